Context: an optimization exercise on an open-source flow, tuned for small area, a short achievable clock period and few clock cycles per item. The choices shown serve that exercise and are no tape-out recipe.
At most, simulation tests tie the RTL to the original design; equivalence was not proved.
The runs stand in the order in which they began. Some may have run side by side, so a run need not build on the results above it, and the first need not be the original design.
The series may have gaps, and a smaller design here may also do less where the tests do not look.
Only the layout flow was run in runs 3 to 6, 14, 16, 17 and 36; the RTL was not checked for function there.
Power and IR drop assume default switching activity.

$ cat flow/run.sh
#!/bin/bash
# synth_recipe.tcl (not shown) runs the flow's synth.tcl, then flattens the netlist and writes it again
# the make line also repeats each setting of config.mk as NAME=value (left out here)
make -C /OpenROAD-flow-scripts/flow DESIGN_CONFIG=/design/flow/config.mk WORK_HOME=/design/flow/orfs CLKGATE_MAP_FILE= SYNTH_SCRIPT=/design/flow/synth_recipe.tcl finish
$ cat flow/config.mk
export PLATFORM = sky130hd
export DESIGN_NAME = MyDesign
export DESIGN_NICKNAME = MyDesign
export VERILOG_FILES = /design/flow/design.v
export SDC_FILE = /design/flow/constraint.sdc
export NUM_CORES = 4
export LEC_CHECK = 0
export CAP_MARGIN = 20
export CORE_MARGIN = 2
export CORE_UTILIZATION = 40
export SLEW_MARGIN = 20
$ cat flow/constraint.sdc
create_clock -name core_clock -period 6.5 [get_ports {clk}]
set_input_delay 1.3000 -clock core_clock [delete_from_list [all_inputs] [get_ports {clk}]]
set_output_delay 1.3000 -clock core_clock [all_outputs]
set_load 0.01 [all_outputs]
$ cat flow/design.v
module MyDesign
(
	input wire			go,		 
	output reg			busy,	 
	input wire 			reset,		 
	input wire			clk,		 
	output reg signed [15:0]	write_data,
	output reg [11:0]	write_address,
	output reg 			write_enable,
	output reg [11:0]	read_input_address,	 
	input wire [15:0]	read_input_data,	 
	output reg [11:0]	read_weight_address,	 
	input wire [15:0]	read_weight_data	 
);
	reg [7:0]			size_count;				 
	reg signed [15:0]	current_data;			 
	reg signed [15:0]	current_weight;			 
    reg [15:0]       	mult_counter_up;		 
	reg [7:0]       	convolution_counter_up;	 
	reg signed [15:0]	accumulator;		 
	reg [3:0]		current_state;				 
	reg [3:0]		next_state;					 
	reg [1:0]    	data_input_enable;			 
	reg [1:0]		weight_input_enable;		 
    reg [1:0]       finish_sum_mult_sel;         
    reg [1:0]		counter_mux_sel;			 
	reg [1:0]		counter_convolution_sel;	 
	reg [1:0]		address_input_mux_sel;		 
	reg [1:0]		address_weight_mux_sel;		 
	reg [1:0]		size_count_mux_sel;			 
	reg [1:0]       ref_mux_sel;                 
	reg [1:0]		accum_n_enable;				 
	reg [9:0]		reference_address;			 
   	wire signed [7:0] 	input_n0 , input_n1; 	 
   	wire signed [1:0]	weight_n0, weight_n1;	 
	wire signed [10:0]	input_mul_weight;		 
	wire [7:0]      	weight_selector;         
	assign input_n1 = current_data[15:8];
	assign input_n0 = current_data[7:0];
	assign weight_selector = {{mult_counter_up[15:2] & 14'b0} , mult_counter_up[1:0]};
	assign {weight_n1,weight_n0} = current_weight >> 4*weight_selector; 
	assign input_mul_weight = input_n1 *weight_n1 + input_n0*weight_n0;
	localparam s0  = 3'b000;
	localparam s1  = 3'b001;
	localparam s2  = 3'b010;
	localparam s3  = 3'b011;
	localparam s4  = 3'b100;
	localparam s5  = 3'b101;
	localparam s6  = 3'b110;
	localparam s7  = 3'b111;
	localparam s8  = 4'b1000;
	always @(posedge clk or negedge reset) begin
		if (!reset)
			current_state <= 4'b0;
		else
			current_state <= next_state;
	end
	always @(*) begin
		casex (current_state)
			s0 : begin								 
                data_input_enable = 2'b0;            
                weight_input_enable = 2'b0;          
                accum_n_enable  = 2'b0;              
                counter_mux_sel = 2'b0;              
				counter_convolution_sel = 2'b0;		 
                address_input_mux_sel = 2'b0;        
                address_weight_mux_sel = 2'b0;       
                size_count_mux_sel = 2'b0;           
                ref_mux_sel  = 2'b0;                 
                finish_sum_mult_sel = 2'b00;         
				busy = 1'b0;
				if (go == 1'b1)
					next_state = s1;
				else
					next_state = s0;
			end
			s1 : begin								 
                data_input_enable = 2'b01;           
                weight_input_enable = 2'b01;         
                accum_n_enable  = 2'b00;              
                counter_mux_sel = 2'b10;             
				counter_convolution_sel = 2'b10;	 
                address_input_mux_sel = 2'b00;       
                address_weight_mux_sel = 2'b00;      
                size_count_mux_sel = 2'b01;          
                ref_mux_sel  = 2'b01;                
                finish_sum_mult_sel = 2'b00;          
				busy = 1'b1;
				next_state 	= s2;
			end
			s2 : begin                               
                data_input_enable = 2'b10;           
                weight_input_enable = 2'b10;         
                accum_n_enable  = 2'b10;             
                counter_mux_sel = 2'b10;             
				counter_convolution_sel = 2'b10;	 
                address_input_mux_sel = 2'b01;        
                address_weight_mux_sel = 2'b01;       
                size_count_mux_sel = 2'b10;          
                ref_mux_sel  = 2'b11;                
                finish_sum_mult_sel = 2'b00;          
				busy = 1'b1;
				next_state 	= s3;
			end
			s3 : begin
                data_input_enable = 2'b01;           
                weight_input_enable = 2'b01;         
				accum_n_enable  = 2'b10;             
				counter_mux_sel = 2'b10;             
				counter_convolution_sel = 2'b10;	 
                address_input_mux_sel = 2'b11;        
                address_weight_mux_sel = 2'b11;       
				size_count_mux_sel = 2'b10;          
				ref_mux_sel  = 2'b11;                
				finish_sum_mult_sel = 2'b10;          
				busy = 1'b1;
				next_state 	= s4;
			end
			s4 : begin								 
                data_input_enable = 2'b01;           
                weight_input_enable = 2'b01;         
				accum_n_enable  = 2'b10;             
				counter_mux_sel = 2'b10;             
				counter_convolution_sel = 2'b10;	 
                address_input_mux_sel = 2'b11;        
                address_weight_mux_sel = 2'b11;       
				size_count_mux_sel = 2'b10;          
				ref_mux_sel  = 2'b11;                
				finish_sum_mult_sel = 2'b10;          
				busy = 1'b1;
				next_state 	= s5;
			end
			s5 : begin
				data_input_enable = 2'b10;           
                weight_input_enable = 2'b10;         
				accum_n_enable  = 2'b01;             
				counter_mux_sel = 2'b01;             
				counter_convolution_sel = 2'b01;	 
				size_count_mux_sel = 2'b10;          
				ref_mux_sel  = 2'b11;                
				finish_sum_mult_sel = 2'b10;          
				busy = 1'b1;
				if (weight_selector == 8'b00000011) 		 
				    address_weight_mux_sel = 2'b10;      	 
				else
					address_weight_mux_sel = 2'b11;      	 
				if (2*(convolution_counter_up) < size_count-2)		 
					begin	
				    	address_input_mux_sel = 2'b10;       
						next_state = s3;
					end
				else
					begin
						if ( (2*mult_counter_up)+2 == (size_count*size_count) )	 
								address_input_mux_sel = 2'b10;       
						else	
								address_input_mux_sel = 2'b01;        
						begin		
							next_state = s6;					
						end
					end
			end
			s6 : begin			 
				accum_n_enable  = 2'b00;             
				counter_mux_sel = 2'b10;             
				counter_convolution_sel = 2'b00;	 
                address_input_mux_sel = 2'b11;        
                address_weight_mux_sel = 2'b11;       
				size_count_mux_sel = 2'b10;          
				ref_mux_sel  = 2'b11;                
				finish_sum_mult_sel = 2'b01;          
				busy = 1'b1;
			if ( (2*mult_counter_up) == (size_count*size_count) )	 
				begin
					data_input_enable = 2'b00;           
                	weight_input_enable = 2'b00;         
					next_state = s7;					 
				end
			else
				begin
					data_input_enable = 2'b10;           
                	weight_input_enable = 2'b10;         
					next_state = s4;					 
				end
			end
			s7 : begin  
				data_input_enable = 2'b10;           
                weight_input_enable = 2'b10;         
			    accum_n_enable  = 2'b00;             
				counter_mux_sel = 2'b00;             
				counter_convolution_sel = 2'b00;	 
                address_input_mux_sel = 2'b10;       
                address_weight_mux_sel = 2'b10;      
                size_count_mux_sel = 2'b01;          
                ref_mux_sel  = 2'b10;                
				finish_sum_mult_sel = 2'b10;         
				busy = 1'b1;
				if(read_input_data[7:0]== 8'b11111111)	 
					next_state 	= s8;
				else
					begin
						next_state = s3;
					end
			end
			s8 : begin  
				data_input_enable = 2'b10;           
                weight_input_enable = 2'b10;         
			    accum_n_enable  = 2'b10;             
				counter_mux_sel = 2'b10;             
				counter_convolution_sel = 2'b10;	 
				address_input_mux_sel = 2'b11;       
                address_weight_mux_sel = 2'b11;      
				size_count_mux_sel = 2'b10;          
                ref_mux_sel  = 2'b11;                
				finish_sum_mult_sel = 2'b10;         
				busy = 1'b0;
				next_state 	= s0;
			end
			default : begin
                data_input_enable = 2'b0;            
                weight_input_enable = 2'b0;          
                accum_n_enable  = 2'b0;              
                counter_mux_sel = 2'b0;              
				counter_convolution_sel = 2'b00;	 
                address_input_mux_sel = 2'b0;        
                address_weight_mux_sel = 2'b0;       
                size_count_mux_sel = 2'b0;           
                ref_mux_sel  = 2'b0;                 
                finish_sum_mult_sel = 2'b00;          
                busy = 1'b1;
				next_state 	= s0;
			end
		endcase 
	end
	always @(posedge clk) 
    begin
			if (data_input_enable == 2'b0) 
				current_data <= 16'b0;               
			else if (data_input_enable == 2'b01)
				current_data <= read_input_data;     
			else if (data_input_enable == 2'b10)
				current_data <= current_data;        
	end
    always @(posedge clk) 
    begin
			if (weight_input_enable == 2'b0) 
				current_weight <= 16'b0;             
			else if (weight_input_enable == 2'b01)
				current_weight <= read_weight_data;  
    		else if (weight_input_enable == 2'b10)
				current_weight <= current_weight;    
	end
	always @(posedge clk) 
	begin
			if (accum_n_enable == 2'b0)
				accumulator <= 16'b0;							 
			else if (accum_n_enable == 2'b01)
				accumulator <= accumulator + input_mul_weight;	 
			else if(accum_n_enable == 2'b10)
				accumulator <= accumulator;						 
	end
	always @(posedge clk) 
	begin
			if (counter_mux_sel == 2'b0)
				mult_counter_up <= 16'b0;					 
			else if (counter_mux_sel == 2'b01)
				mult_counter_up <= mult_counter_up + 8'b01;	 
			else if (counter_mux_sel == 2'b10)
				mult_counter_up <= mult_counter_up;			 
    end	
	always @(posedge clk) 
	begin
			if (counter_convolution_sel == 2'b0)
				convolution_counter_up <= 8'b0;								 
			else if (counter_convolution_sel == 2'b01)
				convolution_counter_up <= convolution_counter_up + 8'b01;	 
			else if (counter_convolution_sel == 2'b10)
				convolution_counter_up <= convolution_counter_up;			 
    end	
	always @(posedge clk) 
	begin
			if (size_count_mux_sel == 2'b0)			 
				size_count <= 8'b0;
			else if (size_count_mux_sel == 2'b01)	 
				size_count <= read_input_data[7:0];
			else if (size_count_mux_sel == 2'b10)	 
				size_count <= size_count;
	end
	always @(posedge clk) 
	begin
			if (ref_mux_sel == 2'b00)	        		 
				reference_address <= 10'b0;
			else if (ref_mux_sel == 2'b01)	             
				reference_address <= reference_address + 1'b1;
			else if (ref_mux_sel == 2'b10)	             
				reference_address <= reference_address + (size_count>>1) + 1'b1;
			else if (ref_mux_sel == 2'b11)	             
				reference_address <= reference_address;
	end
	always @(posedge clk) 
	begin
			if (address_input_mux_sel == 2'b00)
                read_input_address <= 11'b0;                           
            else if (address_input_mux_sel == 2'b01)
				read_input_address <= reference_address;               
			else if (address_input_mux_sel == 2'b10)
				read_input_address <= read_input_address + 1'b1;     
			else if (address_input_mux_sel == 2'b11)
				read_input_address <= read_input_address;            
	end
	always @(posedge clk) 
	begin
			if (address_weight_mux_sel == 2'b00)
				read_weight_address <= 11'b0;                         
			else if (address_weight_mux_sel == 2'b01)
				read_weight_address <= reference_address;             
            else if (address_weight_mux_sel == 2'b10)
				read_weight_address <= read_weight_address + 1'b1;  
			else if (address_weight_mux_sel == 2'b11)
				read_weight_address <= read_weight_address;          
	end
    always@(posedge clk)
    begin
        if (finish_sum_mult_sel == 2'b0 )begin			 
            write_enable = 1'b0;
            write_address = 12'b111111111111;   
            write_data = 16'b0;
		end
        else if (finish_sum_mult_sel == 2'b01 )begin	 
            	write_enable = 1'b1;
            	write_address = write_address + 1'b1;
           		write_data = accumulator;
		end
		else if(finish_sum_mult_sel == 2'b10 )			 
		begin
			write_enable = 1'b0;
			write_address = write_address;
			write_data = write_data; 
		end
    end
endmodule	 
==> results of run 1 <==
[metrics by stage]
step           hold slack (ps)  area (um^2)
6_report                   471        12600
5_1_grt                    492        12600
4_1_cts                    474        12600
3_5_place_dp               455        12000
3_3_place_gp               454        12000
2_1_floorplan              437        10800
[final cells by class]
type | count | share of cell area (%)
timing repair buffer | 111 | 8.42
sequential | 147 | 23.5
multi-input combinational | 954 | 57.8
tap | 341 | 3.37
inverter | 77 | 2.29
clock inverter | 15 | 1.28
clock buffer | 17 | 3.37
[state kept, by name, indices dropped and copies added, names as in the netlist]
name,flops
current_data,16
read_input_address,12
write_data,16
mult_counter_up,16
reference_address,10
read_weight_address,12
write_enable,1
size_count,8
convolution_counter_up,8
current_weight,16
accumulator,16
current_state,4
write_address,12
[cell families after synthesis]
logic type,Yosys count
simple gates,399
compound gates,296
flops,147
buf+inv,137
fa+ha+maj,132
xor+xnor,88
mux,39
[critical path: stages, from the launching register on]
cell and delay, ps:
dfxtp_1 460, nand2_1 120, fa_1 540, fa_1 520
fa_1 550, inv_1 50, fa_1 410, ha_1 350
a21o_1 230, a2111oi_0 460, a311oi_1 130, and2_1 230
a22o_1 210, mux2i_1 270, o41ai_4 160, a211oi_2 340
ha_1 220, buf_6 210, nor2_1 60, a22o_1 190
a22oi_1 180, nor2_1 60
[cell usage in the layout, fill, tap and decap left out, drive strengths merged, types with 21 or more instances in the layout]
master	n
a22o	38
fa	55
and2	26
a21oi	64
o21ai	48
dfxtp	143
and3	21
nand2b	25
buf	23
nand2	104
clkdlybuf4s50	88
a21o	21
mux2i	32
nor3	31
nand3	26
inv	85
nor2	106
xor2	43
xnor2	44
ha	77
[per-layer routing]
layer  vias up  wire length (um)  track usage [%]
li1       4527                 -                -
met1      4383             12600             26.4
met2       165             13200             33.3
met3        34              1080             3.41
met4         2               412             5.88
met5         -                11                0
[repair_timing]
action                                  CTS  global route
endpoints found under the setup margin    0            10
gates resized for setup                   0            10
buffers inserted                          0             2
[Yosys cell counts (all sizes together) (11+ instances only)]
| master | n | area, um^2 |
|---|---|---|
| clkbuf | 48 | 181 |
| a21oi | 64 | 324 |
| a22oi | 18 | 135 |
| a211oi | 17 | 133 |
| xnor2 | 44 | 385 |
| a21o | 21 | 158 |
| fa | 55 | 1100 |
| o22ai | 11 | 68.8 |
| ha | 77 | 963 |
| mux2i | 32 | 320 |
| nor3 | 31 | 155 |
| inv | 77 | 289 |
| nor2 | 106 | 398 |
| xor2 | 43 | 377 |
| nand2b | 25 | 156 |
| nand2 | 104 | 390 |
| a22o | 38 | 333 |
| nand4 | 20 | 125 |
| dfxtp | 143 | 2860 |
| and3 | 21 | 131 |
| and2 | 26 | 163 |
| o21ai | 48 | 240 |
| buf | 12 | 71.3 |
| nand3 | 26 | 130 |
[final timing paths]
check                                               startpoint                                  to  slack (ps)  cells after the start
worst min-delay path            current_weight[9]$_SDFFE_PN0N_      current_weight[9]$_SDFFE_PN0N_         470                      1
max in group asynchronous                                reset          current_state[0]$_DFF_PN0_        5270                      1
min in group asynchronous                                reset          current_state[3]$_DFF_PN0_        1060                      1
worst min register to register  current_weight[9]$_SDFFE_PN0N_      current_weight[9]$_SDFFE_PN0N_         470                      1
worst max-delay path                size_count[7]$_SDFFE_PN0N_  read_input_address[9]$_SDFFE_PN0P_         420                     21
worst max register to register      size_count[7]$_SDFFE_PN0N_  read_input_address[9]$_SDFFE_PN0P_         420                     21
==> implementation parameters, run 1 <==
Parameter                              Value

Clock tree
  Clock tree from TritonCTS    done
  CTS clock-pin slew for the worst setup and hold paths    70 ps
  Buffers from clock root to sink, at most    2
  Master cell of the clock root buffer    clkbuf_16
  Clock sinks    147
  Post-CTS Hold Fix Bufs    0
  Clock latency of the later-clocked register in the worst-skew pair    440 ps
  Number of buffers created by CTS    17
  CTS HTree Levels    4

STA
  Setup Viol. Count Final    0
  Clock skew after layout    16.1 ps
  Fmax    165 MHz
  Min Tclk post-route    6080 ps
  Final Worst Setup Slack    424 ps
  Final-report max-slew violation count    0
  Share of the clock period used by the worst path after layout    93.5%
  Hold Fails Final Rpt    0
  Transition at the pin with the smallest max-transition slack    894 ps
  Setup repair after global routing missed its margin    false
  Final TNS setup    0 ps
  Max transition margin    40.4%

GRT
  Pin count of the biggest net entering global routing    33
  First-pass GRT wire length    45700 um
  All-layer global routing usage    19.9%
  Number of global-route vias before repair    9070
  Overflow after GRT    0
  Number of antenna violations at the first check in global routing    2

Cells and area
  Area taken by flip-flops and latches    2970 um^2
  Final cell count without fillers    1662
  Net count, final    1475
  Fraction of final layout cells with drive strength greater than 1    6.28%
  Antenna diode count    0
  Multi-input combinational cell area    7310 um^2
  Fill cell instance count of the final layout    2588
  Post-layout util    47.3%
  Synthesis-to-layout area growth    17.4%

Setup path
  Nature of the critical path startpoint    flop
  Critical path capture point type    flop
  Critical Path AT    6400 ps
  WP data required    6820 ps
  Critical Setup Path Class    flop to flop
  Largest driver fanout on the critical path    27

Min path
  Worst min path class    flop to flop

Route
  Number of DRC markers in iteration 0    585
  Average wire length per cell after detail routing    16.4 um
  Avg Vias per Cell    5.48
  Drt total wl    27200 um
  Antenna Nets Post-Route    0
  Routed vias    9111
  Total iterations of the first detailed-routing run    5
  Residual DRC    0

Yosys
  Number of unique standard cell types used by synthesis    76
  Synth warnings    1
  Simple-gate share of the synthesized area    18.1%
  Number of enable-type register cells in the synthesized netlist    0
  Fraction of synthesized area in multiplexers    3.91%
  Leading register cell type out of synthesis    dfxtp_1
  Netlist area before placement    10800 um^2
  Area share of fa/ha/maj cells after synthesis    19.2%
  Compound-Gate Fraction of Synth Area    19.0%
  Post-synthesis async set-or-reset flop share    2.72%
  Dominant combinational cell family by area after synthesis    adder cells
  FF+latch count, synth    147
  Post-synthesis sequential area ratio    27.5%
  XOR/XNOR Fraction of Synth Area    7.28%
  Post-Syn Instances    1238
  Mean Syn Cell Area    8.70 um^2

Floorplanning
  DIE WIDTH    168 um
  Core area    26700 um^2
  Vertical extent of the die    168 um
  Number of rows in the core area    60
  Full die area    28300 um^2
  Top-level I/O count    89
  Initial Utilization    40.3%

Placed design
  Post-Place Worst Slack    36.2 ps
  HPWL after detailed placement    20300 um
  # placed instances    1627
  GPL Wtd Cong    0.896
  Buffers added on ports    88

Run
  MaxCap Viol Count    0

Run status
  Status  no timing/DRC/antenna violations
Testbench counts, summed over its fixed seeds: cycles 128,942, macs 85,808.
Power of run 1 is not shown: the default activity estimate is doubtful for this run.
==> inputs of run 2 (changes only) <==
==> flow/design.v (replaced) <==
module MyDesign
(
	input  wire        go,
	output reg         busy,
	input  wire        reset,
	input  wire        clk,
	output wire [15:0] write_data,
	output wire [11:0] write_address,
	output wire        write_enable,
	output wire [11:0] read_input_address,
	input  wire [15:0] read_input_data,
	output wire [11:0] read_weight_address,
	input  wire [15:0] read_weight_data
);
	localparam S_IDLE = 2'd0, S_RUN = 2'd1, S_FLUSH = 2'd2, S_TAIL = 2'd3;
	reg [1:0]  st;
	reg        bub;         
	reg [4:0]  p;           
	reg [3:0]  g;           
	reg [4:0]  K;           
	reg [4:0]  Kn;          
	reg        endn;        
	reg        l1;          
	reg [9:0]  XB;          
	reg [9:0]  IA;
	reg [11:0] B;           
	reg [11:0] WA;
	reg [11:0] OC;
	assign read_input_address  = {2'b00, IA};
	assign read_weight_address = WA;
	assign write_address       = OC;
	wire       sg   = K[0];                   
	wire [4:0] off1 = {1'b0, K[4:1]};         
	wire [4:0] off2 = K;                      
	wire [5:0] off3 = K + K[4:1];             
	wire [4:0] KP   = K + {4'b0, sg};         
	wire [4:0] Pm1  = {KP[3:0] - 4'd1, 1'b1};  
	wire       lastp = (p == Pm1);
	wire       lastg = (g == K[3:0] - 4'd1);
	wire       adv   = sg ? (p[1:0] == 2'd2) : (p[1:0] == 2'd3);
	wire       blkl  = sg ? (p[4:1] == {KP[3:0] - 4'd1}) : lastp;
	wire       dummy = (p[4:1] >= K);
	reg  t_f, t_w, t_z, t_cap;
	always @(*) begin
		t_f = 1'b0; t_w = 1'b0; t_z = 1'b1; t_cap = 1'b0;
		case (st)
			S_RUN: begin
				if (bub) t_cap = 1'b1;
				else begin
					t_f = (p == 5'd0);
					t_w = ~(l1 & (g == 4'd0));
					t_z = dummy;
				end
			end
			S_FLUSH: begin t_f = 1'b1; t_w = 1'b1; end
			default: ;
		endcase
	end
	reg  [5:0]  incB;
	reg  [11:0] Bn;
	reg  [4:0]  pn;
	reg  [5:0]  offn;
	always @(*) begin
		if (adv) incB = blkl ? (lastg ? off3 + 6'd2 : off3 + 6'd1) : 6'd1;
		else     incB = 6'd0;
		Bn = B + {6'b0, incB};
		pn = lastp ? 5'd0 : p + 5'd1;
		case (sg ? (2'd0 - pn[1:0]) : pn[1:0])
			2'd0: offn = 6'd0;
			2'd1: offn = {1'b0, off1};
			2'd2: offn = {1'b0, off2};
			default: offn = off3;
		endcase
	end
	wire [9:0] XBn = XB + {4'b0, K, 1'b1};    
	always @(posedge clk or negedge reset) begin
		if (!reset) begin
			st <= S_IDLE; busy <= 1'b0; bub <= 1'b0; IA <= 10'd0;
		end else begin
			case (st)
				S_IDLE: begin
					IA <= 10'd0;
					if (go) begin
						busy <= 1'b1;
						st   <= S_RUN;
						bub  <= 1'b1;
						IA   <= {4'b0, read_input_data[6:2], 1'b1};
					end
				end
				S_RUN: begin
					if (bub) begin
						bub <= 1'b0;
						IA  <= XB;
					end else if (!lastp) begin
						IA <= IA + 10'd1;
					end else if (!lastg) begin
						IA <= XB;
					end else if (endn) begin
						st <= S_FLUSH;
					end else begin
						bub <= 1'b1;
						IA  <= XBn + {4'b0, Kn, 1'b0};
					end
				end
				S_FLUSH: st <= S_TAIL;
				default: begin
					if (p == 5'd4) begin
						st   <= S_IDLE;
						busy <= 1'b0;
						IA   <= 10'd0;
					end
				end
			endcase
		end
	end
	always @(posedge clk) begin
		case (st)
			S_IDLE: begin
				K  <= read_input_data[6:2];
				l1 <= 1'b1;
				XB <= 10'd1;
				B  <= 12'd1;
				WA <= 12'd1 + {8'b0, read_input_data[6:3]};
				OC <= 12'd0;
			end
			S_RUN: begin
				if (bub) begin
					p  <= 5'd0;
					g  <= 4'd0;
					WA <= B;
				end else begin
					B <= Bn;
					p <= pn;
					if (lastp) g <= g + 4'd1;
					if (lastp && lastg) begin
						K  <= Kn;
						XB <= XBn;
						l1 <= 1'b0;
						WA <= Bn + {8'b0, Kn[4:1]};
					end else
						WA <= Bn + {6'b0, offn};
				end
			end
			S_FLUSH: p <= 5'd0;
			default: p <= p + 5'd1;
		endcase
		if (write_enable) OC <= OC + 12'd1;
	end
	reg        fA, wA, zA, capA, mA;
	reg [1:0]  pA;
	always @(posedge clk or negedge reset) begin
		if (!reset) fA <= 1'b0;
		else        fA <= t_f;
	end
	always @(posedge clk) begin
		wA <= t_w; zA <= t_z; capA <= t_cap; mA <= sg; pA <= p[1:0];
		if (capA) begin
			Kn   <= read_input_data[6:2];
			endn <= &read_input_data[7:0];
		end
	end
	reg [15:0] X0, X1, X2, X3;
	reg [3:0]  xf;
	reg [3:0]  xw, xm;
	reg [1:0]  xp0, xp1, xp2, xp3;
	always @(posedge clk or negedge reset) begin
		if (!reset) xf <= 4'b0;
		else        xf <= {xf[2:0], fA};
	end
	always @(posedge clk) begin
		X0 <= zA ? 16'd0 : read_input_data;
		X1 <= X0; X2 <= X1; X3 <= X2;
		xw <= {xw[2:0], wA};
		xm <= {xm[2:0], mA};
		xp0 <= pA; xp1 <= xp0; xp2 <= xp1; xp3 <= xp2;
	end
	reg [15:0] S1;
	reg [15:4] S2;
	reg [15:8] S3;
	reg [15:12] S4;
	always @(posedge clk) begin
		S1 <= read_weight_data;
		S2 <= S1[15:4];
		S3 <= S2[15:8];
		S4 <= S3[15:12];
	end
	wire [15:0] acc0, acc1, acc2, acc3;
	wire [3:0]  we = xf & xw;
	nn_row #(.ODD(0)) r0 (.clk(clk), .x(X0), .f(xf[0]), .m(xm[0]), .pi(xp0),
		.n0(S1[3:0]), .n1(S2[7:4]), .n2(S3[11:8]), .n3(S4[15:12]), .acc(acc0));
	nn_row #(.ODD(1)) r1 (.clk(clk), .x(X1), .f(xf[1]), .m(xm[1]), .pi(xp1),
		.n0(S1[3:0]), .n1(S2[7:4]), .n2(S3[11:8]), .n3(S4[15:12]), .acc(acc1));
	nn_row #(.ODD(0)) r2 (.clk(clk), .x(X2), .f(xf[2]), .m(xm[2]), .pi(xp2),
		.n0(S1[3:0]), .n1(S2[7:4]), .n2(S3[11:8]), .n3(S4[15:12]), .acc(acc2));
	nn_row #(.ODD(1)) r3 (.clk(clk), .x(X3), .f(xf[3]), .m(xm[3]), .pi(xp3),
		.n0(S1[3:0]), .n1(S2[7:4]), .n2(S3[11:8]), .n3(S4[15:12]), .acc(acc3));
	assign write_enable = |we;
	assign write_data = ({16{we[0]}} & acc0) | ({16{we[1]}} & acc1)
	                  | ({16{we[2]}} & acc2) | ({16{we[3]}} & acc3);
endmodule
module nn_row #(parameter ODD = 0)
(
	input  wire        clk,
	input  wire [15:0] x,
	input  wire        f,
	input  wire        m,
	input  wire [1:0]  pi,
	input  wire [3:0]  n0, n1, n2, n3,
	output reg  [15:0] acc
);
	wire [1:0] j = {pi[1] ^ (m & (ODD != 0)), pi[0]};
	reg  [3:0] wn;
	always @(*) begin
		case (j)
			2'd0: wn = n0;
			2'd1: wn = n1;
			2'd2: wn = n2;
			default: wn = n3;
		endcase
	end
	wire signed [7:0]  xl = x[7:0];
	wire signed [7:0]  xh = x[15:8];
	wire signed [1:0]  wl = wn[1:0];
	wire signed [1:0]  wh = wn[3:2];
	wire signed [10:0] s  = xl * wl + xh * wh;
	always @(posedge clk)
		acc <= (f ? 16'd0 : acc) + {{5{s[10]}}, s};
endmodule
==> run 2 against run 1 <==
  * Still clean on timing, DRC and antenna
  * Synthesized cell count is 66% higher
  * Non-clock buffer count is 2 lower
  * Global-route usage is 0.90 points lower
  * Routed wire length is 74% higher
  * Utilization is 1.1 points lower
  * Flip-flop and latch count is 129 higher
==> implementation parameters, run 2 <==
Parameter                              Value

Yosys
  Post-synthesis sequential area ratio    32.6%
  Mean Syn Cell Area    9.36 um^2
  Most frequent cells after synthesis    ha_1, dfxtp_1, nor2_1
  Synth warnings    3
  Dominant cell by count in the synthesized netlist    ha_1
  Number of unique standard cell types used by synthesis    88
  Leading register cell type out of synthesis    dfxtp_1
  Post-synthesis async set-or-reset flop share    6.88%
  Area leader, netlist    dfxtp_1
  Top cells by area, synth    dfxtp_1, ha_1, edfxtp_1, xnor2_1, a21oi_1
  FF+latch count, synth    276
  Post-Syn Instances    2060
  Number of enable-type register cells in the synthesized netlist    67
  Netlist area before placement    19300 um^2
  Top-area cell type share of the netlist area    19.7%

Min path
  Worst Hold Launch    S2[11]$_DFF_P_
  Number of cells on the worst hold path    0
  WHS Endpoint    S3[11]$_DFF_P_
  Worst min path class    flop to flop

Run status
  Status  no timing/DRC/antenna violations

Clock tree
  Clock latency of the later-clocked register in the worst-skew pair    540 ps
  Post CTS Setup Buffer Count    0
  CTS HTree Levels    2
  Clock tree from TritonCTS    done
  Clock sinks    276
  Number of buffers created by CTS    35
  CTS clock-pin slew for the worst setup and hold paths    60 ps
  Buffers from clock root to sink, at most    3
  Master cell of the clock root buffer    clkbuf_16

STA
  Share of the clock period used by the worst path after layout    93.1%
  Setup Viol. Count Final    0
  Transition at the pin with the smallest max-transition slack    913 ps
  Final Worst Setup Slack    450 ps
  Final-report max-slew violation count    0
  Final TNS setup    0 ps
  Clock skew after layout    22.1 ps
  Max transition margin    38.7%
  Min Tclk post-route    6050 ps
  Fmax    165 MHz
  Hold Fails Final Rpt    0

Route
  Average wire length per cell after detail routing    16.9 um
  Total iterations of the first detailed-routing run    5
  Avg Vias per Cell    5.36
  Antenna Nets Post-Route    0
  Number of DRC markers in iteration 0    939
  Drt total wl    47300 um
  Residual DRC    0
  Routed vias    15.0k

Placed design
  Post-Place Worst Slack    219 ps
  # placed instances    2735
  HPWL after detailed placement    36500 um
  GPL Wtd Cong    0.883
  Buffers added on ports    86

GRT
  Pin count of the biggest net entering global routing    42
  Number of global-route vias before repair    14.9k
  Number of antenna violations at the first check in global routing    0
  Overflow after GRT    0
  First-pass GRT wire length    76500 um
  All-layer global routing usage    19.0%

Setup path
  Crit path max-delay family    compound AO/OA/AOI/OAI gates
  Nature of the critical path startpoint    flop
  Launch instance of the worst register-to-register path    xm[1]$_DFF_P_
  Critical path capture point type    flop
  Register-to-Register Setup Slack    450 ps
  Worst path bufs/invs    2
  Cell repeated most along the worst path    a21oi_1
  Crit-path max cell delay    680 ps
  Critical Path AT    6440 ps
  Cell with the biggest individual delay on the critical path    or4b_2
  End of the worst register-to-register path    r1.acc[13]$_DFF_P_
  Cell depth of the worst flop-to-flop path    25
  Largest driver fanout on the critical path    8
  WP data required    6890 ps
  Critical Setup Path Class    flop to flop

Floorplanning
  DIE WIDTH    224 um
  Top-level I/O count    89
  Core area    47600 um^2
  Initial Utilization    40.5%
  Number of rows in the core area    80
  Full die area    50000 um^2
  Vertical extent of the die    224 um

Cells and area
  Net count, final    2474
  Antenna diode count    0
  Most frequent cells in the layout    ha_1, nor2_1, dfxtp_1, a21oi_1, xnor2_1
  Fraction of final layout cells with drive strength greater than 1    6.32%
  Fill cell instance count of the final layout    4524
  Leading cell type in the layout, fill and taps excluded    ha_1
  Final cell count without fillers    2799
  Synthesis-to-layout area growth    14.2%

Run
  MaxCap Viol Count    0
[run 2: changes by cell type in the layout (fill, tap and decap cells not counted), moves of 34 or more]
cell      previous run  this run
and2_1              26        85
o21bai_1             8        51
edfxtp_1             0        67
ha_1                75       251
nor2b_1              9        86
xnor2_1             44       144
a21oi_1             63       145
nor2_1             105       190
dfxtp_1            141       189
a22o_1              38         4
[run 2: what timing repair did]
item | 4_1_cts | 5_1_grt
resized for setup | 0 | 8
hold buffers | 0 | 0
setup endpoints to repair | 0 | 6
[run 2: layout make-up]
type	count	area (um^2)	share of cell area [%]
Clock buffer	48	995	4.51
Clock inverter	16	133	0.602
Inverter	102	383	1.74
Multi-Input combinational cell	1633	12400	56.4
Sequential cell	276	6290	28.6
Tap cell	615	769	3.49
Timing Repair Buffer	109	1030	4.69
[run 2: metrics by stage]
step | instance area [um^2] | util, % | hold slack (ps)
3_3_place_gp | 20900 | 43.8 | 314
4_1_cts | 22000 | 46.2 | 326
2_1_floorplan | 19300 | - | 310
6_report | 22000 | 46.2 | 323
5_1_grt | 22000 | 46.2 | 332
3_5_place_dp | 20900 | 43.8 | 312
[run 2: cell families (layout without fill, tap and decap cells)]
group,after synthesis,after routing,synth area share (%)
AND/OR/NAND/NOR,641,641,16.7
AO/OA/AOI/OAI,468,468,16.2
adder cells (fa/ha/maj),282,282,19.4
flip-flops,276,276,32.6
XOR/XNOR,199,199,9.11
buffers and inverters,152,275,3.15
multiplexers,41,41,2.73
other,1,2,0.0194
[run 2: worst max path at each step]
| stage | cells past startpoint | endpoint | startpoint |
|---|---|---|---|
| CTS | 26 | r1.acc[13]$_DFF_P_ | xm[1]$_DFF_P_ |
| global route | 25 | r1.acc[13]$_DFF_P_ | xm[1]$_DFF_P_ |
| detailed placement | 26 | r1.acc[13]$_DFF_P_ | xm[1]$_DFF_P_ |
| finish | 25 | r1.acc[13]$_DFF_P_ | xm[1]$_DFF_P_ |
| global placement | 26 | r1.acc[13]$_DFF_P_ | xm[1]$_DFF_P_ |
| floorplan | 27 | r1.acc[13]$_DFF_P_ | xm[1]$_DFF_P_ |
[run 2: layer usage]
metal / track usage [%] / wire length (um)
met5: 0 / 0
met4: 6.84 / 1390
met3: 2.19 / 1930
met2: 32.8 / 22800
met1: 24.5 / 21100
Testbench counts for the RTL of run 2, summed over its fixed seeds: cycles 11,403, macs 85,808.
Power of run 2 is left out: the tool's default activity adds up to more than one toggle a clock period on the data nets, which glitch-free logic cannot reach.
==> inputs of run 3 (changes only) <==
--- a/flow/design.v
+++ b/flow/design.v
@@ -174,26 +174,28 @@
 		xm <= {xm[2:0], mA};
 		xp0 <= pA; xp1 <= xp0; xp2 <= xp1; xp3 <= xp2;
 	end
-	reg [15:0] S1;
-	reg [15:4] S2;
-	reg [15:8] S3;
-	reg [15:12] S4;
+	reg [15:0]  S1;
+	reg [15:4]  S2;
+	reg [15:8]  S3;
 	always @(posedge clk) begin
 		S1 <= read_weight_data;
 		S2 <= S1[15:4];
 		S3 <= S2[15:8];
-		S4 <= S3[15:12];
-	end
+	end
+	wire [3:0] c0 = read_weight_data[3:0];
+	wire [3:0] c1 = S1[7:4];
+	wire [3:0] c2 = S2[11:8];
+	wire [3:0] c3 = S3[15:12];
 	wire [15:0] acc0, acc1, acc2, acc3;
 	wire [3:0]  we = xf & xw;
-	nn_row #(.ODD(0)) r0 (.clk(clk), .x(X0), .f(xf[0]), .m(xm[0]), .pi(xp0),
-		.n0(S1[3:0]), .n1(S2[7:4]), .n2(S3[11:8]), .n3(S4[15:12]), .acc(acc0));
-	nn_row #(.ODD(1)) r1 (.clk(clk), .x(X1), .f(xf[1]), .m(xm[1]), .pi(xp1),
-		.n0(S1[3:0]), .n1(S2[7:4]), .n2(S3[11:8]), .n3(S4[15:12]), .acc(acc1));
-	nn_row #(.ODD(0)) r2 (.clk(clk), .x(X2), .f(xf[2]), .m(xm[2]), .pi(xp2),
-		.n0(S1[3:0]), .n1(S2[7:4]), .n2(S3[11:8]), .n3(S4[15:12]), .acc(acc2));
-	nn_row #(.ODD(1)) r3 (.clk(clk), .x(X3), .f(xf[3]), .m(xm[3]), .pi(xp3),
-		.n0(S1[3:0]), .n1(S2[7:4]), .n2(S3[11:8]), .n3(S4[15:12]), .acc(acc3));
+	nn_row #(.ODD(0)) r0 (.clk(clk), .x(X0), .f(xf[0]), .m(mA), .pi(pA),
+		.c0(c0), .c1(c1), .c2(c2), .c3(c3), .acc(acc0));
+	nn_row #(.ODD(1)) r1 (.clk(clk), .x(X1), .f(xf[1]), .m(xm[0]), .pi(xp0),
+		.c0(c0), .c1(c1), .c2(c2), .c3(c3), .acc(acc1));
+	nn_row #(.ODD(0)) r2 (.clk(clk), .x(X2), .f(xf[2]), .m(xm[1]), .pi(xp1),
+		.c0(c0), .c1(c1), .c2(c2), .c3(c3), .acc(acc2));
+	nn_row #(.ODD(1)) r3 (.clk(clk), .x(X3), .f(xf[3]), .m(xm[2]), .pi(xp2),
+		.c0(c0), .c1(c1), .c2(c2), .c3(c3), .acc(acc3));
 	assign write_enable = |we;
 	assign write_data = ({16{we[0]}} & acc0) | ({16{we[1]}} & acc1)
 	                  | ({16{we[2]}} & acc2) | ({16{we[3]}} & acc3);
@@ -205,24 +207,26 @@
 	input  wire        f,
 	input  wire        m,
 	input  wire [1:0]  pi,
-	input  wire [3:0]  n0, n1, n2, n3,
+	input  wire [3:0]  c0, c1, c2, c3,
 	output reg  [15:0] acc
 );
 	wire [1:0] j = {pi[1] ^ (m & (ODD != 0)), pi[0]};
 	reg  [3:0] wn;
-	always @(*) begin
+	always @(posedge clk) begin
 		case (j)
-			2'd0: wn = n0;
-			2'd1: wn = n1;
-			2'd2: wn = n2;
-			default: wn = n3;
-		endcase
-	end
-	wire signed [7:0]  xl = x[7:0];
-	wire signed [7:0]  xh = x[15:8];
-	wire signed [1:0]  wl = wn[1:0];
-	wire signed [1:0]  wh = wn[3:2];
-	wire signed [10:0] s  = xl * wl + xh * wh;
+			2'd0: wn <= c0;
+			2'd1: wn <= c1;
+			2'd2: wn <= c2;
+			default: wn <= c3;
+		endcase
+	end
+	wire [15:0] xl = {{8{x[7]}}, x[7:0]};
+	wire [15:0] xh = {{8{x[15]}}, x[15:8]};
+	wire [15:0] tl = wn[0] ? xl : (wn[1] ? {xl[14:0], 1'b0} : 16'd0);
+	wire [15:0] th = wn[2] ? xh : (wn[3] ? {xh[14:0], 1'b0} : 16'd0);
+	wire [15:0] pl = tl ^ {16{wn[1]}};
+	wire [15:0] ph = th ^ {16{wn[3]}};
+	wire [15:0] a  = f ? 16'd0 : acc;
 	always @(posedge clk)
-		acc <= (f ? 16'd0 : acc) + {{5{s[10]}}, s};
+		acc <= a + pl + ph + {14'd0, wn[3] & wn[1], wn[3] ^ wn[1]};
 endmodule
--- a/flow/config.mk
+++ b/flow/config.mk
@@ -5,7 +5,9 @@
 export SDC_FILE = /design/flow/constraint.sdc
 export NUM_CORES = 4
 export LEC_CHECK = 0
+export ABC_CLOCK_PERIOD_IN_PS = 3000
 export CAP_MARGIN = 20
 export CORE_MARGIN = 2
 export CORE_UTILIZATION = 40
+export SETUP_SLACK_MARGIN = 3.5
 export SLEW_MARGIN = 20
==> run 3 against run 2 <==
  * First-iteration DRC count shrank 6.7%
  * Sequential share of layout area down 3.1 points
  * Hold slack improved by 1.2 ps
  * Worst setup slack improved by 1300 ps
  * Highest routed layer unchanged
==> implementation parameters, run 3 <==
Parameter                              Value

Floorplanning
  Initial Utilization    40.6%
  Number of rows in the core area    77
  DIE WIDTH    216 um
  Top-level I/O count    89
  Vertical extent of the die    216 um
  Core area    44400 um^2
  Full die area    46800 um^2

Route
  Total iterations of the first detailed-routing run    8
  Average wire length per cell after detail routing    18.5 um
  Avg Vias per Cell    5.39
  Antenna Nets Post-Route    0
  Residual DRC    0
  Drt total wl    51400 um
  Number of DRC markers in iteration 0    876
  Routed vias    15.0k

Yosys
  Post-synthesis async set-or-reset flop share    6.96%
  Dominant cell by count in the synthesized netlist    dfxtp_1
  Number of enable-type register cells in the synthesized netlist    67
  Synth warnings    3
  Post-synthesis sequential area ratio    34.5%
  Netlist area before placement    18000 um^2
  Number of unique standard cell types used by synthesis    75
  Post-Syn Instances    1897
  Top-area cell type share of the netlist area    20.7%
  Mean Syn Cell Area    9.51 um^2
  Area leader, netlist    dfxtp_1
  Top cells by area, synth    dfxtp_1, ha_1, edfxtp_1, fa_1, xnor2_1
  Leading register cell type out of synthesis    dfxtp_1
  Most frequent cells after synthesis    dfxtp_1, ha_1, inv_1
  FF+latch count, synth    273

GRT
  Number of antenna violations at the first check in global routing    3
  Number of global-route vias before repair    15.6k
  Overflow after GRT    0
  All-layer global routing usage    21.8%
  Pin count of the biggest net entering global routing    37
  First-pass GRT wire length    81400 um

Run
  MaxCap Viol Count    0

Clock tree
  Master cell of the clock root buffer    clkbuf_16
  Number of buffers created by CTS    35
  CTS HTree Levels    2
  Clock latency of the later-clocked register in the worst-skew pair    540 ps
  Post-CTS Hold Fix Bufs    0
  CTS clock-pin slew for the worst setup and hold paths    60 ps
  Clock tree from TritonCTS    done
  Clock sinks    273
  Buffers from clock root to sink, at most    3

Cells and area
  Fill cell instance count of the final layout    3707
  Post-layout util    55.7%
  Leading cell type in the layout, fill and taps excluded    dfxtp_1
  Net count, final    2439
  Synthesis-to-layout area growth    37.0%
  Most frequent cells in the layout    dfxtp_1, buf_4, nand2_1, inv_1, nor2_1
  Fraction of final layout cells with drive strength greater than 1    30.4%
  Final standard cell area without fillers    24700 um^2

Placed design
  GPL Wtd Cong    0.887
  Buffers added on ports    86
  Cell area after placement    19800 um^2
  HPWL after detailed placement    33800 um

STA
  Max transition margin    54.8%
  Min Tclk post-route    4750 ps
  Final-report max-slew violation count    0
  Transition at the pin with the smallest max-transition slack    674 ps
  Final TNS setup    0 ps
  Hold Fails Final Rpt    0
  Fmax    210 MHz
  Share of the clock period used by the worst path after layout    73.1%
  Clock skew after layout    33.2 ps
  Setup Viol. Count Final    0
  Setup repair after global routing missed its margin    true

Setup path
  Critical Setup Path Class    flop to flop
  Nature of the critical path startpoint    flop
  Critical path capture point type    flop
  WP data required    6840 ps
  Critical Path AT    5090 ps
  Largest driver fanout on the critical path    5

Min path
  Worst min path class    flop to flop

Run status
  Status  no timing/DRC/antenna violations
-- run 3: cell count changes in the layout (fill, tap and decap cells not counted), sizes merged, moves of 30 or more --
cell    previous run  this run
buf               23       236
ha               253       163
xnor2            144        77
and2              85        25
nor2             191       134
nand2b            24        70
o21bai            52         7
fa                29        73
inv              109       151
nand2            105       146
a21oi            151       114
nor2b             86        56
-- run 3: kinds of logic (layout without fill, tap and decap cells) --
family | count (synthesis) | after routing | synth area share [%]
mux | 66 | 66 | 4.81
flops | 273 | 273 | 34.5
xor+xnor | 133 | 133 | 6.54
simple gates | 567 | 569 | 15.6
buf+inv | 227 | 519 | 4.85
compound gates | 394 | 395 | 14.2
other cells | 1 | 4 | 0.0208
fa+ha+maj | 236 | 236 | 19.4
-- run 3: layout make-up --
cell class | instances | area [um^2] | area share, %
sequential | 273 | 6290 | 25.5
clock buffer | 50 | 1000 | 4.06
tap | 592 | 741 | 3.00
inverter | 152 | 589 | 2.38
antenna | 2 | 5.00 | 0.0202
multi-input combinational | 1401 | 13100 | 52.9
clock inverter | 12 | 166 | 0.673
timing repair buffer | 305 | 2850 | 11.5
-- run 3: worst max-delay path: stages (launching register included) --
cell      delay (ps)
edfxtp_1         440
buf_4            170
buf_6            130
ha_4             160
inv_1             60
fa_2             470
inv_2            110
ha_2             190
a21oi_1           80
nor3b_1          270
xnor2_1          170
nor2_1            80
ha_1             350
o21a_1           130
o31a_1           130
buf_6            130
or4b_4           550
nand2b_4         170
buf_4            140
a211oi_2         210
and3b_1          210
o32ai_2          200
-- run 3: what timing repair did --
action,4_1_cts,5_1_grt
resized for setup,393,104
endpoints found under the setup margin,122,110
pin swaps,174,114
setup buffers,157,53
gates cloned,4,0
-- run 3: final timing paths --
check	slack (ps)	start	to	cells past startpoint
worst max-delay path	1750	K[1]$_DFFE_PP_	WA[8]$_SDFFCE_PN0P_	21
worst min-delay path	320	S2[15]$_DFF_P_	S3[15]$_DFF_P_	0
worst max register to register	1750	K[1]$_DFFE_PP_	WA[8]$_SDFFCE_PN0P_	21
worst min register to register	320	S2[15]$_DFF_P_	S3[15]$_DFF_P_	0
max in group asynchronous	5110	reset	xf[0]$_DFF_PN0_	2
min in group asynchronous	1120	reset	IA[9]$_DFFE_PN0P_	2
-- run 3: per-stage QoR --
| stage | cells | hold slack, ps | setup WS (ps) |
|---|---|---|---|
| 2_1_floorplan | 1898 | 310 | 1760 |
| 3_3_place_gp | 2509 | 311 | 1320 |
| 3_5_place_dp | 2509 | 312 | 1160 |
| 4_1_cts | 2732 | 326 | 1900 |
| 5_1_grt | 2785 | 332 | 1610 |
| 6_report | 2787 | 324 | 1750 |
-- run 3: per-layer routing --
layer  up-vias  wire (um)  GRT usage (%)  share of wire, %
li1       7170          -              -                 -
met1      7332      21900           27.3                43
met2       413      25400           38.1                49
met3       116       2560           3.56               5.0
met4         0       1590           7.28               3.1
met5         -          0              0                 0
Power of run 3 is left out for the same reason.
==> inputs of run 4 (changes only) <==
==> flow/design.v (replaced) <==
module MyDesign
(
	input  wire        go,
	output reg         busy,
	input  wire        reset,
	input  wire        clk,
	output reg  [15:0] write_data,
	output wire [11:0] write_address,
	output reg         write_enable,
	output wire [11:0] read_input_address,
	input  wire [15:0] read_input_data,
	output wire [11:0] read_weight_address,
	input  wire [15:0] read_weight_data
);
	localparam S_IDLE = 2'd0, S_RUN = 2'd1, S_FLUSH = 2'd2, S_TAIL = 2'd3;
	reg [1:0]  st;
	reg        bub;         
	reg [4:0]  pd;          
	reg [3:0]  gd;          
	reg        f0;          
	reg        wfl;         
	reg [4:0]  K;           
	reg [4:0]  Kn;          
	reg        endn;        
	reg [9:0]  XB;          
	reg [9:0]  IA;
	reg [11:0] WA;
	reg [11:0] OC;
	assign read_input_address  = {2'b00, IA};
	assign read_weight_address = WA;
	assign write_address       = OC;
	wire       sg    = K[0];                  
	wire [3:0] h     = K[4:1];                
	wire [3:0] hn    = Kn[4:1];
	wire [4:0] KP    = K + {4'd0, sg};        
	wire [4:0] Pm1   = {KP[3:0] - 4'd1, 1'b1};
	wire       lastp = (pd == 5'd0);
	wire       lastg = (gd == 4'd0);
	wire [1:0] pq    = 2'd0 - pd[1:0];        
	wire       dummy = sg & (pd[4:1] == 4'd0);
	reg  [6:0] dlt;
	always @(*) begin
		if (bub)
			dlt = -{3'd0, h};
		else if (lastp & lastg)
			dlt = sg ? {3'd0, hn} - {3'd0, h} + 7'd1 : {3'd0, hn} + 7'd2;
		else if (sg) begin
			case (pq)
				2'd1:    dlt = {2'd0, K} + {3'd0, h};
				2'd3:    dlt = (pd == 5'd1) ? {2'd0, K} : -{3'd0, h};
				default: dlt = -{3'd0, h};
			endcase
		end else begin
			if (pq != 2'd0)  dlt = {3'd0, h};
			else if (lastp)  dlt = 7'd1;
			else             dlt = 7'd1 - {2'd0, K} - {3'd0, h};
		end
	end
	reg  t_f, t_z;
	always @(*) begin
		t_f = 1'b0; t_z = 1'b1;
		if (st == S_RUN && !bub) begin
			t_f = f0;
			t_z = dummy;
		end else if (st == S_FLUSH)
			t_f = 1'b1;
	end
	wire [9:0] XBn = XB + {4'b0, K, 1'b1};    
	always @(posedge clk or negedge reset) begin
		if (!reset) begin
			st <= S_IDLE; busy <= 1'b0; bub <= 1'b0;
		end else begin
			case (st)
				S_IDLE: if (go) begin
					busy <= 1'b1;
					st   <= S_RUN;
					bub  <= 1'b1;
				end
				S_RUN: begin
					if (bub)
						bub <= 1'b0;
					else if (lastp & lastg) begin
						if (endn) st <= S_FLUSH;
						else      bub <= 1'b1;
					end
				end
				S_FLUSH: st <= S_TAIL;
				default: if (pd == 5'd5) begin
					st   <= S_IDLE;
					busy <= 1'b0;
				end
			endcase
		end
	end
	always @(posedge clk) begin
		case (st)
			S_IDLE: begin
				K   <= read_input_data[6:2];
				XB  <= 10'd1;
				IA  <= go ? {4'b0, read_input_data[6:2], 1'b1} : 10'd0;
				WA  <= 12'd1 + {8'b0, read_input_data[6:3]};
				wfl <= 1'b0;
			end
			S_RUN: begin
				WA <= WA + {{5{dlt[6]}}, dlt};
				if (bub) begin
					pd <= Pm1;
					gd <= K[3:0] - 4'd1;
					f0 <= 1'b1;
					IA <= XB;
				end else if (!lastp) begin
					pd <= pd - 5'd1;
					f0 <= 1'b0;
					IA <= IA + 10'd1;
				end else begin
					pd  <= Pm1;
					gd  <= gd - 4'd1;
					f0  <= 1'b1;
					wfl <= 1'b1;
					IA  <= XB;
					if (lastg) begin
						K  <= Kn;
						XB <= XBn;
						IA <= XBn + {4'b0, Kn, 1'b0};
					end
				end
			end
			S_FLUSH: pd <= 5'd0;
			default: begin
				pd <= pd + 5'd1;
				IA <= 10'd0;
			end
		endcase
	end
	reg        fA, wA, zA, capA, mA;
	reg [1:0]  pA;
	always @(posedge clk or negedge reset) begin
		if (!reset) fA <= 1'b0;
		else        fA <= t_f;
	end
	always @(posedge clk) begin
		wA <= wfl | (st == S_FLUSH); zA <= t_z; capA <= bub; mA <= sg; pA <= ~pd[1:0];
		if (capA) begin
			Kn   <= read_input_data[6:2];
			endn <= &read_input_data[7:0];
		end
	end
	reg [15:0] X0, X1, X2, X3;
	reg [3:0]  xf, xw;
	reg [2:0]  xm;
	reg [1:0]  xp0, xp1, xp2;
	always @(posedge clk or negedge reset) begin
		if (!reset) xf <= 4'b0;
		else        xf <= {xf[2:0], fA};
	end
	always @(posedge clk) begin
		X0 <= zA ? 16'd0 : read_input_data;
		X1 <= X0; X2 <= X1; X3 <= X2;
		xw <= {xw[2:0], wA};
		xm <= {xm[1:0], mA};
		xp0 <= pA; xp1 <= xp0; xp2 <= xp1;
	end
	reg [15:0]  S1;
	reg [15:4]  S2;
	reg [15:8]  S3;
	always @(posedge clk) begin
		S1 <= read_weight_data;
		S2 <= S1[15:4];
		S3 <= S2[15:8];
	end
	wire [3:0] c0 = read_weight_data[3:0];
	wire [3:0] c1 = S1[7:4];
	wire [3:0] c2 = S2[11:8];
	wire [3:0] c3 = S3[15:12];
	wire [15:0] acc0, acc1, acc2, acc3;
	wire [15:0] cy0, cy1, cy2, cy3;
	nn_row #(.ODD(0)) r0 (.clk(clk), .x(X0), .f(xf[0]), .m(mA), .pi(pA),
		.c0(c0), .c1(c1), .c2(c2), .c3(c3), .acc(acc0), .cy(cy0));
	nn_row #(.ODD(1)) r1 (.clk(clk), .x(X1), .f(xf[1]), .m(xm[0]), .pi(xp0),
		.c0(c0), .c1(c1), .c2(c2), .c3(c3), .acc(acc1), .cy(cy1));
	nn_row #(.ODD(0)) r2 (.clk(clk), .x(X2), .f(xf[2]), .m(xm[1]), .pi(xp1),
		.c0(c0), .c1(c1), .c2(c2), .c3(c3), .acc(acc2), .cy(cy2));
	nn_row #(.ODD(1)) r3 (.clk(clk), .x(X3), .f(xf[3]), .m(xm[2]), .pi(xp2),
		.c0(c0), .c1(c1), .c2(c2), .c3(c3), .acc(acc3), .cy(cy3));
	wire [3:0]  we = xf & xw;
	wire [15:0] wacc = ({16{we[0]}} & acc0) | ({16{we[1]}} & acc1)
	                 | ({16{we[2]}} & acc2) | ({16{we[3]}} & acc3);
	wire [15:0] wcy  = ({16{we[0]}} & cy0) | ({16{we[1]}} & cy1)
	                 | ({16{we[2]}} & cy2) | ({16{we[3]}} & cy3);
	always @(posedge clk or negedge reset) begin
		if (!reset) write_enable <= 1'b0;
		else        write_enable <= |we;
	end
	always @(posedge clk) begin
		write_data <= wacc + wcy;
		if (st == S_IDLE) OC <= 12'd0;
		else if (write_enable) OC <= OC + 12'd1;
	end
endmodule
module nn_row #(parameter ODD = 0)
(
	input  wire        clk,
	input  wire [15:0] x,
	input  wire        f,
	input  wire        m,
	input  wire [1:0]  pi,
	input  wire [3:0]  c0, c1, c2, c3,
	output reg  [15:0] acc,
	output wire [15:0] cy
);
	wire [1:0] j = {pi[1] ^ (m & (ODD != 0)), pi[0]};
	reg  [3:0] wn;
	always @(posedge clk) begin
		case (j)
			2'd0: wn <= c0;
			2'd1: wn <= c1;
			2'd2: wn <= c2;
			default: wn <= c3;
		endcase
	end
	reg [7:1] k;                
	assign cy = {1'b0, k[7], 1'b0, k[6], 1'b0, k[5], 1'b0, k[4],
	             1'b0, k[3], 1'b0, k[2], 1'b0, k[1], 2'b00};
	wire [9:0] xl = {{2{x[7]}}, x[7:0]};
	wire [9:0] xh = {{2{x[15]}}, x[15:8]};
	wire [9:0] tl = wn[0] ? xl : (wn[1] ? {xl[8:0], 1'b0} : 10'd0);
	wire [9:0] th = wn[2] ? xh : (wn[3] ? {xh[8:0], 1'b0} : 10'd0);
	wire [9:0] vl = tl ^ {10{wn[1]}};
	wire [9:0] vh = th ^ {10{wn[3]}};
	wire [9:0] ul = {~vl[9], vl[8:0]};
	wire [9:0] uh = {~vh[9], vh[8:0]};
	wire [15:0] a  = f ? 16'd0 : acc;
	wire [7:1]  kk = f ? 7'd0 : k;
	wire [15:0] s, cc;
	assign s[9:0]  = a[9:0] ^ ul ^ uh;
	assign cc[0]   = wn[1];
	assign cc[10:1] = (a[9:0] & ul) | (a[9:0] & uh) | (ul & uh);
	assign s[10]   = ~(a[10] ^ cc[10]);
	assign s[15:11] = ~a[15:11];
	wire   cc11    = a[10] | cc[10];
	wire [15:0] cc2 = {a[14:11], cc11, 1'b0, cc[9:0]};
	wire [8:0]  ci = {1'b0, kk, wn[3]};
	wire [15:0] sum;
	wire [7:0]  co;
	genvar i;
	generate for (i = 0; i < 8; i = i + 1) begin : seg
		wire [2:0] t = {1'b0, s[2*i+1:2*i]} + {1'b0, cc2[2*i+1:2*i]} + {2'b0, ci[i]};
		assign sum[2*i+1:2*i] = t[1:0];
		assign co[i] = t[2];
	end endgenerate
	always @(posedge clk) begin
		acc <= sum;
		k   <= co[6:0];
	end
endmodule
==> flow/config.mk (replaced) <==
export PLATFORM = sky130hd
export DESIGN_NAME = MyDesign
export DESIGN_NICKNAME = MyDesign
export VERILOG_FILES = /design/flow/design.v
export SDC_FILE = /design/flow/constraint.sdc
export NUM_CORES = 4
export LEC_CHECK = 0
export CAP_MARGIN = 20
export CORE_MARGIN = 2
export CORE_UTILIZATION = 40
export SETUP_SLACK_MARGIN = 3.0
export SLEW_MARGIN = 20
==> run 4 against run 3 <==
  * Worst setup slack better by 1000 ps
  * Highest routed layer unchanged
  * Clock skew decreased by 13 ps
  * Die area is 8.7% lower
  * Maximum frequency increased by 28%
  * Still clean on timing, DRC and antenna
  * Utilization fell by 6.8 points
  * Via count decreased by 22%
==> implementation parameters, run 4 <==
Parameter                              Value

Run status
  Status  no timing/DRC/antenna violations

Cells and area
  Post-layout util    48.8%
  Fraction of final layout cells with drive strength greater than 1    13.9%
  Synthesis-to-layout area growth    21.0%
  Net count, final    1952
  Most frequent cells in the layout    dfxtp_1, inv_1, nand2_1, fa_1, clkdlybuf4s50_1
  Antenna diode count    0
  Fill cell instance count of the final layout    3776
  Leading cell type in the layout, fill and taps excluded    dfxtp_1

Clock tree
  Buffers from clock root to sink, at most    3
  Master cell of the clock root buffer    clkbuf_16
  Clock tree from TritonCTS    done
  Number of buffers created by CTS    36
  CTS clock-pin slew for the worst setup and hold paths    60 ps
  Post-CTS Hold Fix Bufs    0
  Clock sinks    307
  CTS HTree Levels    2
  Clock latency of the later-clocked register in the worst-skew pair    550 ps

Placed design
  GPL Wtd Cong    0.832
  Post-Place Worst Slack    2130 ps
  HPWL after detailed placement    27900 um
  Buffers added on ports    86

Route
  Total iterations of the first detailed-routing run    5
  Drt total wl    38600 um
  Top Layer Used    met4
  Detailed route wirelength on metal2    19400 um
  Residual DRC    0
  Avg Vias per Cell    5.08
  Antenna Nets Post-Route    0
  Routed vias    11.7k
  Number of DRC markers in iteration 0    517
  Met1 wire length    16900 um
  Average wire length per cell after detail routing    16.7 um
  Met3 wire len    1280 um

STA
  Hold Fails Final Rpt    0
  Share of the clock period used by the worst path after layout    57.2%
  Max transition margin    48.8%
  Min Tclk post-route    3720 ps
  Setup repair after global routing missed its margin    true
  Setup Viol. Count Final    0
  Final-report max-slew violation count    0
  Final Worst Setup Slack    2780 ps
  Clock skew after layout    20.0 ps
  Transition at the pin with the smallest max-transition slack    767 ps
  Fmax    269 MHz
  Final TNS setup    0 ps

Yosys
  FF+latch count, synth    307
  Synth warnings    3
  Area leader, netlist    dfxtp_1
  Most frequent cells after synthesis    dfxtp_1, inv_1, nand2_1
  Top-area cell type share of the netlist area    29.6%
  Dominant cell by count in the synthesized netlist    dfxtp_1
  Mean Syn Cell Area    10.2 um^2
  Leading register cell type out of synthesis    dfxtp_1
  Top cells by area, synth    dfxtp_1, fa_1, edfxtp_1, ha_1, xnor2_1
  Post-synthesis sequential area ratio    41.0%
  Netlist area before placement    16400 um^2
  Number of unique standard cell types used by synthesis    68
  Post-Syn Instances    1619
  Post-synthesis async set-or-reset flop share    3.26%
  Number of enable-type register cells in the synthesized netlist    54

GRT
  Number of antenna violations at the first check in global routing    0
  First-pass GRT wire length    63500 um
  Pin count of the biggest net entering global routing    53
  Overflow after GRT    0
  All-layer global routing usage    18.9%
  Number of global-route vias before repair    12.2k

Floorplanning
  Vertical extent of the die    207 um
  Top-level I/O count    89
  Full die area    42700 um^2
  Initial Utilization    40.4%
  Core area    40700 um^2
  DIE WIDTH    207 um
  Number of rows in the core area    74

Setup path
  Critical Path AT    4020 ps
  Crit-path max cell delay    520 ps
  Critical path cell sequence    inv_2 > ha_4 > or4b_4 > or2_4 > o311ai_1 > o21ai_2 > nor2_1 > a21oi_2 > ha_2 > buf_4 > a211oi_4 > o21ai_2 > a31oi_4 > o31ai_4 > xnor2_2 > xnor2_1 > and2_1
  Largest driver fanout on the critical path    7
  Cell with the biggest individual delay on the critical path    or4b_4
  Register-to-Register Setup Slack    2780 ps
  Critical Setup Path Class    flop to flop
  Worst path bufs/invs    2
  Crit path max-delay family    simple AND/OR/NAND/NOR gates
  Critical path capture point type    flop
  Nature of the critical path startpoint    flop
  WP data required    6800 ps
  Cell repeated most along the worst path    o21ai_2

Run
  MaxCap Viol Count    0

Min path
  Worst min path class    flop to flop
[run 4: cell count changes after synthesis, moves of 13 or more]
cell and change:
a21o_1 -17, o21a_1 -18, a211oi_1 -15, mux2i_1 -19, edfxtp_1 -13, nand3_1 +23
ha_1 -93, nand2_1 -28, nor2_1 -68, dfxtp_1 +56, nand2b_1 +13, fa_1 +29
xor2_1 -17, a21oi_1 -35
[run 4: worst register-to-register path: stages (launching register included)]
cell,delay (ps)
edfxtp_1,410
inv_2,140
ha_4,140
or4b_4,520
or2_4,330
o311ai_1,120
o21ai_2,90
nor2_1,120
a21oi_2,60
ha_2,210
buf_4,150
a211oi_4,280
o21ai_2,110
a31oi_4,240
o31ai_4,110
xnor2_2,150
xnor2_1,130
and2_1,160
[run 4: logic make-up (layout without fill, tap and decap cells)]
| family | after synthesis | count (layout) | synth area share [%] |
|---|---|---|---|
| adders and majority gates | 172 | 172 | 17.7 |
| muxes | 53 | 53 | 4.54 |
| and+or+nand+nor | 482 | 482 | 15.2 |
| other | 1 | 2 | 0.0228 |
| buffers and inverters | 223 | 375 | 5.29 |
| AOI/OAI and AO/OA | 276 | 276 | 10.6 |
| xor gates and xnor gates | 105 | 105 | 5.59 |
| DFF | 307 | 307 | 41.0 |
[run 4: worst paths after layout]
check | start | end | depth (start not counted)
max in group asynchronous | reset | xf[3]$_DFF_PN0_ | 1
setup / recovery | pd[1]$_DFFE_PN_ | WA[11]$_SDFFCE_PN0P_ | 17
hold reg to reg | S2[12]$_DFF_P_ | S3[12]$_DFF_P_ | 0
hold / removal | S2[12]$_DFF_P_ | S3[12]$_DFF_P_ | 0
min in group asynchronous | reset | xf[1]$_DFF_PN0_ | 1
setup reg to reg | pd[1]$_DFFE_PN_ | WA[11]$_SDFFCE_PN0P_ | 17
[run 4: layout make-up]
cell class,instances,area (um^2),share of cell area [%]
Clock buffer,52,1030,5.19
Clock inverter,13,108,0.541
Inverter,150,566,2.84
Multi-Input combinational cell,1090,9310,46.8
Sequential cell,307,6740,33.9
Tap cell,532,666,3.35
Timing Repair Buffer,160,1480,7.41
[run 4: routing by layer]
metal,global-route usage (%),up-vias
li1,-,5699
met1,23.6,5759
met2,33.4,176
met3,2.90,59
met4,6.21,0
met5,0,-
[run 4: per-stage QoR]
step	cell area, um^2	hold WS, ps	cells
after floorplan	16500	310	1620
after global placement	17700	311	2167
after detailed placement	17700	312	2167
after CTS	19500	326	2293
after global routing	19900	331	2304
final	19900	325	2304
[run 4: what timing repair did]
item,4_1_cts,5_1_grt
pin swaps,59,49
buffers inserted,61,11
setup endpoints to repair,19,17
resized for setup,49,51
cloned,0,0
Power of run 4 is not shown: the default activity estimate is doubtful for this run.
==> inputs of run 5 (changes only) <==
--- a/flow/design.v
+++ b/flow/design.v
@@ -23,8 +23,10 @@
 	reg [4:0]  Kn;          
 	reg        endn;        
 	reg [9:0]  XB;          
+	reg [9:0]  XBN;         
 	reg [9:0]  IA;
 	reg [11:0] WA;
+	reg [6:0]  dW;          
 	reg [11:0] OC;
 	assign read_input_address  = {2'b00, IA};
 	assign read_weight_address = WA;
@@ -34,38 +36,45 @@
 	wire [3:0] hn    = Kn[4:1];
 	wire [4:0] KP    = K + {4'd0, sg};        
 	wire [4:0] Pm1   = {KP[3:0] - 4'd1, 1'b1};
-	wire       lastp = (pd == 5'd0);
-	wire       lastg = (gd == 4'd0);
-	wire [1:0] pq    = 2'd0 - pd[1:0];        
+	reg        lastp;       
+	reg        lastg;       
+	wire       lastl = lastp & lastg;
 	wire       dummy = sg & (pd[4:1] == 4'd0);
-	reg  [6:0] dlt;
+	wire       run   = (st == S_RUN);
+	wire       bub_n = run & ~bub & lastl & ~endn;
+	wire       rel   = bub | lastp;           
+	wire [4:0] pd_n  = rel ? Pm1 : pd - 5'd1;
+	wire       l0_n  = ~rel & (pd == 5'd1);   
+	wire       l1_n  = ~rel & (pd == 5'd2);
+	wire       lg_n  = bub ? (K == 5'd1) : (lastp ? (gd == 4'd1) : lastg);
+	wire [1:0] pq_n  = 2'd0 - pd_n[1:0];         
+	reg [6:0] dW_n;
 	always @(*) begin
-		if (bub)
-			dlt = -{3'd0, h};
-		else if (lastp & lastg)
-			dlt = sg ? {3'd0, hn} - {3'd0, h} + 7'd1 : {3'd0, hn} + 7'd2;
+		if (bub_n)
+			dW_n = -{3'd0, hn};
+		else if (l0_n & lg_n)
+			dW_n = sg ? {3'd0, hn} - {3'd0, h} + 7'd1 : {3'd0, hn} + 7'd2;
 		else if (sg) begin
-			case (pq)
-				2'd1:    dlt = {2'd0, K} + {3'd0, h};
-				2'd3:    dlt = (pd == 5'd1) ? {2'd0, K} : -{3'd0, h};
-				default: dlt = -{3'd0, h};
+			case (pq_n)
+				2'd1:    dW_n = {2'd0, K} + {3'd0, h};
+				2'd3:    dW_n = l1_n ? {2'd0, K} : -{3'd0, h};
+				default: dW_n = -{3'd0, h};
 			endcase
 		end else begin
-			if (pq != 2'd0)  dlt = {3'd0, h};
-			else if (lastp)  dlt = 7'd1;
-			else             dlt = 7'd1 - {2'd0, K} - {3'd0, h};
+			if (pq_n != 2'd0) dW_n = {3'd0, h};
+			else if (l0_n)    dW_n = 7'd1;
+			else              dW_n = 7'd1 - {2'd0, K} - {3'd0, h};
 		end
 	end
 	reg  t_f, t_z;
 	always @(*) begin
 		t_f = 1'b0; t_z = 1'b1;
-		if (st == S_RUN && !bub) begin
+		if (run && !bub) begin
 			t_f = f0;
 			t_z = dummy;
 		end else if (st == S_FLUSH)
 			t_f = 1'b1;
 	end
-	wire [9:0] XBn = XB + {4'b0, K, 1'b1};    
 	always @(posedge clk or negedge reset) begin
 		if (!reset) begin
 			st <= S_IDLE; busy <= 1'b0; bub <= 1'b0;
@@ -77,12 +86,8 @@
 					bub  <= 1'b1;
 				end
 				S_RUN: begin
-					if (bub)
-						bub <= 1'b0;
-					else if (lastp & lastg) begin
-						if (endn) st <= S_FLUSH;
-						else      bub <= 1'b1;
-					end
+					bub <= bub_n;
+					if (~bub & lastl & endn) st <= S_FLUSH;
 				end
 				S_FLUSH: st <= S_TAIL;
 				default: if (pd == 5'd5) begin
@@ -92,38 +97,37 @@
 			endcase
 		end
 	end
+	wire [3:0] hp = read_input_data[6:3];
 	always @(posedge clk) begin
 		case (st)
 			S_IDLE: begin
 				K   <= read_input_data[6:2];
 				XB  <= 10'd1;
+				XBN <= {4'b0, read_input_data[6:2] + 5'd1, 1'b0};
 				IA  <= go ? {4'b0, read_input_data[6:2], 1'b1} : 10'd0;
-				WA  <= 12'd1 + {8'b0, read_input_data[6:3]};
+				WA  <= 12'd1 + {8'b0, hp};
+				dW  <= -{3'd0, hp};
 				wfl <= 1'b0;
+				lastp <= 1'b0;
 			end
 			S_RUN: begin
-				WA <= WA + {{5{dlt[6]}}, dlt};
-				if (bub) begin
-					pd <= Pm1;
-					gd <= K[3:0] - 4'd1;
-					f0 <= 1'b1;
+				WA <= WA + {{5{dW[6]}}, dW};
+				dW <= dW_n;
+				pd <= pd_n;
+				lastp <= l0_n;
+				lastg <= lg_n;
+				f0 <= rel;
+				if (bub)        gd <= K[3:0] - 4'd1;
+				else if (lastp) gd <= gd - 4'd1;
+				if (lastp) wfl <= 1'b1;
+				if (~rel)       IA <= IA + 10'd1;
+				else if (~bub & lastl) begin
+					K   <= Kn;
+					XB  <= XBN;
+					XBN <= XBN + {4'b0, Kn, 1'b1};
+					IA  <= XBN + {4'b0, Kn, 1'b0};
+				end else
 					IA <= XB;
-				end else if (!lastp) begin
-					pd <= pd - 5'd1;
-					f0 <= 1'b0;
-					IA <= IA + 10'd1;
-				end else begin
-					pd  <= Pm1;
-					gd  <= gd - 4'd1;
-					f0  <= 1'b1;
-					wfl <= 1'b1;
-					IA  <= XB;
-					if (lastg) begin
-						K  <= Kn;
-						XB <= XBn;
-						IA <= XBn + {4'b0, Kn, 1'b0};
-					end
-				end
 			end
 			S_FLUSH: pd <= 5'd0;
 			default: begin
--- a/flow/config.mk
+++ b/flow/config.mk
@@ -8,5 +8,5 @@
 export CAP_MARGIN = 20
 export CORE_MARGIN = 2
 export CORE_UTILIZATION = 40
-export SETUP_SLACK_MARGIN = 3.0
+export SETUP_SLACK_MARGIN = 4.0
 export SLEW_MARGIN = 20
==> run 5 against run 4 <==
  * Area after synthesis rose by 5.3%
  * Critical path depth fell by 7
  * Non-clock buffer count rose by 6
  * Utilization fell by 0.24 points
  * Cell count rose by 5.2%
  * Via count rose by 4.2%
  * Worst setup slack improved by 1200 ps
  * Register-to-register slack improved by 1200 ps
  * Die area rose by 5.2%
  * Highest routed layer unchanged
==> implementation parameters, run 5 <==
Parameter                              Value

STA
  Share of the clock period used by the worst path after layout    39.1%
  Hold Fails Final Rpt    0
  Setup Viol. Count Final    0
  Final TNS setup    0 ps
  Max transition margin    51.3%
  Setup repair after global routing missed its margin    true
  Fmax    393 MHz
  Clock skew after layout    28.1 ps
  Final-report max-slew violation count    0
  Final Worst Setup Slack    3960 ps
  Min Tclk post-route    2540 ps
  Transition at the pin with the smallest max-transition slack    728 ps

Floorplanning
  Full die area    45000 um^2
  Vertical extent of the die    212 um
  Number of rows in the core area    76
  DIE WIDTH    212 um
  Initial Utilization    40.4%
  Core area    42900 um^2
  Top-level I/O count    89

Setup path
  Crit-path max cell delay    560 ps
  Critical Path AT    2840 ps
  Critical path cell sequence    inv_2 > ha_4 > inv_2 > fa_2 > ha_4 > nand3b_1 > nor4bb_2 > a21oi_2 > a41oi_2 > o31ai_1
  Critical path capture point type    flop
  Critical Setup Path Class    flop to flop
  Worst path bufs/invs    2
  WP data required    6800 ps
  Nature of the critical path startpoint    flop
  Cell with the biggest individual delay on the critical path    fa_2
  Largest driver fanout on the critical path    4
  Crit path max-delay family    adder cells

Clock tree
  Clock sinks    326
  CTS clock-pin slew for the worst setup and hold paths    60 ps
  CTS HTree Levels    2
  Clock tree from TritonCTS    done
  Master cell of the clock root buffer    clkbuf_16
  Number of buffers created by CTS    38
  Buffers from clock root to sink, at most    3
  Clock latency of the later-clocked register in the worst-skew pair    550 ps
  Post-CTS Hold Fix Bufs    0

Yosys
  Post-synthesis sequential area ratio    42.2%
  Top cells by area, synth    dfxtp_1, edfxtp_1, fa_1, ha_1, inv_1
  Area leader, netlist    dfxtp_1
  Post-Syn Instances    1678
  Dominant cell by count in the synthesized netlist    dfxtp_1
  Leading register cell type out of synthesis    dfxtp_1
  Number of unique standard cell types used by synthesis    82
  Mean Syn Cell Area    10.3 um^2
  Top-area cell type share of the netlist area    28.1%
  Netlist area before placement    17300 um^2
  Synth warnings    3
  FF+latch count, synth    326
  Most frequent cells after synthesis    dfxtp_1, inv_1, nand2_1
  Number of enable-type register cells in the synthesized netlist    73
  Post-synthesis async set-or-reset flop share    3.07%

Route
  Number of DRC markers in iteration 0    777
  Residual DRC    0
  Average wire length per cell after detail routing    17.3 um
  Total iterations of the first detailed-routing run    5
  Antenna Nets Post-Route    0
  Routed vias    12.2k
  Avg Vias per Cell    5.03
  Drt total wl    41800 um

GRT
  Number of global-route vias before repair    12.5k
  All-layer global routing usage    19.1%
  First-pass GRT wire length    67200 um
  Overflow after GRT    0
  Pin count of the biggest net entering global routing    50
  Number of antenna violations at the first check in global routing    0

Cells and area
  Fraction of final layout cells with drive strength greater than 1    18.3%
  Antenna diode count    0
  Most frequent cells in the layout    dfxtp_1, inv_1, nand2_1, fa_1, nand2b_1
  Fill cell instance count of the final layout    3961
  Leading cell type in the layout, fill and taps excluded    dfxtp_1
  Synthesis-to-layout area growth    20.4%
  Net count, final    2017

Run status
  Status  no timing/DRC/antenna violations

Placed design
  GPL Wtd Cong    0.861
  HPWL after detailed placement    30000 um
  Post-Place Worst Slack    3040 ps
  Buffers added on ports    86

Run
  MaxCap Viol Count    0

Min path
  Worst min path class    flop to flop
==> run 5: final cells by class <==
| class | instances | area, um^2 | share of cell area [%] |
|---|---|---|---|
| clock buffer | 51 | 1090 | 5.25 |
| timing repair buffer | 166 | 1380 | 6.63 |
| multi-input combinational | 1116 | 9450 | 45.3 |
| sequential | 326 | 7390 | 35.5 |
| inverter | 163 | 614 | 2.95 |
| tap | 585 | 732 | 3.51 |
| clock inverter | 17 | 184 | 0.882 |
==> run 5: kinds of logic after synthesis <==
family	share of synthesized area, %
AOI/OAI and AO/OA	10.6
xor gates and xnor gates	4.80
adders and majority gates	16.8
buffers and inverters	5.59
DFF	42.2
muxes	4.85
other	0.0217
and+or+nand+nor	15.1
==> run 5: worst paths after layout <==
path / from / to / slack (ps) / cells past startpoint
min in group asynchronous: reset / bub$_DFFE_PN0P_ / 1170 / 1
max: Kn[1]$_DFFE_PP_ / dW[4]$_DFFE_PP_ / 3960 / 10
max reg2reg: Kn[1]$_DFFE_PP_ / dW[4]$_DFFE_PP_ / 3960 / 10
min: S1[15]$_DFF_P_ / S2[15]$_DFF_P_ / 320 / 0
min reg2reg: S1[15]$_DFF_P_ / S2[15]$_DFF_P_ / 320 / 0
max in group asynchronous: reset / xf[2]$_DFF_PN0_ / 4760 / 1
==> run 5: routing by layer <==
| layer | track usage [%] | vias up | routed length, um |
|---|---|---|---|
| met5 | 0 | - | 0 |
| met4 | 5.32 | 0 | 945 |
| met3 | 3.59 | 63 | 1830 |
| li1 | - | 5950 | - |
| met2 | 32.7 | 250 | 20400 |
| met1 | 24.7 | 5926 | 18600 |
==> run 5: repair_timing <==
action | in CTS | in global routing
pin swaps | 20 | 34
resized for setup | 213 | 87
endpoints found under the setup margin | 122 | 47
gates cloned | 1 | 4
buffers inserted | 53 | 21
==> run 5: metrics by stage <==
step / instance area, um^2 / hold WS [ps] / util, % / instances
6_report: 20800 / 320 / 48.6 / 2424
3_5_place_dp: 18600 / 312 / 43.3 / 2277
2_1_floorplan: 17300 / 310 / - / 1679
3_3_place_gp: 18600 / 314 / 43.3 / 2277
4_1_cts: 20400 / 323 / 47.5 / 2399
5_1_grt: 20800 / 328 / 48.6 / 2424
Power of run 5 is not shown: the default activity estimate is doubtful for this run.
==> inputs of run 6 (changes only) <==
--- a/flow/config.mk
+++ b/flow/config.mk
@@ -8,5 +8,5 @@
 export CAP_MARGIN = 20
 export CORE_MARGIN = 2
 export CORE_UTILIZATION = 40
-export SETUP_SLACK_MARGIN = 4.0
+export SETUP_SLACK_MARGIN = 3.6
 export SLEW_MARGIN = 20
==> run 6 against run 5 <==
  * Hold slack got worse by 0.51 ps
  * Critical path depth is 9 lower
  * Cell count is 2.6% lower
  * Sequential share of layout area rose by 0.85 points
  * Highest routed layer unchanged
==> implementation parameters, run 6 <==
Parameter                              Value

STA
  Clock skew after layout    9.98 ps
  Transition at the pin with the smallest max-transition slack    933 ps
  Final-report max-slew violation count    0
  Setup Viol. Count Final    0
  Max transition margin    37.6%
  Final TNS setup    0 ps
  Setup repair after global routing missed its margin    true
  Fmax    351 MHz
  Min Tclk post-route    2850 ps
  Hold Fails Final Rpt    0
  Share of the clock period used by the worst path after layout    43.9%

Placed design
  GPL Wtd Cong    0.880
  Buffers added on ports    86
  # placed instances    2277
  HPWL after detailed placement    30400 um

GRT
  All-layer global routing usage    18.5%
  Pin count of the biggest net entering global routing    49
  Number of antenna violations at the first check in global routing    0
  First-pass GRT wire length    65000 um
  Number of global-route vias before repair    12.0k
  Overflow after GRT    0

Yosys
  Dominant cell by count in the synthesized netlist    dfxtp_1
  Number of enable-type register cells in the synthesized netlist    73
  Leading register cell type out of synthesis    dfxtp_1
  Area leader, netlist    dfxtp_1
  Number of unique standard cell types used by synthesis    82
  Dominant combinational cell family by area after synthesis    adder cells
  Compound-Gate Fraction of Synth Area    10.6%
  XOR/XNOR Fraction of Synth Area    4.80%
  Top cells by area, synth    dfxtp_1, edfxtp_1, fa_1, ha_1, inv_1
  Post-synthesis async set-or-reset flop share    3.07%
  Netlist area before placement    17300 um^2
  Mean Syn Cell Area    10.3 um^2
  Top-area cell type share of the netlist area    28.1%
  Most frequent cells after synthesis    dfxtp_1, inv_1, nand2_1
  Simple-gate share of the synthesized area    15.1%
  Synth warnings    3
  Post-Syn Instances    1678
  FF+latch count, synth    326
  Fraction of synthesized area in multiplexers    4.85%
  Post-synthesis sequential area ratio    42.2%
  Area share of fa/ha/maj cells after synthesis    16.8%

Setup path
  Worst path bufs/invs    1
  Nature of the critical path startpoint    flop
  Largest driver fanout on the critical path    3
  Critical path capture point type    output pin
  WP data required    5200 ps
  Critical Setup Path Class    flop to output pin
  Critical Path AT    1550 ps
  Critical path cell sequence    clkdlybuf4s50_1
  Crit-path max cell delay    570 ps
  Crit path max-delay family    buffers and inverters
  Cell with the biggest individual delay on the critical path    clkdlybuf4s50_1

Route
  Residual DRC    0
  Routed vias    11.9k
  Antenna Nets Post-Route    0
  Avg Vias per Cell    5.06
  Total iterations of the first detailed-routing run    5
  Average wire length per cell after detail routing    17.3 um
  Number of DRC markers in iteration 0    769
  Drt total wl    40800 um

Cells and area
  Net count, final    1954
  Synthesis-to-layout area growth    16.5%
  Fill cell instance count of the final layout    3966
  Multi-input combinational cell area    9100 um^2
  Antenna diode count    0
  Leading cell type in the layout, fill and taps excluded    dfxtp_1
  Fraction of final layout cells with drive strength greater than 1    9.35%
  Area taken by flip-flops and latches    7320 um^2
  Most frequent cells in the layout    dfxtp_1, inv_1, nand2_1, fa_1, nand2b_1
  Final cell count without fillers    2361

Clock tree
  CTS HTree Levels    2
  Clock sinks    326
  Master cell of the clock root buffer    clkbuf_16
  Post-CTS Hold Fix Bufs    0
  Buffers from clock root to sink, at most    3
  Clock tree from TritonCTS    done
  CTS clock-pin slew for the worst setup and hold paths    60 ps
  Clock latency of the later-clocked register in the worst-skew pair    560 ps
  Number of buffers created by CTS    39

Floorplanning
  Core area    42900 um^2
  Number of rows in the core area    76
  DIE WIDTH    212 um
  Full die area    45000 um^2
  Initial Utilization    40.4%
  Vertical extent of the die    212 um
  Top-level I/O count    89

Min path
  Worst min path class    flop to flop

Run status
  Status  no timing/DRC/antenna violations

Run
  MaxCap Viol Count    0
[run 6: final timing paths]
| kind | from | slack [ps] | depth (start not counted) | end |
|---|---|---|---|---|
| setup reg to reg | xf[2]$_DFF_PN0_ | 3680 | 11 | write_data[14]$_DFF_P_ |
| min in group asynchronous | reset | 1180 | 1 | st[0]$_DFFE_PN0P_ |
| hold / removal | xm[1]$_DFF_P_ | 320 | 0 | xm[2]$_DFF_P_ |
| setup / recovery | IA[0]$_DFFE_PN_ | 3650 | 1 | read_input_address[0] |
| max in group asynchronous | reset | 4760 | 1 | xf[3]$_DFF_PN0_ |
| hold reg to reg | xm[1]$_DFF_P_ | 320 | 0 | xm[2]$_DFF_P_ |
[run 6: area by class of cell]
cell class	instances	share of cell area (%)
well taps	585	3.63
repair buffers	105	5.04
multi-input cells	1113	45.1
clock buffers	52	5.79
flip-flops and latches	326	36.3
inverters	163	3.03
clock inverters	17	1.12
[run 6: metrics by stage]
step / worst slack, ps / hold WS, ps / util (%) / area [um^2]
global route: 3550 / 328 / 47.0 / 20200
detailed placement: 3010 / 312 / 43.3 / 18600
global placement: 3180 / 312 / 43.3 / 18600
floorplan: 3880 / 310 / - / 17300
finish: 3650 / 320 / 47.0 / 20200
CTS: 3600 / 323 / 46.7 / 20000
[run 6: cell families after synthesis]
kind of cell	Yosys count
simple gates	510
compound gates	274
other cells	1
mux	62
flops	326
fa+ha+maj	171
buf+inv	240
xor+xnor	94
[run 6: what timing repair did]
item / CTS / global route
endpoints found under the hold margin: 0 / 0
setup endpoints to repair: 19 / 12
setup buffers: 6 / 9
gates resized for setup: 17 / 13
pin swaps: 0 / 3
cloned: 0 / 0
[run 6: per-layer routing]
layer,routed length (um),part of all wire (%),GRT usage [%],up-vias
met5,0,0,0,-
met4,961,2.4,5.93,0
met3,1700,4.2,2.79,65
met2,19900,49,31.5,258
met1,18300,45,24.3,5798
li1,-,-,-,5816
Power of run 6 is not shown: the default activity estimate is doubtful for this run.
==> inputs of run 7 (changes only) <==
--- a/flow/design.v
+++ b/flow/design.v
@@ -27,6 +27,8 @@
 	reg [9:0]  IA;
 	reg [11:0] WA;
 	reg [6:0]  dW;          
+	reg [5:0]  ckh;         
+	reg [6:0]  cL;          
 	reg [11:0] OC;
 	assign read_input_address  = {2'b00, IA};
 	assign read_weight_address = WA;
@@ -53,17 +55,17 @@
 		if (bub_n)
 			dW_n = -{3'd0, hn};
 		else if (l0_n & lg_n)
-			dW_n = sg ? {3'd0, hn} - {3'd0, h} + 7'd1 : {3'd0, hn} + 7'd2;
+			dW_n = cL;
 		else if (sg) begin
 			case (pq_n)
-				2'd1:    dW_n = {2'd0, K} + {3'd0, h};
+				2'd1:    dW_n = bub ? {2'd0, K} + {3'd0, h} : {1'b0, ckh};
 				2'd3:    dW_n = l1_n ? {2'd0, K} : -{3'd0, h};
 				default: dW_n = -{3'd0, h};
 			endcase
 		end else begin
 			if (pq_n != 2'd0) dW_n = {3'd0, h};
 			else if (l0_n)    dW_n = 7'd1;
-			else              dW_n = 7'd1 - {2'd0, K} - {3'd0, h};
+			else              dW_n = 7'd1 - {1'b0, ckh};
 		end
 	end
 	reg  t_f, t_z;
@@ -99,6 +101,17 @@
 	end
 	wire [3:0] hp = read_input_data[6:3];
 	always @(posedge clk) begin
+		ckh <= K + {1'b0, h};
+		cL  <= sg ? {3'd0, hn} - {3'd0, h} + 7'd1 : {3'd0, hn} + 7'd2;
+	end
+	always @(posedge clk) begin
+		WA    <= WA + {{5{dW[6]}}, dW};
+		dW    <= dW_n;
+		pd    <= pd_n;
+		lastp <= l0_n;
+		lastg <= lg_n;
+		f0    <= rel;
+		IA    <= 10'd0;
 		case (st)
 			S_IDLE: begin
 				K   <= read_input_data[6:2];
@@ -111,12 +124,6 @@
 				lastp <= 1'b0;
 			end
 			S_RUN: begin
-				WA <= WA + {{5{dW[6]}}, dW};
-				dW <= dW_n;
-				pd <= pd_n;
-				lastp <= l0_n;
-				lastg <= lg_n;
-				f0 <= rel;
 				if (bub)        gd <= K[3:0] - 4'd1;
 				else if (lastp) gd <= gd - 4'd1;
 				if (lastp) wfl <= 1'b1;
@@ -130,20 +137,21 @@
 					IA <= XB;
 			end
 			S_FLUSH: pd <= 5'd0;
-			default: begin
-				pd <= pd + 5'd1;
-				IA <= 10'd0;
-			end
+			default: pd <= pd + 5'd1;
 		endcase
 	end
 	reg        fA, wA, zA, capA, mA;
 	reg [1:0]  pA;
 	always @(posedge clk or negedge reset) begin
-		if (!reset) fA <= 1'b0;
-		else        fA <= t_f;
-	end
-	always @(posedge clk) begin
-		wA <= wfl | (st == S_FLUSH); zA <= t_z; capA <= bub; mA <= sg; pA <= ~pd[1:0];
+		if (!reset) begin
+			fA <= 1'b0; wA <= 1'b0;
+		end else begin
+			fA <= t_f;
+			wA <= t_f & (wfl | (st == S_FLUSH));    
+		end
+	end
+	always @(posedge clk) begin
+		zA <= t_z; capA <= bub; mA <= sg; pA <= ~pd[1:0];
 		if (capA) begin
 			Kn   <= read_input_data[6:2];
 			endn <= &read_input_data[7:0];
@@ -154,13 +162,16 @@
 	reg [2:0]  xm;
 	reg [1:0]  xp0, xp1, xp2;
 	always @(posedge clk or negedge reset) begin
-		if (!reset) xf <= 4'b0;
-		else        xf <= {xf[2:0], fA};
+		if (!reset) begin
+			xf <= 4'b0; xw <= 4'b0;
+		end else begin
+			xf <= {xf[2:0], fA};
+			xw <= {xw[2:0], wA};
+		end
 	end
 	always @(posedge clk) begin
 		X0 <= zA ? 16'd0 : read_input_data;
 		X1 <= X0; X2 <= X1; X3 <= X2;
-		xw <= {xw[2:0], wA};
 		xm <= {xm[1:0], mA};
 		xp0 <= pA; xp1 <= xp0; xp2 <= xp1;
 	end
@@ -186,7 +197,7 @@
 		.c0(c0), .c1(c1), .c2(c2), .c3(c3), .acc(acc2), .cy(cy2));
 	nn_row #(.ODD(1)) r3 (.clk(clk), .x(X3), .f(xf[3]), .m(xm[2]), .pi(xp2),
 		.c0(c0), .c1(c1), .c2(c2), .c3(c3), .acc(acc3), .cy(cy3));
-	wire [3:0]  we = xf & xw;
+	wire [3:0]  we = xw;
 	wire [15:0] wacc = ({16{we[0]}} & acc0) | ({16{we[1]}} & acc1)
 	                 | ({16{we[2]}} & acc2) | ({16{we[3]}} & acc3);
 	wire [15:0] wcy  = ({16{we[0]}} & cy0) | ({16{we[1]}} & cy1)
@@ -197,8 +208,7 @@
 	end
 	always @(posedge clk) begin
 		write_data <= wacc + wcy;
-		if (st == S_IDLE) OC <= 12'd0;
-		else if (write_enable) OC <= OC + 12'd1;
+		OC <= (st == S_IDLE) ? 12'd0 : OC + {11'd0, write_enable};
 	end
 endmodule
 module nn_row #(parameter ODD = 0)
@@ -213,37 +223,42 @@
 	output wire [15:0] cy
 );
 	wire [1:0] j = {pi[1] ^ (m & (ODD != 0)), pi[0]};
-	reg  [3:0] wn;
-	always @(posedge clk) begin
+	reg  [3:0] wsel;
+	always @(*) begin
 		case (j)
-			2'd0: wn <= c0;
-			2'd1: wn <= c1;
-			2'd2: wn <= c2;
-			default: wn <= c3;
+			2'd0: wsel = c0;
+			2'd1: wsel = c1;
+			2'd2: wsel = c2;
+			default: wsel = c3;
 		endcase
+	end
+	reg  [2:0] dl, dh;
+	always @(posedge clk) begin
+		dl <= {wsel[1], wsel[1] & ~wsel[0], wsel[0]};
+		dh <= {wsel[3], wsel[3] & ~wsel[2], wsel[2]};
 	end
 	reg [7:1] k;                
 	assign cy = {1'b0, k[7], 1'b0, k[6], 1'b0, k[5], 1'b0, k[4],
 	             1'b0, k[3], 1'b0, k[2], 1'b0, k[1], 2'b00};
 	wire [9:0] xl = {{2{x[7]}}, x[7:0]};
 	wire [9:0] xh = {{2{x[15]}}, x[15:8]};
-	wire [9:0] tl = wn[0] ? xl : (wn[1] ? {xl[8:0], 1'b0} : 10'd0);
-	wire [9:0] th = wn[2] ? xh : (wn[3] ? {xh[8:0], 1'b0} : 10'd0);
-	wire [9:0] vl = tl ^ {10{wn[1]}};
-	wire [9:0] vh = th ^ {10{wn[3]}};
+	wire [9:0] tl = ({10{dl[0]}} & xl) | ({10{dl[1]}} & {xl[8:0], 1'b0});
+	wire [9:0] th = ({10{dh[0]}} & xh) | ({10{dh[1]}} & {xh[8:0], 1'b0});
+	wire [9:0] vl = tl ^ {10{dl[2]}};
+	wire [9:0] vh = th ^ {10{dh[2]}};
 	wire [9:0] ul = {~vl[9], vl[8:0]};
 	wire [9:0] uh = {~vh[9], vh[8:0]};
 	wire [15:0] a  = f ? 16'd0 : acc;
 	wire [7:1]  kk = f ? 7'd0 : k;
 	wire [15:0] s, cc;
 	assign s[9:0]  = a[9:0] ^ ul ^ uh;
-	assign cc[0]   = wn[1];
+	assign cc[0]   = dl[2];
 	assign cc[10:1] = (a[9:0] & ul) | (a[9:0] & uh) | (ul & uh);
 	assign s[10]   = ~(a[10] ^ cc[10]);
 	assign s[15:11] = ~a[15:11];
 	wire   cc11    = a[10] | cc[10];
 	wire [15:0] cc2 = {a[14:11], cc11, 1'b0, cc[9:0]};
-	wire [8:0]  ci = {1'b0, kk, wn[3]};
+	wire [8:0]  ci = {1'b0, kk, dh[2]};
 	wire [15:0] sum;
 	wire [7:0]  co;
 	genvar i;
--- a/flow/config.mk
+++ b/flow/config.mk
@@ -8,5 +8,5 @@
 export CAP_MARGIN = 20
 export CORE_MARGIN = 2
 export CORE_UTILIZATION = 40
-export SETUP_SLACK_MARGIN = 3.6
+export SETUP_SLACK_MARGIN = 4.3
 export SLEW_MARGIN = 20
==> run 7 against run 6 <==
  * Register-to-register slack improved by 450 ps
  * Design area is 8.1% higher
  * Worst setup slack better by 450 ps
  * Die area decreased by 1.4%
  * Non-clock buffer count is 94 higher
  * Maximum frequency rose by 19%
  * Routed wire length increased by 3.7%
  * Flip-flop and latch count grew 20
  * Cell count is 1.3% lower
  * Clock-buffer cell count up 9
==> implementation parameters, run 7 <==
Parameter                              Value

Yosys
  Number of enable-type register cells in the synthesized netlist    36
  Synth warnings    3
  Top-area cell type share of the netlist area    34.6%
  Area share of fa/ha/maj cells after synthesis    17.0%
  Compound-Gate Fraction of Synth Area    11.3%
  Mean Syn Cell Area    10.7 um^2
  Most frequent cells after synthesis    dfxtp_1, inv_1, a22oi_1
  Area leader, netlist    dfxtp_1
  Netlist area before placement    17100 um^2
  Top cells by area, synth    dfxtp_1, fa_1, edfxtp_1, ha_1, a22oi_1
  XOR/XNOR Fraction of Synth Area    8.06%
  Dominant cell by count in the synthesized netlist    dfxtp_1
  Leading register cell type out of synthesis    dfxtp_1
  FF+latch count, synth    346
  Dominant combinational cell family by area after synthesis    adder cells
  Post-Syn Instances    1597
  Fraction of synthesized area in multiplexers    3.68%
  Post-synthesis async set-or-reset flop share    4.34%
  Simple-gate share of the synthesized area    11.6%
  Number of unique standard cell types used by synthesis    73
  Post-synthesis sequential area ratio    43.2%

Setup path
  Crit path max-delay family    flip-flops
  Critical Path AT    1100 ps
  Cell with the biggest individual delay on the critical path    dfrtp_1
  Nature of the critical path startpoint    flop
  WP data required    5200 ps
  Largest driver fanout on the critical path    2
  Critical Setup Path Class    flop to output pin
  Worst path bufs/invs    1
  Critical path capture point type    output pin
  Critical path cell sequence    buf_2
  Crit-path max cell delay    400 ps
  CP startpoint    write_enable$_DFF_PN0_
  Launch instance of the worst register-to-register path    xw[0]$_DFF_PN0_

Cells and area
  Most frequent cells in the layout    dfxtp_1, inv_1, buf_4, xor2_1, nand2_1
  Net count, final    1966
  Synthesis-to-layout area growth    27.9%
  Fraction of final layout cells with drive strength greater than 1    30.9%
  Leading cell type in the layout, fill and taps excluded    dfxtp_1
  Antenna diode count    0

Clock tree
  Number of buffers created by CTS    40
  Clock latency of the later-clocked register in the worst-skew pair    550 ps
  Clock tree from TritonCTS    done
  Buffers from clock root to sink, at most    3
  Master cell of the clock root buffer    clkbuf_16
  CTS clock-pin slew for the worst setup and hold paths    60 ps
  Clock sinks    346
  CTS HTree Levels    2

Run
  MaxCap Viol Count    0

STA
  Share of the clock period used by the worst path after layout    36.9%
  Transition at the pin with the smallest max-transition slack    747 ps
  Final TNS setup    0 ps
  Fmax    417 MHz
  Hold Fails Final Rpt    0
  Clock skew after layout    15.2 ps
  Max transition margin    50.1%
  Min Tclk post-route    2400 ps
  Setup Viol. Count Final    0
  Final-report max-slew violation count    0
  Setup repair after global routing missed its margin    true

GRT
  Pin count of the biggest net entering global routing    52
  Overflow after GRT    0
  All-layer global routing usage    19.6%
  First-pass GRT wire length    67800 um
  Number of antenna violations at the first check in global routing    0
  Number of global-route vias before repair    12.6k

Placed design
  HPWL after detailed placement    29000 um
  GPL Wtd Cong    0.841
  Buffers added on ports    86

Floorplanning
  Number of rows in the core area    75
  Core area    42000 um^2
  Vertical extent of the die    210 um
  Top-level I/O count    89
  DIE WIDTH    210 um
  Initial Utilization    40.6%
  Full die area    44300 um^2

Route
  Average wire length per cell after detail routing    18.2 um
  Total iterations of the first detailed-routing run    4
  Residual DRC    0
  Drt total wl    42300 um
  Avg Vias per Cell    5.08
  Number of DRC markers in iteration 0    600
  Antenna Nets Post-Route    0
  Routed vias    11.8k

Min path
  Worst Hold Launch    S2[14]$_DFF_P_
  Worst min path class    flop to flop

Run status
  Status  no timing/DRC/antenna violations
## run 7: repair_timing
action                                 CTS  global route
setup endpoints to repair              159           132
endpoints found under the hold margin    0             0
buffers inserted                        80            26
pin swaps                               71            63
gates cloned                             1             0
gates resized for setup                511            75
hold buffers                             0             0
## run 7: stage by stage
step	hold WS, ps	instances	util (%)	area [um^2]	setup WS [ps]
finish	321	2330	51.9	21800	4100
global route	332	2330	51.9	21800	4050
CTS	324	2304	50.8	21400	4050
detailed placement	313	2150	44.5	18700	3510
global placement	312	2150	44.5	18700	3530
floorplan	310	1598	-	17700	4250
## run 7: routing by layer
layer	vias to the layer above	GRT usage, %	wire length, um
li1	5701	-	-
met4	0	7.12	1210
met5	-	0	0
met2	206	34.7	21300
met3	81	2.79	1390
met1	5858	24.4	18400
## run 7: worst paths after layout
kind	cells after the start	slack, ps	endpoint
worst min register to register	0	320	S3[14]$_DFF_P_
worst min-delay path	0	320	S3[14]$_DFF_P_
worst max register to register	9	4130	write_data[14]$_DFF_P_
worst max-delay path	1	4100	write_enable
min in group asynchronous	1	740	xw[0]$_DFF_PN0_
max in group asynchronous	1	5330	xf[0]$_DFF_PN0_
## run 7: area by class of cell
cell class / count / area (um^2)
clock inverter: 12 / 97.6
multi-input combinational: 1024 / 9920
tap: 539 / 674
inverter: 149 / 573
timing repair buffer: 199 / 1840
sequential: 346 / 7560
clock buffer: 61 / 1160
fill: 3743 / 20200
## run 7: cell families (layout without fill, tap and decap cells)
| kind of cell | count (synthesis) | count (layout) |
|---|---|---|
| AO/OA/AOI/OAI | 282 | 282 |
| XOR/XNOR | 157 | 157 |
| adder cells (fa/ha/maj) | 171 | 171 |
| buffers and inverters | 228 | 421 |
| flip-flops | 346 | 346 |
| multiplexers | 41 | 41 |
| other | 1 | 2 |
| AND/OR/NAND/NOR | 371 | 371 |
Testbench counts for the RTL of run 7, summed over its fixed seeds: cycles 11,427, macs 85,808.
Power of run 7 is not shown: the default activity estimate is doubtful for this run.
==> inputs of run 8 (changes only) <==
--- a/flow/config.mk
+++ b/flow/config.mk
@@ -8,5 +8,5 @@
 export CAP_MARGIN = 20
 export CORE_MARGIN = 2
 export CORE_UTILIZATION = 40
-export SETUP_SLACK_MARGIN = 4.3
+export SETUP_SLACK_MARGIN = 4.0
 export SLEW_MARGIN = 20
==> run 8 against run 7 <==
  * Clock skew rose by 8.0 ps
  * Worst setup slack got worse by 69 ps
  * Global-route usage fell by 1.4 points
  * Maximum frequency fell by 2.8%
  * Hold slack improved by 3.2 ps
  * Die area did not move
  * Highest routed layer unchanged
==> implementation parameters, run 8 <==
Parameter                              Value

Run status
  Status  no timing/DRC/antenna violations

Placed design
  GPL Wtd Cong    0.938
  Buffers added on ports    86
  Cell area after placement    18300 um^2
  HPWL after detailed placement    29100 um

Route
  Routed vias    11.4k
  Antenna Nets Post-Route    0
  Avg Vias per Cell    5.11
  Drt total wl    39400 um
  Number of DRC markers in iteration 0    755
  Total iterations of the first detailed-routing run    6
  Average wire length per cell after detail routing    17.7 um
  Residual DRC    0

GRT
  Number of antenna violations at the first check in global routing    0
  Number of global-route vias before repair    11.6k
  Pin count of the biggest net entering global routing    52
  All-layer global routing usage    18.3%
  First-pass GRT wire length    63600 um
  Overflow after GRT    0

Clock tree
  Buffers from clock root to sink, at most    3
  Master cell of the clock root buffer    clkbuf_16
  Number of buffers created by CTS    40
  Post-CTS Hold Fix Bufs    0
  Clock sinks    346
  CTS HTree Levels    2
  CTS clock-pin slew for the worst setup and hold paths    60 ps
  Clock tree from TritonCTS    done
  Clock latency of the later-clocked register in the worst-skew pair    550 ps

STA
  Setup repair after global routing missed its margin    true
  Hold Fails Final Rpt    0
  Tightest hold margin    324 ps
  Final-report max-slew violation count    0
  Max transition margin    32.1%
  Transition at the pin with the smallest max-transition slack    1010 ps
  Final TNS setup    0 ps
  Share of the clock period used by the worst path after layout    38.0%
  Min Tclk post-route    2470 ps
  Fmax    405 MHz
  Setup Viol. Count Final    0
  Clock skew after layout    23.1 ps

Floorplanning
  Number of rows in the core area    75
  Full die area    44300 um^2
  Core area    42000 um^2
  Initial Utilization    40.6%
  Top-level I/O count    89
  DIE WIDTH    210 um
  Vertical extent of the die    210 um

Yosys
  Most frequent cells after synthesis    dfxtp_1, inv_1, a22oi_1
  Synth warnings    3
  Leading register cell type out of synthesis    dfxtp_1
  Netlist area before placement    17100 um^2
  Mean Syn Cell Area    10.7 um^2
  Number of enable-type register cells in the synthesized netlist    36
  Post-Syn Instances    1597
  Post-synthesis async set-or-reset flop share    4.34%
  Top-area cell type share of the netlist area    34.6%
  Number of unique standard cell types used by synthesis    73
  Post-synthesis sequential area ratio    43.2%
  Dominant cell by count in the synthesized netlist    dfxtp_1
  Area leader, netlist    dfxtp_1
  Top cells by area, synth    dfxtp_1, fa_1, edfxtp_1, ha_1, a22oi_1
  FF+latch count, synth    346

Setup path
  WP data required    6930 ps
  Nature of the critical path startpoint    flop
  Critical Path AT    2900 ps
  Largest driver fanout on the critical path    14
  Critical path capture point type    flop
  Critical Setup Path Class    flop to flop

Cells and area
  Antenna diode count    0
  Most frequent cells in the layout    dfxtp_1, inv_1, a22oi_1, fa_1
  Fill cell instance count of the final layout    3905
  Post-layout util    47.4%
  Net count, final    1865
  Synthesis-to-layout area growth    16.8%
  Leading cell type in the layout, fill and taps excluded    dfxtp_1
  Area taken by flip-flops and latches    7460 um^2
  Final standard cell area without fillers    19900 um^2
  Fraction of final layout cells with drive strength greater than 1    12.8%
  Multi-input combinational cell area    8900 um^2

Run
  MaxCap Viol Count    0

Min path
  Worst min path class    flop to flop
run 8: worst max-delay path, stage by stage, from the launching register on:
cell       delay [ps]
dfrtp_4           570
a22oi_1           220
nand2_1            80
ha_1              350
a21oi_2            90
a211oi_2          240
or3_1             170
o2111ai_1         170
o31a_1            350
xnor2_1           120
run 8: cell families after synthesis:
logic type	share of synthesized area [%]
buffers and inverters	5.14
multiplexers	3.68
adder cells (fa/ha/maj)	17.0
other	0.0220
flip-flops	43.2
AO/OA/AOI/OAI	11.3
AND/OR/NAND/NOR	11.6
XOR/XNOR	8.06
run 8: final cells by class:
type | count | area share, %
multi-input combinational | 1024 | 44.7
sequential | 346 | 37.4
clock buffer | 56 | 6.22
timing repair buffer | 98 | 4.74
tap | 539 | 3.39
inverter | 149 | 2.81
clock inverter | 16 | 0.703
run 8: layer usage:
layer / wire length [um] / GRT usage, % / up-vias
met5: 0 / 0 / -
met4: 1090 / 6.53 / 0
met3: 1820 / 2.59 / 69
met2: 18600 / 29.9 / 285
met1: 17900 / 24.8 / 5555
li1: - / - / 5484
run 8: what timing repair did:
item | CTS | global route
endpoints found under the setup margin | 72 | 42
endpoints found under the hold margin | 0 | 0
pin swaps | 0 | 0
gates resized for setup | 149 | 52
setup buffers | 2 | 5
run 8: path summary, 6_finish.rpt:
kind                       depth (start not counted)                endpoint       startpoint  slack [ps]
max in group asynchronous                          1         xw[0]$_DFF_PN0_            reset        4460
setup reg to reg                                   9  write_data[14]$_DFF_P_  xw[0]$_DFF_PN0_        4030
hold / removal                                     0          S3[15]$_DFF_P_   S2[15]$_DFF_P_         320
min in group asynchronous                          1         xf[3]$_DFF_PN0_            reset        1310
setup / recovery                                   9  write_data[14]$_DFF_P_  xw[0]$_DFF_PN0_        4030
hold reg to reg                                    0          S3[15]$_DFF_P_   S2[15]$_DFF_P_         320
run 8: stage by stage:
step | cells | worst slack, ps
finish | 2228 | 4030
global route | 2228 | 3870
CTS | 2223 | 3830
detailed placement | 2149 | 3470
global placement | 2149 | 3500
floorplan | 1598 | 3990
Power of run 8 is not shown: the default activity estimate is doubtful for this run.
==> inputs of run 9 (changes only) <==
--- a/flow/config.mk
+++ b/flow/config.mk
@@ -7,6 +7,7 @@
 export LEC_CHECK = 0
 export CAP_MARGIN = 20
 export CORE_MARGIN = 2
-export CORE_UTILIZATION = 40
+export CORE_UTILIZATION = 65
+export CTS_BUF_LIST = sky130_fd_sc_hd__clkbuf_8
 export SETUP_SLACK_MARGIN = 4.0
 export SLEW_MARGIN = 20
==> run 9 against run 8 <==
  * Still clean
  * Hold slack is essentially flat
  * Clock skew is 6.5 ps lower
  * Area after synthesis stayed put
  * Global-route usage is 9.3 points higher
==> implementation parameters, run 9 <==
Parameter                              Value

Route
  Avg Vias per Cell    5.52
  Average wire length per cell after detail routing    17.9 um
  Antenna Nets Post-Route    0
  Drt total wl    37000 um
  Total iterations of the first detailed-routing run    6
  Routed vias    11.4k
  Number of DRC markers in iteration 0    788
  Residual DRC    0

Clock tree
  Master cell of the clock root buffer    clkbuf_8
  Post-CTS Hold Fix Bufs    0
  Clock tree from TritonCTS    done
  Clock sinks    346
  Number of buffers created by CTS    55
  Buffers from clock root to sink, at most    3
  Clock latency of the later-clocked register in the worst-skew pair    600 ps
  CTS clock-pin slew for the worst setup and hold paths    60 ps
  CTS HTree Levels    2

STA
  Max transition margin    33.3%
  Transition at the pin with the smallest max-transition slack    998 ps
  Setup repair after global routing missed its margin    true
  Final-report max-slew violation count    0
  Tightest hold margin    324 ps
  Hold Fails Final Rpt    0
  Fmax    401 MHz
  Clock skew after layout    16.6 ps
  Share of the clock period used by the worst path after layout    38.4%
  Min Tclk post-route    2490 ps
  Setup Viol. Count Final    0
  Final TNS setup    0 ps

Floorplanning
  DIE WIDTH    166 um
  Top-level I/O count    89
  Number of rows in the core area    59
  Full die area    27600 um^2
  Vertical extent of the die    166 um
  Core area    25900 um^2
  Initial Utilization    65.8%

GRT
  Number of antenna violations at the first check in global routing    0
  Pin count of the biggest net entering global routing    52
  First-pass GRT wire length    61300 um
  All-layer global routing usage    27.6%
  Number of global-route vias before repair    11.9k
  Overflow after GRT    0

Yosys
  Most frequent cells after synthesis    dfxtp_1, inv_1, a22oi_1
  Post-synthesis sequential area ratio    43.2%
  Top-area cell type share of the netlist area    34.6%
  Leading register cell type out of synthesis    dfxtp_1
  Post-synthesis async set-or-reset flop share    4.34%
  Netlist area before placement    17100 um^2
  FF+latch count, synth    346
  Mean Syn Cell Area    10.7 um^2
  Post-Syn Instances    1597
  Synth warnings    3
  Dominant cell by count in the synthesized netlist    dfxtp_1
  Area leader, netlist    dfxtp_1
  Top cells by area, synth    dfxtp_1, fa_1, edfxtp_1, ha_1, a22oi_1
  Number of unique standard cell types used by synthesis    73
  Number of enable-type register cells in the synthesized netlist    36

Setup path
  Worst path bufs/invs    1
  Critical path capture point type    output pin
  Critical Path AT    1190 ps
  Critical Setup Path Class    flop to output pin
  Largest driver fanout on the critical path    2
  Critical path cell sequence    buf_2
  Nature of the critical path startpoint    flop
  WP data required    5200 ps
  Crit path max-delay family    flip-flops
  Crit-path max cell delay    430 ps
  Cell with the biggest individual delay on the critical path    dfrtp_1

Cells and area
  Fraction of final layout cells with drive strength greater than 1    15.9%
  Fill cell instance count of the final layout    1825
  Area taken by flip-flops and latches    7460 um^2
  Antenna diode count    0
  Multi-input combinational cell area    8920 um^2
  Net count, final    1899
  Synthesis-to-layout area growth    14.5%
  Leading cell type in the layout, fill and taps excluded    dfxtp_1
  Most frequent cells in the layout    dfxtp_1, inv_1, a22oi_1, fa_1, nand2_1
  Final standard cell area without fillers    19500 um^2

Run status
  Status  no timing/DRC/antenna violations

Placed design
  GPL Wtd Cong    0.887
  Cell area after placement    18100 um^2
  Buffers added on ports    86
  HPWL after detailed placement    27100 um

Min path
  Worst min path class    flop to flop

Run
  MaxCap Viol Count    0
-- run 9: final timing paths --
check	depth (start not counted)	to	from	slack [ps]
setup / recovery	1	write_enable	write_enable$_DFF_PN0_	4010
hold / removal	0	S2[8]$_DFF_P_	S1[8]$_DFF_P_	320
setup reg to reg	6	r2.acc[7]$_DFF_P_	r2.dh[0]$_DFF_P_	4050
hold reg to reg	0	S2[8]$_DFF_P_	S1[8]$_DFF_P_	320
max in group asynchronous	1	xw[0]$_DFF_PN0_	reset	4520
min in group asynchronous	1	xf[3]$_DFF_PN0_	reset	1250
-- run 9: final cells by class --
cell class,count,share of cell area [%]
Multi-Input combinational cell,1024,45.7
Clock inverter,35,1.11
Tap cell,335,2.15
Clock buffer,67,4.72
Sequential cell,346,38.2
Inverter,149,2.86
Timing Repair Buffer,117,5.27
-- run 9: kinds of logic (layout without fill, tap and decap cells) --
logic type                 after synthesis  count (layout)  share of synthesized area [%]
AOI/OAI and AO/OA                      282             282                           11.3
xor gates and xnor gates               157             157                           8.06
other                                    1               2                         0.0220
muxes                                   41              41                           3.68
buffers and inverters                  228             368                           5.14
adders and majority gates              171             171                           17.0
and+or+nand+nor                        371             371                           11.6
DFF                                    346             346                           43.2
-- run 9: per-stage QoR --
stage	setup WS, ps	cells	util [%]
after detailed placement	3420	1946	69.7
after global routing	3930	2073	75.4
after CTS	3890	2062	74.8
final	4010	2073	75.4
after global placement	3440	1946	69.7
after floorplan	3990	1598	-
-- run 9: timing repair --
item	4_1_cts	5_1_grt
buffers inserted	14	11
setup endpoints to repair	74	48
endpoints found under the hold margin	0	0
pin swaps	0	4
cloned	0	0
gates resized for setup	194	50
-- run 9: metal layers --
metal,wire length (um),up-vias,GRT usage (%)
li1,-,5576,-
met1,15900,5460,36.2
met2,18200,304,47.3
met3,1650,94,3.67
met4,1250,0,9.72
met5,0,-,0
-- run 9: worst register-to-register path: cells and delay by family, from the launching register on --
kind | cells | cell delay (ps)
adder cells (fa/ha/maj) | 3 | 1290
flip-flops | 1 | 370
XOR/XNOR | 1 | 340
AO/OA/AOI/OAI | 1 | 240
buffers and inverters | 1 | 80
Power of run 9 is not shown: the default activity estimate is doubtful for this run.
==> inputs of run 10 (changes only) <==
--- a/flow/config.mk
+++ b/flow/config.mk
@@ -8,6 +8,7 @@
 export CAP_MARGIN = 20
 export CORE_MARGIN = 2
 export CORE_UTILIZATION = 65
-export CTS_BUF_LIST = sky130_fd_sc_hd__clkbuf_8
+export CTS_BUF_LIST = sky130_fd_sc_hd__clkbuf_4 sky130_fd_sc_hd__clkbuf_8
+export CTS_CLUSTER_SIZE = 40
 export SETUP_SLACK_MARGIN = 4.0
 export SLEW_MARGIN = 20
==> run 10 against run 9 <==
  * Maximum frequency barely moved
  * First-iteration DRC count down 4.6%
  * Design area up 0.53%
  * Critical path type unchanged
  * Sequential share of layout area is 0.20 points lower
  * Area after synthesis stayed put
  * Cell count rose by 0.14%
  * Critical path depth is the same
  * Highest routed layer unchanged
==> implementation parameters, run 10 <==
Parameter                              Value

STA
  Share of the clock period used by the worst path after layout    38.3%
  Setup repair after global routing missed its margin    true
  Final-report max-slew violation count    0
  Clock skew after layout    11.9 ps
  Max transition margin    34.3%
  Min Tclk post-route    2490 ps
  Setup Viol. Count Final    0
  Fmax    401 MHz
  Final TNS setup    0 ps
  Transition at the pin with the smallest max-transition slack    983 ps
  Final Worst Setup Slack    4010 ps
  Hold Fails Final Rpt    0

Placed design
  Cell area after placement    18100 um^2
  Post-Place Worst Slack    3420 ps
  Buffers added on ports    86
  GPL Wtd Cong    0.887
  HPWL after detailed placement    27100 um

Cells and area
  Most frequent cells in the layout    dfxtp_1, inv_1, a22oi_1, fa_1, nand2_1
  Final standard cell area without fillers    19600 um^2
  Antenna diode count    0
  Synthesis-to-layout area growth    15.1%
  Fraction of final layout cells with drive strength greater than 1    16.9%
  Leading cell type in the layout, fill and taps excluded    dfxtp_1
  Net count, final    1902

Floorplanning
  Number of rows in the core area    59
  Vertical extent of the die    166 um
  Initial Utilization    65.8%
  Full die area    27600 um^2
  DIE WIDTH    166 um
  Top-level I/O count    89
  Core area    25900 um^2

Yosys
  Post-Syn Instances    1597
  Netlist area before placement    17100 um^2
  FF+latch count, synth    346
  Area share of fa/ha/maj cells after synthesis    17.0%
  Number of unique standard cell types used by synthesis    73
  Top cells by area, synth    dfxtp_1, fa_1, edfxtp_1, ha_1, a22oi_1
  Area leader, netlist    dfxtp_1
  Most frequent cells after synthesis    dfxtp_1, inv_1, a22oi_1
  Simple-gate share of the synthesized area    11.6%
  Synth warnings    3
  Dominant cell by count in the synthesized netlist    dfxtp_1
  Leading register cell type out of synthesis    dfxtp_1
  Post-synthesis sequential area ratio    43.2%
  Fraction of synthesized area in multiplexers    3.68%
  Mean Syn Cell Area    10.7 um^2
  Compound-Gate Fraction of Synth Area    11.3%
  Top-area cell type share of the netlist area    34.6%
  Dominant combinational cell family by area after synthesis    adder cells
  Number of enable-type register cells in the synthesized netlist    36
  Post-synthesis async set-or-reset flop share    4.34%
  XOR/XNOR Fraction of Synth Area    8.06%

Min path
  Worst min path class    flop to flop
  Worst Hold Launch    S1[8]$_DFF_P_

Setup path
  Critical Setup Path Class    flop to output pin
  Largest driver fanout on the critical path    2
  Cell with the biggest individual delay on the critical path    dfrtp_1
  Critical path capture point type    output pin
  Crit-path max cell delay    430 ps
  Launch instance of the worst register-to-register path    xw[3]$_DFF_PN0_
  Nature of the critical path startpoint    flop
  WP data required    5200 ps
  Worst path bufs/invs    1
  CP startpoint    write_enable$_DFF_PN0_
  Critical Path AT    1190 ps
  Critical path cell sequence    buf_2
  Crit path max-delay family    flip-flops

Clock tree
  Number of buffers created by CTS    55
  Buffers from clock root to sink, at most    3
  Clock sinks    346
  CTS HTree Levels    2
  Clock tree from TritonCTS    done
  Clock latency of the later-clocked register in the worst-skew pair    600 ps
  Master cell of the clock root buffer    clkbuf_8
  CTS clock-pin slew for the worst setup and hold paths    60 ps

Route
  Total iterations of the first detailed-routing run    5
  Number of DRC markers in iteration 0    752
  Average wire length per cell after detail routing    17.9 um
  Residual DRC    0
  Avg Vias per Cell    5.52
  Drt total wl    37100 um
  Antenna Nets Post-Route    0
  Routed vias    11.5k

GRT
  First-pass GRT wire length    61300 um
  Number of antenna violations at the first check in global routing    0
  All-layer global routing usage    27.6%
  Overflow after GRT    0
  Pin count of the biggest net entering global routing    52
  Number of global-route vias before repair    11.9k

Run status
  Status  no timing/DRC/antenna violations

Run
  MaxCap Viol Count    0
-- run 10: cell counts after synthesis --
Identical to the previous run, type by type.
-- run 10: cell type report --
cell class	instances	area, um^2
Clock buffer	80	1020
Clock inverter	22	169
Fill cell	1803	6280
Inverter	149	559
Multi-Input combinational cell	1024	8930
Sequential cell	346	7460
Tap cell	335	419
Timing Repair Buffer	120	1080
-- run 10: repair_timing --
| action | in CTS | in global routing |
|---|---|---|
| hold buffers | 0 | 0 |
| pin swaps | 0 | 3 |
| gates resized for setup | 189 | 55 |
| setup buffers | 16 | 12 |
| endpoints found under the setup margin | 75 | 56 |
-- run 10: path summary, 6_finish.rpt --
kind	to	slack, ps	cells past startpoint
worst max-delay path	write_enable	4010	1
worst min-delay path	S2[8]$_DFF_P_	330	0
worst max register to register	write_data[14]$_DFF_P_	4020	10
worst min register to register	S2[8]$_DFF_P_	330	0
max in group asynchronous	xw[0]$_DFF_PN0_	4530	1
min in group asynchronous	xf[3]$_DFF_PN0_	1250	1
-- run 10: through the flow --
stage	utilization, %	cells	hold slack [ps]
after floorplan	-	1598	310
after global placement	69.7	1946	310
after detailed placement	69.7	1946	312
after CTS	75.1	2064	324
after global routing	75.8	2076	333
final	75.8	2076	326
-- run 10: layer usage --
layer  part of all wire (%)  vias up  track usage (%)  wire length (um)
met1                     43     5486             36.2             15800
met5                      0        -                0                 0
li1                       -     5578                -                 -
met4                    3.4        0             9.68              1270
met3                    4.5       93             3.67              1680
met2                     49      298             47.4             18300
-- run 10: kinds of logic (layout without fill, tap and decap cells) --
kind of cell,after synthesis,in the layout
AOI/OAI and AO/OA,282,282
xor gates and xnor gates,157,157
adders and majority gates,171,171
buffers and inverters,228,371
DFF,346,346
muxes,41,41
other,1,2
and+or+nand+nor,371,371
Power of run 10 is not shown: the default activity estimate is doubtful for this run.
==> inputs of run 11 (changes only) <==
==> flow/config.mk (replaced) <==
export PLATFORM = sky130hd
export DESIGN_NAME = MyDesign
export DESIGN_NICKNAME = MyDesign
export VERILOG_FILES = /design/flow/design.v
export SDC_FILE = /design/flow/constraint.sdc
export NUM_CORES = 4
export LEC_CHECK = 0
export CAP_MARGIN = 5
export CORE_MARGIN = 2
export CORE_UTILIZATION = 65
export CTS_BUF_LIST = sky130_fd_sc_hd__clkbuf_8
export SETUP_SLACK_MARGIN = 4.0
export SLEW_MARGIN = 5
==> run 11 against run 10 <==
  * Highest routed layer unchanged
  * Die area unchanged
  * Cell count fell by 0.14%
  * Worst setup slack worse by 1.6 ps
  * Utilization fell by 0.40 points
  * Largest cell class unchanged
  * Register-to-register slack better by 30 ps
  * First-iteration DRC count is 4.8% higher
  * Clock skew is 4.6 ps higher
  * Critical endpoint unchanged
  * Via count decreased by 0.18%
==> implementation parameters, run 11 <==
Parameter                              Value

Yosys
  Dominant cell by count in the synthesized netlist    dfxtp_1
  Dominant combinational cell family by area after synthesis    adder cells
  Number of enable-type register cells in the synthesized netlist    36
  Most frequent cells after synthesis    dfxtp_1, inv_1, a22oi_1
  Netlist area before placement    17100 um^2
  Post-Syn Instances    1597
  Fraction of synthesized area in multiplexers    3.68%
  Area share of fa/ha/maj cells after synthesis    17.0%
  Area leader, netlist    dfxtp_1
  XOR/XNOR Fraction of Synth Area    8.06%
  Simple-gate share of the synthesized area    11.6%
  FF+latch count, synth    346
  Top-area cell type share of the netlist area    34.6%
  Number of unique standard cell types used by synthesis    73
  Compound-Gate Fraction of Synth Area    11.3%
  Mean Syn Cell Area    10.7 um^2
  Top cells by area, synth    dfxtp_1, fa_1, edfxtp_1, ha_1, a22oi_1
  Post-synthesis async set-or-reset flop share    4.34%
  Post-synthesis sequential area ratio    43.2%
  Leading register cell type out of synthesis    dfxtp_1
  Synth warnings    3

Min path
  Worst min path class    flop to flop

Clock tree
  Clock tree from TritonCTS    done
  CTS HTree Levels    2
  Buffers from clock root to sink, at most    3
  Clock latency of the later-clocked register in the worst-skew pair    600 ps
  Number of buffers created by CTS    55
  CTS clock-pin slew for the worst setup and hold paths    60 ps
  Clock sinks    346
  Master cell of the clock root buffer    clkbuf_8

STA
  Hold Fails Final Rpt    0
  Setup repair after global routing missed its margin    true
  Final-report max-slew violation count    0
  Final TNS setup    0 ps
  Min Tclk post-route    2490 ps
  Setup Viol. Count Final    0
  Clock skew after layout    16.6 ps
  Fmax    401 MHz
  Transition at the pin with the smallest max-transition slack    998 ps
  Max transition margin    33.3%
  Share of the clock period used by the worst path after layout    38.4%

GRT
  All-layer global routing usage    27.6%
  Pin count of the biggest net entering global routing    52
  Number of antenna violations at the first check in global routing    0
  Overflow after GRT    0
  First-pass GRT wire length    61300 um
  Number of global-route vias before repair    11.9k

Setup path
  Worst path bufs/invs    1
  Register-to-Register Setup Slack    4050 ps
  Largest driver fanout on the critical path    2
  Crit-path max cell delay    430 ps
  Critical path cell sequence    buf_2
  WP data required    5200 ps
  Nature of the critical path startpoint    flop
  Crit path max-delay family    flip-flops
  Critical Path AT    1190 ps
  Critical path capture point type    output pin
  Cell with the biggest individual delay on the critical path    dfrtp_1
  Critical Setup Path Class    flop to output pin

Floorplanning
  Top-level I/O count    89
  DIE WIDTH    166 um
  Full die area    27600 um^2
  Number of rows in the core area    59
  Core area    25900 um^2
  Initial Utilization    65.8%
  Vertical extent of the die    166 um

Cells and area
  Synthesis-to-layout area growth    14.5%
  Leading cell type in the layout, fill and taps excluded    dfxtp_1
  Net count, final    1899
  Fraction of final layout cells with drive strength greater than 1    15.9%
  Most frequent cells in the layout    dfxtp_1, inv_1, a22oi_1, fa_1, nand2_1
  Antenna diode count    0

Route
  Number of DRC markers in iteration 0    788
  Drt total wl    37000 um
  Antenna Nets Post-Route    0
  Average wire length per cell after detail routing    17.9 um
  Avg Vias per Cell    5.52
  Residual DRC    0
  Total iterations of the first detailed-routing run    6
  Routed vias    11.4k

Placed design
  Buffers added on ports    86
  GPL Wtd Cong    0.887
  HPWL after detailed placement    27100 um

Run status
  Status  no timing/DRC/antenna violations

Run
  MaxCap Viol Count    0
## run 11: changes by cell type in the layout (fill, tap and decap cells not counted), sizes merged
cell,change
clkbuf,-13
buf,-1
inv,+13
clkdlybuf4s15,-2
## run 11: area by class of cell
type / instances / area (um^2)
sequential: 346 / 7460
clock inverter: 35 / 218
fill: 1825 / 6380
tap: 335 / 419
inverter: 149 / 559
clock buffer: 67 / 922
multi-input combinational: 1024 / 8920
timing repair buffer: 117 / 1030
## run 11: layer usage
layer	track usage, %	wire length [um]	vias to the layer above
li1	-	-	5576
met1	36.2	15900	5460
met2	47.3	18200	304
met3	3.67	1650	94
met4	9.72	1250	0
met5	0	0	-
## run 11: repair_timing
item / CTS / global route
gates resized for setup: 194 / 50
pin swaps: 0 / 4
setup buffers: 14 / 11
setup endpoints to repair: 74 / 48
hold buffers: 0 / 0
## run 11: worst paths after layout
check                                            start           endpoint  cells after the start
worst min register to register           S1[8]$_DFF_P_      S2[8]$_DFF_P_                      0
worst max-delay path            write_enable$_DFF_PN0_       write_enable                      1
max in group asynchronous                        reset    xw[0]$_DFF_PN0_                      1
worst min-delay path                     S1[8]$_DFF_P_      S2[8]$_DFF_P_                      0
min in group asynchronous                        reset    xf[3]$_DFF_PN0_                      1
worst max register to register        r2.dh[0]$_DFF_P_  r2.acc[7]$_DFF_P_                      6
## run 11: through the flow
step	util (%)	hold slack, ps	worst slack, ps	area (um^2)	cells
after floorplan	-	310	3990	17100	1598
after global placement	69.7	310	3440	18100	1946
after detailed placement	69.7	312	3420	18100	1946
after CTS	74.8	324	3890	19400	2062
after global routing	75.4	333	3930	19500	2073
final	75.4	324	4010	19500	2073
## run 11: cell families (layout without fill, tap and decap cells)
kind of cell,count (synthesis),count (layout)
simple gates,371,371
mux,41,41
buf+inv,228,368
xor+xnor,157,157
compound gates,282,282
fa+ha+maj,171,171
other cells,1,2
flops,346,346
Power of run 11 is not shown: the default activity estimate is doubtful for this run.
==> inputs of run 12 (changes only) <==
==> flow/config.mk (replaced) <==
export PLATFORM = sky130hd
export DESIGN_NAME = MyDesign
export DESIGN_NICKNAME = MyDesign
export VERILOG_FILES = /design/flow/design.v
export SDC_FILE = /design/flow/constraint.sdc
export NUM_CORES = 4
export LEC_CHECK = 0
export CAP_MARGIN = 20
export CORE_MARGIN = 2
export CORE_UTILIZATION = 65
export CTS_BUF_LIST = sky130_fd_sc_hd__clkbuf_8
export PLACE_DENSITY = 0.75
export SETUP_SLACK_MARGIN = 4.1
export SLEW_MARGIN = 20
==> run 12 against run 11 <==
  * Non-clock buffer count up 34
  * Clock-buffer cell count up 7
  * Global-route usage up 0.16 points
  * Flip-flop and latch count unchanged
  * Cell count up 1.6%
  * Utilization up 1.5 points
  * First-iteration DRC count up 15%
  * Still clean
  * Critical path type unchanged
  * Critical endpoint unchanged
  * Design area up 2.1%
==> implementation parameters, run 12 <==
Parameter                              Value

Setup path
  Largest driver fanout on the critical path    2
  Worst path depth    1
  Crit path max-delay family    flip-flops
  Launch instance of the worst register-to-register path    xw[2]$_DFF_PN0_
  CP startpoint    write_enable$_DFF_PN0_
  Nature of the critical path startpoint    flop
  Critical Path AT    1170 ps
  Register-to-Register Setup Slack    4100 ps
  Critical Setup Path Class    flop to output pin
  End of the worst register-to-register path    write_data[14]$_DFF_P_
  Critical path cell sequence    buf_2
  WP data required    5200 ps
  Cell depth of the worst flop-to-flop path    10
  Crit-path max cell delay    410 ps
  Cell with the biggest individual delay on the critical path    dfrtp_1
  Timing endpoint of the critical path    write_enable
  Critical path capture point type    output pin
  Worst path bufs/invs    1

Floorplanning
  Core area    25900 um^2
  Full die area    27600 um^2
  Number of rows in the core area    59
  Top-level I/O count    89
  DIE WIDTH    166 um
  Vertical extent of the die    166 um
  Initial Utilization    65.8%

STA
  Setup Viol. Count Final    0
  Setup repair after global routing missed its margin    true
  Max transition margin    32.6%
  Min Tclk post-route    2470 ps
  Final TNS setup    0 ps
  Final-report max-slew violation count    0
  Transition at the pin with the smallest max-transition slack    1010 ps
  Hold Fails Final Rpt    0
  Fmax    405 MHz
  Clock skew after layout    23.6 ps
  Share of the clock period used by the worst path after layout    38.0%

Yosys
  Netlist area before placement    17100 um^2
  Number of unique standard cell types used by synthesis    73
  Top cells by area, synth    dfxtp_1, fa_1, edfxtp_1, ha_1, a22oi_1
  Post-synthesis async set-or-reset flop share    4.34%
  FF+latch count, synth    346
  Top-area cell type share of the netlist area    34.6%
  Number of enable-type register cells in the synthesized netlist    36
  Mean Syn Cell Area    10.7 um^2
  Area leader, netlist    dfxtp_1
  Dominant cell by count in the synthesized netlist    dfxtp_1
  Most frequent cells after synthesis    dfxtp_1, inv_1, a22oi_1
  Leading register cell type out of synthesis    dfxtp_1
  Synth warnings    3
  Post-Syn Instances    1597
  Post-synthesis sequential area ratio    43.2%

Cells and area
  Most frequent cells in the layout    dfxtp_1, inv_1, fa_1, a22oi_1, xor2_1
  Synthesis-to-layout area growth    16.9%
  Antenna diode count    0
  Net count, final    1934
  Area taken by flip-flops and latches    7520 um^2
  Leading cell type in the layout, fill and taps excluded    dfxtp_1
  Fraction of final layout cells with drive strength greater than 1    20.4%
  Fill cell instance count of the final layout    1757
  Multi-input combinational cell area    9130 um^2

Clock tree
  Clock latency of the later-clocked register in the worst-skew pair    600 ps
  CTS HTree Levels    2
  Buffers from clock root to sink, at most    3
  Number of buffers created by CTS    56
  Post-CTS Hold Fix Bufs    0
  CTS clock-pin slew for the worst setup and hold paths    70 ps
  Clock tree from TritonCTS    done
  Clock sinks    346
  Master cell of the clock root buffer    clkbuf_8

Route
  Avg Vias per Cell    5.70
  Routed vias    12.0k
  Drt total wl    39100 um
  Total iterations of the first detailed-routing run    5
  Residual DRC    0
  Antenna Nets Post-Route    0
  Number of DRC markers in iteration 0    906
  Average wire length per cell after detail routing    18.6 um

GRT
  First-pass GRT wire length    61900 um
  Number of antenna violations at the first check in global routing    0
  All-layer global routing usage    27.7%
  Overflow after GRT    0
  Pin count of the biggest net entering global routing    52
  Number of global-route vias before repair    12.4k

Min path
  Worst min path class    flop to flop

Run
  MaxCap Viol Count    0

Placed design
  HPWL after detailed placement    27000 um
  GPL Wtd Cong    0.907
  Buffers added on ports    86

Run status
  Status  no timing/DRC/antenna violations
==> run 12: cell counts after synthesis <==
Identical to the previous run, type by type.
==> run 12: cell type report <==
| class | count | share of cell area, % |
|---|---|---|
| Clock buffer | 74 | 5.11 |
| Clock inverter | 28 | 0.665 |
| Inverter | 149 | 2.81 |
| Multi-Input combinational cell | 1024 | 45.8 |
| Sequential cell | 346 | 37.7 |
| Tap cell | 335 | 2.10 |
| Timing Repair Buffer | 151 | 5.74 |
==> run 12: logic make-up (layout without fill, tap and decap cells) <==
logic type	Yosys count	count (layout)	share of synthesized area, %
and+or+nand+nor	371	371	11.6
AOI/OAI and AO/OA	282	282	11.3
other	1	2	0.0220
muxes	41	41	3.68
adders and majority gates	171	171	17.0
buffers and inverters	228	402	5.14
xor gates and xnor gates	157	157	8.06
DFF	346	346	43.2
==> run 12: worst min path at each step <==
stage                         startpoint  slack, ps  depth (start not counted)             end
after global routing          mA$_DFF_P_        330                          0   xm[0]$_DFF_P_
final                     S1[11]$_DFF_P_        320                          0  S2[11]$_DFF_P_
after CTS                  xm[1]$_DFF_P_        330                          0   xm[2]$_DFF_P_
after detailed placement   xm[1]$_DFF_P_        310                          0   xm[2]$_DFF_P_
after floorplan           S1[10]$_DFF_P_        310                          0  S2[10]$_DFF_P_
after global placement    S1[11]$_DFF_P_        310                          0  S2[11]$_DFF_P_
==> run 12: what timing repair did <==
action / 4_1_cts / 5_1_grt
pin swaps: 0 / 20
endpoints found under the setup margin: 126 / 69
setup buffers: 29 / 32
gates resized for setup: 303 / 89
==> run 12: metal layers <==
metal / global-route usage (%) / vias up / routed length (um)
met5: 0 / - / 0
met2: 48.5 / 417 / 19700
met3: 4.31 / 101 / 2280
met4: 9.15 / 0 / 1120
li1: - / 5642 / -
met1: 35.5 / 5843 / 16000
==> run 12: stage by stage <==
step / area, um^2 / utilization, % / cells / hold WS, ps / worst slack [ps]
after detailed placement: 18100 / 69.7 / 1944 / 312 / 3450
final: 19900 / 76.9 / 2107 / 323 / 4030
after global placement: 18100 / 69.7 / 1944 / 310 / 3500
after floorplan: 17100 / - / 1598 / 310 / 4030
after global routing: 19900 / 76.9 / 2107 / 329 / 4000
after CTS: 19300 / 74.6 / 2075 / 326 / 4000
Power of run 12 is not shown: the default activity estimate is doubtful for this run.
==> inputs of run 13 (changes only) <==
--- a/flow/config.mk
+++ b/flow/config.mk
@@ -7,8 +7,7 @@
 export LEC_CHECK = 0
 export CAP_MARGIN = 20
 export CORE_MARGIN = 2
-export CORE_UTILIZATION = 65
+export CORE_UTILIZATION = 80
 export CTS_BUF_LIST = sky130_fd_sc_hd__clkbuf_8
-export PLACE_DENSITY = 0.75
-export SETUP_SLACK_MARGIN = 4.1
+export SETUP_SLACK_MARGIN = 4.0
 export SLEW_MARGIN = 20
==> run 13 against run 12 <==
  * The flow now stops in global routing
  * Synthesized cell count did not move
  * Area after synthesis stayed put
==> implementation parameters, run 13 <==
Parameter                              Value

Run status
  Status    aborted with a tool error
  Stopping stage    global routing
  First error in the log    [ERROR GRT-0232] Routing congestion too high. Check the congestion heatmap in the GUI.

Yosys
  Most frequent cells after synthesis    dfxtp_1, inv_1, a22oi_1
  Leading register cell type out of synthesis    dfxtp_1
  Number of enable-type register cells in the synthesized netlist    36
  Area leader, netlist    dfxtp_1
  Dominant cell by count in the synthesized netlist    dfxtp_1
  Top-area cell type share of the netlist area    34.6%
  Number of unique standard cell types used by synthesis    73
  Post-synthesis sequential area ratio    43.2%
  Netlist area before placement    17100 um^2
  Post-Syn Instances    1597
  FF+latch count, synth    346
  Mean Syn Cell Area    10.7 um^2
  Synth warnings    3
  Post-synthesis async set-or-reset flop share    4.34%
  Top cells by area, synth    dfxtp_1, fa_1, edfxtp_1, ha_1, a22oi_1

GRT
  Number of antenna violations at the first check in global routing    9
  Overflow after GRT    12
  Pin count of the biggest net entering global routing    45
  All-layer global routing usage    76.0%

STA
  Grt repair worst endpoint    write_data[14]$_DFF_P_/D
  Type of pin the worst path ends at    register data pin

Placed design
  HPWL after detailed placement    28600 um
  Buffers added on ports    86
  Post-Place Worst Slack    3460 ps
  GPL Wtd Cong    0.904

Floorplanning
  DIE WIDTH    150 um
  Vertical extent of the die    150 um
  Number of rows in the core area    53
  Initial Utilization    81.4%
  Top-level I/O count    89

Clock tree
  CTS HTree Levels    2
  Buffers from clock root to sink, at most    3
  Number of buffers created by CTS    53
  Master cell of the clock root buffer    clkbuf_8
  Clock sinks    346
[run 13: how the worst max path moves through the flow]
stage,startpoint,end,cells past startpoint
after floorplan,xw[0]$_DFF_PN0_,write_data[14]$_DFF_P_,11
after global placement,read_input_data[3],dW[4]$_DFF_P_,6
after detailed placement,xw[0]$_DFF_PN0_,write_data[14]$_DFF_P_,10
after CTS,xw[2]$_DFF_PN0_,write_data[14]$_DFF_P_,10
[run 13: stage by stage]
stage	instance area (um^2)	instances	hold slack, ps	util (%)
floorplan	17100	1598	310	-
global placement	18000	1884	311	85.8
detailed placement	18000	1884	313	85.8
CTS	19400	1996	320	92.4
[run 13: cells by family after synthesis]
logic type,synth area share [%]
AOI/OAI and AO/OA,11.3
xor gates and xnor gates,8.06
adders and majority gates,17.0
buffers and inverters,5.14
DFF,43.2
muxes,3.68
other,0.0220
and+or+nand+nor,11.6
[run 13: what timing repair did]
action	4_1_cts
gates cloned	0
buffers inserted	15
pin swaps	1
resized for setup	208
setup endpoints to repair	113
hold buffers	0
[run 13: metal layers]
metal	overflow	track usage, %
met1	0	73.9
met2	6	91.5
met3	0	67.3
met4	6	69.4
met5	0	42.0
==> inputs of run 14 (changes only) <==
--- a/flow/design.v
+++ b/flow/design.v
@@ -15,10 +15,14 @@
 	localparam S_IDLE = 2'd0, S_RUN = 2'd1, S_FLUSH = 2'd2, S_TAIL = 2'd3;
 	reg [1:0]  st;
 	reg        bub;         
+	reg        ln;          
+	reg        hh;          
+	reg        ldn;         
 	reg [4:0]  pd;          
 	reg [3:0]  gd;          
 	reg        f0;          
 	reg        wfl;         
+	reg        lnl, hl;     
 	reg [4:0]  K;           
 	reg [4:0]  Kn;          
 	reg        endn;        
@@ -28,42 +32,61 @@
 	reg [11:0] WA;
 	reg [6:0]  dW;          
 	reg [5:0]  ckh;         
+	reg [5:0]  c3k;         
 	reg [6:0]  cL;          
-	reg [11:0] OC;
 	assign read_input_address  = {2'b00, IA};
 	assign read_weight_address = WA;
-	assign write_address       = OC;
 	wire       sg    = K[0];                  
 	wire [3:0] h     = K[4:1];                
 	wire [3:0] hn    = Kn[4:1];
-	wire [4:0] KP    = K + {4'd0, sg};        
-	wire [4:0] Pm1   = {KP[3:0] - 4'd1, 1'b1};
+	wire       LT    = K[0] & (K[4:1] != 4'd0);     
+	wire       LTn   = Kn[0] & (Kn[4:1] != 4'd0);
 	reg        lastp;       
 	reg        lastg;       
-	wire       lastl = lastp & lastg;
-	wire       dummy = sg & (pd[4:1] == 4'd0);
-	wire       run   = (st == S_RUN);
-	wire       bub_n = run & ~bub & lastl & ~endn;
-	wire       rel   = bub | lastp;           
-	wire [4:0] pd_n  = rel ? Pm1 : pd - 5'd1;
-	wire       l0_n  = ~rel & (pd == 5'd1);   
+	wire       dummy = sg & ~ln & (pd[4:1] == 4'd0);
+	wire [1:0] q     = {~pd[1] ^ (ln & ~hh), ~pd[0]};    
+	wire       run     = (st == S_RUN);
+	wire       lay_end = run & ~bub & ~ln & lastp & lastg;
+	wire       lan_end = run & ~bub & ln & lastp & hh & lastg;
+	wire       to_lane = lay_end & ~endn & LTn;
+	wire       bub_n   = (lay_end & ~endn & ~LTn) | lan_end;
+	wire       ln_n    = bub ? (LT & ~ldn) : (to_lane | (ln & ~lan_end));
+	wire       hh_n    = ~bub & ~to_lane & ln & (hh ^ lastp);
+	wire       rel     = bub | lastp;
+	wire [4:0] Ke      = lay_end ? Kn : K;
+	wire [4:0] KP      = Ke + {4'd0, Ke[0] & ~ln_n};
+	wire [4:0] Pm1     = {KP[3:0] - 4'd1, 1'b1};
+	wire [4:0] pd_n    = rel ? Pm1 : pd - 5'd1;
+	reg  [3:0] gd_n;
+	always @(*) begin
+		if (bub)                     gd_n = (LT & ~ldn) ? K[4:1] - 4'd1 : (LT ? 4'd0 : K[3:0] - 4'd1);
+		else if (to_lane)            gd_n = Kn[4:1] - 4'd1;
+		else if (lastp & (~ln | hh)) gd_n = gd - 4'd1;
+		else                         gd_n = gd;
+	end
+	wire       l0_n  = ~rel & (pd == 5'd1);
 	wire       l1_n  = ~rel & (pd == 5'd2);
-	wire       lg_n  = bub ? (K == 5'd1) : (lastp ? (gd == 4'd1) : lastg);
-	wire [1:0] pq_n  = 2'd0 - pd_n[1:0];         
+	wire       lg_n  = (gd_n == 4'd0);
+	wire [1:0] qq_n  = {~pd_n[1] ^ (ln_n & ~hh_n), ~pd_n[0]} + 2'd1;
 	reg [6:0] dW_n;
 	always @(*) begin
 		if (bub_n)
-			dW_n = -{3'd0, hn};
-		else if (l0_n & lg_n)
+			dW_n = lan_end ? -{3'd0, h} : -{3'd0, hn};
+		else if (~ln_n & l0_n & lg_n)
 			dW_n = cL;
-		else if (sg) begin
-			case (pq_n)
+		else if (ln_n) begin
+			if (l0_n & hh_n & lg_n) dW_n = {3'd0, h} + 7'd1;
+			else if (qq_n != 2'd0)  dW_n = {2'd0, Ke};
+			else if (l0_n & hh_n)   dW_n = 7'd1;
+			else                    dW_n = 7'd1 - {1'b0, c3k};
+		end else if (sg) begin
+			case (qq_n)
 				2'd1:    dW_n = bub ? {2'd0, K} + {3'd0, h} : {1'b0, ckh};
 				2'd3:    dW_n = l1_n ? {2'd0, K} : -{3'd0, h};
 				default: dW_n = -{3'd0, h};
 			endcase
 		end else begin
-			if (pq_n != 2'd0) dW_n = {3'd0, h};
+			if (qq_n != 2'd0) dW_n = {3'd0, h};
 			else if (l0_n)    dW_n = 7'd1;
 			else              dW_n = 7'd1 - {1'b0, ckh};
 		end
@@ -89,7 +112,7 @@
 				end
 				S_RUN: begin
 					bub <= bub_n;
-					if (~bub & lastl & endn) st <= S_FLUSH;
+					if (lay_end & endn) st <= S_FLUSH;
 				end
 				S_FLUSH: st <= S_TAIL;
 				default: if (pd == 5'd5) begin
@@ -102,15 +125,19 @@
 	wire [3:0] hp = read_input_data[6:3];
 	always @(posedge clk) begin
 		ckh <= K + {1'b0, h};
-		cL  <= sg ? {3'd0, hn} - {3'd0, h} + 7'd1 : {3'd0, hn} + 7'd2;
+		c3k <= K + {K, 1'b0};
+		cL  <= (sg ? 7'd1 - {3'd0, h} : 7'd2) + (LTn ? 7'd0 : {3'd0, hn});
 	end
 	always @(posedge clk) begin
 		WA    <= WA + {{5{dW[6]}}, dW};
 		dW    <= dW_n;
 		pd    <= pd_n;
+		gd    <= gd_n;
 		lastp <= l0_n;
 		lastg <= lg_n;
 		f0    <= rel;
+		ln    <= ln_n;
+		hh    <= hh_n;
 		IA    <= 10'd0;
 		case (st)
 			S_IDLE: begin
@@ -121,26 +148,37 @@
 				WA  <= 12'd1 + {8'b0, hp};
 				dW  <= -{3'd0, hp};
 				wfl <= 1'b0;
+				ldn <= 1'b0;
 				lastp <= 1'b0;
+				ln  <= 1'b0;
 			end
 			S_RUN: begin
-				if (bub)        gd <= K[3:0] - 4'd1;
-				else if (lastp) gd <= gd - 4'd1;
 				if (lastp) wfl <= 1'b1;
-				if (~rel)       IA <= IA + 10'd1;
-				else if (~bub & lastl) begin
+				if (~bub) begin
+					lnl <= ln;
+					hl  <= hh;
+				end
+				if (bub)
+					IA <= XB;
+				else if (lay_end) begin
 					K   <= Kn;
 					XB  <= XBN;
 					XBN <= XBN + {4'b0, Kn, 1'b1};
-					IA  <= XBN + {4'b0, Kn, 1'b0};
-				end else
+					IA  <= LTn ? XBN : XBN + {4'b0, Kn, 1'b0};
+					ldn <= 1'b0;
+				end else if (lan_end) begin
+					IA  <= IA + 10'd1;
+					ldn <= 1'b1;
+				end else if (lastp)
 					IA <= XB;
+				else
+					IA <= IA + 10'd1;
 			end
 			S_FLUSH: pd <= 5'd0;
 			default: pd <= pd + 5'd1;
 		endcase
 	end
-	reg        fA, wA, zA, capA, mA;
+	reg        fA, wA, zA, capA, mA, LA, HA;
 	reg [1:0]  pA;
 	always @(posedge clk or negedge reset) begin
 		if (!reset) begin
@@ -151,7 +189,8 @@
 		end
 	end
 	always @(posedge clk) begin
-		zA <= t_z; capA <= bub; mA <= sg; pA <= ~pd[1:0];
+		zA <= t_z; capA <= bub; mA <= sg & ~ln; pA <= q;
+		LA <= lnl; HA <= hl;                      
 		if (capA) begin
 			Kn   <= read_input_data[6:2];
 			endn <= &read_input_data[7:0];
@@ -160,6 +199,8 @@
 	reg [15:0] X0, X1, X2, X3;
 	reg [3:0]  xf, xw;
 	reg [2:0]  xm;
+	reg [3:0]  xL;
+	reg        xH;
 	reg [1:0]  xp0, xp1, xp2;
 	always @(posedge clk or negedge reset) begin
 		if (!reset) begin
@@ -173,6 +214,8 @@
 		X0 <= zA ? 16'd0 : read_input_data;
 		X1 <= X0; X2 <= X1; X3 <= X2;
 		xm <= {xm[1:0], mA};
+		xL <= {xL[2:0], LA};
+		xH <= HA;
 		xp0 <= pA; xp1 <= xp0; xp2 <= xp1;
 	end
 	reg [15:0]  S1;
@@ -197,6 +240,8 @@
 		.c0(c0), .c1(c1), .c2(c2), .c3(c3), .acc(acc2), .cy(cy2));
 	nn_row #(.ODD(1)) r3 (.clk(clk), .x(X3), .f(xf[3]), .m(xm[2]), .pi(xp2),
 		.c0(c0), .c1(c1), .c2(c2), .c3(c3), .acc(acc3), .cy(cy3));
+	reg [11:0] OC;
+	assign write_address = OC;
 	wire [3:0]  we = xw;
 	wire [15:0] wacc = ({16{we[0]}} & acc0) | ({16{we[1]}} & acc1)
 	                 | ({16{we[2]}} & acc2) | ({16{we[3]}} & acc3);
@@ -208,7 +253,9 @@
 	end
 	always @(posedge clk) begin
 		write_data <= wacc + wcy;
-		OC <= (st == S_IDLE) ? 12'd0 : OC + {11'd0, write_enable};
+		if (st == S_IDLE)  OC <= 12'hfff;
+		else if (|we)      OC <= OC + ((we[0] & xL[0] & xH) ? 12'hffb :
+		                               (|(we[3:1] & xL[3:1])) ? 12'd2 : 12'd1);
 	end
 endmodule
 module nn_row #(parameter ODD = 0)
--- a/flow/config.mk
+++ b/flow/config.mk
@@ -7,7 +7,7 @@
 export LEC_CHECK = 0
 export CAP_MARGIN = 20
 export CORE_MARGIN = 2
-export CORE_UTILIZATION = 80
+export CORE_UTILIZATION = 65
 export CTS_BUF_LIST = sky130_fd_sc_hd__clkbuf_8
 export SETUP_SLACK_MARGIN = 4.0
 export SLEW_MARGIN = 20
==> run 14 against run 13 <==
  * The run now finishes clean
  * Synthesized cell count grew 12%
  * Area after synthesis grew 7.3%
==> implementation parameters, run 14 <==
Parameter                              Value

Run status
  Status  no timing/DRC/antenna violations

Clock tree
  Number of buffers created by CTS    60
  Master cell of the clock root buffer    clkbuf_8
  CTS HTree Levels    2
  CTS clock-pin slew for the worst setup and hold paths    60 ps
  Clock tree from TritonCTS    done
  Post-CTS Hold Fix Bufs    0
  Clock sinks    360
  Buffers from clock root to sink, at most    3
  Clock latency of the later-clocked register in the worst-skew pair    610 ps

STA
  Clock skew after layout    31.0 ps
  Setup Viol. Count Final    0
  Final Worst Setup Slack    3360 ps
  Transition at the pin with the smallest max-transition slack    1050 ps
  Final-report max-slew violation count    0
  Min Tclk post-route    3140 ps
  Setup repair after global routing missed its margin    true
  Max transition margin    29.8%
  Share of the clock period used by the worst path after layout    48.3%
  Final TNS setup    0 ps
  Hold Fails Final Rpt    0
  Fmax    318 MHz

GRT
  Number of global-route vias before repair    14.4k
  First-pass GRT wire length    74600 um
  Pin count of the biggest net entering global routing    40
  All-layer global routing usage    32.3%
  Overflow after GRT    0
  Number of antenna violations at the first check in global routing    0

Floorplanning
  Core area    27800 um^2
  Number of rows in the core area    61
  Top-level I/O count    89
  DIE WIDTH    172 um
  Vertical extent of the die    172 um
  Initial Utilization    65.9%
  Full die area    29500 um^2

Placed design
  GPL Wtd Cong    0.907
  HPWL after detailed placement    32300 um
  Buffers added on ports    86
  Post-Place Worst Slack    2740 ps
  # placed instances    2167

Yosys
  XOR/XNOR Fraction of Synth Area    7.95%
  Fraction of synthesized area in multiplexers    3.36%
  FF+latch count, synth    360
  Area leader, netlist    dfxtp_1
  Netlist area before placement    18300 um^2
  Dominant cell by count in the synthesized netlist    dfxtp_1
  Leading register cell type out of synthesis    dfxtp_1
  Post-Syn Instances    1785
  Post-synthesis sequential area ratio    41.7%
  Dominant combinational cell family by area after synthesis    adder cells
  Post-synthesis async set-or-reset flop share    4.17%
  Number of unique standard cell types used by synthesis    79
  Area share of fa/ha/maj cells after synthesis    16.2%
  Synth warnings    3
  Compound-Gate Fraction of Synth Area    13.2%
  Most frequent cells after synthesis    dfxtp_1, inv_1, nor2_1
  Top-area cell type share of the netlist area    33.9%
  Simple-gate share of the synthesized area    12.3%
  Number of enable-type register cells in the synthesized netlist    35
  Top cells by area, synth    dfxtp_1, fa_1, edfxtp_1, ha_1, xnor2_1
  Mean Syn Cell Area    10.3 um^2

Power and ir drop
  Power share of the sequential group    31.5%
  Sw frac    41.0%
  Cell leakage power    0.00947 uW
  P_int    7470 uW
  Net load switching power    5190 uW
  Power density over cell area    565 nW/um^2
  Logic gate share of total power    52.1%
  Peak ir drop on the vdd network    0.356 mV
  Clock group share of total power    16.4%

Cells and area
  Antenna diode count    0
  Post-layout util    80.6%
  Leading cell type in the layout, fill and taps excluded    dfxtp_1
  Net count, final    2168
  Synthesis-to-layout area growth    22.4%
  Final cell count without fillers    2381
  Most frequent cells in the layout    dfxtp_1, inv_1, nor2_1, fa_1, a22oi_1
  Fraction of final layout cells with drive strength greater than 1    22.0%

Setup path
  Critical path cell sequence    clkbuf_8 > and4b_2 > and4_4 > or3b_1 > a22o_1 > nor4_4 > buf_6 > nand2_8 > mux2_4 > a2111oi_4 > o31ai_1
  Cell with the biggest individual delay on the critical path    or3b_1
  Largest driver fanout on the critical path    39
  Launch instance of the worst register-to-register path    bub$_DFFE_PN0P_
  Crit-path max cell delay    370 ps
  WP data required    6990 ps
  Cell depth of the worst flop-to-flop path    11
  Critical path capture point type    flop
  Critical Path AT    3630 ps
  Critical Setup Path Class    flop to flop
  CP startpoint    bub$_DFFE_PN0P_
  Nature of the critical path startpoint    flop

Route
  Antenna Nets Post-Route    0
  Routed vias    14.3k
  Residual DRC    0
  Total iterations of the first detailed-routing run    6
  Avg Vias per Cell    6.00
  Number of DRC markers in iteration 0    1521
  Average wire length per cell after detail routing    20.9 um
  Drt total wl    49700 um

Run
  MaxCap Viol Count    0

Min path
  Worst min path class    flop to flop
  Number of cells on the worst hold path    0
  Worst Hold Launch    xm[1]$_DFF_P_
==> run 14: logic make-up after synthesis <==
kind of cell	count (synthesis)
flip-flops	360
buffers and inverters	248
AND/OR/NAND/NOR	442
AO/OA/AOI/OAI	352
other	1
multiplexers	40
XOR/XNOR	166
adder cells (fa/ha/maj)	176
==> run 14: worst max-delay path, delay by kind of cell, from the launching register on <==
family          cells  cell delay (ps)
buf+inv             2              510
simple gates        5             1170
compound gates      3              660
flops               1              340
mux                 1              320
==> run 14: metrics by stage <==
stage / cell area, um^2 / total power, uW / hold slack, ps
final: 22400 / 12700 / 321
after global routing: 22400 / 13600 / 335
after CTS: 21700 / 12000 / 325
after detailed placement: 19500 / 9540 / 312
after global placement: 19500 / 9210 / 311
after floorplan: 18500 / 7990 / 310
==> run 14: power by group through the flow <==
stage	combinational, uW	sequential, uW	clock, uW
2_1_floorplan	4470	3520	0
3_3_place_gp	5290	3920	0
3_5_place_dp	5600	3940	0
4_1_cts	5980	3920	2080
5_1_grt	7380	4070	2190
6_report	6600	3990	2070
==> run 14: repair_timing <==
item,CTS,global route
cloned,5,1
gates resized for setup,267,111
pin swaps,32,42
buffers inserted,62,38
setup endpoints to repair,136,98
==> run 14: final timing paths <==
| kind | to | slack [ps] |
|---|---|---|
| min reg2reg | xm[2]$_DFF_P_ | 320 |
| min in group asynchronous | st[1]$_DFFE_PN0P_ | 1270 |
| min | xm[2]$_DFF_P_ | 320 |
| max in group asynchronous | xw[0]$_DFF_PN0_ | 4460 |
| max | dW[1]$_DFF_P_ | 3360 |
| max reg2reg | dW[1]$_DFF_P_ | 3360 |
==> run 14: layout make-up <==
class                   instances  area [um^2]
clock buffers                  82         1130
clock inverters                26          143
fillers                      1734         5390
inverters                     155          589
multi-input cells            1180        10400
flip-flops and latches        360         7730
well taps                     378          473
repair buffers                200         1890
==> run 14: metal layers <==
metal / share of wire (%) / up-vias / global-route usage, % / wire (um)
met5: 0 / - / 0 / 0
met1: 38 / 6994 / 38.3 / 18700
met3: 6.9 / 225 / 5.61 / 3420
met4: 4.7 / 0 / 14.1 / 2340
met2: 51 / 652 / 57.6 / 25300
li1: - / 6413 / - / -
==> inputs of run 15 (changes only) <==
==> flow/design.v: back to that of run 7 <==
--- a/flow/config.mk
+++ b/flow/config.mk
@@ -9,5 +9,6 @@
 export CORE_MARGIN = 2
 export CORE_UTILIZATION = 65
 export CTS_BUF_LIST = sky130_fd_sc_hd__clkbuf_8
+export CTS_CLUSTER_SIZE = 30
 export SETUP_SLACK_MARGIN = 4.0
 export SLEW_MARGIN = 20
==> run 15 against run 14 <==
  * Die area shrank 6.6%
  * Cell count shrank 13%
  * Critical path type is now flop to output pin
  * Critical path depth shrank 10
==> implementation parameters, run 15 <==
Parameter                              Value

Run status
  Status  no timing/DRC/antenna violations

Setup path
  Critical Setup Path Class    flop to output pin
  Critical Path AT    1190 ps
  Critical path cell sequence    buf_2
  Largest driver fanout on the critical path    2
  Crit path max-delay family    flip-flops
  Nature of the critical path startpoint    flop
  Worst path bufs/invs    1
  WP data required    5200 ps
  Critical path capture point type    output pin
  Crit-path max cell delay    430 ps
  Cell with the biggest individual delay on the critical path    dfrtp_1

Yosys
  FF+latch count, synth    346
  Number of unique standard cell types used by synthesis    73
  Dominant cell by count in the synthesized netlist    dfxtp_1
  Most frequent cells after synthesis    dfxtp_1, inv_1, a22oi_1
  Mean Syn Cell Area    10.7 um^2
  Top-area cell type share of the netlist area    34.6%
  Post-Syn Instances    1597
  Netlist area before placement    17100 um^2
  Post-synthesis sequential area ratio    43.2%
  Leading register cell type out of synthesis    dfxtp_1
  Synth warnings    3
  Area leader, netlist    dfxtp_1
  Top cells by area, synth    dfxtp_1, fa_1, edfxtp_1, ha_1, a22oi_1
  Number of enable-type register cells in the synthesized netlist    36
  Post-synthesis async set-or-reset flop share    4.34%

STA
  Fmax    401 MHz
  Clock skew after layout    16.6 ps
  Setup Viol. Count Final    0
  Setup repair after global routing missed its margin    true
  Share of the clock period used by the worst path after layout    38.4%
  Transition at the pin with the smallest max-transition slack    998 ps
  Final TNS setup    0 ps
  Min Tclk post-route    2490 ps
  Hold Fails Final Rpt    0
  Final-report max-slew violation count    0
  Max transition margin    33.3%

GRT
  Number of global-route vias before repair    11.9k
  First-pass GRT wire length    61300 um
  Number of antenna violations at the first check in global routing    0
  All-layer global routing usage    27.6%
  Pin count of the biggest net entering global routing    52
  Overflow after GRT    0

Cells and area
  Multi-input combinational cell area    8920 um^2
  Fraction of final layout cells with drive strength greater than 1    15.9%
  Antenna diode count    0
  Final cell count without fillers    2073
  Area taken by flip-flops and latches    7460 um^2
  Net count, final    1899
  Synthesis-to-layout area growth    14.5%
  Most frequent cells in the layout    dfxtp_1, inv_1, a22oi_1, fa_1, nand2_1
  Leading cell type in the layout, fill and taps excluded    dfxtp_1
  Fill cell instance count of the final layout    1825

Clock tree
  Clock tree from TritonCTS    done
  Clock sinks    346
  Clock latency of the later-clocked register in the worst-skew pair    600 ps
  CTS clock-pin slew for the worst setup and hold paths    60 ps
  Buffers from clock root to sink, at most    3
  Master cell of the clock root buffer    clkbuf_8
  CTS HTree Levels    2
  Number of buffers created by CTS    55

Floorplanning
  DIE WIDTH    166 um
  Core area    25900 um^2
  Top-level I/O count    89
  Vertical extent of the die    166 um
  Initial Utilization    65.8%
  Number of rows in the core area    59
  Full die area    27600 um^2

Route
  Number of DRC markers in iteration 0    788
  Average wire length per cell after detail routing    17.9 um
  Residual DRC    0
  Routed vias    11.4k
  Avg Vias per Cell    5.52
  Antenna Nets Post-Route    0
  Drt total wl    37000 um
  Total iterations of the first detailed-routing run    6

Run
  MaxCap Viol Count    0

Placed design
  Buffers added on ports    86
  HPWL after detailed placement    27100 um
  GPL Wtd Cong    0.887
  # placed instances    1946

Min path
  Worst min path class    flop to flop
-- run 15: cell types whose count changed after synthesis, moves of 12 or more --
cell      previous run  this run
a21oi_1             69        38
clkbuf_1            82        62
dfxtp_1            310       295
nand2_1             97        85
nor2_1             104        57
nor2b_1             75        63
xnor2_1             95        72
xor2_1              71        85
-- run 15: final timing paths --
check	to	slack (ps)	cells after the start	startpoint
min	S2[8]$_DFF_P_	320	0	S1[8]$_DFF_P_
max	write_enable	4010	1	write_enable$_DFF_PN0_
min reg2reg	S2[8]$_DFF_P_	320	0	S1[8]$_DFF_P_
max reg2reg	r2.acc[7]$_DFF_P_	4050	6	r2.dh[0]$_DFF_P_
min in group asynchronous	xf[3]$_DFF_PN0_	1250	1	reset
max in group asynchronous	xw[0]$_DFF_PN0_	4520	1	reset
-- run 15: per-stage QoR --
stage	utilization (%)	instance area (um^2)	hold WS [ps]	setup slack, ps
CTS	74.8	19400	324	3890
detailed placement	69.7	18100	312	3420
floorplan	-	17100	310	3990
global route	75.4	19500	333	3930
global placement	69.7	18100	310	3440
finish	75.4	19500	324	4010
-- run 15: metal layers --
metal	vias up	routed length [um]	track usage (%)	share of wire, %
li1	5576	-	-	-
met1	5460	15900	36.2	43
met2	304	18200	47.3	49
met3	94	1650	3.67	4.5
met4	0	1250	9.72	3.4
met5	-	0	0	0
-- run 15: area by class of cell --
cell class              instances  share of cell area [%]
multi-input cells            1024                    45.7
flip-flops and latches        346                    38.2
repair buffers                117                    5.27
clock buffers                  67                    4.72
inverters                     149                    2.86
well taps                     335                    2.15
clock inverters                35                    1.11
-- run 15: repair_timing --
item                                    in CTS  in global routing
buffers inserted                            14                 11
gates cloned                                 0                  0
pin swaps                                    0                  4
resized for setup                          194                 50
hold buffers                                 0                  0
endpoints found under the setup margin      74                 48
-- run 15: kinds of logic after synthesis --
kind of cell | synth area share, %
AO/OA/AOI/OAI | 11.3
XOR/XNOR | 8.06
adder cells (fa/ha/maj) | 17.0
buffers and inverters | 5.14
flip-flops | 43.2
multiplexers | 3.68
other | 0.0220
AND/OR/NAND/NOR | 11.6
Testbench counts for the RTL of run 15, summed over its fixed seeds: cycles 11,427, macs 85,808.
Power of run 15 is not shown: the default activity estimate is doubtful for this run.
==> inputs of run 16 (changes only) <==
--- a/flow/design.v
+++ b/flow/design.v
@@ -23,7 +23,6 @@
 	reg [4:0]  Kn;          
 	reg        endn;        
 	reg [9:0]  XB;          
-	reg [9:0]  XBN;         
 	reg [9:0]  IA;
 	reg [11:0] WA;
 	reg [6:0]  dW;          
@@ -116,7 +115,6 @@
 			S_IDLE: begin
 				K   <= read_input_data[6:2];
 				XB  <= 10'd1;
-				XBN <= {4'b0, read_input_data[6:2] + 5'd1, 1'b0};
 				IA  <= go ? {4'b0, read_input_data[6:2], 1'b1} : 10'd0;
 				WA  <= 12'd1 + {8'b0, hp};
 				dW  <= -{3'd0, hp};
@@ -130,9 +128,8 @@
 				if (~rel)       IA <= IA + 10'd1;
 				else if (~bub & lastl) begin
 					K   <= Kn;
-					XB  <= XBN;
-					XBN <= XBN + {4'b0, Kn, 1'b1};
-					IA  <= XBN + {4'b0, Kn, 1'b0};
+					XB  <= XB + {4'b0, K, 1'b1};
+					IA  <= XB + {3'b0, {1'b0, K} + {1'b0, Kn}, 1'b1};
 				end else
 					IA <= XB;
 			end
--- a/flow/config.mk
+++ b/flow/config.mk
@@ -8,7 +8,8 @@
 export CAP_MARGIN = 20
 export CORE_MARGIN = 2
 export CORE_UTILIZATION = 65
-export CTS_BUF_LIST = sky130_fd_sc_hd__clkbuf_8
-export CTS_CLUSTER_SIZE = 30
+export CTS_BUF_LIST = sky130_fd_sc_hd__clkbuf_16
+export CTS_CLUSTER_DIAMETER = 80
+export CTS_CLUSTER_SIZE = 32
 export SETUP_SLACK_MARGIN = 4.0
 export SLEW_MARGIN = 20
==> run 16 against run 15 <==
  * Still clean on timing, DRC and antenna
  * Global-route usage increased by 0.41 points
  * Via count increased by 1.3%
  * Clock-buffer cell count decreased by 50
  * Routed wire length increased by 1.8%
  * Die area decreased by 1.1%
  * Non-clock buffer count increased by 26
  * Synthesized cell count decreased by 0.25%
  * First-iteration DRC count increased by 30%
  * Largest cell class unchanged
==> implementation parameters, run 16 <==
Parameter                              Value

Run status
  Status  no timing/DRC/antenna violations

Floorplanning
  Vertical extent of the die    165 um
  Number of rows in the core area    58
  Initial Utilization    66.6%
  Full die area    27300 um^2
  Core area    25300 um^2
  Top-level I/O count    89
  DIE WIDTH    165 um

STA
  Share of the clock period used by the worst path after layout    43.7%
  Min Tclk post-route    2840 ps
  Final TNS setup    0 ps
  Hold Fails Final Rpt    0
  Max transition margin    33.1%
  Clock skew after layout    14.9 ps
  Tightest hold margin    333 ps
  Final Worst Setup Slack    3660 ps
  Final-report max-slew violation count    0
  Fmax    352 MHz
  Setup repair after global routing missed its margin    true
  Setup Viol. Count Final    0
  Transition at the pin with the smallest max-transition slack    999 ps

Yosys
  Top-area cell type share of the netlist area    35.0%
  Post-synthesis async set-or-reset flop share    4.46%
  Area share of fa/ha/maj cells after synthesis    18.0%
  XOR/XNOR Fraction of Synth Area    8.46%
  Compound-Gate Fraction of Synth Area    11.6%
  FF+latch count, synth    336
  Simple-gate share of the synthesized area    12.0%
  Post-Syn Instances    1593
  Dominant combinational cell family by area after synthesis    adder cells
  Most frequent cells after synthesis    dfxtp_1, inv_1, a22oi_1, fa_1, nand2_1
  Synth warnings    3
  Number of unique standard cell types used by synthesis    77
  Post-synthesis sequential area ratio    41.9%
  Area leader, netlist    dfxtp_1
  Mean Syn Cell Area    10.6 um^2
  Leading register cell type out of synthesis    dfxtp_1
  Dominant cell by count in the synthesized netlist    dfxtp_1
  Fraction of synthesized area in multiplexers    2.89%
  Top cells by area, synth    dfxtp_1, fa_1, ha_1, edfxtp_1, xnor2_1
  Netlist area before placement    16900 um^2
  Number of enable-type register cells in the synthesized netlist    26

Cells and area
  Post-layout util    75.4%
  Antenna diode count    0
  Most frequent cells in the layout    dfxtp_1, inv_1, fa_1, a22oi_1, nand2_1
  Net count, final    1904
  Synthesis-to-layout area growth    13.2%
  Fraction of final layout cells with drive strength greater than 1    13.3%
  Leading cell type in the layout, fill and taps excluded    dfxtp_1

Min path
  Worst min path class    flop to flop

Route
  Routed vias    11.6k
  Antenna Nets Post-Route    0
  Avg Vias per Cell    5.72
  Total iterations of the first detailed-routing run    7
  Residual DRC    0
  Drt total wl    37700 um
  Number of DRC markers in iteration 0    1025
  Average wire length per cell after detail routing    18.6 um

Clock tree
  Clock tree from TritonCTS    done
  CTS clock-pin slew for the worst setup and hold paths    110 ps
  Master cell of the clock root buffer    clkbuf_16
  CTS HTree Levels    1
  Clock sinks    336
  Buffers from clock root to sink, at most    3
  Clock latency of the later-clocked register in the worst-skew pair    520 ps
  Number of buffers created by CTS    16

GRT
  All-layer global routing usage    28.0%
  Overflow after GRT    0
  Number of global-route vias before repair    11.4k
  Pin count of the biggest net entering global routing    40
  First-pass GRT wire length    59600 um
  Number of antenna violations at the first check in global routing    0

Setup path
  Crit-path max cell delay    450 ps
  Largest driver fanout on the critical path    5
  WP data required    6920 ps
  Critical path cell sequence    buf_4 > fa_2 > a21oi_2 > nor2_1 > nor2_1 > xor2_1 > ha_2 > o21a_1 > a211oi_2 > nor3_1 > xor2_1 > o211a_1
  Critical Path AT    3260 ps
  Critical Setup Path Class    flop to flop
  Cell with the biggest individual delay on the critical path    edfxtp_1
  Critical path capture point type    flop
  Nature of the critical path startpoint    flop

Placed design
  Post-Place Worst Slack    3190 ps
  HPWL after detailed placement    27400 um
  Buffers added on ports    86
  GPL Wtd Cong    0.938

Run
  MaxCap Viol Count    0
[run 16: final timing paths]
| check | cells past startpoint | slack, ps | from | to |
|---|---|---|---|---|
| worst min-delay path | 0 | 330 | S2[13]$_DFF_P_ | S3[13]$_DFF_P_ |
| max in group asynchronous | 1 | 4630 | reset | xw[0]$_DFF_PN0_ |
| min in group asynchronous | 1 | 1260 | reset | write_enable$_DFF_PN0_ |
| worst min register to register | 0 | 330 | S2[13]$_DFF_P_ | S3[13]$_DFF_P_ |
| worst max register to register | 12 | 3660 | Kn[1]$_DFFE_PP_ | IA[9]$_DFF_P_ |
| worst max-delay path | 12 | 3660 | Kn[1]$_DFFE_PP_ | IA[9]$_DFF_P_ |
[run 16: layer usage]
metal,vias up,wire length [um],GRT usage [%]
li1,5530,-,-
met1,5606,16700,39.3
met2,378,17700,45.7
met3,64,2220,3.40
met4,0,1050,8.46
met5,-,0,0
[run 16: what timing repair did]
| item | 4_1_cts | 5_1_grt |
|---|---|---|
| hold buffers | 0 | 0 |
| setup endpoints to repair | 90 | 56 |
| setup buffers | 33 | 20 |
| cloned | 0 | 1 |
| resized for setup | 125 | 70 |
| pin swaps | 14 | 15 |
[run 16: through the flow]
stage	cell area (um^2)	cells
2_1_floorplan	16900	1594
3_3_place_gp	17900	1945
3_5_place_dp	17900	1945
4_1_cts	18800	2004
5_1_grt	19100	2025
6_report	19100	2025
[run 16: layout make-up]
class	instances	area, um^2
clock inverter	9	93.8
tap	330	413
inverter	151	571
timing repair buffer	143	1260
sequential	336	7170
multi-input combinational	1039	9170
clock buffer	17	425
fill	1805	6230
[run 16: cells by family after synthesis]
family / count (synthesis)
compound gates: 279
xor+xnor: 163
fa+ha+maj: 182
buf+inv: 220
flops: 336
mux: 28
other cells: 1
simple gates: 384
[run 16: critical path, delay by kind of cell (launching register included)]
| family | cells | cell delay (ps) |
|---|---|---|
| XOR/XNOR | 2 | 360 |
| buffers and inverters | 1 | 200 |
| AO/OA/AOI/OAI | 4 | 760 |
| adder cells (fa/ha/maj) | 2 | 700 |
| AND/OR/NAND/NOR | 3 | 280 |
| flip-flops | 1 | 450 |
Power of run 16 is not shown: the default activity estimate is doubtful for this run.
==> inputs of run 17 (changes only) <==
--- a/flow/config.mk
+++ b/flow/config.mk
@@ -9,7 +9,7 @@
 export CORE_MARGIN = 2
 export CORE_UTILIZATION = 65
 export CTS_BUF_LIST = sky130_fd_sc_hd__clkbuf_16
-export CTS_CLUSTER_DIAMETER = 80
-export CTS_CLUSTER_SIZE = 32
+export CTS_CLUSTER_DIAMETER = 60
+export CTS_CLUSTER_SIZE = 25
 export SETUP_SLACK_MARGIN = 4.0
 export SLEW_MARGIN = 20
==> run 17 against run 16 <==
  * Routed wire length grew 2.1%
  * Global-route usage grew 0.50 points
  * Die area is the same
  * Cell count grew 1.6%
  * Sequential share of layout area shrank 1.1 points
  * Critical endpoint unchanged
  * Hold slack lost 4.9 ps
  * Clock-buffer cell count grew 11
  * Synthesized cell count is the same
==> implementation parameters, run 17 <==
Parameter                              Value

Run status
  Status  no timing/DRC/antenna violations

Yosys
  Number of unique standard cell types used by synthesis    77
  Dominant cell by count in the synthesized netlist    dfxtp_1
  Top cells by area, synth    dfxtp_1, fa_1, ha_1, edfxtp_1, xnor2_1
  Mean Syn Cell Area    10.6 um^2
  Synth warnings    3
  Number of enable-type register cells in the synthesized netlist    26
  Post-Syn Instances    1593
  Leading register cell type out of synthesis    dfxtp_1
  Area leader, netlist    dfxtp_1
  Top-area cell type share of the netlist area    35.0%
  Post-synthesis async set-or-reset flop share    4.46%
  Netlist area before placement    16900 um^2
  Post-synthesis sequential area ratio    41.9%
  Most frequent cells after synthesis    dfxtp_1, inv_1, a22oi_1, fa_1, nand2_1
  FF+latch count, synth    336

Route
  Average wire length per cell after detail routing    18.7 um
  Avg Vias per Cell    5.72
  Number of DRC markers in iteration 0    812
  Total iterations of the first detailed-routing run    5
  Drt total wl    38500 um
  Residual DRC    0
  Antenna Nets Post-Route    0
  Routed vias    11.8k

Setup path
  Cell with the biggest individual delay on the critical path    edfxtp_1
  Critical path cell sequence    ha_2 > fa_2 > a21oi_2 > nor2_1 > nor2_1 > xor2_1 > ha_2 > o21a_1 > a211oi_2 > nor3_1 > xor2_1 > o211a_1
  Critical Path AT    3250 ps
  Critical path capture point type    flop
  Register-to-Register Setup Slack    3700 ps
  Largest driver fanout on the critical path    2
  Crit-path max cell delay    430 ps
  Nature of the critical path startpoint    flop
  Critical Setup Path Class    flop to flop
  WP data required    6950 ps

Cells and area
  Leading cell type in the layout, fill and taps excluded    dfxtp_1
  Area taken by flip-flops and latches    7160 um^2
  Fill cell instance count of the final layout    1724
  Antenna diode count    0
  Fraction of final layout cells with drive strength greater than 1    16.0%
  Multi-input combinational cell area    9170 um^2
  Most frequent cells in the layout    dfxtp_1, inv_1, fa_1, nand2_1, a22oi_1
  Synthesis-to-layout area growth    16.5%
  Net count, final    1924

Floorplanning
  Number of rows in the core area    58
  Initial Utilization    66.6%
  Top-level I/O count    89
  Full die area    27300 um^2
  Core area    25300 um^2
  DIE WIDTH    165 um
  Vertical extent of the die    165 um

GRT
  Overflow after GRT    0
  All-layer global routing usage    28.5%
  Number of antenna violations at the first check in global routing    0
  Pin count of the biggest net entering global routing    40
  First-pass GRT wire length    60600 um
  Number of global-route vias before repair    11.6k

Placed design
  GPL Wtd Cong    0.938
  Buffers added on ports    86
  HPWL after detailed placement    27400 um

Clock tree
  Buffers from clock root to sink, at most    3
  Clock latency of the later-clocked register in the worst-skew pair    570 ps
  CTS clock-pin slew for the worst setup and hold paths    80 ps
  Number of buffers created by CTS    27
  CTS HTree Levels    1
  Clock tree from TritonCTS    done
  Master cell of the clock root buffer    clkbuf_16
  Clock sinks    336

STA
  Fmax    357 MHz
  Final-report max-slew violation count    0
  Hold Fails Final Rpt    0
  Transition at the pin with the smallest max-transition slack    869 ps
  Min Tclk post-route    2800 ps
  Setup repair after global routing missed its margin    true
  Max transition margin    41.9%
  Setup Viol. Count Final    0
  Clock skew after layout    20.8 ps
  Share of the clock period used by the worst path after layout    43.1%
  Final TNS setup    0 ps

Min path
  Worst min path class    flop to flop

Run
  MaxCap Viol Count    0
[run 17: routing by layer]
| layer | up-vias | global-route usage [%] | share of wire [%] |
|---|---|---|---|
| met3 | 85 | 4.20 | 5.6 |
| met1 | 5757 | 39.1 | 44 |
| met4 | 0 | 9.09 | 3.1 |
| met5 | - | 0 | 0 |
| met2 | 348 | 46.8 | 47 |
| li1 | 5588 | - | - |
[run 17: final timing paths]
kind | end | startpoint | cells past startpoint
max | IA[9]$_DFF_P_ | K[0]$_DFFE_PP_ | 12
min | S3[13]$_DFF_P_ | S2[13]$_DFF_P_ | 0
max reg2reg | IA[9]$_DFF_P_ | K[0]$_DFFE_PP_ | 12
min reg2reg | S3[13]$_DFF_P_ | S2[13]$_DFF_P_ | 0
max in group asynchronous | xw[3]$_DFF_PN0_ | reset | 1
min in group asynchronous | busy$_DFFE_PN0P_ | reset | 1
[run 17: logic make-up after synthesis]
group                    Yosys count  share of synthesized area, %
AND/OR/NAND/NOR                  384                          12.0
flip-flops                       336                          41.9
AO/OA/AOI/OAI                    279                          11.6
buffers and inverters            220                          5.13
adder cells (fa/ha/maj)          182                          18.0
XOR/XNOR                         163                          8.46
multiplexers                      28                          2.89
other                              1                        0.0222
[run 17: layout make-up]
type / instances / area share, %
Inverter: 151 / 2.92
Multi-Input combinational cell: 1039 / 46.6
Sequential cell: 336 / 36.4
Tap cell: 330 / 2.10
Timing Repair Buffer: 152 / 6.86
Clock inverter: 22 / 1.51
Clock buffer: 28 / 3.56
[run 17: repair_timing]
item | in CTS | in global routing
hold buffers | 0 | 0
setup endpoints to repair | 85 | 69
cloned | 0 | 1
pin swaps | 15 | 16
resized for setup | 160 | 80
buffers inserted | 38 | 24
[run 17: critical path: cells and delay by family (launching register included)]
family | cells | cell delay, ps
flip-flops | 1 | 430
AO/OA/AOI/OAI | 4 | 750
XOR/XNOR | 2 | 360
AND/OR/NAND/NOR | 3 | 260
adder cells (fa/ha/maj) | 3 | 900
[run 17: per-stage QoR]
stage	std cells	hold slack (ps)	area [um^2]	worst slack [ps]	utilization [%]
6_report	2058	328	19700	3700	77.6
2_1_floorplan	1594	310	16900	3880	-
3_5_place_dp	1945	312	17900	3190	70.6
5_1_grt	2058	335	19700	3550	77.6
3_3_place_gp	1945	310	17900	3210	70.6
4_1_cts	2033	328	19300	3770	76.3
Power of run 17 is not shown: the default activity estimate is doubtful for this run.
==> inputs of run 18 (changes only) <==
--- a/flow/design.v
+++ b/flow/design.v
@@ -28,6 +28,7 @@
 	reg [6:0]  dW;          
 	reg [5:0]  ckh;         
 	reg [6:0]  cL;          
+	reg [6:0]  cS;          
 	reg [11:0] OC;
 	assign read_input_address  = {2'b00, IA};
 	assign read_weight_address = WA;
@@ -101,6 +102,7 @@
 	wire [3:0] hp = read_input_data[6:3];
 	always @(posedge clk) begin
 		ckh <= K + {1'b0, h};
+		cS  <= {{1'b0, K} + {1'b0, Kn}, 1'b1};
 		cL  <= sg ? {3'd0, hn} - {3'd0, h} + 7'd1 : {3'd0, hn} + 7'd2;
 	end
 	always @(posedge clk) begin
@@ -129,7 +131,7 @@
 				else if (~bub & lastl) begin
 					K   <= Kn;
 					XB  <= XB + {4'b0, K, 1'b1};
-					IA  <= XB + {3'b0, {1'b0, K} + {1'b0, Kn}, 1'b1};
+					IA  <= XB + {3'b0, cS};
 				end else
 					IA <= XB;
 			end
--- a/flow/config.mk
+++ b/flow/config.mk
@@ -8,8 +8,6 @@
 export CAP_MARGIN = 20
 export CORE_MARGIN = 2
 export CORE_UTILIZATION = 65
-export CTS_BUF_LIST = sky130_fd_sc_hd__clkbuf_16
-export CTS_CLUSTER_DIAMETER = 60
-export CTS_CLUSTER_SIZE = 25
+export CTS_BUF_LIST = sky130_fd_sc_hd__clkbuf_8
 export SETUP_SLACK_MARGIN = 4.0
 export SLEW_MARGIN = 20
==> run 18 against run 17 <==
  * Still clean
  * Area after synthesis rose by 0.78%
  * Clock skew grew 25 ps
  * Die area is 0.76% higher
  * Utilization is 1.5 points lower
  * Via count barely moved
  * Routed wire length is 0.78% higher
  * First-iteration DRC count increased by 0.49%
  * Design area about the same
  * Cell count up 1.9%
  * Register-to-register slack improved by 340 ps
  * Critical endpoint is now read_weight_address[1]
  * Largest cell class unchanged
  * Highest routed layer unchanged
==> implementation parameters, run 18 <==
Parameter                              Value

Floorplanning
  Number of rows in the core area    59
  Full die area    27500 um^2
  DIE WIDTH    166 um
  Core area    25800 um^2
  Top-level I/O count    89
  Initial Utilization    65.8%
  Vertical extent of the die    166 um

STA
  Max transition margin    46.7%
  Final TNS setup    0 ps
  Setup Viol. Count Final    0
  Final-report max-slew violation count    0
  Clock skew after layout    45.9 ps
  Tightest hold margin    326 ps
  Transition at the pin with the smallest max-transition slack    797 ps
  Setup repair after global routing missed its margin    true
  Hold Fails Final Rpt    0
  Share of the clock period used by the worst path after layout    38.1%
  Min Tclk post-route    2480 ps
  Fmax    403 MHz

Clock tree
  Clock tree from TritonCTS    done
  Master cell of the clock root buffer    clkbuf_8
  Number of buffers created by CTS    55
  Clock latency of the later-clocked register in the worst-skew pair    610 ps
  Buffers from clock root to sink, at most    3
  CTS clock-pin slew for the worst setup and hold paths    60 ps
  Clock sinks    342
  CTS HTree Levels    2

Yosys
  Post-synthesis sequential area ratio    42.2%
  Number of enable-type register cells in the synthesized netlist    26
  Dominant cell by count in the synthesized netlist    dfxtp_1
  FF+latch count, synth    342
  Post-Syn Instances    1599
  Netlist area before placement    17000 um^2
  Top-area cell type share of the netlist area    35.4%
  Most frequent cells after synthesis    dfxtp_1, inv_1, a22oi_1
  Top cells by area, synth    dfxtp_1, fa_1, ha_1, a22oi_1, edfxtp_1
  Number of unique standard cell types used by synthesis    77
  Post-synthesis async set-or-reset flop share    4.39%
  Synth warnings    3
  Area leader, netlist    dfxtp_1
  Leading register cell type out of synthesis    dfxtp_1
  Mean Syn Cell Area    10.6 um^2

Setup path
  End of the worst register-to-register path    write_data[14]$_DFF_P_
  Crit path max-delay family    flip-flops
  Largest driver fanout on the critical path    3
  Critical Setup Path Class    flop to output pin
  Critical path cell sequence    clkdlybuf4s15_2
  Crit-path max cell delay    350 ps
  Launch instance of the worst register-to-register path    xw[2]$_DFF_PN0_
  Worst path bufs/invs    1
  WP data required    5200 ps
  Critical Path AT    1180 ps
  Worst path depth    1
  Critical path capture point type    output pin
  Cell with the biggest individual delay on the critical path    dfxtp_2
  Register-to-Register Setup Slack    4040 ps
  Cell depth of the worst flop-to-flop path    11
  Nature of the critical path startpoint    flop

Cells and area
  Antenna diode count    0
  Post-layout util    76.2%
  Leading cell type in the layout, fill and taps excluded    dfxtp_1
  Fraction of final layout cells with drive strength greater than 1    16.8%
  Final standard cell area without fillers    19700 um^2
  Fill cell instance count of the final layout    1775
  Most frequent cells in the layout    dfxtp_1, inv_1, fa_1, a22oi_1, nand2_1
  Net count, final    1934
  Synthesis-to-layout area growth    15.7%

Route
  Drt total wl    38800 um
  Residual DRC    0
  Number of DRC markers in iteration 0    816
  Antenna Nets Post-Route    0
  Average wire length per cell after detail routing    18.5 um
  Avg Vias per Cell    5.62
  Total iterations of the first detailed-routing run    5
  Routed vias    11.8k

GRT
  Overflow after GRT    0
  Pin count of the biggest net entering global routing    52
  All-layer global routing usage    28.0%
  Number of antenna violations at the first check in global routing    0
  First-pass GRT wire length    62200 um
  Number of global-route vias before repair    11.8k

Run
  MaxCap Viol Count    0

Placed design
  GPL Wtd Cong    0.916
  Buffers added on ports    86
  HPWL after detailed placement    27800 um
  Cell area after placement    18000 um^2

Run status
  Status  no timing/DRC/antenna violations

Min path
  Worst Hold Launch    S1[8]$_DFF_P_
  WHS Endpoint    S2[8]$_DFF_P_
  Worst min path class    flop to flop
  Number of cells on the worst hold path    0
[run 18: cells by family (layout without fill, tap and decap cells)]
| kind of cell | Yosys count | after routing | share of synthesized area, % |
|---|---|---|---|
| other cells | 1 | 2 | 0.0221 |
| xor+xnor | 153 | 153 | 7.88 |
| compound gates | 289 | 289 | 11.8 |
| mux | 32 | 32 | 3.12 |
| buf+inv | 217 | 380 | 5.19 |
| flops | 342 | 342 | 42.2 |
| simple gates | 384 | 384 | 11.9 |
| fa+ha+maj | 181 | 181 | 17.8 |
[run 18: worst max-delay path by stage]
stage | start | endpoint | slack [ps]
CTS | OC[2]$_SDFF_PP0_ | write_address[2] | 3890
floorplan | xw[0]$_DFF_PN0_ | write_data[14]$_DFF_P_ | 4000
detailed placement | read_input_data[3] | dW[2]$_DFF_P_ | 3640
finish | WA[1]$_DFF_P_ | read_weight_address[1] | 4020
global placement | read_input_data[3] | dW[2]$_DFF_P_ | 3680
global route | xw[2]$_DFF_PN0_ | write_data[14]$_DFF_P_ | 3940
[run 18: through the flow]
stage               cells  worst slack, ps
finish               2098             4020
global route         2098             3940
CTS                  2082             3890
detailed placement   1958             3640
global placement     1958             3680
floorplan            1600             4000
[run 18: cell type report]
class / count / area, um^2 / area share (%)
Clock inverter: 39 / 234 / 1.19
Sequential cell: 342 / 7280 / 37.0
Tap cell: 335 / 419 / 2.13
Clock buffer: 63 / 867 / 4.41
Multi-Input combinational cell: 1041 / 9140 / 46.5
Inverter: 150 / 567 / 2.88
Timing Repair Buffer: 128 / 1160 / 5.91
[run 18: repair_timing]
action,in CTS,in global routing
setup endpoints to repair,94,62
setup buffers,20,16
gates cloned,2,0
gates resized for setup,204,61
pin swaps,13,8
hold buffers,0,0
[run 18: per-layer routing]
layer / vias to the layer above / track usage (%) / share of wire [%]
met5: - / 0 / 0
met4: 0 / 9.94 / 2.7
met3: 78 / 3.44 / 4.1
met2: 306 / 48.5 / 51
met1: 5753 / 36.4 / 42
li1: 5651 / - / -
Testbench counts for the RTL of run 18, summed over its fixed seeds: cycles 11,427, macs 85,808.
Power of run 18 is not shown: the default activity estimate is doubtful for this run.
==> inputs of run 19 (changes only) <==
--- a/flow/config.mk
+++ b/flow/config.mk
@@ -8,6 +8,8 @@
 export CAP_MARGIN = 20
 export CORE_MARGIN = 2
 export CORE_UTILIZATION = 65
-export CTS_BUF_LIST = sky130_fd_sc_hd__clkbuf_8
+export CTS_BUF_LIST = sky130_fd_sc_hd__clkbuf_16
+export CTS_CLUSTER_DIAMETER = 80
+export CTS_CLUSTER_SIZE = 32
 export SETUP_SLACK_MARGIN = 4.0
 export SLEW_MARGIN = 20
==> run 19 against run 18 <==
  * Largest cell class unchanged
  * Routed wire length shrank 3.3%
  * Register-to-register slack gained 30 ps
  * Still clean
  * Cell count shrank 3.7%
==> implementation parameters, run 19 <==
Parameter                              Value

Route
  Drt total wl    37500 um
  Average wire length per cell after detail routing    18.6 um
  Residual DRC    0
  Routed vias    11.5k
  Antenna Nets Post-Route    0
  Total iterations of the first detailed-routing run    5
  Number of DRC markers in iteration 0    813
  Avg Vias per Cell    5.70

Setup path
  Worst path bufs/invs    1
  Cell depth of the worst flop-to-flop path    11
  Critical Setup Path Class    flop to output pin
  Nature of the critical path startpoint    flop
  End of the worst register-to-register path    write_data[14]$_DFF_P_
  Crit path max-delay family    flip-flops
  Critical path capture point type    output pin
  Critical Path AT    1160 ps
  Launch instance of the worst register-to-register path    xw[2]$_DFF_PN0_
  WP data required    5200 ps
  Largest driver fanout on the critical path    2
  Critical path cell sequence    clkdlybuf4s15_2
  Cell with the biggest individual delay on the critical path    dfxtp_1
  Crit-path max cell delay    400 ps
  Register-to-Register Setup Slack    4070 ps

Clock tree
  CTS HTree Levels    1
  Clock latency of the later-clocked register in the worst-skew pair    520 ps
  CTS clock-pin slew for the worst setup and hold paths    110 ps
  Number of buffers created by CTS    16
  Clock tree from TritonCTS    done
  Buffers from clock root to sink, at most    3
  Master cell of the clock root buffer    clkbuf_16
  Clock sinks    342
  Post-CTS Hold Fix Bufs    0

Min path
  WHS Endpoint    S2[13]$_DFF_P_
  Worst min path class    flop to flop
  Worst Hold Launch    S1[13]$_DFF_P_
  Number of cells on the worst hold path    0

Yosys
  Top cells by area, synth    dfxtp_1, fa_1, ha_1, a22oi_1, edfxtp_1
  Area leader, netlist    dfxtp_1
  Dominant cell by count in the synthesized netlist    dfxtp_1
  Post-Syn Instances    1599
  Most frequent cells after synthesis    dfxtp_1, inv_1, a22oi_1
  Top-area cell type share of the netlist area    35.4%
  Number of unique standard cell types used by synthesis    77
  Synth warnings    3
  Mean Syn Cell Area    10.6 um^2
  Netlist area before placement    17000 um^2
  Leading register cell type out of synthesis    dfxtp_1
  Number of enable-type register cells in the synthesized netlist    26
  FF+latch count, synth    342
  Post-synthesis sequential area ratio    42.2%
  Post-synthesis async set-or-reset flop share    4.39%

STA
  Setup repair after global routing missed its margin    true
  Clock skew after layout    21.7 ps
  Share of the clock period used by the worst path after layout    37.8%
  Min Tclk post-route    2460 ps
  Final Worst Setup Slack    4040 ps
  Hold Fails Final Rpt    0
  Final TNS setup    0 ps
  Fmax    407 MHz
  Setup Viol. Count Final    0
  Max transition margin    48.9%
  Final-report max-slew violation count    0
  Transition at the pin with the smallest max-transition slack    765 ps

GRT
  First-pass GRT wire length    60600 um
  Pin count of the biggest net entering global routing    52
  All-layer global routing usage    27.2%
  Number of global-route vias before repair    11.4k
  Number of antenna violations at the first check in global routing    0
  Overflow after GRT    0

Floorplanning
  DIE WIDTH    166 um
  Top-level I/O count    89
  Number of rows in the core area    59
  Core area    25800 um^2
  Vertical extent of the die    166 um
  Full die area    27500 um^2
  Initial Utilization    65.8%

Placed design
  GPL Wtd Cong    0.916
  HPWL after detailed placement    27800 um
  Buffers added on ports    86
  Post-Place Worst Slack    3640 ps

Cells and area
  Fill cell instance count of the final layout    1838
  Synthesis-to-layout area growth    12.6%
  Fraction of final layout cells with drive strength greater than 1    12.2%
  Net count, final    1893
  Post-layout util    74.1%
  Most frequent cells in the layout    dfxtp_1, inv_1, fa_1, a22oi_1, nand2_1
  Antenna diode count    0
  Leading cell type in the layout, fill and taps excluded    dfxtp_1

Run status
  Status  no timing/DRC/antenna violations

Run
  MaxCap Viol Count    0
[run 19: changes by cell type in the layout (fill, tap and decap cells not counted), sizes merged]
cell / change
dlygate4sd2: +29
buf: -11
clkinv: -12
clkdlybuf4s15: -11
inv: -16
bufinv: -2
clkbuf: -54
bufbuf: -1
[run 19: layout make-up]
type	count	area, um^2	share of cell area (%)
Tap cell	335	419	2.19
Timing Repair Buffer	126	1180	6.16
Clock buffer	17	425	2.22
Clock inverter	9	93.8	0.490
Multi-Input combinational cell	1041	9190	48.0
Sequential cell	342	7270	38.0
Inverter	150	567	2.96
[run 19: worst max-delay path by stage]
stage / start / to / slack [ps] / depth (start not counted)
6_report: WA[3]$_DFF_P_ / read_weight_address[3] / 4040 / 1
5_1_grt: K[0]$_DFFE_PP_ / XB[6]$_SDFFCE_PN0P_ / 3920 / 9
4_1_cts: OC[2]$_SDFF_PP0_ / write_address[2] / 3990 / 1
3_5_place_dp: read_input_data[3] / dW[2]$_DFF_P_ / 3640 / 6
3_3_place_gp: read_input_data[3] / dW[2]$_DFF_P_ / 3680 / 6
2_1_floorplan: xw[0]$_DFF_PN0_ / write_data[14]$_DFF_P_ / 4000 / 12
[run 19: per-stage QoR]
stage | hold WS [ps] | cell area [um^2] | instances
2_1_floorplan | 310 | 17000 | 1600
3_3_place_gp | 312 | 18000 | 1958
3_5_place_dp | 312 | 18000 | 1958
4_1_cts | 340 | 18900 | 2005
5_1_grt | 345 | 19100 | 2020
6_report | 338 | 19100 | 2020
[run 19: logic make-up (layout without fill, tap and decap cells)]
| logic type | count (synthesis) | in the layout | share of synthesized area (%) |
|---|---|---|---|
| AOI/OAI and AO/OA | 289 | 289 | 11.8 |
| xor gates and xnor gates | 153 | 153 | 7.88 |
| adders and majority gates | 181 | 181 | 17.8 |
| buffers and inverters | 217 | 302 | 5.19 |
| DFF | 342 | 342 | 42.2 |
| muxes | 32 | 32 | 3.12 |
| other | 1 | 2 | 0.0221 |
| and+or+nand+nor | 384 | 384 | 11.9 |
[run 19: what timing repair did]
action	4_1_cts	5_1_grt
cloned	2	0
setup buffers	19	15
resized for setup	130	62
setup endpoints to repair	98	50
pin swaps	13	11
[run 19: per-layer routing]
layer	part of all wire [%]	wire, um	vias up	global-route usage, %
met2	51	19100	272	47.8
met3	3.1	1170	61	2.34
li1	-	-	5528	-
met4	2.8	1040	0	7.52
met5	0	0	-	0
met1	43	16200	5650	36.4
Power of run 19 is not shown: the default activity estimate is doubtful for this run.
==> inputs of run 20 (changes only) <==
--- a/flow/config.mk
+++ b/flow/config.mk
@@ -9,7 +9,7 @@
 export CORE_MARGIN = 2
 export CORE_UTILIZATION = 65
 export CTS_BUF_LIST = sky130_fd_sc_hd__clkbuf_16
-export CTS_CLUSTER_DIAMETER = 80
-export CTS_CLUSTER_SIZE = 32
+export CTS_CLUSTER_DIAMETER = 70
+export CTS_CLUSTER_SIZE = 28
 export SETUP_SLACK_MARGIN = 4.0
 export SLEW_MARGIN = 20
==> run 20 against run 19 <==
  * Flip-flop and latch count is the same
  * Clock-buffer cell count grew 4
  * Cell count grew 0.30%
  * Global-route usage grew 0.29 points
  * Routed wire length grew 0.94%
  * Non-clock buffer count shrank 4
  * Utilization grew 0.50 points
  * Critical path depth is the same
  * Design area grew 0.67%
  * Register-to-register slack is essentially flat
  * Clock skew shrank 4.7 ps
  * Highest routed layer unchanged
==> implementation parameters, run 20 <==
Parameter                              Value

Setup path
  Crit-path max cell delay    390 ps
  Critical path cell sequence    clkdlybuf4s15_2
  Critical Setup Path Class    flop to output pin
  Nature of the critical path startpoint    flop
  Critical path capture point type    output pin
  Crit path max-delay family    flip-flops
  WP data required    5200 ps
  Largest driver fanout on the critical path    4
  Critical Path AT    1170 ps
  Worst path bufs/invs    1
  Cell with the biggest individual delay on the critical path    dfxtp_2

Cells and area
  Fill cell instance count of the final layout    1819
  Multi-input combinational cell area    9170 um^2
  Synthesis-to-layout area growth    13.4%
  Leading cell type in the layout, fill and taps excluded    dfxtp_1
  Area taken by flip-flops and latches    7270 um^2
  Fraction of final layout cells with drive strength greater than 1    12.7%
  Net count, final    1893
  Antenna diode count    0
  Most frequent cells in the layout    dfxtp_1, inv_1, fa_1, a22oi_1, nand2_1

Route
  Number of DRC markers in iteration 0    741
  Routed vias    11.5k
  Drt total wl    37900 um
  Avg Vias per Cell    5.69
  Average wire length per cell after detail routing    18.7 um
  Residual DRC    0
  Antenna Nets Post-Route    0
  Total iterations of the first detailed-routing run    5

Floorplanning
  Top-level I/O count    89
  Number of rows in the core area    59
  Vertical extent of the die    166 um
  DIE WIDTH    166 um
  Initial Utilization    65.8%
  Full die area    27500 um^2
  Core area    25800 um^2

Clock tree
  Clock latency of the later-clocked register in the worst-skew pair    530 ps
  CTS HTree Levels    1
  Clock sinks    342
  CTS clock-pin slew for the worst setup and hold paths    100 ps
  Clock tree from TritonCTS    done
  Number of buffers created by CTS    20
  Buffers from clock root to sink, at most    3
  Master cell of the clock root buffer    clkbuf_16
  Post-CTS Hold Fix Bufs    0

STA
  Share of the clock period used by the worst path after layout    37.9%
  Final-report max-slew violation count    0
  Max transition margin    47.0%
  Setup Viol. Count Final    0
  Min Tclk post-route    2470 ps
  Transition at the pin with the smallest max-transition slack    793 ps
  Hold Fails Final Rpt    0
  Fmax    405 MHz
  Final TNS setup    0 ps
  Setup repair after global routing missed its margin    true
  Clock skew after layout    17.0 ps

Yosys
  Top-area cell type share of the netlist area    35.4%
  Post-Syn Instances    1599
  Number of enable-type register cells in the synthesized netlist    26
  Area leader, netlist    dfxtp_1
  Dominant cell by count in the synthesized netlist    dfxtp_1
  Mean Syn Cell Area    10.6 um^2
  Post-synthesis sequential area ratio    42.2%
  Post-synthesis async set-or-reset flop share    4.39%
  Leading register cell type out of synthesis    dfxtp_1
  Top cells by area, synth    dfxtp_1, fa_1, ha_1, a22oi_1, edfxtp_1
  Synth warnings    3
  Most frequent cells after synthesis    dfxtp_1, inv_1, a22oi_1
  Number of unique standard cell types used by synthesis    77
  Netlist area before placement    17000 um^2
  FF+latch count, synth    342

Run status
  Status  no timing/DRC/antenna violations

Placed design
  Buffers added on ports    86
  HPWL after detailed placement    27800 um
  GPL Wtd Cong    0.916

GRT
  First-pass GRT wire length    61200 um
  Overflow after GRT    0
  All-layer global routing usage    27.5%
  Pin count of the biggest net entering global routing    52
  Number of global-route vias before repair    11.5k
  Number of antenna violations at the first check in global routing    0

Run
  MaxCap Viol Count    0

Min path
  Worst min path class    flop to flop
## run 20: cell types whose count changed in the layout (fill, tap and decap cells not counted), moves of 3 or more
cell,delta
inv_6,+3
buf_4,-4
clkbuf_16,+4
dlygate4sd2_1,-6
clkbuf_2,+3
clkinv_8,+3
## run 20: stage by stage
step / instance area, um^2 / cells / worst slack [ps] / utilization [%] / hold slack [ps]
global placement: 18000 / 1958 / 3680 / 69.7 / 312
detailed placement: 18000 / 1958 / 3640 / 69.7 / 312
global route: 19300 / 2026 / 3950 / 74.6 / 341
finish: 19300 / 2026 / 4030 / 74.6 / 334
floorplan: 17000 / 1600 / 4000 / - / 310
CTS: 19100 / 2015 / 3970 / 73.9 / 335
## run 20: logic make-up after synthesis
logic type               Yosys count  share of synthesized area [%]
flip-flops                       342                           42.2
buffers and inverters            217                           5.19
XOR/XNOR                         153                           7.88
other                              1                         0.0221
multiplexers                      32                           3.12
adder cells (fa/ha/maj)          181                           17.8
AND/OR/NAND/NOR                  384                           11.9
AO/OA/AOI/OAI                    289                           11.8
## run 20: layout make-up
type | count | share of cell area, %
Timing Repair Buffer | 122 | 5.88
Clock inverter | 15 | 0.980
Sequential cell | 342 | 37.7
Inverter | 150 | 2.94
Clock buffer | 21 | 2.73
Tap cell | 335 | 2.18
Multi-Input combinational cell | 1041 | 47.6
## run 20: path summary, 6_finish.rpt
| check | start | endpoint | slack [ps] | cells after the start |
|---|---|---|---|---|
| max | IA[0]$_DFF_P_ | read_input_address[0] | 4030 | 1 |
| min | S2[13]$_DFF_P_ | S3[13]$_DFF_P_ | 330 | 0 |
| max reg2reg | r1.dh[0]$_DFF_P_ | r1.acc[7]$_DFF_P_ | 4060 | 6 |
| min reg2reg | S2[13]$_DFF_P_ | S3[13]$_DFF_P_ | 330 | 0 |
| max in group asynchronous | reset | xw[3]$_DFF_PN0_ | 4690 | 1 |
| min in group asynchronous | reset | xw[0]$_DFF_PN0_ | 1220 | 1 |
## run 20: routing by layer
layer	GRT usage, %	up-vias	routed length (um)
met2	48.2	280	19100
met1	36.5	5625	16300
met4	8.13	0	1080
met5	0	-	0
li1	-	5545	-
met3	2.60	68	1400
## run 20: what timing repair did
| action | 4_1_cts | 5_1_grt |
|---|---|---|
| hold endpoints to repair | 0 | 0 |
| pin swaps | 13 | 10 |
| cloned | 2 | 0 |
| endpoints found under the setup margin | 96 | 56 |
| resized for setup | 141 | 61 |
| setup buffers | 19 | 11 |
Power of run 20 is not shown: the default activity estimate is doubtful for this run.
==> inputs of run 21 (changes only) <==
--- a/flow/config.mk
+++ b/flow/config.mk
@@ -9,7 +9,7 @@
 export CORE_MARGIN = 2
 export CORE_UTILIZATION = 65
 export CTS_BUF_LIST = sky130_fd_sc_hd__clkbuf_16
-export CTS_CLUSTER_DIAMETER = 70
-export CTS_CLUSTER_SIZE = 28
-export SETUP_SLACK_MARGIN = 4.0
+export CTS_CLUSTER_DIAMETER = 80
+export CTS_CLUSTER_SIZE = 32
+export SETUP_SLACK_MARGIN = 3.9
 export SLEW_MARGIN = 20
==> run 21 against run 20 <==
  * Sequential share of layout area is 0.72 points higher
  * Cell count is 0.84% lower
  * Clock skew is 13 ps higher
  * Worst setup slack worse by 93 ps
  * Global-route usage is 0.32 points lower
  * Hold slack better by 4.1 ps
  * Critical endpoint is now write_data[14]$_DFF_P_
==> implementation parameters, run 21 <==
Parameter                              Value

Clock tree
  CTS clock-pin slew for the worst setup and hold paths    120 ps
  Clock tree from TritonCTS    done
  Clock sinks    342
  CTS HTree Levels    1
  Buffers from clock root to sink, at most    3
  Master cell of the clock root buffer    clkbuf_16
  Number of buffers created by CTS    17
  Clock latency of the later-clocked register in the worst-skew pair    530 ps

GRT
  Number of antenna violations at the first check in global routing    0
  Number of global-route vias before repair    11.5k
  Overflow after GRT    0
  Pin count of the biggest net entering global routing    52
  First-pass GRT wire length    60100 um
  All-layer global routing usage    27.2%

Cells and area
  Net count, final    1881
  Antenna diode count    0
  Multi-input combinational cell area    9050 um^2
  Fill cell instance count of the final layout    1951
  Leading cell type in the layout, fill and taps excluded    dfxtp_1
  Most frequent cells in the layout    dfxtp_1, inv_1, a22oi_1, fa_1, nand2_1
  Fraction of final layout cells with drive strength greater than 1    8.96%
  Synthesis-to-layout area growth    10.8%
  Area taken by flip-flops and latches    7240 um^2

STA
  Final-report max-slew violation count    0
  Min Tclk post-route    2560 ps
  Share of the clock period used by the worst path after layout    39.4%
  Max transition margin    47.3%
  Final TNS setup    0 ps
  Transition at the pin with the smallest max-transition slack    788 ps
  Setup repair after global routing missed its margin    false
  Fmax    391 MHz
  Setup Viol. Count Final    0
  Hold Fails Final Rpt    0
  Clock skew after layout    29.9 ps

Run status
  Status  no timing/DRC/antenna violations

Floorplanning
  Top-level I/O count    89
  DIE WIDTH    166 um
  Vertical extent of the die    166 um
  Number of rows in the core area    59
  Full die area    27500 um^2
  Core area    25800 um^2
  Initial Utilization    65.8%

Yosys
  Synth warnings    3
  Dominant cell by count in the synthesized netlist    dfxtp_1
  Netlist area before placement    17000 um^2
  Top-area cell type share of the netlist area    35.4%
  Number of unique standard cell types used by synthesis    77
  Most frequent cells after synthesis    dfxtp_1, inv_1, a22oi_1
  FF+latch count, synth    342
  Top cells by area, synth    dfxtp_1, fa_1, ha_1, a22oi_1, edfxtp_1
  Mean Syn Cell Area    10.6 um^2
  Post-synthesis sequential area ratio    42.2%
  Number of enable-type register cells in the synthesized netlist    26
  Post-synthesis async set-or-reset flop share    4.39%
  Area leader, netlist    dfxtp_1
  Leading register cell type out of synthesis    dfxtp_1
  Post-Syn Instances    1599

Route
  Drt total wl    37500 um
  Average wire length per cell after detail routing    18.7 um
  Number of DRC markers in iteration 0    890
  Detailed route wirelength on metal2    19400 um
  Antenna Nets Post-Route    0
  Met1 wire length    15700 um
  Residual DRC    0
  Top Layer Used    met4
  Total iterations of the first detailed-routing run    5
  Met3 wire len    1450 um
  Routed vias    11.4k
  Avg Vias per Cell    5.69

Setup path
  Nature of the critical path startpoint    flop
  Critical path capture point type    flop
  Critical Path AT    3010 ps
  WP data required    6950 ps
  Critical Setup Path Class    flop to flop
  Largest driver fanout on the critical path    5

Placed design
  Buffers added on ports    86
  HPWL after detailed placement    28000 um
  GPL Wtd Cong    0.896

Min path
  Worst min path class    flop to flop

Run
  MaxCap Viol Count    0
run 21: cell counts after synthesis:
Identical to the previous run, type by type.
run 21: repair_timing:
item                                   CTS  global route
setup endpoints to repair               78            45
pin swaps                                0             4
gates resized for setup                 79            40
hold buffers                             0             0
endpoints found under the hold margin    0             0
buffers inserted                         7            17
run 21: kinds of logic after synthesis:
family	count (synthesis)	share of synthesized area (%)
adder cells (fa/ha/maj)	181	17.8
other	1	0.0221
AO/OA/AOI/OAI	289	11.8
buffers and inverters	217	5.19
AND/OR/NAND/NOR	384	11.9
flip-flops	342	42.2
multiplexers	32	3.12
XOR/XNOR	153	7.88
run 21: layout make-up:
class | instances | share of cell area (%)
clock buffers | 17 | 2.26
well taps | 335 | 2.22
multi-input cells | 1041 | 48.0
repair buffers | 113 | 5.34
flip-flops and latches | 342 | 38.4
inverters | 150 | 3.01
clock inverters | 11 | 0.691
run 21: critical path: stages (launching register included):
cell      delay [ps]
dfrtp_4          540
buf_4            160
a22oi_1          210
nand2_1          120
ha_4             270
a21oi_4          140
a211oi_1          90
or3_1            400
o2111a_1         180
a221oi_2         240
xnor2_1          140
run 21: path summary, 6_finish.rpt:
path                                       from                      to  slack (ps)  cells past startpoint
worst max-delay path            xw[2]$_DFF_PN0_  write_data[14]$_DFF_P_        3940                     10
worst min-delay path                 mA$_DFF_P_           xm[0]$_DFF_P_         340                      0
min in group asynchronous                 reset            fA$_DFF_PN0_        1210                      1
worst max register to register  xw[2]$_DFF_PN0_  write_data[14]$_DFF_P_        3940                     10
max in group asynchronous                 reset         xw[2]$_DFF_PN0_        4700                      1
worst min register to register       mA$_DFF_P_           xm[0]$_DFF_P_         340                      0
run 21: metrics by stage:
stage	util (%)	cells	hold WS (ps)	instance area, um^2	worst slack (ps)
floorplan	-	1600	310	17000	3900
global placement	69.6	1957	312	18000	3690
detailed placement	69.6	1957	312	18000	3630
CTS	72.0	1992	335	18600	3700
global route	72.9	2009	346	18800	3890
finish	72.9	2009	338	18800	3940
run 21: routing by layer:
| layer | track usage, % | vias up |
|---|---|---|
| met2 | 48.9 | 243 |
| met5 | 0 | - |
| met4 | 6.88 | 0 |
| li1 | - | 5511 |
| met3 | 2.92 | 52 |
| met1 | 35.2 | 5627 |
Power of run 21 is not shown: the default activity estimate is doubtful for this run.
==> inputs of run 22 (changes only) <==
--- a/flow/config.mk
+++ b/flow/config.mk
@@ -11,5 +11,5 @@
 export CTS_BUF_LIST = sky130_fd_sc_hd__clkbuf_16
 export CTS_CLUSTER_DIAMETER = 80
 export CTS_CLUSTER_SIZE = 32
-export SETUP_SLACK_MARGIN = 3.9
+export SETUP_SLACK_MARGIN = 4.15
 export SLEW_MARGIN = 20
==> run 22 against run 21 <==
  * Routed wire length increased by 7.2%
  * Area after synthesis is the same
  * Clock-buffer cell count grew 1
  * Clock skew down 7.4 ps
  * Hold slack hardly changed
  * Global-route usage grew 0.69 points
  * Sequential share of layout area decreased by 1.5 points
  * First-iteration DRC count grew 4.8%
  * Critical endpoint unchanged
==> implementation parameters, run 22 <==
Parameter                              Value

Run status
  Status  no timing/DRC/antenna violations

Clock tree
  CTS HTree Levels    1
  Clock sinks    342
  Master cell of the clock root buffer    clkbuf_16
  Buffers from clock root to sink, at most    3
  Clock latency of the later-clocked register in the worst-skew pair    530 ps
  Clock tree from TritonCTS    done
  Number of buffers created by CTS    16
  CTS clock-pin slew for the worst setup and hold paths    110 ps

Route
  Average wire length per cell after detail routing    19.4 um
  Routed vias    11.9k
  Residual DRC    0
  Drt total wl    40200 um
  Total iterations of the first detailed-routing run    5
  Number of DRC markers in iteration 0    933
  Avg Vias per Cell    5.75
  Antenna Nets Post-Route    0

GRT
  Routing layer with the top usage in global route    met2
  Number of global-route vias before repair    11.9k
  First-pass GRT wire length    62000 um
  Number of antenna violations at the first check in global routing    0
  Met2 usage    49.9%
  Overflow after GRT    0
  Met1 usage    35.5%
  Pin count of the biggest net entering global routing    52
  M3 GR Usage    3.30%
  All-layer global routing usage    27.8%

Setup path
  Largest driver fanout on the critical path    8
  Nature of the critical path startpoint    flop
  Critical Setup Path Class    flop to flop
  Critical path capture point type    flop
  WP data required    6950 ps
  Critical Path AT    2910 ps

Yosys
  Compound-Gate Fraction of Synth Area    11.8%
  Leading register cell type out of synthesis    dfxtp_1
  Number of unique standard cell types used by synthesis    77
  Post-synthesis async set-or-reset flop share    4.39%
  Area leader, netlist    dfxtp_1
  Simple-gate share of the synthesized area    11.9%
  Netlist area before placement    17000 um^2
  Top-area cell type share of the netlist area    35.4%
  Fraction of synthesized area in multiplexers    3.12%
  Most frequent cells after synthesis    dfxtp_1, inv_1, a22oi_1
  Area share of fa/ha/maj cells after synthesis    17.8%
  Dominant combinational cell family by area after synthesis    adder cells
  Number of enable-type register cells in the synthesized netlist    26
  Dominant cell by count in the synthesized netlist    dfxtp_1
  Post-Syn Instances    1599
  Synth warnings    3
  Mean Syn Cell Area    10.6 um^2
  XOR/XNOR Fraction of Synth Area    7.88%
  Post-synthesis sequential area ratio    42.2%
  FF+latch count, synth    342
  Top cells by area, synth    dfxtp_1, fa_1, ha_1, a22oi_1, edfxtp_1

Placed design
  HPWL after detailed placement    27800 um
  GPL Wtd Cong    0.892
  Buffers added on ports    86

STA
  Clock skew after layout    22.5 ps
  Final TNS setup    0 ps
  Hold Fails Final Rpt    0
  Max transition margin    48.9%
  Min Tclk post-route    2470 ps
  Share of the clock period used by the worst path after layout    37.9%
  Setup Viol. Count Final    0
  Final-report max-slew violation count    0
  Fmax    405 MHz
  Transition at the pin with the smallest max-transition slack    764 ps
  Setup repair after global routing missed its margin    true

Cells and area
  Area taken by flip-flops and latches    7360 um^2
  Multi-input combinational cell area    9650 um^2
  Net count, final    1947
  Fill cell instance count of the final layout    1756
  Most frequent cells in the layout    dfxtp_1, inv_1, fa_1, nand2_1, buf_4
  Antenna diode count    0
  Synthesis-to-layout area growth    17.2%
  Fraction of final layout cells with drive strength greater than 1    23.6%
  Leading cell type in the layout, fill and taps excluded    dfxtp_1

Floorplanning
  Full die area    27500 um^2
  Initial Utilization    65.8%
  Number of rows in the core area    59
  Top-level I/O count    89
  DIE WIDTH    166 um
  Vertical extent of the die    166 um
  Core area    25800 um^2

Run
  MaxCap Viol Count    0

Min path
  Worst min path class    flop to flop
==> run 22: cell counts after synthesis <==
No cell type changed its count.
==> run 22: layout make-up <==
| class | count | area share (%) |
|---|---|---|
| multi-input cells | 1041 | 48.5 |
| flip-flops and latches | 342 | 36.9 |
| repair buffers | 180 | 6.86 |
| inverters | 150 | 2.88 |
| clock buffers | 18 | 2.26 |
| well taps | 335 | 2.10 |
| clock inverters | 9 | 0.496 |
==> run 22: routing by layer <==
metal	wire length, um	part of all wire [%]	up-vias
met3	1670	4.1	87
li1	-	-	5632
met2	21100	53	318
met1	16100	40	5898
met5	0	0	-
met4	1290	3.2	0
==> run 22: final timing paths <==
| kind | startpoint | endpoint | slack (ps) | cells past startpoint |
|---|---|---|---|---|
| min in group asynchronous | reset | bub$_DFFE_PN0P_ | 1210 | 1 |
| min | S1[13]$_DFF_P_ | S2[13]$_DFF_P_ | 340 | 0 |
| min reg2reg | S1[13]$_DFF_P_ | S2[13]$_DFF_P_ | 340 | 0 |
| max reg2reg | xw[3]$_DFF_PN0_ | write_data[14]$_DFF_P_ | 4030 | 10 |
| max | xw[3]$_DFF_PN0_ | write_data[14]$_DFF_P_ | 4030 | 10 |
| max in group asynchronous | reset | xw[2]$_DFF_PN0_ | 4720 | 1 |
==> run 22: kinds of logic after synthesis <==
family,after synthesis
XOR/XNOR,153
adder cells (fa/ha/maj),181
AND/OR/NAND/NOR,384
multiplexers,32
other,1
AO/OA/AOI/OAI,289
buffers and inverters,217
flip-flops,342
==> run 22: timing repair <==
action | 4_1_cts | 5_1_grt
hold buffers | 0 | 0
pin swaps | 15 | 51
setup endpoints to repair | 120 | 64
resized for setup | 332 | 137
cloned | 0 | 1
buffers inserted | 56 | 34
==> run 22: metrics by stage <==
step / utilization [%] / instances / setup WS [ps] / area (um^2) / hold slack [ps]
2_1_floorplan: - / 1600 / 4050 / 17100 / 310
3_3_place_gp: 69.8 / 1957 / 3690 / 18000 / 311
3_5_place_dp: 69.8 / 1957 / 3590 / 18000 / 312
4_1_cts: 73.7 / 2040 / 4000 / 19100 / 338
5_1_grt: 77.1 / 2075 / 3950 / 19900 / 342
6_report: 77.1 / 2075 / 4030 / 19900 / 337
==> run 22: worst max-delay path, stage by stage, from the launching register on <==
cell	delay (ps)
dfrtp_4	570
buf_6	170
a22oi_2	190
nand2_2	90
ha_4	180
a21oi_4	150
a211oi_2	70
or3_4	400
o2111a_1	170
a221oi_2	250
xnor2_1	150
Power of run 22 is not shown: the default activity estimate is doubtful for this run.
==> inputs of run 23 (changes only) <==
--- a/flow/config.mk
+++ b/flow/config.mk
@@ -5,11 +5,12 @@
 export SDC_FILE = /design/flow/constraint.sdc
 export NUM_CORES = 4
 export LEC_CHECK = 0
+export ABC_AREA = 1
 export CAP_MARGIN = 20
 export CORE_MARGIN = 2
 export CORE_UTILIZATION = 65
 export CTS_BUF_LIST = sky130_fd_sc_hd__clkbuf_16
 export CTS_CLUSTER_DIAMETER = 80
 export CTS_CLUSTER_SIZE = 32
-export SETUP_SLACK_MARGIN = 4.15
+export SETUP_SLACK_MARGIN = 4.0
 export SLEW_MARGIN = 20
==> run 23 against run 22 <==
  * Critical path depth fell by 9
  * Non-clock buffer count fell by 51
  * Cell count rose by 21%
  * Critical path type is now flop to output pin
  * Routed wire length rose by 5.0%
  * Still clean on timing, DRC and antenna
  * Design area fell by 1.2%
  * Utilization fell by 3.2 points
==> implementation parameters, run 23 <==
Parameter                              Value

GRT
  First-pass GRT wire length    67200 um
  All-layer global routing usage    29.9%
  Pin count of the biggest net entering global routing    34
  Overflow after GRT    0
  Number of global-route vias before repair    13.6k
  Number of antenna violations at the first check in global routing    0

Clock tree
  Master cell of the clock root buffer    clkbuf_16
  Clock tree from TritonCTS    done
  Number of buffers created by CTS    17
  CTS clock-pin slew for the worst setup and hold paths    100 ps
  Clock latency of the later-clocked register in the worst-skew pair    530 ps
  Buffers from clock root to sink, at most    3
  Clock sinks    342
  Post-CTS Hold Fix Bufs    0
  CTS HTree Levels    1

Min path
  Worst min path class    flop to flop

Yosys
  Number of enable-type register cells in the synthesized netlist    26
  Post-Syn Instances    2046
  Area leader, netlist    dfxtp_1
  Dominant combinational cell family by area after synthesis    adder cells
  Area share of fa/ha/maj cells after synthesis    17.3%
  Leading register cell type out of synthesis    dfxtp_1
  Top-area cell type share of the netlist area    34.5%
  Simple-gate share of the synthesized area    15.6%
  Number of unique standard cell types used by synthesis    58
  FF+latch count, synth    342
  Dominant cell by count in the synthesized netlist    inv_1
  Compound-Gate Fraction of Synth Area    10.8%
  Top cells by area, synth    dfxtp_1, fa_1, inv_1, nand2_1, ha_1
  Most frequent cells after synthesis    inv_1, nand2_1, dfxtp_1
  Post-synthesis sequential area ratio    41.1%
  XOR/XNOR Fraction of Synth Area    5.36%
  Fraction of synthesized area in multiplexers    0%
  Synth warnings    3
  Netlist area before placement    17500 um^2
  Post-synthesis async set-or-reset flop share    4.39%
  Mean Syn Cell Area    8.54 um^2

Cells and area
  Most frequent cells in the layout    inv_1, nand2_1, dfxtp_1, nor2_1, o21ai_0
  Fraction of final layout cells with drive strength greater than 1    9.46%
  Final standard cell area without fillers    19700 um^2
  Synthesis-to-layout area growth    12.7%
  Antenna diode count    0
  Fill cell instance count of the final layout    2074
  Leading cell type in the layout, fill and taps excluded    inv_1
  Net count, final    2374

Setup path
  Critical path capture point type    output pin
  Critical path cell sequence    clkdlybuf4s15_1
  Cell with the biggest individual delay on the critical path    dfrtp_1
  Worst path bufs/invs    1
  Critical Path AT    1190 ps
  Largest driver fanout on the critical path    2
  WP data required    5200 ps
  Critical Setup Path Class    flop to output pin
  Crit-path max cell delay    420 ps
  Nature of the critical path startpoint    flop
  Crit path max-delay family    flip-flops

Route
  Drt total wl    42200 um
  Met3 wire len    2260 um
  Top Layer Used    met4
  Residual DRC    0
  Antenna Nets Post-Route    0
  Number of DRC markers in iteration 0    969
  Avg Vias per Cell    5.45
  Met1 wire length    16600 um
  Average wire length per cell after detail routing    16.8 um
  Total iterations of the first detailed-routing run    6
  Detailed route wirelength on metal2    21300 um
  Routed vias    13.7k

Floorplanning
  Number of rows in the core area    60
  DIE WIDTH    168 um
  Core area    26700 um^2
  Initial Utilization    65.6%
  Full die area    28200 um^2
  Top-level I/O count    89
  Vertical extent of the die    168 um

Placed design
  Buffers added on ports    86
  Cell area after placement    18600 um^2
  GPL Wtd Cong    0.976
  HPWL after detailed placement    32400 um

STA
  Min Tclk post-route    2490 ps
  Final TNS setup    0 ps
  Share of the clock period used by the worst path after layout    38.3%
  Clock skew after layout    18.4 ps
  Max transition margin    44.9%
  Setup repair after global routing missed its margin    true
  Fmax    402 MHz
  Setup Viol. Count Final    0
  Final-report max-slew violation count    0
  Hold Fails Final Rpt    0
  Transition at the pin with the smallest max-transition slack    824 ps

Run status
  Status  no timing/DRC/antenna violations

Run
  MaxCap Viol Count    0
-- run 23: cell count changes in the layout (fill, tap and decap cells not counted), sizes merged, moves of 68 or more --
cell / previous run / this run
nor2: 63 / 155
o21ai: 53 / 121
buf: 138 / 44
xnor2: 80 / 8
inv: 151 / 394
a22oi: 107 / 2
nand2: 91 / 353
-- run 23: metrics by stage --
step | worst slack, ps | hold WS, ps | instances | utilization [%]
after floorplan | 3980 | 310 | 2047 | -
after global placement | 3600 | 310 | 2438 | 69.8
after detailed placement | 3560 | 312 | 2438 | 69.8
after CTS | 4000 | 332 | 2478 | 72.3
after global routing | 3890 | 345 | 2509 | 73.9
final | 4010 | 336 | 2509 | 73.9
-- run 23: final timing paths --
check                                      start  cells past startpoint           endpoint  slack [ps]
worst max-delay path            busy$_DFFE_PN0P_                      1               busy        4010
worst min-delay path              S1[13]$_DFF_P_                      0     S2[13]$_DFF_P_         340
worst max register to register  r3.dl[0]$_DFF_P_                      7  r3.acc[7]$_DFF_P_        4040
worst min register to register    S1[13]$_DFF_P_                      0     S2[13]$_DFF_P_         340
max in group asynchronous                  reset                      1    bub$_DFFE_PN0P_        4680
min in group asynchronous                  reset                      1    xf[3]$_DFF_PN0_        1230
-- run 23: timing repair --
| item | CTS | global route |
|---|---|---|
| pin swaps | 2 | 17 |
| buffers inserted | 11 | 29 |
| endpoints found under the setup margin | 84 | 54 |
| cloned | 0 | 2 |
| resized for setup | 92 | 76 |
-- run 23: routing by layer --
layer  vias up  track usage [%]
met2       436             55.2
met1      6463             35.6
met5         -                0
met3       119             3.17
li1       6664                -
met4         0             12.2
-- run 23: layout make-up --
type,count,area [um^2],share of cell area [%]
Clock inverter,12,138,0.699
Clock buffer,17,425,2.16
Inverter,401,1560,7.90
Sequential cell,342,7260,36.9
Multi-Input combinational cell,1265,8750,44.4
Tap cell,341,427,2.17
Timing Repair Buffer,129,1130,5.73
Timing Repair inverter,2,10.0,0.0508
-- run 23: cell families after synthesis --
logic type	Yosys count
simple gates	646
buf+inv	440
flops	342
compound gates	329
fa+ha+maj	181
xor+xnor	107
other cells	1
Power of run 23 is not shown: the default activity estimate is doubtful for this run.
==> inputs of run 24 (changes only) <==
--- a/flow/config.mk
+++ b/flow/config.mk
@@ -5,12 +5,12 @@
 export SDC_FILE = /design/flow/constraint.sdc
 export NUM_CORES = 4
 export LEC_CHECK = 0
-export ABC_AREA = 1
 export CAP_MARGIN = 20
 export CORE_MARGIN = 2
-export CORE_UTILIZATION = 65
+export CORE_UTILIZATION = 60
 export CTS_BUF_LIST = sky130_fd_sc_hd__clkbuf_16
 export CTS_CLUSTER_DIAMETER = 80
 export CTS_CLUSTER_SIZE = 32
 export SETUP_SLACK_MARGIN = 4.0
 export SLEW_MARGIN = 20
+export TNS_END_PERCENT = 100
==> run 24 against run 23 <==
  * Still clean
  * Non-clock buffer count decreased by 5
  * Sequential share of layout area increased by 1.2 points
  * First-iteration DRC count shrank 16%
  * Clock-buffer cell count did not move
  * Register-to-register slack is essentially flat
  * Flip-flop and latch count is the same
  * Area after synthesis is 2.7% lower
  * Critical path depth unchanged
  * Hold slack hardly changed
  * Critical endpoint is now write_address[2]
==> implementation parameters, run 24 <==
Parameter                              Value

Min path
  Worst Hold Launch    S1[10]$_DFF_P_
  WHS Endpoint    S2[10]$_DFF_P_
  Worst min path class    flop to flop
  Number of cells on the worst hold path    0

Yosys
  Post-synthesis sequential area ratio    42.2%
  FF+latch count, synth    342
  Mean Syn Cell Area    10.6 um^2
  Fraction of synthesized area in multiplexers    3.12%
  Area share of fa/ha/maj cells after synthesis    17.8%
  Area leader, netlist    dfxtp_1
  Synth warnings    3
  Leading register cell type out of synthesis    dfxtp_1
  XOR/XNOR Fraction of Synth Area    7.88%
  Dominant cell by count in the synthesized netlist    dfxtp_1
  Post-synthesis async set-or-reset flop share    4.39%
  Dominant combinational cell family by area after synthesis    adder cells
  Post-Syn Instances    1599
  Number of unique standard cell types used by synthesis    77
  Most frequent cells after synthesis    dfxtp_1, inv_1, a22oi_1
  Compound-Gate Fraction of Synth Area    11.8%
  Number of enable-type register cells in the synthesized netlist    26
  Top cells by area, synth    dfxtp_1, fa_1, ha_1, a22oi_1, edfxtp_1
  Top-area cell type share of the netlist area    35.4%
  Simple-gate share of the synthesized area    11.9%
  Netlist area before placement    17000 um^2

Placed design
  HPWL after detailed placement    28300 um
  Buffers added on ports    86
  GPL Wtd Cong    0.907

GRT
  Overflow after GRT    0
  Number of antenna violations at the first check in global routing    0
  First-pass GRT wire length    59700 um
  All-layer global routing usage    25.8%
  Pin count of the biggest net entering global routing    52
  Number of global-route vias before repair    11.2k

Setup path
  Critical Setup Path Class    flop to output pin
  Worst path bufs/invs    1
  Nature of the critical path startpoint    flop
  Critical path cell sequence    clkdlybuf4s15_1
  Critical path capture point type    output pin
  Crit-path max cell delay    410 ps
  Register-to-Register Setup Slack    4050 ps
  Cell with the biggest individual delay on the critical path    dfxtp_4
  Launch instance of the worst register-to-register path    r1.dl[1]$_DFF_P_
  Critical Path AT    1180 ps
  Crit path max-delay family    flip-flops
  Cell depth of the worst flop-to-flop path    7
  WP data required    5200 ps
  Largest driver fanout on the critical path    7
  End of the worst register-to-register path    r1.acc[9]$_DFF_P_

Floorplanning
  Number of rows in the core area    61
  Top-level I/O count    89
  Full die area    29700 um^2
  Core area    27900 um^2
  Vertical extent of the die    172 um
  Initial Utilization    61.0%
  DIE WIDTH    172 um

Cells and area
  Synthesis-to-layout area growth    12.4%
  Fill cell instance count of the final layout    2176
  Fraction of final layout cells with drive strength greater than 1    11.5%
  Post-layout util    68.6%
  Net count, final    1892
  Leading cell type in the layout, fill and taps excluded    dfxtp_1
  Antenna diode count    0
  Most frequent cells in the layout    dfxtp_1, inv_1, fa_1, a22oi_1, nand2_1

Run
  MaxCap Viol Count    0

STA
  Hold Fails Final Rpt    0
  Clock skew after layout    17.7 ps
  Share of the clock period used by the worst path after layout    38.1%
  Fmax    403 MHz
  Setup repair after global routing missed its margin    true
  Setup Viol. Count Final    0
  Max transition margin    48.3%
  Final-report max-slew violation count    0
  Transition at the pin with the smallest max-transition slack    773 ps
  Final TNS setup    0 ps
  Min Tclk post-route    2480 ps

Clock tree
  CTS clock-pin slew for the worst setup and hold paths    110 ps
  Buffers from clock root to sink, at most    3
  Number of buffers created by CTS    17
  CTS HTree Levels    1
  Clock tree from TritonCTS    done
  Clock latency of the later-clocked register in the worst-skew pair    520 ps
  Master cell of the clock root buffer    clkbuf_16
  Post-CTS Hold Fix Bufs    0
  Clock sinks    342

Route
  Antenna Nets Post-Route    0
  Avg Vias per Cell    5.53
  Drt total wl    37800 um
  Residual DRC    0
  Number of DRC markers in iteration 0    815
  Total iterations of the first detailed-routing run    5
  Routed vias    11.4k
  Average wire length per cell after detail routing    18.3 um

Run status
  Status  no timing/DRC/antenna violations
-- run 24: changes by cell type in the layout (fill, tap and decap cells not counted), moves of 56 or more --
cell	before	now
o21ai_0	111	49
inv_1	368	150
nand2b_1	0	61
nand2_1	343	88
a21oi_1	93	37
xnor2_1	8	77
nor2b_1	3	68
nor2_1	150	61
a22oi_1	2	96
-- run 24: cells by family (layout without fill, tap and decap cells) --
logic type | after synthesis | after routing
compound gates | 289 | 289
simple gates | 384 | 384
mux | 32 | 32
buf+inv | 217 | 302
xor+xnor | 153 | 153
flops | 342 | 342
fa+ha+maj | 181 | 181
other cells | 1 | 2
-- run 24: how the worst max path moves through the flow --
stage | startpoint | end | slack, ps | cells past startpoint
after floorplan | xw[0]$_DFF_PN0_ | write_data[14]$_DFF_P_ | 4000 | 12
after global placement | read_input_data[3] | dW[2]$_DFF_P_ | 3690 | 6
after detailed placement | xw[2]$_DFF_PN0_ | write_data[14]$_DFF_P_ | 3620 | 10
after CTS | OC[2]$_SDFF_PP0_ | write_address[2] | 3990 | 1
after global routing | K[2]$_DFFE_PP_ | cL[4]$_DFF_P_ | 3940 | 8
final | OC[2]$_SDFF_PP0_ | write_address[2] | 4020 | 1
-- run 24: what timing repair did --
action,CTS,global route
setup buffers,20,14
hold endpoints to repair,0,0
gates resized for setup,124,54
pin swaps,12,14
endpoints found under the setup margin,97,38
-- run 24: routing by layer --
layer | vias up | global-route usage, % | share of wire (%)
li1 | 5525 | - | -
met1 | 5630 | 33.9 | 43
met5 | - | 0 | 0
met3 | 38 | 2.43 | 3.4
met4 | 0 | 4.97 | 1.7
met2 | 206 | 46.6 | 52
-- run 24: final cells by class --
class                           instances  area (um^2)  area share [%]
Timing Repair Buffer                  124         1120            5.85
Tap cell                              378          473            2.48
Multi-Input combinational cell       1041         9150            47.9
Clock buffer                           17          425            2.23
Clock inverter                         11          103           0.537
Inverter                              150          567            2.97
Sequential cell                       342         7270            38.0
-- run 24: per-stage QoR --
step | cell area (um^2) | instances | hold WS (ps) | setup slack [ps]
after floorplan | 17000 | 1600 | 310 | 4000
after CTS | 18800 | 2049 | 337 | 3990
final | 19100 | 2063 | 335 | 4020
after global placement | 18100 | 2001 | 313 | 3690
after global routing | 19100 | 2063 | 338 | 3940
after detailed placement | 18100 | 2001 | 312 | 3620
Power of run 24 is not shown: the default activity estimate is doubtful for this run.
==> inputs of run 25 (changes only) <==
--- a/flow/config.mk
+++ b/flow/config.mk
@@ -7,10 +7,10 @@
 export LEC_CHECK = 0
 export CAP_MARGIN = 20
 export CORE_MARGIN = 2
-export CORE_UTILIZATION = 60
+export CORE_UTILIZATION = 65
 export CTS_BUF_LIST = sky130_fd_sc_hd__clkbuf_16
 export CTS_CLUSTER_DIAMETER = 80
 export CTS_CLUSTER_SIZE = 32
+export GPL_TIMING_DRIVEN = 0
 export SETUP_SLACK_MARGIN = 4.0
 export SLEW_MARGIN = 20
-export TNS_END_PERCENT = 100
==> run 25 against run 24 <==
  * Still clean on timing, DRC and antenna
  * Cell count increased by 1.2%
  * Non-clock buffer count is 67 higher
  * Clock-buffer cell count did not move
  * Clock skew shrank 4.3 ps
  * Via count up 4.2%
  * Area after synthesis stayed put
  * Utilization up 7.5 points
  * Highest routed layer unchanged
==> implementation parameters, run 25 <==
Parameter                              Value

STA
  Min Tclk post-route    2650 ps
  Share of the clock period used by the worst path after layout    40.8%
  Setup repair after global routing missed its margin    true
  Clock skew after layout    13.4 ps
  Max transition margin    42.7%
  Fmax    377 MHz
  Hold Fails Final Rpt    0
  Final-report max-slew violation count    0
  Transition at the pin with the smallest max-transition slack    857 ps
  Final TNS setup    0 ps
  Setup Viol. Count Final    0

Route
  Drt total wl    39300 um
  Antenna Nets Post-Route    0
  Number of DRC markers in iteration 0    779
  Avg Vias per Cell    5.69
  Total iterations of the first detailed-routing run    5
  Average wire length per cell after detail routing    18.8 um
  Routed vias    11.9k
  Residual DRC    0

Placed design
  GPL Wtd Cong    0.914
  HPWL after detailed placement    30000 um
  Buffers added on ports    86

GRT
  M3 GR Usage    2.82%
  Pin count of the biggest net entering global routing    33
  Met2 usage    51.5%
  Overflow after GRT    0
  Routing layer with the top usage in global route    met2
  Met1 usage    35.0%
  Number of antenna violations at the first check in global routing    0
  All-layer global routing usage    28.2%
  Number of global-route vias before repair    12.3k
  First-pass GRT wire length    62800 um

Yosys
  Top cells by area, synth    dfxtp_1, fa_1, ha_1, a22oi_1, edfxtp_1
  FF+latch count, synth    342
  Number of unique standard cell types used by synthesis    77
  Top-area cell type share of the netlist area    35.4%
  Post-synthesis async set-or-reset flop share    4.39%
  Area leader, netlist    dfxtp_1
  Leading register cell type out of synthesis    dfxtp_1
  Most frequent cells after synthesis    dfxtp_1, inv_1, a22oi_1
  Number of enable-type register cells in the synthesized netlist    26
  Dominant cell by count in the synthesized netlist    dfxtp_1
  Mean Syn Cell Area    10.6 um^2
  Post-Syn Instances    1599
  Netlist area before placement    17000 um^2
  Synth warnings    3
  Post-synthesis sequential area ratio    42.2%

Clock tree
  Post-CTS Hold Fix Bufs    0
  Clock sinks    342
  Master cell of the clock root buffer    clkbuf_16
  CTS HTree Levels    1
  Clock tree from TritonCTS    done
  Buffers from clock root to sink, at most    3
  CTS clock-pin slew for the worst setup and hold paths    120 ps
  Clock latency of the later-clocked register in the worst-skew pair    520 ps
  Number of buffers created by CTS    16

Cells and area
  Fraction of final layout cells with drive strength greater than 1    14.2%
  Synthesis-to-layout area growth    15.6%
  Most frequent cells in the layout    dfxtp_1, inv_1, fa_1, nand2_1, a22oi_1
  Antenna diode count    0
  Post-layout util    76.1%
  Net count, final    1958
  Leading cell type in the layout, fill and taps excluded    dfxtp_1

Setup path
  Critical Setup Path Class    flop to flop
  WP data required    6950 ps
  Largest driver fanout on the critical path    10
  Critical path capture point type    flop
  Nature of the critical path startpoint    flop
  Critical Path AT    3100 ps

Floorplanning
  Full die area    27500 um^2
  Initial Utilization    65.8%
  Core area    25800 um^2
  Vertical extent of the die    166 um
  Number of rows in the core area    59
  DIE WIDTH    166 um
  Top-level I/O count    89

Run
  MaxCap Viol Count    0

Min path
  Worst min path class    flop to flop

Run status
  Status  no timing/DRC/antenna violations
==> run 25: timing repair <==
item	in CTS	in global routing
pin swaps	4	35
setup endpoints to repair	119	49
setup buffers	13	25
gates resized for setup	157	109
==> run 25: final timing paths <==
check,slack (ps),depth (start not counted),end,from
min reg2reg,340,0,S2[14]$_DFF_P_,S1[14]$_DFF_P_
min,340,0,S2[14]$_DFF_P_,S1[14]$_DFF_P_
max in group asynchronous,4650,1,xw[0]$_DFF_PN0_,reset
max,3850,11,write_data[14]$_DFF_P_,xw[2]$_DFF_PN0_
max reg2reg,3850,11,write_data[14]$_DFF_P_,xw[2]$_DFF_PN0_
min in group asynchronous,1260,1,wA$_DFF_PN0_,reset
==> run 25: cell families (layout without fill, tap and decap cells) <==
logic type | Yosys count | in the layout | synth area share, %
AOI/OAI and AO/OA | 289 | 289 | 11.8
xor gates and xnor gates | 153 | 153 | 7.88
adders and majority gates | 181 | 181 | 17.8
buffers and inverters | 217 | 369 | 5.19
DFF | 342 | 342 | 42.2
muxes | 32 | 32 | 3.12
other | 1 | 2 | 0.0221
and+or+nand+nor | 384 | 384 | 11.9
==> run 25: critical path: stages, from the launching register on <==
cell and delay, ps:
dfrtp_2 440, clkbuf_8 190, buf_6 160, a22oi_2 220, nand2_1 130, ha_4 260
a21oi_4 140, a211oi_2 60, or3_4 360, o2111a_2 200, a221oi_2 260, xnor2_1 160
==> run 25: per-layer routing <==
metal	vias to the layer above	wire, um
li1	5678	-
met1	5806	15900
met2	311	20400
met3	84	1530
met4	0	1520
met5	-	0
==> run 25: cell type report <==
| class | instances | area [um^2] |
|---|---|---|
| buffer | 67 | 509 |
| clock buffer | 17 | 425 |
| clock inverter | 11 | 150 |
| fill | 1807 | 6180 |
| inverter | 150 | 574 |
| multi-input combinational | 1041 | 9270 |
| sequential | 342 | 7230 |
| tap | 335 | 419 |
| timing repair buffer | 124 | 1090 |
==> run 25: stage by stage <==
stage          cell area, um^2  worst slack (ps)  std cells  hold slack [ps]
2_1_floorplan            17000              4000       1600              310
3_3_place_gp             18300              3240       2021              310
3_5_place_dp             18300              3280       2021              312
4_1_cts                  19200              3780       2062              340
5_1_grt                  19700              3790       2087              343
6_report                 19700              3850       2087              339
Power of run 25 is not shown: the default activity estimate is doubtful for this run.
==> inputs of run 26 (changes only) <==
--- a/flow/config.mk
+++ b/flow/config.mk
@@ -11,6 +11,6 @@
 export CTS_BUF_LIST = sky130_fd_sc_hd__clkbuf_16
 export CTS_CLUSTER_DIAMETER = 80
 export CTS_CLUSTER_SIZE = 32
-export GPL_TIMING_DRIVEN = 0
+export PLACE_DENSITY = 0.7
 export SETUP_SLACK_MARGIN = 4.0
 export SLEW_MARGIN = 20
==> run 26 against run 25 <==
  * Non-clock buffer count down 65
  * Via count is 3.1% lower
  * Die area unchanged
  * Worst setup slack improved by 200 ps
  * Clock-buffer cell count unchanged
  * Utilization decreased by 2.0 points
  * Register-to-register slack improved by 220 ps
  * Hold slack got worse by 0.72 ps
  * Global-route usage is 1.0 points lower
  * Routed wire length down 4.6%
  * Critical path type is now flop to output pin
==> implementation parameters, run 26 <==
Parameter                              Value

STA
  Setup Viol. Count Final    0
  Min Tclk post-route    2460 ps
  Hold Fails Final Rpt    0
  Fmax    407 MHz
  Final TNS setup    0 ps
  Transition at the pin with the smallest max-transition slack    765 ps
  Setup repair after global routing missed its margin    true
  Max transition margin    48.9%
  Clock skew after layout    21.7 ps
  Final-report max-slew violation count    0
  Share of the clock period used by the worst path after layout    37.8%

Route
  Routed vias    11.5k
  Number of DRC markers in iteration 0    813
  Average wire length per cell after detail routing    18.6 um
  Drt total wl    37500 um
  Total iterations of the first detailed-routing run    5
  Avg Vias per Cell    5.70
  Residual DRC    0
  Antenna Nets Post-Route    0

Run status
  Status  no timing/DRC/antenna violations

Yosys
  Area leader, netlist    dfxtp_1
  Area share of fa/ha/maj cells after synthesis    17.8%
  Leading register cell type out of synthesis    dfxtp_1
  Top cells by area, synth    dfxtp_1, fa_1, ha_1, a22oi_1, edfxtp_1
  FF+latch count, synth    342
  Most frequent cells after synthesis    dfxtp_1, inv_1, a22oi_1
  Netlist area before placement    17000 um^2
  Post-synthesis sequential area ratio    42.2%
  XOR/XNOR Fraction of Synth Area    7.88%
  Mean Syn Cell Area    10.6 um^2
  Dominant cell by count in the synthesized netlist    dfxtp_1
  Fraction of synthesized area in multiplexers    3.12%
  Post-synthesis async set-or-reset flop share    4.39%
  Dominant combinational cell family by area after synthesis    adder cells
  Top-area cell type share of the netlist area    35.4%
  Number of unique standard cell types used by synthesis    77
  Simple-gate share of the synthesized area    11.9%
  Post-Syn Instances    1599
  Synth warnings    3
  Compound-Gate Fraction of Synth Area    11.8%
  Number of enable-type register cells in the synthesized netlist    26

GRT
  All-layer global routing usage    27.2%
  Overflow after GRT    0
  Number of global-route vias before repair    11.4k
  Number of antenna violations at the first check in global routing    0
  First-pass GRT wire length    60600 um
  Pin count of the biggest net entering global routing    52

Floorplanning
  Vertical extent of the die    166 um
  Top-level I/O count    89
  Initial Utilization    65.8%
  DIE WIDTH    166 um
  Number of rows in the core area    59
  Core area    25800 um^2
  Full die area    27500 um^2

Clock tree
  Clock tree from TritonCTS    done
  CTS clock-pin slew for the worst setup and hold paths    110 ps
  Buffers from clock root to sink, at most    3
  Clock latency of the later-clocked register in the worst-skew pair    520 ps
  Number of buffers created by CTS    16
  Master cell of the clock root buffer    clkbuf_16
  CTS HTree Levels    1
  Clock sinks    342

Setup path
  Worst path bufs/invs    1
  Critical path cell sequence    clkdlybuf4s15_2
  Crit path max-delay family    flip-flops
  Critical Path AT    1160 ps
  Critical Setup Path Class    flop to output pin
  WP data required    5200 ps
  Largest driver fanout on the critical path    2
  Cell with the biggest individual delay on the critical path    dfxtp_1
  Nature of the critical path startpoint    flop
  Critical path capture point type    output pin
  Crit-path max cell delay    400 ps

Min path
  Worst min path class    flop to flop

Cells and area
  Fill cell instance count of the final layout    1838
  Multi-input combinational cell area    9190 um^2
  Synthesis-to-layout area growth    12.6%
  Antenna diode count    0
  Area taken by flip-flops and latches    7270 um^2
  Fraction of final layout cells with drive strength greater than 1    12.2%
  Leading cell type in the layout, fill and taps excluded    dfxtp_1
  Most frequent cells in the layout    dfxtp_1, inv_1, fa_1, a22oi_1, nand2_1
  Net count, final    1893

Run
  MaxCap Viol Count    0

Placed design
  GPL Wtd Cong    0.916
  Buffers added on ports    86
  HPWL after detailed placement    27800 um
[run 26: changes by cell type in the layout (fill, tap and decap cells not counted), sizes merged, moves of 2 or more]
cell	delta
clkbuf	-42
buf	-24
clkdlybuf4s15	+7
dlygate4sd2	-7
inv	+3
bufinv	-2
clkinvlp	-2
[run 26: timing repair]
action                                  in CTS  in global routing
gates resized for setup                    130                 62
endpoints found under the setup margin      98                 50
pin swaps                                   13                 11
hold buffers                                 0                  0
buffers inserted                            19                 15
gates cloned                                 2                  0
[run 26: path summary, 6_finish.rpt]
check / from / endpoint / slack [ps] / depth (start not counted)
worst min register to register: S1[13]$_DFF_P_ / S2[13]$_DFF_P_ / 340 / 0
worst max-delay path: WA[3]$_DFF_P_ / read_weight_address[3] / 4040 / 1
max in group asynchronous: reset / xw[3]$_DFF_PN0_ / 4730 / 1
worst min-delay path: S1[13]$_DFF_P_ / S2[13]$_DFF_P_ / 340 / 0
min in group asynchronous: reset / st[0]$_DFFE_PN0P_ / 1210 / 1
worst max register to register: xw[2]$_DFF_PN0_ / write_data[14]$_DFF_P_ / 4070 / 11
[run 26: cell families after synthesis]
logic type	Yosys count
fa+ha+maj	181
compound gates	289
xor+xnor	153
other cells	1
mux	32
flops	342
simple gates	384
buf+inv	217
[run 26: final cells by class]
cell class | count | area share, %
clock buffers | 17 | 2.22
clock inverters | 9 | 0.490
inverters | 150 | 2.96
multi-input cells | 1041 | 48.0
flip-flops and latches | 342 | 38.0
well taps | 335 | 2.19
repair buffers | 126 | 6.16
[run 26: metal layers]
layer | vias to the layer above | GRT usage (%) | wire length (um)
met1 | 5650 | 36.4 | 16200
met2 | 272 | 47.8 | 19100
li1 | 5528 | - | -
met5 | - | 0 | 0
met4 | 0 | 7.52 | 1040
met3 | 61 | 2.34 | 1170
[run 26: per-stage QoR]
step / setup slack (ps) / util, % / hold slack, ps / instance area (um^2) / instances
2_1_floorplan: 4000 / - / 310 / 17000 / 1600
3_3_place_gp: 3680 / 69.7 / 312 / 18000 / 1958
3_5_place_dp: 3640 / 69.7 / 312 / 18000 / 1958
4_1_cts: 3990 / 73.1 / 340 / 18900 / 2005
5_1_grt: 3920 / 74.1 / 345 / 19100 / 2020
6_report: 4040 / 74.1 / 338 / 19100 / 2020
Power of run 26 is not shown: the default activity estimate is doubtful for this run.
==> inputs of run 27 (changes only) <==
--- a/flow/config.mk
+++ b/flow/config.mk
@@ -11,6 +11,5 @@
 export CTS_BUF_LIST = sky130_fd_sc_hd__clkbuf_16
 export CTS_CLUSTER_DIAMETER = 80
 export CTS_CLUSTER_SIZE = 32
-export PLACE_DENSITY = 0.7
-export SETUP_SLACK_MARGIN = 4.0
+export SETUP_SLACK_MARGIN = 4.05
 export SLEW_MARGIN = 20
==> run 27 against run 26 <==
  * Worst setup slack worse by 20 ps
  * Utilization up 0.65 points
  * Register-to-register slack got worse by 50 ps
  * Sequential share of layout area is 0.22 points lower
  * Design area rose by 0.88%
  * Clock skew grew 1.3 ps
  * Flip-flop and latch count unchanged
  * Non-clock buffer count up 14
  * Clock-buffer cell count stayed put
  * Maximum frequency down 0.80%
  * Cell count up 0.64%
  * Global-route usage is essentially flat
==> implementation parameters, run 27 <==
Parameter                              Value

Run status
  Status  no timing/DRC/antenna violations

STA
  Fmax    403 MHz
  Share of the clock period used by the worst path after layout    38.1%
  Final TNS setup    0 ps
  Min Tclk post-route    2480 ps
  Transition at the pin with the smallest max-transition slack    799 ps
  Clock skew after layout    23.0 ps
  Setup repair after global routing missed its margin    true
  Hold Fails Final Rpt    0
  Final-report max-slew violation count    0
  Final Worst Setup Slack    4020 ps
  Setup Viol. Count Final    0
  Max transition margin    46.6%

Floorplanning
  Vertical extent of the die    166 um
  DIE WIDTH    166 um
  Core area    25800 um^2
  Initial Utilization    65.8%
  Number of rows in the core area    59
  Full die area    27500 um^2
  Top-level I/O count    89

Yosys
  Area leader, netlist    dfxtp_1
  Post-synthesis async set-or-reset flop share    4.39%
  Leading register cell type out of synthesis    dfxtp_1
  FF+latch count, synth    342
  Netlist area before placement    17000 um^2
  Mean Syn Cell Area    10.6 um^2
  Top-area cell type share of the netlist area    35.4%
  Number of unique standard cell types used by synthesis    77
  Synth warnings    3
  Top cells by area, synth    dfxtp_1, fa_1, ha_1, a22oi_1, edfxtp_1
  Number of enable-type register cells in the synthesized netlist    26
  Post-Syn Instances    1599
  Post-synthesis sequential area ratio    42.2%
  Dominant cell by count in the synthesized netlist    dfxtp_1
  Most frequent cells after synthesis    dfxtp_1, inv_1, a22oi_1

Clock tree
  Number of buffers created by CTS    16
  Clock sinks    342
  Clock tree from TritonCTS    done
  Clock latency of the later-clocked register in the worst-skew pair    520 ps
  CTS clock-pin slew for the worst setup and hold paths    110 ps
  CTS HTree Levels    1
  Master cell of the clock root buffer    clkbuf_16
  Post-CTS Hold Fix Bufs    0
  Buffers from clock root to sink, at most    3

Min path
  Worst min path class    flop to flop

Cells and area
  Synthesis-to-layout area growth    13.6%
  Area taken by flip-flops and latches    7290 um^2
  Fill cell instance count of the final layout    1791
  Fraction of final layout cells with drive strength greater than 1    14.8%
  Multi-input combinational cell area    9260 um^2
  Antenna diode count    0
  Post-layout util    74.7%
  Leading cell type in the layout, fill and taps excluded    dfxtp_1
  Net count, final    1907
  Most frequent cells in the layout    dfxtp_1, inv_1, fa_1, a22oi_1, nand2_1

GRT
  Overflow after GRT    0
  All-layer global routing usage    27.2%
  First-pass GRT wire length    60600 um
  Number of global-route vias before repair    11.6k
  Number of antenna violations at the first check in global routing    0
  Pin count of the biggest net entering global routing    52

Route
  Total iterations of the first detailed-routing run    5
  Residual DRC    0
  Average wire length per cell after detail routing    19.2 um
  Drt total wl    38900 um
  Antenna Nets Post-Route    0
  Routed vias    11.7k
  Avg Vias per Cell    5.74
  Number of DRC markers in iteration 0    834

Setup path
  Nature of the critical path startpoint    flop
  WP data required    6950 ps
  Critical Setup Path Class    flop to flop
  Largest driver fanout on the critical path    8
  Critical Path AT    2930 ps
  Critical path capture point type    flop

Run
  MaxCap Viol Count    0

Placed design
  Buffers added on ports    86
  Post-Place Worst Slack    3640 ps
  HPWL after detailed placement    28100 um
  GPL Wtd Cong    0.896
==> run 27: cell type report <==
type                    count  share of cell area, %
clock buffers              17                   2.20
clock inverters             8                  0.499
inverters                 150                   2.94
multi-input cells        1041                   48.0
flip-flops and latches    342                   37.8
well taps                 335                   2.17
repair buffers            140                   6.46
==> run 27: path summary, 6_finish.rpt <==
check / slack [ps] / depth (start not counted) / endpoint / from
max in group asynchronous: 4670 / 1 / xf[3]$_DFF_PN0_ / reset
min reg2reg: 340 / 0 / S2[11]$_DFF_P_ / S1[11]$_DFF_P_
max: 4020 / 10 / write_data[14]$_DFF_P_ / xw[3]$_DFF_PN0_
min in group asynchronous: 1240 / 1 / st[0]$_DFFE_PN0P_ / reset
max reg2reg: 4020 / 10 / write_data[14]$_DFF_P_ / xw[3]$_DFF_PN0_
min: 340 / 0 / S2[11]$_DFF_P_ / S1[11]$_DFF_P_
==> run 27: layer usage <==
layer,vias to the layer above,GRT usage [%],share of wire (%)
met5,-,0,0
met4,0,7.79,2.7
met3,77,2.82,4.0
met2,289,48.9,52
met1,5758,35.0,42
li1,5551,-,-
==> run 27: kinds of logic after synthesis <==
group	Yosys count	synth area share [%]
other	1	0.0221
flip-flops	342	42.2
XOR/XNOR	153	7.88
multiplexers	32	3.12
adder cells (fa/ha/maj)	181	17.8
AND/OR/NAND/NOR	384	11.9
AO/OA/AOI/OAI	289	11.8
buffers and inverters	217	5.19
==> run 27: through the flow <==
step	hold WS (ps)	cell area [um^2]	instances
6_report	339	19300	2033
4_1_cts	339	18900	2011
3_5_place_dp	312	18000	1958
5_1_grt	346	19300	2033
3_3_place_gp	311	18000	1958
2_1_floorplan	310	17100	1600
==> run 27: repair_timing <==
| item | 4_1_cts | 5_1_grt |
|---|---|---|
| resized for setup | 173 | 86 |
| endpoints found under the setup margin | 108 | 68 |
| cloned | 0 | 1 |
| setup buffers | 28 | 21 |
| pin swaps | 7 | 14 |
==> run 27: worst max-delay path: stages, from the launching register on <==
cell and delay, ps:
dfrtp_4 570, buf_6 150, a22oi_2 230, nand2_2 100, ha_4 180, a21oi_4 180
a211oi_4 70, or3_4 360, o2111a_1 170, a221oi_2 250, xnor2_1 140
Power of run 27 is not shown: the default activity estimate is doubtful for this run.
==> inputs of run 28 (changes only) <==
--- a/flow/config.mk
+++ b/flow/config.mk
@@ -11,5 +11,5 @@
 export CTS_BUF_LIST = sky130_fd_sc_hd__clkbuf_16
 export CTS_CLUSTER_DIAMETER = 80
 export CTS_CLUSTER_SIZE = 32
-export SETUP_SLACK_MARGIN = 4.05
+export SETUP_SLACK_MARGIN = 3.95
 export SLEW_MARGIN = 20
==> run 28 against run 27 <==
  * Die area unchanged
  * Hold slack barely moved
  * Non-clock buffer count decreased by 18
  * Global-route usage grew 0.43 points
  * Clock-buffer cell count grew 2
  * Area after synthesis unchanged
  * Register-to-register slack about the same
  * Via count fell by 1.2%
  * Clock skew about the same
  * Cell count decreased by 0.79%
  * Maximum frequency down 1.7%
  * Critical endpoint is now read_input_address[0]
  * Largest cell class unchanged
==> implementation parameters, run 28 <==
Parameter                              Value

Route
  Met1 wire length    15900 um
  Drt total wl    38100 um
  Avg Vias per Cell    5.72
  Total iterations of the first detailed-routing run    5
  Number of DRC markers in iteration 0    765
  Detailed route wirelength on metal2    19300 um
  Average wire length per cell after detail routing    18.9 um
  Antenna Nets Post-Route    0
  Top Layer Used    met4
  Met3 wire len    1680 um
  Routed vias    11.5k
  Residual DRC    0

STA
  Setup repair after global routing missed its margin    true
  Hold Fails Final Rpt    0
  Min Tclk post-route    2520 ps
  Tightest hold margin    340 ps
  Max transition margin    46.0%
  Share of the clock period used by the worst path after layout    38.8%
  Clock skew after layout    23.1 ps
  Setup Viol. Count Final    0
  Final TNS setup    0 ps
  Final-report max-slew violation count    0
  Fmax    397 MHz
  Transition at the pin with the smallest max-transition slack    808 ps

Min path
  WHS Endpoint    S2[13]$_DFF_P_
  Number of cells on the worst hold path    0
  Worst min path class    flop to flop
  Worst Hold Launch    S1[13]$_DFF_P_

Clock tree
  Buffers from clock root to sink, at most    3
  Master cell of the clock root buffer    clkbuf_16
  CTS HTree Levels    1
  Clock tree from TritonCTS    done
  Number of buffers created by CTS    16
  Post-CTS Hold Fix Bufs    0
  Clock latency of the later-clocked register in the worst-skew pair    520 ps
  CTS clock-pin slew for the worst setup and hold paths    120 ps
  Clock sinks    342

Yosys
  Netlist area before placement    17000 um^2
  Area leader, netlist    dfxtp_1
  FF+latch count, synth    342
  Top cells by area, synth    dfxtp_1, fa_1, ha_1, a22oi_1, edfxtp_1
  Post-Syn Instances    1599
  Leading register cell type out of synthesis    dfxtp_1
  Post-synthesis sequential area ratio    42.2%
  Top-area cell type share of the netlist area    35.4%
  Number of enable-type register cells in the synthesized netlist    26
  Post-synthesis async set-or-reset flop share    4.39%
  Synth warnings    3
  Dominant cell by count in the synthesized netlist    dfxtp_1
  Most frequent cells after synthesis    dfxtp_1, inv_1, a22oi_1
  Number of unique standard cell types used by synthesis    77
  Mean Syn Cell Area    10.6 um^2

Setup path
  Critical Setup Path Class    flop to output pin
  Critical path capture point type    output pin
  Nature of the critical path startpoint    flop
  Crit path max-delay family    flip-flops
  Worst path bufs/invs    1
  Launch instance of the worst register-to-register path    xw[2]$_DFF_PN0_
  Crit-path max cell delay    410 ps
  Cell depth of the worst flop-to-flop path    10
  Register-to-Register Setup Slack    4010 ps
  Critical Path AT    1220 ps
  End of the worst register-to-register path    write_data[14]$_DFF_P_
  WP data required    5200 ps
  Cell with the biggest individual delay on the critical path    dfxtp_2
  Largest driver fanout on the critical path    4
  Critical path cell sequence    dlygate4sd2_1

GRT
  All-layer global routing usage    27.7%
  Number of antenna violations at the first check in global routing    0
  Overflow after GRT    0
  First-pass GRT wire length    61000 um
  Pin count of the biggest net entering global routing    52
  Number of global-route vias before repair    11.6k

Floorplanning
  Initial Utilization    65.8%
  Core area    25800 um^2
  Vertical extent of the die    166 um
  Number of rows in the core area    59
  Top-level I/O count    89
  Full die area    27500 um^2
  DIE WIDTH    166 um

Cells and area
  Multi-input combinational cell area    9150 um^2
  Antenna diode count    0
  Net count, final    1889
  Area taken by flip-flops and latches    7250 um^2
  Synthesis-to-layout area growth    12.0%
  Most frequent cells in the layout    dfxtp_1, inv_1, fa_1, a22oi_1, nand2_1
  Fill cell instance count of the final layout    1887
  Leading cell type in the layout, fill and taps excluded    dfxtp_1
  Fraction of final layout cells with drive strength greater than 1    10.9%

Placed design
  HPWL after detailed placement    28100 um
  Buffers added on ports    86
  GPL Wtd Cong    0.924

Run status
  Status  no timing/DRC/antenna violations

Run
  MaxCap Viol Count    0
## run 28: cell type report
type / instances / share of cell area [%]
clock buffer: 19 / 2.50
clock inverter: 8 / 0.460
inverter: 150 / 3.00
multi-input combinational: 1041 / 48.0
sequential: 342 / 38.1
tap: 335 / 2.20
timing repair buffer: 122 / 5.77
## run 28: kinds of logic after synthesis
family	Yosys count	synth area share, %
adders and majority gates	181	17.8
AOI/OAI and AO/OA	289	11.8
muxes	32	3.12
other	1	0.0221
xor gates and xnor gates	153	7.88
buffers and inverters	217	5.19
and+or+nand+nor	384	11.9
DFF	342	42.2
## run 28: worst max path at each step
stage | start | endpoint | slack, ps | depth (start not counted)
after global placement | K[0]$_DFFE_PP_ | XB[6]$_SDFFCE_PN0P_ | 3460 | 8
after CTS | lastp$_SDFF_PP0_ | XB[8]$_SDFFCE_PN0P_ | 3910 | 4
after detailed placement | K[0]$_DFFE_PP_ | XB[6]$_SDFFCE_PN0P_ | 3420 | 8
final | IA[0]$_DFF_P_ | read_input_address[0] | 3980 | 1
after global routing | xw[2]$_DFF_PN0_ | write_data[14]$_DFF_P_ | 3890 | 10
after floorplan | xw[0]$_DFF_PN0_ | write_data[14]$_DFF_P_ | 3960 | 12
## run 28: metal layers
metal,track usage (%),up-vias
li1,-,5521
met1,36.0,5646
met2,48.7,291
met3,2.87,73
met4,9.11,0
met5,0,-
## run 28: worst register-to-register path, cell delays in order (launching register included)
cell and delay (ps):
dfrtp_4 570, buf_6 170, a22oi_2 210, nand2_1 80
ha_1 300, inv_2 80, a211oi_2 50, or3_1 400
o2111a_2 180, a221oi_2 250, xnor2_1 100
## run 28: what timing repair did
item,in CTS,in global routing
resized for setup,94,52
setup buffers,15,19
endpoints found under the setup margin,96,45
pin swaps,2,11
## run 28: through the flow
step / utilization (%) / cells / area [um^2] / setup WS [ps]
floorplan: - / 1600 / 17000 / 3960
CTS: 72.4 / 1998 / 18700 / 3910
global route: 73.7 / 2017 / 19000 / 3890
finish: 73.7 / 2017 / 19000 / 3980
detailed placement: 69.6 / 1956 / 18000 / 3420
global placement: 69.6 / 1956 / 18000 / 3460
Power of run 28 is not shown: the default activity estimate is doubtful for this run.
==> inputs of run 29 (changes only) <==
==> flow/flow/run.sh (new file) <==
#!/bin/bash
export BUFFER_PORTS_ARGS="-buffer_cell sky130_fd_sc_hd__buf_4"
cp standard.sh standard_sh_copy.log
bash standard.sh > standard.log 2>&1
==> flow/standard.sh (new file) <==
#!/bin/bash
# synth_recipe.tcl (not shown) runs the flow's synth.tcl, then flattens the netlist and writes it again
# the make line also repeats each setting of config.mk as NAME=value (left out here)
make -C /OpenROAD-flow-scripts/flow DESIGN_CONFIG=/design/flow/config.mk WORK_HOME=/design/flow/orfs CLKGATE_MAP_FILE= SYNTH_SCRIPT=/design/flow/synth_recipe.tcl "${@:-finish}"
--- a/flow/config.mk
+++ b/flow/config.mk
@@ -11,5 +11,5 @@
 export CTS_BUF_LIST = sky130_fd_sc_hd__clkbuf_16
 export CTS_CLUSTER_DIAMETER = 80
 export CTS_CLUSTER_SIZE = 32
-export SETUP_SLACK_MARGIN = 3.95
+export SETUP_SLACK_MARGIN = 4.0
 export SLEW_MARGIN = 20
removed: flow/run.sh
==> run 29 against run 28 <==
  * Via count up 0.29%
  * Clock skew down 0.53 ps
  * Hold slack worse by 1.8 ps
  * Critical path depth up 9
  * First-iteration DRC count up 29%
  * Maximum frequency up 1.0%
  * Clock-buffer cell count down 2
  * Worst setup slack better by 26 ps
  * Flip-flop and latch count unchanged
  * Global-route usage about the same
  * Routed wire length up 0.79%
  * Design area down 0.84%
  * Critical endpoint is now write_data[14]$_DFF_P_
==> implementation parameters, run 29 <==
Parameter                              Value

Setup path
  Critical Path AT    2910 ps
  WP data required    6910 ps
  Crit-path max cell delay    580 ps
  Cell with the biggest individual delay on the critical path    dfrtp_4
  Critical path capture point type    flop
  Nature of the critical path startpoint    flop
  Launch instance of the worst register-to-register path    xw[2]$_DFF_PN0_
  Critical path cell sequence    buf_4 > a22oi_2 > nand2_2 > ha_4 > inv_4 > a211oi_2 > or3_4 > o2111a_1 > a221oi_2 > xnor2_1
  CP startpoint    xw[2]$_DFF_PN0_
  Critical Setup Path Class    flop to flop
  Largest driver fanout on the critical path    7

Yosys
  Number of unique standard cell types used by synthesis    77
  Netlist area before placement    17000 um^2
  Dominant cell by count in the synthesized netlist    dfxtp_1
  Post-synthesis sequential area ratio    42.2%
  Top cells by area, synth    dfxtp_1, fa_1, ha_1, a22oi_1, edfxtp_1
  Number of enable-type register cells in the synthesized netlist    26
  Mean Syn Cell Area    10.6 um^2
  Synth warnings    3
  Leading register cell type out of synthesis    dfxtp_1
  Most frequent cells after synthesis    dfxtp_1, inv_1, a22oi_1
  Top-area cell type share of the netlist area    35.4%
  Area leader, netlist    dfxtp_1
  Post-synthesis async set-or-reset flop share    4.39%
  FF+latch count, synth    342
  Post-Syn Instances    1599

STA
  Max transition margin    58.7%
  Transition at the pin with the smallest max-transition slack    615 ps
  Final-report max-slew violation count    0
  Clock skew after layout    22.6 ps
  Final Worst Setup Slack    4000 ps
  Share of the clock period used by the worst path after layout    38.4%
  Setup Viol. Count Final    0
  Min Tclk post-route    2500 ps
  Fmax    401 MHz
  Setup repair after global routing missed its margin    true
  Hold Fails Final Rpt    0
  Final TNS setup    0 ps

GRT
  Met1 usage    35.6%
  All-layer global routing usage    27.7%
  Pin count of the biggest net entering global routing    51
  M3 GR Usage    2.63%
  Number of global-route vias before repair    11.6k
  Met2 usage    49.6%
  Overflow after GRT    0
  Routing layer with the top usage in global route    met2
  First-pass GRT wire length    61000 um
  Number of antenna violations at the first check in global routing    0

Route
  Total iterations of the first detailed-routing run    7
  Drt total wl    38400 um
  Routed vias    11.6k
  Avg Vias per Cell    5.73
  Residual DRC    0
  Average wire length per cell after detail routing    19.0 um
  Number of DRC markers in iteration 0    987
  Antenna Nets Post-Route    0

Floorplanning
  Initial Utilization    65.8%
  Full die area    27500 um^2
  Core area    25800 um^2
  Number of rows in the core area    59
  Top-level I/O count    89
  DIE WIDTH    166 um
  Vertical extent of the die    166 um

Min path
  Worst min path class    flop to flop
  Worst Hold Launch    S1[13]$_DFF_P_

Clock tree
  Post-CTS Hold Fix Bufs    0
  Number of buffers created by CTS    16
  Clock sinks    342
  Buffers from clock root to sink, at most    3
  Master cell of the clock root buffer    clkbuf_16
  CTS HTree Levels    1
  CTS clock-pin slew for the worst setup and hold paths    110 ps
  Clock latency of the later-clocked register in the worst-skew pair    530 ps
  Clock tree from TritonCTS    done

Cells and area
  Antenna diode count    0
  Fill cell instance count of the final layout    1868
  Most frequent cells in the layout    dfxtp_1, inv_1, buf_4, fa_1, a22oi_1
  Leading cell type in the layout, fill and taps excluded    dfxtp_1
  Fraction of final layout cells with drive strength greater than 1    15.9%
  Final standard cell area without fillers    18900 um^2
  Final cell count without fillers    2020
  Net count, final    1892
  Synthesis-to-layout area growth    11.1%

Placed design
  HPWL after detailed placement    28200 um
  Post-Place Worst Slack    3430 ps
  GPL Wtd Cong    0.903
  Cell area after placement    17800 um^2
  # placed instances    1957
  Buffers added on ports    86

Run status
  Status  no timing/DRC/antenna violations

Run
  MaxCap Viol Count    0
-- run 29: per-stage QoR --
| stage | utilization, % | hold WS [ps] |
|---|---|---|
| global route | 73.1 | 346 |
| detailed placement | 68.8 | 312 |
| finish | 73.1 | 338 |
| floorplan | - | 310 |
| CTS | 71.9 | 340 |
| global placement | 68.8 | 310 |
-- run 29: path summary, 6_finish.rpt --
check,end,slack [ps],cells past startpoint
min,S2[13]$_DFF_P_,340,0
min in group asynchronous,st[1]$_DFFE_PN0P_,610,1
max,write_data[14]$_DFF_P_,4000,10
min reg2reg,S2[13]$_DFF_P_,340,0
max in group asynchronous,xw[1]$_DFF_PN0_,5660,1
max reg2reg,write_data[14]$_DFF_P_,4000,10
-- run 29: what timing repair did --
| action | 4_1_cts | 5_1_grt |
|---|---|---|
| setup endpoints to repair | 33 | 48 |
| gates resized for setup | 40 | 54 |
| setup buffers | 21 | 15 |
| pin swaps | 3 | 19 |
-- run 29: layer usage --
| layer | vias up | wire length (um) | part of all wire [%] |
|---|---|---|---|
| met5 | - | 0 | 0 |
| met3 | 73 | 1490 | 3.9 |
| met2 | 262 | 19800 | 52 |
| met4 | 0 | 1330 | 3.5 |
| met1 | 5704 | 15800 | 41 |
| li1 | 5526 | - | - |
-- run 29: kinds of logic (layout without fill, tap and decap cells) --
| family | count (synthesis) | after routing | share of synthesized area (%) |
|---|---|---|---|
| AO/OA/AOI/OAI | 289 | 289 | 11.8 |
| flip-flops | 342 | 342 | 42.2 |
| buffers and inverters | 217 | 302 | 5.19 |
| XOR/XNOR | 153 | 153 | 7.88 |
| adder cells (fa/ha/maj) | 181 | 181 | 17.8 |
| multiplexers | 32 | 32 | 3.12 |
| other | 1 | 2 | 0.0221 |
| AND/OR/NAND/NOR | 384 | 384 | 11.9 |
-- run 29: critical path: cells and delay by family (launching register included) --
kind / cells / cell delay (ps)
xor+xnor: 1 / 110
buf+inv: 2 / 260
flops: 1 / 580
compound gates: 4 / 740
fa+ha+maj: 1 / 260
simple gates: 2 / 440
-- run 29: final cells by class --
| type | instances | area, um^2 | area share, % |
|---|---|---|---|
| Multi-Input combinational cell | 1041 | 9190 | 48.6 |
| Clock buffer | 17 | 425 | 2.25 |
| Tap cell | 335 | 419 | 2.22 |
| Timing Repair Buffer | 125 | 943 | 4.99 |
| Sequential cell | 342 | 7240 | 38.3 |
| Inverter | 150 | 566 | 2.99 |
| Clock inverter | 10 | 109 | 0.576 |
Power of run 29 is not shown: the default activity estimate is doubtful for this run.
==> inputs of run 30 (changes only) <==
--- a/flow/config.mk
+++ b/flow/config.mk
@@ -11,5 +11,5 @@
 export CTS_BUF_LIST = sky130_fd_sc_hd__clkbuf_16
 export CTS_CLUSTER_DIAMETER = 80
 export CTS_CLUSTER_SIZE = 32
-export SETUP_SLACK_MARGIN = 4.0
+export SETUP_SLACK_MARGIN = 4.1
 export SLEW_MARGIN = 20
==> run 30 against run 29 <==
  * Sequential share of layout area is 0.32 points lower
  * Area after synthesis stayed put
  * Routed wire length is 2.4% higher
  * Clock-buffer cell count stayed put
==> implementation parameters, run 30 <==
Parameter                              Value

Run status
  Status  no timing/DRC/antenna violations

Floorplanning
  Core area    25800 um^2
  DIE WIDTH    166 um
  Full die area    27500 um^2
  Number of rows in the core area    59
  Top-level I/O count    89
  Initial Utilization    65.8%
  Vertical extent of the die    166 um

Yosys
  Netlist area before placement    17000 um^2
  Leading register cell type out of synthesis    dfxtp_1
  Synth warnings    3
  Top-area cell type share of the netlist area    35.4%
  Post-Syn Instances    1599
  Dominant cell by count in the synthesized netlist    dfxtp_1
  Area leader, netlist    dfxtp_1
  Post-synthesis async set-or-reset flop share    4.39%
  FF+latch count, synth    342
  Top cells by area, synth    dfxtp_1, fa_1, ha_1, a22oi_1, edfxtp_1
  Mean Syn Cell Area    10.6 um^2
  Most frequent cells after synthesis    dfxtp_1, inv_1, a22oi_1
  Number of enable-type register cells in the synthesized netlist    26
  Number of unique standard cell types used by synthesis    77
  Post-synthesis sequential area ratio    42.2%

Setup path
  Launch instance of the worst register-to-register path    xw[2]$_DFF_PN0_
  Worst path bufs/invs    1
  Cell with the biggest individual delay on the critical path    dfrtp_4
  Nature of the critical path startpoint    flop
  WP data required    6950 ps
  Critical Path AT    2950 ps
  Critical path capture point type    flop
  CP startpoint    xw[2]$_DFF_PN0_
  Largest driver fanout on the critical path    7
  Critical path cell sequence    buf_6 > a22oi_2 > nand2_2 > ha_4 > a21oi_4 > a211oi_2 > or3_4 > o2111a_1 > a221oi_2 > xnor2_1
  Critical Setup Path Class    flop to flop
  Crit path max-delay family    compound AO/OA/AOI/OAI gates
  Crit-path max cell delay    550 ps

GRT
  Pin count of the biggest net entering global routing    52
  Number of global-route vias before repair    11.6k
  Number of antenna violations at the first check in global routing    0
  Met1 usage    35.4%
  Met2 usage    48.6%
  First-pass GRT wire length    61000 um
  All-layer global routing usage    27.5%
  M3 GR Usage    2.99%
  Routing layer with the top usage in global route    met2
  Overflow after GRT    0

Cells and area
  Net count, final    1901
  Fraction of final layout cells with drive strength greater than 1    18.5%
  Most frequent cells in the layout    dfxtp_1, inv_1, buf_4, fa_1
  Area taken by flip-flops and latches    7300 um^2
  Fill cell instance count of the final layout    1827
  Leading cell type in the layout, fill and taps excluded    dfxtp_1
  Antenna diode count    0
  Synthesis-to-layout area growth    13.0%
  Multi-input combinational cell area    9330 um^2

Placed design
  Buffers added on ports    86
  HPWL after detailed placement    28400 um
  GPL Wtd Cong    0.907
  Post-Place Worst Slack    3730 ps

STA
  Final-report max-slew violation count    0
  Setup Viol. Count Final    0
  Transition at the pin with the smallest max-transition slack    632 ps
  Hold Fails Final Rpt    0
  Clock skew after layout    25.5 ps
  Max transition margin    57.8%
  Fmax    400 MHz
  Final TNS setup    0 ps
  Tightest hold margin    332 ps
  Share of the clock period used by the worst path after layout    38.5%
  Setup repair after global routing missed its margin    true
  Final Worst Setup Slack    4000 ps
  Min Tclk post-route    2500 ps

Clock tree
  Buffers from clock root to sink, at most    3
  Post-CTS Hold Fix Bufs    0
  Master cell of the clock root buffer    clkbuf_16
  CTS clock-pin slew for the worst setup and hold paths    120 ps
  Number of buffers created by CTS    17
  Clock sinks    342
  CTS HTree Levels    1
  Clock latency of the later-clocked register in the worst-skew pair    520 ps
  Clock tree from TritonCTS    done

Min path
  Worst Hold Launch    S1[15]$_DFF_P_
  Worst min path class    flop to flop

Route
  Avg Vias per Cell    5.75
  Drt total wl    39300 um
  Total iterations of the first detailed-routing run    5
  Antenna Nets Post-Route    0
  Residual DRC    0
  Average wire length per cell after detail routing    19.4 um
  Routed vias    11.7k
  Number of DRC markers in iteration 0    785

Run
  MaxCap Viol Count    0
==> run 30: cell families (layout without fill, tap and decap cells) <==
kind of cell | Yosys count | after routing | synth area share [%]
AOI/OAI and AO/OA | 289 | 289 | 11.8
xor gates and xnor gates | 153 | 153 | 7.88
adders and majority gates | 181 | 181 | 17.8
buffers and inverters | 217 | 310 | 5.19
DFF | 342 | 342 | 42.2
muxes | 32 | 32 | 3.12
other | 1 | 2 | 0.0221
and+or+nand+nor | 384 | 384 | 11.9
==> run 30: area by class of cell <==
| class | instances | area share [%] |
|---|---|---|
| multi-input combinational | 1041 | 48.5 |
| sequential | 342 | 38.0 |
| timing repair buffer | 133 | 5.39 |
| inverter | 150 | 2.97 |
| clock buffer | 17 | 2.21 |
| tap | 335 | 2.18 |
| clock inverter | 10 | 0.697 |
==> run 30: per-layer routing <==
metal | wire length [um] | vias to the layer above | part of all wire (%)
li1 | - | 5545 | -
met1 | 15800 | 5750 | 40
met2 | 20600 | 290 | 52
met3 | 1420 | 81 | 3.6
met4 | 1500 | 0 | 3.8
met5 | 0 | - | 0
==> run 30: path summary, 6_finish.rpt <==
check / end / slack, ps / cells past startpoint
max: write_data[14]$_DFF_P_ / 4000 / 10
min: S2[15]$_DFF_P_ / 330 / 0
max reg2reg: write_data[14]$_DFF_P_ / 4000 / 10
min reg2reg: S2[15]$_DFF_P_ / 330 / 0
max in group asynchronous: xw[3]$_DFF_PN0_ / 5640 / 1
min in group asynchronous: st[1]$_DFFE_PN0P_ / 620 / 1
==> run 30: stage by stage <==
step | cell area, um^2 | util, % | std cells
after global routing | 19200 | 74.4 | 2028
after global placement | 17800 | 68.9 | 1957
after CTS | 18700 | 72.2 | 2001
after floorplan | 17100 | - | 1600
final | 19200 | 74.4 | 2028
after detailed placement | 17800 | 68.9 | 1957
==> run 30: timing repair <==
| item | CTS | global route |
|---|---|---|
| gates resized for setup | 67 | 83 |
| setup buffers | 17 | 26 |
| gates cloned | 0 | 1 |
| endpoints found under the setup margin | 63 | 63 |
| pin swaps | 3 | 27 |
Power of run 30 is not shown: the default activity estimate is doubtful for this run.
==> inputs of run 31 (changes only) <==
--- a/flow/config.mk
+++ b/flow/config.mk
@@ -11,5 +11,5 @@
 export CTS_BUF_LIST = sky130_fd_sc_hd__clkbuf_16
 export CTS_CLUSTER_DIAMETER = 80
 export CTS_CLUSTER_SIZE = 32
-export SETUP_SLACK_MARGIN = 4.1
+export SETUP_SLACK_MARGIN = 4.05
 export SLEW_MARGIN = 20
==> run 31 against run 30 <==
  * Highest routed layer unchanged
  * Flip-flop and latch count is the same
  * Critical endpoint unchanged
  * Still clean on timing, DRC and antenna
  * Cell count shrank 0.20%
  * Utilization shrank 0.89 points
  * Clock skew grew 12 ps
  * Critical path depth is the same
  * Via count shrank 1.4%
  * Area after synthesis is the same
==> implementation parameters, run 31 <==
Parameter                              Value

Clock tree
  Clock latency of the later-clocked register in the worst-skew pair    540 ps
  Post-CTS Hold Fix Bufs    0
  Master cell of the clock root buffer    clkbuf_16
  Buffers from clock root to sink, at most    3
  CTS clock-pin slew for the worst setup and hold paths    120 ps
  CTS HTree Levels    1
  Clock sinks    342
  Number of buffers created by CTS    16
  Clock tree from TritonCTS    done

Run
  MaxCap Viol Count    0

Yosys
  Area leader, netlist    dfxtp_1
  Post-synthesis sequential area ratio    42.2%
  Post-synthesis async set-or-reset flop share    4.39%
  FF+latch count, synth    342
  Dominant cell by count in the synthesized netlist    dfxtp_1
  Top cells by area, synth    dfxtp_1, fa_1, ha_1, a22oi_1, edfxtp_1
  Number of enable-type register cells in the synthesized netlist    26
  Netlist area before placement    17000 um^2
  Number of unique standard cell types used by synthesis    77
  Synth warnings    3
  Most frequent cells after synthesis    dfxtp_1, inv_1, a22oi_1
  Post-Syn Instances    1599
  Leading register cell type out of synthesis    dfxtp_1
  Top-area cell type share of the netlist area    35.4%
  Mean Syn Cell Area    10.6 um^2

Setup path
  Cell depth of the worst flop-to-flop path    10
  Nature of the critical path startpoint    flop
  Critical path cell sequence    a22oi_2 > nand2_1 > ha_2 > ha_4 > a21oi_2 > a211oi_2 > or3_1 > o2111a_1 > a221oi_2 > xnor2_1
  Register-to-Register Setup Slack    4000 ps
  Critical Path AT    2960 ps
  Cell with the biggest individual delay on the critical path    dfrtp_4
  Critical path capture point type    flop
  End of the worst register-to-register path    write_data[14]$_DFF_P_
  Largest driver fanout on the critical path    7
  Critical Setup Path Class    flop to flop
  Launch instance of the worst register-to-register path    xw[2]$_DFF_PN0_
  WP data required    6960 ps
  Crit-path max cell delay    560 ps

Cells and area
  Synthesis-to-layout area growth    11.7%
  Fill cell instance count of the final layout    1891
  Antenna diode count    0
  Area taken by flip-flops and latches    7260 um^2
  Most frequent cells in the layout    dfxtp_1, inv_1, buf_4, fa_1, a22oi_1
  Multi-input combinational cell area    9190 um^2
  Fraction of final layout cells with drive strength greater than 1    16.2%
  Net count, final    1897
  Post-layout util    73.5%
  Leading cell type in the layout, fill and taps excluded    dfxtp_1

STA
  Fmax    401 MHz
  Final TNS setup    0 ps
  Hold Fails Final Rpt    0
  Share of the clock period used by the worst path after layout    38.4%
  Max transition margin    56.8%
  Final Worst Setup Slack    4000 ps
  Clock skew after layout    37.1 ps
  Tightest hold margin    338 ps
  Setup Viol. Count Final    0
  Transition at the pin with the smallest max-transition slack    647 ps
  Min Tclk post-route    2500 ps
  Final-report max-slew violation count    0
  Setup repair after global routing missed its margin    true

GRT
  Pin count of the biggest net entering global routing    52
  All-layer global routing usage    26.7%
  First-pass GRT wire length    59400 um
  Met2 usage    46.9%
  Number of global-route vias before repair    11.5k
  Routing layer with the top usage in global route    met2
  Number of antenna violations at the first check in global routing    0
  Met1 usage    34.4%
  Overflow after GRT    0
  M3 GR Usage    2.99%

Min path
  WHS Endpoint    S3[13]$_DFF_P_
  Worst Hold Launch    S2[13]$_DFF_P_
  Number of cells on the worst hold path    0
  Worst min path class    flop to flop

Floorplanning
  Number of rows in the core area    59
  DIE WIDTH    166 um
  Core area    25800 um^2
  Top-level I/O count    89
  Full die area    27500 um^2
  Initial Utilization    65.8%
  Vertical extent of the die    166 um

Route
  Antenna Nets Post-Route    0
  Total iterations of the first detailed-routing run    5
  Residual DRC    0
  Drt total wl    37700 um
  Number of DRC markers in iteration 0    816
  Average wire length per cell after detail routing    18.6 um
  Avg Vias per Cell    5.68
  Routed vias    11.5k

Placed design
  Post-Place Worst Slack    3750 ps
  Buffers added on ports    86
  HPWL after detailed placement    28200 um
  GPL Wtd Cong    0.897

Run status
  Status  no timing/DRC/antenna violations
-- run 31: cell counts after synthesis --
Identical to the previous run, type by type.
-- run 31: cell type report --
class / instances / share of cell area, %
clock buffers: 17 / 2.24
clock inverters: 9 / 0.554
inverters: 150 / 2.99
multi-input cells: 1041 / 48.4
flip-flops and latches: 342 / 38.2
well taps: 335 / 2.21
repair buffers: 130 / 5.37
-- run 31: worst max-delay path: cells and delay by family (launching register included) --
family,cells,cell delay (ps)
AOI/OAI and AO/OA,5,880
DFF,1,560
and+or+nand+nor,2,480
adders and majority gates,2,370
xor gates and xnor gates,1,130
-- run 31: worst max-delay path by stage --
stage	from	to	slack, ps	cells past startpoint
2_1_floorplan	xw[0]$_DFF_PN0_	write_data[14]$_DFF_P_	4030	12
6_report	xw[2]$_DFF_PN0_	write_data[14]$_DFF_P_	4000	10
3_3_place_gp	xw[2]$_DFF_PN0_	write_data[14]$_DFF_P_	3830	9
3_5_place_dp	xw[2]$_DFF_PN0_	write_data[14]$_DFF_P_	3750	9
4_1_cts	xw[0]$_DFF_PN0_	write_data[14]$_DFF_P_	4000	10
5_1_grt	xw[0]$_DFF_PN0_	write_data[14]$_DFF_P_	3900	10
-- run 31: cell families (layout without fill, tap and decap cells) --
logic type | after synthesis | count (layout) | share of synthesized area, %
AND/OR/NAND/NOR | 384 | 384 | 11.9
flip-flops | 342 | 342 | 42.2
other | 1 | 2 | 0.0221
XOR/XNOR | 153 | 153 | 7.88
adder cells (fa/ha/maj) | 181 | 181 | 17.8
multiplexers | 32 | 32 | 3.12
AO/OA/AOI/OAI | 289 | 289 | 11.8
buffers and inverters | 217 | 306 | 5.19
-- run 31: repair_timing --
item,in CTS,in global routing
gates resized for setup,42,65
buffers inserted,6,34
gates cloned,0,1
setup endpoints to repair,55,33
pin swaps,0,15
-- run 31: routing by layer --
layer,share of wire [%],vias up
li1,-,5539
met1,41,5624
met3,3.7,79
met2,51,257
met5,0,-
met4,4.2,0
-- run 31: per-stage QoR --
| stage | std cells | cell area, um^2 |
|---|---|---|
| 4_1_cts | 1989 | 18500 |
| 6_report | 2024 | 19000 |
| 3_5_place_dp | 1957 | 17800 |
| 5_1_grt | 2024 | 19000 |
| 3_3_place_gp | 1957 | 17800 |
| 2_1_floorplan | 1600 | 17100 |
Power of run 31 is not shown: the default activity estimate is doubtful for this run.
==> inputs of run 32 (changes only) <==
==> flow/flow/run.sh (replaced) <==
#!/bin/bash
export BUFFER_PORTS_ARGS="-buffer_cell sky130_fd_sc_hd__buf_2"
cp standard.sh standard_sh_copy.log
bash standard.sh > standard.log 2>&1
--- a/flow/config.mk
+++ b/flow/config.mk
@@ -11,5 +11,5 @@
 export CTS_BUF_LIST = sky130_fd_sc_hd__clkbuf_16
 export CTS_CLUSTER_DIAMETER = 80
 export CTS_CLUSTER_SIZE = 32
-export SETUP_SLACK_MARGIN = 4.05
+export SETUP_SLACK_MARGIN = 4.0
 export SLEW_MARGIN = 20
==> run 32 against run 31 <==
  * Still clean
  * Worst setup slack better by 33 ps
  * Sequential share of layout area rose by 0.67 points
  * Utilization shrank 1.4 points
  * Flip-flop and latch count did not move
  * Register-to-register slack better by 30 ps
  * Clock-buffer cell count unchanged
  * Critical path depth fell by 9
  * Global-route usage up 0.088 points
  * Area after synthesis is the same
  * Critical path type is now flop to output pin
  * Largest cell class unchanged
==> implementation parameters, run 32 <==
Parameter                              Value

Run status
  Status  no timing/DRC/antenna violations

STA
  Transition at the pin with the smallest max-transition slack    676 ps
  Hold Fails Final Rpt    0
  Max transition margin    54.8%
  Fmax    406 MHz
  Final TNS setup    0 ps
  Clock skew after layout    24.5 ps
  Min Tclk post-route    2460 ps
  Setup Viol. Count Final    0
  Setup repair after global routing missed its margin    true
  Final-report max-slew violation count    0
  Share of the clock period used by the worst path after layout    37.9%

Yosys
  Area leader, netlist    dfxtp_1
  Top-area cell type share of the netlist area    35.4%
  Dominant cell by count in the synthesized netlist    dfxtp_1
  Netlist area before placement    17000 um^2
  Dominant combinational cell family by area after synthesis    adder cells
  Mean Syn Cell Area    10.6 um^2
  Simple-gate share of the synthesized area    11.9%
  Top cells by area, synth    dfxtp_1, fa_1, ha_1, a22oi_1, edfxtp_1
  Post-Syn Instances    1599
  Number of unique standard cell types used by synthesis    77
  Post-synthesis sequential area ratio    42.2%
  XOR/XNOR Fraction of Synth Area    7.88%
  Area share of fa/ha/maj cells after synthesis    17.8%
  Post-synthesis async set-or-reset flop share    4.39%
  Most frequent cells after synthesis    dfxtp_1, inv_1, a22oi_1
  Fraction of synthesized area in multiplexers    3.12%
  Synth warnings    3
  Leading register cell type out of synthesis    dfxtp_1
  Compound-Gate Fraction of Synth Area    11.8%
  FF+latch count, synth    342
  Number of enable-type register cells in the synthesized netlist    26

Route
  Drt total wl    37500 um
  Number of DRC markers in iteration 0    737
  Residual DRC    0
  Average wire length per cell after detail routing    18.6 um
  Total iterations of the first detailed-routing run    5
  Routed vias    11.5k
  Antenna Nets Post-Route    0
  Avg Vias per Cell    5.70

Setup path
  Worst path depth    1
  Critical path capture point type    output pin
  Nature of the critical path startpoint    flop
  Launch instance of the worst register-to-register path    r3.dh[1]$_DFF_P_
  Register-to-Register Setup Slack    4040 ps
  Timing endpoint of the critical path    read_input_address[0]
  Crit-path max cell delay    470 ps
  Critical Setup Path Class    flop to output pin
  Worst path bufs/invs    1
  WP data required    5200 ps
  Largest driver fanout on the critical path    4
  Cell depth of the worst flop-to-flop path    7
  Crit path max-delay family    flip-flops
  Critical Path AT    1160 ps
  End of the worst register-to-register path    r3.acc[9]$_DFF_P_
  CP startpoint    IA[0]$_DFF_P_
  Cell with the biggest individual delay on the critical path    dfxtp_1
  Critical path cell sequence    buf_2

Floorplanning
  Core area    25800 um^2
  Initial Utilization    65.8%
  Top-level I/O count    89
  Vertical extent of the die    166 um
  Full die area    27500 um^2
  DIE WIDTH    166 um
  Number of rows in the core area    59

Cells and area
  Area taken by flip-flops and latches    7240 um^2
  Leading cell type in the layout, fill and taps excluded    dfxtp_1
  Multi-input combinational cell area    9150 um^2
  Fraction of final layout cells with drive strength greater than 1    15.3%
  Fill cell instance count of the final layout    1935
  Most frequent cells in the layout    dfxtp_1, inv_1, fa_1, a22oi_1, nand2_1
  Synthesis-to-layout area growth    9.46%
  Net count, final    1890
  Antenna diode count    0

Placed design
  GPL Wtd Cong    0.915
  HPWL after detailed placement    27700 um
  Buffers added on ports    86

Clock tree
  Post-CTS Hold Fix Bufs    0
  Clock latency of the later-clocked register in the worst-skew pair    520 ps
  Clock sinks    342
  Buffers from clock root to sink, at most    3
  Clock tree from TritonCTS    done
  Master cell of the clock root buffer    clkbuf_16
  CTS clock-pin slew for the worst setup and hold paths    110 ps
  Number of buffers created by CTS    16
  CTS HTree Levels    1

GRT
  First-pass GRT wire length    59500 um
  Number of global-route vias before repair    11.4k
  All-layer global routing usage    26.8%
  Pin count of the biggest net entering global routing    51
  Overflow after GRT    0
  Number of antenna violations at the first check in global routing    0

Min path
  Worst min path class    flop to flop

Run
  MaxCap Viol Count    0
-- run 32: area by class of cell --
class / instances / share of cell area (%)
repair buffers: 123 / 3.85
well taps: 335 / 2.25
inverters: 150 / 3.03
multi-input cells: 1041 / 49.2
clock buffers: 17 / 2.29
clock inverters: 9 / 0.504
flip-flops and latches: 342 / 38.9
-- run 32: how the worst min path moves through the flow --
| stage | from | end | slack, ps | depth (start not counted) |
|---|---|---|---|---|
| 2_1_floorplan | S1[10]$_DFF_P_ | S2[10]$_DFF_P_ | 310 | 0 |
| 6_report | S2[14]$_DFF_P_ | S3[14]$_DFF_P_ | 340 | 0 |
| 3_5_place_dp | S2[14]$_DFF_P_ | S3[14]$_DFF_P_ | 310 | 0 |
| 5_1_grt | S1[10]$_DFF_P_ | S2[10]$_DFF_P_ | 340 | 0 |
| 3_3_place_gp | xm[1]$_DFF_P_ | xm[2]$_DFF_P_ | 310 | 0 |
| 4_1_cts | S2[14]$_DFF_P_ | S3[14]$_DFF_P_ | 340 | 0 |
-- run 32: what timing repair did --
action                                  4_1_cts  5_1_grt
gates resized for setup                      50       32
buffers inserted                             17       17
endpoints found under the setup margin       34       47
pin swaps                                    10       16
-- run 32: logic make-up after synthesis --
group / Yosys count
xor+xnor: 153
other cells: 1
mux: 32
fa+ha+maj: 181
compound gates: 289
flops: 342
simple gates: 384
buf+inv: 217
-- run 32: per-layer routing --
| metal | track usage, % | share of wire (%) | vias to the layer above |
|---|---|---|---|
| met5 | 0 | 0 | - |
| met1 | 35.0 | 43 | 5641 |
| met4 | 8.54 | 3.1 | 0 |
| met3 | 2.65 | 3.6 | 62 |
| li1 | - | - | 5531 |
| met2 | 47.3 | 51 | 253 |
-- run 32: stage by stage --
stage	instance area, um^2	setup WS [ps]	util [%]	hold WS, ps	cells
2_1_floorplan	17000	4000	-	310	1600
3_3_place_gp	17600	3470	68.0	311	1957
3_5_place_dp	17600	3420	68.0	312	1957
4_1_cts	18400	4000	71.1	339	2000
5_1_grt	18600	3950	72.0	343	2017
6_report	18600	4040	72.0	339	2017
Power of run 32 is not shown: the default activity estimate is doubtful for this run.
==> inputs of run 33 (changes only) <==
==> flow/flow/run.sh (replaced) <==
#!/bin/bash
export BUFFER_PORTS_ARGS="-buffer_cell sky130_fd_sc_hd__buf_1"
cp standard.sh standard_sh_copy.log
bash standard.sh > standard.log 2>&1
==> run 33 against run 32 <==
  * Design area decreased by 0.34%
  * Routed wire length increased by 1.6%
  * Area after synthesis unchanged
  * Synthesized cell count unchanged
  * Utilization is 0.25 points lower
  * Critical path type is now flop to flop
  * Critical endpoint is now write_data[14]$_DFF_P_
==> implementation parameters, run 33 <==
Parameter                              Value

Route
  Total iterations of the first detailed-routing run    4
  Avg Vias per Cell    5.71
  Residual DRC    0
  Antenna Nets Post-Route    0
  Number of DRC markers in iteration 0    700
  Average wire length per cell after detail routing    18.9 um
  Drt total wl    38100 um
  Routed vias    11.5k

Floorplanning
  Full die area    27500 um^2
  Initial Utilization    65.8%
  Top-level I/O count    89
  Number of rows in the core area    59
  DIE WIDTH    166 um
  Core area    25800 um^2
  Vertical extent of the die    166 um

Cells and area
  Synthesis-to-layout area growth    9.08%
  Post-layout util    71.8%
  Fraction of final layout cells with drive strength greater than 1    10.2%
  Most frequent cells in the layout    dfxtp_1, inv_1, fa_1, a22oi_1, nand2_1
  Net count, final    1887
  Leading cell type in the layout, fill and taps excluded    dfxtp_1
  Antenna diode count    0
  Fill cell instance count of the final layout    1931

Setup path
  Timing endpoint of the critical path    write_data[14]$_DFF_P_
  Crit-path max cell delay    550 ps
  Critical Setup Path Class    flop to flop
  Cell with the biggest individual delay on the critical path    dfrtp_4
  Register-to-Register Setup Slack    4020 ps
  Critical Path AT    2880 ps
  End of the worst register-to-register path    write_data[14]$_DFF_P_
  WP data required    6910 ps
  Critical path cell sequence    buf_6 > a22oi_2 > nand2_1 > ha_4 > a21oi_4 > a211oi_2 > or3_1 > o2111a_2 > a221oi_2 > xnor2_1
  Cell depth of the worst flop-to-flop path    10
  Critical path capture point type    flop
  Largest driver fanout on the critical path    6
  CP startpoint    xw[0]$_DFF_PN0_
  Nature of the critical path startpoint    flop
  Launch instance of the worst register-to-register path    xw[0]$_DFF_PN0_

STA
  Fmax    404 MHz
  Share of the clock period used by the worst path after layout    38.1%
  Transition at the pin with the smallest max-transition slack    870 ps
  Hold Fails Final Rpt    0
  Final TNS setup    0 ps
  Final-report max-slew violation count    0
  Min Tclk post-route    2480 ps
  Setup Viol. Count Final    0
  Setup repair after global routing missed its margin    true
  Final Worst Setup Slack    4020 ps
  Clock skew after layout    18.0 ps
  Max transition margin    41.9%
  Tightest hold margin    337 ps

Yosys
  Synth warnings    3
  Post-synthesis sequential area ratio    42.2%
  FF+latch count, synth    342
  Netlist area before placement    17000 um^2
  Number of unique standard cell types used by synthesis    77
  Mean Syn Cell Area    10.6 um^2
  Post-Syn Instances    1599
  Top cells by area, synth    dfxtp_1, fa_1, ha_1, a22oi_1, edfxtp_1
  Top-area cell type share of the netlist area    35.4%
  Number of enable-type register cells in the synthesized netlist    26
  Post-synthesis async set-or-reset flop share    4.39%
  Area leader, netlist    dfxtp_1
  Most frequent cells after synthesis    dfxtp_1, inv_1, a22oi_1
  Dominant cell by count in the synthesized netlist    dfxtp_1
  Leading register cell type out of synthesis    dfxtp_1

Min path
  Worst min path class    flop to flop
  Worst Hold Launch    xm[1]$_DFF_P_
  Number of cells on the worst hold path    0

GRT
  Pin count of the biggest net entering global routing    51
  Number of antenna violations at the first check in global routing    0
  First-pass GRT wire length    60400 um
  All-layer global routing usage    27.4%
  Number of global-route vias before repair    11.5k
  Overflow after GRT    0

Clock tree
  Clock latency of the later-clocked register in the worst-skew pair    520 ps
  Post-CTS Hold Fix Bufs    0
  CTS HTree Levels    1
  Number of buffers created by CTS    16
  Master cell of the clock root buffer    clkbuf_16
  Buffers from clock root to sink, at most    3
  Clock tree from TritonCTS    done
  CTS clock-pin slew for the worst setup and hold paths    120 ps
  Clock sinks    342

Run
  MaxCap Viol Count    0

Placed design
  GPL Wtd Cong    0.946
  Post-Place Worst Slack    3670 ps
  HPWL after detailed placement    28500 um
  Buffers added on ports    86

Run status
  Status  no timing/DRC/antenna violations
[run 33: per-layer routing]
metal  wire, um  up-vias  GRT usage, %
met4       1180        0          8.28
met2      19700      259          48.9
met3       1600       69          3.73
met5          0        -             0
li1           -     5520             -
met1      15600     5645          34.6
[run 33: cell families after synthesis]
| kind of cell | synth area share [%] |
|---|---|
| mux | 3.12 |
| compound gates | 11.8 |
| buf+inv | 5.19 |
| xor+xnor | 7.88 |
| simple gates | 11.9 |
| other cells | 0.0221 |
| fa+ha+maj | 17.8 |
| flops | 42.2 |
[run 33: area by class of cell]
class                   instances  area, um^2  share of cell area [%]
multi-input cells            1041        9150                    49.3
clock buffers                  18         450                    2.43
flip-flops and latches        342        7240                    39.0
well taps                     335         419                    2.26
inverters                     150         571                    3.08
repair buffers                120         606                    3.27
clock inverters                 8         111                   0.600
[run 33: critical path, delay by kind of cell (launching register included)]
family / cells / cell delay, ps
adder cells (fa/ha/maj): 1 / 200
AO/OA/AOI/OAI: 5 / 850
flip-flops: 1 / 550
XOR/XNOR: 1 / 100
buffers and inverters: 1 / 150
AND/OR/NAND/NOR: 2 / 500
[run 33: worst min path at each step]
stage,to,slack (ps)
5_1_grt,S2[9]$_DFF_P_,340
6_report,xm[2]$_DFF_P_,340
3_5_place_dp,S3[14]$_DFF_P_,310
3_3_place_gp,S2[13]$_DFF_P_,310
4_1_cts,S3[14]$_DFF_P_,340
2_1_floorplan,S2[10]$_DFF_P_,310
[run 33: timing repair]
action                                  in CTS  in global routing
buffers inserted                            17                 11
resized for setup                           34                 61
endpoints found under the setup margin      28                 29
pin swaps                                    0                 10
endpoints found under the hold margin        0                  0
[run 33: per-stage QoR]
step | cell area (um^2) | std cells
global route | 18500 | 2014
CTS | 18200 | 2002
global placement | 17500 | 1959
detailed placement | 17500 | 1959
finish | 18500 | 2014
floorplan | 17000 | 1600
Power of run 33 is not shown: the default activity estimate is doubtful for this run.
==> inputs of run 34 (changes only) <==
==> flow/flow/run.sh (replaced) <==
#!/bin/bash
export BUFFER_PORTS_ARGS="-buffer_cell sky130_fd_sc_hd__buf_2"
cp standard.sh standard_sh_copy.log
bash standard.sh > standard.log 2>&1
--- a/flow/config.mk
+++ b/flow/config.mk
@@ -7,7 +7,7 @@
 export LEC_CHECK = 0
 export CAP_MARGIN = 20
 export CORE_MARGIN = 2
-export CORE_UTILIZATION = 65
+export CORE_UTILIZATION = 70
 export CTS_BUF_LIST = sky130_fd_sc_hd__clkbuf_16
 export CTS_CLUSTER_DIAMETER = 80
 export CTS_CLUSTER_SIZE = 32
==> run 34 against run 33 <==
  * Area after synthesis stayed put
  * Sequential share of layout area is 0.37 points lower
  * Die area down 7.0%
  * Utilization grew 5.9 points
  * Flip-flop and latch count unchanged
  * Register-to-register slack better by 20 ps
  * Maximum frequency up 0.93%
  * Design area increased by 0.91%
  * Synthesized cell count unchanged
  * Largest cell class unchanged
==> implementation parameters, run 34 <==
Parameter                              Value

Yosys
  Top cells by area, synth    dfxtp_1, fa_1, ha_1, a22oi_1, edfxtp_1
  Mean Syn Cell Area    10.6 um^2
  Leading register cell type out of synthesis    dfxtp_1
  Dominant cell by count in the synthesized netlist    dfxtp_1
  Number of unique standard cell types used by synthesis    77
  Number of enable-type register cells in the synthesized netlist    26
  Post-synthesis sequential area ratio    42.2%
  Synth warnings    3
  Post-Syn Instances    1599
  Post-synthesis async set-or-reset flop share    4.39%
  Top-area cell type share of the netlist area    35.4%
  Netlist area before placement    17000 um^2
  Area leader, netlist    dfxtp_1
  Most frequent cells after synthesis    dfxtp_1, inv_1, a22oi_1
  FF+latch count, synth    342

STA
  Final TNS setup    0 ps
  Max transition margin    48.9%
  Tightest hold margin    339 ps
  Share of the clock period used by the worst path after layout    37.7%
  Hold Fails Final Rpt    0
  Clock skew after layout    32.6 ps
  Transition at the pin with the smallest max-transition slack    765 ps
  Final-report max-slew violation count    0
  Fmax    408 MHz
  Min Tclk post-route    2450 ps
  Setup Viol. Count Final    0
  Setup repair after global routing missed its margin    true

Cells and area
  Post-layout util    77.6%
  Net count, final    1892
  Antenna diode count    0
  Final cell count without fillers    2008
  Fraction of final layout cells with drive strength greater than 1    15.7%
  Multi-input combinational cell area    9210 um^2
  Leading cell type in the layout, fill and taps excluded    dfxtp_1
  Synthesis-to-layout area growth    10.1%
  Fill cell instance count of the final layout    1591
  Most frequent cells in the layout    dfxtp_1, inv_1, fa_1, a22oi_1, nand2_1
  Area taken by flip-flops and latches    7240 um^2

GRT
  Overflow after GRT    0
  Pin count of the biggest net entering global routing    52
  First-pass GRT wire length    61400 um
  Number of global-route vias before repair    11.9k
  Number of antenna violations at the first check in global routing    0
  All-layer global routing usage    30.2%

Route
  Residual DRC    0
  Total iterations of the first detailed-routing run    5
  Number of DRC markers in iteration 0    919
  Avg Vias per Cell    5.84
  Average wire length per cell after detail routing    19.2 um
  Drt total wl    38600 um
  Routed vias    11.7k
  Antenna Nets Post-Route    0

Setup path
  Nature of the critical path startpoint    flop
  Crit-path max cell delay    570 ps
  Register-to-Register Setup Slack    4050 ps
  Critical path capture point type    flop
  Cell with the biggest individual delay on the critical path    dfrtp_4
  Cell repeated most along the worst path    ha_4
  Critical path cell sequence    a22oi_2 > nand2_2 > ha_4 > ha_4 > a21oi_4 > a211oi_2 > or3_4 > o2111a_1 > a221oi_2 > xnor2_1
  WP data required    6950 ps
  Largest driver fanout on the critical path    7
  Critical Path AT    2910 ps
  Critical Setup Path Class    flop to flop

Floorplanning
  DIE WIDTH    160 um
  Initial Utilization    70.5%
  Full die area    25600 um^2
  Number of rows in the core area    57
  Vertical extent of the die    160 um
  Core area    24100 um^2
  Top-level I/O count    89

Clock tree
  Clock latency of the later-clocked register in the worst-skew pair    530 ps
  Clock tree from TritonCTS    done
  CTS clock-pin slew for the worst setup and hold paths    120 ps
  Post-CTS Hold Fix Bufs    0
  CTS HTree Levels    1
  Number of buffers created by CTS    16
  Buffers from clock root to sink, at most    3
  Clock sinks    342
  Master cell of the clock root buffer    clkbuf_16

Placed design
  HPWL after detailed placement    28200 um
  Buffers added on ports    86
  # placed instances    1945
  GPL Wtd Cong    0.940

Min path
  Worst min path class    flop to flop

Run status
  Status  no timing/DRC/antenna violations

Run
  MaxCap Viol Count    0
==> run 34: cell count changes in the layout (fill, tap and decap cells not counted), moves of 3 or more <==
cell,delta
nand2_1,-3
inv_1,+3
buf_4,+5
buf_2,+86
nand2_2,+3
ha_4,+3
buf_1,-86
==> run 34: layout make-up <==
class	instances	share of cell area (%)
multi-input cells	1041	49.2
flip-flops and latches	342	38.7
repair buffers	125	3.96
inverters	150	3.01
clock buffers	19	2.54
well taps	324	2.17
clock inverters	7	0.435
==> run 34: cell families (layout without fill, tap and decap cells) <==
| logic type | count (synthesis) | after routing | synth area share, % |
|---|---|---|---|
| buffers and inverters | 217 | 301 | 5.19 |
| multiplexers | 32 | 32 | 3.12 |
| adder cells (fa/ha/maj) | 181 | 181 | 17.8 |
| other | 1 | 2 | 0.0221 |
| AND/OR/NAND/NOR | 384 | 384 | 11.9 |
| XOR/XNOR | 153 | 153 | 7.88 |
| AO/OA/AOI/OAI | 289 | 289 | 11.8 |
| flip-flops | 342 | 342 | 42.2 |
==> run 34: timing repair <==
action                     4_1_cts  5_1_grt
pin swaps                       13       12
setup endpoints to repair       50       34
resized for setup               53       40
setup buffers                   23       14
gates cloned                     0        0
==> run 34: critical path, delay by kind of cell, from the launching register on <==
kind	cells	cell delay [ps]
XOR/XNOR	1	140
flip-flops	1	570
AND/OR/NAND/NOR	2	460
AO/OA/AOI/OAI	5	860
adder cells (fa/ha/maj)	2	360
==> run 34: path summary, 6_finish.rpt <==
kind	start	end	cells past startpoint
worst max-delay path	xw[0]$_DFF_PN0_	write_data[14]$_DFF_P_	10
max in group asynchronous	reset	xw[1]$_DFF_PN0_	1
worst min register to register	S1[9]$_DFF_P_	S2[9]$_DFF_P_	0
worst min-delay path	S1[9]$_DFF_P_	S2[9]$_DFF_P_	0
worst max register to register	xw[0]$_DFF_PN0_	write_data[14]$_DFF_P_	10
min in group asynchronous	reset	st[0]$_DFFE_PN0P_	1
==> run 34: routing by layer <==
layer  global-route usage (%)  up-vias  wire (um)
li1                         -     5527          -
met1                     37.5     5792      15400
met2                     54.1      322      19900
met3                     3.25       91       1580
met4                     12.2        0       1650
met5                        0        -          0
==> run 34: stage by stage <==
stage               area, um^2  worst slack (ps)
floorplan                17000              4000
global placement         17500              3390
detailed placement       17500              3400
CTS                      18400              3990
global route             18700              3950
finish                   18700              4050
Power of run 34 is not shown: the default activity estimate is doubtful for this run.
==> inputs of run 35 (changes only) <==
--- a/flow/config.mk
+++ b/flow/config.mk
@@ -7,9 +7,9 @@
 export LEC_CHECK = 0
 export CAP_MARGIN = 20
 export CORE_MARGIN = 2
-export CORE_UTILIZATION = 70
+export CORE_UTILIZATION = 65
 export CTS_BUF_LIST = sky130_fd_sc_hd__clkbuf_16
-export CTS_CLUSTER_DIAMETER = 80
-export CTS_CLUSTER_SIZE = 32
+export CTS_CLUSTER_DIAMETER = 90
+export CTS_CLUSTER_SIZE = 30
 export SETUP_SLACK_MARGIN = 4.0
 export SLEW_MARGIN = 20
==> run 35 against run 34 <==
  * Via count shrank 1.7%
  * Routed wire length shrank 1.9%
  * Global-route usage shrank 3.2 points
  * Flip-flop and latch count is the same
  * Die area grew 7.5%
  * Critical endpoint is now r1.acc[9]$_DFF_P_
  * Largest cell class unchanged
==> implementation parameters, run 35 <==
Parameter                              Value

Run status
  Status  no timing/DRC/antenna violations

GRT
  First-pass GRT wire length    59900 um
  Pin count of the biggest net entering global routing    51
  Overflow after GRT    0
  Routing layer with the top usage in global route    met2
  Number of antenna violations at the first check in global routing    0
  All-layer global routing usage    26.9%
  M3 GR Usage    2.49%
  Number of global-route vias before repair    11.5k
  Met1 usage    35.5%
  Met2 usage    47.0%

Yosys
  Area leader, netlist    dfxtp_1
  Post-synthesis sequential area ratio    42.2%
  Netlist area before placement    17000 um^2
  Top-area cell type share of the netlist area    35.4%
  Post-Syn Instances    1599
  Number of unique standard cell types used by synthesis    77
  Post-synthesis async set-or-reset flop share    4.39%
  Number of enable-type register cells in the synthesized netlist    26
  Synth warnings    3
  Dominant cell by count in the synthesized netlist    dfxtp_1
  FF+latch count, synth    342
  Most frequent cells after synthesis    dfxtp_1, inv_1, a22oi_1
  Top cells by area, synth    dfxtp_1, fa_1, ha_1, a22oi_1, edfxtp_1
  Leading register cell type out of synthesis    dfxtp_1
  Mean Syn Cell Area    10.6 um^2

Route
  Drt total wl    37800 um
  Number of DRC markers in iteration 0    740
  Total iterations of the first detailed-routing run    5
  Average wire length per cell after detail routing    18.7 um
  Residual DRC    0
  Antenna Nets Post-Route    0
  Avg Vias per Cell    5.72
  Routed vias    11.5k

Cells and area
  Synthesis-to-layout area growth    9.66%
  Net count, final    1893
  Fill cell instance count of the final layout    1944
  Leading cell type in the layout, fill and taps excluded    dfxtp_1
  Antenna diode count    0
  Most frequent cells in the layout    dfxtp_1, inv_1, fa_1, nand2_1, a22oi_1
  Fraction of final layout cells with drive strength greater than 1    15.8%

STA
  Hold Fails Final Rpt    0
  Min Tclk post-route    2450 ps
  Final TNS setup    0 ps
  Transition at the pin with the smallest max-transition slack    700 ps
  Setup repair after global routing missed its margin    true
  Max transition margin    53.2%
  Final Worst Setup Slack    4050 ps
  Fmax    409 MHz
  Setup Viol. Count Final    0
  Clock skew after layout    16.8 ps
  Share of the clock period used by the worst path after layout    37.6%
  Final-report max-slew violation count    0

Placed design
  Buffers added on ports    86
  GPL Wtd Cong    0.915
  HPWL after detailed placement    27700 um
  Post-Place Worst Slack    3420 ps

Floorplanning
  Top-level I/O count    89
  Vertical extent of the die    166 um
  Core area    25800 um^2
  Full die area    27500 um^2
  Number of rows in the core area    59
  DIE WIDTH    166 um
  Initial Utilization    65.8%

Setup path
  Worst path bufs/invs    2
  Crit path max-delay family    adder cells
  Critical path cell sequence    o21ai_0 > xnor2_1 > fa_1 > inv_1 > fa_1 > inv_1 > fa_1
  Critical path capture point type    flop
  Critical Path AT    2850 ps
  Cell with the biggest individual delay on the critical path    fa_1
  Largest driver fanout on the critical path    9
  Cell repeated most along the worst path    fa_1
  Nature of the critical path startpoint    flop
  WP data required    6900 ps
  Critical Setup Path Class    flop to flop
  Crit-path max cell delay    540 ps

Clock tree
  Post-CTS Hold Fix Bufs    0
  Clock sinks    342
  CTS clock-pin slew for the worst setup and hold paths    110 ps
  Clock tree from TritonCTS    done
  Number of buffers created by CTS    16
  CTS HTree Levels    1
  Clock latency of the later-clocked register in the worst-skew pair    510 ps
  Buffers from clock root to sink, at most    3
  Master cell of the clock root buffer    clkbuf_16

Min path
  Worst min path class    flop to flop

Run
  MaxCap Viol Count    0
==> run 35: cell count changes in the layout (fill, tap and decap cells not counted), sizes merged <==
cell / delta
buf: +1
clkinv: +3
inv: -3
clkbuf: -2
==> run 35: area by class of cell <==
cell class / count / area [um^2] / share of cell area [%]
repair buffers: 126 / 744 / 3.99
clock buffers: 17 / 425 / 2.28
well taps: 335 / 419 / 2.25
inverters: 150 / 563 / 3.02
clock inverters: 7 / 68.8 / 0.369
multi-input cells: 1041 / 9180 / 49.3
flip-flops and latches: 342 / 7240 / 38.8
==> run 35: metal layers <==
metal / up-vias / routed length (um)
met5: - / 0
met4: 0 / 1410
met3: 76 / 1370
met2: 249 / 19000
met1: 5681 / 16000
li1: 5530 / -
==> run 35: worst paths after layout <==
kind / cells past startpoint / slack, ps / start / to
worst max-delay path: 7 / 4050 / r1.dl[0]$_DFF_P_ / r1.acc[9]$_DFF_P_
worst min-delay path: 0 / 340 / S2[15]$_DFF_P_ / S3[15]$_DFF_P_
worst max register to register: 7 / 4050 / r1.dl[0]$_DFF_P_ / r1.acc[9]$_DFF_P_
worst min register to register: 0 / 340 / S2[15]$_DFF_P_ / S3[15]$_DFF_P_
max in group asynchronous: 1 / 5450 / reset / xw[3]$_DFF_PN0_
min in group asynchronous: 1 / 710 / reset / write_enable$_DFF_PN0_
==> run 35: logic make-up (layout without fill, tap and decap cells) <==
group	Yosys count	after routing	share of synthesized area, %
flops	342	342	42.2
compound gates	289	289	11.8
simple gates	384	384	11.9
buf+inv	217	300	5.19
other cells	1	2	0.0221
mux	32	32	3.12
fa+ha+maj	181	181	17.8
xor+xnor	153	153	7.88
==> run 35: repair_timing <==
action                     in CTS  in global routing
buffers inserted               16                 21
resized for setup              49                 40
pin swaps                       9                 16
setup endpoints to repair      35                 49
==> run 35: stage by stage <==
| stage | area (um^2) | cells | utilization [%] | hold WS (ps) |
|---|---|---|---|---|
| after global placement | 17600 | 1957 | 68.0 | 311 |
| after floorplan | 17000 | 1600 | - | 310 |
| after CTS | 18300 | 1997 | 70.9 | 337 |
| final | 18600 | 2018 | 72.2 | 337 |
| after detailed placement | 17600 | 1957 | 68.0 | 312 |
| after global routing | 18600 | 2018 | 72.2 | 341 |
Power of run 35 is not shown: the default activity estimate is doubtful for this run.
==> inputs of run 36 (changes only) <==
--- a/flow/design.v
+++ b/flow/design.v
@@ -231,11 +231,10 @@
 			default: wsel = c3;
 		endcase
 	end
-	reg  [2:0] dl, dh;
-	always @(posedge clk) begin
-		dl <= {wsel[1], wsel[1] & ~wsel[0], wsel[0]};
-		dh <= {wsel[3], wsel[3] & ~wsel[2], wsel[2]};
-	end
+	reg  [3:0] wn;
+	always @(posedge clk) wn <= wsel;
+	wire [2:0] dl = {wn[1], wn[1] & ~wn[0], wn[0]};
+	wire [2:0] dh = {wn[3], wn[3] & ~wn[2], wn[2]};
 	reg [7:1] k;                
 	assign cy = {1'b0, k[7], 1'b0, k[6], 1'b0, k[5], 1'b0, k[4],
 	             1'b0, k[3], 1'b0, k[2], 1'b0, k[1], 2'b00};
--- a/flow/config.mk
+++ b/flow/config.mk
@@ -9,7 +9,7 @@
 export CORE_MARGIN = 2
 export CORE_UTILIZATION = 65
 export CTS_BUF_LIST = sky130_fd_sc_hd__clkbuf_16
-export CTS_CLUSTER_DIAMETER = 90
-export CTS_CLUSTER_SIZE = 30
+export CTS_CLUSTER_DIAMETER = 80
+export CTS_CLUSTER_SIZE = 32
 export SETUP_SLACK_MARGIN = 4.0
 export SLEW_MARGIN = 20
==> run 36 against run 35 <==
  * Cell count grew 4.1%
  * Synthesized cell count grew 4.4%
  * Routed wire length decreased by 1.1%
  * Clock skew increased by 11 ps
  * Non-clock buffer count is 14 higher
  * Area after synthesis decreased by 0.18%
  * Critical path depth down 6
  * Clock-buffer cell count did not move
  * Register-to-register slack got worse by 20 ps
  * Via count is 2.0% higher
  * First-iteration DRC count is 12% lower
  * Critical endpoint is now write_enable
==> implementation parameters, run 36 <==
Parameter                              Value

STA
  Setup repair after global routing missed its margin    true
  Min Tclk post-route    2490 ps
  Final TNS setup    0 ps
  Tightest hold margin    337 ps
  Max transition margin    47.9%
  Final-report max-slew violation count    0
  Transition at the pin with the smallest max-transition slack    781 ps
  Share of the clock period used by the worst path after layout    38.4%
  Setup Viol. Count Final    0
  Clock skew after layout    27.9 ps
  Fmax    401 MHz
  Hold Fails Final Rpt    0

Run
  MaxCap Viol Count    0

Placed design
  Buffers added on ports    86
  HPWL after detailed placement    27300 um
  GPL Wtd Cong    0.900

Floorplanning
  Initial Utilization    65.7%
  DIE WIDTH    166 um
  Number of rows in the core area    59
  Full die area    27400 um^2
  Top-level I/O count    89
  Core area    25800 um^2
  Vertical extent of the die    166 um

Clock tree
  Number of buffers created by CTS    17
  Post-CTS Hold Fix Bufs    0
  Clock latency of the later-clocked register in the worst-skew pair    540 ps
  CTS clock-pin slew for the worst setup and hold paths    100 ps
  Clock sinks    334
  Master cell of the clock root buffer    clkbuf_16
  Buffers from clock root to sink, at most    3
  Clock tree from TritonCTS    done
  CTS HTree Levels    1

Cells and area
  Net count, final    1973
  Synthesis-to-layout area growth    10.7%
  Area taken by flip-flops and latches    7090 um^2
  Multi-input combinational cell area    9250 um^2
  Antenna diode count    0
  Fill cell instance count of the final layout    1915
  Leading cell type in the layout, fill and taps excluded    dfxtp_1
  Fraction of final layout cells with drive strength greater than 1    15.4%
  Most frequent cells in the layout    dfxtp_1, inv_1, nand2_1, fa_1, buf_2

Yosys
  Netlist area before placement    17000 um^2
  Top-area cell type share of the netlist area    34.6%
  Mean Syn Cell Area    10.2 um^2
  Dominant cell by count in the synthesized netlist    dfxtp_1
  Synth warnings    3
  Top cells by area, synth    dfxtp_1, fa_1, ha_1, edfxtp_1, xor2_1
  Leading register cell type out of synthesis    dfxtp_1
  Post-synthesis sequential area ratio    41.4%
  Number of unique standard cell types used by synthesis    71
  Area leader, netlist    dfxtp_1
  FF+latch count, synth    334
  Post-synthesis async set-or-reset flop share    4.49%
  Number of enable-type register cells in the synthesized netlist    26
  Post-Syn Instances    1670
  Most frequent cells after synthesis    dfxtp_1, inv_1, nand2_1

Min path
  WHS Endpoint    S2[8]$_DFF_P_
  Worst Hold Launch    S1[8]$_DFF_P_
  Number of cells on the worst hold path    0
  Worst min path class    flop to flop

Route
  Routed vias    11.8k
  Average wire length per cell after detail routing    17.8 um
  Drt total wl    37400 um
  Avg Vias per Cell    5.60
  Residual DRC    0
  Antenna Nets Post-Route    0
  Total iterations of the first detailed-routing run    5
  Number of DRC markers in iteration 0    652

Setup path
  Cell depth of the worst flop-to-flop path    7
  Critical path cell sequence    buf_6
  Crit-path max cell delay    510 ps
  Largest driver fanout on the critical path    2
  Critical path capture point type    output pin
  Launch instance of the worst register-to-register path    r3.wn[3]$_DFF_P_
  Worst path bufs/invs    1
  Register-to-Register Setup Slack    4030 ps
  WP data required    5200 ps
  Crit path max-delay family    flip-flops
  End of the worst register-to-register path    r3.acc[7]$_DFF_P_
  Cell with the biggest individual delay on the critical path    dfrtp_2
  Critical Setup Path Class    flop to output pin
  Critical Path AT    1190 ps
  Nature of the critical path startpoint    flop

GRT
  All-layer global routing usage    26.7%
  First-pass GRT wire length    57200 um
  Number of antenna violations at the first check in global routing    0
  Overflow after GRT    0
  Number of global-route vias before repair    11.4k
  Pin count of the biggest net entering global routing    41

Run status
  Status  no timing/DRC/antenna violations
## run 36: cell count changes after synthesis, moves of 8 or more
cell      before  now
nor2b_1       68   55
xnor2_1       80   55
a21oi_1       38   79
nand2b_1      61   69
nand2_1       91  123
o31ai_1        4   14
nor3_1        27   48
nand3_1       22   37
buf_2          0    9
dfxtp_1      301  293
a22oi_1      107   49
## run 36: cell families after synthesis
group / Yosys count / share of synthesized area, %
mux: 37 / 3.41
fa+ha+maj: 181 / 17.9
buf+inv: 227 / 5.18
xor+xnor: 131 / 6.76
other cells: 1 / 0.0221
flops: 334 / 41.4
compound gates: 290 / 11.0
simple gates: 469 / 14.4
## run 36: worst max-delay path by stage
stage / from / to / slack, ps / cells past startpoint
3_3_place_gp: r3.wn[3]$_DFF_P_ / r3.acc[9]$_DFF_P_ / 3640 / 8
2_1_floorplan: r2.wn[1]$_DFF_P_ / r2.acc[9]$_DFF_P_ / 3950 / 9
5_1_grt: xw[0]$_DFF_PN0_ / write_data[15]$_DFF_P_ / 3900 / 9
3_5_place_dp: r3.wn[3]$_DFF_P_ / r3.acc[9]$_DFF_P_ / 3550 / 8
4_1_cts: write_enable$_DFF_PN0_ / write_enable / 3980 / 1
6_report: write_enable$_DFF_PN0_ / write_enable / 4010 / 1
## run 36: metrics by stage
stage | area, um^2 | setup WS (ps) | std cells | utilization (%)
global placement | 17600 | 3640 | 2025 | 68.0
CTS | 18200 | 3980 | 2061 | 70.6
finish | 18800 | 4010 | 2101 | 72.7
global route | 18800 | 3900 | 2101 | 72.7
detailed placement | 17600 | 3550 | 2025 | 68.0
floorplan | 17000 | 3950 | 1671 | -
## run 36: routing by layer
metal,global-route usage (%),wire length [um],vias up
li1,-,-,5774
met3,3.65,1500,52
met4,7.25,950,0
met5,0,0,-
met2,47.5,19000,248
met1,34.1,16000,5696
## run 36: layout make-up
type                    instances  area share (%)
multi-input cells            1110            49.3
flip-flops and latches        334            37.7
repair buffers                140            4.76
inverters                     154            3.13
clock buffers                  17            2.26
well taps                     335            2.23
clock inverters                11           0.613
## run 36: what timing repair did
| action | CTS | global route |
|---|---|---|
| resized for setup | 40 | 56 |
| cloned | 0 | 1 |
| setup buffers | 8 | 39 |
| endpoints found under the setup margin | 55 | 43 |
| pin swaps | 4 | 9 |
Power of run 36 is not shown: the default activity estimate is doubtful for this run.
==> inputs of run 37 (changes only) <==
--- a/flow/design.v
+++ b/flow/design.v
@@ -231,10 +231,11 @@
 			default: wsel = c3;
 		endcase
 	end
-	reg  [3:0] wn;
-	always @(posedge clk) wn <= wsel;
-	wire [2:0] dl = {wn[1], wn[1] & ~wn[0], wn[0]};
-	wire [2:0] dh = {wn[3], wn[3] & ~wn[2], wn[2]};
+	reg  [2:0] dl, dh;
+	always @(posedge clk) begin
+		dl <= {wsel[1], wsel[1] & ~wsel[0], wsel[0]};
+		dh <= {wsel[3], wsel[3] & ~wsel[2], wsel[2]};
+	end
 	reg [7:1] k;                
 	assign cy = {1'b0, k[7], 1'b0, k[6], 1'b0, k[5], 1'b0, k[4],
 	             1'b0, k[3], 1'b0, k[2], 1'b0, k[1], 2'b00};
--- a/flow/config.mk
+++ b/flow/config.mk
@@ -11,5 +11,5 @@
 export CTS_BUF_LIST = sky130_fd_sc_hd__clkbuf_16
 export CTS_CLUSTER_DIAMETER = 80
 export CTS_CLUSTER_SIZE = 32
-export SETUP_SLACK_MARGIN = 4.0
+export SETUP_SLACK_MARGIN = 3.95
 export SLEW_MARGIN = 20
==> run 37 against run 36 <==
  * Hold slack gained 3.1 ps
  * Clock skew is 11 ps lower
  * Highest routed layer unchanged
  * Sequential share of layout area up 1.3 points
  * Via count decreased by 3.1%
  * Routed wire length down 0.83%
  * Maximum frequency increased by 0.91%
  * Critical endpoint is now r0.acc[11]$_DFF_P_
==> implementation parameters, run 37 <==
Parameter                              Value

Floorplanning
  Full die area    27500 um^2
  DIE WIDTH    166 um
  Number of rows in the core area    59
  Core area    25800 um^2
  Top-level I/O count    89
  Vertical extent of the die    166 um
  Initial Utilization    65.8%

Cells and area
  Fill cell instance count of the final layout    1992
  Fraction of final layout cells with drive strength greater than 1    14.6%
  Antenna diode count    0
  Leading cell type in the layout, fill and taps excluded    dfxtp_1
  Synthesis-to-layout area growth    9.02%
  Most frequent cells in the layout    dfxtp_1, inv_1, fa_1, a22oi_1, nand2_1
  Multi-input combinational cell area    9130 um^2
  Net count, final    1883
  Area taken by flip-flops and latches    7230 um^2

Route
  Top Layer Used    met4
  Met3 wire len    1400 um
  Antenna Nets Post-Route    0
  Detailed route wirelength on metal2    18700 um
  Routed vias    11.4k
  Average wire length per cell after detail routing    18.5 um
  Avg Vias per Cell    5.67
  Residual DRC    0
  Total iterations of the first detailed-routing run    5
  Drt total wl    37100 um
  Met1 wire length    15800 um
  Number of DRC markers in iteration 0    718

STA
  Setup repair after global routing missed its margin    true
  Max transition margin    52.9%
  Setup Viol. Count Final    0
  Min Tclk post-route    2470 ps
  Fmax    405 MHz
  Final TNS setup    0 ps
  Share of the clock period used by the worst path after layout    38.0%
  Transition at the pin with the smallest max-transition slack    705 ps
  Hold Fails Final Rpt    0
  Clock skew after layout    17.0 ps
  Final-report max-slew violation count    0

Yosys
  Area share of fa/ha/maj cells after synthesis    17.8%
  Synth warnings    3
  Area leader, netlist    dfxtp_1
  Fraction of synthesized area in multiplexers    3.12%
  Top cells by area, synth    dfxtp_1, fa_1, ha_1, a22oi_1, edfxtp_1
  Netlist area before placement    17000 um^2
  Post-synthesis sequential area ratio    42.2%
  XOR/XNOR Fraction of Synth Area    7.88%
  Compound-Gate Fraction of Synth Area    11.8%
  Number of enable-type register cells in the synthesized netlist    26
  Post-synthesis async set-or-reset flop share    4.39%
  Post-Syn Instances    1599
  Dominant combinational cell family by area after synthesis    adder cells
  Number of unique standard cell types used by synthesis    77
  Top-area cell type share of the netlist area    35.4%
  Leading register cell type out of synthesis    dfxtp_1
  Dominant cell by count in the synthesized netlist    dfxtp_1
  Most frequent cells after synthesis    dfxtp_1, inv_1, a22oi_1
  Mean Syn Cell Area    10.6 um^2
  FF+latch count, synth    342
  Simple-gate share of the synthesized area    11.9%

Setup path
  CP startpoint    r0.dh[1]$_DFF_P_
  Cell repeated most along the worst path    inv_1
  Launch instance of the worst register-to-register path    r0.dh[1]$_DFF_P_
  Cell depth of the worst flop-to-flop path    9
  Critical Setup Path Class    flop to flop
  Cell with the biggest individual delay on the critical path    dfxtp_1
  Worst path depth    9
  WP data required    6940 ps
  Critical path cell sequence    o21ai_1 > xnor2_1 > fa_1 > ha_1 > inv_1 > ha_1 > inv_1 > fa_1 > inv_1
  Worst path bufs/invs    3
  Crit-path max cell delay    480 ps
  Nature of the critical path startpoint    flop
  Crit path max-delay family    adder cells
  Largest driver fanout on the critical path    8
  Critical path capture point type    flop
  Critical Path AT    2910 ps

Run status
  Status  no timing/DRC/antenna violations

GRT
  Overflow after GRT    0
  Pin count of the biggest net entering global routing    52
  All-layer global routing usage    26.8%
  Number of antenna violations at the first check in global routing    0
  First-pass GRT wire length    59800 um
  Number of global-route vias before repair    11.4k

Min path
  Worst Hold Launch    S1[15]$_DFF_P_
  Worst min path class    flop to flop
  Number of cells on the worst hold path    0

Clock tree
  Clock sinks    342
  CTS clock-pin slew for the worst setup and hold paths    120 ps
  Master cell of the clock root buffer    clkbuf_16
  Number of buffers created by CTS    16
  Clock latency of the later-clocked register in the worst-skew pair    520 ps
  Clock tree from TritonCTS    done
  CTS HTree Levels    1
  Buffers from clock root to sink, at most    3

Placed design
  HPWL after detailed placement    27600 um
  Buffers added on ports    86
  GPL Wtd Cong    0.948

Run
  MaxCap Viol Count    0
-- run 37: cell count changes in the layout (fill, tap and decap cells not counted), moves of 9 or more --
cell,change
a21oi_1,-38
a22oi_1,+59
o31ai_1,-9
nand2_1,-34
xnor2_1,+26
nor3_1,-20
dfxtp_2,+12
buf_4,-19
nand3_1,-15
nor2b_1,+13
dfxtp_4,-9
-- run 37: metrics by stage --
stage	worst slack, ps	hold slack, ps	cells	util (%)	instance area (um^2)
finish	4030	340	2011	71.7	18500
detailed placement	3480	312	1957	68.0	17600
CTS	3920	340	1999	70.7	18300
global route	3910	343	2011	71.7	18500
floorplan	3960	310	1600	-	17000
global placement	3520	312	1957	68.0	17600
-- run 37: kinds of logic (layout without fill, tap and decap cells) --
group | count (synthesis) | count (layout)
AND/OR/NAND/NOR | 384 | 384
flip-flops | 342 | 342
AO/OA/AOI/OAI | 289 | 289
buffers and inverters | 217 | 293
adder cells (fa/ha/maj) | 181 | 181
XOR/XNOR | 153 | 153
multiplexers | 32 | 32
other | 1 | 2
-- run 37: final timing paths --
path	slack, ps	end
max	4030	r0.acc[11]$_DFF_P_
min	340	S2[15]$_DFF_P_
max reg2reg	4030	r0.acc[11]$_DFF_P_
min reg2reg	340	S2[15]$_DFF_P_
max in group asynchronous	5490	xw[3]$_DFF_PN0_
min in group asynchronous	680	write_enable$_DFF_PN0_
-- run 37: area by class of cell --
type / instances / share of cell area [%]
timing repair buffer: 116 / 3.54
clock inverter: 10 / 0.554
tap: 335 / 2.26
multi-input combinational: 1041 / 49.3
inverter: 150 / 3.04
clock buffer: 17 / 2.30
sequential: 342 / 39.0
-- run 37: timing repair --
action / in CTS / in global routing
resized for setup: 22 / 55
hold buffers: 0 / 0
setup endpoints to repair: 41 / 31
pin swaps: 0 / 15
buffers inserted: 15 / 12
-- run 37: metal layers --
layer,vias to the layer above,track usage [%]
met3,61,2.70
met1,5592,35.5
met5,-,0
li1,5515,-
met2,238,46.9
met4,0,7.75
-- run 37: worst reg2reg max path, delay by kind of cell, from the launching register on --
kind / cells / cell delay, ps
buffers and inverters: 3 / 170
flip-flops: 1 / 480
XOR/XNOR: 1 / 230
AO/OA/AOI/OAI: 1 / 140
adder cells (fa/ha/maj): 4 / 1360
Testbench counts for the RTL of run 37, summed over its fixed seeds: cycles 11,427, macs 85,808.
Power of run 37 is not shown: the default activity estimate is doubtful for this run.
==> inputs of run 38 (changes only) <==
--- a/flow/config.mk
+++ b/flow/config.mk
@@ -8,8 +8,8 @@
 export CAP_MARGIN = 20
 export CORE_MARGIN = 2
 export CORE_UTILIZATION = 65
-export CTS_BUF_LIST = sky130_fd_sc_hd__clkbuf_16
+export CTS_BUF_LIST = sky130_fd_sc_hd__clkbuf_8 sky130_fd_sc_hd__clkbuf_16
 export CTS_CLUSTER_DIAMETER = 80
 export CTS_CLUSTER_SIZE = 32
-export SETUP_SLACK_MARGIN = 3.95
+export SETUP_SLACK_MARGIN = 4.0
 export SLEW_MARGIN = 20
==> run 38 against run 37 <==
  * Maximum frequency increased by 0.46%
  * Via count increased by 0.68%
  * Global-route usage increased by 0.062 points
  * Sequential share of layout area decreased by 0.17 points
  * Routed wire length increased by 1.0%
  * Still clean
  * Critical path depth decreased by 2
==> implementation parameters, run 38 <==
Parameter                              Value

STA
  Transition at the pin with the smallest max-transition slack    682 ps
  Clock skew after layout    26.5 ps
  Setup repair after global routing missed its margin    true
  Final TNS setup    0 ps
  Share of the clock period used by the worst path after layout    37.8%
  Final-report max-slew violation count    0
  Fmax    407 MHz
  Max transition margin    54.5%
  Final Worst Setup Slack    4040 ps
  Min Tclk post-route    2460 ps
  Setup Viol. Count Final    0
  Hold Fails Final Rpt    0

Setup path
  Critical path capture point type    flop
  Cell with the biggest individual delay on the critical path    fa_1
  Worst path bufs/invs    2
  Crit path max-delay family    adder cells
  Critical Path AT    2860 ps
  Largest driver fanout on the critical path    8
  Cell repeated most along the worst path    fa_1
  Nature of the critical path startpoint    flop
  Crit-path max cell delay    530 ps
  Critical path cell sequence    o21ai_1 > xnor2_2 > fa_1 > inv_1 > fa_1 > inv_1 > fa_1
  Critical Setup Path Class    flop to flop
  WP data required    6900 ps

GRT
  Number of global-route vias before repair    11.4k
  All-layer global routing usage    26.8%
  First-pass GRT wire length    59500 um
  Pin count of the biggest net entering global routing    51
  Overflow after GRT    0
  Number of antenna violations at the first check in global routing    0

Yosys
  Leading register cell type out of synthesis    dfxtp_1
  Number of unique standard cell types used by synthesis    77
  Area leader, netlist    dfxtp_1
  Top cells by area, synth    dfxtp_1, fa_1, ha_1, a22oi_1, edfxtp_1
  Dominant cell by count in the synthesized netlist    dfxtp_1
  Netlist area before placement    17000 um^2
  Post-Syn Instances    1599
  Most frequent cells after synthesis    dfxtp_1, inv_1, a22oi_1
  Synth warnings    3
  Post-synthesis sequential area ratio    42.2%
  Mean Syn Cell Area    10.6 um^2
  FF+latch count, synth    342
  Number of enable-type register cells in the synthesized netlist    26
  Top-area cell type share of the netlist area    35.4%
  Post-synthesis async set-or-reset flop share    4.39%

Cells and area
  Antenna diode count    0
  Fraction of final layout cells with drive strength greater than 1    15.4%
  Synthesis-to-layout area growth    9.57%
  Multi-input combinational cell area    9150 um^2
  Leading cell type in the layout, fill and taps excluded    dfxtp_1
  Net count, final    1890
  Area taken by flip-flops and latches    7240 um^2
  Fill cell instance count of the final layout    1932
  Most frequent cells in the layout    dfxtp_1, inv_1, fa_1, a22oi_1, nand2_1

Clock tree
  Buffers from clock root to sink, at most    3
  Clock latency of the later-clocked register in the worst-skew pair    520 ps
  Clock sinks    342
  CTS clock-pin slew for the worst setup and hold paths    110 ps
  Clock tree from TritonCTS    done
  Master cell of the clock root buffer    clkbuf_16
  CTS HTree Levels    1
  Number of buffers created by CTS    16

Floorplanning
  Initial Utilization    65.8%
  Vertical extent of the die    166 um
  Full die area    27500 um^2
  Number of rows in the core area    59
  Core area    25800 um^2
  Top-level I/O count    89
  DIE WIDTH    166 um

Run status
  Status  no timing/DRC/antenna violations

Route
  Number of DRC markers in iteration 0    721
  Residual DRC    0
  Avg Vias per Cell    5.69
  Average wire length per cell after detail routing    18.6 um
  Antenna Nets Post-Route    0
  Routed vias    11.5k
  Total iterations of the first detailed-routing run    5
  Drt total wl    37500 um

Placed design
  Buffers added on ports    86
  HPWL after detailed placement    27700 um
  GPL Wtd Cong    0.915
  Post-Place Worst Slack    3420 ps

Run
  MaxCap Viol Count    0

Min path
  Worst min path class    flop to flop
run 38: cell counts after synthesis:
No cell type changed its count.
run 38: worst paths after layout:
| path | from | end | slack (ps) | cells after the start |
|---|---|---|---|---|
| hold reg to reg | S2[14]$_DFF_P_ | S3[14]$_DFF_P_ | 340 | 0 |
| max in group asynchronous | reset | xw[2]$_DFF_PN0_ | 5480 | 1 |
| setup reg to reg | r3.dh[1]$_DFF_P_ | r3.acc[9]$_DFF_P_ | 4040 | 7 |
| setup / recovery | r3.dh[1]$_DFF_P_ | r3.acc[9]$_DFF_P_ | 4040 | 7 |
| min in group asynchronous | reset | bub$_DFFE_PN0P_ | 690 | 1 |
| hold / removal | S2[14]$_DFF_P_ | S3[14]$_DFF_P_ | 340 | 0 |
run 38: per-stage QoR:
stage               util [%]  instance area (um^2)  instances  hold WS [ps]
finish                  72.1                 18600       2017           339
CTS                     71.1                 18400       2000           339
detailed placement      68.0                 17600       1957           312
global route            72.1                 18600       2017           343
global placement        68.0                 17600       1957           311
floorplan                  -                 17000       1600           310
run 38: logic make-up after synthesis:
kind of cell    synth area share [%]
fa+ha+maj                       17.8
flops                           42.2
compound gates                  11.8
simple gates                    11.9
buf+inv                         5.19
xor+xnor                        7.88
mux                             3.12
other cells                   0.0221
run 38: repair_timing:
item | 4_1_cts | 5_1_grt
setup endpoints to repair | 34 | 47
pin swaps | 10 | 16
buffers inserted | 17 | 17
gates resized for setup | 50 | 32
hold buffers | 0 | 0
run 38: cell type report:
class / instances / share of cell area, %
Clock buffer: 19 / 2.43
Clock inverter: 7 / 0.463
Inverter: 150 / 3.02
Multi-Input combinational cell: 1041 / 49.1
Sequential cell: 342 / 38.9
Tap cell: 335 / 2.25
Timing Repair Buffer: 123 / 3.84
run 38: per-layer routing:
metal  routed length (um)  vias to the layer above  GRT usage, %
met1                15800                     5612          35.0
li1                     -                     5529             -
met2                19000                      274          47.3
met5                    0                        -             0
met3                 1480                       69          2.65
met4                 1220                        0          8.54
Power of run 38 is not shown: the default activity estimate is doubtful for this run.

## separate check: timing with driven ports
The flow's constraints put no driver on any port. The routed layouts listed below were extracted and timed again, unchanged, in two steps. Step 1 assumes that a clkbuf_16 drives the clock port and a buf_2 every other input. Step 2 times the ports against the registers' clock, not the clock port: input delays grow and output delays shrink by t, the midpoint of the rising clock arrivals with the driver on. a / b / c = ideal ports / drivers / drivers and shift; a / b = the first two.
run	t (ns)	setup slack, ns	worst setup path after step 2
run 1	0.478	0.424 / 0.424 / 0.424	register to register
run 2	0.587	0.450 / 0.450 / 0.450	register to register
run 3	0.587	1.747 / 1.747 / 1.747	register to register
run 4	0.596	2.779 / 2.779 / 2.779	register to register
run 5	0.593	3.957 / 3.957 / 3.513	input to register
run 6	0.607	3.647 / 3.594 / 3.141	input to register
run 7	0.604	4.102 / 4.044 / 3.792	input to register
run 8	0.599	4.033 / 3.982 / 3.498	input to register
run 9	0.641	4.007 / 3.960 / 3.528	input to register
run 10	0.641	4.009 / 3.962 / 3.528	input to register
run 11	0.641	4.007 / 3.960 / 3.528	input to register
run 12	0.635	4.029 / 3.984 / 3.591	input to register
run 14	0.643	3.360 / 3.360 / 3.360	register to register
run 15	0.641	4.007 / 3.960 / 3.528	input to register
run 16	0.559	3.660 / 3.660 / 3.601	input to register
run 17	0.611	3.701 / 3.701 / 3.624	input to register
run 18	0.629	4.021 / 3.977 / 3.645	input to register
run 19	0.561	4.041 / 3.991 / 3.613	input to register
run 20	0.574	4.033 / 3.983 / 3.644	input to register
run 21	0.564	3.940 / 3.933 / 3.632	input to register
run 22	0.567	4.034 / 4.034 / 3.656	input to register
run 23	0.570	4.012 / 3.961 / 3.587	input to register
run 24	0.560	4.021 / 3.970 / 3.664	input to register
run 25	0.566	3.846 / 3.846 / 3.539	input to register
run 26	0.561	4.041 / 3.991 / 3.613	input to register
run 27	0.557	4.021 / 4.021 / 3.624	input to register
run 28	0.561	3.978 / 3.930 / 3.651	input to register
run 29	0.569	4.004 / 4.004 / 4.004	register to register
run 30	0.562	3.999 / 3.999 / 3.999	register to register
run 31	0.569	4.004 / 4.004 / 4.004	register to register
run 32	0.562	4.037 / 3.986 / 3.997	input to register
run 33	0.564	4.024 / 4.013 / 3.922	input to register
run 34	0.564	4.046 / 4.046 / 4.014	input to register
run 35	0.554	4.053 / 4.020 / 3.998	input to register
run 36	0.579	4.007 / 3.955 / 3.906	input to register
run 37	0.568	4.030 / 4.029 / 4.030	register to register
run 38	0.561	4.041 / 3.992 / 3.993	input to register
After both steps every run listed still meets setup and hold. For run 8, which loses most, drivers alone change the setup slack by -0.051 ns; drivers and shift together by -0.535 ns.
